Background: an optimization exercise with open tools, aiming at small area, a short achievable clock period and few clock cycles. Do not read the settings as production practice. At most, simulation tests tie the RTL to the original design; equivalence was not proved. Order is by start time. A run may have started before the one above it ended, and the first run may already hold edits. Some runs may be left out. An edit can pass the tests and still lose a function that they never use. Function not checked in runs 2 to 12, 26, 28, 29, 38 and 39: the RTL went through the layout flow alone. Power and IR drop assume default switching activity.

$ cat design/flow/design.v
module HW2_divider(Clk, Rst, St, Divisor, Dividend, Quotient, Remainder, Overflow, Done );
	input Clk, Rst, St;
	input [15:0] Divisor;
	input [15:0] Dividend;
	output [15:0] Quotient;
	output [15:0] Remainder;
	output  Overflow;
	output reg Done;
	parameter Z = 0;
	reg [15:0] divisor;
	reg [15:0] dividend;
	reg [2:0] State;
	reg [3:0] count;
	reg [16:0] ACC;
	wire B;
	wire [16:0] Sum;
	wire K;
	wire o;
	assign K = (count==15)?1:0;
	assign Sum = ACC+~{1'b0, divisor}+1'b1;
	assign B = Sum[16];
	assign Overflow = (divisor == Z) ? 1'b1 : 1'b0;
	assign Quotient = dividend;
	assign Remainder = ACC[15:0];
	always @(posedge Clk)
	begin
		if (Rst)
			begin
				State<=0;
				Done<=1;
				count<=0;
			end
		else
		case(State)
			0:
				begin
					if(St==1'b1)	
						begin
							dividend<=Dividend;
							divisor<=Divisor;
							ACC<=0;
							State<=1;
							Done<=0;
						end
				end
			1:
				begin
					if(Overflow)
						begin
							State<=0;
							Done<=1;
						end
					else
					begin
						State<=2;
						ACC<={ACC[15:0], dividend[15]};
						dividend<={dividend[14:0], 1'b0};
						count<=count+1;
					end
				end
			2:
				begin
					if(B && ~K)
						begin
							ACC<={ACC[15:0], dividend[15]};
							dividend<={dividend[14:0], 1'b0};
							count<=count+1;
							State<=2;
						end
					else if(~B)
						begin			
							ACC<=Sum;
							dividend[0] = 1'b1;
							State<=2;
						end
					else if(K && B)
						begin
							ACC<={ACC[15:0], dividend[15]};
							dividend<={dividend[14:0], 1'b0};
							count<=count+1;
							State<=3;
						end
				end
			3:
				begin
					if(~B)
						begin			
							ACC<=Sum;
							dividend[0] = 1'b1;
							State<=3;
						end
					else
						begin
							Done<=1;
							State<=0;
						end
				end
		endcase
	end
endmodule
$ cat design/flow/config.mk
export PLATFORM = sky130hd
export DESIGN_NAME = HW2_divider
export DESIGN_NICKNAME = HW2_divider
export VERILOG_FILES = /design/flow/design.v
export SDC_FILE = /design/flow/constraint.sdc
export NUM_CORES = 4
export LEC_CHECK = 0
export CAP_MARGIN = 20
export CORE_MARGIN = 2
export CORE_UTILIZATION = 40
export SLEW_MARGIN = 20
$ cat design/flow/run.sh
#!/bin/bash
# synth_recipe.tcl (not shown) runs the flow's synth.tcl, then flattens the netlist and writes it again
# the make line also repeats each setting of config.mk as NAME=value (left out here)
make -C /OpenROAD-flow-scripts/flow DESIGN_CONFIG=/design/flow/config.mk WORK_HOME=/design/flow/orfs CLKGATE_MAP_FILE= SYNTH_SCRIPT=/design/flow/synth_recipe.tcl finish
$ cat design/flow/constraint.sdc
create_clock -name core_clock -period 6.0 [get_ports {Clk}]
set_input_delay 1.2000 -clock core_clock [delete_from_list [all_inputs] [get_ports {Clk}]]
set_output_delay 1.2000 -clock core_clock [all_outputs]
set_load 0.01 [all_outputs]
==> run notes, run 1 <==
- # clock sinks: 56
- Met1 GRT Util: 25.1%
- Max_cap viols: 0
- I/O Buffers: 68
- Critical Path Fanout Max: 3
- Sw Pwr: 519 uW
- Die Outline Area: 9310 um^2
- Mapped Area: 3420 um^2
- Top FF cell, synth: edfxtp_1
- CP Class: flip-flop to output pin
- WP data required: 4.80 ns
- ANT cells: 0
- Met2 Use GR: 25.7%
- Post-Place Cells: 469
- Synthesized Nets: 376
- CORE AREA: 8260 um^2
- Slowest cell on crit path: clkdlybuf4s50_1
- Static leakage: 0.00161 uW
- Endpoint arrival time on the critical path: 2.21 ns
- Tmin final: 3.41 ns
- Finished Layout Cells: 477
- Gpl congestion: 0.813
- Area of the multi-input gates: 1570 um^2
- Drt pass-1 iters: 4
- Area grow syn2layout: 23.0%
- Library cells used by synthesis: 52
- Unrepaired setup endpoints after global routing: false
- Initial core utilization: 41.5%
- #FFs+latches synth: 56
- Clock root buffer: clkbuf_8
- Worst Setup Start Kind: flip-flop
- Layout cell share with drive strength beyond 1: 10.5%
- Seq. cell area: 1610 um^2
- Max incr delay on CP: 0.54 ns
- Share of the synthesized area in the top cell type: 43.0%
- CTS tree: built
- Seq pwr share: 40.1%
- Most common cell in the synthesized netlist: edfxtp_1
- Slew Limit Fails: 0
- First-pass GRT wire length: 12.3 mm
- Clock transition at path regs: 0.11 ns
- Commonest cells post-synth: edfxtp_1, nor2_1, inv_1
- Fmax: 294 MHz
- Filler cells: 775
- Logic pwr share: 44.1%
- H-tree Lvls: 2
- Total CTS buffers: 5
- HP Class: flip-flop to flip-flop
- Final clock skew: 0.00766 ns
- Cts hold-fix bufs: 0
- DIE WIDTH: 96.5 um
- Status: finished clean
- Net Sw Frac: 36.4%
- Synth Instances: 316
- WL per Instance: 15.8 um
- Synth area leader: edfxtp_1
- Clock Power Share: 15.8%
- Power per cell area: 339 nW/um^2
- Die H: 96.5 um
- Worst-path cell chain: nor4_1, nand4_1, inv_1, clkdlybuf4s50_1
- Gr ovfl total: 0
- Busiest grt layer: met2
- Area contributors post-synth: edfxtp_1, ha_1, mux2_2, dfxtp_1, buf_4
- Drc violations: 0
- Worst-Margin Slew: 0.852 ns
- Number of global-route vias before repair: 2518
- Total GRT Usage: 17.2%
- Final hold violations: 0
- Endpoints failing setup: 0
- Setup TNS: 0 ns
- Internal power: 907 uW
- Cell Rows: 33
- Final wirelength: 7.51 mm
- CP Capture Type: output pin
- Ys async rst share: 0%
- Largest net degree at the start of global routing: 21
- Via count: 2561
- Post-synth EDFFs: 49
- DRT antenna net count: 0
- Total I/O pin count: 69
- Post-DR vias/cell: 5.37
- Max-slew headroom: 43.0%
- CTS max path bufs: 2
- Avg Inst Size Synth: 10.8 um^2
- Final #Nets: 431
- Post-DP HPWL: 5.51 mm
- Met3 usage: 4.50%
- Syn. warnings: 1
- Fin crit share: 56.8%
- Max VDD drop: 141 uV
- Cts repair resizes: 0
- Initial antenna violation count: 0
- DR iter-0 viols: 192
- Seq/Total Area, Yosys: 47.1%
- Clock latency on the worst-skew pair: 0.31 ns
- Design Power: 1430 uW
- # Post-CTS Setup Buffers: 0
[path summary, 6_finish.rpt]
check	slack, ns	end	from	cells past startpoint
max	2.59	Overflow	divisor[13]	4
min	0.55	count[1]	count[1]	2
max reg2reg	2.88	ACC[6]	ACC[0]	10
min reg2reg	0.55	count[1]	count[1]	2
[placed cells by master (no fill, tap or decap), types with 3 or more instances in the layout]
master,netlist,routed
a32oi_1,4,4
nand2_1,14,14
a21o_1,7,7
buf_4,18,3
ha_1,24,24
xnor2_1,10,10
nor2_1,27,27
clkdlybuf4s50_1,0,68
nand3_1,5,5
o211ai_1,3,3
nand2b_1,7,7
a21oi_1,18,18
o21ai_0,13,13
nor3_1,3,3
clkbuf_8,0,5
o21a_1,5,5
edfxtp_1,49,49
nand3b_1,3,3
mux2_2,16,16
nor4_1,4,4
a31oi_1,4,4
inv_1,25,25
a22oi_1,9,9
dfxtp_1,7,7
[stage by stage]
stage | setup slack, ns | area (um^2) | utilization [%] | hold slack [ns]
after floorplan | 1.11 | 3420 | - | 0.488
after global placement | 2.92 | 4110 | 49.8 | 0.510
after detailed placement | 2.90 | 4110 | 49.8 | 0.531
after CTS | 2.58 | 4210 | 51.0 | 0.560
after global routing | 2.51 | 4210 | 51.0 | 0.594
final | 2.59 | 4210 | 51.0 | 0.553
[kinds of logic (layout without fill, tap and decap cells)]
logic type	count (synthesis)	in the layout	share of synthesized area [%]
simple gates	77	77	11.2
flops	56	56	47.1
buf+inv	48	104	7.27
xor+xnor	11	11	2.81
compound gates	81	81	16.4
fa+ha+maj	25	25	9.36
mux	18	18	5.88
[flip-flops by register name (all words and copies together), names as in the netlist]
name,cells
count,4
dividend,16
Done,1
divisor,16
State,2
ACC,17
[power by group through the flow]
stage / Combinational (uW) / Clock [uW] / Sequential (uW)
global route: 699 / 251 / 581
global placement: 626 / 0 / 580
finish: 628 / 225 / 572
CTS: 633 / 234 / 573
detailed placement: 628 / 0 / 581
floorplan: 437 / 0 / 580
[layout make-up]
class / instances / share of cell area [%]
Clock inverter: 3 / 0.624
Clock buffer: 5 / 1.63
Inverter: 25 / 2.23
Multi-Input combinational cell: 212 / 37.4
Sequential cell: 56 / 38.3
Tap cell: 105 / 3.12
Timing Repair Buffer: 71 / 16.7
[per-layer routing]
layer / up-vias / wire length (um)
li1: 1256 / -
met1: 1217 / 3590
met2: 83 / 3310
met3: 5 / 571
met4: 0 / 53
met5: - / 0
[worst max-delay path: cells and delay by family (launching register included)]
family        cells  cell delay (ns)
flops             1             0.42
simple gates      2             0.79
buf+inv           2             0.69
Testbench counts, summed over its fixed seeds: cycles 178,698.
==> run 2, diff against run 1 <==
==> design/flow/design.v (replaced) <==
module HW2_divider(Clk, Rst, St, Divisor, Dividend, Quotient, Remainder, Overflow, Done);
	input Clk, Rst, St;
	input [15:0] Divisor;
	input [15:0] Dividend;
	output [15:0] Quotient;
	output [15:0] Remainder;
	output Overflow;
	output reg Done;
	reg [15:0] R;      
	reg [15:0] D;      
	reg [15:0] Q;      
	reg [3:0] cnt;     
	reg ovf;
	wire z8 = ~|Divisor[15:8];
	wire [15:0] n1 = z8 ? {Divisor[7:0], 8'b0} : Divisor;
	wire z4 = ~|n1[15:12];
	wire [15:0] n2 = z4 ? {n1[11:0], 4'b0} : n1;
	wire z2 = ~|n2[15:14];
	wire [15:0] n3 = z2 ? {n2[13:0], 2'b0} : n2;
	wire z1 = ~n3[15];
	wire [15:0] n4 = z1 ? {n3[14:0], 1'b0} : n3;
	wire [16:0] diff = {1'b0, R} - {1'b0, D};
	wire ge = ~diff[16];
	assign Quotient = Q;
	assign Remainder = R;
	assign Overflow = ovf;
	always @(posedge Clk) begin
		if (Rst) begin
			Done <= 1'b1;
		end else if (Done) begin
			D <= n4;
			cnt <= {z8, z4, z2, z1};
			if (St) begin
				Done <= 1'b0;
				R <= Dividend;
				Q <= 16'd0;
				ovf <= ~|Divisor;
			end
		end else begin
			if (ge) R <= diff[15:0];
			Q <= {Q[14:0], ge};
			D <= {1'b0, D[15:1]};
			cnt <= cnt - 4'd1;
			if (cnt == 4'd0 || ovf) Done <= 1'b1;
		end
	end
endmodule
==> run 2 against run 1 <==
  * Sequential cell count down 2
  * Non-clock buffer count unchanged
  * Hold slack better by 0.011 ns
  * Critical path depth up 3
  * Register-to-register slack about the same
  * Count of clock-buffer cells in the layout increased by 1
  * Clock power is 6% lower
  * Sequential share of layout area decreased by 3.3 points
  * Synthesized area increased by 9.5%
  * Synthesized cell count grew 27%
  * Critical path type is now input port to flip-flop
==> run notes, run 2 <==
- Commonest cells post-synth: edfxtp_1, nor2_1, o21ai_0
- Initial antenna violation count: 0 (unchanged)
- Initial core utilization: 41.0% (-0.48 points)
- Worst reg2reg endpoint: R[2]
- WHS Endpoint: Done
- Post-synth EDFFs: 53 (+8.2%)
- Max Used Layer: met4
- Gr ovfl total: 0 (unchanged)
- Final hold violations: 0 (unchanged)
- Area grow syn2layout: 22.8%
- H-tree Lvls: 2 (unchanged)
- Cell Rows: 35 (+6.1%)
- Most frequent cells in the layout: clkdlybuf4s50_1, edfxtp_1, nor2_1
- Top flop regs: D x16, Q x16, R x16
- I/O Buffers: 68 (unchanged)
- Avg Inst Size Synth: 9.33 um^2 (-14%)
- Top FF cell, synth: edfxtp_1
- Final clock skew: 0.0184 ns (+0.0107 ns)
- Total I/O pin count: 69 (unchanged)
- Finished Layout Cells: 575 (+21%)
- #FFs+latches synth: 54 (-3.6%)
- Critical Path Fanout Max: 21 (+18)
- Die Outline Area: 10200 um^2 (+9.1%)
- FF-to-FF Start: R[0]
- Max-slew headroom: 34.4% (-8.6 points)
- Drt pass-1 iters: 4 (unchanged)
- Hold depth: 2 (unchanged)
- Worst-Margin Slew: 0.984 ns (+0.132 ns)
- Worst Setup Start Kind: input port
- Number of global-route vias before repair: 3031 (+20%)
- Via count: 3143 (+23%)
- Seq/Total Area, Yosys: 43.0% (-4.1 points)
- CTS tree: built
- Met2 wire length: 3.99 mm (+21%)
- Total CTS buffers: 5 (unchanged)
- Tmin final: 4.29 ns (+0.886 ns)
- Final #Nets: 516 (+20%)
- HP Class: flip-flop to flip-flop
- Power per cell area: 221 nW/um^2 (-35%)
- WP data required: 6.15 ns (+1.35 ns)
- Clock latency on the worst-skew pair: 0.31 ns (about the same)
- # Post-CTS Setup Buffers: 0 (unchanged)
- Clock root buffer: clkbuf_8
- Commonest non-fill, non-tap cell in the layout: clkdlybuf4s50_1
- Endpoints failing setup: 0 (unchanged)
- Library cells used by synthesis: 57 (+9.6%)
- Post-DR vias/cell: 5.47 (+1.8%)
- Share of the synthesized area in the top cell type: 42.4% (-0.54 points)
- CP Class: input port to flip-flop
- # clock sinks: 54 (-3.6%)
- Area contributors post-synth: edfxtp_1, ha_1, o21ai_0, a21oi_1, nor2_1
- First-pass GRT wire length: 15.1 mm (+23%)
- Setup TNS: 0 ns (unchanged)
- Max_cap viols: 0 (unchanged)
- DR iter-0 viols: 157 (-18%)
- DRT antenna net count: 0 (unchanged)
- Filler cells: 873 (+13%)
- Layout cell share with drive strength beyond 1: 5.17% (-5.3 points)
- Synth Instances: 402 (+27%)
- Met3 Wirelength: 373 um (-35%)
- DIE WIDTH: 101 um (+4.5%)
- CTS max path bufs: 2 (unchanged)
- Synth area leader: edfxtp_1
- Fin crit share: 71.6% (+15 points)
- WL per Instance: 15.7 um (-0.44%)
- Post-Place Cells: 567 (+21%)
- Clock transition at path regs: 0.10 ns (about the same)
- Endpoint arrival time on the critical path: 4.45 ns (+2.24 ns)
- ANT cells: 0 (unchanged)
- Worst R2R Path Depth: 11 (+1)
- Most common cell in the synthesized netlist: edfxtp_1
- Syn. warnings: 1 (unchanged)
- Slew Limit Fails: 0 (unchanged)
- Design Power: 1020 uW (-29%)
- Final wirelength: 9.02 mm (+20%)
- Drc violations: 0 (unchanged)
- Fmax: 233 MHz (-21%)
- Gpl congestion: 0.828 (+1.9%)
- Cts hold-fix bufs: 0 (unchanged)
- Post-DP HPWL: 6.56 mm (+19%)
- Largest net degree at the start of global routing: 76 (+260%)
- Met1 Wirelength: 4.61 mm (+29%)
- Max VDD drop: 76.5 uV (-46%)
- Status: finished clean
- Cts repair resizes: 0 (unchanged)
- Static leakage: 0.00177 uW (+9.4%)
- Unrepaired setup endpoints after global routing: false
- Ys async rst share: 0% (unchanged)
- Die H: 101 um (+4.5%)
- Reg2reg setup slack: 2.87 ns (about the same)
- Synthesized Nets: 455 (+21%)
- Mapped Area: 3750 um^2 (+9.5%)
- Hold path start: ovf
- Total GRT Usage: 18.4% (+1.3 points)
- CP Capture Type: flip-flop
- CORE AREA: 9150 um^2 (+11%)
==> run 2: cell types whose count changed after synthesis, moves of 14 or more <==
cell	change
nor2_1	+14
a21oi_1	+14
o21ai_0	+20
nor2b_1	+21
buf_4	-16
nand2_1	+18
==> run 2: final cells by class <==
class	instances	area [um^2]	area share (%)
sequential	54	1610	35.0
multi-input combinational	300	1950	42.3
tap	111	139	3.02
inverter	31	116	2.53
clock inverter	2	13.8	0.299
timing repair buffer	71	703	15.3
clock buffer	6	72.6	1.58
==> run 2: kinds of logic after synthesis <==
group / Yosys count / share of synthesized area, %
XOR/XNOR: 10 / 2.34
adder cells (fa/ha/maj): 18 / 6.21
multiplexers: 21 / 5.84
flip-flops: 54 / 43.0
buffers and inverters: 48 / 5.34
AO/OA/AOI/OAI: 114 / 19.5
AND/OR/NAND/NOR: 137 / 17.8
==> run 2: report_power, final <==
group | total [uW] | internal [uW] | leakage, uW | switching (uW)
Sequential | 479 | 459 | 0.000522 | 19.9
Clock | 211 | 83.8 | 0.0000456 | 127
Combinational | 329 | 153 | 0.00120 | 176
Total | 1020 | 696 | 0.00177 | 323
==> run 2: worst max-delay path, cell delays in order <==
cell	delay, ns
clkdlybuf4s50_1	0.49
or4_1	0.74
o21a_1	0.36
a221o_1	0.37
a21oi_2	0.71
mux2_2	0.42
a21oi_1	0.14
==> run 2: worst max path at each step <==
stage               startpoint     to  slack, ns
floorplan                   St   R[0]       2.43
global placement    Divisor[9]  D[13]       1.44
detailed placement  Divisor[9]  D[12]       1.39
CTS                 Divisor[9]  D[12]       1.69
global route        Divisor[9]  D[12]       1.47
finish              Divisor[9]   D[7]       1.71
==> run 2: layer usage <==
| metal | track usage, % | vias to the layer above |
|---|---|---|
| met1 | 28.1 | 1467 |
| met3 | 2.29 | 4 |
| met5 | 0 | - |
| met2 | 28.2 | 77 |
| li1 | - | 1595 |
| met4 | 3.37 | 0 |
==> run 2: stage by stage <==
stage	utilization (%)	worst slack, ns	cell area, um^2	hold WS [ns]
final	50.3	1.71	4610	0.564
after global placement	49.4	1.44	4520	0.531
after global routing	50.3	1.47	4610	0.609
after CTS	50.3	1.69	4610	0.567
after floorplan	-	2.43	3750	0.564
after detailed placement	49.4	1.39	4520	0.539
==> run 3, diff against run 2 <==
--- a/design/flow/config.mk
+++ b/design/flow/config.mk
@@ -6,6 +6,8 @@
 export NUM_CORES = 4
 export LEC_CHECK = 0
+export ABC_CLOCK_PERIOD_IN_PS = 2000
 export CAP_MARGIN = 20
 export CORE_MARGIN = 2
 export CORE_UTILIZATION = 40
+export SETUP_SLACK_MARGIN = 3.8
 export SLEW_MARGIN = 20
==> run 3 against run 2 <==
  * Register-to-register slack improved by 0.50 ns
  * Hold slack gained 0.016 ns
  * Sequential share of layout area down 5.9 points
  * Count of clock-buffer cells in the layout fell by 1
  * Sequential cell count unchanged
  * Via count grew 14%
  * Largest cell class unchanged
==> run notes, run 3 <==
- Gr ovfl total: 0 (unchanged)
- # clock sinks: 54 (unchanged)
- Endpoint arrival time on the critical path: 3.27 ns (-1.18 ns)
- Unrepaired setup endpoints after global routing: true
- H-tree Lvls: 2 (unchanged)
- Post-DP HPWL: 6.49 mm (-1.1%)
- Initial antenna violation count: 0 (unchanged)
- Filler cells: 795 (-8.9%)
- Fin crit share: 53.5% (-18 points)
- Synthesized Nets: 455 (unchanged)
- Max-slew headroom: 59.4% (+25 points)
- Syn. warnings: 1 (unchanged)
- Avg Inst Size Synth: 9.33 um^2 (unchanged)
- Top flop regs: D x16, Q x16, R x16
- Max VDD drop: 116 uV (+51%)
- WL per Instance: 16.7 um (+6.7%)
- Die H: 101 um (unchanged)
- Number of global-route vias before repair: 3452 (+14%)
- DIE WIDTH: 101 um (unchanged)
- Area contributors post-synth: edfxtp_1, ha_1, o21ai_0, a21oi_1, nor2_1
- ANT cells: 0 (unchanged)
- Worst-Margin Slew: 0.610 ns (-0.374 ns)
- Drt pass-1 iters: 4 (unchanged)
- Final #Nets: 588 (+14%)
- Gpl congestion: 0.890 (+7.5%)
- Final wirelength: 10.8 mm (+20%)
- Static leakage: 0.00226 uW (+28%)
- Area grow syn2layout: 48.0%
- Power per cell area: 211 nW/um^2 (-4.5%)
- Main combinational cell family by area after synthesis: compound AO/OA/AOI/OAI gates
- Top FF cell, synth: edfxtp_1
- Total GRT Usage: 21.5% (+3.1 points)
- Initial core utilization: 41.0% (unchanged)
- Most frequent cells in the layout: buf_4, edfxtp_1, nor2_1
- Crit-path most repeated cell: buf_4
- Share of the synthesized area in the top cell type: 42.4% (unchanged)
- Via count: 3573 (+14%)
- Clock transition at path regs: 0.11 ns (about the same)
- First-pass GRT wire length: 17.2 mm (+14%)
- Final Util: 60.6% (+10 points)
- Cell area after layout: 5550 um^2 (+21%)
- Mapped Area: 3750 um^2 (unchanged)
- Slew Limit Fails: 0 (unchanged)
- Cell Rows: 35 (unchanged)
- Fmax: 312 MHz (+34%)
- Slowest cell on crit path: or4_4
- Max_cap viols: 0 (unchanged)
- DR iter-0 viols: 221 (+41%)
- Endpoints failing setup: 0 (unchanged)
- Status: finished clean
- CP Capture Type: flip-flop
- Tmin final: 3.21 ns (-1.09 ns)
- Max incr delay on CP: 0.57 ns (-0.17 ns)
- Synth Area in Compound Gates: 19.5% (unchanged)
- HP Class: flip-flop to flip-flop
- Library cells used by synthesis: 57 (unchanged)
- Seq/Total Area, Yosys: 43.0% (unchanged)
- WP data required: 6.06 ns (-0.09 ns)
- Adder-cell share of the synthesized area: 6.21% (unchanged)
- #FFs+latches synth: 54 (unchanged)
- CTS tree: built
- Worst-path cell chain: buf_8, or4_4, buf_4, o41ai_4, buf_4, o21ba_4, o21ai_1, mux2_4, a21oi_2
- Clock latency on the worst-skew pair: 0.31 ns (about the same)
- Layout cell share with drive strength beyond 1: 34.9% (+30 points)
- Post-DR vias/cell: 5.52 (+1.0%)
- Worst Setup Start Kind: input port
- Clock root buffer: clkbuf_8
- Commonest cells post-synth: edfxtp_1, nor2_1, o21ai_0
- Post-synth EDFFs: 53 (unchanged)
- Final clock skew: 0.00944 ns (-0.00896 ns)
- Total I/O pin count: 69 (unchanged)
- CORE AREA: 9150 um^2 (unchanged)
- Largest net degree at the start of global routing: 59 (-22%)
- Drc violations: 0 (unchanged)
- Setup TNS: 0 ns (unchanged)
- CTS max path bufs: 2 (unchanged)
- Most common cell in the synthesized netlist: edfxtp_1
- Commonest non-fill, non-tap cell in the layout: buf_4
- Synth area leader: edfxtp_1
- Xor and xnor area share after synthesis: 2.34% (unchanged)
- Critical Path Fanout Max: 6 (-71%)
- CP Class: input port to flip-flop
- Ys async rst share: 0% (unchanged)
- Die Outline Area: 10200 um^2 (unchanged)
- Final hold violations: 0 (unchanged)
- DRT antenna net count: 0 (unchanged)
- Simple logic cell fraction of the synthesized area: 17.8% (unchanged)
- Total CTS buffers: 5 (unchanged)
- Synth Instances: 402 (unchanged)
- I/O Buffers: 68 (unchanged)
- Post-DP Area: 4600 um^2 (+1.7%)
- Mux cell area share after synthesis: 5.84% (unchanged)
[run 3: cell counts after synthesis]
No cell type changed its count.
[run 3: layout make-up]
type	instances	area [um^2]	area share [%]
Clock buffer	5	68.8	1.24
Clock inverter	3	28.8	0.518
Inverter	31	123	2.21
Multi-Input combinational cell	303	2390	43.0
Sequential cell	54	1620	29.1
Tap cell	111	139	2.50
Timing Repair Buffer	139	1180	21.3
Timing Repair inverter	1	7.51	0.135
[run 3: cell families after synthesis]
kind of cell	Yosys count
AO/OA/AOI/OAI	114
multiplexers	21
buffers and inverters	48
adder cells (fa/ha/maj)	18
XOR/XNOR	10
AND/OR/NAND/NOR	137
flip-flops	54
[run 3: path summary, 6_finish.rpt]
| kind | to | slack [ns] | startpoint | cells past startpoint |
|---|---|---|---|---|
| setup / recovery | D[12] | 2.79 | Divisor[10] | 9 |
| hold / removal | Q[7] | 0.58 | Q[6] | 1 |
| setup reg to reg | R[2] | 3.37 | D[0] | 11 |
| hold reg to reg | Q[7] | 0.58 | Q[6] | 1 |
[run 3: metrics by stage]
| step | power [uW] | setup slack, ns | cells | hold slack [ns] |
|---|---|---|---|---|
| 6_report | 1170 | 2.79 | 647 | 0.581 |
| 5_1_grt | 1240 | 2.77 | 647 | 0.605 |
| 4_1_cts | 1150 | 2.89 | 634 | 0.586 |
| 3_5_place_dp | 826 | 1.39 | 565 | 0.554 |
| 3_3_place_gp | 821 | 1.44 | 565 | 0.546 |
| 2_1_floorplan | 714 | 2.62 | 402 | 0.562 |
[run 3: per-layer routing]
metal	GRT usage (%)	wire length, um
met4	7.17	307
met5	0	0
met3	2.77	475
met1	29.3	4980
met2	35.4	5060
[run 3: critical path: cells and delay by family]
family | cells | cell delay (ns)
AO/OA/AOI/OAI | 4 | 0.84
multiplexers | 1 | 0.19
AND/OR/NAND/NOR | 1 | 0.57
buffers and inverters | 3 | 0.45
[run 3: report_power, final]
group	internal, uW	total (uW)	switching [uW]
Sequential	459	476	17.3
Combinational	231	471	239
Clock	87.0	226	139
Total	777	1170	395
[run 3: timing repair]
item / in CTS / in global routing
gates cloned: 5 / 1
setup buffers: 56 / 12
hold endpoints to repair: 0 / 0
resized for setup: 195 / 49
endpoints found under the setup margin: 119 / 78
hold buffers: 0 / 0
pin swaps: 32 / 17
==> run 4, diff against run 3 <==
--- a/design/flow/design.v
+++ b/design/flow/design.v
@@ -11,7 +11,8 @@
 	reg [15:0] Q;      
 	reg [3:0] cnt;     
+	reg nrm;           
 	reg ovf;
-	wire z8 = ~|Divisor[15:8];
-	wire [15:0] n1 = z8 ? {Divisor[7:0], 8'b0} : Divisor;
+	wire z8 = ~|D[15:8];
+	wire [15:0] n1 = z8 ? {D[7:0], 8'b0} : D;
 	wire z4 = ~|n1[15:12];
 	wire [15:0] n2 = z4 ? {n1[11:0], 4'b0} : n1;
@@ -28,13 +29,19 @@
 		if (Rst) begin
 			Done <= 1'b1;
+			nrm <= 1'b0;
 		end else if (Done) begin
+			D <= Divisor;
+			if (St) begin
+				Done <= 1'b0;
+				nrm <= 1'b1;
+				R <= Dividend;
+			end
+		end else if (nrm) begin
+			nrm <= 1'b0;
 			D <= n4;
 			cnt <= {z8, z4, z2, z1};
-			if (St) begin
-				Done <= 1'b0;
-				R <= Dividend;
-				Q <= 16'd0;
-				ovf <= ~|Divisor;
-			end
+			Q <= 16'd0;
+			ovf <= ~n4[15];
+			if (~n4[15]) Done <= 1'b1;
 		end else begin
 			if (ge) R <= diff[15:0];
@@ -42,5 +49,5 @@
 			D <= {1'b0, D[15:1]};
 			cnt <= cnt - 4'd1;
-			if (cnt == 4'd0 || ovf) Done <= 1'b1;
+			if (cnt == 4'd0) Done <= 1'b1;
 		end
 	end
--- a/design/flow/config.mk
+++ b/design/flow/config.mk
@@ -10,4 +10,4 @@
 export CORE_MARGIN = 2
 export CORE_UTILIZATION = 40
-export SETUP_SLACK_MARGIN = 3.8
+export SETUP_SLACK_MARGIN = 3.5
 export SLEW_MARGIN = 20
==> run 4 against run 3 <==
  * Still clean
  * Design area rose by 3.8%
  * Via count rose by 4.3%
  * Clock skew barely moved
  * Synthesized area rose by 3.0%
  * Setup slack improved by 0.47 ns
  * Wire length rose by 13%
  * Clock power fell by 4%
  * Synthesized cell count fell by 0.50%
  * Maximum frequency rose by 17%
  * Sequential cell count rose by 1
  * Global-route usage rose by 1.5 points
  * Critical path depth rose by 1
  * Largest cell class unchanged
  * Largest power group is now combinational cells
==> run notes, run 4 <==
- Max-slew headroom: 60.7% (+1.3 points)
- Status: finished clean
- FF-to-FF Start: D[2]
- Setup TNS: 0 ns (unchanged)
- DIE WIDTH: 102 um (+1.4%)
- Post-Place Cells: 582 (+3.0%)
- Library cells used by synthesis: 58 (+1.8%)
- HP Class: flip-flop to flip-flop
- Mapped Area: 3860 um^2 (+3.0%)
- Post-DP HPWL: 7.48 mm (+15%)
- I/O Buffers: 68 (unchanged)
- #FFs+latches synth: 55 (+1.9%)
- Reg2reg setup slack: 3.26 ns (-0.11 ns)
- Clock transition at path regs: 0.11 ns (about the same)
- Slew Limit Fails: 0 (unchanged)
- Initial antenna violation count: 0 (unchanged)
- Top flop regs: D x16, Q x16, R x16
- CP Capture Type: flip-flop
- Fmax: 365 MHz (+17%)
- Critical Path Fanout Max: 8 (+2)
- Buf/Inv on CP: 2 (-1)
- Worst Setup Start Kind: flip-flop
- Power per cell area: 209 nW/um^2 (-1.2%)
- CTS tree: built
- Commonest cells post-synth: edfxtp_1, o21ai_0, nand2_1
- Top FF cell, synth: edfxtp_1
- Most frequent cells in the layout: buf_4, clkdlybuf4s50_1, edfxtp_1
- Worst R2R Path Depth: 10 (-1)
- Worst-path cell chain: inv_2, ha_4, nor2b_2, o31a_1, o211a_1, o41ai_4, nand3b_1, a31oi_4, o22ai_4, clkbuf_16
- Clock root buffer: clkbuf_8
- CTS max path bufs: 2 (unchanged)
- Max VDD drop: 116 uV (+0.24%)
- Die H: 102 um (+1.4%)
- CORE AREA: 9280 um^2 (+1.4%)
- Filler cells: 785 (-1.3%)
- Post-DR vias/cell: 5.54 (+0.40%)
- # clock sinks: 55 (+1.9%)
- Drc violations: 0 (unchanged)
- WL per Instance: 18.2 um (+9.0%)
- Total GRT Usage: 23.1% (+1.5 points)
- Max_cap viols: 0 (unchanged)
- Cell Rows: 35 (unchanged)
- Gpl congestion: 0.889 (about the same)
- DRT antenna net count: 0 (unchanged)
- Final #Nets: 595 (+1.2%)
- Worst-Margin Slew: 0.588 ns (-0.0216 ns)
- Synthesized Nets: 453 (-0.44%)
- Number of global-route vias before repair: 3720 (+7.8%)
- Hold_ws: 0.581 ns (+0.0000430 ns)
- Most common cell in the synthesized netlist: edfxtp_1
- Endpoint arrival time on the critical path: 2.83 ns (-0.44 ns)
- Share of the synthesized area in the top cell type: 41.2% (-1.2 points)
- Setup crit start: D[2]
- ANT cells: 0 (unchanged)
- Cts hold-fix bufs: 0 (unchanged)
- Clock latency on the worst-skew pair: 0.32 ns (about the same)
- Largest net degree at the start of global routing: 39 (-34%)
- CP Class: flip-flop to flip-flop
- CP delay by family, top: compound AO/OA/AOI/OAI gates
- Layout cell share with drive strength beyond 1: 28.5% (-6.3 points)
- Area contributors post-synth: edfxtp_1, ha_1, o21ai_0, mux2i_1, nand2_1
- Slowest cell on crit path: edfxtp_1
- Finished Layout Cells: 672 (+3.9%)
- Total CTS buffers: 5 (unchanged)
- WP data required: 6.09 ns (+0.03 ns)
- Via count: 3726 (+4.3%)
- Commonest non-fill, non-tap cell in the layout: buf_4
- Final wirelength: 12.3 mm (+13%)
- Initial core utilization: 41.6% (+0.63 points)
- Die Outline Area: 10500 um^2 (+2.9%)
- Final Util: 62.1% (+1.4 points)
- Max incr delay on CP: 0.44 ns (-0.13 ns)
- Unrepaired setup endpoints after global routing: true
- Total I/O pin count: 69 (unchanged)
- Post-synth EDFFs: 53 (unchanged)
- DR iter-0 viols: 176 (-20%)
- Tmin final: 2.74 ns (-0.466 ns)
- Area of the multi-input gates: 2370 um^2 (-0.58%)
- Endpoints failing setup: 0 (unchanged)
- H-tree Lvls: 2 (unchanged)
- Seq. cell area: 1640 um^2 (+1.2%)
- Levels on crit path: 10 (+1)
- Gr ovfl total: 0 (unchanged)
- Avg Inst Size Synth: 9.66 um^2 (+3.5%)
- Syn. warnings: 1 (unchanged)
- Seq/Total Area, Yosys: 42.2% (-0.73 points)
- Drt pass-1 iters: 5 (+1)
- Static leakage: 0.00227 uW (+0.81%)
- Final hold violations: 0 (unchanged)
- Ys async rst share: 0% (unchanged)
- Fin crit share: 45.7% (-7.8 points)
- Worst reg2reg endpoint: R[11]
- Synth area leader: edfxtp_1
- First-pass GRT wire length: 18.5 mm (+7.9%)
- Synth Instances: 400 (-0.50%)
- Area grow syn2layout: 49.2%
- CP endpoint: R[11]
- Final clock skew: 0.00936 ns (-0.0000820 ns)
==> run 4: cell types whose count changed after synthesis, moves of 4 or more <==
| cell | delta |
|---|---|
| nor2_1 | -18 |
| nor3_1 | +17 |
| inv_1 | -9 |
| a21oi_1 | -7 |
| clkbuf_1 | +7 |
| o21ai_0 | +7 |
| mux2i_1 | +5 |
| nand2_1 | +5 |
| nor2b_1 | -5 |
| a211oi_1 | -4 |
| a21o_1 | +4 |
| o31ai_1 | -4 |
==> run 4: cell families (layout without fill, tap and decap cells) <==
family          count (synthesis)  count (layout)  synth area share, %
simple gates                  137             137                 19.0
mux                            27              27                 7.64
buf+inv                        40             183                 4.31
flops                          55              55                 42.2
compound gates                112             112                 18.3
fa+ha+maj                      18              18                 6.03
xor+xnor                       11              11                 2.49
==> run 4: what timing repair did <==
item | in CTS | in global routing
endpoints found under the setup margin | 46 | 46
pin swaps | 22 | 28
gates resized for setup | 56 | 32
setup buffers | 59 | 21
gates cloned | 1 | 1
==> run 4: layout make-up <==
cell class              count  area share (%)
clock buffers               6            1.26
inverters                  23            1.56
repair buffers            152            24.5
well taps                 129            2.80
flip-flops and latches     55            28.4
multi-input cells         305            41.2
clock inverters             2           0.282
==> run 4: where the power goes <==
part	internal [uW]	switching, uW
registers	459	21.7
clock network	84.4	134
logic	248	256
total	791	411
==> run 4: per-stage QoR <==
stage	total power, uW	setup slack [ns]	instance area [um^2]
after floorplan	740	3.41	3930
after global placement	848	2.51	4700
after detailed placement	852	2.47	4700
after CTS	1160	3.22	5450
after global routing	1260	3.12	5760
final	1200	3.26	5760
==> run 4: worst min-delay path by stage <==
stage / depth (start not counted) / to / start
2_1_floorplan: 1 / cnt[0] / cnt[0]
3_3_place_gp: 1 / Q[9] / Q[8]
3_5_place_dp: 1 / Q[8] / Q[7]
4_1_cts: 1 / Q[14] / Q[13]
5_1_grt: 1 / Q[10] / Q[9]
6_report: 1 / Q[11] / Q[10]
==> run 4: worst register-to-register path: stages, from the launching register on <==
cell,delay [ns]
edfxtp_1,0.44
inv_2,0.12
ha_4,0.20
nor2b_2,0.15
o31a_1,0.27
o211a_1,0.28
o41ai_4,0.35
nand3b_1,0.18
a31oi_4,0.21
o22ai_4,0.13
clkbuf_16,0.19
==> run 4: metal layers <==
| layer | part of all wire (%) | track usage, % | up-vias |
|---|---|---|---|
| li1 | - | - | 1777 |
| met4 | 2.1 | 7.28 | 0 |
| met1 | 44 | 32.1 | 1785 |
| met3 | 5.9 | 3.69 | 24 |
| met2 | 47 | 37.0 | 140 |
| met5 | 0 | 0 | - |
==> run 5, diff against run 4 <==
--- a/design/flow/config.mk
+++ b/design/flow/config.mk
@@ -6,8 +6,8 @@
 export NUM_CORES = 4
 export LEC_CHECK = 0
-export ABC_CLOCK_PERIOD_IN_PS = 2000
+export ABC_CLOCK_PERIOD_IN_PS = 1500
 export CAP_MARGIN = 20
 export CORE_MARGIN = 2
 export CORE_UTILIZATION = 40
-export SETUP_SLACK_MARGIN = 3.5
+export SETUP_SLACK_MARGIN = 3.9
 export SLEW_MARGIN = 20
==> run 5 against run 4 <==
  * Maximum frequency rose by 2.4%
  * Setup slack improved by 0.063 ns
  * Die area did not move
  * Via count rose by 2.5%
  * Synthesized cell count did not move
  * Clock skew rose by 0.0064 ns
  * Sequential share of layout area fell by 0.45 points
  * Global-route usage rose by 0.16 points
  * Clock power rose by 4%
  * Critical endpoint is now D[7]
  * Count of clock-buffer cells in the layout fell by 1
  * Wire length barely moved
  * Combinational power rose by 4.2%
  * Highest routed layer unchanged
==> run notes, run 5 <==
- Buf/Inv on CP: 1 (-1)
- Final hold violations: 0 (unchanged)
- Via count: 3821 (+2.5%)
- Fin worst setup slack: 3.32 ns (+0.0631 ns)
- Most frequent cells in the layout: buf_4, edfxtp_1, buf_6
- #FFs+latches synth: 55 (unchanged)
- Initial antenna violation count: 0 (unchanged)
- Mapped Area: 3860 um^2 (unchanged)
- Tmin final: 2.68 ns (-0.0631 ns)
- # clock sinks: 55 (unchanged)
- Library cells used by synthesis: 58 (unchanged)
- Max_cap viols: 0 (unchanged)
- Initial core utilization: 41.6% (unchanged)
- Worst Setup Start Kind: flip-flop
- FF-to-FF Start: D[10]
- Total CTS buffers: 5 (unchanged)
- Max-slew headroom: 59.5% (-1.2 points)
- Mux cell area share after synthesis: 7.64% (unchanged)
- Top flop regs: D x16, Q x16, R x16
- Slowest cell on crit path: or4_4
- CP Capture Type: flip-flop
- Die H: 102 um (unchanged)
- Total I/O pin count: 69 (unchanged)
- Worst-Margin Slew: 0.603 ns (+0.0152 ns)
- DR iter-0 viols: 232 (+32%)
- CTS max path bufs: 2 (unchanged)
- DRT antenna net count: 0 (unchanged)
- Static leakage: 0.00235 uW (+3.3%)
- Levels on crit path: 7 (-3)
- Drc violations: 0 (unchanged)
- Total GRT Usage: 23.2% (+0.16 points)
- Reg2reg setup slack: 3.32 ns (+0.06 ns)
- CORE AREA: 9280 um^2 (unchanged)
- Unrepaired setup endpoints after global routing: true
- Die Outline Area: 10500 um^2 (unchanged)
- Cell Rows: 35 (unchanged)
- ANT cells: 0 (unchanged)
- WL per Instance: 17.9 um (-1.9%)
- Commonest non-fill, non-tap cell in the layout: buf_4
- Area contributors post-synth: edfxtp_1, ha_1, o21ai_0, mux2i_1, nand2_1
- Top FF cell, synth: edfxtp_1
- Commonest cells post-synth: edfxtp_1, o21ai_0, nand2_1
- Avg Inst Size Synth: 9.66 um^2 (unchanged)
- Final Util: 63.1% (+1.0 points)
- Clock latency on the worst-skew pair: 0.33 ns (about the same)
- Max VDD drop: 99.7 uV (-14%)
- Final #Nets: 608 (+2.2%)
- CTS tree: built
- Power per cell area: 211 nW/um^2 (+0.92%)
- CP delay by family, top: compound AO/OA/AOI/OAI gates
- Endpoints failing setup: 0 (unchanged)
- Finished Layout Cells: 685 (+1.9%)
- Most common cell in the synthesized netlist: edfxtp_1
- Post-DR vias/cell: 5.58 (+0.60%)
- Worst reg2reg endpoint: D[7]
- Clock root buffer: clkbuf_8
- Fmax: 373 MHz (+2.4%)
- Synth area leader: edfxtp_1
- Area grow syn2layout: 51.6%
- Xor and xnor area share after synthesis: 2.49% (unchanged)
- Hold path start: Q[10]
- Gr ovfl total: 0 (unchanged)
- Synth Instances: 400 (unchanged)
- Largest net degree at the start of global routing: 39 (unchanged)
- Seq/Total Area, Yosys: 42.2% (unchanged)
- Synthesized Nets: 453 (unchanged)
- Slew Limit Fails: 0 (unchanged)
- HP Class: flip-flop to flip-flop
- Layout cell share with drive strength beyond 1: 37.2% (+8.7 points)
- Clock transition at path regs: 0.10 ns (about the same)
- Critical Path Fanout Max: 5 (-3)
- CP endpoint: D[7]
- Number of global-route vias before repair: 3717 (-0.081%)
- Post-Place Cells: 582 (unchanged)
- Setup TNS: 0 ns (unchanged)
- Main combinational cell family by area after synthesis: simple AND/OR/NAND/NOR gates
- Setup crit start: D[10]
- Ys async rst share: 0% (unchanged)
- Cts hold-fix bufs: 0 (unchanged)
- Fin crit share: 44.6% (-1.1 points)
- WP data required: 6.16 ns (+0.07 ns)
- Max incr delay on CP: 0.61 ns (+0.17 ns)
- Worst-path cell chain: or4_4, o31ai_4, buf_4, o21ai_4, a31oi_4, mux4_2, o21ai_1
- Simple logic cell fraction of the synthesized area: 19.0% (unchanged)
- Pre-CTS WS: 2.45 ns (-0.0189 ns)
- Drt pass-1 iters: 7 (+2)
- Syn. warnings: 1 (unchanged)
- Status: finished clean
- Endpoint arrival time on the critical path: 2.84 ns (about the same)
- First-pass GRT wire length: 18.8 mm (+1.3%)
- DIE WIDTH: 102 um (unchanged)
- Post-DP HPWL: 7.45 mm (-0.47%)
- Final wirelength: 12.3 mm (about the same)
- H-tree Lvls: 2 (unchanged)
- Synth Area in Compound Gates: 18.3% (unchanged)
- Gpl congestion: 0.894 (+0.55%)
- Adder-cell share of the synthesized area: 6.03% (unchanged)
- CP Class: flip-flop to flip-flop
- Share of the synthesized area in the top cell type: 41.2% (unchanged)
- I/O Buffers: 68 (unchanged)
- Post-synth EDFFs: 53 (unchanged)
- Final clock skew: 0.0158 ns (+0.00644 ns)
- Worst R2R Path Depth: 7 (-3)
-- run 5: cell counts after synthesis --
Identical to the previous run, type by type.
-- run 5: cell families after synthesis --
logic type / count (synthesis)
muxes: 27
xor gates and xnor gates: 11
DFF: 55
AOI/OAI and AO/OA: 112
and+or+nand+nor: 137
adders and majority gates: 18
buffers and inverters: 40
-- run 5: timing repair --
action | in CTS | in global routing
setup buffers | 76 | 18
pin swaps | 28 | 23
gates cloned | 1 | 0
endpoints found under the hold margin | 0 | 0
endpoints found under the setup margin | 120 | 98
resized for setup | 209 | 41
-- run 5: worst reg2reg max path, cell delays in order, from the launching register on --
cell and delay, ns:
edfxtp_1 0.44, or4_4 0.61, o31ai_4 0.27, buf_4 0.18, o21ai_4 0.06, a31oi_4 0.29, mux4_2 0.55, o21ai_1 0.13
-- run 5: worst min-delay path by stage --
stage / endpoint / slack, ns / cells past startpoint
5_1_grt: Q[12] / 0.60 / 1
6_report: Q[11] / 0.58 / 1
3_3_place_gp: Q[14] / 0.55 / 1
3_5_place_dp: Q[3] / 0.56 / 1
4_1_cts: Q[11] / 0.59 / 1
2_1_floorplan: cnt[0] / 0.57 / 1
-- run 5: area by class of cell --
class                           count  area, um^2
Inverter                           23        95.1
Tap cell                          129         161
Fill cell                         758        3430
Sequential cell                    55        1640
Clock buffer                        5        68.8
Multi-Input combinational cell    305        2450
Timing Repair Buffer              165        1420
Clock inverter                      3        27.5
-- run 5: report_power, final --
part / total, uW / internal, uW / switching [uW] / leakage, uW
Sequential: 481 / 459 / 22.3 / 0.000520
Clock: 226 / 86.2 / 140 / 0.0000463
Combinational: 525 / 260 / 265 / 0.00178
Total: 1230 / 805 / 428 / 0.00235
-- run 5: metal layers --
metal	routed length, um	global-route usage, %
met1	5330	33.0
met2	5850	37.1
met3	873	3.63
met4	201	5.95
met5	0	0
-- run 5: per-stage QoR --
step                instance area (um^2)  total power [uW]  hold WS, ns
floorplan                           3980               746        0.572
global placement                    4750               856        0.545
detailed placement                  4750               858        0.555
CTS                                 5570              1180        0.587
global route                        5860              1300        0.605
finish                              5860              1230        0.578
==> run 6, diff against run 5 <==
==> design/flow/design.v (replaced) <==
module HW2_divider(Clk, Rst, St, Divisor, Dividend, Quotient, Remainder, Overflow, Done);
	input Clk, Rst, St;
	input [15:0] Divisor;
	input [15:0] Dividend;
	output [15:0] Quotient;
	output [15:0] Remainder;
	output Overflow;
	output reg Done;
	reg [15:0] R;      
	reg [15:0] B;      
	reg [15:0] Q;      
	reg [2:0] cnt;     
	reg nrm;           
	reg ovf;
	reg [2:0] e;
	always @(*) begin
		casez (Divisor)
			16'b1???????????????, 16'b01??????????????: e = 3'd0;
			16'b001?????????????, 16'b0001????????????: e = 3'd1;
			16'b00001???????????, 16'b000001??????????: e = 3'd2;
			16'b0000001?????????, 16'b00000001????????: e = 3'd3;
			16'b000000001???????, 16'b0000000001??????: e = 3'd4;
			16'b00000000001?????, 16'b000000000001????: e = 3'd5;
			16'b0000000000001???, 16'b00000000000001??: e = 3'd6;
			default: e = 3'd7;
		endcase
	end
	wire [15:0] n1 = cnt[2] ? {B[7:0], 8'b0} : B;
	wire [15:0] n2 = cnt[1] ? {n1[11:0], 4'b0} : n1;
	wire [15:0] n3 = cnt[0] ? {n2[13:0], 2'b0} : n2;
	wire [17:0] d1 = {2'b0, R} - {2'b0, B};
	wire [17:0] d2 = {2'b0, R} - {1'b0, B, 1'b0};
	wire [18:0] ca = {3'b0, R};
	wire [18:0] cb = ~{3'b0, B};
	wire [18:0] cc = ~{2'b0, B, 1'b0};
	wire [18:0] cs = ca ^ cb ^ cc;
	wire [18:0] cy = {(ca[17:0] & cb[17:0]) | (ca[17:0] & cc[17:0]) | (cb[17:0] & cc[17:0]), 1'b1};
	wire [18:0] d3 = cs + cy + 19'd1;
	wire ge1 = ~d1[17];
	wire ge2 = ~d2[17];
	wire ge3 = ~d3[18];
	assign Quotient = Q;
	assign Remainder = R;
	assign Overflow = ovf;
	always @(posedge Clk) begin
		if (Rst) begin
			Done <= 1'b1;
			nrm <= 1'b0;
		end else if (Done) begin
			B <= Divisor;
			cnt <= e;
			if (St) begin
				Done <= 1'b0;
				nrm <= 1'b1;
				R <= Dividend;
			end
		end else if (nrm) begin
			nrm <= 1'b0;
			B <= n3;
			Q <= 16'd0;
			ovf <= ~|B;
			if (~|B) Done <= 1'b1;
		end else begin
			if (ge3) R <= d3[15:0];
			else if (ge2) R <= d2[15:0];
			else if (ge1) R <= d1[15:0];
			Q <= {Q[13:0], ge2, ge3 | (ge1 & ~ge2)};
			B <= {2'b0, B[15:2]};
			cnt <= cnt - 3'd1;
			if (cnt == 3'd0) Done <= 1'b1;
		end
	end
endmodule
--- a/design/flow/config.mk
+++ b/design/flow/config.mk
@@ -6,8 +6,8 @@
 export NUM_CORES = 4
 export LEC_CHECK = 0
-export ABC_CLOCK_PERIOD_IN_PS = 1500
+export ABC_CLOCK_PERIOD_IN_PS = 2000
 export CAP_MARGIN = 20
 export CORE_MARGIN = 2
 export CORE_UTILIZATION = 40
-export SETUP_SLACK_MARGIN = 3.9
+export SETUP_SLACK_MARGIN = 3.3
 export SLEW_MARGIN = 20
==> run 6 against run 5 <==
  * Design area up 26%
  * First-iteration DRC count up 110%
  * Sequential power up 5.2%
  * Synthesized area up 42%
  * Clock skew down 0.0081 ns
  * Utilization down 7.5 points
  * Die area up 40%
  * Sequential share of layout area down 6.2 points
  * Maximum frequency down 16%
  * Critical endpoint is now R[1]
  * Register-to-register slack worse by 0.51 ns
  * Setup slack worse by 0.51 ns
==> run notes, run 6 <==
- Status: finished clean
- ANT cells: 0 (unchanged)
- Top flop regs: B x16, Q x16, R x16
- Cell Rows: 42 (+20%)
- Share of the synthesized area in the top cell type: 28.5% (-13 points)
- Post-DR vias/cell: 5.82 (+4.4%)
- Reg2reg setup slack: 2.81 ns (-0.51 ns)
- Worst-Margin Slew: 0.785 ns (+0.181 ns)
- Hold_ws: 0.576 ns (-0.00205 ns)
- Most frequent cells in the layout: clkdlybuf4s50_1, edfxtp_1, nand2_1
- First-pass GRT wire length: 26.6 mm (+41%)
- Area grow syn2layout: 34.9%
- Mapped Area: 5470 um^2 (+42%)
- I/O Buffers: 68 (unchanged)
- Fin worst setup slack: 2.81 ns (-0.515 ns)
- Initial core utilization: 41.2% (-0.43 points)
- Top FF cell, synth: edfxtp_1
- Total GRT Usage: 23.1% (-0.10 points)
- Max VDD drop: 132 uV (+32%)
- CP Capture Type: flip-flop
- Initial antenna violation count: 0 (unchanged)
- Ys async rst share: 0% (unchanged)
- Setup TNS: 0 ns (unchanged)
- Commonest non-fill, non-tap cell in the layout: clkdlybuf4s50_1
- Seq. cell area: 1600 um^2 (-2.0%)
- Fmax: 313 MHz (-16%)
- Cts hold-fix bufs: 0 (unchanged)
- Clock transition at path regs: 0.08 ns (-0.02 ns)
- Hold depth: 1 (unchanged)
- Worst Setup Start Kind: flip-flop
- Worst R2R Path Depth: 12 (+5)
- DIE WIDTH: 121 um (+18%)
- Library cells used by synthesis: 73 (+26%)
- Syn. warnings: 1 (unchanged)
- Final #Nets: 814 (+34%)
- Commonest cells post-synth: edfxtp_1, nand2_1, nor2_1
- Post-DP Area: 6380 um^2 (+34%)
- DRT antenna net count: 0 (unchanged)
- Post-Place Cells: 830 (+43%)
- Finished Layout Cells: 889 (+30%)
- Clock latency on the worst-skew pair: 0.31 ns (-0.02 ns)
- WP data required: 6.06 ns (-0.10 ns)
- Power per cell area: 275 nW/um^2 (+30%)
- CORE AREA: 13300 um^2 (+43%)
- Endpoint arrival time on the critical path: 3.25 ns (+0.41 ns)
- #FFs+latches synth: 54 (-1.8%)
- Number of global-route vias before repair: 5115 (+38%)
- DR iter-0 viols: 480 (+110%)
- Final wirelength: 17.2 mm (+40%)
- # clock sinks: 54 (-1.8%)
- Total CTS buffers: 5 (unchanged)
- Max-slew headroom: 47.1% (-12 points)
- H-tree Lvls: 2 (unchanged)
- Layout cell share with drive strength beyond 1: 20.3% (-17 points)
- Clock root buffer: clkbuf_16
- Post-synth EDFFs: 52 (-1.9%)
- WL per Instance: 19.3 um (+8.1%)
- Seq/Total Area, Yosys: 29.3% (-13 points)
- CTS tree: built
- Post-DP HPWL: 12.1 mm (+62%)
- HP Class: flip-flop to flip-flop
- Gr ovfl total: 0 (unchanged)
- Tmin final: 3.19 ns (+0.515 ns)
- Final hold violations: 0 (unchanged)
- Area contributors post-synth: edfxtp_1, ha_1, fa_1, nand2_1, a21oi_1
- Area of the multi-input gates: 4000 um^2 (+63%)
- Slowest cell on crit path: fa_1
- Cell area after layout: 7380 um^2 (+26%)
- Synth Instances: 602 (+51%)
- Synth area leader: edfxtp_1
- Drt pass-1 iters: 5 (-2)
- Via count: 5176 (+35%)
- Max_cap viols: 0 (unchanged)
- Largest net degree at the start of global routing: 34 (-13%)
- Total I/O pin count: 69 (unchanged)
- Static leakage: 0.00295 uW (+26%)
- Gpl congestion: 0.912 (+2.1%)
- Final clock skew: 0.00774 ns (-0.00806 ns)
- Avg Inst Size Synth: 9.09 um^2 (-5.8%)
- Filler cells: 1210 (+60%)
- Endpoints failing setup: 0 (unchanged)
- CTS max path bufs: 2 (unchanged)
- Die Outline Area: 14600 um^2 (+40%)
- CP Class: flip-flop to flip-flop
- Slew Limit Fails: 0 (unchanged)
- Critical Path Fanout Max: 11 (+6)
- Unrepaired setup endpoints after global routing: true
- Fin crit share: 53.2% (+8.6 points)
- Pre-CTS WS: 2.21 ns (-0.236 ns)
- Max incr delay on CP: 0.56 ns (-0.05 ns)
- Drc violations: 0 (unchanged)
- Worst-path cell chain: inv_2, fa_1, ha_1, nor2b_4, o31a_1, o21ai_2, o21a_2, nor3_4, o31ai_4, buf_12, mux2i_1, mux2_2
- Synthesized Nets: 704 (+55%)
- Die H: 121 um (+18%)
[run 6: cell count changes after synthesis, moves of 6 or more]
cell / before / now
o21ai_0: 40 / 34
nand2_1: 37 / 52
nor3_1: 27 / 19
mux2i_1: 19 / 13
a21oi_1: 25 / 38
o211ai_1: 1 / 7
ha_1: 17 / 49
inv_1: 22 / 41
nand2b_1: 3 / 12
fa_1: 1 / 18
nor2_1: 23 / 50
a2bb2oi_1: 0 / 6
xnor2_1: 5 / 20
[run 6: logic make-up (layout without fill, tap and decap cells)]
logic type,Yosys count,in the layout,synth area share [%]
and+or+nand+nor,186,186,16.3
AOI/OAI and AO/OA,183,183,23.4
adders and majority gates,67,67,17.8
buffers and inverters,63,174,4.71
DFF,54,54,29.3
xor gates and xnor gates,28,28,4.48
muxes,21,21,4.02
[run 6: what timing repair did]
item | 4_1_cts | 5_1_grt
setup endpoints to repair | 35 | 35
setup buffers | 34 | 14
pin swaps | 14 | 21
gates resized for setup | 42 | 33
cloned | 2 | 1
[run 6: layout make-up]
cell class              instances  area share [%]
clock buffers                   5            1.69
clock inverters                 3           0.390
inverters                      42            2.24
multi-input cells             485            54.2
flip-flops and latches         54            21.7
well taps                     176            2.98
repair buffers                124            16.8
[run 6: critical path, delay by kind of cell (launching register included)]
family	cells	cell delay (ns)
fa+ha+maj	2	0.79
compound gates	4	0.89
buf+inv	2	0.25
mux	2	0.36
simple gates	2	0.18
flops	1	0.46
[run 6: report_power, final]
part           internal, uW  leakage [uW]  switching [uW]
sequential              459      0.000512            46.9
clock                   160     0.0000759             158
combinational           566       0.00236             638
[run 6: worst paths after layout]
check | startpoint | to
hold reg to reg | Q[6] | Q[8]
setup / recovery | B[1] | R[1]
setup reg to reg | B[1] | R[1]
hold / removal | Q[6] | Q[8]
[run 6: stage by stage]
step / power, uW / utilization, %
after CTS: 1910 / 52.9
after floorplan: 1220 / -
final: 2030 / 55.5
after global routing: 2150 / 55.5
after global placement: 1440 / 48.0
after detailed placement: 1460 / 48.0
[run 6: metal layers]
metal | vias to the layer above | global-route usage (%) | wire length, um
met3 | 19 | 2.58 | 664
met5 | - | 0 | 0
li1 | 2467 | - | -
met4 | 0 | 5.38 | 216
met2 | 161 | 37.4 | 8180
met1 | 2529 | 33.2 | 8130
==> run 7, diff against run 6 <==
--- a/design/flow/design.v
+++ b/design/flow/design.v
@@ -29,15 +29,9 @@
 	wire [15:0] n2 = cnt[1] ? {n1[11:0], 4'b0} : n1;
 	wire [15:0] n3 = cnt[0] ? {n2[13:0], 2'b0} : n2;
-	wire [17:0] d1 = {2'b0, R} - {2'b0, B};
-	wire [17:0] d2 = {2'b0, R} - {1'b0, B, 1'b0};
-	wire [18:0] ca = {3'b0, R};
-	wire [18:0] cb = ~{3'b0, B};
-	wire [18:0] cc = ~{2'b0, B, 1'b0};
-	wire [18:0] cs = ca ^ cb ^ cc;
-	wire [18:0] cy = {(ca[17:0] & cb[17:0]) | (ca[17:0] & cc[17:0]) | (cb[17:0] & cc[17:0]), 1'b1};
-	wire [18:0] d3 = cs + cy + 19'd1;
-	wire ge1 = ~d1[17];
-	wire ge2 = ~d2[17];
-	wire ge3 = ~d3[18];
+	wire [17:0] t2 = {2'b0, R} - {1'b0, B, 1'b0};
+	wire g2 = ~t2[17];
+	wire [15:0] R1 = g2 ? t2[15:0] : R;
+	wire [16:0] t1 = {1'b0, R1} - {1'b0, B};
+	wire g1 = ~t1[16];
 	assign Quotient = Q;
 	assign Remainder = R;
@@ -62,8 +56,6 @@
 			if (~|B) Done <= 1'b1;
 		end else begin
-			if (ge3) R <= d3[15:0];
-			else if (ge2) R <= d2[15:0];
-			else if (ge1) R <= d1[15:0];
-			Q <= {Q[13:0], ge2, ge3 | (ge1 & ~ge2)};
+			R <= g1 ? t1[15:0] : R1;
+			Q <= {Q[13:0], g2, g1};
 			B <= {2'b0, B[15:2]};
 			cnt <= cnt - 3'd1;
--- a/design/flow/config.mk
+++ b/design/flow/config.mk
@@ -6,8 +6,8 @@
 export NUM_CORES = 4
 export LEC_CHECK = 0
-export ABC_CLOCK_PERIOD_IN_PS = 2000
+export ABC_CLOCK_PERIOD_IN_PS = 2500
 export CAP_MARGIN = 20
 export CORE_MARGIN = 2
 export CORE_UTILIZATION = 40
-export SETUP_SLACK_MARGIN = 3.3
+export SETUP_SLACK_MARGIN = 2.6
 export SLEW_MARGIN = 20
==> run 7 against run 6 <==
  * Still clean on timing, DRC and antenna
  * Synthesized area shrank 14%
  * Sequential cell count is the same
  * Sequential share of layout area grew 4.1 points
  * Largest power group unchanged
==> run notes, run 7 <==
- Final wirelength: 13.7 mm (-21%)
- Pre-CTS WS: 0.705 ns (-1.51 ns)
- Post-synth EDFFs: 52 (unchanged)
- Worst-path cell chain: inv_1, ha_1, or3_1, o21ai_2, o211ai_2, a21boi_4, buf_12, buf_6, mux2_4, ha_4, o211a_1, o31ai_4, a31oi_4, a211o_4, o311ai_4, buf_6, o41ai_1, a2111oi_1, a221o_1
- Area grow syn2layout: 32.4%
- Total CTS buffers: 5 (unchanged)
- H-tree Lvls: 2 (unchanged)
- Ys async rst share: 0% (unchanged)
- Setup TNS: 0 ns (unchanged)
- Post-DP Area: 5510 um^2 (-14%)
- Commonest cells post-synth: edfxtp_1, nor2_1, a21oi_1
- Max VDD drop: 137 uV (+3.8%)
- Max incr delay on CP: 0.46 ns (-0.10 ns)
- Synth Instances: 513 (-15%)
- DRT antenna net count: 0 (unchanged)
- Fin crit share: 77.1% (+24 points)
- Layout cell share with drive strength beyond 1: 17.5% (-2.8 points)
- DR iter-0 viols: 261 (-46%)
- ANT cells: 0 (unchanged)
- Fmax: 216 MHz (-31%)
- Initial antenna violation count: 0 (unchanged)
- CTS max path bufs: 2 (unchanged)
- CP Capture Type: flip-flop
- Die Outline Area: 12600 um^2 (-14%)
- CTS tree: built
- Static leakage: 0.00240 uW (-19%)
- I/O Buffers: 68 (unchanged)
- Top flop regs: B x16, Q x16, R x16
- Post-DP HPWL: 9.49 mm (-21%)
- Number of global-route vias before repair: 4051 (-21%)
- Mapped Area: 4680 um^2 (-14%)
- Synth area leader: edfxtp_1
- Worst R2R Path Depth: 19 (+7)
- WL per Instance: 18.2 um (-5.7%)
- #FFs+latches synth: 54 (unchanged)
- Final clock skew: 0.00612 ns (-0.00162 ns)
- Library cells used by synthesis: 68 (-6.8%)
- CP Class: flip-flop to flip-flop
- Endpoint arrival time on the critical path: 4.82 ns (+1.57 ns)
- Unrepaired setup endpoints after global routing: true
- Commonest non-fill, non-tap cell in the layout: clkdlybuf4s50_1
- Drt pass-1 iters: 7 (+2)
- # clock sinks: 54 (unchanged)
- Syn. warnings: 1 (unchanged)
- Slowest cell on crit path: a2111oi_1
- Area contributors post-synth: edfxtp_1, ha_1, a21oi_1, mux2i_1, nor2_1
- Gr ovfl total: 0 (unchanged)
- Slew Limit Fails: 0 (unchanged)
- Clock transition at path regs: 0.08 ns (about the same)
- Die H: 112 um (-7.3%)
- Cell Rows: 39 (-7.1%)
- HP Class: flip-flop to flip-flop
- Largest net degree at the start of global routing: 34 (unchanged)
- DIE WIDTH: 112 um (-7.3%)
- Drc violations: 0 (unchanged)
- Most frequent cells in the layout: clkdlybuf4s50_1, edfxtp_1, nor2_1
- Tmin final: 4.63 ns (+1.43 ns)
- Crit-path most repeated cell: buf_6
- Final #Nets: 675 (-17%)
- Total I/O pin count: 69 (unchanged)
- WP data required: 6.19 ns (+0.13 ns)
- Max_cap viols: 0 (unchanged)
- Cell area after layout: 6200 um^2 (-16%)
- Critical Path Fanout Max: 5 (-6)
- Fin worst setup slack: 1.37 ns (-1.43 ns)
- Max-slew headroom: 54.9% (+7.8 points)
- Avg Inst Size Synth: 9.13 um^2 (+0.37%)
- Worst-Margin Slew: 0.674 ns (-0.111 ns)
- Via count: 4351 (-16%)
- Share of the synthesized area in the top cell type: 33.4% (+4.8 points)
- Filler cells: 1046 (-14%)
- Final hold violations: 0 (unchanged)
- First-pass GRT wire length: 21.2 mm (-20%)
- Clock root buffer: clkbuf_16
- Total GRT Usage: 21.1% (-2.0 points)
- Post-DR vias/cell: 5.81 (-0.23%)
- Most common cell in the synthesized netlist: edfxtp_1
- Endpoints failing setup: 0 (unchanged)
- Hold_ws: 0.574 ns (-0.00155 ns)
- Seq/Total Area, Yosys: 34.2% (+4.9 points)
- CORE AREA: 11400 um^2 (-14%)
- Gpl congestion: 0.915 (+0.29%)
- Power per cell area: 284 nW/um^2 (+3.4%)
- Cts hold-fix bufs: 0 (unchanged)
- Top FF cell, synth: edfxtp_1
- Hold depth: 1 (unchanged)
- Worst Setup Start Kind: flip-flop
- Synthesized Nets: 583 (-17%)
- Initial core utilization: 41.0% (-0.17 points)
- Clock latency on the worst-skew pair: 0.32 ns (about the same)
- Status: finished clean
[run 7: critical path, delay by kind of cell (launching register included)]
kind	cells	cell delay, ns
flops	1	0.39
compound gates	11	2.32
simple gates	1	0.43
buf+inv	4	0.52
mux	1	0.31
fa+ha+maj	2	0.50
[run 7: metrics by stage]
step / std cells / power, uW / util [%]
after floorplan: 513 / 1050 / -
after global placement: 708 / 1230 / 48.3
after detailed placement: 708 / 1240 / 48.3
after CTS: 742 / 1700 / 53.1
after global routing: 749 / 1850 / 54.3
final: 749 / 1760 / 54.3
[run 7: area by class of cell]
type	instances	area, um^2	area share [%]
repair buffers	103	987	15.9
clock buffers	5	125	2.02
inverters	36	135	2.18
clock inverters	3	28.8	0.464
well taps	143	179	2.89
multi-input cells	405	3140	50.7
flip-flops and latches	54	1600	25.8
[run 7: worst paths after layout]
kind | startpoint | to | slack [ns]
hold / removal | Q[9] | Q[11] | 0.57
setup reg to reg | B[6] | R[14] | 1.37
hold reg to reg | Q[9] | Q[11] | 0.57
setup / recovery | B[6] | R[14] | 1.37
[run 7: cells by family (layout without fill, tap and decap cells)]
logic type      after synthesis  after routing  synth area share (%)
compound gates              159            162                  24.1
mux                          31             31                  6.97
xor+xnor                     14             14                  2.62
simple gates                163            163                  17.2
buf+inv                      57            147                  5.18
flops                        54             54                  34.2
fa+ha+maj                    35             35                  9.67
[run 7: what timing repair did]
action | 4_1_cts | 5_1_grt
setup endpoints to repair | 18 | 18
resized for setup | 25 | 23
pin swaps | 16 | 14
setup buffers | 22 | 7
hold endpoints to repair | 0 | 0
gates cloned | 4 | 0
[run 7: where the power goes]
group	switching (uW)	internal (uW)
logic	489	451
clock network	167	160
registers	36.4	457
[run 7: metal layers]
| layer | vias to the layer above | share of wire, % | GRT usage, % | wire [um] |
|---|---|---|---|---|
| met2 | 162 | 47 | 33.1 | 6380 |
| met1 | 2042 | 46 | 29.0 | 6210 |
| met3 | 24 | 5.1 | 3.73 | 694 |
| li1 | 2123 | - | - | - |
| met5 | - | 0 | 0 | 0 |
| met4 | 0 | 2.6 | 8.62 | 361 |
==> run 8, diff against run 7 <==
--- a/design/flow/design.v
+++ b/design/flow/design.v
@@ -11,5 +11,4 @@
 	reg [15:0] Q;      
 	reg [2:0] cnt;     
-	reg nrm;           
 	reg ovf;
 	reg [2:0] e;
@@ -26,12 +25,18 @@
 		endcase
 	end
-	wire [15:0] n1 = cnt[2] ? {B[7:0], 8'b0} : B;
-	wire [15:0] n2 = cnt[1] ? {n1[11:0], 4'b0} : n1;
-	wire [15:0] n3 = cnt[0] ? {n2[13:0], 2'b0} : n2;
-	wire [17:0] t2 = {2'b0, R} - {1'b0, B, 1'b0};
-	wire g2 = ~t2[17];
-	wire [15:0] R1 = g2 ? t2[15:0] : R;
-	wire [16:0] t1 = {1'b0, R1} - {1'b0, B};
-	wire g1 = ~t1[16];
+	wire [15:0] n1 = e[2] ? {Divisor[7:0], 8'b0} : Divisor;
+	wire [15:0] n2 = e[1] ? {n1[11:0], 4'b0} : n1;
+	wire [15:0] n3 = e[0] ? {n2[13:0], 2'b0} : n2;
+	wire [17:0] d1 = {2'b0, R} - {2'b0, B};
+	wire [17:0] d2 = {2'b0, R} - {1'b0, B, 1'b0};
+	wire [18:0] ca = {3'b0, R};
+	wire [18:0] cb = ~{3'b0, B};
+	wire [18:0] cc = ~{2'b0, B, 1'b0};
+	wire [18:0] cs = ca ^ cb ^ cc;
+	wire [18:0] cy = {(ca[17:0] & cb[17:0]) | (ca[17:0] & cc[17:0]) | (cb[17:0] & cc[17:0]), 1'b1};
+	wire [18:0] d3 = cs + cy + 19'd1;
+	wire ge1 = ~d1[17];
+	wire ge2 = ~d2[17];
+	wire ge3 = ~d3[18];
 	assign Quotient = Q;
 	assign Remainder = R;
@@ -40,25 +45,21 @@
 		if (Rst) begin
 			Done <= 1'b1;
-			nrm <= 1'b0;
 		end else if (Done) begin
-			B <= Divisor;
+			B <= n3;
 			cnt <= e;
 			if (St) begin
 				Done <= 1'b0;
-				nrm <= 1'b1;
 				R <= Dividend;
+				Q <= 16'd0;
+				ovf <= ~|Divisor;
 			end
-		end else if (nrm) begin
-			nrm <= 1'b0;
-			B <= n3;
-			Q <= 16'd0;
-			ovf <= ~|B;
-			if (~|B) Done <= 1'b1;
 		end else begin
-			R <= g1 ? t1[15:0] : R1;
-			Q <= {Q[13:0], g2, g1};
+			if (ge3) R <= d3[15:0];
+			else if (ge2) R <= d2[15:0];
+			else if (ge1) R <= d1[15:0];
+			Q <= {Q[13:0], ge2, ge3 | (ge1 & ~ge2)};
 			B <= {2'b0, B[15:2]};
 			cnt <= cnt - 3'd1;
-			if (cnt == 3'd0) Done <= 1'b1;
+			if (cnt == 3'd0 || ovf) Done <= 1'b1;
 		end
 	end
--- a/design/flow/config.mk
+++ b/design/flow/config.mk
@@ -6,8 +6,8 @@
 export NUM_CORES = 4
 export LEC_CHECK = 0
-export ABC_CLOCK_PERIOD_IN_PS = 2500
+export ABC_CLOCK_PERIOD_IN_PS = 2000
 export CAP_MARGIN = 20
 export CORE_MARGIN = 2
 export CORE_UTILIZATION = 40
-export SETUP_SLACK_MARGIN = 2.6
+export SETUP_SLACK_MARGIN = 3.0
 export SLEW_MARGIN = 20
==> run 8 against run 7 <==
  * Utilization is 1.5 points higher
  * Via count is 14% higher
  * Largest power group unchanged
  * Critical path type unchanged
  * Combinational power up about 30%
  * Wire length up 18%
  * Clock power down 1%
==> run notes, run 8 <==
- Area of the multi-input gates: 3850 um^2 (+23%)
- Filler cells: 1172 (+12%)
- Seq. cell area: 1580 um^2 (-1.2%)
- WL per Instance: 18.6 um (+2.2%)
- Worst-Margin Slew: 0.777 ns (+0.103 ns)
- Hold depth: 1 (unchanged)
- Die H: 119 um (+6.1%)
- Worst Setup Start Kind: flip-flop
- Finished Layout Cells: 866 (+16%)
- Number of global-route vias before repair: 4834 (+19%)
- Slowest cell on crit path: edfxtp_1
- Cts hold-fix bufs: 0 (unchanged)
- CP Capture Type: flip-flop
- Total GRT Usage: 22.6% (+1.5 points)
- Post-DP HPWL: 11.4 mm (+20%)
- Drc violations: 0 (unchanged)
- Endpoints failing setup: 0 (unchanged)
- H-tree Lvls: 2 (unchanged)
- Endpoint arrival time on the critical path: 3.55 ns (-1.27 ns)
- Drt pass-1 iters: 5 (-2)
- Max incr delay on CP: 0.49 ns (+0.03 ns)
- Cell area after layout: 7310 um^2 (+18%)
- Ys async rst share: 0% (unchanged)
- Clock root buffer: clkbuf_16
- Final hold violations: 0 (unchanged)
- Fin crit share: 57.0% (-20 points)
- Synth area leader: edfxtp_1
- Post-synth EDFFs: 52 (unchanged)
- Library cells used by synthesis: 73 (+7.4%)
- Via count: 4960 (+14%)
- Final #Nets: 791 (+17%)
- Avg Inst Size Synth: 9.39 um^2 (+2.8%)
- Status: finished clean
- Cell Rows: 42 (+7.7%)
- Initial antenna violation count: 0 (unchanged)
- # clock sinks: 53 (-1.9%)
- HP Class: flip-flop to flip-flop
- Largest net degree at the start of global routing: 71 (+110%)
- Commonest cells post-synth: edfxtp_1, ha_1, a21oi_1
- Total I/O pin count: 69 (unchanged)
- Initial core utilization: 40.5% (-0.55 points)
- Worst-path cell chain: fa_1, ha_1, or3_4, or2_2, o311a_1, a21o_1, o21ai_4, a21bo_4, buf_12, buf_8, nor2_1, o31ai_1
- Post-DR vias/cell: 5.73 (-1.4%)
- DRT antenna net count: 0 (unchanged)
- ANT cells: 0 (unchanged)
- I/O Buffers: 68 (unchanged)
- WHS Endpoint: Q[6]
- First-pass GRT wire length: 25.4 mm (+20%)
- Final wirelength: 16.1 mm (+18%)
- Gr ovfl total: 0 (unchanged)
- Power per cell area: 278 nW/um^2 (-2.2%)
- Top FF cell, synth: edfxtp_1
- CORE AREA: 13100 um^2 (+15%)
- Max VDD drop: 141 uV (+3.0%)
- Worst reg2reg endpoint: R[3]
- Hold_ws: 0.577 ns (+0.00291 ns)
- Fmax: 293 MHz (+35%)
- Unrepaired setup endpoints after global routing: true
- WP data required: 6.14 ns (-0.05 ns)
- Synth Instances: 564 (+9.9%)
- Most frequent cells in the layout: clkdlybuf4s50_1, edfxtp_1, buf_4
- Max_cap viols: 0 (unchanged)
- Static leakage: 0.00293 uW (+22%)
- Layout cell share with drive strength beyond 1: 24.9% (+7.4 points)
- Share of the synthesized area in the top cell type: 29.5% (-3.9 points)
- Hold path start: Q[4]
- Clock latency on the worst-skew pair: 0.31 ns (about the same)
- Post-DP Area: 6220 um^2 (+13%)
- Slew Limit Fails: 0 (unchanged)
- Area grow syn2layout: 38.0%
- DR iter-0 viols: 331 (+27%)
- Top flop regs: B x16, Q x16, R x16
- Mapped Area: 5290 um^2 (+13%)
- Seq/Total Area, Yosys: 29.9% (-4.3 points)
- FF-to-FF Start: R[6]
- Most common cell in the synthesized netlist: edfxtp_1
- Clock transition at path regs: 0.08 ns (about the same)
- CTS max path bufs: 2 (unchanged)
- CTS tree: built
- Syn. warnings: 1 (unchanged)
- Final clock skew: 0.00901 ns (+0.00289 ns)
- CP Class: flip-flop to flip-flop
- Max-slew headroom: 47.9% (-7.1 points)
- #FFs+latches synth: 53 (-1.9%)
- Die Outline Area: 14200 um^2 (+13%)
- Total CTS buffers: 5 (unchanged)
- Commonest non-fill, non-tap cell in the layout: clkdlybuf4s50_1
- Area contributors post-synth: edfxtp_1, ha_1, fa_1, a21oi_1, o21ai_0
- Design Power: 2030 uW (+15%)
- Critical Path Fanout Max: 5 (unchanged)
- Synthesized Nets: 666 (+14%)
- Worst R2R Path Depth: 12 (-7)
- Post-Place Cells: 795 (+12%)
- Setup TNS: 0 ns (unchanged)
- Tmin final: 3.42 ns (-1.21 ns)
- Gpl congestion: 0.874 (-4.5%)
- DIE WIDTH: 119 um (+6.1%)
- Reg2reg setup slack: 2.58 ns (+1.21 ns)
## run 8: report_power, final
group | switching, uW | internal, uW | leakage (uW)
logic | 636 | 589 | 0.00234
registers | 28.9 | 453 | 0.000514
clock network | 162 | 161 | 0.0000763
## run 8: cells by family after synthesis
| kind of cell | share of synthesized area, % |
|---|---|
| simple gates | 14.6 |
| buf+inv | 4.61 |
| mux | 3.17 |
| fa+ha+maj | 18.4 |
| compound gates | 24.7 |
| flops | 29.9 |
| xor+xnor | 4.63 |
## run 8: cell type report
type,instances,area share (%)
inverter,42,2.35
sequential,53,21.7
clock buffer,5,1.71
clock inverter,3,0.394
multi-input combinational,453,52.7
tap,176,3.01
timing repair buffer,134,18.1
## run 8: critical path, delay by kind of cell, from the launching register on
kind            cells  cell delay, ns
flops               1            0.49
compound gates      5            1.06
buf+inv             2            0.25
simple gates        3            0.72
fa+ha+maj           2            0.71
## run 8: worst max-delay path by stage
stage	start	to	slack, ns	cells past startpoint
2_1_floorplan	B[1]	R[11]	2.75	12
3_3_place_gp	Divisor[7]	B[10]	2.00	9
3_5_place_dp	Divisor[7]	B[11]	1.97	9
4_1_cts	B[1]	R[10]	2.66	12
5_1_grt	R[6]	R[3]	2.49	12
6_report	R[6]	R[3]	2.58	12
## run 8: per-layer routing
layer | track usage (%) | vias to the layer above | routed length (um)
li1 | - | 2359 | -
met1 | 31.1 | 2437 | 7160
met2 | 37.6 | 141 | 7840
met3 | 2.92 | 23 | 817
met4 | 5.88 | 0 | 309
met5 | 0 | - | 0
## run 8: metrics by stage
stage	setup WS (ns)	util [%]
6_report	2.58	55.8
5_1_grt	2.49	55.8
4_1_cts	2.66	53.3
3_5_place_dp	1.97	47.5
3_3_place_gp	2.00	47.5
2_1_floorplan	2.75	-
## run 8: what timing repair did
action	4_1_cts	5_1_grt
cloned	1	0
pin swaps	35	25
buffers inserted	45	17
resized for setup	89	40
setup endpoints to repair	66	62
==> run 9, diff against run 8 <==
==> design/flow/flow/run.sh (new file) <==
#!/bin/bash
# The standard layout, with each port buffered by a small buffer instead of
# the delay cell that buffer_ports picks by default.
set -euo pipefail
bash standard.sh "BUFFER_PORTS_ARGS=-buffer_cell sky130_fd_sc_hd__buf_2" finish > standard.log 2>&1
==> design/flow/standard.sh (new file) <==
#!/bin/bash
# synth_recipe.tcl (not shown) runs the flow's synth.tcl, then flattens the netlist and writes it again
# the make line also repeats each setting of config.mk as NAME=value (left out here)
make -C /OpenROAD-flow-scripts/flow DESIGN_CONFIG=/design/flow/config.mk WORK_HOME=/design/flow/orfs CLKGATE_MAP_FILE= SYNTH_SCRIPT=/design/flow/synth_recipe.tcl "${@:-finish}"
removed: design/flow/run.sh
==> run 9 against run 8 <==
  * Maximum frequency up 0.76%
  * Clock power about the same
  * Combinational power down 7%
  * Critical path depth up 1
  * Wire length down 0.36%
  * Clock skew up 0.0022 ns
  * Via count down 0.44%
  * Utilization down 3.9 points
  * Critical path type unchanged
  * Largest cell class unchanged
  * Highest routed layer unchanged
==> run notes, run 9 <==
- Status: finished clean
- Cell Rows: 42 (unchanged)
- Mapped Area: 5290 um^2 (unchanged)
- CP delay by family, top: compound AO/OA/AOI/OAI gates
- Worst R2R Path Depth: 13 (+1)
- Commonest cells post-synth: edfxtp_1, ha_1, a21oi_1
- Xor and xnor area share after synthesis: 4.63% (unchanged)
- Ys async rst share: 0% (unchanged)
- Unrepaired setup endpoints after global routing: true
- Max-slew headroom: 39.4% (-8.5 points)
- Clock latency on the worst-skew pair: 0.32 ns (about the same)
- Post-synth EDFFs: 52 (unchanged)
- Worst reg2reg endpoint: R[11]
- Max incr delay on CP: 0.54 ns (+0.05 ns)
- WP data required: 6.07 ns (-0.07 ns)
- Synth Instances: 564 (unchanged)
- Setup TNS: 0 ns (unchanged)
- Drt pass-1 iters: 5 (unchanged)
- Die Outline Area: 14200 um^2 (unchanged)
- WHS Endpoint: Q[12]
- Slowest cell on crit path: fa_1
- Initial core utilization: 40.5% (unchanged)
- Total GRT Usage: 23.1% (+0.45 points)
- FF-to-FF Start: B[1]
- # clock sinks: 53 (unchanged)
- Total I/O pin count: 69 (unchanged)
- Die H: 119 um (unchanged)
- Worst-Margin Slew: 0.900 ns (+0.123 ns)
- Post-DP HPWL: 11.5 mm (+0.59%)
- Layout cell share with drive strength beyond 1: 30.5% (+5.5 points)
- Worst-path cell chain: buf_6, fa_1, ha_4, buf_12, nor2b_4, o31a_1, o311a_4, a21o_1, o21ai_4, a21bo_4, buf_12, nor3_4, a221o_1
- Largest net degree at the start of global routing: 71 (unchanged)
- Hold path start: Q[10]
- Worst Setup Start Kind: flip-flop
- Gr ovfl total: 0 (unchanged)
- Clock transition at path regs: 0.08 ns (about the same)
- Max_cap viols: 0 (unchanged)
- Top flop regs: B x16, Q x16, R x16
- Crit-path most repeated cell: buf_12
- DIE WIDTH: 119 um (unchanged)
- Max VDD drop: 142 uV (+0.71%)
- Synth Area in Compound Gates: 24.7% (unchanged)
- Slew Limit Fails: 0 (unchanged)
- Endpoints failing setup: 0 (unchanged)
- Fin crit share: 56.5% (-0.43 points)
- Total CTS buffers: 5 (unchanged)
- Most common cell in the synthesized netlist: edfxtp_1
- First-pass GRT wire length: 26.1 mm (+2.8%)
- CORE AREA: 13100 um^2 (unchanged)
- Power per cell area: 287 nW/um^2 (+3.4%)
- Final hold violations: 0 (unchanged)
- Initial antenna violation count: 0 (unchanged)
- Critical Path Fanout Max: 7 (+2)
- Filler cells: 1175 (+0.26%)
- Drc violations: 0 (unchanged)
- Cts hold-fix bufs: 0 (unchanged)
- Library cells used by synthesis: 73 (unchanged)
- ANT cells: 0 (unchanged)
- CTS tree: built
- Number of global-route vias before repair: 4950 (+2.4%)
- Syn. warnings: 1 (unchanged)
- Clock root buffer: clkbuf_16
- Reg2reg setup slack: 2.61 ns (+0.03 ns)
- Setup crit start: B[1]
- Share of the synthesized area in the top cell type: 29.5% (unchanged)
- Mux cell area share after synthesis: 3.17% (unchanged)
- Area contributors post-synth: edfxtp_1, ha_1, fa_1, a21oi_1, o21ai_0
- Most frequent cells in the layout: buf_2, edfxtp_1, ha_1
- HP Class: flip-flop to flip-flop
- Simple logic cell fraction of the synthesized area: 14.6% (unchanged)
- Gpl congestion: 0.873 (-0.13%)
- Synth area leader: edfxtp_1
- Area grow syn2layout: 28.4%
- DRT antenna net count: 0 (unchanged)
- Via count: 4938 (-0.44%)
- #FFs+latches synth: 53 (unchanged)
- Static leakage: 0.00283 uW (-3.4%)
- Design Power: 1950 uW (-3.9%)
- DR iter-0 viols: 402 (+21%)
- Fin worst setup slack: 2.61 ns (+0.0258 ns)
- Synthesized Nets: 666 (unchanged)
- Endpoint arrival time on the critical path: 3.46 ns (-0.09 ns)
- CTS max path bufs: 2 (unchanged)
- H-tree Lvls: 2 (unchanged)
- Final Util: 51.9% (-3.9 points)
- Tmin final: 3.39 ns (-0.0258 ns)
- Buf/Inv on CP: 3 (+1)
- Fmax: 295 MHz (+0.76%)
- Hold depth: 1 (unchanged)
- Pre-CTS WS: 2.10 ns (+0.129 ns)
- Top FF cell, synth: edfxtp_1
- Final #Nets: 777 (-1.8%)
- WL per Instance: 18.9 um (+1.3%)
- Post-DR vias/cell: 5.80 (+1.2%)
- CP Class: flip-flop to flip-flop
- Seq/Total Area, Yosys: 29.9% (unchanged)
- Final clock skew: 0.0112 ns (+0.00224 ns)
- Final wirelength: 16.1 mm (-0.36%)
- Adder-cell share of the synthesized area: 18.4% (unchanged)
- Main combinational cell family by area after synthesis: compound AO/OA/AOI/OAI gates
- CP Capture Type: flip-flop
- Avg Inst Size Synth: 9.39 um^2 (unchanged)
- I/O Buffers: 68 (unchanged)
- Commonest non-fill, non-tap cell in the layout: buf_2
run 9: how the worst max path moves through the flow:
stage | slack, ns | to | depth (start not counted)
finish | 2.61 | R[11] | 13
detailed placement | 2.10 | R[5] | 11
floorplan | 2.75 | R[11] | 12
CTS | 2.64 | R[5] | 11
global placement | 2.20 | R[5] | 11
global route | 2.49 | R[15] | 13
run 9: timing repair:
action                     in CTS  in global routing
pin swaps                      23                 10
setup endpoints to repair      63                 63
buffers inserted               38                  9
gates resized for setup        56                 22
cloned                          2                  0
run 9: cell families after synthesis:
logic type               Yosys count
AO/OA/AOI/OAI                    190
AND/OR/NAND/NOR                  152
adder cells (fa/ha/maj)           67
buffers and inverters             58
flip-flops                        53
XOR/XNOR                          28
multiplexers                      16
run 9: worst register-to-register path, stage by stage, from the launching register on:
cell	delay, ns
edfxtp_1	0.45
buf_6	0.15
fa_1	0.54
ha_4	0.18
buf_12	0.10
nor2b_4	0.03
o31a_1	0.29
o311a_4	0.37
a21o_1	0.19
o21ai_4	0.19
a21bo_4	0.19
buf_12	0.13
nor3_4	0.04
a221o_1	0.28
run 9: per-stage QoR:
stage / hold WS [ns] / cell area (um^2) / std cells
after detailed placement: 0.552 / 5870 / 794
after global routing: 0.582 / 6800 / 852
after global placement: 0.534 / 5870 / 794
after floorplan: 0.549 / 5390 / 564
after CTS: 0.572 / 6610 / 842
final: 0.568 / 6800 / 852
run 9: final cells by class:
type                            count  area [um^2]  area share [%]
Clock buffer                        5          125            1.84
Clock inverter                      3         28.8           0.423
Inverter                           42          166            2.45
Multi-Input combinational cell    453         3760            55.3
Sequential cell                    53         1580            23.3
Tap cell                          176          220            3.24
Timing Repair Buffer              120          911            13.4
run 9: where the power goes:
part           total, uW  internal, uW  switching (uW)  leakage (uW)
registers            482           453            29.6      0.000514
logic               1140           522             622       0.00224
clock network        325           161             164     0.0000763
run 9: metal layers:
| layer | routed length [um] | GRT usage, % | vias up |
|---|---|---|---|
| met5 | 0 | 0 | - |
| met4 | 429 | 7.74 | 0 |
| met3 | 969 | 3.69 | 30 |
| met2 | 7630 | 37.7 | 196 |
| met1 | 7040 | 31.1 | 2382 |
| li1 | - | - | 2330 |
==> run 10, diff against run 9 <==
==> design/flow/run.sh (new file) <==
#!/bin/bash
# synth_recipe.tcl (not shown) runs the flow's synth.tcl, then flattens the netlist and writes it again
# the make line also repeats each setting of config.mk as NAME=value (left out here)
make -C /OpenROAD-flow-scripts/flow DESIGN_CONFIG=/design/flow/config.mk WORK_HOME=/design/flow/orfs CLKGATE_MAP_FILE= SYNTH_SCRIPT=/design/flow/synth_recipe.tcl finish
--- a/design/flow/config.mk
+++ b/design/flow/config.mk
@@ -10,4 +10,4 @@
 export CORE_MARGIN = 2
 export CORE_UTILIZATION = 40
-export SETUP_SLACK_MARGIN = 3.0
+export SETUP_SLACK_MARGIN = 0
 export SLEW_MARGIN = 20
removed: design/flow/flow/run.sh
removed: design/flow/standard.sh
==> run 10 against run 9 <==
  * Still clean
  * Register-to-register slack got worse by 0.56 ns
  * Sequential share of layout area is 1.9 points higher
  * Hold slack got worse by 0.0035 ns
  * Critical path depth decreased by 1
  * Maximum frequency down 14%
  * Wire length is 7.6% lower
  * Synthesized area did not move
  * Via count shrank 7.0%
  * Total power fell by 11%
  * Synthesized cell count unchanged
  * Combinational power shrank 17%
  * Critical endpoint unchanged
  * Largest cell class unchanged
==> run notes, run 10 <==
- Status: finished clean
- Cts hold-fix bufs: 0 (unchanged)
- Via count: 4594 (-7.0%)
- Cell Rows: 42 (unchanged)
- Total CTS buffers: 5 (unchanged)
- Slowest cell on crit path: a21boi_1
- Mapped Area: 5290 um^2 (unchanged)
- WHS Endpoint: Q[11]
- Max_cap viols: 0 (unchanged)
- CTS max path bufs: 2 (unchanged)
- Number of global-route vias before repair: 4479 (-9.5%)
- Filler cells: 1233 (+4.9%)
- Hold depth: 1 (unchanged)
- Fin worst setup slack: 2.05 ns (-0.556 ns)
- Post-Place Cells: 795 (+0.13%)
- Slew Limit Fails: 0 (unchanged)
- Top flop regs: B x16, Q x16, R x16
- Layout cell share with drive strength beyond 1: 5.74% (-25 points)
- Synthesized Nets: 666 (unchanged)
- Hold path start: Q[9]
- Post-DR vias/cell: 5.72 (-1.3%)
- Initial core utilization: 40.5% (unchanged)
- Reg2reg setup slack: 2.05 ns (-0.56 ns)
- Finished Layout Cells: 803 (-5.8%)
- Commonest non-fill, non-tap cell in the layout: clkdlybuf4s50_1
- # Post-CTS Setup Buffers: 0 (-100%)
- Worst R2R Path Depth: 12 (-1)
- Pre-CTS WS: 1.95 ns (-0.152 ns)
- Most frequent cells in the layout: clkdlybuf4s50_1, edfxtp_1, ha_1
- Worst-Margin Slew: 1.00 ns (+0.104 ns)
- Die Outline Area: 14200 um^2 (unchanged)
- Endpoints failing setup: 0 (unchanged)
- Met2 Use GR: 34.0% (-3.7 points)
- Worst Setup Start Kind: flip-flop
- Share of the synthesized area in the top cell type: 29.5% (unchanged)
- Unrepaired setup endpoints after global routing: false
- # clock sinks: 53 (unchanged)
- Max VDD drop: 129 uV (-9.4%)
- I/O Buffers: 68 (unchanged)
- Synth Instances: 564 (unchanged)
- ANT cells: 0 (unchanged)
- Gpl congestion: 0.909 (+4.1%)
- CP Class: flip-flop to flip-flop
- Area grow syn2layout: 18.7%
- Total GRT Usage: 20.9% (-2.2 points)
- Final clock skew: 0.0108 ns (-0.000407 ns)
- Tmin final: 3.95 ns (+0.556 ns)
- #FFs+latches synth: 53 (unchanged)
- Drt pass-1 iters: 6 (+1)
- Initial antenna violation count: 0 (unchanged)
- Clock transition at path regs: 0.07 ns (about the same)
- Clock latency on the worst-skew pair: 0.30 ns (-0.02 ns)
- Endpoint arrival time on the critical path: 3.94 ns (+0.48 ns)
- Post-DP HPWL: 11.8 mm (+2.7%)
- Final #Nets: 728 (-6.3%)
- Top FF cell, synth: edfxtp_1
- Worst-path cell chain: inv_1, fa_1, ha_1, nor2b_1, o31a_1, o311a_1, a21o_1, o21ai_2, a21boi_1, nor2_4, a31oi_1, buf_4
- Static leakage: 0.00248 uW (-12%)
- CTS tree: built
- Setup TNS: 0 ns (unchanged)
- DRT antenna net count: 0 (unchanged)
- FF-to-FF Start: B[1]
- Gr ovfl total: 0 (unchanged)
- Max incr delay on CP: 0.70 ns (+0.16 ns)
- Most common cell in the synthesized netlist: edfxtp_1
- Largest net degree at the start of global routing: 71 (unchanged)
- DR iter-0 viols: 393 (-2.2%)
- Cts repair resizes: 0 (-100%)
- Fin crit share: 65.8% (+9.3 points)
- Final wirelength: 14.8 mm (-7.6%)
- Library cells used by synthesis: 73 (unchanged)
- Busiest grt layer: met2
- Critical Path Fanout Max: 15 (+8)
- Die H: 119 um (unchanged)
- Final hold violations: 0 (unchanged)
- Met3 usage: 2.83% (-0.86 points)
- Avg Inst Size Synth: 9.39 um^2 (unchanged)
- DIE WIDTH: 119 um (unchanged)
- Synth area leader: edfxtp_1
- CORE AREA: 13100 um^2 (unchanged)
- H-tree Lvls: 2 (unchanged)
- Max-slew headroom: 33.1% (-6.3 points)
- Met1 GRT Util: 28.1% (-3.0 points)
- Seq/Total Area, Yosys: 29.9% (unchanged)
- Ys async rst share: 0% (unchanged)
- Fmax: 253 MHz (-14%)
- Drc violations: 0 (unchanged)
- Commonest cells post-synth: edfxtp_1, ha_1, a21oi_1
- First-pass GRT wire length: 23.4 mm (-10%)
- CP Capture Type: flip-flop
- Design Power: 1730 uW (-11%)
- WL per Instance: 18.5 um (-2.0%)
- HP Class: flip-flop to flip-flop
- Post-synth EDFFs: 52 (unchanged)
- Total I/O pin count: 69 (unchanged)
- Area contributors post-synth: edfxtp_1, ha_1, fa_1, a21oi_1, o21ai_0
- Worst reg2reg endpoint: R[11]
- Syn. warnings: 1 (unchanged)
- WP data required: 6.00 ns (-0.07 ns)
- Clock root buffer: clkbuf_16
- Power per cell area: 275 nW/um^2 (-4.1%)
- Hold_ws: 0.565 ns (-0.00345 ns)
run 10: cell counts after synthesis:
No cell type changed its count.
run 10: per-stage QoR:
stage               utilization [%]  instance area, um^2
finish                         48.0                 6280
detailed placement             46.9                 6130
floorplan                         -                 5290
CTS                            48.0                 6280
global placement               46.9                 6130
global route                   48.0                 6280
run 10: cell type report:
cell class | count | area [um^2] | area share [%]
timing repair buffer | 71 | 703 | 11.2
inverter | 42 | 158 | 2.51
tap | 176 | 220 | 3.51
multi-input combinational | 453 | 3470 | 55.2
clock inverter | 3 | 25.0 | 0.398
sequential | 53 | 1580 | 25.2
clock buffer | 5 | 125 | 1.99
run 10: worst max-delay path by stage:
stage	start	end	slack, ns	cells past startpoint
after floorplan	B[1]	R[10]	2.11	11
after global placement	Divisor[4]	B[10]	1.98	9
after detailed placement	Divisor[4]	B[13]	1.95	9
after CTS	B[1]	R[0]	2.05	11
after global routing	B[1]	R[3]	1.86	12
final	B[1]	R[11]	2.05	12
run 10: metal layers:
| metal | wire, um | share of wire [%] | vias to the layer above |
|---|---|---|---|
| li1 | - | - | 2226 |
| met1 | 6830 | 46 | 2216 |
| met2 | 6890 | 46 | 126 |
| met3 | 668 | 4.5 | 26 |
| met4 | 461 | 3.1 | 0 |
| met5 | 0 | 0 | - |
run 10: cell families after synthesis:
family | share of synthesized area, %
compound gates | 24.7
xor+xnor | 4.63
fa+ha+maj | 18.4
buf+inv | 4.61
flops | 29.9
mux | 3.17
simple gates | 14.6
run 10: where the power goes:
part | internal (uW) | total [uW] | switching (uW) | leakage, uW
clock | 158 | 305 | 147 | 0.0000708
sequential | 453 | 483 | 30.1 | 0.000514
combinational | 416 | 942 | 527 | 0.00190
total | 1030 | 1730 | 703 | 0.00248
run 10: worst max-delay path: cells and delay by family, from the launching register on:
kind                       cells  cell delay [ns]
AOI/OAI and AO/OA              6             1.58
adders and majority gates      2             0.84
buffers and inverters          2             0.42
DFF                            1             0.47
and+or+nand+nor                2             0.32
==> run 11, diff against run 10 <==
--- a/design/flow/config.mk
+++ b/design/flow/config.mk
@@ -10,4 +10,4 @@
 export CORE_MARGIN = 2
 export CORE_UTILIZATION = 40
-export SETUP_SLACK_MARGIN = 0
+export SETUP_SLACK_MARGIN = 2
 export SLEW_MARGIN = 20
==> run 11 against run 10 <==
  * Largest cell class unchanged
  * Critical endpoint is now R[5]
  * Synthesized area unchanged
  * Total power is 0.12% higher
  * Global-route usage is the same
  * Clock skew about the same
  * Highest routed layer unchanged
  * Non-clock buffer count stayed put
  * Sequential power about the same
  * Combinational power barely moved
==> run notes, run 11 <==
- Status: finished clean
- Synth Instances: 564 (unchanged)
- Commonest non-fill, non-tap cell in the layout: clkdlybuf4s50_1
- WP data required: 6.04 ns (+0.04 ns)
- Tmin final: 3.81 ns (-0.140 ns)
- Fmax: 263 MHz (+3.7%)
- WHS Endpoint: Q[11]
- Avg Inst Size Synth: 9.39 um^2 (unchanged)
- Max VDD drop: 129 uV (about the same)
- Number of global-route vias before repair: 4479 (unchanged)
- Logic pwr share: 54.5% (about the same)
- FF-to-FF Start: B[1]
- Seq/Total Area, Yosys: 29.9% (unchanged)
- Final clock skew: 0.0104 ns (-0.000417 ns)
- HP Class: flip-flop to flip-flop
- Clock transition at path regs: 0.08 ns (about the same)
- Ys async rst share: 0% (unchanged)
- Max-slew headroom: 31.6% (-1.5 points)
- Commonest cells post-synth: edfxtp_1, ha_1, a21oi_1
- Final hold violations: 0 (unchanged)
- Unrepaired setup endpoints after global routing: true
- CTS max path bufs: 2 (unchanged)
- Worst R2R Path Depth: 11 (-1)
- Internal power: 1030 uW (about the same)
- Worst Setup Start Kind: flip-flop
- Clock root buffer: clkbuf_16
- First-pass GRT wire length: 23.4 mm (unchanged)
- Largest net degree at the start of global routing: 71 (unchanged)
- Top flop regs: B x16, Q x16, R x16
- Post-synth EDFFs: 52 (unchanged)
- Area of the multi-input gates: 3470 um^2 (+0.11%)
- Max_cap viols: 0 (unchanged)
- Slew Limit Fails: 0 (unchanged)
- Final wirelength: 14.9 mm (about the same)
- Reg2reg setup slack: 2.19 ns (+0.14 ns)
- DRT antenna net count: 0 (unchanged)
- Critical Path Fanout Max: 18 (+3)
- Total GRT Usage: 20.9% (unchanged)
- Fin crit share: 63.5% (-2.3 points)
- Top FF cell, synth: edfxtp_1
- Post-DP Area: 6130 um^2 (unchanged)
- DIE WIDTH: 119 um (unchanged)
- Layout cell share with drive strength beyond 1: 5.90% (+0.16 points)
- Initial antenna violation count: 0 (unchanged)
- Seq. cell area: 1580 um^2 (unchanged)
- Power per cell area: 276 nW/um^2 (about the same)
- Most common cell in the synthesized netlist: edfxtp_1
- Post-DP HPWL: 11.8 mm (unchanged)
- Filler cells: 1233 (unchanged)
- Hold_ws: 0.565 ns (-0.000265 ns)
- Hold path start: Q[9]
- CTS tree: built
- Initial core utilization: 40.5% (unchanged)
- Clock Power Share: 17.6% (about the same)
- Share of the synthesized area in the top cell type: 29.5% (unchanged)
- Synth area leader: edfxtp_1
- I/O Buffers: 68 (unchanged)
- Most frequent cells in the layout: clkdlybuf4s50_1, edfxtp_1, ha_1
- Gpl congestion: 0.909 (unchanged)
- Hold depth: 1 (unchanged)
- Seq pwr share: 27.9% (about the same)
- Drt pass-1 iters: 7 (+1)
- WL per Instance: 18.5 um (about the same)
- Cell area after layout: 6290 um^2 (about the same)
- Net Sw Frac: 40.7% (about the same)
- #FFs+latches synth: 53 (unchanged)
- Fin worst setup slack: 2.19 ns (+0.140 ns)
- Area grow syn2layout: 18.7% (about the same)
- Drc violations: 0 (unchanged)
- Cell Rows: 42 (unchanged)
- Die Outline Area: 14200 um^2 (unchanged)
- Endpoints failing setup: 0 (unchanged)
- Synthesized Nets: 666 (unchanged)
- Total I/O pin count: 69 (unchanged)
- Total CTS buffers: 5 (unchanged)
- ANT cells: 0 (unchanged)
- Final #Nets: 728 (unchanged)
- Worst reg2reg endpoint: R[5]
- Clock latency on the worst-skew pair: 0.30 ns (about the same)
- # clock sinks: 53 (unchanged)
- DR iter-0 viols: 393 (unchanged)
- CP Capture Type: flip-flop
- Cts hold-fix bufs: 0 (unchanged)
- H-tree Lvls: 2 (unchanged)
- Library cells used by synthesis: 73 (unchanged)
- Sw Pwr: 705 uW (+0.21%)
- Gr ovfl total: 0 (unchanged)
- Syn. warnings: 1 (unchanged)
- Final Util: 48.0% (about the same)
- Area contributors post-synth: edfxtp_1, ha_1, fa_1, a21oi_1, o21ai_0
- Endpoint arrival time on the critical path: 3.84 ns (-0.10 ns)
- Setup TNS: 0 ns (unchanged)
- Die H: 119 um (unchanged)
- Mapped Area: 5290 um^2 (unchanged)
- Worst-Margin Slew: 1.03 ns (+0.0223 ns)
- Pre-CTS WS: 1.95 ns (unchanged)
- CORE AREA: 13100 um^2 (unchanged)
- Static leakage: 0.00248 uW (about the same)
- CP Class: flip-flop to flip-flop
- Via count: 4600 (+0.13%)
- Post-DR vias/cell: 5.73 (+0.13%)
[run 11: cell types whose count changed in the layout (fill, tap and decap cells not counted)]
cell and change:
a21boi_1 -1, a21boi_2 +1
[run 11: power by group through the flow]
| stage | combinational (uW) | sequential (uW) | clock (uW) |
|---|---|---|---|
| after CTS | 935 | 483 | 310 |
| after global placement | 914 | 491 | 0 |
| after global routing | 1040 | 487 | 321 |
| after floorplan | 681 | 492 | 0 |
| final | 945 | 483 | 305 |
| after detailed placement | 928 | 491 | 0 |
[run 11: metrics by stage]
step | std cells | power, uW
floorplan | 564 | 1170
global placement | 795 | 1410
detailed placement | 795 | 1420
CTS | 803 | 1730
global route | 803 | 1850
finish | 803 | 1730
[run 11: timing repair]
item | 4_1_cts | 5_1_grt
resized for setup | 0 | 1
setup endpoints to repair | 0 | 16
setup buffers | 0 | 0
[run 11: routing by layer]
layer,vias to the layer above,share of wire [%],track usage (%)
met5,-,0,0
met4,0,3.1,8.18
met3,26,4.4,2.83
met2,129,46,34.0
met1,2217,46,28.1
li1,2228,-,-
[run 11: cell families after synthesis]
kind of cell / synth area share, %
AO/OA/AOI/OAI: 24.7
XOR/XNOR: 4.63
adder cells (fa/ha/maj): 18.4
buffers and inverters: 4.61
flip-flops: 29.9
multiplexers: 3.17
AND/OR/NAND/NOR: 14.6
[run 11: cell type report]
class / count / share of cell area [%]
Timing Repair Buffer: 71 / 11.2
Sequential cell: 53 / 25.2
Multi-Input combinational cell: 453 / 55.2
Clock inverter: 3 / 0.398
Clock buffer: 5 / 1.99
Tap cell: 176 / 3.50
Inverter: 42 / 2.51
[run 11: how the worst max path moves through the flow]
stage	start	to	slack, ns	cells past startpoint
after floorplan	B[1]	R[10]	2.11	11
after global placement	Divisor[4]	B[10]	1.98	9
after detailed placement	Divisor[4]	B[13]	1.95	9
after CTS	B[1]	R[0]	2.05	11
after global routing	B[1]	R[15]	1.99	11
final	B[1]	R[5]	2.19	11
[run 11: critical path, cell delays in order, from the launching register on]
cell and delay, ns:
edfxtp_1 0.47, inv_1 0.15, fa_1 0.61, ha_1 0.24, nor2b_1 0.14, o31a_1 0.27, o311a_1 0.37, a21o_1 0.20
o21ai_2 0.17, a21bo_1 0.56, o311a_1 0.30, o31ai_2 0.07
==> run 12, diff against run 11 <==
==> design/flow/flow/run.sh (new file) <==
#!/bin/bash
# The standard layout, with two changes: each port is buffered by a small
# buffer instead of the delay cell that buffer_ports picks by default, and
# synthesis leaves adders to abc instead of mapping them to fa/ha cells.
set -euo pipefail
bash standard.sh "BUFFER_PORTS_ARGS=-buffer_cell sky130_fd_sc_hd__buf_2" "ADDER_MAP_FILE=" finish > standard.log 2>&1
==> design/flow/standard.sh (new file) <==
#!/bin/bash
# synth_recipe.tcl (not shown) runs the flow's synth.tcl, then flattens the netlist and writes it again
# the make line also repeats each setting of config.mk as NAME=value (left out here)
make -C /OpenROAD-flow-scripts/flow DESIGN_CONFIG=/design/flow/config.mk WORK_HOME=/design/flow/orfs CLKGATE_MAP_FILE= SYNTH_SCRIPT=/design/flow/synth_recipe.tcl "${@:-finish}"
--- a/design/flow/config.mk
+++ b/design/flow/config.mk
@@ -10,4 +10,4 @@
 export CORE_MARGIN = 2
 export CORE_UTILIZATION = 40
-export SETUP_SLACK_MARGIN = 2
+export SETUP_SLACK_MARGIN = 3.0
 export SLEW_MARGIN = 20
removed: design/flow/run.sh
==> run 12 against run 11 <==
  * Register-to-register slack improved by 0.40 ns
  * Critical path depth unchanged
  * Still clean
  * Global-route usage increased by 4.3 points
  * Via count increased by 43%
  * Clock skew decreased by 0.0032 ns
  * Utilization increased by 5.5 points
  * Design area increased by 28%
==> run notes, run 12 <==
- Final hold violations: 0 (unchanged)
- Top FF cell, synth: edfxtp_1
- Max VDD drop: 124 uV (-3.5%)
- Clock latency on the worst-skew pair: 0.32 ns (+0.02 ns)
- Max incr delay on CP: 0.46 ns (-0.15 ns)
- Total I/O pin count: 69 (unchanged)
- Power per cell area: 248 nW/um^2 (-10%)
- Critical Path Fanout Max: 8 (-10)
- Post-DP HPWL: 12.7 mm (+7.7%)
- Total CTS buffers: 5 (unchanged)
- Max_cap viols: 0 (unchanged)
- Worst-path cell chain: buf_6, nor2b_4, maj3_2, o21ai_4, a31oi_4, or3_4, nand4_1, a222oi_1, a2111o_1, and3b_2, o31a_4
- CORE AREA: 15000 um^2 (+15%)
- Library cells used by synthesis: 79 (+8.2%)
- Static leakage: 0.00314 uW (+26%)
- Gpl congestion: 0.909 (about the same)
- Drt pass-1 iters: 7 (unchanged)
- DRT antenna net count: 0 (unchanged)
- # clock sinks: 53 (unchanged)
- Largest net degree at the start of global routing: 58 (-18%)
- First-pass GRT wire length: 32.2 mm (+38%)
- Ys async rst share: 0% (unchanged)
- Die Outline Area: 16200 um^2 (+14%)
- Tmin final: 3.41 ns (-0.396 ns)
- Total GRT Usage: 25.1% (+4.3 points)
- Endpoint arrival time on the critical path: 3.46 ns (-0.38 ns)
- Unrepaired setup endpoints after global routing: true
- Met2 Use GR: 40.6% (+6.6 points)
- Clock root buffer: clkbuf_16
- Fmax: 293 MHz (+12%)
- Endpoints failing setup: 0 (unchanged)
- Clock transition at path regs: 0.09 ns (about the same)
- Post-DR vias/cell: 5.93 (+3.5%)
- Slowest cell on crit path: edfxtp_1
- Top flop regs: B x16, Q x16, R x16
- Area of the multi-input gates: 4680 um^2 (+35%)
- Status: finished clean
- H-tree Lvls: 2 (unchanged)
- Setup TNS: 0 ns (unchanged)
- Area grow syn2layout: 32.6%
- I/O Buffers: 68 (unchanged)
- Initial core utilization: 40.3% (-0.12 points)
- Avg Inst Size Synth: 7.73 um^2 (-18%)
- #FFs+latches synth: 53 (unchanged)
- Share of the synthesized area in the top cell type: 25.8% (-3.7 points)
- DIE WIDTH: 127 um (+6.8%)
- Worst-Margin Slew: 0.970 ns (-0.0559 ns)
- Final #Nets: 954 (+31%)
- Gr ovfl total: 0 (unchanged)
- Fin crit share: 56.9% (-6.6 points)
- Final wirelength: 20.8 mm (+40%)
- Synthesized Nets: 819 (+23%)
- Commonest non-fill, non-tap cell in the layout: buf_4
- Cts hold-fix bufs: 0 (unchanged)
- Via count: 6571 (+43%)
- Final clock skew: 0.00720 ns (-0.00321 ns)
- ANT cells: 0 (unchanged)
- CP Class: flip-flop to flip-flop
- DR iter-0 viols: 569 (+45%)
- Filler cells: 1370 (+11%)
- CTS tree: built
- Mapped Area: 6060 um^2 (+15%)
- Final Util: 53.5% (+5.5 points)
- Synth area leader: edfxtp_1
- Most common cell in the synthesized netlist: nand2_1
- Cell Rows: 45 (+7.1%)
- Most frequent cells in the layout: buf_4, nand2_1, buf_2
- CP Capture Type: flip-flop
- Commonest cells post-synth: nand2_1, nor2_1, a21oi_1
- CTS max path bufs: 2 (unchanged)
- WL per Instance: 18.8 um (+1.5%)
- Met3 usage: 4.40% (+1.6 points)
- Post-synth EDFFs: 52 (unchanged)
- Met1 GRT Util: 34.0% (+5.9 points)
- Number of global-route vias before repair: 6116 (+37%)
- Slew Limit Fails: 0 (unchanged)
- WP data required: 6.05 ns (about the same)
- HP Class: flip-flop to flip-flop
- Seq. cell area: 1580 um^2 (unchanged)
- Max-slew headroom: 35.2% (+3.7 points)
- Layout cell share with drive strength beyond 1: 32.8% (+27 points)
- Synth Instances: 784 (+39%)
- Worst Setup Start Kind: flip-flop
- Syn. warnings: 1 (unchanged)
- Initial antenna violation count: 0 (unchanged)
- Drc violations: 0 (unchanged)
- Busiest grt layer: met2
- Area contributors post-synth: edfxtp_1, xnor2_1, nand2_1, a21oi_1, o21ai_0
- Seq/Total Area, Yosys: 26.1% (-3.8 points)
- Die H: 127 um (+6.8%)
-- run 12: changes by cell type in the layout (fill, tap and decap cells not counted), sizes merged, moves of 16 or more --
cell,delta
fa,-18
o21ai,+33
nand2b,+18
nor2,+24
nand2,+58
ha,-49
buf,+180
clkdlybuf4s50,-68
a21oi,+16
xnor2,+26
-- run 12: power breakdown --
group,internal (uW),switching [uW]
sequential,452,40.9
combinational,521,642
clock,162,172
-- run 12: final timing paths --
kind	from	endpoint	slack (ns)	depth (start not counted)
max reg2reg	R[6]	R[1]	2.59	11
max	R[6]	R[1]	2.59	11
min reg2reg	ovf	Done	0.53	2
min	ovf	Done	0.53	2
-- run 12: layout make-up --
class	instances	share of cell area, %
Clock buffer	5	1.56
Clock inverter	3	0.358
Inverter	32	1.57
Multi-Input combinational cell	644	58.3
Sequential cell	53	19.7
Tap cell	188	2.93
Timing Repair Buffer	183	15.7
-- run 12: metrics by stage --
step / instance area (um^2) / hold slack (ns) / instances / power, uW / worst slack, ns
6_report: 8040 / 0.528 / 1108 / 1990 / 2.59
4_1_cts: 7770 / 0.536 / 1092 / 1910 / 2.62
5_1_grt: 8040 / 0.591 / 1108 / 2100 / 2.49
2_1_floorplan: 6140 / 0.552 / 784 / 1170 / 2.78
3_3_place_gp: 6450 / 0.508 / 985 / 1360 / 1.81
3_5_place_dp: 6450 / 0.514 / 985 / 1350 / 1.76
-- run 12: timing repair --
item	CTS	global route
buffers inserted	97	16
resized for setup	80	32
cloned	2	0
pin swaps	24	25
endpoints found under the setup margin	37	39
-- run 12: kinds of logic (layout without fill, tap and decap cells) --
logic type               after synthesis  count (layout)  synth area share [%]
AO/OA/AOI/OAI                        258             260                  28.4
flip-flops                            53              53                  26.1
XOR/XNOR                              68              68                  10.2
adder cells (fa/ha/maj)               10              10                  1.67
multiplexers                          29              29                  5.10
AND/OR/NAND/NOR                      277             277                  22.2
buffers and inverters                 89             223                  6.29
-- run 12: layer usage --
layer | share of wire [%] | vias to the layer above
met3 | 6.5 | 35
met5 | 0 | -
li1 | - | 3144
met4 | 2.4 | 0
met1 | 44 | 3134
met2 | 47 | 258
-- run 12: critical path, delay by kind of cell (launching register included) --
| kind | cells | cell delay [ns] |
|---|---|---|
| flops | 1 | 0.46 |
| simple gates | 4 | 0.97 |
| compound gates | 5 | 1.22 |
| fa+ha+maj | 1 | 0.32 |
| buf+inv | 1 | 0.16 |
==> run 13, diff against run 12 <==
--- a/design/flow/design.v
+++ b/design/flow/design.v
@@ -39,15 +39,26 @@
 	wire ge2 = ~d2[17];
 	wire ge3 = ~d3[18];
+	wire s3 = ge3;
+	wire s2 = ge2 & ~ge3;
+	wire s1 = ge1 & ~ge2;
+	wire s0 = ~ge1;
+	wire [15:0] rn = ({16{s3}} & d3[15:0]) | ({16{s2}} & d2[15:0]) |
+	                 ({16{s1}} & d1[15:0]) | ({16{s0}} & R);
 	assign Quotient = Q;
 	assign Remainder = R;
 	assign Overflow = ovf;
 	always @(posedge Clk) begin
-		if (Rst) begin
+		if (Rst)
 			Done <= 1'b1;
-		end else if (Done) begin
+		else if (Done)
+			Done <= ~St;
+		else if (cnt == 3'd0 || ovf)
+			Done <= 1'b1;
+	end
+	always @(posedge Clk) begin
+		if (Done) begin
 			B <= n3;
 			cnt <= e;
 			if (St) begin
-				Done <= 1'b0;
 				R <= Dividend;
 				Q <= 16'd0;
@@ -55,11 +66,8 @@
 			end
 		end else begin
-			if (ge3) R <= d3[15:0];
-			else if (ge2) R <= d2[15:0];
-			else if (ge1) R <= d1[15:0];
+			R <= rn;
 			Q <= {Q[13:0], ge2, ge3 | (ge1 & ~ge2)};
 			B <= {2'b0, B[15:2]};
 			cnt <= cnt - 3'd1;
-			if (cnt == 3'd0 || ovf) Done <= 1'b1;
 		end
 	end
==> design/flow/flow/run.sh (replaced) <==
#!/bin/bash
# The standard layout, with each port buffered by a small buffer instead of
# the delay cell that buffer_ports picks by default.
set -euo pipefail
bash standard.sh "BUFFER_PORTS_ARGS=-buffer_cell sky130_fd_sc_hd__buf_2" finish > standard.log 2>&1
--- a/design/flow/config.mk
+++ b/design/flow/config.mk
@@ -9,5 +9,5 @@
 export CAP_MARGIN = 20
 export CORE_MARGIN = 2
-export CORE_UTILIZATION = 40
-export SETUP_SLACK_MARGIN = 3.0
+export CORE_UTILIZATION = 60
+export SETUP_SLACK_MARGIN = 3
 export SLEW_MARGIN = 20
==> run 13 against run 12 <==
  * Critical endpoint is now R[15]
  * Largest power group unchanged
  * Synthesized area fell by 17%
  * Setup slack improved by 0.062 ns
  * Sequential cell count did not move
==> run notes, run 13 <==
- Unrepaired setup endpoints after global routing: true
- Die H: 95.8 um (-25%)
- Setup TNS: 0 ns (unchanged)
- Setup crit start: R[1]
- Static leakage: 0.00280 uW (-11%)
- Most common cell in the synthesized netlist: ha_1
- CP Class: flip-flop to flip-flop
- Tmin final: 3.35 ns (-0.0617 ns)
- Initial core utilization: 61.8% (+21 points)
- Via count: 5046 (-23%)
- Slew Limit Fails: 0 (unchanged)
- Avg Inst Size Synth: 8.99 um^2 (+16%)
- Max VDD drop: 329 uV (+170%)
- Initial antenna violation count: 0 (unchanged)
- Final clock skew: 0.0125 ns (+0.00527 ns)
- Gr ovfl total: 0 (unchanged)
- Final hold violations: 0 (unchanged)
- CTS tree: built
- Drt pass-1 iters: 7 (unchanged)
- Post-DP Area: 5560 um^2 (-14%)
- Endpoint arrival time on the critical path: 3.43 ns (-0.03 ns)
- Most frequent cells in the layout: buf_2, ha_1, buf_4
- Final wirelength: 16.0 mm (-23%)
- FF-to-FF Start: R[1]
- Top flop regs: B x16, Q x16, R x16
- Filler cells: 510 (-63%)
- Synth Instances: 562 (-28%)
- #FFs+latches synth: 53 (unchanged)
- Mapped Area: 5050 um^2 (-17%)
- HP Class: flip-flop to flip-flop
- Status: finished clean
- Post-DR vias/cell: 6.48 (+9.2%)
- Cell Rows: 33 (-27%)
- Cell area after layout: 6590 um^2 (-18%)
- Syn. warnings: 1 (unchanged)
- Hold path start: cnt[0]
- Top FF cell, synth: edfxtp_1
- Area grow syn2layout: 30.4%
- CTS max path bufs: 2 (unchanged)
- Drc violations: 0 (unchanged)
- Max_cap viols: 0 (unchanged)
- Post-synth EDFFs: 33 (-37%)
- DRT antenna net count: 0 (unchanged)
- Commonest cells post-synth: ha_1, a21oi_1, nor2_1
- Library cells used by synthesis: 63 (-20%)
- Share of the synthesized area in the top cell type: 19.6% (-6.1 points)
- Post-DP HPWL: 10.3 mm (-19%)
- Ys async rst share: 0% (unchanged)
- CORE AREA: 8180 um^2 (-46%)
- Hold_ws: 0.459 ns (-0.0687 ns)
- DR iter-0 viols: 403 (-29%)
- DIE WIDTH: 95.8 um (-25%)
- Clock root buffer: clkbuf_8
- Largest net degree at the start of global routing: 62 (+6.9%)
- CP Capture Type: flip-flop
- ANT cells: 0 (unchanged)
- Number of global-route vias before repair: 4674 (-24%)
- WL per Instance: 20.5 um (+9.4%)
- Gpl congestion: 0.983 (+8.1%)
- Busiest grt layer: met2
- Clock transition at path regs: 0.11 ns (+0.02 ns)
- Reg2reg setup slack: 2.65 ns (+0.06 ns)
- Critical Path Fanout Max: 2 (-6)
- Endpoints failing setup: 0 (unchanged)
- WP data required: 6.08 ns (+0.03 ns)
- Power per cell area: 395 nW/um^2 (+60%)
- Seq/Total Area, Yosys: 27.5% (+1.4 points)
- Layout cell share with drive strength beyond 1: 32.8% (-0.037 points)
- Met2 Use GR: 56.4% (+16 points)
- Synthesized Nets: 664 (-19%)
- Met3 usage: 4.31% (-0.090 points)
- Die Outline Area: 9170 um^2 (-43%)
- I/O Buffers: 68 (unchanged)
- Total I/O pin count: 69 (unchanged)
- Fin crit share: 55.8% (-1.0 points)
- Fmax: 299 MHz (+1.8%)
- Worst Setup Start Kind: flip-flop
- Max-slew headroom: 28.5% (-6.7 points)
- # clock sinks: 53 (unchanged)
- Met1 GRT Util: 42.4% (+8.4 points)
- Worst-Margin Slew: 1.07 ns (+0.0956 ns)
- Area contributors post-synth: edfxtp_1, ha_1, dfxtp_1, fa_1, a21oi_1
- H-tree Lvls: 2 (unchanged)
- First-pass GRT wire length: 23.3 mm (-27%)
- Commonest non-fill, non-tap cell in the layout: buf_2
- Total CTS buffers: 5 (unchanged)
- Clock latency on the worst-skew pair: 0.33 ns (about the same)
- Total GRT Usage: 33.1% (+8.0 points)
- Final #Nets: 775 (-19%)
- Synth area leader: edfxtp_1
- Cts hold-fix bufs: 0 (unchanged)
[run 13: cell types whose count changed after synthesis, sizes merged, moves of 19 or more]
| cell | previous run | this run |
|---|---|---|
| nand2 | 88 | 34 |
| ha | 0 | 49 |
| o21ai | 69 | 34 |
| nor2 | 66 | 41 |
| xnor2 | 46 | 25 |
| buf | 27 | 8 |
| clkbuf | 30 | 11 |
| dfxtp | 1 | 20 |
| edfxtp | 52 | 33 |
[run 13: cells by family (layout without fill, tap and decap cells)]
| group | after synthesis | count (layout) | share of synthesized area (%) |
|---|---|---|---|
| and+or+nand+nor | 161 | 161 | 16.1 |
| muxes | 13 | 13 | 2.57 |
| buffers and inverters | 50 | 162 | 4.01 |
| AOI/OAI and AO/OA | 183 | 183 | 24.4 |
| DFF | 53 | 53 | 27.5 |
| xor gates and xnor gates | 35 | 35 | 6.07 |
| adders and majority gates | 67 | 67 | 19.3 |
[run 13: what timing repair did]
action / in CTS / in global routing
gates resized for setup: 35 / 60
cloned: 0 / 2
pin swaps: 15 / 32
setup endpoints to repair: 20 / 24
setup buffers: 25 / 24
[run 13: metal layers]
metal  wire [um]  up-vias  part of all wire (%)
li1            -     2307                     -
met1        6270     2425                    39
met2        7770      251                    49
met3        1250       63                   7.8
met4         708        0                   4.4
met5           0        -                     0
[run 13: final cells by class]
type	count	area, um^2	area share, %
multi-input combinational	459	3940	59.7
tap	105	131	1.99
sequential	53	1400	21.2
timing repair buffer	123	870	13.2
inverter	31	121	1.84
clock buffer	5	68.8	1.04
clock inverter	3	65.1	0.988
[run 13: metrics by stage]
step                      power [uW]  utilization, %  std cells  setup WS (ns)
after floorplan                 1510               -        562           2.83
after global placement          1760            68.0        720           2.18
after detailed placement        1800            68.0        720           2.18
after CTS                       2280            74.2        753           2.76
after global routing            2760            80.6        779           2.56
final                           2600            80.6        779           2.65
[run 13: final timing paths]
kind | endpoint | cells after the start
worst max-delay path | R[15] | 13
worst min-delay path | cnt[0] | 1
worst max register to register | R[15] | 13
worst min register to register | cnt[0] | 1
[run 13: power breakdown]
group          switching, uW  leakage, uW  internal [uW]
registers               37.9     0.000506            441
logic                   1000      0.00223            821
clock network            135    0.0000681            166
[run 13: critical path, stage by stage, from the launching register on]
cell	delay, ns
edfxtp_1	0.38
inv_2	0.05
fa_1	0.48
ha_1	0.15
inv_1	0.05
fa_2	0.34
a21o_1	0.22
a2111oi_4	0.40
o31ai_2	0.13
a41oi_2	0.22
mux2i_1	0.31
a21oi_2	0.12
a21oi_1	0.16
a2bb2oi_1	0.09
Testbench counts for the RTL of run 13, summed over its fixed seeds: cycles 47,499.
==> run 14, diff against run 13 <==
==> design/flow/design.v (replaced) <==
module HW2_divider(Clk, Rst, St, Divisor, Dividend, Quotient, Remainder, Overflow, Done);
	input Clk, Rst, St;
	input [15:0] Divisor;
	input [15:0] Dividend;
	output [15:0] Quotient;
	output [15:0] Remainder;
	output Overflow;
	output reg Done;
	reg [15:0] R;      
	reg [15:0] D;      
	reg [15:0] Q;      
	reg [3:0] cnt;     
	reg ovf;
	wire z8 = ~|Divisor[15:8];
	wire [15:0] n1 = z8 ? {Divisor[7:0], 8'b0} : Divisor;
	wire z4 = ~|n1[15:12];
	wire [15:0] n2 = z4 ? {n1[11:0], 4'b0} : n1;
	wire z2 = ~|n2[15:14];
	wire [15:0] n3 = z2 ? {n2[13:0], 2'b0} : n2;
	wire z1 = ~n3[15];
	wire [15:0] n4 = z1 ? {n3[14:0], 1'b0} : n3;
	wire [16:0] diff = {1'b0, R} - {1'b0, D};
	wire ge = ~diff[16];
	assign Quotient = Q;
	assign Remainder = R;
	assign Overflow = ovf;
	always @(posedge Clk) begin
		if (Rst)
			Done <= 1'b1;
		else if (Done)
			Done <= ~St;
		else if (cnt == 4'd0 || ovf)
			Done <= 1'b1;
	end
	always @(posedge Clk) begin
		if (Done) begin
			D <= n4;
			cnt <= {z8, z4, z2, z1};
			if (St) begin
				R <= Dividend;
				Q <= 16'd0;
				ovf <= ~|Divisor;
			end
		end else begin
			if (ge) R <= diff[15:0];
			Q <= {Q[14:0], ge};
			D <= {1'b0, D[15:1]};
			cnt <= cnt - 4'd1;
		end
	end
endmodule
--- a/design/flow/config.mk
+++ b/design/flow/config.mk
@@ -9,5 +9,5 @@
 export CAP_MARGIN = 20
 export CORE_MARGIN = 2
-export CORE_UTILIZATION = 60
-export SETUP_SLACK_MARGIN = 3
+export CORE_UTILIZATION = 40
+export SETUP_SLACK_MARGIN = 3.5
 export SLEW_MARGIN = 20
==> run 14 against run 13 <==
  * First-iteration DRC count shrank 48%
  * Global-route usage fell by 13 points
  * Utilization shrank 23 points
  * Combinational power decreased by 67%
  * Sequential power up 2%
  * Wire length fell by 37%
  * Count of clock-buffer cells in the layout stayed put
  * Largest cell class unchanged
==> run notes, run 14 <==
- Status: finished clean
- WL per Instance: 16.9 um (-18%)
- Met1 GRT Util: 26.2% (-16 points)
- Worst Setup Start Kind: input port
- # clock sinks: 54 (+1.9%)
- Area of the multi-input gates: 2340 um^2 (-41%)
- Library cells used by synthesis: 69 (+9.5%)
- Die Outline Area: 9610 um^2 (+4.8%)
- Max-slew headroom: 49.5% (+21 points)
- Post-DP Area: 3990 um^2 (-28%)
- Final clock skew: 0.00438 ns (-0.00809 ns)
- Initial antenna violation count: 0 (unchanged)
- DR iter-0 viols: 210 (-48%)
- DRT antenna net count: 0 (unchanged)
- Die H: 98.0 um (+2.4%)
- CP Class: input port to flip-flop
- Total I/O pin count: 69 (unchanged)
- HP Class: flip-flop to flip-flop
- Synth Instances: 380 (-32%)
- Design Power: 1320 uW (-49%)
- Most common cell in the synthesized netlist: nand2_1
- Clock root buffer: clkbuf_8
- Filler cells: 758 (+49%)
- Max VDD drop: 130 uV (-61%)
- Worst reg2reg endpoint: R[7]
- Hold_ws: 0.489 ns (+0.0301 ns)
- Mapped Area: 3540 um^2 (-30%)
- Number of global-route vias before repair: 3187 (-32%)
- Initial core utilization: 41.0% (-21 points)
- FF-to-FF Start: R[0]
- Cts hold-fix bufs: 0 (unchanged)
- Drt pass-1 iters: 4 (-3)
- Tmin final: 2.96 ns (-0.388 ns)
- Power per cell area: 267 nW/um^2 (-32%)
- Syn. warnings: 1 (unchanged)
- Area grow syn2layout: 39.5%
- Gr ovfl total: 0 (unchanged)
- WP data required: 6.25 ns (+0.17 ns)
- Hold depth: 2 (+1)
- H-tree Lvls: 2 (unchanged)
- Fmax: 338 MHz (+13%)
- Final #Nets: 536 (-31%)
- Drc violations: 0 (unchanged)
- Clock transition at path regs: 0.11 ns (about the same)
- Max incr delay on CP: 0.58 ns (+0.10 ns)
- First-pass GRT wire length: 15.8 mm (-32%)
- Most frequent cells in the layout: buf_2, edfxtp_1, nand2_1
- Pre-CTS WS: 2.25 ns (+0.0683 ns)
- Top flop regs: D x16, Q x16, R x16
- Total CTS buffers: 5 (unchanged)
- CP Capture Type: flip-flop
- Gpl congestion: 0.951 (-3.2%)
- Seq. cell area: 1420 um^2 (+1.4%)
- Fin crit share: 49.4% (-6.5 points)
- Total GRT Usage: 20.4% (-13 points)
- Layout cell share with drive strength beyond 1: 38.4% (+5.6 points)
- Share of the synthesized area in the top cell type: 28.0% (+8.4 points)
- Commonest non-fill, non-tap cell in the layout: buf_2
- WHS Endpoint: D[10]
- Worst-path cell chain: buf_8, or4_4, o31ai_4, buf_6, buf_12, nor2_4, mux2_4, a211oi_4, nand2_1, o221ai_1
- Fin worst setup slack: 3.04 ns (+0.388 ns)
- Final hold violations: 0 (unchanged)
- Via count: 3377 (-33%)
- Worst-Margin Slew: 0.758 ns (-0.308 ns)
- Seq/Total Area, Yosys: 39.9% (+12 points)
- CTS tree: built
- Buf/Inv on CP: 3 (+1)
- Clock latency on the worst-skew pair: 0.32 ns (about the same)
- Synthesized Nets: 433 (-35%)
- Synth area leader: edfxtp_1
- Post-synth EDFFs: 33 (unchanged)
- Cell Rows: 34 (+3.0%)
- Area contributors post-synth: edfxtp_1, dfxtp_1, ha_1, nand2_1, nor2b_1
- Avg Inst Size Synth: 9.31 um^2 (+3.5%)
- Post-DR vias/cell: 5.70 (-12%)
- Endpoints failing setup: 0 (unchanged)
- Met3 usage: 3.58% (-0.73 points)
- Slowest cell on crit path: or4_4
- Busiest grt layer: met2
- CTS max path bufs: 2 (unchanged)
- Endpoint arrival time on the critical path: 3.21 ns (-0.22 ns)
- Slew Limit Fails: 0 (unchanged)
- Static leakage: 0.00204 uW (-27%)
- Hold path start: D[11]
- Post-DP HPWL: 6.32 mm (-39%)
- Unrepaired setup endpoints after global routing: true
- #FFs+latches synth: 54 (+1.9%)
- Commonest cells post-synth: nand2_1, edfxtp_1, inv_1, nor2_1, o21ai_0
- Setup TNS: 0 ns (unchanged)
- CP delay by family, top: simple AND/OR/NAND/NOR gates
- Largest net degree at the start of global routing: 31 (-50%)
- Reg2reg setup slack: 3.17 ns (+0.52 ns)
- Critical Path Fanout Max: 8 (+6)
- ANT cells: 0 (unchanged)
- Final wirelength: 10.0 mm (-37%)
- DIE WIDTH: 98.0 um (+2.4%)
- CORE AREA: 8640 um^2 (+5.6%)
- Ys async rst share: 0% (unchanged)
- Met2 Use GR: 34.6% (-22 points)
- Worst R2R Path Depth: 12 (-1)
- Max_cap viols: 0 (unchanged)
- Cell area after layout: 4930 um^2 (-25%)
- Top FF cell, synth: edfxtp_1
- I/O Buffers: 68 (unchanged)
run 14: repair_timing:
item                       in CTS  in global routing
setup endpoints to repair      39                 42
gates resized for setup        47                 44
buffers inserted               28                 11
pin swaps                      20                  9
cloned                          4                  0
run 14: metrics by stage:
step | std cells | utilization, %
final | 592 | 57.1
after floorplan | 380 | -
after detailed placement | 541 | 46.2
after CTS | 581 | 53.4
after global placement | 541 | 46.2
after global routing | 592 | 57.1
run 14: worst max-delay path by stage:
stage               cells past startpoint  slack (ns)  endpoint   startpoint
CTS                                     8        3.13      D[9]   Divisor[8]
global route                            9        3.02     D[14]   Divisor[8]
global placement                        8        2.34     D[11]  Divisor[13]
finish                                 10        3.04     D[14]   Divisor[8]
detailed placement                      8        2.25      D[5]  Divisor[13]
floorplan                               8        2.97      D[3]   Divisor[9]
run 14: report_power, final:
group,internal (uW),switching (uW),leakage [uW]
clock,87.8,138,0.0000506
sequential,459,31.4,0.000514
combinational,286,317,0.00147
run 14: cell type report:
cell class	instances	share of cell area, %
clock buffers	5	1.39
clock inverters	3	0.583
inverters	28	2.13
multi-input cells	284	47.5
flip-flops and latches	54	28.7
well taps	108	2.74
repair buffers	110	17.0
run 14: kinds of logic after synthesis:
logic type | synth area share (%)
mux | 2.12
compound gates | 24.8
xor+xnor | 1.49
flops | 39.9
buf+inv | 5.06
fa+ha+maj | 6.58
simple gates | 20.0
run 14: layer usage:
| layer | share of wire (%) | wire [um] | vias up |
|---|---|---|---|
| met2 | 48 | 4830 | 121 |
| met3 | 5.6 | 556 | 17 |
| met4 | 1.9 | 193 | 0 |
| met1 | 44 | 4440 | 1602 |
| li1 | - | - | 1637 |
| met5 | 0 | 0 | - |
run 14: tightest hold or removal path, stage by stage, from the launching register on:
cell	delay (ns)
dfxtp_1	0.35
nand2_1	0.06
o221ai_1	0.06
Testbench counts for the RTL of run 14, summed over its fixed seeds: cycles 83,106.
==> run 15, diff against run 14 <==
--- a/design/flow/config.mk
+++ b/design/flow/config.mk
@@ -10,4 +10,4 @@
 export CORE_MARGIN = 2
 export CORE_UTILIZATION = 40
-export SETUP_SLACK_MARGIN = 3.5
+export SETUP_SLACK_MARGIN = 3.0
 export SLEW_MARGIN = 20
==> run 15 against run 14 <==
  * Total power is 11% lower
  * Critical path depth is 1 lower
  * Highest routed layer unchanged
  * Clock skew is 0.0028 ns higher
  * First-iteration DRC count is 26% lower
==> run notes, run 15 <==
- Static leakage: 0.00181 uW (-11%)
- Ys async rst share: 0% (unchanged)
- Commonest cells post-synth: nand2_1, edfxtp_1, inv_1, nor2_1, o21ai_0
- Max VDD drop: 148 uV (+14%)
- Die Outline Area: 9610 um^2 (unchanged)
- HP Class: flip-flop to flip-flop
- Most common cell in the synthesized netlist: nand2_1
- Area grow syn2layout: 22.7%
- DR iter-0 viols: 156 (-26%)
- Largest net degree at the start of global routing: 97 (+210%)
- #FFs+latches synth: 54 (unchanged)
- CP Capture Type: flip-flop
- Worst Setup Start Kind: input port
- Max-slew headroom: 38.9% (-11 points)
- Total CTS buffers: 5 (unchanged)
- Avg Inst Size Synth: 9.31 um^2 (unchanged)
- Clock latency on the worst-skew pair: 0.31 ns (about the same)
- Initial antenna violation count: 0 (unchanged)
- Synth area leader: edfxtp_1
- Share of the synthesized area in the top cell type: 28.0% (unchanged)
- CP Class: input port to flip-flop
- DRT antenna net count: 0 (unchanged)
- Post-DP Area: 3960 um^2 (-0.63%)
- Library cells used by synthesis: 69 (unchanged)
- Most frequent cells in the layout: buf_2, nand2_1, edfxtp_1
- WL per Instance: 15.6 um (-8.0%)
- Total GRT Usage: 18.1% (-2.3 points)
- Fmax: 338 MHz (+0.13%)
- Post-DP HPWL: 6.12 mm (-3.3%)
- WP data required: 6.23 ns (-0.02 ns)
- # clock sinks: 54 (unchanged)
- I/O Buffers: 68 (unchanged)
- Post-DR vias/cell: 5.54 (-2.8%)
- Gr ovfl total: 0 (unchanged)
- Cell Rows: 34 (unchanged)
- Slew Limit Fails: 0 (unchanged)
- Drc violations: 0 (unchanged)
- Seq/Total Area, Yosys: 39.9% (unchanged)
- Final hold violations: 0 (unchanged)
- Layout cell share with drive strength beyond 1: 28.3% (-10 points)
- Filler cells: 849 (+12%)
- Critical Path Fanout Max: 5 (-3)
- Commonest non-fill, non-tap cell in the layout: buf_2
- ANT cells: 0 (unchanged)
- Post-Place Cells: 542 (+0.18%)
- Via count: 3143 (-6.9%)
- Unrepaired setup endpoints after global routing: true
- Final #Nets: 511 (-4.7%)
- Clock transition at path regs: 0.10 ns (about the same)
- Hold_ws: 0.509 ns (+0.0192 ns)
- Status: finished clean
- Max_cap viols: 0 (unchanged)
- Initial core utilization: 41.0% (unchanged)
- Gpl congestion: 0.898 (-5.6%)
- CTS max path bufs: 2 (unchanged)
- Finished Layout Cells: 567 (-4.2%)
- Top FF cell, synth: edfxtp_1
- Tmin final: 2.96 ns (-0.00394 ns)
- Drt pass-1 iters: 4 (unchanged)
- H-tree Lvls: 2 (unchanged)
- Top flop regs: D x16, Q x16, R x16
- Power per cell area: 271 nW/um^2 (+1.5%)
- Post-synth EDFFs: 33 (unchanged)
- Clock root buffer: clkbuf_8
- Worst-Margin Slew: 0.917 ns (+0.159 ns)
- Setup TNS: 0 ns (unchanged)
- CORE AREA: 8640 um^2 (unchanged)
- Mapped Area: 3540 um^2 (unchanged)
- Number of global-route vias before repair: 2990 (-6.2%)
- First-pass GRT wire length: 14.4 mm (-9.3%)
- DIE WIDTH: 98.0 um (unchanged)
- Die H: 98.0 um (unchanged)
- Endpoints failing setup: 0 (unchanged)
- CTS tree: built
- Total I/O pin count: 69 (unchanged)
- Fin crit share: 49.3% (-0.066 points)
- Endpoint arrival time on the critical path: 3.19 ns (-0.02 ns)
- Final wirelength: 8.82 mm (-12%)
- Syn. warnings: 1 (unchanged)
- Synthesized Nets: 433 (unchanged)
- Area contributors post-synth: edfxtp_1, dfxtp_1, ha_1, nand2_1, nor2b_1
- Synth Instances: 380 (unchanged)
- Final clock skew: 0.00716 ns (+0.00278 ns)
- Cell area after layout: 4340 um^2 (-12%)
## run 15: cell counts after synthesis
No cell type changed its count.
## run 15: worst paths after layout
path,startpoint,end,slack (ns),depth (start not counted)
worst max-delay path,Divisor[8],D[14],3.04,9
worst min-delay path,cnt[0],cnt[0],0.51,1
worst max register to register,R[0],R[1],3.18,11
worst min register to register,cnt[0],cnt[0],0.51,1
## run 15: per-layer routing
layer  up-vias  wire (um)  part of all wire [%]  GRT usage [%]
li1       1583          -                     -              -
met1      1477       4020                    46           23.8
met2        72       4280                    49           31.7
met3        11        384                   4.4           2.86
met4         0        131                   1.5           3.74
met5         -          0                     0              0
## run 15: cell families after synthesis
| logic type | after synthesis | share of synthesized area (%) |
|---|---|---|
| fa+ha+maj | 18 | 6.58 |
| mux | 7 | 2.12 |
| xor+xnor | 6 | 1.49 |
| buf+inv | 44 | 5.06 |
| compound gates | 117 | 24.8 |
| flops | 54 | 39.9 |
| simple gates | 134 | 20.0 |
## run 15: area by class of cell
type	count	area (um^2)	share of cell area, %
Timing Repair Buffer	86	510	11.8
Clock buffer	5	68.8	1.59
Clock inverter	3	28.8	0.663
Multi-Input combinational cell	283	2080	47.9
Sequential cell	54	1410	32.5
Tap cell	108	135	3.11
Inverter	28	105	2.42
## run 15: metrics by stage
stage	total power, uW	worst slack [ns]	util, %
6_report	1180	3.04	50.3
5_1_grt	1270	2.91	50.3
4_1_cts	1170	3.01	48.0
3_5_place_dp	931	2.45	45.9
3_3_place_gp	926	2.48	45.9
2_1_floorplan	809	2.97	-
## run 15: critical path: stages
cell and delay (ns):
buf_8 0.10, or4_4 0.59, o41ai_4 0.38, buf_6 0.17, nor2_4 0.06, mux2_4 0.32, a211oi_4 0.23, nand2_1 0.08
o221ai_1 0.06
## run 15: power by group
part	switching, uW	internal [uW]	total [uW]
sequential	24.6	459	483
combinational	273	199	472
clock	135	87.7	222
## run 15: timing repair
action	in CTS	in global routing
setup buffers	5	11
gates resized for setup	7	22
setup endpoints to repair	32	32
hold buffers	0	0
cloned	0	1
pin swaps	2	14
==> run 16, diff against run 15 <==
==> design/flow/design.v (replaced) <==
module HW2_divider(Clk, Rst, St, Divisor, Dividend, Quotient, Remainder, Overflow, Done);
	input Clk, Rst, St;
	input [15:0] Divisor;
	input [15:0] Dividend;
	output [15:0] Quotient;
	output [15:0] Remainder;
	output Overflow;
	output reg Done;
	reg [15:0] R;      
	reg [15:0] B;      
	reg [15:0] Q;      
	reg [2:0] cnt;     
	reg ovf;
	reg [2:0] e;
	always @(*) begin
		casez (Divisor)
			16'b1???????????????, 16'b01??????????????: e = 3'd0;
			16'b001?????????????, 16'b0001????????????: e = 3'd1;
			16'b00001???????????, 16'b000001??????????: e = 3'd2;
			16'b0000001?????????, 16'b00000001????????: e = 3'd3;
			16'b000000001???????, 16'b0000000001??????: e = 3'd4;
			16'b00000000001?????, 16'b000000000001????: e = 3'd5;
			16'b0000000000001???, 16'b00000000000001??: e = 3'd6;
			default: e = 3'd7;
		endcase
	end
	wire [15:0] n1 = e[2] ? {Divisor[7:0], 8'b0} : Divisor;
	wire [15:0] n2 = e[1] ? {n1[11:0], 4'b0} : n1;
	wire [15:0] n3 = e[0] ? {n2[13:0], 2'b0} : n2;
	wire [17:0] d1 = {2'b0, R} - {2'b0, B};
	wire [17:0] d2 = {2'b0, R} - {1'b0, B, 1'b0};
	wire [18:0] ca = {3'b0, R};
	wire [18:0] cb = ~{3'b0, B};
	wire [18:0] cc = ~{2'b0, B, 1'b0};
	wire [18:0] cs = ca ^ cb ^ cc;
	wire [18:0] cy = {(ca[17:0] & cb[17:0]) | (ca[17:0] & cc[17:0]) | (cb[17:0] & cc[17:0]), 1'b1};
	wire [18:0] d3 = cs + cy + 19'd1;
	wire ge1 = ~d1[17];
	wire ge2 = ~d2[17];
	wire ge3 = ~d3[18];
	wire s3 = ge3;
	wire s2 = ge2 & ~ge3;
	wire s1 = ge1 & ~ge2;
	wire s0 = ~ge1;
	wire [15:0] rn = ({16{s3}} & d3[15:0]) | ({16{s2}} & d2[15:0]) |
	                 ({16{s1}} & d1[15:0]) | ({16{s0}} & R);
	assign Quotient = Q;
	assign Remainder = R;
	assign Overflow = ovf;
	always @(posedge Clk) begin
		if (Rst)
			Done <= 1'b1;
		else if (Done)
			Done <= ~St;
		else if (cnt == 3'd0 || ovf)
			Done <= 1'b1;
	end
	always @(posedge Clk) begin
		if (Done) begin
			B <= n3;
			cnt <= e;
			if (St) begin
				R <= Dividend;
				Q <= 16'd0;
				ovf <= ~|Divisor;
			end
		end else begin
			R <= rn;
			Q <= {Q[13:0], ge2, ge3 | (ge1 & ~ge2)};
			B <= {2'b0, B[15:2]};
			cnt <= cnt - 3'd1;
		end
	end
endmodule
--- a/design/flow/config.mk
+++ b/design/flow/config.mk
@@ -10,4 +10,4 @@
 export CORE_MARGIN = 2
 export CORE_UTILIZATION = 40
-export SETUP_SLACK_MARGIN = 3.0
+export SETUP_SLACK_MARGIN = 2
 export SLEW_MARGIN = 20
==> run 16 against run 15 <==
  * Utilization decreased by 4.4 points
  * Hold slack worse by 0.065 ns
  * Sequential cell count down 1
  * Sequential power about the same
  * Clock power increased by 33%
  * Clock skew is essentially flat
  * First-iteration DRC count rose by 95%
  * Largest power group is now combinational cells
  * Highest routed layer unchanged
==> run notes, run 16 <==
- HP Class: flip-flop to flip-flop
- WL per Instance: 17.7 um (+14%)
- Post-DR vias/cell: 5.69 (+2.6%)
- Filler cells: 1232 (+45%)
- Die Outline Area: 13500 um^2 (+41%)
- Library cells used by synthesis: 63 (-8.7%)
- Finished Layout Cells: 797 (+41%)
- Area of the multi-input gates: 3470 um^2 (+67%)
- Met2 Use GR: 35.2% (+3.6 points)
- Status: finished clean
- Commonest non-fill, non-tap cell in the layout: buf_2
- Top flop regs: B x16, Q x16, R x16
- Worst reg2reg endpoint: R[15]
- Avg Inst Size Synth: 8.99 um^2 (-3.4%)
- H-tree Lvls: 2 (unchanged)
- Final wirelength: 14.1 mm (+60%)
- Layout cell share with drive strength beyond 1: 15.2% (-13 points)
- Fin worst setup slack: 2.15 ns (-0.894 ns)
- Drc violations: 0 (unchanged)
- Number of global-route vias before repair: 4541 (+52%)
- Final #Nets: 726 (+42%)
- Endpoints failing setup: 0 (unchanged)
- Setup TNS: 0 ns (unchanged)
- Max_cap viols: 0 (unchanged)
- Met1 GRT Util: 28.6% (+4.8 points)
- Max-slew headroom: 38.5% (-0.38 points)
- WHS Endpoint: cnt[0]
- First-pass GRT wire length: 22.7 mm (+58%)
- Area grow syn2layout: 13.2%
- Clock transition at path regs: 0.08 ns (-0.02 ns)
- Unrepaired setup endpoints after global routing: true
- Synthesized Nets: 664 (+53%)
- Synth Instances: 562 (+48%)
- Clock root buffer: clkbuf_16
- Slew Limit Fails: 0 (unchanged)
- Gr ovfl total: 0 (unchanged)
- Hold depth: 1 (unchanged)
- Fmax: 260 MHz (-23%)
- Seq. cell area: 1390 um^2 (-1.4%)
- CP Capture Type: flip-flop
- Static leakage: 0.00246 uW (+36%)
- Seq/Total Area, Yosys: 27.5% (-12 points)
- Worst-path cell chain: inv_1, fa_1, ha_1, inv_1, fa_1, a21o_1, a2111oi_2, o31ai_1, a41oi_1, mux2i_1, a21oi_1, a21oi_1, a2bb2oi_1
- Mapped Area: 5050 um^2 (+43%)
- Max incr delay on CP: 0.51 ns (-0.08 ns)
- DIE WIDTH: 116 um (+19%)
- Share of the synthesized area in the top cell type: 19.6% (-8.4 points)
- Total CTS buffers: 5 (unchanged)
- Largest net degree at the start of global routing: 62 (-36%)
- Max VDD drop: 142 uV (-3.8%)
- FF-to-FF Start: R[1]
- CORE AREA: 12500 um^2 (+44%)
- Die H: 116 um (+19%)
- Most common cell in the synthesized netlist: ha_1
- DRT antenna net count: 0 (unchanged)
- # clock sinks: 53 (-1.9%)
- Ys async rst share: 0% (unchanged)
- Total GRT Usage: 21.7% (+3.5 points)
- Post-DP HPWL: 10.8 mm (+77%)
- Post-Place Cells: 789 (+46%)
- Power per cell area: 361 nW/um^2 (+33%)
- Initial core utilization: 40.5% (-0.42 points)
- Pre-CTS WS: 1.99 ns (-0.461 ns)
- Most frequent cells in the layout: buf_2, ha_1, a21oi_1
- #FFs+latches synth: 53 (-1.9%)
- Cell Rows: 41 (+21%)
- Tmin final: 3.85 ns (+0.894 ns)
- CTS max path bufs: 2 (unchanged)
- Clock latency on the worst-skew pair: 0.30 ns (about the same)
- Area contributors post-synth: edfxtp_1, ha_1, dfxtp_1, fa_1, a21oi_1
- Worst Setup Start Kind: flip-flop
- I/O Buffers: 68 (unchanged)
- Slowest cell on crit path: a2111oi_2
- Commonest cells post-synth: ha_1, a21oi_1, nor2_1
- Post-synth EDFFs: 33 (unchanged)
- CP Class: flip-flop to flip-flop
- DR iter-0 viols: 304 (+95%)
- Design Power: 2070 uW (+75%)
- ANT cells: 0 (unchanged)
- Final hold violations: 0 (unchanged)
- Via count: 4533 (+44%)
- Endpoint arrival time on the critical path: 3.90 ns (+0.71 ns)
- Syn. warnings: 1 (unchanged)
- Hold path start: cnt[0]
- Total I/O pin count: 69 (unchanged)
- Critical Path Fanout Max: 6 (+1)
- Reg2reg setup slack: 2.15 ns (-1.03 ns)
- WP data required: 6.05 ns (-0.18 ns)
- Worst-Margin Slew: 0.919 ns (+0.00226 ns)
- Busiest grt layer: met2
- Top FF cell, synth: edfxtp_1
- Final clock skew: 0.00762 ns (+0.000466 ns)
- Drt pass-1 iters: 4 (unchanged)
- Met3 usage: 3.58% (+0.72 points)
- CTS tree: built
- Worst R2R Path Depth: 13 (+2)
- Synth area leader: edfxtp_1
- Initial antenna violation count: 0 (unchanged)
- Hold_ws: 0.443 ns (-0.0653 ns)
- Gpl congestion: 0.956 (+6.5%)
- Fin crit share: 64.2% (+15 points)
[run 16: cell count changes after synthesis, moves of 7 or more]
cell      change
o221ai_1      -9
nor2_1       +13
mux2i_1       +7
a221oi_1      +8
fa_1         +17
xnor2_1      +25
o21ai_1      +15
nor3_1        +8
ha_1         +32
o31ai_1       -8
a21o_1       +19
a21oi_1      +28
[run 16: how the worst max path moves through the flow]
stage,cells past startpoint,end,startpoint
after floorplan,13,R[15],R[1]
after global placement,13,R[15],R[1]
after detailed placement,13,R[15],R[1]
after CTS,13,R[15],R[1]
after global routing,13,R[15],R[1]
final,13,R[15],R[1]
[run 16: per-layer routing]
metal  wire (um)  vias up
met3         806       28
li1            -     2211
met2        6430      144
met5           0        -
met4         395        0
met1        6470     2150
[run 16: where the power goes]
group	total, uW	switching (uW)	leakage (uW)	internal [uW]
clock	295	142	0.0000696	154
sequential	485	43.9	0.000505	441
combinational	1290	741	0.00188	546
total	2070	927	0.00246	1140
[run 16: final cells by class]
cell class                      instances  share of cell area (%)
Tap cell                              172                    3.76
Multi-Input combinational cell        459                    60.6
Clock buffer                            5                    2.19
Timing Repair Buffer                   74                    6.74
Inverter                               31                    2.03
Sequential cell                        53                    24.3
Clock inverter                          3                   0.306
[run 16: repair_timing]
action                                  in CTS  in global routing
hold buffers                                 0                  0
gates resized for setup                      1                  2
endpoints found under the setup margin       1                  4
buffers inserted                             0                  0
[run 16: through the flow]
| step | util [%] | instance area [um^2] |
|---|---|---|
| 3_5_place_dp | 44.7 | 5570 |
| 4_1_cts | 45.8 | 5710 |
| 6_report | 45.9 | 5720 |
| 5_1_grt | 45.9 | 5720 |
| 3_3_place_gp | 44.7 | 5570 |
| 2_1_floorplan | - | 5050 |
[run 16: cells by family (layout without fill, tap and decap cells)]
family | count (synthesis) | count (layout) | synth area share, %
AND/OR/NAND/NOR | 161 | 161 | 16.1
adder cells (fa/ha/maj) | 67 | 67 | 19.3
flip-flops | 53 | 53 | 27.5
buffers and inverters | 50 | 113 | 4.01
multiplexers | 13 | 13 | 2.57
AO/OA/AOI/OAI | 183 | 183 | 24.4
XOR/XNOR | 35 | 35 | 6.07
[run 16: critical path: cells and delay by family, from the launching register on]
family | cells | cell delay, ns
flip-flops | 1 | 0.49
multiplexers | 1 | 0.22
buffers and inverters | 2 | 0.18
AO/OA/AOI/OAI | 7 | 1.62
adder cells (fa/ha/maj) | 3 | 1.08
Testbench counts for the RTL of run 16, summed over its fixed seeds: cycles 47,499.
==> run 17, diff against run 16 <==
==> design/flow/design.v (replaced) <==
module HW2_divider(Clk, Rst, St, Divisor, Dividend, Quotient, Remainder, Overflow, Done);
	input Clk, Rst, St;
	input [15:0] Divisor;
	input [15:0] Dividend;
	output [15:0] Quotient;
	output [15:0] Remainder;
	output Overflow;
	output reg Done;
	reg [15:0] R;      
	reg [15:0] D;      
	reg [15:0] Q;      
	reg [3:0] cnt;     
	reg ovf;
	wire z8 = ~|Divisor[15:8];
	wire [15:0] n1 = z8 ? {Divisor[7:0], 8'b0} : Divisor;
	wire z4 = ~|n1[15:12];
	wire [15:0] n2 = z4 ? {n1[11:0], 4'b0} : n1;
	wire z2 = ~|n2[15:14];
	wire [15:0] n3 = z2 ? {n2[13:0], 2'b0} : n2;
	wire z1 = ~n3[15];
	wire [15:0] n4 = z1 ? {n3[14:0], 1'b0} : n3;
	wire [16:0] diff = {1'b0, R} - {1'b0, D};
	wire ge = ~diff[16];
	assign Quotient = Q;
	assign Remainder = R;
	assign Overflow = ovf;
	always @(posedge Clk) begin
		if (Rst)
			Done <= 1'b1;
		else if (Done)
			Done <= ~St;
		else if (cnt == 4'd0 || ovf)
			Done <= 1'b1;
	end
	always @(posedge Clk) begin
		if (Done) begin
			D <= n4;
			cnt <= {z8, z4, z2, z1};
			if (St) begin
				R <= Dividend;
				Q <= 16'd0;
				ovf <= ~|Divisor;
			end
		end else begin
			if (ge) R <= diff[15:0];
			Q <= {Q[14:0], ge};
			D <= {1'b0, D[15:1]};
			cnt <= cnt - 4'd1;
		end
	end
endmodule
--- a/design/flow/config.mk
+++ b/design/flow/config.mk
@@ -9,5 +9,5 @@
 export CAP_MARGIN = 20
 export CORE_MARGIN = 2
-export CORE_UTILIZATION = 40
-export SETUP_SLACK_MARGIN = 2
+export CORE_UTILIZATION = 55
+export SETUP_SLACK_MARGIN = 3.0
 export SLEW_MARGIN = 20
==> run 17 against run 16 <==
  * Utilization up 25 points
  * Via count down 27%
  * Still clean on timing, DRC and antenna
  * Wire length down 33%
  * Highest routed layer unchanged
  * Cell count down 32%
==> run notes, run 17 <==
- H-tree Lvls: 2 (unchanged)
- CORE AREA: 6280 um^2 (-50%)
- Clock transition at path regs: 0.11 ns (+0.03 ns)
- Library cells used by synthesis: 69 (+9.5%)
- Post-DP Area: 3920 um^2 (-30%)
- Clock root buffer: clkbuf_8
- Drt pass-1 iters: 4 (unchanged)
- Max incr delay on CP: 0.60 ns (+0.09 ns)
- Setup crit start: Divisor[8]
- WP data required: 6.25 ns (+0.20 ns)
- Synth Instances: 380 (-32%)
- Worst Setup Start Kind: input port
- Slowest cell on crit path: or4_4
- Number of global-route vias before repair: 2821 (-38%)
- Static leakage: 0.00187 uW (-24%)
- Largest net degree at the start of global routing: 96 (+55%)
- CP Class: input port to flip-flop
- First-pass GRT wire length: 13.7 mm (-40%)
- Share of the synthesized area in the top cell type: 28.0% (+8.4 points)
- Internal power: 805 uW (-29%)
- Tmin final: 3.03 ns (-0.824 ns)
- Post-DP HPWL: 6.04 mm (-44%)
- Clock latency on the worst-skew pair: 0.32 ns (+0.02 ns)
- Top flop regs: D x16, Q x16, R x16
- Net Sw Frac: 35.8% (-9.1 points)
- # clock sinks: 54 (+1.9%)
- Levels on crit path: 9 (-4)
- Max-slew headroom: 41.1% (+2.6 points)
- Gr ovfl total: 0 (unchanged)
- Met1 GRT Util: 34.0% (+5.4 points)
- ANT cells: 0 (unchanged)
- Commonest cells post-synth: nand2_1, edfxtp_1, inv_1, nor2_1, o21ai_0
- Die Outline Area: 7090 um^2 (-48%)
- Gpl congestion: 0.944 (-1.2%)
- Most frequent cells in the layout: buf_2, nand2_1, edfxtp_1
- Worst reg2reg endpoint: R[1]
- Total CTS buffers: 5 (unchanged)
- CP delay by family, top: simple AND/OR/NAND/NOR gates
- #FFs+latches synth: 54 (+1.9%)
- Cts hold-fix bufs: 0 (unchanged)
- Status: finished clean
- Commonest non-fill, non-tap cell in the layout: buf_2
- WL per Instance: 17.3 um (-2.1%)
- Ys async rst share: 0% (unchanged)
- Area grow syn2layout: 25.0%
- Finished Layout Cells: 545 (-32%)
- Busiest grt layer: met2
- Max_cap viols: 0 (unchanged)
- Worst R2R Path Depth: 11 (-2)
- CP endpoint: D[13]
- Area contributors post-synth: edfxtp_1, dfxtp_1, ha_1, nand2_1, nor2b_1
- Worst-Margin Slew: 0.884 ns (-0.0354 ns)
- Top FF cell, synth: edfxtp_1
- HP Class: flip-flop to flip-flop
- Post-DR vias/cell: 6.09 (+7.0%)
- Syn. warnings: 1 (unchanged)
- Total I/O pin count: 69 (unchanged)
- CTS max path bufs: 2 (unchanged)
- Logic pwr share: 40.7% (-22 points)
- Met3 usage: 3.34% (-0.24 points)
- Endpoints failing setup: 0 (unchanged)
- I/O Buffers: 68 (unchanged)
- Synth area leader: edfxtp_1
- Clock Power Share: 20.7% (+6.4 points)
- Met2 Use GR: 37.5% (+2.3 points)
- Synthesized Nets: 433 (-35%)
- Cell area after layout: 4420 um^2 (-23%)
- DR iter-0 viols: 248 (-18%)
- DRT antenna net count: 0 (unchanged)
- Sw Pwr: 449 uW (-52%)
- Unrepaired setup endpoints after global routing: true
- Mapped Area: 3540 um^2 (-30%)
- Drc violations: 0 (unchanged)
- Post-Place Cells: 510 (-35%)
- Most common cell in the synthesized netlist: nand2_1
- Endpoint arrival time on the critical path: 3.28 ns (-0.62 ns)
- Setup TNS: 0 ns (unchanged)
- Critical Path Fanout Max: 6 (unchanged)
- Worst-path cell chain: buf_8, or4_4, o41ai_4, buf_4, nor2_4, mux2_4, a211oi_4, nor2_2, o22ai_2
- CTS tree: built
- DIE WIDTH: 84.2 um (-28%)
- CP Capture Type: flip-flop
- Initial antenna violation count: 0 (unchanged)
- Initial core utilization: 56.3% (+16 points)
- Final clock skew: 0.00825 ns (+0.000624 ns)
- Final wirelength: 9.44 mm (-33%)
- Final hold violations: 0 (unchanged)
- FF-to-FF Start: R[0]
- Avg Inst Size Synth: 9.31 um^2 (+3.5%)
- Reg2reg setup slack: 3.10 ns (+0.95 ns)
- Final #Nets: 520 (-28%)
- Fin crit share: 50.5% (-14 points)
- Seq pwr share: 38.6% (+15 points)
- Buf/Inv on CP: 2 (unchanged)
- Cell Rows: 29 (-29%)
- Max VDD drop: 188 uV (+32%)
- Die H: 84.2 um (-28%)
- Post-synth EDFFs: 33 (unchanged)
- Slew Limit Fails: 0 (unchanged)
- Total GRT Usage: 23.8% (+2.1 points)
- Via count: 3317 (-27%)
- Power per cell area: 283 nW/um^2 (-22%)
- Seq/Total Area, Yosys: 39.9% (+12 points)
- Fmax: 330 MHz (+27%)
- Layout cell share with drive strength beyond 1: 30.1% (+15 points)
-- run 17: final cells by class --
class                   instances  area (um^2)
clock inverters                 3         47.5
multi-input cells             284         2090
well taps                      77         96.3
repair buffers                 94          598
clock buffers                   5         68.8
flip-flops and latches         54         1410
fillers                       506         1850
inverters                      28          105
-- run 17: worst min-delay path by stage --
stage | depth (start not counted) | endpoint | startpoint
floorplan | 2 | D[10] | D[11]
global placement | 2 | D[10] | D[11]
detailed placement | 1 | cnt[0] | cnt[0]
CTS | 1 | cnt[0] | cnt[0]
global route | 2 | D[7] | D[8]
finish | 1 | cnt[0] | cnt[0]
-- run 17: power groups by stage --
stage	clock network, uW	logic [uW]	registers, uW
final	260	510	484
after global routing	275	563	490
after CTS	259	457	483
after detailed placement	0	438	493
after global placement	0	428	492
after floorplan	0	305	505
-- run 17: cell families after synthesis --
group,after synthesis,synth area share (%)
multiplexers,7,2.12
AND/OR/NAND/NOR,134,20.0
AO/OA/AOI/OAI,117,24.8
adder cells (fa/ha/maj),18,6.58
XOR/XNOR,6,1.49
flip-flops,54,39.9
buffers and inverters,44,5.06
-- run 17: stage by stage --
stage	power (uW)	hold slack [ns]	utilization [%]	setup slack (ns)
detailed placement	930	0.489	62.4	1.98
floorplan	809	0.433	-	2.97
finish	1250	0.508	70.5	2.97
CTS	1200	0.509	66.1	2.96
global route	1330	0.542	70.5	2.89
global placement	920	0.486	62.4	2.04
-- run 17: routing by layer --
metal	vias to the layer above	part of all wire, %
met1	1547	45
li1	1611	-
met2	139	47
met4	0	1.7
met3	20	6.6
met5	-	0
-- run 17: timing repair --
| item | in CTS | in global routing |
|---|---|---|
| cloned | 0 | 3 |
| endpoints found under the setup margin | 34 | 33 |
| hold endpoints to repair | 0 | 0 |
| setup buffers | 7 | 17 |
| resized for setup | 6 | 26 |
| pin swaps | 4 | 17 |
Testbench counts for the RTL of run 17, summed over its fixed seeds: cycles 83,106.
==> run 18, diff against run 17 <==
==> design/flow/design.v (replaced) <==
module HW2_divider(Clk, Rst, St, Divisor, Dividend, Quotient, Remainder, Overflow, Done);
	input Clk, Rst, St;
	input [15:0] Divisor;
	input [15:0] Dividend;
	output [15:0] Quotient;
	output [15:0] Remainder;
	output Overflow;
	output reg Done;
	reg [15:0] R;      
	reg [15:0] B;      
	reg [15:0] Q;      
	reg [2:0] cnt;     
	reg ovf;
	reg [2:0] e;
	always @(*) begin
		casez (Divisor)
			16'b1???????????????, 16'b01??????????????: e = 3'd0;
			16'b001?????????????, 16'b0001????????????: e = 3'd1;
			16'b00001???????????, 16'b000001??????????: e = 3'd2;
			16'b0000001?????????, 16'b00000001????????: e = 3'd3;
			16'b000000001???????, 16'b0000000001??????: e = 3'd4;
			16'b00000000001?????, 16'b000000000001????: e = 3'd5;
			16'b0000000000001???, 16'b00000000000001??: e = 3'd6;
			default: e = 3'd7;
		endcase
	end
	wire [15:0] n1 = e[2] ? {Divisor[7:0], 8'b0} : Divisor;
	wire [15:0] n2 = e[1] ? {n1[11:0], 4'b0} : n1;
	wire [15:0] n3 = e[0] ? {n2[13:0], 2'b0} : n2;
	wire [17:0] d1 = {2'b0, R} - {2'b0, B};
	wire [17:0] d2 = {2'b0, R} - {1'b0, B, 1'b0};
	wire [18:0] ca = {3'b0, R};
	wire [18:0] cb = ~{3'b0, B};
	wire [18:0] cc = ~{2'b0, B, 1'b0};
	wire [18:0] cs = ca ^ cb ^ cc;
	wire [18:0] cy = {(ca[17:0] & cb[17:0]) | (ca[17:0] & cc[17:0]) | (cb[17:0] & cc[17:0]), 1'b1};
	wire [18:0] d3 = cs + cy + 19'd1;
	wire ge1 = ~d1[17];
	wire ge2 = ~d2[17];
	wire ge3 = ~d3[18];
	wire s3 = ge3;
	wire s2 = ge2 & ~ge3;
	wire s1 = ge1 & ~ge2;
	wire s0 = ~ge1;
	wire [15:0] rn = ({16{s3}} & d3[15:0]) | ({16{s2}} & d2[15:0]) |
	                 ({16{s1}} & d1[15:0]) | ({16{s0}} & R);
	assign Quotient = Q;
	assign Remainder = R;
	assign Overflow = ovf;
	always @(posedge Clk) begin
		if (Rst)
			Done <= 1'b1;
		else if (Done)
			Done <= ~St;
		else if (cnt == 3'd0 || ovf)
			Done <= 1'b1;
	end
	always @(posedge Clk) begin
		if (Done) begin
			B <= n3;
			cnt <= e;
			if (St) begin
				R <= Dividend;
				Q <= 16'd0;
				ovf <= ~|Divisor;
			end
		end else begin
			R <= rn;
			Q <= {Q[13:0], ge2, ge3 | (ge1 & ~ge2)};
			B <= {2'b0, B[15:2]};
			cnt <= cnt - 3'd1;
		end
	end
endmodule
==> design/flow/flow/run.sh (replaced) <==
#!/bin/bash
# The standard layout, with each port buffered by a small buffer instead of
# the delay cell that buffer_ports picks by default.
set -euo pipefail
bash standard.sh "BUFFER_PORTS_ARGS=-buffer_cell sky130_fd_sc_hd__buf_1" finish > standard.log 2>&1
--- a/design/flow/config.mk
+++ b/design/flow/config.mk
@@ -9,5 +9,5 @@
 export CAP_MARGIN = 20
 export CORE_MARGIN = 2
-export CORE_UTILIZATION = 55
-export SETUP_SLACK_MARGIN = 3.0
+export CORE_UTILIZATION = 40
+export SETUP_SLACK_MARGIN = 2
 export SLEW_MARGIN = 20
==> run 18 against run 17 <==
  * Largest power group unchanged
  * Count of clock-buffer cells in the layout unchanged
  * Sequential power about the same
  * Still clean
  * Cell count up 46%
==> run notes, run 18 <==
- Initial core utilization: 40.5% (-16 points)
- CTS tree: built
- Top flop regs: B x16, Q x16, R x16
- DRT antenna net count: 0 (unchanged)
- Layout cell share with drive strength beyond 1: 4.49% (-26 points)
- Reg2reg setup slack: 2.26 ns (-0.84 ns)
- Slew Limit Fails: 0 (unchanged)
- Unrepaired setup endpoints after global routing: true
- Filler cells: 1250 (+150%)
- CORE AREA: 12500 um^2 (+99%)
- Max VDD drop: 142 uV (-25%)
- Area grow syn2layout: 11.4%
- Worst R2R Path Depth: 13 (+2)
- Commonest cells post-synth: ha_1, a21oi_1, nor2_1
- Endpoints failing setup: 0 (unchanged)
- Total I/O pin count: 69 (unchanged)
- Clock transition at path regs: 0.07 ns (-0.04 ns)
- Status: finished clean
- Endpoint arrival time on the critical path: 3.79 ns (+0.51 ns)
- # clock sinks: 53 (-1.9%)
- Number of global-route vias before repair: 4582 (+62%)
- Final hold violations: 0 (unchanged)
- Total CTS buffers: 5 (unchanged)
- Hold path start: cnt[0]
- Avg Inst Size Synth: 8.99 um^2 (-3.4%)
- Tmin final: 3.74 ns (+0.714 ns)
- Worst-path cell chain: inv_1, fa_1, ha_1, inv_1, fa_1, a21o_1, a2111oi_2, o31ai_1, a41oi_1, mux2i_1, a21oi_1, a21oi_1, a2bb2oi_1
- FF-to-FF Start: R[1]
- Die H: 116 um (+38%)
- H-tree Lvls: 2 (unchanged)
- Power per cell area: 368 nW/um^2 (+30%)
- Post-DR vias/cell: 5.74 (-5.7%)
- I/O Buffers: 68 (unchanged)
- Synth area leader: edfxtp_1
- Die Outline Area: 13500 um^2 (+91%)
- CP Capture Type: flip-flop
- Clock latency on the worst-skew pair: 0.31 ns (about the same)
- Post-DP HPWL: 10.8 mm (+79%)
- Cts hold-fix bufs: 0 (unchanged)
- WP data required: 6.05 ns (-0.20 ns)
- Max incr delay on CP: 0.50 ns (-0.10 ns)
- CP Class: flip-flop to flip-flop
- Drt pass-1 iters: 5 (+1)
- Initial antenna violation count: 0 (unchanged)
- Ys async rst share: 0% (unchanged)
- #FFs+latches synth: 53 (-1.9%)
- Setup TNS: 0 ns (unchanged)
- DIE WIDTH: 116 um (+38%)
- Clock root buffer: clkbuf_16
- Most common cell in the synthesized netlist: ha_1
- Largest net degree at the start of global routing: 62 (-35%)
- Worst Setup Start Kind: flip-flop
- Most frequent cells in the layout: buf_1, ha_1, a21oi_1
- Seq/Total Area, Yosys: 27.5% (-12 points)
- Gpl congestion: 0.979 (+3.7%)
- Max_cap viols: 0 (unchanged)
- ANT cells: 0 (unchanged)
- Hold depth: 1 (unchanged)
- Cts repair resizes: 0 (-6)
- Top FF cell, synth: edfxtp_1
- Max-slew headroom: 39.9% (-1.2 points)
- Cell Rows: 41 (+41%)
- CTS max path bufs: 2 (unchanged)
- Synth Instances: 562 (+48%)
- Fin crit share: 62.4% (+12 points)
- Gr ovfl total: 0 (unchanged)
- Share of the synthesized area in the top cell type: 19.6% (-8.4 points)
- Via count: 4565 (+38%)
- Total GRT Usage: 21.8% (-2.0 points)
- Post-synth EDFFs: 33 (unchanged)
- Synthesized Nets: 664 (+53%)
- DR iter-0 viols: 299 (+21%)
- First-pass GRT wire length: 22.8 mm (+67%)
- Drc violations: 0 (unchanged)
- Critical Path Fanout Max: 6 (unchanged)
- Library cells used by synthesis: 63 (-8.7%)
- Final clock skew: 0.00772 ns (-0.000522 ns)
- Final wirelength: 14.1 mm (+50%)
- # Post-CTS Setup Buffers: 0 (-7)
- WHS Endpoint: cnt[0]
- Setup crit start: R[1]
- Static leakage: 0.00225 uW (+20%)
- Fmax: 267 MHz (-19%)
- HP Class: flip-flop to flip-flop
- Slowest cell on crit path: edfxtp_1
- Worst-Margin Slew: 0.896 ns (+0.0121 ns)
- Design Power: 2070 uW (+65%)
- Area contributors post-synth: edfxtp_1, ha_1, dfxtp_1, fa_1, a21oi_1
- Syn. warnings: 1 (unchanged)
- Final #Nets: 724 (+39%)
- WL per Instance: 17.8 um (+2.6%)
- Worst reg2reg endpoint: R[15]
- Commonest non-fill, non-tap cell in the layout: buf_1
- Mapped Area: 5050 um^2 (+43%)
run 18: cell families after synthesis:
| kind of cell | after synthesis | share of synthesized area (%) |
|---|---|---|
| simple gates | 161 | 16.1 |
| compound gates | 183 | 24.4 |
| mux | 13 | 2.57 |
| flops | 53 | 27.5 |
| xor+xnor | 35 | 6.07 |
| fa+ha+maj | 67 | 19.3 |
| buf+inv | 50 | 4.01 |
run 18: power breakdown:
part	leakage [uW]	internal [uW]	switching [uW]	total [uW]
clock network	0.0000696	154	145	299
registers	0.000505	441	45.8	487
logic	0.00168	536	748	1280
run 18: layout make-up:
class | instances | area, um^2 | share of cell area (%)
Clock buffer | 5 | 125 | 2.22
Sequential cell | 53 | 1390 | 24.7
Tap cell | 172 | 215 | 3.82
Multi-Input combinational cell | 459 | 3480 | 61.8
Timing Repair Buffer | 72 | 285 | 5.07
Inverter | 31 | 116 | 2.07
Clock inverter | 3 | 17.5 | 0.311
run 18: worst max-delay path: cells and delay by family (launching register included):
family	cells	cell delay [ns]
buffers and inverters	2	0.18
AO/OA/AOI/OAI	7	1.51
flip-flops	1	0.50
adder cells (fa/ha/maj)	3	1.09
multiplexers	1	0.23
run 18: how the worst max path moves through the flow:
stage,end,slack (ns)
2_1_floorplan,R[15],2.51
3_3_place_gp,R[15],2.09
3_5_place_dp,R[15],2.03
4_1_cts,R[15],2.00
5_1_grt,R[15],1.96
6_report,R[15],2.26
run 18: per-layer routing:
metal / vias up / track usage [%] / part of all wire, %
li1: 2210 / - / -
met1: 2183 / 28.1 / 45
met2: 148 / 36.9 / 47
met3: 24 / 4.00 / 5.7
met4: 0 / 7.06 / 2.3
met5: - / 0 / 0
run 18: metrics by stage:
step / worst slack, ns / std cells / instance area [um^2] / hold slack (ns) / util [%]
final: 2.26 / 795 / 5630 / 0.446 / 45.2
after global routing: 1.96 / 795 / 5630 / 0.464 / 45.2
after CTS: 2.00 / 795 / 5610 / 0.445 / 45.0
after detailed placement: 2.03 / 787 / 5470 / 0.434 / 43.9
after global placement: 2.09 / 787 / 5470 / 0.426 / 43.9
after floorplan: 2.51 / 562 / 5050 / 0.411 / -
Testbench counts for the RTL of run 18, summed over its fixed seeds: cycles 47,499.
==> run 19, diff against run 18 <==
==> design/flow/flow/run.sh (replaced) <==
#!/bin/bash
# The standard layout, with each port buffered by a small buffer instead of
# the delay cell that buffer_ports picks by default.
set -euo pipefail
bash standard.sh "BUFFER_PORTS_ARGS=-buffer_cell sky130_fd_sc_hd__buf_2" finish > standard.log 2>&1
--- a/design/flow/config.mk
+++ b/design/flow/config.mk
@@ -6,5 +6,5 @@
 export NUM_CORES = 4
 export LEC_CHECK = 0
-export ABC_CLOCK_PERIOD_IN_PS = 2000
+export ABC_CLOCK_PERIOD_IN_PS = 1500
 export CAP_MARGIN = 20
 export CORE_MARGIN = 2
==> run 19 against run 18 <==
  * Sequential share of layout area decreased by 0.38 points
  * Setup slack got worse by 0.11 ns
  * Combinational power about the same
  * Total power decreased by 0.12%
  * Clock power decreased by 1%
  * Non-clock buffer count increased by 2
  * First-iteration DRC count increased by 1.7%
  * Wire length decreased by 0.18%
  * Largest cell class unchanged
==> run notes, run 19 <==
- Status: finished clean
- ANT cells: 0 (unchanged)
- Initial antenna violation count: 0 (unchanged)
- Slowest cell on crit path: a2111oi_2
- Static leakage: 0.00246 uW (+9.1%)
- Setup crit start: R[1]
- HP Class: flip-flop to flip-flop
- Most common cell in the synthesized netlist: ha_1
- Top FF cell, synth: edfxtp_1
- Gpl congestion: 0.956 (-2.3%)
- Die Outline Area: 13500 um^2 (unchanged)
- Setup TNS: 0 ns (unchanged)
- Avg Inst Size Synth: 8.99 um^2 (unchanged)
- Synth Instances: 562 (unchanged)
- CTS tree: built
- Area contributors post-synth: edfxtp_1, ha_1, dfxtp_1, fa_1, a21oi_1
- Gr ovfl total: 0 (unchanged)
- Post-DR vias/cell: 5.69 (-0.95%)
- Final hold violations: 0 (unchanged)
- Power per cell area: 361 nW/um^2 (-1.7%)
- CP Capture Type: flip-flop
- Post-DP Area: 5570 um^2 (+1.8%)
- #FFs+latches synth: 53 (unchanged)
- Worst-path cell chain: inv_1, fa_1, ha_1, inv_1, fa_1, a21o_1, a2111oi_2, o31ai_1, a41oi_1, mux2i_1, a21oi_1, a21oi_1, a2bb2oi_1
- Number of global-route vias before repair: 4541 (-0.89%)
- Max incr delay on CP: 0.51 ns (about the same)
- Slew Limit Fails: 0 (unchanged)
- Top flop regs: B x16, Q x16, R x16
- Ys async rst share: 0% (unchanged)
- # Post-CTS Setup Buffers: 0 (unchanged)
- Drt pass-1 iters: 4 (-1)
- Total I/O pin count: 69 (unchanged)
- Share of the synthesized area in the top cell type: 19.6% (unchanged)
- Tmin final: 3.85 ns (+0.110 ns)
- Largest net degree at the start of global routing: 62 (unchanged)
- DRT antenna net count: 0 (unchanged)
- Area grow syn2layout: 13.2%
- Commonest cells post-synth: ha_1, a21oi_1, nor2_1
- Final clock skew: 0.00762 ns (-0.000102 ns)
- Drc violations: 0 (unchanged)
- Cell Rows: 41 (unchanged)
- Fmax: 260 MHz (-2.9%)
- Clock latency on the worst-skew pair: 0.30 ns (about the same)
- Final #Nets: 726 (+0.28%)
- I/O Buffers: 68 (unchanged)
- DIE WIDTH: 116 um (unchanged)
- DR iter-0 viols: 304 (+1.7%)
- Endpoint arrival time on the critical path: 3.90 ns (+0.11 ns)
- CP Class: flip-flop to flip-flop
- CORE AREA: 12500 um^2 (unchanged)
- Die H: 116 um (unchanged)
- Worst-Margin Slew: 0.919 ns (+0.0234 ns)
- Post-synth EDFFs: 33 (unchanged)
- Synthesized Nets: 664 (unchanged)
- CTS max path bufs: 2 (unchanged)
- Max-slew headroom: 38.5% (-1.4 points)
- First-pass GRT wire length: 22.7 mm (-0.42%)
- Syn. warnings: 1 (unchanged)
- Endpoints failing setup: 0 (unchanged)
- Synth area leader: edfxtp_1
- Unrepaired setup endpoints after global routing: true
- Initial core utilization: 40.5% (unchanged)
- Final wirelength: 14.1 mm (-0.18%)
- Critical Path Fanout Max: 6 (unchanged)
- Max_cap viols: 0 (unchanged)
- Via count: 4533 (-0.70%)
- Clock root buffer: clkbuf_16
- Mapped Area: 5050 um^2 (unchanged)
- Cell area after layout: 5720 um^2 (+1.6%)
- WP data required: 6.05 ns (about the same)
- Worst Setup Start Kind: flip-flop
- FF-to-FF Start: R[1]
- # clock sinks: 53 (unchanged)
- Max VDD drop: 142 uV (+0.39%)
- Seq/Total Area, Yosys: 27.5% (unchanged)
- Hold path start: cnt[0]
- Total CTS buffers: 5 (unchanged)
- Total GRT Usage: 21.7% (-0.10 points)
- Clock transition at path regs: 0.08 ns (about the same)
- Fin crit share: 64.2% (+1.8 points)
- Post-DP HPWL: 10.8 mm (about the same)
- H-tree Lvls: 2 (unchanged)
- Library cells used by synthesis: 63 (unchanged)
- WL per Instance: 17.7 um (-0.43%)
- Commonest non-fill, non-tap cell in the layout: buf_2
- Layout cell share with drive strength beyond 1: 15.2% (+11 points)
- Most frequent cells in the layout: buf_2, ha_1, a21oi_1
run 19: cell counts after synthesis:
Identical to the previous run, type by type.
run 19: per-stage QoR:
stage | power (uW) | utilization (%) | hold slack [ns] | instances | setup WS, ns
detailed placement | 1750 | 44.7 | 0.433 | 789 | 1.99
global placement | 1730 | 44.7 | 0.424 | 789 | 2.09
global route | 2240 | 45.9 | 0.457 | 797 | 1.85
CTS | 2050 | 45.8 | 0.445 | 797 | 2.07
finish | 2070 | 45.9 | 0.443 | 797 | 2.15
floorplan | 1450 | - | 0.411 | 562 | 2.51
run 19: critical path, delay by kind of cell (launching register included):
family                   cells  cell delay, ns
AO/OA/AOI/OAI                7            1.62
adder cells (fa/ha/maj)      3            1.08
buffers and inverters        2            0.18
flip-flops                   1            0.49
multiplexers                 1            0.22
run 19: final cells by class:
cell class,count,area (um^2)
clock buffer,5,125
sequential,53,1390
multi-input combinational,459,3470
timing repair buffer,74,385
clock inverter,3,17.5
inverter,31,116
fill,1232,6750
tap,172,215
run 19: routing by layer:
metal	global-route usage [%]	vias up	routed length (um)
met5	0	-	0
met4	9.05	0	395
met3	3.58	28	806
met2	35.2	144	6430
met1	28.6	2150	6470
li1	-	2211	-
run 19: logic make-up after synthesis:
family          count (synthesis)  share of synthesized area, %
xor+xnor                       35                          6.07
compound gates                183                          24.4
buf+inv                        50                          4.01
flops                          53                          27.5
simple gates                  161                          16.1
mux                            13                          2.57
fa+ha+maj                      67                          19.3
run 19: repair_timing:
action,4_1_cts,5_1_grt
resized for setup,1,2
hold buffers,0,0
setup endpoints to repair,1,4
run 19: power by group:
part / leakage, uW / switching, uW / internal (uW) / total [uW]
sequential: 0.000505 / 43.9 / 441 / 485
clock: 0.0000696 / 142 / 154 / 295
combinational: 0.00188 / 741 / 546 / 1290
total: 0.00246 / 927 / 1140 / 2070
run 19: worst paths after layout:
kind         slack (ns)  cells past startpoint  endpoint
max                2.15                     13     R[15]
min                0.44                      1    cnt[0]
max reg2reg        2.15                     13     R[15]
min reg2reg        0.44                      1    cnt[0]
==> run 20, diff against run 19 <==
==> design/flow/flow/run.sh (replaced) <==
#!/bin/bash
# The standard layout, with each port buffered by a small buffer instead of
# the delay cell that buffer_ports picks by default.
set -euo pipefail
bash standard.sh "BUFFER_PORTS_ARGS=-buffer_cell sky130_fd_sc_hd__buf_1" finish > standard.log 2>&1
--- a/design/flow/config.mk
+++ b/design/flow/config.mk
@@ -6,8 +6,8 @@
 export NUM_CORES = 4
 export LEC_CHECK = 0
-export ABC_CLOCK_PERIOD_IN_PS = 1500
+export ABC_CLOCK_PERIOD_IN_PS = 2000
 export CAP_MARGIN = 20
 export CORE_MARGIN = 2
 export CORE_UTILIZATION = 40
-export SETUP_SLACK_MARGIN = 2
+export SETUP_SLACK_MARGIN = 2.5
 export SLEW_MARGIN = 20
==> run 20 against run 19 <==
  * Still clean
  * Global-route usage is 0.30 points higher
  * Sequential share of layout area is 0.79 points lower
  * First-iteration DRC count decreased by 14%
  * Synthesized area unchanged
  * Via count rose by 3.4%
  * Combinational power is 14% higher
  * Synthesized cell count unchanged
==> run notes, run 20 <==
- Syn. warnings: 1 (unchanged)
- Number of global-route vias before repair: 4611 (+1.5%)
- Cts hold-fix bufs: 0 (unchanged)
- Most common cell in the synthesized netlist: ha_1
- Library cells used by synthesis: 63 (unchanged)
- Commonest non-fill, non-tap cell in the layout: buf_1
- I/O Buffers: 68 (unchanged)
- Tmin final: 3.45 ns (-0.403 ns)
- Final wirelength: 14.8 mm (+5.3%)
- Clock root buffer: clkbuf_16
- Filler cells: 1216 (-1.3%)
- # clock sinks: 53 (unchanged)
- Max VDD drop: 171 uV (+20%)
- WL per Instance: 18.3 um (+3.4%)
- Drt pass-1 iters: 5 (+1)
- Die H: 116 um (unchanged)
- Worst-Margin Slew: 0.925 ns (+0.00574 ns)
- Layout cell share with drive strength beyond 1: 11.0% (-4.2 points)
- Total I/O pin count: 69 (unchanged)
- Clock latency on the worst-skew pair: 0.31 ns (about the same)
- Mux cell area share after synthesis: 2.57% (unchanged)
- Fin worst setup slack: 2.55 ns (+0.403 ns)
- Hold path start: cnt[0]
- DIE WIDTH: 116 um (unchanged)
- Drc violations: 0 (unchanged)
- Main combinational cell family by area after synthesis: compound AO/OA/AOI/OAI gates
- First-pass GRT wire length: 23.1 mm (+1.5%)
- H-tree Lvls: 2 (unchanged)
- Simple logic cell fraction of the synthesized area: 16.1% (unchanged)
- Seq/Total Area, Yosys: 27.5% (unchanged)
- Commonest cells post-synth: ha_1, a21oi_1, nor2_1
- Via count: 4687 (+3.4%)
- Endpoint arrival time on the critical path: 3.48 ns (-0.42 ns)
- Max-slew headroom: 38.0% (-0.54 points)
- Setup crit start: R[2]
- Most frequent cells in the layout: buf_1, ha_1, a21oi_1
- Largest net degree at the start of global routing: 62 (unchanged)
- CP Class: flip-flop to flip-flop
- Post-synth EDFFs: 33 (unchanged)
- CORE AREA: 12500 um^2 (unchanged)
- Area grow syn2layout: 17.1%
- Unrepaired setup endpoints after global routing: true
- Top flop regs: B x16, Q x16, R x16
- Ys async rst share: 0% (unchanged)
- #FFs+latches synth: 53 (unchanged)
- Share of the synthesized area in the top cell type: 19.6% (unchanged)
- Synthesized Nets: 664 (unchanged)
- Post-DR vias/cell: 5.78 (+1.6%)
- Cell area after layout: 5920 um^2 (+3.4%)
- Avg Inst Size Synth: 8.99 um^2 (unchanged)
- WP data required: 6.03 ns (-0.02 ns)
- Synth Area in Compound Gates: 24.4% (unchanged)
- ANT cells: 0 (unchanged)
- Max_cap viols: 0 (unchanged)
- Xor and xnor area share after synthesis: 6.07% (unchanged)
- Worst Setup Start Kind: flip-flop
- Initial antenna violation count: 0 (unchanged)
- FF-to-FF Start: R[2]
- Hold depth: 1 (unchanged)
- Static leakage: 0.00234 uW (-4.9%)
- Area of the multi-input gates: 3630 um^2 (+4.8%)
- Synth area leader: edfxtp_1
- CTS max path bufs: 2 (unchanged)
- Gpl congestion: 0.979 (+2.4%)
- Critical Path Fanout Max: 10 (+4)
- Die Outline Area: 13500 um^2 (unchanged)
- Status: finished clean
- Top FF cell, synth: edfxtp_1
- Post-DP HPWL: 10.8 mm (about the same)
- Slew Limit Fails: 0 (unchanged)
- Gr ovfl total: 0 (unchanged)
- Pre-CTS WS: 2.03 ns (+0.0366 ns)
- Post-DP Area: 5470 um^2 (-1.8%)
- Endpoints failing setup: 0 (unchanged)
- CP Capture Type: flip-flop
- Power per cell area: 380 nW/um^2 (+5.3%)
- Total GRT Usage: 21.9% (+0.30 points)
- DRT antenna net count: 0 (unchanged)
- Clock transition at path regs: 0.08 ns (about the same)
- Worst R2R Path Depth: 10 (-3)
- Final #Nets: 740 (+1.9%)
- Final clock skew: 0.0103 ns (+0.00271 ns)
- Adder-cell share of the synthesized area: 19.3% (unchanged)
- Hold_ws: 0.446 ns (+0.00236 ns)
- Setup TNS: 0 ns (unchanged)
- CTS tree: built
- DR iter-0 viols: 262 (-14%)
- Fin crit share: 57.5% (-6.7 points)
- Final hold violations: 0 (unchanged)
- Initial core utilization: 40.5% (unchanged)
- Cell Rows: 41 (unchanged)
- Area contributors post-synth: edfxtp_1, ha_1, dfxtp_1, fa_1, a21oi_1
- Fmax: 290 MHz (+12%)
- Synth Instances: 562 (unchanged)
- Mapped Area: 5050 um^2 (unchanged)
- Total CTS buffers: 5 (unchanged)
- HP Class: flip-flop to flip-flop
- Seq. cell area: 1390 um^2 (about the same)
-- run 20: final timing paths --
path / to / slack, ns
min reg2reg: cnt[0] / 0.45
min: cnt[0] / 0.45
max: R[7] / 2.55
max reg2reg: R[7] / 2.55
-- run 20: worst max-delay path, stage by stage, from the launching register on --
cell       delay (ns)
edfxtp_1         0.50
fa_1             0.51
ha_1             0.30
nand2b_1         0.10
a21o_1           0.22
a211o_1          0.36
a21oi_4          0.20
a41o_4           0.35
mux2i_1          0.15
a2111oi_1        0.38
a21oi_1          0.07
-- run 20: cell type report --
class | instances | share of cell area (%)
Multi-Input combinational cell | 459 | 61.4
Inverter | 31 | 1.97
Clock inverter | 3 | 0.296
Tap cell | 172 | 3.64
Sequential cell | 53 | 23.6
Clock buffer | 5 | 2.12
Timing Repair Buffer | 88 | 6.98
-- run 20: cells by family (layout without fill, tap and decap cells) --
group	after synthesis	count (layout)
DFF	53	53
AOI/OAI and AO/OA	183	183
buffers and inverters	50	127
muxes	13	13
xor gates and xnor gates	35	35
adders and majority gates	67	67
and+or+nand+nor	161	161
-- run 20: what timing repair did --
| item | in CTS | in global routing |
|---|---|---|
| endpoints found under the setup margin | 14 | 17 |
| gates resized for setup | 14 | 28 |
| setup buffers | 3 | 13 |
| pin swaps | 0 | 12 |
-- run 20: layer usage --
metal,vias up,track usage [%],part of all wire (%)
met5,-,0,0
met3,28,4.00,6.6
li1,2234,-,-
met4,0,6.98,2.2
met2,176,37.0,48
met1,2249,28.6,43
-- run 20: where the power goes --
part / switching [uW] / internal (uW) / leakage, uW
Combinational: 827 / 642 / 0.00176
Sequential: 41.9 / 441 / 0.000505
Clock: 144 / 154 / 0.0000696
-- run 20: through the flow --
stage | instances | total power (uW) | util (%)
2_1_floorplan | 562 | 1450 | -
3_3_place_gp | 787 | 1720 | 43.9
3_5_place_dp | 787 | 1750 | 43.9
5_1_grt | 811 | 2420 | 47.5
6_report | 811 | 2250 | 47.5
4_1_cts | 798 | 2100 | 45.6
==> run 21, diff against run 20 <==
--- a/design/flow/config.mk
+++ b/design/flow/config.mk
@@ -6,8 +6,9 @@
 export NUM_CORES = 4
 export LEC_CHECK = 0
+export ABC_AREA = 1
 export ABC_CLOCK_PERIOD_IN_PS = 2000
 export CAP_MARGIN = 20
 export CORE_MARGIN = 2
 export CORE_UTILIZATION = 40
-export SETUP_SLACK_MARGIN = 2.5
+export SETUP_SLACK_MARGIN = 2
 export SLEW_MARGIN = 20
==> run 21 against run 20 <==
  * Count of clock-buffer cells in the layout stayed put
  * Total power is 20% higher
  * Critical path depth is 4 higher
  * Design area is 8.5% higher
  * Setup slack better by 0.35 ns
  * Synthesized area is 16% higher
  * Synthesized cell count is 57% higher
  * Combinational power is 26% higher
  * Non-clock buffer count is 18 lower
  * Critical endpoint is now R[9]
==> run notes, run 21 <==
- Reg2reg setup slack: 2.90 ns (+0.35 ns)
- Total GRT Usage: 21.6% (-0.37 points)
- Drc violations: 0 (unchanged)
- Max-slew headroom: 40.9% (+2.9 points)
- Top FF cell, synth: edfxtp_1
- Final clock skew: 0.00979 ns (-0.000534 ns)
- Power per cell area: 419 nW/um^2 (+10%)
- CTS tree: built
- Cts repair resizes: 0 (-14)
- H-tree Lvls: 2 (unchanged)
- Share of the synthesized area in the top cell type: 17.5% (-2.1 points)
- Cell Rows: 44 (+7.3%)
- Total I/O pin count: 69 (unchanged)
- Worst Setup Start Kind: flip-flop
- CORE AREA: 14400 um^2 (+16%)
- Number of global-route vias before repair: 5348 (+16%)
- Setup TNS: 0 ns (unchanged)
- Seq. cell area: 1390 um^2 (-0.18%)
- Area contributors post-synth: nand2_1, edfxtp_1, ha_1, inv_1, nor2_1
- Gr ovfl total: 0 (unchanged)
- Cts hold-fix bufs: 0 (unchanged)
- Total CTS buffers: 5 (unchanged)
- Slew Limit Fails: 0 (unchanged)
- Endpoints failing setup: 0 (unchanged)
- CP Class: flip-flop to flip-flop
- Post-DP Area: 6260 um^2 (+14%)
- Synth area leader: nand2_1
- Gpl congestion: 0.916 (-6.4%)
- HP Class: flip-flop to flip-flop
- Hold_ws: 0.457 ns (+0.0110 ns)
- Synth Instances: 881 (+57%)
- Die H: 125 um (+7.3%)
- DRT antenna net count: 0 (unchanged)
- Library cells used by synthesis: 49 (-22%)
- Fin crit share: 51.6% (-5.9 points)
- Max_cap viols: 0 (unchanged)
- Post-DP HPWL: 13.3 mm (+23%)
- First-pass GRT wire length: 27.0 mm (+17%)
- CTS max path bufs: 2 (unchanged)
- Area grow syn2layout: 9.85%
- Clock transition at path regs: 0.08 ns (about the same)
- Ys async rst share: 0% (unchanged)
- CP Capture Type: flip-flop
- Clock latency on the worst-skew pair: 0.32 ns (about the same)
- ANT cells: 0 (unchanged)
- Unrepaired setup endpoints after global routing: false
- Max VDD drop: 140 uV (-18%)
- Critical Path Fanout Max: 6 (-4)
- Seq/Total Area, Yosys: 23.8% (-3.7 points)
- Initial antenna violation count: 0 (unchanged)
- Drt pass-1 iters: 5 (unchanged)
- Area of the multi-input gates: 3880 um^2 (+6.8%)
- Avg Inst Size Synth: 6.63 um^2 (-26%)
- Status: finished clean
- WL per Instance: 14.8 um (-19%)
- Commonest non-fill, non-tap cell in the layout: nand2_1
- Final #Nets: 1047 (+41%)
- Static leakage: 0.00312 uW (+34%)
- Mapped Area: 5840 um^2 (+16%)
- Syn. warnings: 1 (unchanged)
- Post-synth EDFFs: 33 (unchanged)
- Final hold violations: 0 (unchanged)
- Post-DR vias/cell: 5.01 (-13%)
- #FFs+latches synth: 53 (unchanged)
- Most common cell in the synthesized netlist: nand2_1
- Fmax: 323 MHz (+11%)
- Via count: 5666 (+21%)
- Synthesized Nets: 983 (+48%)
- Layout cell share with drive strength beyond 1: 5.92% (-5.0 points)
- Largest net degree at the start of global routing: 34 (-45%)
- # clock sinks: 53 (unchanged)
- Final wirelength: 16.7 mm (+12%)
- Commonest cells post-synth: nand2_1, inv_1, nor2_1
- Initial core utilization: 40.5% (about the same)
- Filler cells: 1572 (+29%)
- WP data required: 6.08 ns (+0.05 ns)
- Worst-Margin Slew: 0.886 ns (-0.0385 ns)
- DIE WIDTH: 125 um (+7.3%)
- Cell area after layout: 6420 um^2 (+8.5%)
- DR iter-0 viols: 301 (+15%)
- Die Outline Area: 15600 um^2 (+15%)
- Endpoint arrival time on the critical path: 3.18 ns (-0.30 ns)
- Most frequent cells in the layout: nand2_1, inv_1, nor2_1
- I/O Buffers: 68 (unchanged)
- # Post-CTS Setup Buffers: 0 (-3)
- Top flop regs: B x16, Q x16, R x16
- Clock root buffer: clkbuf_16
- Tmin final: 3.10 ns (-0.352 ns)
-- run 21: final timing paths --
kind	from	end	depth (start not counted)
setup reg to reg	R[1]	R[9]	14
hold / removal	cnt[0]	cnt[0]	1
hold reg to reg	cnt[0]	cnt[0]	1
setup / recovery	R[1]	R[9]	14
-- run 21: logic make-up (layout without fill, tap and decap cells) --
family          after synthesis  after routing  synth area share, %
compound gates               91             91                 9.66
fa+ha+maj                    67             67                 16.7
buf+inv                     143            208                 9.74
xor+xnor                     13             13                 1.95
simple gates                514            514                 38.2
flops                        53             53                 23.8
-- run 21: layout make-up --
class	count	share of cell area (%)
Sequential cell	53	21.7
Tap cell	184	3.59
Multi-Input combinational cell	685	60.5
Inverter	130	7.64
Clock inverter	3	0.448
Timing Repair Buffer	70	4.21
Clock buffer	5	1.95
-- run 21: metrics by stage --
stage | setup WS [ns] | total power [uW] | instances | utilization [%]
2_1_floorplan | 3.23 | 1910 | 881 | -
3_3_place_gp | 2.86 | 2340 | 1122 | 43.4
3_5_place_dp | 2.81 | 2360 | 1122 | 43.4
4_1_cts | 2.89 | 2690 | 1130 | 44.5
5_1_grt | 2.68 | 2960 | 1130 | 44.5
6_report | 2.90 | 2690 | 1130 | 44.5
-- run 21: metal layers --
metal | wire length [um] | global-route usage, % | share of wire, %
met3 | 854 | 3.48 | 5.1
met4 | 501 | 7.39 | 3.0
met2 | 7620 | 35.3 | 46
met5 | 0 | 0 | 0
met1 | 7720 | 29.0 | 46
-- run 21: power by group --
| part | leakage [uW] | internal [uW] | switching [uW] |
|---|---|---|---|
| sequential | 0.000506 | 458 | 59.5 |
| clock | 0.0000763 | 161 | 163 |
| combinational | 0.00254 | 637 | 1210 |
-- run 21: worst max-delay path: stages (launching register included) --
cell and delay [ns]:
edfxtp_1 0.47, inv_1 0.10, fa_1 0.49, ha_1 0.21, inv_1 0.13, fa_1 0.45, nand3_1 0.11, nand3_1 0.11
nand3_1 0.09, nand2_1 0.10, or2_2 0.28, nand3_1 0.09, nand3_1 0.07, nor2_1 0.11, nor2_1 0.05
==> run 22, diff against run 21 <==
--- a/design/flow/config.mk
+++ b/design/flow/config.mk
@@ -11,4 +11,4 @@
 export CORE_MARGIN = 2
 export CORE_UTILIZATION = 40
-export SETUP_SLACK_MARGIN = 2
+export SETUP_SLACK_MARGIN = 3.0
 export SLEW_MARGIN = 20
==> run 22 against run 21 <==
  * Maximum frequency rose by 8.3%
  * Total power rose by 4.7%
  * Critical path type unchanged
  * Synthesized cell count did not move
  * Cell count rose by 1.9%
  * Clock power barely moved
  * Sequential share of layout area fell by 0.77 points
==> run notes, run 22 <==
- CTS tree: built
- Post-synth EDFFs: 33 (unchanged)
- Clock transition at path regs: 0.08 ns (about the same)
- Crit-path most repeated cell: nand3_1
- Most common cell in the synthesized netlist: nand2_1
- Worst-path cell chain: inv_1, fa_1, ha_4, inv_2, fa_2, nand3_1, nand3_1, nand3_1, nand2_1, or2_2, nand3_1, nand3_1, nor2_1, nor2_1
- Cell Rows: 44 (unchanged)
- Commonest cells post-synth: nand2_1, inv_1, nor2_1
- Clock root buffer: clkbuf_16
- CTS max path bufs: 2 (unchanged)
- Synthesized Nets: 983 (unchanged)
- First-pass GRT wire length: 27.0 mm (+0.10%)
- Seq/Total Area, Yosys: 23.8% (unchanged)
- Cell area after layout: 6660 um^2 (+3.8%)
- Die Outline Area: 15600 um^2 (unchanged)
- Endpoints failing setup: 0 (unchanged)
- WP data required: 6.08 ns (about the same)
- Post-DP HPWL: 13.3 mm (unchanged)
- Buf/Inv on CP: 2 (unchanged)
- Filler cells: 1560 (-0.76%)
- Area grow syn2layout: 14.0%
- Max incr delay on CP: 0.54 ns (+0.05 ns)
- Initial core utilization: 40.5% (unchanged)
- I/O Buffers: 68 (unchanged)
- Mapped Area: 5840 um^2 (unchanged)
- Most frequent cells in the layout: nand2_1, nor2_1, inv_1
- Syn. warnings: 1 (unchanged)
- Unrepaired setup endpoints after global routing: true
- Endpoint arrival time on the critical path: 2.94 ns (-0.24 ns)
- Final #Nets: 1068 (+2.0%)
- Tmin final: 2.86 ns (-0.238 ns)
- Total I/O pin count: 69 (unchanged)
- Synth area leader: nand2_1
- Initial antenna violation count: 0 (unchanged)
- CP Class: flip-flop to flip-flop
- Clock latency on the worst-skew pair: 0.32 ns (about the same)
- Via count: 5768 (+1.8%)
- Top FF cell, synth: edfxtp_1
- Avg Inst Size Synth: 6.63 um^2 (unchanged)
- Status: finished clean
- Total GRT Usage: 21.6% (about the same)
- Max VDD drop: 149 uV (+6.2%)
- Fin crit share: 47.6% (-4.0 points)
- Drc violations: 0 (unchanged)
- Slew Limit Fails: 0 (unchanged)
- DRT antenna net count: 0 (unchanged)
- Post-DP Area: 6260 um^2 (unchanged)
- # clock sinks: 53 (unchanged)
- Share of the synthesized area in the top cell type: 17.5% (unchanged)
- Max_cap viols: 0 (unchanged)
- Die H: 125 um (unchanged)
- Area contributors post-synth: nand2_1, edfxtp_1, ha_1, inv_1, nor2_1
- Top flop regs: B x16, Q x16, R x16
- Final clock skew: 0.00980 ns (+0.00000231 ns)
- Setup TNS: 0 ns (unchanged)
- Static leakage: 0.00322 uW (+3.2%)
- Synth Instances: 881 (unchanged)
- Library cells used by synthesis: 49 (unchanged)
- Total CTS buffers: 5 (unchanged)
- Final wirelength: 17.0 mm (+1.9%)
- Critical Path Fanout Max: 3 (-3)
- Commonest non-fill, non-tap cell in the layout: nand2_1
- Post-DR vias/cell: 5.01 (about the same)
- Fmax: 350 MHz (+8.3%)
- Number of global-route vias before repair: 5352 (+0.075%)
- Final hold violations: 0 (unchanged)
- Power per cell area: 423 nW/um^2 (+0.89%)
- ANT cells: 0 (unchanged)
- HP Class: flip-flop to flip-flop
- CP Capture Type: flip-flop
- Largest net degree at the start of global routing: 34 (unchanged)
- WL per Instance: 14.8 um (about the same)
- DIE WIDTH: 125 um (unchanged)
- Drt pass-1 iters: 7 (+2)
- CP delay by family, top: adder cells
- H-tree Lvls: 2 (unchanged)
- Worst-Margin Slew: 0.895 ns (+0.00923 ns)
- Max-slew headroom: 40.3% (-0.62 points)
- Ys async rst share: 0% (unchanged)
- Gr ovfl total: 0 (unchanged)
- Gpl congestion: 0.916 (unchanged)
- Layout cell share with drive strength beyond 1: 10.4% (+4.5 points)
- #FFs+latches synth: 53 (unchanged)
- Worst Setup Start Kind: flip-flop
- CORE AREA: 14400 um^2 (unchanged)
- Slowest cell on crit path: fa_1
- DR iter-0 viols: 276 (-8.3%)
-- run 22: cell counts after synthesis --
No cell type changed its count.
-- run 22: stage by stage --
step           cells  util, %  hold slack [ns]  total power [uW]  setup WS [ns]
2_1_floorplan    881        -            0.427              1910           3.23
3_3_place_gp    1122     43.4            0.452              2340           2.86
3_5_place_dp    1122     43.4            0.451              2360           2.81
4_1_cts         1131     44.6            0.464              2690           3.00
5_1_grt         1151     46.2            0.530              3090           2.95
6_report        1151     46.2            0.455              2820           3.14
-- run 22: final timing paths --
kind / to / from / cells after the start / slack (ns)
max: R[9] / R[1] / 14 / 3.14
min: cnt[0] / cnt[0] / 1 / 0.46
max reg2reg: R[9] / R[1] / 14 / 3.14
min reg2reg: cnt[0] / cnt[0] / 1 / 0.46
-- run 22: repair_timing --
item                                    4_1_cts  5_1_grt
resized for setup                             0       28
endpoints found under the setup margin        2       25
buffers inserted                              1       19
hold buffers                                  0        0
pin swaps                                     0        6
gates cloned                                  0        1
-- run 22: logic make-up after synthesis --
logic type | synth area share [%]
and+or+nand+nor | 38.2
buffers and inverters | 9.74
AOI/OAI and AO/OA | 9.66
adders and majority gates | 16.7
DFF | 23.8
xor gates and xnor gates | 1.95
-- run 22: worst reg2reg max path: cells and delay by family (launching register included) --
| family | cells | cell delay, ns |
|---|---|---|
| adders and majority gates | 3 | 1.12 |
| DFF | 1 | 0.36 |
| and+or+nand+nor | 9 | 1.00 |
| buffers and inverters | 2 | 0.14 |
-- run 22: layer usage --
metal | up-vias | track usage [%] | wire length (um)
met5 | - | 0 | 0
met4 | 0 | 7.39 | 571
met3 | 38 | 3.48 | 819
met2 | 159 | 35.4 | 7770
met1 | 2566 | 29.0 | 7850
li1 | 3005 | - | -
-- run 22: final cells by class --
cell class | count | area [um^2] | area share, %
multi-input cells | 686 | 3960 | 59.5
flip-flops and latches | 53 | 1390 | 20.9
clock buffers | 5 | 125 | 1.88
inverters | 130 | 490 | 7.36
well taps | 184 | 230 | 3.46
repair buffers | 90 | 433 | 6.50
clock inverters | 3 | 28.8 | 0.432
-- run 22: where the power goes --
group / internal (uW) / switching, uW
Combinational: 717 / 1270
Clock: 161 / 162
Sequential: 458 / 48.1
Total: 1340 / 1480
==> run 23, diff against run 22 <==
--- a/design/flow/config.mk
+++ b/design/flow/config.mk
@@ -11,4 +11,4 @@
 export CORE_MARGIN = 2
 export CORE_UTILIZATION = 40
-export SETUP_SLACK_MARGIN = 3.0
+export SETUP_SLACK_MARGIN = 2.5
 export SLEW_MARGIN = 20
==> run 23 against run 22 <==
  * Still clean on timing, DRC and antenna
  * Register-to-register slack got worse by 0.24 ns
  * Die area stayed put
  * Clock skew barely moved
  * Wire length fell by 1.9%
  * Hold slack improved by 0.0011 ns
  * Utilization is 1.7 points lower
  * Design area is 3.6% lower
  * Sequential share of layout area rose by 0.77 points
  * Count of clock-buffer cells in the layout unchanged
  * Critical endpoint unchanged
==> run notes, run 23 <==
- Status: finished clean
- Fmax: 323 MHz (-7.7%)
- WL per Instance: 14.8 um (about the same)
- I/O Buffers: 68 (unchanged)
- Worst-path cell chain: inv_1, fa_1, ha_1, inv_1, fa_1, nand3_1, nand3_1, nand3_1, nand2_1, or2_2, nand3_1, nand3_1, nor2_1, nor2_1
- Seq/Total Area, Yosys: 23.8% (unchanged)
- Final hold violations: 0 (unchanged)
- Fin worst setup slack: 2.90 ns (-0.238 ns)
- Cts repair resizes: 0 (unchanged)
- Hold_ws: 0.457 ns (+0.00107 ns)
- Static leakage: 0.00312 uW (-3.1%)
- Max VDD drop: 140 uV (-5.8%)
- DRT antenna net count: 0 (unchanged)
- Synth Instances: 881 (unchanged)
- First-pass GRT wire length: 27.0 mm (about the same)
- Most frequent cells in the layout: nand2_1, inv_1, nor2_1
- Crit-path most repeated cell: nand3_1
- Tmin final: 3.10 ns (+0.238 ns)
- Via count: 5666 (-1.8%)
- CP Class: flip-flop to flip-flop
- Most common cell in the synthesized netlist: nand2_1
- Max incr delay on CP: 0.49 ns (-0.05 ns)
- Worst-Margin Slew: 0.886 ns (-0.00923 ns)
- Drt pass-1 iters: 5 (-2)
- Setup TNS: 0 ns (unchanged)
- Worst R2R Path Depth: 14 (unchanged)
- Final clock skew: 0.00979 ns (-0.00000231 ns)
- Die Outline Area: 15600 um^2 (unchanged)
- Final wirelength: 16.7 mm (-1.9%)
- Clock transition at path regs: 0.08 ns (about the same)
- Share of the synthesized area in the top cell type: 17.5% (unchanged)
- Library cells used by synthesis: 49 (unchanged)
- HP Class: flip-flop to flip-flop
- Fin crit share: 51.6% (+4.0 points)
- # Post-CTS Setup Buffers: 0 (-1)
- Pre-CTS WS: 2.81 ns (unchanged)
- Max-slew headroom: 40.9% (+0.62 points)
- Endpoints failing setup: 0 (unchanged)
- Post-synth EDFFs: 33 (unchanged)
- DIE WIDTH: 125 um (unchanged)
- WP data required: 6.08 ns (about the same)
- Post-DR vias/cell: 5.01 (about the same)
- Buf/Inv on CP: 2 (unchanged)
- #FFs+latches synth: 53 (unchanged)
- CORE AREA: 14400 um^2 (unchanged)
- ANT cells: 0 (unchanged)
- Initial antenna violation count: 0 (unchanged)
- CTS tree: built
- Drc violations: 0 (unchanged)
- Cell Rows: 44 (unchanged)
- Post-Place Cells: 1122 (unchanged)
- Post-DP HPWL: 13.3 mm (unchanged)
- # clock sinks: 53 (unchanged)
- Number of global-route vias before repair: 5348 (-0.075%)
- Unrepaired setup endpoints after global routing: false
- Gpl congestion: 0.916 (unchanged)
- Endpoint arrival time on the critical path: 3.18 ns (+0.24 ns)
- Mapped Area: 5840 um^2 (unchanged)
- Worst reg2reg endpoint: R[9]
- Hold depth: 1 (unchanged)
- Syn. warnings: 1 (unchanged)
- Critical Path Fanout Max: 6 (+3)
- Finished Layout Cells: 1130 (-1.8%)
- Gr ovfl total: 0 (unchanged)
- Power per cell area: 419 nW/um^2 (-0.88%)
- Max_cap viols: 0 (unchanged)
- DR iter-0 viols: 301 (+9.1%)
- Commonest cells post-synth: nand2_1, inv_1, nor2_1
- Avg Inst Size Synth: 6.63 um^2 (unchanged)
- Reg2reg setup slack: 2.90 ns (-0.24 ns)
- FF-to-FF Start: R[1]
- H-tree Lvls: 2 (unchanged)
- Clock latency on the worst-skew pair: 0.32 ns (about the same)
- Worst Setup Start Kind: flip-flop
- Synthesized Nets: 983 (unchanged)
- Area contributors post-synth: nand2_1, edfxtp_1, ha_1, inv_1, nor2_1
- Largest net degree at the start of global routing: 34 (unchanged)
- Area grow syn2layout: 9.85%
- Commonest non-fill, non-tap cell in the layout: nand2_1
- Synth area leader: nand2_1
- Hold path start: cnt[0]
- Ys async rst share: 0% (unchanged)
- Top flop regs: B x16, Q x16, R x16
- Cts hold-fix bufs: 0 (unchanged)
- Slowest cell on crit path: fa_1
- Initial core utilization: 40.5% (unchanged)
- Top FF cell, synth: edfxtp_1
- Die H: 125 um (unchanged)
- WHS Endpoint: cnt[0]
- CP Capture Type: flip-flop
- Total CTS buffers: 5 (unchanged)
- CP delay by family, top: adder cells
- CTS max path bufs: 2 (unchanged)
- Final #Nets: 1047 (-2.0%)
- Total I/O pin count: 69 (unchanged)
- Total GRT Usage: 21.6% (about the same)
- Clock root buffer: clkbuf_16
- Slew Limit Fails: 0 (unchanged)
- Layout cell share with drive strength beyond 1: 5.92% (-4.5 points)
[run 23: changes by cell type in the layout (fill, tap and decap cells not counted), moves of 2 or more]
cell / previous run / this run
buf_4: 21 / 2
nand3_4: 2 / 0
ha_1: 45 / 49
nor2_1: 109 / 111
nor2_2: 2 / 0
ha_4: 2 / 0
ha_2: 2 / 0
inv_1: 107 / 121
inv_2: 22 / 8
[run 23: kinds of logic after synthesis]
logic type,count (synthesis),synth area share (%)
and+or+nand+nor,514,38.2
AOI/OAI and AO/OA,91,9.66
xor gates and xnor gates,13,1.95
DFF,53,23.8
buffers and inverters,143,9.74
adders and majority gates,67,16.7
[run 23: worst max-delay path by stage]
stage | from | to | cells after the start
after floorplan | R[1] | R[9] | 14
after global placement | Divisor[12] | B[6] | 10
after detailed placement | Divisor[12] | B[6] | 10
after CTS | R[1] | R[9] | 14
after global routing | R[1] | R[9] | 14
final | R[1] | R[9] | 14
[run 23: power breakdown]
part	internal [uW]	switching [uW]	leakage [uW]
sequential	458	59.5	0.000506
clock	161	163	0.0000763
combinational	637	1210	0.00254
total	1260	1440	0.00312
[run 23: per-layer routing]
layer | up-vias | GRT usage [%] | part of all wire, %
met3 | 31 | 3.48 | 5.1
met1 | 2536 | 29.0 | 46
met5 | - | 0 | 0
li1 | 2960 | - | -
met4 | 0 | 7.39 | 3.0
met2 | 139 | 35.3 | 46
[run 23: stage by stage]
stage	total power, uW	area, um^2	utilization (%)
global placement	2340	6260	43.4
CTS	2690	6420	44.5
finish	2690	6420	44.5
floorplan	1910	5840	-
global route	2960	6420	44.5
detailed placement	2360	6260	43.4
[run 23: cell type report]
cell class,count,area [um^2]
multi-input combinational,685,3880
tap,184,230
inverter,130,490
sequential,53,1390
timing repair buffer,70,270
clock inverter,3,28.8
clock buffer,5,125
fill,1572,8010
[run 23: worst reg2reg max path: cells and delay by family, from the launching register on]
kind / cells / cell delay [ns]
buf+inv: 2 / 0.23
flops: 1 / 0.47
simple gates: 9 / 1.01
fa+ha+maj: 3 / 1.15
==> run 24, diff against run 23 <==
--- a/design/flow/config.mk
+++ b/design/flow/config.mk
@@ -11,4 +11,4 @@
 export CORE_MARGIN = 2
 export CORE_UTILIZATION = 40
-export SETUP_SLACK_MARGIN = 2.5
+export SETUP_SLACK_MARGIN = 3.4
 export SLEW_MARGIN = 20
==> run 24 against run 23 <==
  * Sequential cell count did not move
  * Clock power rose by 1%
  * Critical path type unchanged
  * Wire length rose by 9.0%
  * Highest routed layer unchanged
  * Critical path depth fell by 1
  * Largest power group unchanged
  * Global-route usage rose by 1.5 points
  * First-iteration DRC count rose by 17%
==> run notes, run 24 <==
- Status: finished clean
- WL per Instance: 15.5 um (+4.9%)
- Worst-path cell chain: fa_1, ha_4, nand2_4, inv_2, a21oi_4, nand3_4, nand2_8, nand2_8, buf_12, nand3_1, nand3_1, nor2_1, nor2_1
- Post-DR vias/cell: 5.13 (+2.4%)
- Total CTS buffers: 5 (unchanged)
- CP Capture Type: flip-flop
- ANT cells: 0 (unchanged)
- Top flop regs: B x16, Q x16, R x16
- Seq/Total Area, Yosys: 23.8% (unchanged)
- Endpoints failing setup: 0 (unchanged)
- CORE AREA: 14400 um^2 (unchanged)
- Fmax: 370 MHz (+14%)
- Worst Setup Start Kind: flip-flop
- DIE WIDTH: 125 um (unchanged)
- Area grow syn2layout: 24.5%
- Unrepaired setup endpoints after global routing: true
- Post-synth EDFFs: 33 (unchanged)
- HP Class: flip-flop to flip-flop
- Ys async rst share: 0% (unchanged)
- I/O Buffers: 68 (unchanged)
- Area contributors post-synth: nand2_1, edfxtp_1, ha_1, inv_1, nor2_1
- Clock transition at path regs: 0.09 ns (about the same)
- Final clock skew: 0.0160 ns (+0.00625 ns)
- Gr ovfl total: 0 (unchanged)
- Setup TNS: 0 ns (unchanged)
- Max_cap viols: 0 (unchanged)
- WP data required: 6.08 ns (about the same)
- Drc violations: 0 (unchanged)
- Top FF cell, synth: edfxtp_1
- Clock root buffer: clkbuf_16
- Gpl congestion: 0.963 (+5.2%)
- Share of the synthesized area in the top cell type: 17.5% (unchanged)
- DRT antenna net count: 0 (unchanged)
- Hold_ws: 0.462 ns (+0.00542 ns)
- Synth area leader: nand2_1
- Most common cell in the synthesized netlist: nand2_1
- CP Class: flip-flop to flip-flop
- Fin crit share: 45.1% (-6.5 points)
- Endpoint arrival time on the critical path: 2.78 ns (-0.40 ns)
- Setup crit start: R[8]
- CTS max path bufs: 2 (unchanged)
- Most frequent cells in the layout: nand2_1, inv_1, nor2_1
- # clock sinks: 53 (unchanged)
- Cell Rows: 44 (unchanged)
- Layout cell share with drive strength beyond 1: 20.0% (+14 points)
- Cell area after layout: 7270 um^2 (+13%)
- Mapped Area: 5840 um^2 (unchanged)
- #FFs+latches synth: 53 (unchanged)
- Initial core utilization: 40.5% (unchanged)
- Clock latency on the worst-skew pair: 0.32 ns (about the same)
- Initial antenna violation count: 0 (unchanged)
- Avg Inst Size Synth: 6.63 um^2 (unchanged)
- DR iter-0 viols: 351 (+17%)
- CTS tree: built
- Power per cell area: 458 nW/um^2 (+9.3%)
- Library cells used by synthesis: 49 (unchanged)
- Commonest non-fill, non-tap cell in the layout: nand2_1
- Post-DP Area: 6270 um^2 (about the same)
- Die Outline Area: 15600 um^2 (unchanged)
- Total I/O pin count: 69 (unchanged)
- First-pass GRT wire length: 28.9 mm (+7.0%)
- FF-to-FF Start: R[8]
- Post-DP HPWL: 13.2 mm (-0.87%)
- Synth Instances: 881 (unchanged)
- Static leakage: 0.00339 uW (+8.7%)
- Worst-Margin Slew: 0.918 ns (+0.0313 ns)
- CP delay by family, top: adder cells
- Final wirelength: 18.2 mm (+9.0%)
- Syn. warnings: 1 (unchanged)
- Design Power: 3330 uW (+24%)
- Final #Nets: 1092 (+4.3%)
- Drt pass-1 iters: 5 (unchanged)
- Die H: 125 um (unchanged)
- Cts hold-fix bufs: 0 (unchanged)
- Commonest cells post-synth: nand2_1, inv_1, nor2_1
- Buf/Inv on CP: 2 (unchanged)
- Slowest cell on crit path: fa_1
- Final hold violations: 0 (unchanged)
- Hold path start: cnt[0]
- Number of global-route vias before repair: 5652 (+5.7%)
- Max incr delay on CP: 0.61 ns (+0.12 ns)
- Filler cells: 1492 (-5.1%)
- Synthesized Nets: 983 (unchanged)
- Max VDD drop: 154 uV (+9.3%)
- Max-slew headroom: 38.8% (-2.1 points)
- Largest net degree at the start of global routing: 38 (+12%)
- Slew Limit Fails: 0 (unchanged)
- Critical Path Fanout Max: 8 (+2)
- Total GRT Usage: 23.1% (+1.5 points)
- Via count: 6031 (+6.4%)
- Tmin final: 2.70 ns (-0.391 ns)
- H-tree Lvls: 2 (unchanged)
run 24: cell counts after synthesis:
No cell type changed its count.
run 24: final timing paths:
check	end	slack, ns	cells past startpoint
hold / removal	cnt[0]	0.46	1
setup / recovery	R[7]	3.30	13
hold reg to reg	cnt[0]	0.46	1
setup reg to reg	R[7]	3.30	13
run 24: area by class of cell:
type	count	area, um^2	area share, %
Clock buffer	5	125	1.72
Clock inverter	3	28.8	0.396
Inverter	130	498	6.85
Multi-Input combinational cell	688	4370	60.1
Sequential cell	53	1400	19.2
Tap cell	184	230	3.16
Timing Repair Buffer	112	626	8.60
run 24: cells by family after synthesis:
group | after synthesis | synth area share, %
adders and majority gates | 67 | 16.7
and+or+nand+nor | 514 | 38.2
DFF | 53 | 23.8
buffers and inverters | 143 | 9.74
AOI/OAI and AO/OA | 91 | 9.66
xor gates and xnor gates | 13 | 1.95
run 24: repair_timing:
| action | CTS | global route |
|---|---|---|
| gates cloned | 2 | 1 |
| buffers inserted | 29 | 13 |
| setup endpoints to repair | 33 | 29 |
| pin swaps | 27 | 41 |
| resized for setup | 68 | 53 |
run 24: where the power goes:
part	total, uW	leakage (uW)	internal (uW)	switching, uW
clock network	328	0.0000763	161	167
logic	2510	0.00281	991	1520
registers	497	0.000507	458	38.7
total	3330	0.00339	1610	1720
run 24: worst reg2reg max path: cells and delay by family (launching register included):
family	cells	cell delay [ns]
adder cells (fa/ha/maj)	2	0.85
AO/OA/AOI/OAI	1	0.16
buffers and inverters	2	0.23
AND/OR/NAND/NOR	8	0.77
flip-flops	1	0.45
run 24: routing by layer:
layer / wire [um] / vias to the layer above / track usage, %
li1: - / 3060 / -
met1: 8280 / 2802 / 31.6
met2: 8680 / 150 / 39.0
met3: 925 / 19 / 2.88
met4: 314 / 0 / 5.10
met5: 0 / - / 0
run 24: metrics by stage:
| stage | std cells | worst slack, ns | util (%) |
|---|---|---|---|
| after floorplan | 881 | 3.31 | - |
| final | 1175 | 3.30 | 50.4 |
| after detailed placement | 1122 | 2.87 | 43.5 |
| after CTS | 1161 | 3.28 | 48.4 |
| after global placement | 1122 | 2.90 | 43.5 |
| after global routing | 1175 | 3.18 | 50.4 |
==> run 25, diff against run 24 <==
==> design/flow/design.v (replaced) <==
module HW2_divider(Clk, Rst, St, Divisor, Dividend, Quotient, Remainder, Overflow, Done);
	input Clk, Rst, St;
	input [15:0] Divisor;
	input [15:0] Dividend;
	output [15:0] Quotient;
	output [15:0] Remainder;
	output Overflow;
	output reg Done;
	reg [15:0] R;      
	reg [15:0] D;      
	reg [15:0] Q;      
	reg [3:0] cnt;     
	reg ovf;
	wire z8 = ~|Divisor[15:8];
	wire [15:0] n1 = z8 ? {Divisor[7:0], 8'b0} : Divisor;
	wire z4 = ~|n1[15:12];
	wire [15:0] n2 = z4 ? {n1[11:0], 4'b0} : n1;
	wire z2 = ~|n2[15:14];
	wire [15:0] n3 = z2 ? {n2[13:0], 2'b0} : n2;
	wire z1 = ~n3[15];
	wire [15:0] n4 = z1 ? {n3[14:0], 1'b0} : n3;
	wire [16:0] diff = {1'b0, R} - {1'b0, D};
	wire ge = ~diff[16];
	assign Quotient = Q;
	assign Remainder = R;
	assign Overflow = ovf;
	always @(posedge Clk) begin
		if (Rst)
			Done <= 1'b1;
		else if (Done)
			Done <= ~St;
		else if (cnt == 4'd0 || ovf)
			Done <= 1'b1;
	end
	always @(posedge Clk) begin
		if (Done) begin
			D <= n4;
			cnt <= {z8, z4, z2, z1};
			if (St) begin
				R <= Dividend;
				Q <= 16'd0;
				ovf <= ~|Divisor;
			end
		end else begin
			if (ge) R <= diff[15:0];
			Q <= {Q[14:0], ge};
			D <= {1'b0, D[15:1]};
			cnt <= cnt - 4'd1;
		end
	end
endmodule
--- a/design/flow/config.mk
+++ b/design/flow/config.mk
@@ -11,4 +11,4 @@
 export CORE_MARGIN = 2
 export CORE_UTILIZATION = 40
-export SETUP_SLACK_MARGIN = 3.4
+export SETUP_SLACK_MARGIN = 3.8
 export SLEW_MARGIN = 20
==> run 25 against run 24 <==
  * Sequential cell count is 1 higher
  * Largest cell class unchanged
  * Critical path type is now input port to flip-flop
  * Hold slack worse by 0.0099 ns
  * Maximum frequency is 9.4% higher
  * Critical path depth stayed put
  * Critical endpoint is now D[0]
==> run notes, run 25 <==
- Initial antenna violation count: 0 (unchanged)
- Top FF cell, synth: edfxtp_1
- Library cells used by synthesis: 35 (-29%)
- Worst R2R Path Depth: 13 (unchanged)
- Total I/O pin count: 69 (unchanged)
- Worst-Margin Slew: 0.404 ns (-0.513 ns)
- Clock transition at path regs: 0.10 ns (about the same)
- Static leakage: 0.00213 uW (-37%)
- Via count: 3278 (-46%)
- Drc violations: 0 (unchanged)
- Final clock skew: 0.0186 ns (+0.00254 ns)
- Max_cap viols: 0 (unchanged)
- Met2 wire length: 4.21 mm (-52%)
- Mapped Area: 3510 um^2 (-40%)
- Design Power: 1190 uW (-64%)
- Finished Layout Cells: 671 (-43%)
- Gr ovfl total: 0 (unchanged)
- Clock latency on the worst-skew pair: 0.32 ns (about the same)
- Final wirelength: 8.63 mm (-53%)
- DRT antenna net count: 0 (unchanged)
- Total GRT Usage: 17.5% (-5.6 points)
- Hold depth: 1 (unchanged)
- CP Capture Type: flip-flop
- Post-DR vias/cell: 4.89 (-4.8%)
- Clock root buffer: clkbuf_8
- #FFs+latches synth: 54 (+1.9%)
- Commonest cells post-synth: nand2_1, inv_1, nor2_1
- Internal power: 743 uW (-54%)
- Fin worst setup slack: 3.53 ns (+0.232 ns)
- ANT cells: 0 (unchanged)
- Synthesized Nets: 526 (-46%)
- CTS max path bufs: 2 (unchanged)
- Layout cell share with drive strength beyond 1: 21.8% (+1.9 points)
- WL per Instance: 12.9 um (-17%)
- CTS tree: built
- Most frequent cells in the layout: nand2_1, inv_1, buf_1
- Worst reg2reg endpoint: R[13]
- Avg Inst Size Synth: 7.42 um^2 (+12%)
- Max incr delay on CP: 0.20 ns (-0.41 ns)
- Seq pwr share: 40.1% (+25 points)
- Cts hold-fix bufs: 0 (unchanged)
- Gpl congestion: 0.898 (-6.8%)
- Cell Rows: 34 (-23%)
- WHS Endpoint: cnt[0]
- Die H: 97.7 um (-22%)
- CP delay by family, top: simple AND/OR/NAND/NOR gates
- Top flop regs: D x16, Q x16, R x16
- Die Outline Area: 9540 um^2 (-39%)
- Share of the synthesized area in the top cell type: 28.2% (+11 points)
- Area grow syn2layout: 30.6%
- Worst-path cell chain: buf_8, nor2_4, nand2_4, nor2_8, inv_6, o21bai_4, nand3_2, nand2_2, nand2_8, a21oi_4, buf_12, nand2_1, o21ai_1
- H-tree Lvls: 2 (unchanged)
- Slowest cell on crit path: nor2_8
- Final #Nets: 615 (-44%)
- Most common cell in the synthesized netlist: nand2_1
- Fin crit share: 41.2% (-3.9 points)
- DR iter-0 viols: 74 (-79%)
- CP Class: input port to flip-flop
- Endpoint arrival time on the critical path: 2.72 ns (-0.06 ns)
- Worst Setup Start Kind: input port
- Area contributors post-synth: edfxtp_1, nand2_1, dfxtp_1, inv_1, ha_1
- Total CTS buffers: 5 (unchanged)
- Status: finished clean
- Net Sw Frac: 37.8% (-14 points)
- Final hold violations: 0 (unchanged)
- FF-to-FF Start: R[0]
- HP Class: flip-flop to flip-flop
- Largest net degree at the start of global routing: 50 (+32%)
- # clock sinks: 54 (+1.9%)
- Clock Power Share: 18.3% (+8.5 points)
- Sw Pwr: 452 uW (-74%)
- Endpoints failing setup: 0 (unchanged)
- Synth Instances: 473 (-46%)
- Pre-CTS WS: 3.02 ns (+0.152 ns)
- Seq/Total Area, Yosys: 40.2% (+16 points)
- Power per cell area: 261 nW/um^2 (-43%)
- Number of global-route vias before repair: 3109 (-45%)
- Syn. warnings: 1 (unchanged)
- Tmin final: 2.47 ns (-0.232 ns)
- Post-Place Cells: 636 (-43%)
- I/O Buffers: 68 (unchanged)
- Hold path start: cnt[0]
- Max-slew headroom: 73.0% (+34 points)
- Met1 Wirelength: 3.93 mm (-53%)
- Setup TNS: 0 ns (unchanged)
- Fmax: 404 MHz (+9.4%)
- Critical Path Fanout Max: 14 (+6)
- Hold_ws: 0.452 ns (-0.00989 ns)
- Ys async rst share: 0% (unchanged)
- Filler cells: 858 (-42%)
- CORE AREA: 8590 um^2 (-40%)
- Max Used Layer: met4
- Post-synth EDFFs: 33 (unchanged)
- Synth area leader: edfxtp_1
- Logic pwr share: 41.6% (-34 points)
- Drt pass-1 iters: 4 (-1)
- Commonest non-fill, non-tap cell in the layout: nand2_1
- Initial core utilization: 40.8% (+0.33 points)
- Slew Limit Fails: 0 (unchanged)
- Max VDD drop: 136 uV (-12%)
- WP data required: 6.24 ns (+0.16 ns)
- Met3 Wirelength: 373 um (-60%)
- Unrepaired setup endpoints after global routing: true
- Reg2reg setup slack: 3.64 ns (+0.34 ns)
- Buf/Inv on CP: 3 (+1)
- First-pass GRT wire length: 14.0 mm (-52%)
- Post-DP HPWL: 6.05 mm (-54%)
- DIE WIDTH: 97.7 um (-22%)
## run 25: routing by layer
| layer | vias up | GRT usage [%] |
|---|---|---|
| li1 | 1707 | - |
| met1 | 1488 | 23.3 |
| met2 | 73 | 30.2 |
| met3 | 10 | 2.73 |
| met4 | 0 | 3.31 |
| met5 | - | 0 |
## run 25: layout make-up
type / count / area, um^2 / share of cell area (%)
inverters: 65 / 262 / 5.71
repair buffers: 95 / 613 / 13.4
clock inverters: 3 / 28.8 / 0.628
flip-flops and latches: 54 / 1420 / 30.9
multi-input cells: 341 / 2060 / 44.9
clock buffers: 5 / 68.8 / 1.50
well taps: 108 / 135 / 2.95
## run 25: how the worst max path moves through the flow
stage / endpoint / depth (start not counted) / from
2_1_floorplan: D[10] / 15 / Divisor[9]
3_3_place_gp: D[0] / 12 / Divisor[11]
3_5_place_dp: D[0] / 12 / Divisor[11]
4_1_cts: Done / 1 / Done
5_1_grt: D[0] / 13 / Divisor[12]
6_report: D[0] / 13 / Divisor[12]
## run 25: worst register-to-register path: stages (launching register included)
cell and delay, ns:
edfxtp_1 0.37, inv_1 0.05, ha_2 0.18, fa_2 0.33, inv_2 0.07, nand3_2 0.06, nand2_2 0.07, inv_2 0.04
o21bai_4 0.23, nand3_4 0.13, nand2_4 0.10, a31oi_4 0.10, o21ai_4 0.18, buf_12 0.16
## run 25: power by group through the flow
stage / Sequential, uW / Clock (uW) / Combinational, uW
4_1_cts: 486 / 226 / 434
5_1_grt: 486 / 242 / 560
3_5_place_dp: 495 / 0 / 401
6_report: 479 / 219 / 497
3_3_place_gp: 494 / 0 / 397
2_1_floorplan: 493 / 0 / 304
## run 25: kinds of logic after synthesis
group | count (synthesis) | synth area share (%)
AOI/OAI and AO/OA | 61 | 10.2
xor gates and xnor gates | 5 | 1.25
adders and majority gates | 18 | 6.63
buffers and inverters | 79 | 9.45
DFF | 54 | 40.2
and+or+nand+nor | 256 | 32.2
## run 25: metrics by stage
| step | instance area (um^2) | util, % |
|---|---|---|
| floorplan | 3630 | - |
| CTS | 4310 | 50.2 |
| detailed placement | 3940 | 45.8 |
| global placement | 3940 | 45.8 |
| finish | 4580 | 53.3 |
| global route | 4580 | 53.3 |
## run 25: what timing repair did
action	CTS	global route
pin swaps	17	10
gates cloned	1	0
buffers inserted	15	11
resized for setup	37	37
endpoints found under the setup margin	39	44
Testbench counts for the RTL of run 25, summed over its fixed seeds: cycles 83,106.
==> run 26, diff against run 25 <==
--- a/design/flow/design.v
+++ b/design/flow/design.v
@@ -12,12 +12,28 @@
 	reg [3:0] cnt;     
 	reg ovf;
-	wire z8 = ~|Divisor[15:8];
-	wire [15:0] n1 = z8 ? {Divisor[7:0], 8'b0} : Divisor;
-	wire z4 = ~|n1[15:12];
-	wire [15:0] n2 = z4 ? {n1[11:0], 4'b0} : n1;
-	wire z2 = ~|n2[15:14];
-	wire [15:0] n3 = z2 ? {n2[13:0], 2'b0} : n2;
-	wire z1 = ~n3[15];
-	wire [15:0] n4 = z1 ? {n3[14:0], 1'b0} : n3;
+	wire [15:0] lead;
+	genvar k;
+	generate
+		for (k = 0; k < 16; k = k + 1) begin : g_lead
+			if (k == 0) begin : g0
+				assign lead[k] = Divisor[15];
+			end else begin : gk
+				assign lead[k] = Divisor[15-k] & ~|Divisor[15:16-k];
+			end
+		end
+	endgenerate
+	reg [15:0] n4;
+	reg [3:0] lz;
+	integer i, j;
+	always @(*) begin
+		n4 = 16'd0;
+		lz = 4'd0;
+		for (i = 0; i < 16; i = i + 1) begin
+			for (j = 0; j < 16; j = j + 1)
+				if (j >= i) n4[j] = n4[j] | (lead[i] & Divisor[j-i]);
+			if (lead[i]) lz = lz | i[3:0];
+		end
+	end
+	wire z8 = lz[3], z4 = lz[2], z2 = lz[1], z1 = lz[0];
 	wire [16:0] diff = {1'b0, R} - {1'b0, D};
 	wire ge = ~diff[16];
--- a/design/flow/config.mk
+++ b/design/flow/config.mk
@@ -11,4 +11,4 @@
 export CORE_MARGIN = 2
 export CORE_UTILIZATION = 40
-export SETUP_SLACK_MARGIN = 3.8
+export SETUP_SLACK_MARGIN = 3.5
 export SLEW_MARGIN = 20
==> run 26 against run 25 <==
  * Combinational power is 13% lower
  * Sequential power is 1% lower
  * Utilization is 7.3 points lower
  * First-iteration DRC count grew to 3.1 times the previous value
  * Sequential cell count stayed put
  * Die area is 17% higher
  * Synthesized cell count is 27% higher
  * Synthesized area is 18% higher
  * Critical path depth is 4 lower
  * Wire length is 35% higher
  * Maximum frequency is 2.8% higher
  * Total power is 7.1% lower
  * Largest power group is now sequential cells
==> run notes, run 26 <==
- Gpl congestion: 0.931 (+3.7%)
- Gr ovfl total: 0 (unchanged)
- FF-to-FF Start: R[0]
- Synthesized Nets: 655 (+25%)
- Largest net degree at the start of global routing: 67 (+34%)
- Die H: 106 um (+8.3%)
- Worst Setup Start Kind: input port
- Top FF cell, synth: edfxtp_1
- Hold path start: D[8]
- Sw Pwr: 429 uW (-5.0%)
- DIE WIDTH: 106 um (+8.3%)
- Reg2reg setup slack: 3.65 ns (about the same)
- Clock transition at path regs: 0.10 ns (about the same)
- Setup TNS: 0 ns (unchanged)
- Initial core utilization: 40.7% (-0.19 points)
- Fmax: 416 MHz (+2.8%)
- Total CTS buffers: 5 (unchanged)
- Max incr delay on CP: 0.24 ns (+0.04 ns)
- First-pass GRT wire length: 18.8 mm (+35%)
- CTS max path bufs: 2 (unchanged)
- Final #Nets: 717 (+17%)
- Post-DR vias/cell: 5.30 (+8.6%)
- Die Outline Area: 11200 um^2 (+17%)
- Post-DP HPWL: 8.58 mm (+42%)
- Total GRT Usage: 20.7% (+3.3 points)
- Post-synth EDFFs: 33 (unchanged)
- Syn. warnings: 1 (unchanged)
- Layout cell share with drive strength beyond 1: 11.3% (-11 points)
- Commonest non-fill, non-tap cell in the layout: nand2_1
- DR iter-0 viols: 226 (+210%)
- Seq/Total Area, Yosys: 34.1% (-6.1 points)
- Synth area leader: edfxtp_1
- Seq pwr share: 42.6% (+2.5 points)
- Final clock skew: 0.00782 ns (-0.0108 ns)
- Most common cell in the synthesized netlist: nand2_1
- Number of global-route vias before repair: 3898 (+25%)
- Status: finished clean
- Clock latency on the worst-skew pair: 0.32 ns (about the same)
- Tmin final: 2.41 ns (-0.0667 ns)
- Endpoint arrival time on the critical path: 2.48 ns (-0.24 ns)
- Total I/O pin count: 69 (unchanged)
- Drc violations: 0 (unchanged)
- CORE AREA: 10200 um^2 (+19%)
- Max VDD drop: 96.7 uV (-29%)
- Design Power: 1110 uW (-7.1%)
- Static leakage: 0.00216 uW (+1.7%)
- Hold depth: 2 (+1)
- Slew Limit Fails: 0 (unchanged)
- Clock root buffer: clkbuf_8
- Commonest cells post-synth: nand2_1, inv_1, nor2_1
- Slowest cell on crit path: nand3_2
- Cell Rows: 37 (+8.8%)
- ANT cells: 0 (unchanged)
- Mapped Area: 4140 um^2 (+18%)
- Net Sw Frac: 38.7% (+0.87 points)
- CP Capture Type: flip-flop
- Endpoints failing setup: 0 (unchanged)
- Worst R2R Path Depth: 14 (+1)
- Avg Inst Size Synth: 6.88 um^2 (-7.3%)
- Setup crit start: Divisor[8]
- WP data required: 6.08 ns (-0.16 ns)
- # clock sinks: 54 (unchanged)
- Initial antenna violation count: 0 (unchanged)
- Filler cells: 1086 (+27%)
- WHS Endpoint: D[7]
- DRT antenna net count: 0 (unchanged)
- I/O Buffers: 68 (unchanged)
- Cts hold-fix bufs: 0 (unchanged)
- Drt pass-1 iters: 4 (unchanged)
- Via count: 4248 (+30%)
- Share of the synthesized area in the top cell type: 23.9% (-4.3 points)
- Ys async rst share: 0% (unchanged)
- HP Class: flip-flop to flip-flop
- CTS tree: built
- Final wirelength: 11.7 mm (+35%)
- Top flop regs: D x16, Q x16, R x16
- Library cells used by synthesis: 42 (+20%)
- H-tree Lvls: 2 (unchanged)
- Worst reg2reg endpoint: R[14]
- Unrepaired setup endpoints after global routing: true
- Power per cell area: 237 nW/um^2 (-9.2%)
- Max-slew headroom: 54.2% (-19 points)
- Internal power: 680 uW (-8.4%)
- Max_cap viols: 0 (unchanged)
- Area contributors post-synth: edfxtp_1, nand2_1, dfxtp_1, inv_1, nor2_1
- CP Class: input port to flip-flop
- Most frequent cells in the layout: nand2_1, inv_1, nor2_1
- Synth Instances: 602 (+27%)
- Logic pwr share: 38.8% (-2.8 points)
- Clock Power Share: 18.7% (+0.4 points)
- Final hold violations: 0 (unchanged)
- Worst-path cell chain: clkbuf_2, inv_1, nand3_2, nor2_2, nand2_1, nor2_2, inv_1, nand4_1, nor3_1
- Area grow syn2layout: 13.2%
- Worst-Margin Slew: 0.686 ns (+0.282 ns)
- Fin crit share: 40.1% (-1.1 points)
- Critical Path Fanout Max: 8 (-6)
- #FFs+latches synth: 54 (unchanged)
- WL per Instance: 14.6 um (+13%)
==> run 26: layer usage <==
metal | routed length, um | part of all wire [%] | vias up | track usage, %
met1 | 5160 | 44 | 1912 | 26.8
li1 | - | - | 2136 | -
met4 | 365 | 3.1 | 0 | 8.83
met5 | 0 | 0 | - | 0
met3 | 719 | 6.2 | 34 | 3.09
met2 | 5420 | 46 | 166 | 34.4
==> run 26: power groups by stage <==
stage / Clock, uW / Combinational, uW / Sequential [uW]
detailed placement: 0 / 407 / 482
floorplan: 0 / 293 / 488
global route: 229 / 489 / 478
CTS: 217 / 413 / 473
finish: 207 / 430 / 473
global placement: 0 / 404 / 480
==> run 26: worst max-delay path by stage <==
stage / end / slack (ns)
final: ovf / 3.59
after CTS: D[13] / 3.47
after global placement: D[13] / 2.65
after detailed placement: D[13] / 2.64
after global routing: R[8] / 3.48
after floorplan: R[0] / 3.52
==> run 26: through the flow <==
stage               instance area (um^2)  hold slack, ns  worst slack [ns]  util, %  std cells
floorplan                           4140           0.426              3.52        -        602
global placement                    4460           0.445              2.65     43.8        784
detailed placement                  4460           0.438              2.64     43.8        784
CTS                                 4580           0.459              3.47     45.0        793
global route                        4690           0.471              3.48     46.0        801
finish                              4690           0.457              3.59     46.0        801
==> run 26: final cells by class <==
class	count	area (um^2)	area share, %
multi-input combinational	435	2330	49.7
sequential	54	1410	30.1
inverter	91	350	7.47
timing repair buffer	76	334	7.13
tap	136	170	3.63
clock buffer	6	72.6	1.55
clock inverter	2	13.8	0.294
timing repair inverter	1	5.00	0.107
==> run 26: logic make-up (layout without fill, tap and decap cells) <==
group                    Yosys count  count (layout)  share of synthesized area, %
buffers and inverters            114             176                          11.0
AO/OA/AOI/OAI                     97              97                          13.4
XOR/XNOR                           4               4                         0.846
AND/OR/NAND/NOR                  315             316                          35.1
flip-flops                        54              54                          34.1
adder cells (fa/ha/maj)           18              18                          5.62
==> run 26: repair_timing <==
item	4_1_cts	5_1_grt
pin swaps	1	2
endpoints found under the setup margin	32	45
resized for setup	11	21
setup buffers	0	7
cloned	1	1
==> run 26: worst max-delay path, delay by kind of cell <==
| family | cells | cell delay, ns |
|---|---|---|
| buf+inv | 3 | 0.42 |
| simple gates | 6 | 0.86 |
==> run 27, diff against run 26 <==
--- a/design/flow/design.v
+++ b/design/flow/design.v
@@ -12,28 +12,12 @@
 	reg [3:0] cnt;     
 	reg ovf;
-	wire [15:0] lead;
-	genvar k;
-	generate
-		for (k = 0; k < 16; k = k + 1) begin : g_lead
-			if (k == 0) begin : g0
-				assign lead[k] = Divisor[15];
-			end else begin : gk
-				assign lead[k] = Divisor[15-k] & ~|Divisor[15:16-k];
-			end
-		end
-	endgenerate
-	reg [15:0] n4;
-	reg [3:0] lz;
-	integer i, j;
-	always @(*) begin
-		n4 = 16'd0;
-		lz = 4'd0;
-		for (i = 0; i < 16; i = i + 1) begin
-			for (j = 0; j < 16; j = j + 1)
-				if (j >= i) n4[j] = n4[j] | (lead[i] & Divisor[j-i]);
-			if (lead[i]) lz = lz | i[3:0];
-		end
-	end
-	wire z8 = lz[3], z4 = lz[2], z2 = lz[1], z1 = lz[0];
+	wire z8 = ~|Divisor[15:8];
+	wire [15:0] n1 = z8 ? {Divisor[7:0], 8'b0} : Divisor;
+	wire z4 = ~|n1[15:12];
+	wire [15:0] n2 = z4 ? {n1[11:0], 4'b0} : n1;
+	wire z2 = ~|n2[15:14];
+	wire [15:0] n3 = z2 ? {n2[13:0], 2'b0} : n2;
+	wire z1 = ~n3[15];
+	wire [15:0] n4 = z1 ? {n3[14:0], 1'b0} : n3;
 	wire [16:0] diff = {1'b0, R} - {1'b0, D};
 	wire ge = ~diff[16];
==> run 27 against run 26 <==
  * Setup slack worse by 0.061 ns
  * Sequential share of layout area up 2.4 points
  * Synthesized area down 15%
  * Combinational power up 3%
  * Via count down 24%
  * Cell count down 17%
  * Synthesized cell count down 21%
  * Maximum frequency down 2.5%
  * Non-clock buffer count up 12
==> run notes, run 27 <==
- Top FF cell, synth: edfxtp_1
- Total CTS buffers: 5 (unchanged)
- Gpl congestion: 0.898 (-3.6%)
- Worst-path cell chain: clkbuf_2, nor2_4, nand2_4, nor2_8, nand2_2, nand2_2, nor2_4, nand3_1, nand2_2, buf_4, buf_4, a21oi_1, nand3_1, nand3_1
- Slowest cell on crit path: nor2_8
- Post-DR vias/cell: 4.85 (-8.5%)
- CTS max path bufs: 2 (unchanged)
- Reg2reg setup slack: 3.59 ns (-0.06 ns)
- DR iter-0 viols: 90 (-60%)
- Mapped Area: 3510 um^2 (-15%)
- #FFs+latches synth: 54 (unchanged)
- Top flop regs: D x16, Q x16, R x16
- Max-slew headroom: 64.5% (+10 points)
- Ys async rst share: 0% (unchanged)
- Final #Nets: 608 (-15%)
- Drt pass-1 iters: 4 (unchanged)
- Endpoint arrival time on the critical path: 2.72 ns (+0.24 ns)
- # clock sinks: 54 (unchanged)
- Via count: 3222 (-24%)
- CORE AREA: 8590 um^2 (-16%)
- Cts hold-fix bufs: 0 (unchanged)
- WHS Endpoint: cnt[0]
- Area grow syn2layout: 23.9%
- Initial antenna violation count: 0 (unchanged)
- Max incr delay on CP: 0.20 ns (-0.04 ns)
- WP data required: 6.25 ns (+0.17 ns)
- Commonest non-fill, non-tap cell in the layout: nand2_1
- Design Power: 1150 uW (+3.7%)
- Final clock skew: 0.0126 ns (+0.00483 ns)
- WL per Instance: 12.5 um (-14%)
- Synth Instances: 473 (-21%)
- Drc violations: 0 (unchanged)
- I/O Buffers: 68 (unchanged)
- Area contributors post-synth: edfxtp_1, nand2_1, dfxtp_1, inv_1, ha_1
- Initial core utilization: 40.8% (+0.19 points)
- FF-to-FF Start: R[0]
- Final hold violations: 0 (unchanged)
- Library cells used by synthesis: 35 (-17%)
- DRT antenna net count: 0 (unchanged)
- Fmax: 405 MHz (-2.5%)
- CP Class: input port to flip-flop
- Fin crit share: 41.1% (+1.0 points)
- Power per cell area: 265 nW/um^2 (+12%)
- Largest net degree at the start of global routing: 50 (-25%)
- Layout cell share with drive strength beyond 1: 16.4% (+5.1 points)
- Max_cap viols: 0 (unchanged)
- Share of the synthesized area in the top cell type: 28.2% (+4.3 points)
- Post-DP Area: 3890 um^2 (-13%)
- Status: finished clean
- Max VDD drop: 112 uV (+16%)
- Slew Limit Fails: 0 (unchanged)
- DIE WIDTH: 97.7 um (-7.6%)
- CTS tree: built
- Cell area after layout: 4350 um^2 (-7.3%)
- Clock latency on the worst-skew pair: 0.31 ns (about the same)
- Gr ovfl total: 0 (unchanged)
- H-tree Lvls: 2 (unchanged)
- First-pass GRT wire length: 13.8 mm (-27%)
- Final wirelength: 8.28 mm (-29%)
- Pre-CTS WS: 3.01 ns (+0.366 ns)
- Commonest cells post-synth: nand2_1, inv_1, nor2_1
- Cell Rows: 34 (-8.1%)
- HP Class: flip-flop to flip-flop
- Post-synth EDFFs: 33 (unchanged)
- Worst R2R Path Depth: 13 (-1)
- Fin worst setup slack: 3.53 ns (-0.0610 ns)
- Worst Setup Start Kind: input port
- Seq/Total Area, Yosys: 40.2% (+6.1 points)
- Total GRT Usage: 17.2% (-3.5 points)
- Static leakage: 0.00205 uW (-5.3%)
- Die Outline Area: 9540 um^2 (-15%)
- Setup TNS: 0 ns (unchanged)
- Post-DP HPWL: 6.04 mm (-30%)
- Hold depth: 1 (-1)
- Critical Path Fanout Max: 8 (unchanged)
- Die H: 97.7 um (-7.6%)
- Clock transition at path regs: 0.11 ns (about the same)
- Endpoints failing setup: 0 (unchanged)
- Tmin final: 2.47 ns (+0.0610 ns)
- Unrepaired setup endpoints after global routing: true
- Syn. warnings: 1 (unchanged)
- Avg Inst Size Synth: 7.42 um^2 (+7.9%)
- Most common cell in the synthesized netlist: nand2_1
- CP Capture Type: flip-flop
- Synthesized Nets: 526 (-20%)
- ANT cells: 0 (unchanged)
- Clock root buffer: clkbuf_8
- Number of global-route vias before repair: 3082 (-21%)
- Worst-Margin Slew: 0.532 ns (-0.154 ns)
- Total I/O pin count: 69 (unchanged)
- Most frequent cells in the layout: nand2_1, buf_1, inv_1
- Synth area leader: edfxtp_1
- Worst reg2reg endpoint: R[12]
- Hold path start: cnt[0]
==> run 27: changes by cell type after synthesis, sizes merged, moves of 10 or more <==
cell   previous run  this run
nand2           141       167
nor2             79        43
a21oi            30        20
o22ai            11         0
o21ai            35        24
nand3            53        35
nand4            19         0
nor3             13         2
inv              89        65
==> run 27: area by class of cell <==
type	count	area, um^2
Clock buffer	5	68.8
Timing Repair Buffer	88	513
Tap cell	108	135
Fill cell	877	4250
Clock inverter	3	28.8
Inverter	65	264
Multi-Input combinational cell	341	1920
Sequential cell	54	1420
==> run 27: worst max-delay path by stage <==
stage | start | to | depth (start not counted)
3_5_place_dp | Divisor[11] | D[0] | 12
2_1_floorplan | Divisor[9] | D[10] | 15
4_1_cts | Divisor[13] | D[5] | 13
6_report | Divisor[10] | D[2] | 14
3_3_place_gp | Divisor[9] | D[0] | 12
5_1_grt | Divisor[12] | D[7] | 15
==> run 27: per-stage QoR <==
step | hold slack, ns | util [%] | instances
2_1_floorplan | 0.409 | - | 473
3_3_place_gp | 0.427 | 45.2 | 636
3_5_place_dp | 0.428 | 45.2 | 636
4_1_cts | 0.441 | 48.1 | 656
5_1_grt | 0.476 | 50.6 | 664
6_report | 0.438 | 50.6 | 664
==> run 27: cells by family (layout without fill, tap and decap cells) <==
| logic type | count (synthesis) | after routing | share of synthesized area, % |
|---|---|---|---|
| adder cells (fa/ha/maj) | 18 | 18 | 6.63 |
| XOR/XNOR | 5 | 5 | 1.25 |
| AO/OA/AOI/OAI | 61 | 61 | 10.2 |
| flip-flops | 54 | 54 | 40.2 |
| buffers and inverters | 79 | 161 | 9.45 |
| AND/OR/NAND/NOR | 256 | 257 | 32.2 |
==> run 27: per-layer routing <==
layer	up-vias	share of wire (%)	global-route usage (%)
li1	1680	-	-
met1	1465	47	22.6
met2	69	48	30.7
met3	8	4.0	2.66
met4	0	0.94	2.56
met5	-	0	0
==> run 27: what timing repair did <==
action	4_1_cts	5_1_grt
pin swaps	6	11
setup buffers	12	6
endpoints found under the setup margin	32	35
gates resized for setup	5	42
cloned	0	2
==> run 27: power by group <==
part | leakage [uW] | switching, uW | internal (uW)
logic | 0.00149 | 263 | 181
clock network | 0.0000502 | 135 | 86.9
registers | 0.000512 | 34.4 | 451
total | 0.00205 | 432 | 719
==> run 27: worst max-delay path, delay by kind of cell <==
family | cells | cell delay, ns
AO/OA/AOI/OAI | 1 | 0.16
buffers and inverters | 3 | 0.38
AND/OR/NAND/NOR | 10 | 0.98
Testbench counts for the RTL of run 27, summed over its fixed seeds: cycles 83,106.
==> run 28, diff against run 27 <==
--- a/design/flow/design.v
+++ b/design/flow/design.v
@@ -10,5 +10,4 @@
 	reg [15:0] D;      
 	reg [15:0] Q;      
-	reg [3:0] cnt;     
 	reg ovf;
 	wire z8 = ~|Divisor[15:8];
@@ -20,4 +19,15 @@
 	wire z1 = ~n3[15];
 	wire [15:0] n4 = z1 ? {n3[14:0], 1'b0} : n3;
+	wire [15:0] lead;
+	genvar k;
+	generate
+		for (k = 0; k < 16; k = k + 1) begin : g_lead
+			if (k == 15) begin : g_top
+				assign lead[k] = Divisor[k];
+			end else begin : g_low
+				assign lead[k] = Divisor[k] & ~|Divisor[15:k+1];
+			end
+		end
+	endgenerate
 	wire [16:0] diff = {1'b0, R} - {1'b0, D};
 	wire ge = ~diff[16];
@@ -30,5 +40,5 @@
 		else if (Done)
 			Done <= ~St;
-		else if (cnt == 4'd0 || ovf)
+		else if (Q[15] || ovf)
 			Done <= 1'b1;
 	end
@@ -36,8 +46,7 @@
 		if (Done) begin
 			D <= n4;
-			cnt <= {z8, z4, z2, z1};
 			if (St) begin
 				R <= Dividend;
-				Q <= 16'd0;
+				Q <= lead;
 				ovf <= ~|Divisor;
 			end
@@ -46,5 +55,4 @@
 			Q <= {Q[14:0], ge};
 			D <= {1'b0, D[15:1]};
-			cnt <= cnt - 4'd1;
 		end
 	end
==> run 28 against run 27 <==
  * Still clean on timing, DRC and antenna
  * Hold slack improved by 0.048 ns
  * Sequential share of layout area decreased by 2.9 points
  * Combinational power increased by 9.5%
==> run notes, run 28 <==
- WL per Instance: 14.3 um (+14%)
- Synthesized Nets: 522 (-0.76%)
- Number of global-route vias before repair: 3265 (+5.9%)
- Mapped Area: 3420 um^2 (-2.6%)
- Status: finished clean
- CTS max path bufs: 2 (unchanged)
- Clock latency on the worst-skew pair: 0.30 ns (about the same)
- DIE WIDTH: 96.4 um (-1.3%)
- Gr ovfl total: 0 (unchanged)
- Worst R2R Path Depth: 10 (-3)
- Largest net degree at the start of global routing: 56 (+12%)
- Hold_ws: 0.486 ns (+0.0480 ns)
- HP Class: flip-flop to flip-flop
- Tmin final: 2.59 ns (+0.123 ns)
- Clock root buffer: clkbuf_8
- Setup TNS: 0 ns (unchanged)
- # clock sinks: 50 (-7.4%)
- Post-Place Cells: 630 (-0.94%)
- Ys async rst share: 0% (unchanged)
- Die Outline Area: 9300 um^2 (-2.5%)
- Total CTS buffers: 5 (unchanged)
- Max-slew headroom: 35.3% (-29 points)
- Final hold violations: 0 (unchanged)
- Total GRT Usage: 20.8% (+3.6 points)
- CTS tree: built
- Final wirelength: 9.47 mm (+14%)
- Synth Instances: 470 (-0.63%)
- Share of the synthesized area in the top cell type: 29.0% (+0.75 points)
- Top FF cell, synth: edfxtp_1
- Fin crit share: 43.2% (+2.1 points)
- Endpoint arrival time on the critical path: 2.83 ns (+0.11 ns)
- Post-synth EDFFs: 33 (unchanged)
- Syn. warnings: 1 (unchanged)
- Max VDD drop: 113 uV (+0.12%)
- Post-DR vias/cell: 5.18 (+6.7%)
- CORE AREA: 8260 um^2 (-3.9%)
- Worst-Margin Slew: 0.970 ns (+0.437 ns)
- Design Power: 1170 uW (+1.6%)
- Cell Rows: 33 (-2.9%)
- Gpl congestion: 0.908 (+1.1%)
- Filler cells: 818 (-6.7%)
- CP Capture Type: flip-flop
- Area contributors post-synth: edfxtp_1, nand2_1, dfxtp_1, ha_1, nand3_1
- Post-DP HPWL: 6.58 mm (+8.9%)
- ANT cells: 0 (unchanged)
- Initial core utilization: 41.4% (+0.55 points)
- Slew Limit Fails: 0 (unchanged)
- Power per cell area: 260 nW/um^2 (-1.6%)
- Initial antenna violation count: 0 (unchanged)
- Endpoints failing setup: 0 (unchanged)
- CP Class: input port to flip-flop
- Cell area after layout: 4490 um^2 (+3.2%)
- First-pass GRT wire length: 15.1 mm (+9.9%)
- WP data required: 6.24 ns (about the same)
- Unrepaired setup endpoints after global routing: true
- Clock transition at path regs: 0.09 ns (-0.02 ns)
- DR iter-0 viols: 200 (+120%)
- Total I/O pin count: 69 (unchanged)
- Most frequent cells in the layout: nand2_1, buf_1, inv_1
- Fmax: 386 MHz (-4.8%)
- Drc violations: 0 (unchanged)
- Layout cell share with drive strength beyond 1: 24.5% (+8.1 points)
- I/O Buffers: 68 (unchanged)
- Area grow syn2layout: 31.3%
- Worst Setup Start Kind: input port
- Finished Layout Cells: 664 (unchanged)
- Max_cap viols: 0 (unchanged)
- Critical Path Fanout Max: 7 (-1)
- Final clock skew: 0.00945 ns (-0.00320 ns)
- Hold depth: 2 (+1)
- Cts hold-fix bufs: 0 (unchanged)
- Commonest non-fill, non-tap cell in the layout: nand2_1
- Most common cell in the synthesized netlist: nand2_1
- Avg Inst Size Synth: 7.27 um^2 (-2.0%)
- Library cells used by synthesis: 38 (+8.6%)
- H-tree Lvls: 2 (unchanged)
- Final #Nets: 610 (+0.33%)
- #FFs+latches synth: 50 (-7.4%)
- DRT antenna net count: 0 (unchanged)
- Via count: 3438 (+6.7%)
- Die H: 96.4 um (-1.3%)
- Commonest cells post-synth: nand2_1, inv_1, nand3_1
- Synth area leader: edfxtp_1
- Post-DP Area: 3770 um^2 (-2.9%)
- Static leakage: 0.00209 uW (+2.2%)
- Top flop regs: D x16, Q x16, R x16
- Seq/Total Area, Yosys: 38.9% (-1.3 points)
- Drt pass-1 iters: 5 (+1)
## run 28: worst max-delay path: stages
cell and delay (ns):
clkbuf_2 0.11, nor2_4 0.14, nand2_4 0.08, nor2_8 0.18, nand2_2 0.09, nand2_2 0.12, nor2_4 0.06, nand3_2 0.09
nand2_4 0.07, buf_6 0.13, nor2_4 0.20, nand2_2 0.08, nand2_2 0.11, nand2_1 0.08, nand3_1 0.08
## run 28: report_power, final
group / switching, uW / internal (uW)
Combinational: 299 / 187
Sequential: 29.8 / 428
Clock: 119 / 106
## run 28: worst paths after layout
path	start	to	slack (ns)
setup / recovery	Divisor[10]	D[8]	3.41
hold / removal	D[10]	D[9]	0.49
setup reg to reg	R[0]	R[2]	3.60
hold reg to reg	D[10]	D[9]	0.49
## run 28: cell type report
class	instances	area, um^2	share of cell area (%)
Clock buffer	7	96.3	2.15
Clock inverter	1	8.76	0.195
Timing Repair Buffer	93	526	11.7
Inverter	52	208	4.63
Multi-Input combinational cell	356	2190	48.7
Sequential cell	50	1330	29.7
Tap cell	105	131	2.93
## run 28: kinds of logic after synthesis
logic type	Yosys count	share of synthesized area, %
simple gates	261	33.0
compound gates	73	13.2
buf+inv	66	7.69
flops	50	38.9
fa+ha+maj	17	6.44
xor+xnor	3	0.769
## run 28: metal layers
| metal | vias to the layer above | share of wire (%) | track usage (%) |
|---|---|---|---|
| li1 | 1729 | - | - |
| met4 | 0 | 2.0 | 6.57 |
| met2 | 89 | 49 | 36.1 |
| met1 | 1606 | 44 | 26.8 |
| met5 | - | 0 | 0 |
| met3 | 14 | 4.3 | 2.72 |
## run 28: timing repair
action                     CTS  global route
buffers inserted            18             5
gates cloned                 3             0
resized for setup           54            63
pin swaps                   27            28
setup endpoints to repair   33            33
## run 28: metrics by stage
step	util, %	worst slack, ns
after CTS	51.2	3.45
final	54.3	3.41
after global routing	54.3	3.31
after floorplan	-	3.40
after global placement	45.7	2.92
after detailed placement	45.7	2.89
==> run 29, diff against run 28 <==
--- a/design/flow/design.v
+++ b/design/flow/design.v
@@ -30,6 +30,10 @@
 		end
 	endgenerate
-	wire [16:0] diff = {1'b0, R} - {1'b0, D};
-	wire ge = ~diff[16];
+	wire [16:0] d1 = {1'b0, R} - {1'b0, D};          
+	wire [16:0] dh = {1'b0, R} - {2'b0, D[15:1]};    
+	wire c1 = ~d1[16];
+	wire c2 = ~dh[16];
+	wire last = Q[15];           
+	wire two = ~c1 & ~last;      
 	assign Quotient = Q;
 	assign Remainder = R;
@@ -40,5 +44,5 @@
 		else if (Done)
 			Done <= ~St;
-		else if (Q[15] || ovf)
+		else if (ovf || (two ? Q[14] : Q[15]))
 			Done <= 1'b1;
 	end
@@ -52,7 +56,15 @@
 			end
 		end else begin
-			if (ge) R <= diff[15:0];
-			Q <= {Q[14:0], ge};
-			D <= {1'b0, D[15:1]};
+			if (c1)
+				R <= d1[15:0];
+			else if (two && c2)
+				R <= dh[15:0];
+			if (two) begin
+				Q <= {Q[13:0], 1'b0, c2};
+				D <= {2'b0, D[15:2]};
+			end else begin
+				Q <= {Q[14:0], c1};
+				D <= {1'b0, D[15:1]};
+			end
 		end
 	end
--- a/design/flow/config.mk
+++ b/design/flow/config.mk
@@ -11,4 +11,4 @@
 export CORE_MARGIN = 2
 export CORE_UTILIZATION = 40
-export SETUP_SLACK_MARGIN = 3.5
+export SETUP_SLACK_MARGIN = 3.3
 export SLEW_MARGIN = 20
==> run 29 against run 28 <==
  * Setup slack worse by 0.12 ns
  * Still clean
  * First-iteration DRC count is 65% higher
  * Critical endpoint is now D[0]
  * Design area is 37% higher
  * Critical path depth stayed put
  * Utilization is 2.7 points lower
  * Combinational power grew to 3.7 times the previous value
  * Total power is 130% higher
  * Clock skew is 0.0040 ns lower
==> run notes, run 29 <==
- Max-slew headroom: 54.1% (+19 points)
- Setup TNS: 0 ns (unchanged)
- HP Class: flip-flop to flip-flop
- Number of global-route vias before repair: 4740 (+45%)
- Tmin final: 2.71 ns (+0.123 ns)
- Final wirelength: 15.4 mm (+62%)
- Clock transition at path regs: 0.07 ns (-0.02 ns)
- Cts repair resizes: 28 (-48%)
- Final hold violations: 0 (unchanged)
- I/O Buffers: 68 (unchanged)
- Total CTS buffers: 5 (unchanged)
- Library cells used by synthesis: 41 (+7.9%)
- Static leakage: 0.00289 uW (+38%)
- Cell area after layout: 6150 um^2 (+37%)
- Gpl congestion: 0.898 (-1.1%)
- Total GRT Usage: 22.8% (+2.0 points)
- Via count: 5191 (+51%)
- Synth area leader: edfxtp_1
- Post-synth EDFFs: 33 (unchanged)
- Final clock skew: 0.00543 ns (-0.00402 ns)
- Syn. warnings: 1 (unchanged)
- Final #Nets: 867 (+42%)
- Area contributors post-synth: edfxtp_1, nand2_1, nand3_1, ha_1, dfxtp_1
- Hold_ws: 0.494 ns (+0.00834 ns)
- Die H: 114 um (+18%)
- Post-DP Area: 5110 um^2 (+36%)
- Top flop regs: D x16, Q x16, R x16
- Seq/Total Area, Yosys: 27.6% (-11 points)
- CORE AREA: 11900 um^2 (+44%)
- CP Class: input port to flip-flop
- Status: finished clean
- Initial antenna violation count: 0 (unchanged)
- Max VDD drop: 159 uV (+41%)
- CTS tree: built
- Ys async rst share: 0% (unchanged)
- Post-DP HPWL: 10.9 mm (+66%)
- Clock latency on the worst-skew pair: 0.29 ns (about the same)
- # Post-CTS Setup Buffers: 22 (+4)
- Fin crit share: 45.2% (+2.0 points)
- Most frequent cells in the layout: nand2_1, inv_1, nand3_1
- Cell Rows: 40 (+21%)
- Top FF cell, synth: edfxtp_1
- Commonest cells post-synth: nand2_1, inv_1, nand3_1
- DR iter-0 viols: 329 (+65%)
- Fmax: 369 MHz (-4.5%)
- Layout cell share with drive strength beyond 1: 19.4% (-5.1 points)
- CP Capture Type: flip-flop
- Gr ovfl total: 0 (unchanged)
- Critical Path Fanout Max: 6 (-1)
- WP data required: 6.18 ns (-0.06 ns)
- Cts hold-fix bufs: 0 (unchanged)
- Initial core utilization: 40.5% (-0.90 points)
- Unrepaired setup endpoints after global routing: true
- Synthesized Nets: 767 (+47%)
- #FFs+latches synth: 50 (unchanged)
- Commonest non-fill, non-tap cell in the layout: nand2_1
- Synth Instances: 699 (+49%)
- DRT antenna net count: 0 (unchanged)
- Most common cell in the synthesized netlist: nand2_1
- Endpoint arrival time on the critical path: 2.89 ns (+0.06 ns)
- Total I/O pin count: 69 (unchanged)
- Share of the synthesized area in the top cell type: 20.5% (-8.4 points)
- Drc violations: 0 (unchanged)
- DIE WIDTH: 114 um (+18%)
- WL per Instance: 16.2 um (+14%)
- Slew Limit Fails: 0 (unchanged)
- Avg Inst Size Synth: 6.90 um^2 (-5.1%)
- Endpoints failing setup: 0 (unchanged)
- First-pass GRT wire length: 23.5 mm (+56%)
- Worst-Margin Slew: 0.688 ns (-0.281 ns)
- ANT cells: 0 (unchanged)
- Area grow syn2layout: 27.4%
- Largest net degree at the start of global routing: 53 (-5.4%)
- Die Outline Area: 13000 um^2 (+39%)
- Drt pass-1 iters: 5 (unchanged)
- Power per cell area: 430 nW/um^2 (+65%)
- H-tree Lvls: 2 (unchanged)
- CTS max path bufs: 2 (unchanged)
- Post-DR vias/cell: 5.48 (+5.9%)
- Max_cap viols: 0 (unchanged)
- Worst Setup Start Kind: input port
- Clock root buffer: clkbuf_16
- # clock sinks: 50 (unchanged)
- Mapped Area: 4820 um^2 (+41%)
[run 29: cell types whose count changed after synthesis, moves of 5 or more]
cell      before  now
nor2_1        26   43
or2_2          7    2
a21oi_1       17   38
o21ai_1        6   13
inv_1         47   82
o21ai_0       21   36
ha_1          16   31
buf_6          0    7
nand2_1      172  183
o211ai_1       0   24
nand3_1       37   81
xor2_1         2   13
a21o_1         4    9
[run 29: metal layers]
layer  part of all wire [%]  GRT usage, %  routed length [um]  vias up
li1                       -             -                   -     2558
met1                     43          30.0                6670     2433
met2                     49          38.9                7480      175
met3                    5.6          2.92                 857       25
met4                    2.3          7.56                 356        0
met5                      0             0                   0        -
[run 29: through the flow]
| stage | power (uW) | util [%] | cells | worst slack (ns) |
|---|---|---|---|---|
| 2_1_floorplan | 1630 | - | 699 | 3.32 |
| 3_3_place_gp | 1940 | 42.9 | 889 | 2.52 |
| 3_5_place_dp | 1960 | 42.9 | 889 | 2.42 |
| 4_1_cts | 2430 | 47.3 | 922 | 3.30 |
| 5_1_grt | 2860 | 51.6 | 947 | 3.19 |
| 6_report | 2640 | 51.6 | 947 | 3.29 |
[run 29: path summary, 6_finish.rpt]
kind                                   from  endpoint  slack (ns)  depth (start not counted)
worst max-delay path            Divisor[15]      D[0]        3.29                         15
worst min-delay path                  D[15]     D[14]        0.49                          2
worst min register to register        D[15]     D[14]        0.49                          2
worst max register to register         R[0]     Q[11]        3.33                         15
[run 29: logic make-up after synthesis]
group	Yosys count	synth area share [%]
xor gates and xnor gates	15	2.72
AOI/OAI and AO/OA	138	17.4
DFF	50	27.6
buffers and inverters	114	10.6
adders and majority gates	33	8.87
and+or+nand+nor	349	32.8
[run 29: final cells by class]
cell class | instances | area, um^2
flip-flops and latches | 50 | 1340
clock inverters | 3 | 16.3
well taps | 147 | 184
clock buffers | 5 | 125
repair buffers | 119 | 812
inverters | 87 | 344
multi-input cells | 536 | 3330
fillers | 1158 | 5770
[run 29: report_power, final]
group          internal [uW]  total [uW]  switching [uW]
Combinational            731        1780            1050
Clock                    153         288             135
Sequential               480         569            88.9
[run 29: critical path: stages]
cell and delay (ns):
buf_6 0.10, nor2_4 0.15, nand2_4 0.08, nor2_4 0.15
buf_6 0.15, nand2_2 0.05, nand2_2 0.09, nor2_4 0.06
nand3_2 0.09, nand2_4 0.09, nor2_4 0.22, clkbuf_16 0.19
nor2_1 0.04, a21oi_1 0.16, a21oi_2 0.04
==> run 30, diff against run 29 <==
==> design/flow/design.v (replaced) <==
module HW2_divider(Clk, Rst, St, Divisor, Dividend, Quotient, Remainder, Overflow, Done);
	input Clk, Rst, St;
	input [15:0] Divisor;
	input [15:0] Dividend;
	output [15:0] Quotient;
	output [15:0] Remainder;
	output Overflow;
	output reg Done;
	reg [15:0] R;      
	reg [15:0] D;      
	reg [15:0] Q;      
	reg [3:0] cnt;     
	reg ovf;
	wire z8 = ~|Divisor[15:8];
	wire [15:0] n1 = z8 ? {Divisor[7:0], 8'b0} : Divisor;
	wire z4 = ~|n1[15:12];
	wire [15:0] n2 = z4 ? {n1[11:0], 4'b0} : n1;
	wire z2 = ~|n2[15:14];
	wire [15:0] n3 = z2 ? {n2[13:0], 2'b0} : n2;
	wire z1 = ~n3[15];
	wire [15:0] n4 = z1 ? {n3[14:0], 1'b0} : n3;
	wire [16:0] diff = {1'b0, R} - {1'b0, D};
	wire ge = ~diff[16];
	assign Quotient = Q;
	assign Remainder = R;
	assign Overflow = ovf;
	always @(posedge Clk) begin
		if (Rst)
			Done <= 1'b1;
		else if (Done)
			Done <= ~St;
		else if (cnt == 4'd0 || ovf)
			Done <= 1'b1;
	end
	always @(posedge Clk) begin
		if (Done) begin
			D <= n4;
			cnt <= {z8, z4, z2, z1};
			if (St) begin
				R <= Dividend;
				Q <= 16'd0;
				ovf <= ~|Divisor;
			end
		end else begin
			if (ge) R <= diff[15:0];
			Q <= {Q[14:0], ge};
			D <= {1'b0, D[15:1]};
			cnt <= cnt - 4'd1;
		end
	end
endmodule
--- a/design/flow/config.mk
+++ b/design/flow/config.mk
@@ -10,5 +10,5 @@
 export CAP_MARGIN = 20
 export CORE_MARGIN = 2
-export CORE_UTILIZATION = 40
-export SETUP_SLACK_MARGIN = 3.3
+export CORE_UTILIZATION = 55
+export SETUP_SLACK_MARGIN = 3.5
 export SLEW_MARGIN = 20
==> run 30 against run 29 <==
  * Still clean
  * Maximum frequency up 8.4%
  * Clock skew is 0.0025 ns higher
  * Sequential share of layout area increased by 10 points
  * First-iteration DRC count down 53%
  * Utilization rose by 18 points
  * Synthesized area decreased by 27%
  * Total power down 56%
  * Design area is 28% lower
  * Critical endpoint is now D[12]
==> run notes, run 30 <==
- Synth area leader: edfxtp_1
- FF-to-FF Start: R[0]
- Most common cell in the synthesized netlist: nand2_1
- CP Class: input port to flip-flop
- ANT cells: 0 (unchanged)
- Logic pwr share: 39.8% (-28 points)
- CP Capture Type: flip-flop
- Worst Setup Start Kind: input port
- Unrepaired setup endpoints after global routing: true
- Net Sw Frac: 38.2% (-10 points)
- Drt pass-1 iters: 4 (-1)
- Final wirelength: 8.36 mm (-46%)
- Fin worst setup slack: 3.50 ns (+0.210 ns)
- Die H: 83.9 um (-26%)
- Total GRT Usage: 22.9% (+0.14 points)
- DRT antenna net count: 0 (unchanged)
- Post-DP Area: 3850 um^2 (-25%)
- Reg2reg setup slack: 3.54 ns (+0.21 ns)
- Post-synth EDFFs: 33 (unchanged)
- Filler cells: 542 (-53%)
- # clock sinks: 54 (+8.0%)
- Ys async rst share: 0% (unchanged)
- Drc violations: 0 (unchanged)
- Initial core utilization: 55.9% (+15 points)
- Total I/O pin count: 69 (unchanged)
- CORE AREA: 6280 um^2 (-47%)
- Gpl congestion: 0.904 (+0.62%)
- Number of global-route vias before repair: 3078 (-35%)
- Cell area after layout: 4400 um^2 (-28%)
- Final clock skew: 0.00797 ns (+0.00254 ns)
- Endpoint arrival time on the critical path: 2.76 ns (-0.13 ns)
- Cell Rows: 29 (-28%)
- Seq/Total Area, Yosys: 40.2% (+13 points)
- Setup TNS: 0 ns (unchanged)
- Post-DP HPWL: 5.93 mm (-46%)
- Synth Instances: 473 (-32%)
- CTS max path bufs: 2 (unchanged)
- WP data required: 6.25 ns (+0.07 ns)
- Hold path start: cnt[0]
- Max-slew headroom: 66.2% (+12 points)
- Post-DR vias/cell: 5.19 (-5.3%)
- Worst R2R Path Depth: 13 (-2)
- First-pass GRT wire length: 13.4 mm (-43%)
- Status: finished clean
- Mapped Area: 3510 um^2 (-27%)
- Clock transition at path regs: 0.10 ns (+0.03 ns)
- WL per Instance: 13.4 um (-18%)
- Worst reg2reg endpoint: R[14]
- Avg Inst Size Synth: 7.42 um^2 (+7.5%)
- Area contributors post-synth: edfxtp_1, nand2_1, dfxtp_1, inv_1, ha_1
- Clock latency on the worst-skew pair: 0.31 ns (+0.02 ns)
- Layout cell share with drive strength beyond 1: 19.9% (+0.48 points)
- Total CTS buffers: 5 (unchanged)
- Hold depth: 1 (-1)
- Most frequent cells in the layout: nand2_1, buf_1, inv_1
- Syn. warnings: 1 (unchanged)
- Internal power: 717 uW (-47%)
- Fmax: 399 MHz (+8.4%)
- WHS Endpoint: cnt[0]
- DIE WIDTH: 83.9 um (-26%)
- Pre-CTS WS: 3.02 ns (+0.595 ns)
- Static leakage: 0.00210 uW (-27%)
- Commonest cells post-synth: nand2_1, inv_1, nor2_1
- Initial antenna violation count: 0 (unchanged)
- Area grow syn2layout: 25.3%
- Commonest non-fill, non-tap cell in the layout: nand2_1
- Sw Pwr: 442 uW (-65%)
- Gr ovfl total: 0 (unchanged)
- Share of the synthesized area in the top cell type: 28.2% (+7.7 points)
- Top flop regs: D x16, Q x16, R x16
- Clock Power Share: 18.5% (+7.6 points)
- #FFs+latches synth: 54 (+8.0%)
- Seq pwr share: 41.8% (+20 points)
- HP Class: flip-flop to flip-flop
- DR iter-0 viols: 154 (-53%)
- Final #Nets: 601 (-31%)
- I/O Buffers: 68 (unchanged)
- Library cells used by synthesis: 35 (-15%)
- Critical Path Fanout Max: 7 (+1)
- Fin crit share: 41.7% (-3.5 points)
- Final hold violations: 0 (unchanged)
- Largest net degree at the start of global routing: 50 (-5.7%)
- Worst-Margin Slew: 0.507 ns (-0.181 ns)
- Max VDD drop: 155 uV (-2.3%)
- Synthesized Nets: 526 (-31%)
- Via count: 3249 (-37%)
- Power per cell area: 264 nW/um^2 (-39%)
- Tmin final: 2.50 ns (-0.210 ns)
- Endpoints failing setup: 0 (unchanged)
- CTS tree: built
- Top FF cell, synth: edfxtp_1
- H-tree Lvls: 2 (unchanged)
- Slew Limit Fails: 0 (unchanged)
- Clock root buffer: clkbuf_8
- Hold_ws: 0.452 ns (-0.0416 ns)
- Max_cap viols: 0 (unchanged)
- Die Outline Area: 7040 um^2 (-46%)
==> run 30: stage by stage <==
step           power, uW  cells  utilization [%]
2_1_floorplan        780    473                -
3_3_place_gp         870    605             61.3
3_5_place_dp         877    605             61.3
4_1_cts             1100    616             63.9
5_1_grt             1240    626             70.0
6_report            1160    626             70.0
==> run 30: what timing repair did <==
item / CTS / global route
pin swaps: 2 / 20
endpoints found under the setup margin: 31 / 35
buffers inserted: 3 / 6
hold buffers: 0 / 0
cloned: 0 / 4
resized for setup: 5 / 76
==> run 30: final cells by class <==
class | instances | area (um^2) | share of cell area, %
clock buffers | 5 | 68.8 | 1.57
flip-flops and latches | 54 | 1420 | 32.2
multi-input cells | 342 | 2080 | 47.4
well taps | 77 | 96.3 | 2.19
inverters | 65 | 256 | 5.83
clock inverters | 3 | 20.0 | 0.455
repair buffers | 80 | 457 | 10.4
==> run 30: kinds of logic (layout without fill, tap and decap cells) <==
kind of cell               after synthesis  in the layout  share of synthesized area, %
xor gates and xnor gates                 5              5                          1.25
and+or+nand+nor                        256            258                          32.2
AOI/OAI and AO/OA                       61             61                          10.2
adders and majority gates               18             18                          6.63
DFF                                     54             54                          40.2
buffers and inverters                   79            153                          9.45
==> run 30: worst max-delay path by stage <==
stage,startpoint,end,slack [ns],cells past startpoint
floorplan,Divisor[9],D[10],3.50,15
global placement,Divisor[9],D[0],3.12,12
detailed placement,Divisor[11],D[0],3.02,12
CTS,Divisor[11],D[0],3.49,13
global route,R[0],R[14],3.39,13
finish,Divisor[15],D[12],3.50,15
==> run 30: worst max-delay path, cell delays in order <==
cell	delay (ns)
buf_6	0.10
nor2_4	0.12
nand2_4	0.09
nor2_8	0.18
nand2_2	0.06
nand2_2	0.09
nor2_4	0.06
nand3_2	0.09
nand2_4	0.08
inv_6	0.09
nand2_8	0.07
a21oi_4	0.20
clkbuf_16	0.21
nand2_1	0.05
nand3_1	0.05
==> run 30: power by group through the flow <==
stage / registers [uW] / clock network (uW) / logic [uW]
detailed placement: 493 / 0 / 384
global route: 491 / 230 / 517
global placement: 492 / 0 / 379
finish: 484 / 214 / 461
CTS: 484 / 216 / 402
floorplan: 493 / 0 / 287
==> run 30: routing by layer <==
layer	GRT usage (%)	wire length (um)	share of wire [%]
met5	0	0	0
met3	3.36	416	5.0
met2	40.0	4260	51
met4	5.87	65	0.78
met1	29.9	3620	43
Testbench counts for the RTL of run 30, summed over its fixed seeds: cycles 83,106.
==> run 31, diff against run 30 <==
--- a/design/flow/config.mk
+++ b/design/flow/config.mk
@@ -10,5 +10,7 @@
 export CAP_MARGIN = 20
 export CORE_MARGIN = 2
-export CORE_UTILIZATION = 55
+export CORE_UTILIZATION = 40
+export CTS_CLUSTER_DIAMETER = 100
+export CTS_CLUSTER_SIZE = 40
 export SETUP_SLACK_MARGIN = 3.5
 export SLEW_MARGIN = 20
==> run 31 against run 30 <==
  * Synthesized area is the same
  * Largest cell class unchanged
  * Sequential power is essentially flat
  * Wire length shrank 0.99%
==> run notes, run 31 <==
- Initial antenna violation count: 0 (unchanged)
- Status: finished clean
- DR iter-0 viols: 90 (-42%)
- Final clock skew: 0.0126 ns (+0.00468 ns)
- Largest net degree at the start of global routing: 50 (unchanged)
- Synthesized Nets: 526 (unchanged)
- Final #Nets: 608 (+1.2%)
- Commonest cells post-synth: nand2_1, inv_1, nor2_1
- Setup TNS: 0 ns (unchanged)
- HP Class: flip-flop to flip-flop
- Cell Rows: 34 (+17%)
- Slew Limit Fails: 0 (unchanged)
- Total GRT Usage: 17.2% (-5.7 points)
- Final hold violations: 0 (unchanged)
- Net Sw Frac: 37.5% (-0.66 points)
- Synth Instances: 473 (unchanged)
- WHS Endpoint: cnt[0]
- Hold_ws: 0.438 ns (-0.0147 ns)
- Fmax: 405 MHz (+1.5%)
- Commonest non-fill, non-tap cell in the layout: nand2_1
- ANT cells: 0 (unchanged)
- WL per Instance: 12.5 um (-6.7%)
- Slowest cell on crit path: nor2_8
- Pre-CTS WS: 3.01 ns (-0.00783 ns)
- Post-DR vias/cell: 4.85 (-6.5%)
- # clock sinks: 54 (unchanged)
- CP Capture Type: flip-flop
- Share of the synthesized area in the top cell type: 28.2% (unchanged)
- Static leakage: 0.00205 uW (-2.6%)
- CORE AREA: 8590 um^2 (+37%)
- Fin crit share: 41.1% (-0.61 points)
- Worst-path cell chain: clkbuf_2, nor2_4, nand2_4, nor2_8, nand2_2, nand2_2, nor2_4, nand3_1, nand2_2, buf_4, buf_4, a21oi_1, nand3_1, nand3_1
- Syn. warnings: 1 (unchanged)
- Die H: 97.7 um (+16%)
- Power per cell area: 265 nW/um^2 (+0.35%)
- Drt pass-1 iters: 4 (unchanged)
- Area contributors post-synth: edfxtp_1, nand2_1, dfxtp_1, inv_1, ha_1
- Endpoint arrival time on the critical path: 2.72 ns (-0.04 ns)
- Drc violations: 0 (unchanged)
- Max-slew headroom: 64.5% (-1.7 points)
- Most common cell in the synthesized netlist: nand2_1
- Max VDD drop: 112 uV (-28%)
- Fin worst setup slack: 3.53 ns (+0.0366 ns)
- Unrepaired setup endpoints after global routing: true
- Met1 GRT Util: 22.6% (-7.3 points)
- Endpoints failing setup: 0 (unchanged)
- Met2 Use GR: 30.7% (-9.3 points)
- CP Class: input port to flip-flop
- Worst R2R Path Depth: 13 (unchanged)
- Design Power: 1150 uW (-0.76%)
- Clock transition at path regs: 0.11 ns (about the same)
- Synth area leader: edfxtp_1
- CTS max path bufs: 2 (unchanged)
- Hold path start: cnt[0]
- Gr ovfl total: 0 (unchanged)
- #FFs+latches synth: 54 (unchanged)
- Seq pwr share: 42.2% (+0.4 points)
- Initial core utilization: 40.8% (-15 points)
- Critical Path Fanout Max: 8 (+1)
- Layout cell share with drive strength beyond 1: 16.4% (-3.5 points)
- Logic pwr share: 38.6% (-1.2 points)
- Die Outline Area: 9540 um^2 (+36%)
- Worst reg2reg endpoint: R[12]
- Post-synth EDFFs: 33 (unchanged)
- Area grow syn2layout: 23.9%
- Hold depth: 1 (unchanged)
- Tmin final: 2.47 ns (-0.0366 ns)
- Final Util: 50.6% (-19 points)
- Post-DP HPWL: 6.04 mm (+2.0%)
- Number of global-route vias before repair: 3082 (+0.13%)
- Mapped Area: 3510 um^2 (unchanged)
- Library cells used by synthesis: 35 (unchanged)
- Internal power: 719 uW (+0.29%)
- Top flop regs: D x16, Q x16, R x16
- Total I/O pin count: 69 (unchanged)
- Top FF cell, synth: edfxtp_1
- Most frequent cells in the layout: nand2_1, buf_1, inv_1
- Clock Power Share: 19.3% (+0.8 points)
- Met3 usage: 2.66% (-0.70 points)
- DIE WIDTH: 97.7 um (+16%)
- Cts hold-fix bufs: 0 (unchanged)
- Max incr delay on CP: 0.20 ns (about the same)
- I/O Buffers: 68 (unchanged)
- Clock latency on the worst-skew pair: 0.31 ns (about the same)
- CTS tree: built
- Via count: 3222 (-0.83%)
- Worst-Margin Slew: 0.532 ns (+0.0250 ns)
- H-tree Lvls: 2 (unchanged)
- Max_cap viols: 0 (unchanged)
- Worst Setup Start Kind: input port
- WP data required: 6.25 ns (about the same)
- Seq/Total Area, Yosys: 40.2% (unchanged)
- First-pass GRT wire length: 13.8 mm (+2.9%)
- Gpl congestion: 0.898 (-0.64%)
- CP delay by family, top: simple AND/OR/NAND/NOR gates
- Clock root buffer: clkbuf_8
- Ys async rst share: 0% (unchanged)
- Final wirelength: 8.28 mm (-0.99%)
- DRT antenna net count: 0 (unchanged)
- Avg Inst Size Synth: 7.42 um^2 (unchanged)
- Busiest grt layer: met2
- Total CTS buffers: 5 (unchanged)
- FF-to-FF Start: R[0]
- Buf/Inv on CP: 3 (unchanged)
- Sw Pwr: 432 uW (-2.5%)
- Reg2reg setup slack: 3.59 ns (+0.05 ns)
==> run 31: logic make-up (layout without fill, tap and decap cells) <==
logic type	count (synthesis)	after routing	synth area share, %
fa+ha+maj	18	18	6.63
simple gates	256	257	32.2
xor+xnor	5	5	1.25
compound gates	61	61	10.2
buf+inv	79	161	9.45
flops	54	54	40.2
==> run 31: per-layer routing <==
metal  routed length [um]  share of wire, %
met5                    0                 0
met4                   78              0.94
met3                  335               4.0
met2                 4000                48
met1                 3860                47
==> run 31: layout make-up <==
type / count / area [um^2]
multi-input combinational: 341 / 1920
clock inverter: 3 / 28.8
timing repair buffer: 88 / 513
tap: 108 / 135
inverter: 65 / 264
sequential: 54 / 1420
fill: 877 / 4250
clock buffer: 5 / 68.8
==> run 31: worst max-delay path by stage <==
stage | slack [ns] | cells after the start | startpoint | end
2_1_floorplan | 3.50 | 15 | Divisor[9] | D[10]
3_3_place_gp | 3.04 | 12 | Divisor[9] | D[0]
3_5_place_dp | 3.01 | 12 | Divisor[11] | D[0]
4_1_cts | 3.50 | 13 | Divisor[13] | D[5]
5_1_grt | 3.43 | 15 | Divisor[12] | D[7]
6_report | 3.53 | 14 | Divisor[10] | D[2]
==> run 31: repair_timing <==
action                     in CTS  in global routing
cloned                          0                  2
setup endpoints to repair      32                 35
pin swaps                       6                 11
buffers inserted               12                  6
gates resized for setup         5                 42
==> run 31: through the flow <==
step | std cells | area [um^2]
floorplan | 473 | 3570
global placement | 636 | 3890
detailed placement | 636 | 3890
finish | 664 | 4350
global route | 664 | 4350
CTS | 656 | 4140
==> run 31: power groups by stage <==
stage / clock network, uW / logic, uW / registers (uW)
6_report: 222 / 444 / 485
5_1_grt: 244 / 502 / 493
4_1_cts: 230 / 413 / 486
3_5_place_dp: 0 / 383 / 495
3_3_place_gp: 0 / 378 / 493
2_1_floorplan: 0 / 287 / 493
==> run 32, diff against run 31 <==
--- a/design/flow/config.mk
+++ b/design/flow/config.mk
@@ -10,7 +10,5 @@
 export CAP_MARGIN = 20
 export CORE_MARGIN = 2
-export CORE_UTILIZATION = 40
-export CTS_CLUSTER_DIAMETER = 100
-export CTS_CLUSTER_SIZE = 40
+export CORE_UTILIZATION = 30
 export SETUP_SLACK_MARGIN = 3.5
 export SLEW_MARGIN = 20
==> run 32 against run 31 <==
  * Critical endpoint is now D[10]
  * First-iteration DRC count up 38%
  * Wire length is 6.5% higher
  * Design area grew 6.8%
  * Die area up 32%
  * Critical path depth down 1
  * Count of clock-buffer cells in the layout stayed put
  * Clock skew is 0.0065 ns lower
  * Combinational power increased by 4%
  * Largest power group unchanged
==> run notes, run 32 <==
- Status: finished clean
- Area grow syn2layout: 32.4%
- Final Util: 40.7% (-9.9 points)
- Most frequent cells in the layout: nand2_1, inv_1, buf_1
- Slew Limit Fails: 0 (unchanged)
- #FFs+latches synth: 54 (unchanged)
- Drc violations: 0 (unchanged)
- Reg2reg setup slack: 3.62 ns (+0.03 ns)
- Total CTS buffers: 5 (unchanged)
- Post-DP Area: 3930 um^2 (+1.1%)
- Final #Nets: 608 (unchanged)
- Fin crit share: 42.9% (+1.7 points)
- ANT cells: 0 (unchanged)
- Number of global-route vias before repair: 3103 (+0.68%)
- Mapped Area: 3510 um^2 (unchanged)
- Syn. warnings: 1 (unchanged)
- Synth area leader: edfxtp_1
- Clock transition at path regs: 0.08 ns (-0.03 ns)
- Final clock skew: 0.00617 ns (-0.00648 ns)
- Library cells used by synthesis: 35 (unchanged)
- Setup TNS: 0 ns (unchanged)
- I/O Buffers: 68 (unchanged)
- Slowest cell on crit path: a21oi_4
- Initial core utilization: 30.7% (-10 points)
- Post-DP HPWL: 6.50 mm (+7.7%)
- Max VDD drop: 151 uV (+34%)
- Gr ovfl total: 0 (unchanged)
- Post-Place Cells: 671 (+5.5%)
- Final hold violations: 0 (unchanged)
- Fmax: 389 MHz (-4.1%)
- Avg Inst Size Synth: 7.42 um^2 (unchanged)
- Clock root buffer: clkbuf_16
- Hold path start: cnt[0]
- Total I/O pin count: 69 (unchanged)
- DR iter-0 viols: 124 (+38%)
- Seq/Total Area, Yosys: 40.2% (unchanged)
- Gpl congestion: 0.854 (-5.0%)
- Synthesized Nets: 526 (unchanged)
- Critical Path Fanout Max: 8 (unchanged)
- Worst-path cell chain: buf_6, nor2_4, nand2_4, nor2_8, buf_6, a21o_1, nand3_2, nand2_4, inv_8, a21oi_4, clkbuf_16, nand2_1, nand3_1
- Hold depth: 1 (unchanged)
- Tmin final: 2.57 ns (+0.105 ns)
- Die H: 112 um (+15%)
- Unrepaired setup endpoints after global routing: true
- Static leakage: 0.00218 uW (+6.6%)
- Pre-CTS WS: 2.98 ns (-0.0254 ns)
- Max_cap viols: 0 (unchanged)
- Worst reg2reg endpoint: R[0]
- Worst R2R Path Depth: 13 (unchanged)
- Seq. cell area: 1420 um^2 (unchanged)
- Initial antenna violation count: 0 (unchanged)
- Post-synth EDFFs: 33 (unchanged)
- WL per Instance: 12.6 um (+1.2%)
- Most common cell in the synthesized netlist: nand2_1
- Worst-Margin Slew: 0.512 ns (-0.0202 ns)
- HP Class: flip-flop to flip-flop
- Die Outline Area: 12600 um^2 (+32%)
- Drt pass-1 iters: 4 (unchanged)
- DIE WIDTH: 112 um (+15%)
- CORE AREA: 11400 um^2 (+33%)
- Max incr delay on CP: 0.22 ns (+0.02 ns)
- # clock sinks: 54 (unchanged)
- Top flop regs: D x16, Q x16, R x16
- Via count: 3219 (-0.093%)
- CTS tree: built
- Total GRT Usage: 13.4% (-3.8 points)
- WP data required: 6.24 ns (about the same)
- CP Class: input port to flip-flop
- Area of the multi-input gates: 2100 um^2 (+9.4%)
- Endpoint arrival time on the critical path: 2.81 ns (+0.09 ns)
- Filler cells: 1180 (+35%)
- Clock latency on the worst-skew pair: 0.29 ns (-0.02 ns)
- Cts hold-fix bufs: 0 (unchanged)
- Worst Setup Start Kind: input port
- Post-DR vias/cell: 4.61 (-5.1%)
- Area contributors post-synth: edfxtp_1, nand2_1, dfxtp_1, inv_1, ha_1
- CTS max path bufs: 2 (unchanged)
- Power per cell area: 268 nW/um^2 (+1.3%)
- Layout cell share with drive strength beyond 1: 22.8% (+6.5 points)
- Final wirelength: 8.82 mm (+6.5%)
- Ys async rst share: 0% (unchanged)
- DRT antenna net count: 0 (unchanged)
- Fin worst setup slack: 3.43 ns (-0.105 ns)
- Top FF cell, synth: edfxtp_1
- Commonest cells post-synth: nand2_1, inv_1, nor2_1
- Cell Rows: 39 (+15%)
- Largest net degree at the start of global routing: 50 (unchanged)
- Finished Layout Cells: 699 (+5.3%)
- First-pass GRT wire length: 14.0 mm (+1.9%)
- Max-slew headroom: 65.8% (+1.3 points)
- CP Capture Type: flip-flop
- FF-to-FF Start: R[0]
- H-tree Lvls: 2 (unchanged)
- Endpoints failing setup: 0 (unchanged)
- Synth Instances: 473 (unchanged)
- Share of the synthesized area in the top cell type: 28.2% (unchanged)
- Cell area after layout: 4650 um^2 (+6.8%)
- WHS Endpoint: cnt[0]
- Commonest non-fill, non-tap cell in the layout: nand2_1
==> run 32: cell counts after synthesis <==
No cell type changed its count.
==> run 32: timing repair <==
item,in CTS,in global routing
gates resized for setup,8,90
pin swaps,4,38
cloned,0,3
endpoints found under the setup margin,34,34
setup buffers,5,12
==> run 32: cells by family (layout without fill, tap and decap cells) <==
kind of cell               Yosys count  in the layout  synth area share (%)
AOI/OAI and AO/OA                   61             61                  10.2
xor gates and xnor gates             5              5                  1.25
DFF                                 54             54                  40.2
buffers and inverters               79            161                  9.45
adders and majority gates           18             18                  6.63
and+or+nand+nor                    256            257                  32.2
==> run 32: worst max-delay path, delay by kind of cell <==
| family | cells | cell delay (ns) |
|---|---|---|
| and+or+nand+nor | 7 | 0.72 |
| buffers and inverters | 4 | 0.50 |
| AOI/OAI and AO/OA | 2 | 0.38 |
==> run 32: layout make-up <==
| cell class | instances | share of cell area (%) |
|---|---|---|
| Clock buffer | 5 | 2.69 |
| Timing Repair Buffer | 88 | 11.5 |
| Inverter | 65 | 5.63 |
| Tap cell | 143 | 3.85 |
| Sequential cell | 54 | 30.5 |
| Multi-Input combinational cell | 341 | 45.3 |
| Clock inverter | 3 | 0.566 |
==> run 32: metrics by stage <==
step           power [uW]  hold slack, ns
2_1_floorplan         780           0.409
3_3_place_gp          873           0.429
3_5_place_dp          879           0.438
4_1_cts              1190           0.445
5_1_grt              1330           0.462
6_report             1250           0.452
==> run 32: where the power goes <==
part / switching, uW / internal, uW / total (uW)
registers: 35.7 / 451 / 487
logic: 276 / 187 / 463
clock network: 138 / 157 / 296
==> run 32: layer usage <==
layer  wire, um  up-vias  global-route usage, %
li1           -     1685                      -
met1       4080     1469                   17.2
met2       4370       59                   23.5
met3        270        6                   1.89
met4         99        0                   4.07
met5          0        -                      0
==> run 32: worst max path at each step <==
stage | slack (ns) | start | end
floorplan | 3.50 | Divisor[9] | D[10]
global placement | 3.04 | Divisor[9] | D[0]
detailed placement | 2.98 | Divisor[9] | D[0]
CTS | 3.48 | Divisor[13] | D[2]
global route | 3.36 | Divisor[11] | D[7]
finish | 3.43 | Divisor[8] | D[10]
==> run 33, diff against run 32 <==
==> design/flow/design.v (replaced) <==
module HW2_divider(Clk, Rst, St, Divisor, Dividend, Quotient, Remainder, Overflow, Done);
	input Clk, Rst, St;
	input [15:0] Divisor;
	input [15:0] Dividend;
	output [15:0] Quotient;
	output [15:0] Remainder;
	output Overflow;
	output reg Done;
	reg [15:0] R;      
	reg [15:0] B;      
	reg [15:0] Q;      
	reg [2:0] cnt;     
	reg ovf;
	reg [2:0] e;
	always @(*) begin
		casez (Divisor)
			16'b1???????????????, 16'b01??????????????: e = 3'd0;
			16'b001?????????????, 16'b0001????????????: e = 3'd1;
			16'b00001???????????, 16'b000001??????????: e = 3'd2;
			16'b0000001?????????, 16'b00000001????????: e = 3'd3;
			16'b000000001???????, 16'b0000000001??????: e = 3'd4;
			16'b00000000001?????, 16'b000000000001????: e = 3'd5;
			16'b0000000000001???, 16'b00000000000001??: e = 3'd6;
			default: e = 3'd7;
		endcase
	end
	wire [15:0] n1 = e[2] ? {Divisor[7:0], 8'b0} : Divisor;
	wire [15:0] n2 = e[1] ? {n1[11:0], 4'b0} : n1;
	wire [15:0] n3 = e[0] ? {n2[13:0], 2'b0} : n2;
	wire [17:0] d1 = {2'b0, R} - {2'b0, B};
	wire [17:0] d2 = {2'b0, R} - {1'b0, B, 1'b0};
	wire [18:0] ca = {3'b0, R};
	wire [18:0] cb = ~{3'b0, B};
	wire [18:0] cc = ~{2'b0, B, 1'b0};
	wire [18:0] cs = ca ^ cb ^ cc;
	wire [18:0] cy = {(ca[17:0] & cb[17:0]) | (ca[17:0] & cc[17:0]) | (cb[17:0] & cc[17:0]), 1'b1};
	wire [18:0] d3 = cs + cy + 19'd1;
	wire ge1 = ~d1[17];
	wire ge2 = ~d2[17];
	wire ge3 = ~d3[18];
	wire s3 = ge3;
	wire s2 = ge2 & ~ge3;
	wire s1 = ge1 & ~ge2;
	wire s0 = ~ge1;
	wire [15:0] rn = ({16{s3}} & d3[15:0]) | ({16{s2}} & d2[15:0]) |
	                 ({16{s1}} & d1[15:0]) | ({16{s0}} & R);
	assign Quotient = Q;
	assign Remainder = R;
	assign Overflow = ovf;
	always @(posedge Clk) begin
		if (Rst)
			Done <= 1'b1;
		else if (Done)
			Done <= ~St;
		else if (cnt == 3'd0 || ovf)
			Done <= 1'b1;
	end
	always @(posedge Clk) begin
		if (Done) begin
			B <= n3;
			cnt <= e;
			if (St) begin
				R <= Dividend;
				Q <= 16'd0;
				ovf <= ~|Divisor;
			end
		end else begin
			R <= rn;
			Q <= {Q[13:0], ge2, ge3 | (ge1 & ~ge2)};
			B <= {2'b0, B[15:2]};
			cnt <= cnt - 3'd1;
		end
	end
endmodule
--- a/design/flow/config.mk
+++ b/design/flow/config.mk
@@ -10,5 +10,5 @@
 export CAP_MARGIN = 20
 export CORE_MARGIN = 2
-export CORE_UTILIZATION = 30
-export SETUP_SLACK_MARGIN = 3.5
+export CORE_UTILIZATION = 45
+export SETUP_SLACK_MARGIN = 3.2
 export SLEW_MARGIN = 20
==> run 33 against run 32 <==
  * Wire length rose by 100%
  * Register-to-register slack got worse by 0.42 ns
  * Count of clock-buffer cells in the layout unchanged
  * Clock skew rose by 0.0079 ns
  * Die area up 11%
  * Design area rose by 52%
  * Hold slack better by 0.014 ns
  * Maximum frequency shrank 8.0%
  * Setup slack got worse by 0.22 ns
  * Non-clock buffer count grew 17
  * Largest power group is now combinational cells
==> run notes, run 33 <==
- Ys async rst share: 0% (unchanged)
- Post-DR vias/cell: 5.14 (+12%)
- Met2 wire length: 8.42 mm (+93%)
- Final hold violations: 0 (unchanged)
- Most common cell in the synthesized netlist: nand2_1
- Clock transition at path regs: 0.09 ns (about the same)
- Post-Place Cells: 1110 (+65%)
- Max VDD drop: 233 uV (+54%)
- Seq/Total Area, Yosys: 23.8% (-16 points)
- H-tree Lvls: 2 (unchanged)
- Commonest cells post-synth: nand2_1, inv_1, nor2_1
- Mapped Area: 5840 um^2 (+66%)
- WL per Instance: 15.5 um (+23%)
- Synth area leader: nand2_1
- Total GRT Usage: 25.6% (+12 points)
- Synthesized Nets: 983 (+87%)
- DIE WIDTH: 118 um (+5.2%)
- DRT antenna net count: 0 (unchanged)
- Layout cell share with drive strength beyond 1: 16.2% (-6.7 points)
- Reg2reg setup slack: 3.20 ns (-0.42 ns)
- Tmin final: 2.80 ns (+0.225 ns)
- Total CTS buffers: 5 (unchanged)
- Status: finished clean
- Top flop regs: B x16, Q x16, R x16
- Number of global-route vias before repair: 5682 (+83%)
- Cell Rows: 41 (+5.1%)
- CTS tree: built
- Endpoints failing setup: 0 (unchanged)
- Hold path start: cnt[0]
- Met3 Wirelength: 858 um (+220%)
- Critical Path Fanout Max: 6 (-2)
- Clock latency on the worst-skew pair: 0.31 ns (+0.02 ns)
- DR iter-0 viols: 476 (+280%)
- I/O Buffers: 68 (unchanged)
- Syn. warnings: 1 (unchanged)
- Top FF cell, synth: edfxtp_1
- WHS Endpoint: cnt[0]
- Drt pass-1 iters: 5 (+1)
- Fmax: 358 MHz (-8.0%)
- Drc violations: 0 (unchanged)
- Die H: 118 um (+5.2%)
- Final clock skew: 0.0141 ns (+0.00792 ns)
- Endpoint arrival time on the critical path: 2.88 ns (+0.07 ns)
- Worst Setup Start Kind: flip-flop
- Post-DP HPWL: 13.3 mm (+100%)
- Final #Nets: 1084 (+78%)
- Final wirelength: 17.9 mm (+100%)
- First-pass GRT wire length: 28.4 mm (+100%)
- CP Class: flip-flop to flip-flop
- # clock sinks: 53 (-1.9%)
- WP data required: 6.08 ns (-0.16 ns)
- Post-synth EDFFs: 33 (unchanged)
- Hold depth: 1 (unchanged)
- Gpl congestion: 0.923 (+8.2%)
- Max-slew headroom: 39.2% (-27 points)
- Max Used Layer: met4
- Area grow syn2layout: 21.2%
- Total I/O pin count: 69 (unchanged)
- Synth Instances: 881 (+86%)
- Library cells used by synthesis: 49 (+40%)
- Initial core utilization: 46.1% (+15 points)
- Die Outline Area: 13900 um^2 (+11%)
- Worst R2R Path Depth: 13 (unchanged)
- Initial antenna violation count: 0 (unchanged)
- Gr ovfl total: 0 (unchanged)
- Slew Limit Fails: 0 (unchanged)
- Avg Inst Size Synth: 6.63 um^2 (-11%)
- Finished Layout Cells: 1155 (+65%)
- CP Capture Type: flip-flop
- Met1 Wirelength: 8.22 mm (+100%)
- HP Class: flip-flop to flip-flop
- Via count: 5932 (+84%)
- ANT cells: 0 (unchanged)
- Power per cell area: 449 nW/um^2 (+68%)
- CTS max path bufs: 2 (unchanged)
- Clock root buffer: clkbuf_16
- Worst reg2reg endpoint: R[6]
- Commonest non-fill, non-tap cell in the layout: nand2_1
- #FFs+latches synth: 53 (-1.9%)
- Unrepaired setup endpoints after global routing: true
- Static leakage: 0.00336 uW (+54%)
- Setup TNS: 0 ns (unchanged)
- Most frequent cells in the layout: nand2_1, nor2_1, inv_1
- Area contributors post-synth: nand2_1, edfxtp_1, ha_1, inv_1, nor2_1
- Worst-Margin Slew: 0.911 ns (+0.399 ns)
- CORE AREA: 12700 um^2 (+11%)
- Share of the synthesized area in the top cell type: 17.5% (-11 points)
- Largest net degree at the start of global routing: 38 (-24%)
- FF-to-FF Start: R[7]
- Fin crit share: 46.6% (+3.7 points)
- Max_cap viols: 0 (unchanged)
[run 33: worst max path at each step]
stage                startpoint     to  slack [ns]  cells after the start
finish                     R[7]   R[6]        3.20                     13
global route               R[1]   R[7]        3.11                     13
CTS                        B[0]   R[9]        3.15                     13
detailed placement  Divisor[12]  B[10]        2.80                     10
global placement    Divisor[12]   B[6]        2.86                     10
floorplan                  R[1]   R[9]        3.23                     14
[run 33: worst max-delay path, cell delays in order (launching register included)]
cell and delay, ns:
edfxtp_1 0.45, fa_2 0.62, ha_4 0.23, nand2_4 0.08, nand2_2 0.05, a21oi_2 0.17, nand3_2 0.16, nand2_4 0.15
nand2_8 0.13, buf_8 0.18, nand3_1 0.08, nand3_1 0.09, nor2_1 0.12, nor2_1 0.04
[run 33: layout make-up]
cell class,count,area [um^2]
fillers,1305,5590
multi-input cells,687,4230
flip-flops and latches,53,1390
repair buffers,105,586
inverters,130,500
well taps,172,215
clock buffers,5,125
clock inverters,3,28.8
[run 33: power breakdown]
part | internal [uW] | switching (uW) | total [uW]
Sequential | 457 | 38.9 | 496
Clock | 161 | 166 | 327
Combinational | 934 | 1420 | 2360
Total | 1550 | 1630 | 3180
[run 33: timing repair]
| item | 4_1_cts | 5_1_grt |
|---|---|---|
| gates cloned | 2 | 1 |
| setup buffers | 25 | 9 |
| resized for setup | 24 | 64 |
| pin swaps | 8 | 36 |
| hold buffers | 0 | 0 |
| hold endpoints to repair | 0 | 0 |
| endpoints found under the setup margin | 24 | 24 |
[run 33: routing by layer]
layer  global-route usage (%)  vias to the layer above
li1                         -                     3045
met1                     34.4                     2720
met2                     43.7                      141
met3                     3.10                       26
met4                     6.48                        0
met5                        0                        -
[run 33: metrics by stage]
stage               setup WS [ns]  util [%]  hold slack, ns  power, uW  area (um^2)
floorplan                    3.23         -           0.427       1910         5840
global placement             2.86      49.3           0.462       2340         6250
detailed placement           2.80      49.3           0.451       2340         6250
CTS                          3.15      52.8           0.472       2840         6690
global route                 3.11      55.9           0.499       3460         7080
finish                       3.20      55.9           0.466       3180         7080
[run 33: cells by family (layout without fill, tap and decap cells)]
kind of cell / Yosys count / after routing / share of synthesized area (%)
and+or+nand+nor: 514 / 516 / 38.2
xor gates and xnor gates: 13 / 13 / 1.95
buffers and inverters: 143 / 243 / 9.74
adders and majority gates: 67 / 67 / 16.7
AOI/OAI and AO/OA: 91 / 91 / 9.66
DFF: 53 / 53 / 23.8
Testbench counts for the RTL of run 33, summed over its fixed seeds: cycles 47,499.
==> run 34, diff against run 33 <==
==> design/flow/design.v (replaced) <==
module HW2_divider(Clk, Rst, St, Divisor, Dividend, Quotient, Remainder, Overflow, Done);
	input Clk, Rst, St;
	input [15:0] Divisor;
	input [15:0] Dividend;
	output [15:0] Quotient;
	output [15:0] Remainder;
	output Overflow;
	output reg Done;
	reg [15:0] R;      
	reg [15:0] D;      
	reg [15:0] Q;      
	reg [3:0] cnt;     
	reg ovf;
	wire z8 = ~|Divisor[15:8];
	wire [15:0] n1 = z8 ? {Divisor[7:0], 8'b0} : Divisor;
	wire z4 = ~|n1[15:12];
	wire [15:0] n2 = z4 ? {n1[11:0], 4'b0} : n1;
	wire z2 = ~|n2[15:14];
	wire [15:0] n3 = z2 ? {n2[13:0], 2'b0} : n2;
	wire z1 = ~n3[15];
	wire [15:0] n4 = z1 ? {n3[14:0], 1'b0} : n3;
	wire [16:0] diff = {1'b0, R} - {1'b0, D};
	wire ge = ~diff[16];
	assign Quotient = Q;
	assign Remainder = R;
	assign Overflow = ovf;
	always @(posedge Clk) begin
		if (Rst)
			Done <= 1'b1;
		else if (Done)
			Done <= ~St;
		else if (cnt == 4'd0 || ovf)
			Done <= 1'b1;
	end
	always @(posedge Clk) begin
		if (Done) begin
			D <= n4;
			cnt <= {z8, z4, z2, z1};
			if (St) begin
				R <= Dividend;
				Q <= 16'd0;
				ovf <= ~|Divisor;
			end
		end else begin
			if (ge) R <= diff[15:0];
			Q <= {Q[14:0], ge};
			D <= {1'b0, D[15:1]};
			cnt <= cnt - 4'd1;
		end
	end
endmodule
--- a/design/flow/config.mk
+++ b/design/flow/config.mk
@@ -10,5 +10,5 @@
 export CAP_MARGIN = 20
 export CORE_MARGIN = 2
-export CORE_UTILIZATION = 45
-export SETUP_SLACK_MARGIN = 3.2
+export CORE_UTILIZATION = 40
+export SETUP_SLACK_MARGIN = 3.1
 export SLEW_MARGIN = 20
==> run 34 against run 33 <==
  * Still clean on timing, DRC and antenna
  * Maximum frequency rose by 5.0%
  * Hold slack got worse by 0.024 ns
  * Critical path depth fell by 12
  * Via count fell by 49%
  * Synthesized area fell by 40%
  * Non-clock buffer count fell by 35
  * Clock skew fell by 0.0072 ns
  * Design area fell by 44%
  * Sequential share of layout area rose by 16 points
  * Total power fell by 66%
  * Global-route usage fell by 9.2 points
  * Largest cell class unchanged
==> run notes, run 34 <==
- Largest net degree at the start of global routing: 50 (+32%)
- Slowest cell on crit path: dfxtp_2
- Drt pass-1 iters: 4 (-1)
- Adder-cell share of the synthesized area: 6.63% (-10 points)
- Buf/Inv on CP: 1 (unchanged)
- Seq. cell area: 1410 um^2 (+1.4%)
- First-pass GRT wire length: 13.2 mm (-54%)
- Endpoints failing setup: 0 (unchanged)
- Endpoint arrival time on the critical path: 1.46 ns (-1.42 ns)
- Die Outline Area: 9540 um^2 (-31%)
- # clock sinks: 54 (+1.9%)
- Xor and xnor area share after synthesis: 1.25% (-0.70 points)
- Area of the multi-input gates: 1780 um^2 (-58%)
- Via count: 3032 (-49%)
- Post-synth EDFFs: 33 (unchanged)
- Area contributors post-synth: edfxtp_1, nand2_1, dfxtp_1, inv_1, ha_1
- DIE WIDTH: 97.7 um (-17%)
- Max incr delay on CP: 0.93 ns (+0.31 ns)
- Met3 usage: 2.88% (-0.22 points)
- Max VDD drop: 132 uV (-43%)
- Final Util: 46.0% (-9.9 points)
- CTS max path bufs: 2 (unchanged)
- Die H: 97.7 um (-17%)
- Gpl congestion: 0.848 (-8.2%)
- Tmin final: 2.66 ns (-0.133 ns)
- Synth Instances: 473 (-46%)
- Post-DP HPWL: 6.00 mm (-55%)
- Worst-Margin Slew: 0.907 ns (-0.00432 ns)
- Mapped Area: 3510 um^2 (-40%)
- CP Capture Type: output pin
- Fmax: 375 MHz (+5.0%)
- Post-DR vias/cell: 4.70 (-8.5%)
- Total CTS buffers: 5 (unchanged)
- Power per cell area: 275 nW/um^2 (-39%)
- I/O Buffers: 68 (unchanged)
- Top FF cell, synth: edfxtp_1
- Final clock skew: 0.00693 ns (-0.00716 ns)
- Clock latency on the worst-skew pair: 0.32 ns (about the same)
- Library cells used by synthesis: 35 (-29%)
- CP Class: flip-flop to output pin
- Top flop regs: D x16, Q x16, R x16
- Cts hold-fix bufs: 0 (unchanged)
- Initial core utilization: 40.8% (-5.3 points)
- CP delay by family, top: flip-flops
- Gr ovfl total: 0 (unchanged)
- Layout cell share with drive strength beyond 1: 8.19% (-8.0 points)
- DRT antenna net count: 0 (unchanged)
- ANT cells: 0 (unchanged)
- Most common cell in the synthesized netlist: nand2_1
- Slew Limit Fails: 0 (unchanged)
- Worst Setup Start Kind: flip-flop
- Commonest cells post-synth: nand2_1, inv_1, nor2_1
- Mux cell area share after synthesis: 0% (unchanged)
- H-tree Lvls: 2 (unchanged)
- Fin worst setup slack: 3.34 ns (+0.133 ns)
- Final wirelength: 7.63 mm (-57%)
- WP data required: 4.80 ns (-1.28 ns)
- Initial antenna violation count: 0 (unchanged)
- Unrepaired setup endpoints after global routing: false
- Simple logic cell fraction of the synthesized area: 32.2% (-6.0 points)
- Main combinational cell family by area after synthesis: simple AND/OR/NAND/NOR gates
- Worst-path cell chain: buf_1
- Total I/O pin count: 69 (unchanged)
- Cell Rows: 34 (-17%)
- Final #Nets: 589 (-46%)
- Ys async rst share: 0% (unchanged)
- Met2 Use GR: 28.9% (-15 points)
- Area grow syn2layout: 12.7%
- HP Class: flip-flop to flip-flop
- Max-slew headroom: 39.5% (+0.29 points)
- WL per Instance: 11.8 um (-24%)
- Critical Path Fanout Max: 49 (+43)
- Static leakage: 0.00186 uW (-44%)
- #FFs+latches synth: 54 (+1.9%)
- Final hold violations: 0 (unchanged)
- Total GRT Usage: 16.5% (-9.2 points)
- Fin crit share: 44.4% (-2.2 points)
- Clock root buffer: clkbuf_8
- Max_cap viols: 0 (unchanged)
- Design Power: 1090 uW (-66%)
- CORE AREA: 8590 um^2 (-32%)
- Commonest non-fill, non-tap cell in the layout: nand2_1
- Met1 GRT Util: 21.5% (-13 points)
- Pre-CTS WS: 2.97 ns (+0.173 ns)
- Filler cells: 902 (-31%)
- Clock transition at path regs: 0.10 ns (about the same)
- Hold_ws: 0.442 ns (-0.0244 ns)
- Number of global-route vias before repair: 2978 (-48%)
- Syn. warnings: 1 (unchanged)
- Busiest grt layer: met2
- CTS tree: built
- Most frequent cells in the layout: nand2_1, buf_1, inv_1
- Setup TNS: 0 ns (unchanged)
- Seq/Total Area, Yosys: 40.2% (+16 points)
- Synthesized Nets: 526 (-46%)
- Synth Area in Compound Gates: 10.2% (+0.57 points)
- Share of the synthesized area in the top cell type: 28.2% (+11 points)
- Avg Inst Size Synth: 7.42 um^2 (+12%)
- DR iter-0 viols: 92 (-81%)
- Synth area leader: edfxtp_1
- Drc violations: 0 (unchanged)
- Status: finished clean
[run 34: final timing paths]
kind / to / start / cells past startpoint / slack (ns)
setup / recovery: Done / Done / 1 / 3.34
hold / removal: cnt[0] / cnt[0] / 1 / 0.44
hold reg to reg: cnt[0] / cnt[0] / 1 / 0.44
setup reg to reg: R[3] / R[0] / 13 / 3.37
[run 34: cell families after synthesis]
kind of cell | after synthesis
flops | 54
simple gates | 256
buf+inv | 79
compound gates | 61
xor+xnor | 5
fa+ha+maj | 18
[run 34: report_power, final]
part / internal (uW) / switching, uW / total [uW]
sequential: 451 / 33.8 / 484
clock: 87.7 / 135 / 222
combinational: 143 / 237 / 380
[run 34: per-layer routing]
layer / part of all wire [%] / vias up
li1: - / 1643
met1: 50 / 1333
met2: 45 / 49
met3: 3.8 / 7
met4: 0.79 / 0
met5: 0 / -
[run 34: layout make-up]
class	instances	share of cell area [%]
multi-input combinational	340	45.0
inverter	65	6.30
clock inverter	3	0.728
timing repair buffer	70	7.15
sequential	54	35.7
clock buffer	5	1.74
tap	108	3.42
[run 34: what timing repair did]
item | 4_1_cts | 5_1_grt
setup buffers | 0 | 1
pin swaps | 0 | 1
endpoints found under the hold margin | 0 | 0
setup endpoints to repair | 16 | 16
gates cloned | 0 | 0
resized for setup | 1 | 0
[run 34: metrics by stage]
| step | area [um^2] | cells |
|---|---|---|
| after floorplan | 3510 | 473 |
| after global placement | 3830 | 636 |
| after detailed placement | 3830 | 636 |
| after CTS | 3940 | 644 |
| after global routing | 3960 | 645 |
| final | 3960 | 645 |
Testbench counts for the RTL of run 34, summed over its fixed seeds: cycles 83,106.
==> run 35, diff against run 34 <==
--- a/design/flow/config.mk
+++ b/design/flow/config.mk
@@ -11,4 +11,4 @@
 export CORE_MARGIN = 2
 export CORE_UTILIZATION = 40
-export SETUP_SLACK_MARGIN = 3.1
+export SETUP_SLACK_MARGIN = 3.2
 export SLEW_MARGIN = 20
==> run 35 against run 34 <==
  * Clock power hardly changed
  * Global-route usage is 0.061 points higher
  * Largest power group unchanged
  * Non-clock buffer count is 1 higher
  * Maximum frequency is 3.2% higher
  * Utilization is 0.31 points higher
  * Synthesized cell count stayed put
  * Largest cell class unchanged
  * Still clean on timing, DRC and antenna
  * Synthesized area stayed put
  * Count of clock-buffer cells in the layout stayed put
  * Die area stayed put
  * Combinational power is 2% higher
  * Wire length is 0.81% higher
==> run notes, run 35 <==
- Die Outline Area: 9540 um^2 (unchanged)
- Post-Place Cells: 636 (unchanged)
- Most common cell in the synthesized netlist: nand2_1
- DR iter-0 viols: 102 (+11%)
- Post-DP HPWL: 6.00 mm (unchanged)
- ANT cells: 0 (unchanged)
- Drt pass-1 iters: 4 (unchanged)
- Total CTS buffers: 5 (unchanged)
- Cell area after layout: 3980 um^2 (+0.66%)
- Power per cell area: 275 nW/um^2 (about the same)
- Critical Path Fanout Max: 16 (-67%)
- Synthesized Nets: 526 (unchanged)
- Final clock skew: 0.00830 ns (+0.00136 ns)
- Clock transition at path regs: 0.11 ns (about the same)
- Final hold violations: 0 (unchanged)
- Final #Nets: 590 (+0.17%)
- Area contributors post-synth: edfxtp_1, nand2_1, dfxtp_1, inv_1, ha_1
- Max incr delay on CP: 0.26 ns (-0.67 ns)
- Gpl congestion: 0.848 (unchanged)
- Avg Inst Size Synth: 7.42 um^2 (unchanged)
- Total I/O pin count: 69 (unchanged)
- Max-slew headroom: 65.7% (+26 points)
- Post-DP Area: 3830 um^2 (unchanged)
- Most frequent cells in the layout: nand2_1, buf_1, inv_1
- Cts hold-fix bufs: 0 (unchanged)
- Tmin final: 2.58 ns (-0.0817 ns)
- Synth Instances: 473 (unchanged)
- Max_cap viols: 0 (unchanged)
- Total GRT Usage: 16.5% (+0.061 points)
- Max VDD drop: 131 uV (-0.56%)
- Ys async rst share: 0% (unchanged)
- FF-to-FF Start: R[0]
- Initial antenna violation count: 0 (unchanged)
- Endpoints failing setup: 0 (unchanged)
- Seq/Total Area, Yosys: 40.2% (unchanged)
- I/O Buffers: 68 (unchanged)
- Static leakage: 0.00188 uW (+0.65%)
- Drc violations: 0 (unchanged)
- Commonest cells post-synth: nand2_1, inv_1, nor2_1
- Mapped Area: 3510 um^2 (unchanged)
- CORE AREA: 8590 um^2 (unchanged)
- Share of the synthesized area in the top cell type: 28.2% (unchanged)
- H-tree Lvls: 2 (unchanged)
- # clock sinks: 54 (unchanged)
- Crit-path most repeated cell: nand2_1
- DRT antenna net count: 0 (unchanged)
- CTS max path bufs: 2 (unchanged)
- CTS tree: built
- Fin crit share: 43.0% (-1.4 points)
- Slowest cell on crit path: o21ai_0
- HP Class: flip-flop to flip-flop
- Library cells used by synthesis: 35 (unchanged)
- Status: finished clean
- Die H: 97.7 um (unchanged)
- Endpoint arrival time on the critical path: 2.84 ns (+1.38 ns)
- DIE WIDTH: 97.7 um (unchanged)
- #FFs+latches synth: 54 (unchanged)
- CP Capture Type: flip-flop
- Worst reg2reg endpoint: R[12]
- CP endpoint: D[11]
- Worst-path cell chain: buf_1, nor2_1, nand2_2, nor2_8, nand2_1, nand2_2, nor2_4, nand2_2, inv_2, o21ai_0, nand2_1, nand2_1, nand2_1, nand3_1
- Top FF cell, synth: edfxtp_1
- First-pass GRT wire length: 13.2 mm (+0.26%)
- Syn. warnings: 1 (unchanged)
- Gr ovfl total: 0 (unchanged)
- Cell Rows: 34 (unchanged)
- Setup crit start: Divisor[13]
- Clock latency on the worst-skew pair: 0.32 ns (about the same)
- Unrepaired setup endpoints after global routing: false
- Hold_ws: 0.441 ns (-0.0000820 ns)
- Fmax: 387 MHz (+3.2%)
- Area grow syn2layout: 13.4%
- Commonest non-fill, non-tap cell in the layout: nand2_1
- WL per Instance: 11.9 um (+0.66%)
- Worst R2R Path Depth: 13 (unchanged)
- Post-DR vias/cell: 4.71 (+0.17%)
- Layout cell share with drive strength beyond 1: 8.55% (+0.36 points)
- Via count: 3042 (+0.33%)
- Initial core utilization: 40.8% (unchanged)
- Clock root buffer: clkbuf_8
- Reg2reg setup slack: 3.45 ns (+0.08 ns)
- Final wirelength: 7.69 mm (+0.81%)
- Largest net degree at the start of global routing: 50 (unchanged)
- CP Class: input port to flip-flop
- Finished Layout Cells: 646 (+0.16%)
- Slew Limit Fails: 0 (unchanged)
- Number of global-route vias before repair: 2979 (+0.034%)
- Post-synth EDFFs: 33 (unchanged)
- Setup TNS: 0 ns (unchanged)
- Top flop regs: D x16, Q x16, R x16
- Worst-Margin Slew: 0.515 ns (-0.392 ns)
- Synth area leader: edfxtp_1
- Design Power: 1090 uW (+0.65%)
- WP data required: 6.26 ns (+1.46 ns)
- Worst Setup Start Kind: input port
==> run 35: cell type report <==
class                      count  area [um^2]
fill                         896         4610
multi-input combinational    340         1780
sequential                    54         1420
timing repair buffer          71          303
inverter                      65          249
tap                          108          135
clock buffer                   5         68.8
clock inverter                 3         28.8
==> run 35: report_power, final <==
group | switching, uW | internal [uW]
Sequential | 33.8 | 451
Clock | 135 | 87.7
Combinational | 239 | 148
==> run 35: worst max-delay path: cells and delay by family <==
family	cells	cell delay, ns
AOI/OAI and AO/OA	1	0.26
and+or+nand+nor	11	1.17
buffers and inverters	2	0.19
==> run 35: logic make-up (layout without fill, tap and decap cells) <==
group,Yosys count,count (layout),synth area share (%)
and+or+nand+nor,256,256,32.2
buffers and inverters,79,144,9.45
AOI/OAI and AO/OA,61,61,10.2
DFF,54,54,40.2
adders and majority gates,18,18,6.63
xor gates and xnor gates,5,5,1.25
==> run 35: how the worst min path moves through the flow <==
stage / end / cells after the start / startpoint / slack, ns
2_1_floorplan: cnt[0] / 1 / cnt[0] / 0.41
3_3_place_gp: cnt[0] / 1 / cnt[0] / 0.43
3_5_place_dp: cnt[0] / 1 / cnt[0] / 0.43
4_1_cts: cnt[0] / 1 / cnt[0] / 0.45
5_1_grt: cnt[0] / 1 / cnt[0] / 0.49
6_report: cnt[0] / 1 / cnt[0] / 0.44
==> run 35: repair_timing <==
action	in CTS	in global routing
setup buffers	2	0
endpoints found under the hold margin	0	0
setup endpoints to repair	16	20
gates resized for setup	1	3
pin swaps	1	0
==> run 35: per-layer routing <==
metal / part of all wire, % / global-route usage [%] / up-vias
met2: 46 / 29.0 / 49
li1: - / - / 1646
met4: 0.78 / 2.88 / 0
met3: 3.4 / 2.88 / 7
met1: 49 / 21.6 / 1340
met5: 0 / 0 / -
==> run 35: metrics by stage <==
step           setup WS, ns  util, %
2_1_floorplan          3.36        -
3_3_place_gp           3.07     44.6
3_5_place_dp           2.97     44.6
4_1_cts                3.28     46.3
5_1_grt                3.20     46.3
6_report               3.42     46.3
==> run 36, diff against run 35 <==
--- a/design/flow/config.mk
+++ b/design/flow/config.mk
@@ -11,4 +11,4 @@
 export CORE_MARGIN = 2
 export CORE_UTILIZATION = 40
-export SETUP_SLACK_MARGIN = 3.2
+export SETUP_SLACK_MARGIN = 3.3
 export SLEW_MARGIN = 20
==> run 36 against run 35 <==
  * Wire length barely moved
  * Count of clock-buffer cells in the layout stayed put
  * Clock power about the same
  * First-iteration DRC count shrank 7.8%
  * Utilization up 0.38 points
  * Sequential share of layout area is 0.29 points lower
  * Critical path depth shrank 1
  * Cell count grew 0.15%
  * Sequential power is essentially flat
  * Critical endpoint is now D[0]
  * Via count increased by 0.33%
  * Die area is the same
==> run notes, run 36 <==
- Filler cells: 897 (+0.11%)
- Gpl congestion: 0.848 (unchanged)
- Clock latency on the worst-skew pair: 0.32 ns (about the same)
- Drt pass-1 iters: 4 (unchanged)
- Seq/Total Area, Yosys: 40.2% (unchanged)
- CP Class: input port to flip-flop
- Post-DR vias/cell: 4.72 (+0.17%)
- Total GRT Usage: 16.5% (unchanged)
- Initial core utilization: 40.8% (unchanged)
- I/O Buffers: 68 (unchanged)
- Status: finished clean
- Total CTS buffers: 5 (unchanged)
- CP Capture Type: flip-flop
- Unrepaired setup endpoints after global routing: false
- Clock Power Share: 20.2% (about the same)
- Via count: 3052 (+0.33%)
- WP data required: 6.25 ns (about the same)
- Final wirelength: 7.70 mm (about the same)
- Endpoint arrival time on the critical path: 2.77 ns (-0.07 ns)
- # clock sinks: 54 (unchanged)
- Share of the synthesized area in the top cell type: 28.2% (unchanged)
- Clock root buffer: clkbuf_8
- Logic pwr share: 35.8% (+0.4 points)
- Top flop regs: D x16, Q x16, R x16
- Drc violations: 0 (unchanged)
- Initial antenna violation count: 0 (unchanged)
- Syn. warnings: 1 (unchanged)
- Final clock skew: 0.00845 ns (+0.000155 ns)
- Hold_ws: 0.438 ns (-0.00303 ns)
- Slew Limit Fails: 0 (unchanged)
- Synthesized Nets: 526 (unchanged)
- Fin crit share: 42.0% (-1.0 points)
- Gr ovfl total: 0 (unchanged)
- HP Class: flip-flop to flip-flop
- Max_cap viols: 0 (unchanged)
- Commonest non-fill, non-tap cell in the layout: nand2_1
- WL per Instance: 11.9 um (-0.12%)
- #FFs+latches synth: 54 (unchanged)
- Number of global-route vias before repair: 2979 (unchanged)
- Layout cell share with drive strength beyond 1: 8.72% (+0.17 points)
- Final #Nets: 591 (+0.17%)
- Endpoints failing setup: 0 (unchanged)
- Cell Rows: 34 (unchanged)
- Total I/O pin count: 69 (unchanged)
- Final hold violations: 0 (unchanged)
- Clock transition at path regs: 0.10 ns (about the same)
- Sw Pwr: 410 uW (+0.51%)
- Max-slew headroom: 65.7% (about the same)
- Post-DP HPWL: 6.00 mm (unchanged)
- Commonest cells post-synth: nand2_1, inv_1, nor2_1
- Synth area leader: edfxtp_1
- Most common cell in the synthesized netlist: nand2_1
- Top FF cell, synth: edfxtp_1
- First-pass GRT wire length: 13.2 mm (unchanged)
- Internal power: 691 uW (+0.71%)
- Worst-Margin Slew: 0.515 ns (+0.000267 ns)
- Tmin final: 2.52 ns (-0.0622 ns)
- Net Sw Frac: 37.2% (-0.046 points)
- Fmax: 397 MHz (+2.5%)
- H-tree Lvls: 2 (unchanged)
- DIE WIDTH: 97.7 um (unchanged)
- CTS max path bufs: 2 (unchanged)
- Area contributors post-synth: edfxtp_1, nand2_1, dfxtp_1, inv_1, ha_1
- ANT cells: 0 (unchanged)
- DRT antenna net count: 0 (unchanged)
- Library cells used by synthesis: 35 (unchanged)
- Seq pwr share: 44.0% (-0.3 points)
- Avg Inst Size Synth: 7.42 um^2 (unchanged)
- Most frequent cells in the layout: nand2_1, buf_1, inv_1
- Setup TNS: 0 ns (unchanged)
- CORE AREA: 8590 um^2 (unchanged)
- Die H: 97.7 um (unchanged)
- Synth Instances: 473 (unchanged)
- Critical Path Fanout Max: 14 (-2)
- DR iter-0 viols: 94 (-7.8%)
- CTS tree: built
- Static leakage: 0.00190 uW (+1.1%)
- Worst Setup Start Kind: input port
- Post-synth EDFFs: 33 (unchanged)
- Max VDD drop: 135 uV (+3.5%)
- Largest net degree at the start of global routing: 50 (unchanged)
- Power per cell area: 274 nW/um^2 (-0.18%)
- Ys async rst share: 0% (unchanged)
- Die Outline Area: 9540 um^2 (unchanged)
- Area grow syn2layout: 14.4%
- Mapped Area: 3510 um^2 (unchanged)
-- run 36: cell counts after synthesis --
No cell type changed its count.
-- run 36: power groups by stage --
stage,clock network [uW],logic (uW),registers (uW)
after CTS,231,387,486
after floorplan,0,281,493
final,222,395,484
after detailed placement,0,375,494
after global routing,245,451,493
after global placement,0,371,493
-- run 36: logic make-up (layout without fill, tap and decap cells) --
logic type                 count (synthesis)  after routing  synth area share [%]
and+or+nand+nor                          256            256                  32.2
DFF                                       54             54                  40.2
xor gates and xnor gates                   5              5                  1.25
adders and majority gates                 18             18                  6.63
buffers and inverters                     79            145                  9.45
AOI/OAI and AO/OA                         61             61                  10.2
-- run 36: stage by stage --
step | utilization [%] | instances | worst slack (ns) | area, um^2 | total power [uW]
after floorplan | - | 473 | 3.36 | 3510 | 774
after global placement | 44.6 | 636 | 3.07 | 3830 | 864
after detailed placement | 44.6 | 636 | 2.97 | 3830 | 869
after CTS | 46.3 | 646 | 3.36 | 3980 | 1100
after global routing | 46.7 | 647 | 3.31 | 4010 | 1190
final | 46.7 | 647 | 3.48 | 4010 | 1100
-- run 36: area by class of cell --
| type | count | area (um^2) | share of cell area (%) |
|---|---|---|---|
| clock buffers | 5 | 68.8 | 1.71 |
| repair buffers | 72 | 323 | 8.04 |
| multi-input cells | 340 | 1790 | 44.7 |
| flip-flops and latches | 54 | 1420 | 35.3 |
| inverters | 65 | 249 | 6.20 |
| well taps | 108 | 135 | 3.37 |
| clock inverters | 3 | 28.8 | 0.717 |
-- run 36: path summary, 6_finish.rpt --
check,to,slack (ns),start,cells after the start
worst max-delay path,D[0],3.48,Divisor[13],13
worst min-delay path,cnt[0],0.44,cnt[0],1
worst max register to register,R[12],3.53,R[0],13
worst min register to register,cnt[0],0.44,cnt[0],1
-- run 36: metal layers --
metal	track usage, %	vias up	wire (um)
li1	-	1643	-
met5	0	-	0
met3	2.88	7	272
met1	21.6	1347	3800
met4	2.88	0	60
met2	29.0	55	3570
-- run 36: timing repair --
item	in CTS	in global routing
setup endpoints to repair	17	30
pin swaps	1	2
buffers inserted	2	1
hold buffers	0	0
hold endpoints to repair	0	0
resized for setup	2	5
-- run 36: critical path, cell delays in order --
cell and delay, ns:
buf_1 0.08, nor2_1 0.13, nand2_2 0.10, nor2_8 0.17
inv_2 0.11, o21bai_1 0.20, nand3_1 0.12, nand2_2 0.13
nand2_4 0.08, a21oi_4 0.17, buf_12 0.15, nand2_1 0.05
o21ai_1 0.07
==> run 37, diff against run 36 <==
--- a/design/flow/config.mk
+++ b/design/flow/config.mk
@@ -11,4 +11,4 @@
 export CORE_MARGIN = 2
 export CORE_UTILIZATION = 40
-export SETUP_SLACK_MARGIN = 3.3
+export SETUP_SLACK_MARGIN = 3.4
 export SLEW_MARGIN = 20
==> run 37 against run 36 <==
  * Still clean
  * Die area is the same
  * First-iteration DRC count grew 29%
  * Sequential share of layout area shrank 1.1 points
  * Count of clock-buffer cells in the layout is the same
  * Sequential cell count is the same
  * Sequential power is essentially flat
  * Cell count grew 1.1%
  * Hold slack gained 0.0064 ns
  * Combinational power grew 4%
  * Synthesized area is the same
  * Utilization grew 1.5 points
==> run notes, run 37 <==
- Hold depth: 1 (unchanged)
- Top flop regs: D x16, Q x16, R x16
- Max_cap viols: 0 (unchanged)
- Syn. warnings: 1 (unchanged)
- Mapped Area: 3510 um^2 (unchanged)
- Met1 Wirelength: 3.75 mm (-1.3%)
- Commonest non-fill, non-tap cell in the layout: nand2_1
- Drc violations: 0 (unchanged)
- Status: finished clean
- Most common cell in the synthesized netlist: nand2_1
- Met2 wire length: 3.80 mm (+6.4%)
- I/O Buffers: 68 (unchanged)
- Worst reg2reg endpoint: R[13]
- Final wirelength: 7.96 mm (+3.4%)
- Reg2reg setup slack: 3.59 ns (+0.06 ns)
- Pre-CTS WS: 3.09 ns (+0.121 ns)
- Post-DP HPWL: 6.09 mm (+1.7%)
- Die H: 97.7 um (unchanged)
- Worst Setup Start Kind: input port
- CORE AREA: 8590 um^2 (unchanged)
- Fmax: 406 MHz (+2.4%)
- Critical Path Fanout Max: 11 (-3)
- Filler cells: 908 (+1.2%)
- Share of the synthesized area in the top cell type: 28.2% (unchanged)
- Clock transition at path regs: 0.10 ns (about the same)
- #FFs+latches synth: 54 (unchanged)
- Cts hold-fix bufs: 0 (unchanged)
- Final Util: 48.2% (+1.5 points)
- # clock sinks: 54 (unchanged)
- Avg Inst Size Synth: 7.42 um^2 (unchanged)
- Seq/Total Area, Yosys: 40.2% (unchanged)
- Setup TNS: 0 ns (unchanged)
- Die Outline Area: 9540 um^2 (unchanged)
- Synth area leader: edfxtp_1
- Power per cell area: 269 nW/um^2 (-1.8%)
- Cell Rows: 34 (unchanged)
- WHS Endpoint: cnt[0]
- DR iter-0 viols: 121 (+29%)
- Endpoint arrival time on the critical path: 2.72 ns (-0.05 ns)
- Slew Limit Fails: 0 (unchanged)
- Post-synth EDFFs: 33 (unchanged)
- Cell area after layout: 4140 um^2 (+3.2%)
- CP Class: input port to flip-flop
- Drt pass-1 iters: 4 (unchanged)
- Area grow syn2layout: 18.0%
- Max Used Layer: met4
- Fin worst setup slack: 3.54 ns (+0.0580 ns)
- Worst-Margin Slew: 0.524 ns (+0.00928 ns)
- Final hold violations: 0 (unchanged)
- HP Class: flip-flop to flip-flop
- H-tree Lvls: 2 (unchanged)
- Post-DP Area: 3840 um^2 (+0.20%)
- Initial core utilization: 40.8% (unchanged)
- Met3 Wirelength: 354 um (+30%)
- WP data required: 6.26 ns (about the same)
- Final #Nets: 598 (+1.2%)
- Tmin final: 2.46 ns (-0.0580 ns)
- Total GRT Usage: 16.8% (+0.31 points)
- Clock root buffer: clkbuf_8
- Number of global-route vias before repair: 2983 (+0.13%)
- CP Capture Type: flip-flop
- Post-DR vias/cell: 4.75 (+0.68%)
- Library cells used by synthesis: 35 (unchanged)
- Max VDD drop: 151 uV (+11%)
- DRT antenna net count: 0 (unchanged)
- DIE WIDTH: 97.7 um (unchanged)
- Via count: 3106 (+1.8%)
- Top FF cell, synth: edfxtp_1
- Worst R2R Path Depth: 13 (unchanged)
- Final clock skew: 0.0156 ns (+0.00710 ns)
- First-pass GRT wire length: 13.4 mm (+1.5%)
- Design Power: 1120 uW (+1.3%)
- Unrepaired setup endpoints after global routing: false
- Synthesized Nets: 526 (unchanged)
- Static leakage: 0.00195 uW (+2.7%)
- Max-slew headroom: 65.0% (-0.62 points)
- Clock latency on the worst-skew pair: 0.32 ns (about the same)
- Synth Instances: 473 (unchanged)
- WL per Instance: 12.2 um (+2.3%)
- Total I/O pin count: 69 (unchanged)
- Gr ovfl total: 0 (unchanged)
- Commonest cells post-synth: nand2_1, inv_1, nor2_1
- Area contributors post-synth: edfxtp_1, nand2_1, dfxtp_1, inv_1, ha_1
- Fin crit share: 41.0% (-0.97 points)
- Total CTS buffers: 5 (unchanged)
- Layout cell share with drive strength beyond 1: 11.4% (+2.6 points)
- Most frequent cells in the layout: nand2_1, buf_1, inv_1
- Endpoints failing setup: 0 (unchanged)
- CTS max path bufs: 2 (unchanged)
- Largest net degree at the start of global routing: 50 (unchanged)
- ANT cells: 0 (unchanged)
- Hold path start: cnt[0]
- Ys async rst share: 0% (unchanged)
- Gpl congestion: 0.869 (+2.6%)
- CTS tree: built
- Initial antenna violation count: 0 (unchanged)
- FF-to-FF Start: R[0]
## run 37: cell counts after synthesis
No cell type changed its count.
## run 37: worst max-delay path by stage
stage	start	to	slack, ns	cells past startpoint
after floorplan	Divisor[13]	D[10]	3.44	15
after global placement	Divisor[13]	D[0]	3.09	12
after detailed placement	Divisor[12]	D[11]	3.09	14
after CTS	Divisor[12]	D[11]	3.43	14
after global routing	Divisor[13]	ovf	3.39	12
final	Divisor[8]	D[14]	3.54	16
## run 37: what timing repair did
action                                 in CTS  in global routing
pin swaps                                   1                  6
resized for setup                           2                 15
setup buffers                               2                  7
setup endpoints to repair                  17                 34
cloned                                      0                  1
endpoints found under the hold margin       0                  0
## run 37: per-layer routing
metal	up-vias	GRT usage, %
met1	1384	22.5
met4	0	4.27
met5	-	0
li1	1654	-
met2	62	28.2
met3	6	3.02
## run 37: kinds of logic (layout without fill, tap and decap cells)
| logic type | after synthesis | after routing | synth area share, % |
|---|---|---|---|
| compound gates | 61 | 61 | 10.2 |
| fa+ha+maj | 18 | 18 | 6.63 |
| buf+inv | 79 | 151 | 9.45 |
| xor+xnor | 5 | 5 | 1.25 |
| simple gates | 256 | 257 | 32.2 |
| flops | 54 | 54 | 40.2 |
## run 37: through the flow
| stage | cells | hold slack, ns |
|---|---|---|
| after floorplan | 473 | 0.409 |
| after global placement | 636 | 0.429 |
| after detailed placement | 636 | 0.439 |
| after CTS | 646 | 0.459 |
| after global routing | 654 | 0.479 |
| final | 654 | 0.445 |
## run 37: worst max-delay path, cell delays in order
cell and delay, ns:
buf_1 0.11, nor2_1 0.06, nand2_2 0.14, nor2_8 0.07
nand2_1 0.07, nand2_2 0.07, nor2_4 0.18, nand3_2 0.12
nand2_4 0.10, inv_4 0.06, nand2_4 0.08, nand2_4 0.07
nor2_4 0.14, buf_12 0.13, nand2_1 0.06, nand3_1 0.06
## run 37: final cells by class
cell class / instances / area [um^2] / area share (%)
clock buffers: 5 / 68.8 / 1.66
well taps: 108 / 135 / 3.26
repair buffers: 78 / 393 / 9.49
inverters: 65 / 251 / 6.07
clock inverters: 3 / 28.8 / 0.695
flip-flops and latches: 54 / 1420 / 34.2
multi-input cells: 341 / 1850 / 44.7
## run 37: report_power, final
| part | leakage, uW | internal, uW | switching [uW] |
|---|---|---|---|
| Clock | 0.0000502 | 86.8 | 132 |
| Sequential | 0.000512 | 451 | 34.7 |
| Combinational | 0.00139 | 161 | 250 |
==> run 38, diff against run 37 <==
--- a/design/flow/design.v
+++ b/design/flow/design.v
@@ -10,5 +10,4 @@
 	reg [15:0] D;      
 	reg [15:0] Q;      
-	reg [3:0] cnt;     
 	reg ovf;
 	wire z8 = ~|Divisor[15:8];
@@ -20,4 +19,15 @@
 	wire z1 = ~n3[15];
 	wire [15:0] n4 = z1 ? {n3[14:0], 1'b0} : n3;
+	wire [15:0] lead;
+	genvar k;
+	generate
+		for (k = 0; k < 16; k = k + 1) begin : g_lead
+			if (k == 15) begin : g_top
+				assign lead[k] = Divisor[k];
+			end else begin : g_low
+				assign lead[k] = Divisor[k] & ~|Divisor[15:k+1];
+			end
+		end
+	endgenerate
 	wire [16:0] diff = {1'b0, R} - {1'b0, D};
 	wire ge = ~diff[16];
@@ -30,5 +40,5 @@
 		else if (Done)
 			Done <= ~St;
-		else if (cnt == 4'd0 || ovf)
+		else if (Q[15] || ovf)
 			Done <= 1'b1;
 	end
@@ -36,8 +46,7 @@
 		if (Done) begin
 			D <= n4;
-			cnt <= {z8, z4, z2, z1};
 			if (St) begin
 				R <= Dividend;
-				Q <= 16'd0;
+				Q <= lead;
 				ovf <= ~|Divisor;
 			end
@@ -46,5 +55,4 @@
 			Q <= {Q[14:0], ge};
 			D <= {1'b0, D[15:1]};
-			cnt <= cnt - 4'd1;
 		end
 	end
--- a/design/flow/config.mk
+++ b/design/flow/config.mk
@@ -11,4 +11,4 @@
 export CORE_MARGIN = 2
 export CORE_UTILIZATION = 40
-export SETUP_SLACK_MARGIN = 3.4
+export SETUP_SLACK_MARGIN = 3.3
 export SLEW_MARGIN = 20
==> run 38 against run 37 <==
  * Combinational power is 5.8% higher
  * Count of clock-buffer cells in the layout unchanged
  * Utilization is 1.6 points higher
  * First-iteration DRC count grew 33%
  * Die area is 2.5% lower
  * Hold slack better by 0.039 ns
  * Clock skew shrank 0.0096 ns
  * Clock power rose by about 10%
  * Via count increased by 4.2%
  * Setup slack lost 0.17 ns
  * Global-route usage up 2.0 points
  * Largest cell class unchanged
  * Highest routed layer unchanged
==> run notes, run 38 <==
- Synth Instances: 470 (-0.63%)
- CP delay by family, top: simple AND/OR/NAND/NOR gates
- Setup TNS: 0 ns (unchanged)
- Logic pwr share: 38.5% (+1.6 points)
- Max VDD drop: 101 uV (-33%)
- Largest net degree at the start of global routing: 57 (+14%)
- Post-DP HPWL: 6.36 mm (+4.4%)
- CP Capture Type: flip-flop
- Post-DP Area: 3750 um^2 (-2.2%)
- Total I/O pin count: 69 (unchanged)
- HP Class: flip-flop to flip-flop
- Sw Pwr: 419 uW (+0.51%)
- Clock latency on the worst-skew pair: 0.30 ns (-0.02 ns)
- Internal power: 713 uW (+2.1%)
- Drt pass-1 iters: 4 (unchanged)
- Gpl congestion: 0.924 (+6.3%)
- Worst-Margin Slew: 0.996 ns (+0.471 ns)
- Fin crit share: 43.8% (+2.8 points)
- Slowest cell on crit path: nor2_8
- Final #Nets: 595 (-0.50%)
- CORE AREA: 8260 um^2 (-3.9%)
- Cell Rows: 33 (-2.9%)
- H-tree Lvls: 2 (unchanged)
- Max incr delay on CP: 0.22 ns (+0.04 ns)
- #FFs+latches synth: 50 (-7.4%)
- Commonest cells post-synth: nand2_1, inv_1, nand3_1
- Crit-path most repeated cell: nand2_4
- I/O Buffers: 68 (unchanged)
- Layout cell share with drive strength beyond 1: 12.5% (+1.1 points)
- Via count: 3235 (+4.2%)
- Final hold violations: 0 (unchanged)
- Drc violations: 0 (unchanged)
- Cts hold-fix bufs: 0 (unchanged)
- DRT antenna net count: 0 (unchanged)
- Seq. cell area: 1330 um^2 (-5.9%)
- Cell area after layout: 4110 um^2 (-0.66%)
- Initial core utilization: 41.4% (+0.55 points)
- Top FF cell, synth: edfxtp_1
- Die Outline Area: 9300 um^2 (-2.5%)
- Status: finished clean
- # clock sinks: 50 (-7.4%)
- WP data required: 6.25 ns (about the same)
- Area of the multi-input gates: 1960 um^2 (+5.8%)
- Total CTS buffers: 5 (unchanged)
- Top flop regs: D x16, Q x16, R x16
- Slew Limit Fails: 0 (unchanged)
- Reg2reg setup slack: 3.52 ns (-0.07 ns)
- Max_cap viols: 0 (unchanged)
- Power per cell area: 275 nW/um^2 (+2.2%)
- Final wirelength: 8.64 mm (+8.6%)
- Buf/Inv on CP: 3 (unchanged)
- Ys async rst share: 0% (unchanged)
- Final clock skew: 0.00591 ns (-0.00965 ns)
- Share of the synthesized area in the top cell type: 29.0% (+0.75 points)
- Most frequent cells in the layout: nand2_1, buf_1, inv_1
- Seq pwr share: 40.3% (-3.2 points)
- Initial antenna violation count: 0 (unchanged)
- Clock root buffer: clkbuf_8
- Endpoints failing setup: 0 (unchanged)
- Clock Power Share: 21.3% (+1.7 points)
- Worst Setup Start Kind: input port
- CTS max path bufs: 2 (unchanged)
- Max-slew headroom: 33.6% (-31 points)
- Fmax: 380 MHz (-6.3%)
- Unrepaired setup endpoints after global routing: false
- Tmin final: 2.63 ns (+0.167 ns)
- Most common cell in the synthesized netlist: nand2_1
- Finished Layout Cells: 649 (-0.76%)
- Synthesized Nets: 522 (-0.76%)
- First-pass GRT wire length: 13.8 mm (+2.6%)
- Area contributors post-synth: edfxtp_1, nand2_1, dfxtp_1, ha_1, nand3_1
- Met2 wire length: 4.08 mm (+7.5%)
- Critical Path Fanout Max: 6 (-5)
- Area grow syn2layout: 20.4%
- Net Sw Frac: 37.0% (-0.36 points)
- Total GRT Usage: 18.9% (+2.0 points)
- Post-Place Cells: 630 (-0.94%)
- Die H: 96.4 um (-1.3%)
- Seq/Total Area, Yosys: 38.9% (-1.3 points)
- Filler cells: 845 (-6.9%)
- Synth area leader: edfxtp_1
- Static leakage: 0.00192 uW (-1.6%)
- Library cells used by synthesis: 38 (+8.6%)
- Max Used Layer: met4
- WL per Instance: 13.3 um (+9.5%)
- Avg Inst Size Synth: 7.27 um^2 (-2.0%)
- Gr ovfl total: 0 (unchanged)
- Endpoint arrival time on the critical path: 2.88 ns (+0.16 ns)
- CP Class: input port to flip-flop
- Worst-path cell chain: clkbuf_2, nor2_4, nand2_4, nor2_8, nand2_2, nand2_2, nor2_4, nand3_2, nand2_4, inv_4, nand2_4, a21oi_4, clkbuf_16, nand2_1, nand3_1
- Syn. warnings: 1 (unchanged)
- DR iter-0 viols: 161 (+33%)
- ANT cells: 0 (unchanged)
- Post-DR vias/cell: 4.98 (+5.0%)
- Mapped Area: 3420 um^2 (-2.6%)
- CTS tree: built
- Commonest non-fill, non-tap cell in the layout: nand2_1
- DIE WIDTH: 96.4 um (-1.3%)
- Clock transition at path regs: 0.10 ns (about the same)
- Met3 Wirelength: 423 um (+19%)
- Met1 Wirelength: 4.04 mm (+7.9%)
- Number of global-route vias before repair: 2958 (-0.84%)
- Post-synth EDFFs: 33 (unchanged)
==> run 38: cells by family (layout without fill, tap and decap cells) <==
family                     count (synthesis)  count (layout)  synth area share (%)
AOI/OAI and AO/OA                         73              73                  13.2
adders and majority gates                 17              17                  6.44
buffers and inverters                     66             139                  7.69
and+or+nand+nor                          261             262                  33.0
xor gates and xnor gates                   3               3                 0.769
DFF                                       50              50                  38.9
==> run 38: cell type report <==
| cell class | instances | area share [%] |
|---|---|---|
| flip-flops and latches | 50 | 32.4 |
| clock buffers | 5 | 1.67 |
| multi-input cells | 355 | 47.6 |
| inverters | 52 | 5.11 |
| well taps | 105 | 3.19 |
| clock inverters | 3 | 0.973 |
| repair buffers | 79 | 9.12 |
==> run 38: worst register-to-register path: cells and delay by family (launching register included) <==
kind | cells | cell delay, ns
compound gates | 3 | 0.63
flops | 1 | 0.36
buf+inv | 1 | 0.05
fa+ha+maj | 2 | 0.61
simple gates | 4 | 0.51
==> run 38: final timing paths <==
path	start	depth (start not counted)	endpoint
setup / recovery	Divisor[14]	15	D[9]
hold / removal	D[15]	2	D[14]
setup reg to reg	R[0]	10	R[2]
hold reg to reg	D[15]	2	D[14]
==> run 38: stage by stage <==
step                utilization, %  total power, uW  setup slack [ns]  hold slack, ns
global route                  49.8             1220              3.27           0.515
finish                        49.8             1130              3.37           0.484
CTS                           47.4             1120              3.28           0.488
detailed placement            45.4              875              2.91           0.463
global placement              45.4              872              2.95           0.461
floorplan                        -              767              3.31           0.442
==> run 38: metal layers <==
layer	GRT usage, %	vias to the layer above
met2	30.6	67
li1	-	1696
met4	4.58	0
met1	26.6	1461
met5	0	-
met3	2.72	11
==> run 38: timing repair <==
action	4_1_cts	5_1_grt
gates cloned	1	1
setup endpoints to repair	31	33
setup buffers	1	8
gates resized for setup	7	35
pin swaps	1	7
==> run 38: power by group through the flow <==
stage          logic, uW  registers (uW)  clock network, uW
2_1_floorplan        295             472                  0
3_3_place_gp         409             463                  0
3_5_place_dp         410             465                  0
4_1_cts              420             457                247
5_1_grt              496             463                265
6_report             435             456                241
==> run 39, diff against run 38 <==
==> design/flow/design.v (replaced) <==
module HW2_divider(Clk, Rst, St, Divisor, Dividend, Quotient, Remainder, Overflow, Done);
	input Clk, Rst, St;
	input [15:0] Divisor;
	input [15:0] Dividend;
	output [15:0] Quotient;
	output [15:0] Remainder;
	output Overflow;
	output reg Done;
	reg [15:0] R;      
	reg [15:0] D;      
	reg [15:0] Q;      
	reg [3:0] cnt;     
	reg ovf;
	wire [15:0] lead;
	genvar k;
	generate
		for (k = 0; k < 16; k = k + 1) begin : g_lead
			if (k == 0) begin : g0
				assign lead[k] = Divisor[15];
			end else begin : gk
				assign lead[k] = Divisor[15-k] & ~|Divisor[15:16-k];
			end
		end
	endgenerate
	reg [15:0] n4;
	reg [3:0] lz;
	integer i, j;
	always @(*) begin
		n4 = 16'd0;
		lz = 4'd0;
		for (i = 0; i < 16; i = i + 1) begin
			for (j = 0; j < 16; j = j + 1)
				if (j >= i) n4[j] = n4[j] | (lead[i] & Divisor[j-i]);
			if (lead[i]) lz = lz | i[3:0];
		end
	end
	wire z8 = lz[3], z4 = lz[2], z2 = lz[1], z1 = lz[0];
	wire [16:0] diff = {1'b0, R} - {1'b0, D};
	wire ge = ~diff[16];
	assign Quotient = Q;
	assign Remainder = R;
	assign Overflow = ovf;
	always @(posedge Clk) begin
		if (Rst)
			Done <= 1'b1;
		else if (Done)
			Done <= ~St;
		else if (cnt == 4'd0 || ovf)
			Done <= 1'b1;
	end
	always @(posedge Clk) begin
		if (Done) begin
			D <= n4;
			cnt <= {z8, z4, z2, z1};
			if (St) begin
				R <= Dividend;
				Q <= 16'd0;
				ovf <= ~|Divisor;
			end
		end else begin
			if (ge) R <= diff[15:0];
			Q <= {Q[14:0], ge};
			D <= {1'b0, D[15:1]};
			cnt <= cnt - 4'd1;
		end
	end
endmodule
==> run 39 against run 38 <==
  * Synthesized area rose by 21%
  * Sequential cell count increased by 4
  * Via count is 29% higher
  * Count of clock-buffer cells in the layout up 1
  * Hold slack got worse by 0.028 ns
  * Critical path type unchanged
  * Largest cell class unchanged
==> run notes, run 39 <==
- Status: finished clean
- Max VDD drop: 97.3 uV (-3.3%)
- Critical Path Fanout Max: 10 (+4)
- CP Capture Type: flip-flop
- Slew Limit Fails: 0 (unchanged)
- Most frequent cells in the layout: nand2_1, inv_1, nor2_1
- Initial core utilization: 40.7% (-0.74 points)
- DRT antenna net count: 0 (unchanged)
- Clock root buffer: clkbuf_8
- Post-DP Area: 4460 um^2 (+19%)
- Total CTS buffers: 5 (unchanged)
- # Post-CTS Setup Buffers: 0 (-1)
- Final hold violations: 0 (unchanged)
- Via count: 4162 (+29%)
- Area contributors post-synth: edfxtp_1, nand2_1, dfxtp_1, inv_1, nor2_1
- Static leakage: 0.00210 uW (+9.7%)
- Tmin final: 2.60 ns (-0.0313 ns)
- Synth Instances: 602 (+28%)
- Clock transition at path regs: 0.10 ns (about the same)
- Drc violations: 0 (unchanged)
- Ys async rst share: 0% (unchanged)
- Die Outline Area: 11200 um^2 (+20%)
- Fin crit share: 43.3% (-0.52 points)
- Synthesized Nets: 655 (+25%)
- Die H: 106 um (+9.6%)
- # clock sinks: 54 (+8.0%)
- Mapped Area: 4140 um^2 (+21%)
- Most common cell in the synthesized netlist: nand2_1
- Synth area leader: edfxtp_1
- HP Class: flip-flop to flip-flop
- Top flop regs: D x16, Q x16, R x16
- Number of global-route vias before repair: 3880 (+31%)
- Commonest cells post-synth: nand2_1, inv_1, nor2_1
- Fmax: 385 MHz (+1.2%)
- Total I/O pin count: 69 (unchanged)
- Final #Nets: 708 (+19%)
- Post-synth EDFFs: 33 (unchanged)
- Commonest non-fill, non-tap cell in the layout: nand2_1
- Gr ovfl total: 0 (unchanged)
- CORE AREA: 10200 um^2 (+23%)
- Worst-Margin Slew: 0.873 ns (-0.123 ns)
- DIE WIDTH: 106 um (+9.6%)
- Final wirelength: 11.4 mm (+31%)
- Hold depth: 2 (unchanged)
- Gpl congestion: 0.931 (+0.80%)
- Worst Setup Start Kind: input port
- Seq/Total Area, Yosys: 34.1% (-4.9 points)
- Library cells used by synthesis: 42 (+11%)
- WL per Instance: 14.3 um (+7.6%)
- Setup TNS: 0 ns (unchanged)
- Initial antenna violation count: 0 (unchanged)
- Post-DR vias/cell: 5.26 (+5.4%)
- Worst R2R Path Depth: 14 (+4)
- Post-Place Cells: 784 (+24%)
- CTS tree: built
- ANT cells: 0 (unchanged)
- Final clock skew: 0.00601 ns (+0.000100 ns)
- Filler cells: 1089 (+29%)
- CP Class: input port to flip-flop
- Layout cell share with drive strength beyond 1: 7.16% (-5.3 points)
- DR iter-0 viols: 274 (+70%)
- Unrepaired setup endpoints after global routing: false
- Power per cell area: 239 nW/um^2 (-13%)
- Avg Inst Size Synth: 6.88 um^2 (-5.4%)
- CTS max path bufs: 2 (unchanged)
- Cell area after layout: 4590 um^2 (+12%)
- Cts hold-fix bufs: 0 (unchanged)
- Drt pass-1 iters: 5 (+1)
- Cell Rows: 37 (+12%)
- Finished Layout Cells: 792 (+22%)
- Design Power: 1100 uW (-3.2%)
- Max_cap viols: 0 (unchanged)
- Area grow syn2layout: 10.8%
- H-tree Lvls: 2 (unchanged)
- #FFs+latches synth: 54 (+8.0%)
- Share of the synthesized area in the top cell type: 23.9% (-5.1 points)
- First-pass GRT wire length: 18.6 mm (+35%)
- Endpoints failing setup: 0 (unchanged)
- WP data required: 6.16 ns (-0.09 ns)
- Total GRT Usage: 20.4% (+1.5 points)
- Endpoint arrival time on the critical path: 2.76 ns (-0.12 ns)
- Top FF cell, synth: edfxtp_1
- Max-slew headroom: 41.8% (+8.2 points)
- Post-DP HPWL: 8.58 mm (+35%)
- Final Util: 45.0% (-4.8 points)
- Clock latency on the worst-skew pair: 0.32 ns (+0.02 ns)
- I/O Buffers: 68 (unchanged)
- Syn. warnings: 1 (unchanged)
- Largest net degree at the start of global routing: 67 (+18%)
run 39: metrics by stage:
step           worst slack (ns)  hold slack, ns
2_1_floorplan              3.52           0.426
3_3_place_gp               2.65           0.445
3_5_place_dp               2.64           0.438
4_1_cts                    3.32           0.459
5_1_grt                    3.30           0.471
6_report                   3.40           0.456
run 39: metal layers:
layer | wire length (um) | global-route usage, % | up-vias
li1 | - | - | 2111
met1 | 5060 | 26.5 | 1866
met2 | 5270 | 33.7 | 157
met3 | 744 | 3.15 | 28
met4 | 281 | 8.55 | 0
met5 | 0 | 0 | -
run 39: cells by family (layout without fill, tap and decap cells):
| kind of cell | Yosys count | after routing | synth area share (%) |
|---|---|---|---|
| flops | 54 | 54 | 34.1 |
| compound gates | 97 | 97 | 13.4 |
| simple gates | 315 | 315 | 35.1 |
| xor+xnor | 4 | 4 | 0.846 |
| buf+inv | 114 | 168 | 11.0 |
| fa+ha+maj | 18 | 18 | 5.62 |
run 39: worst max-delay path: stages:
cell and delay, ns:
buf_1 0.42, clkinvlp_4 0.38, nand2_1 0.17, nor4_1 0.07
o21ai_1 0.22, nand4_1 0.14, nor3_1 0.16
run 39: area by class of cell:
type	instances	area [um^2]	area share, %
clock inverter	2	13.8	0.300
clock buffer	6	72.6	1.58
sequential	54	1410	30.8
tap	136	170	3.71
inverter	91	345	7.53
multi-input combinational	434	2310	50.3
timing repair buffer	69	268	5.84
run 39: repair_timing:
action                     4_1_cts  5_1_grt
gates cloned                     0        0
gates resized for setup          3       10
setup endpoints to repair       20       21
pin swaps                        0        0
run 39: final timing paths:
| kind | startpoint | end | slack (ns) |
|---|---|---|---|
| max reg2reg | R[0] | R[0] | 3.51 |
| max | Divisor[3] | ovf | 3.40 |
| min reg2reg | D[8] | D[7] | 0.46 |
| min | D[8] | D[7] | 0.46 |
run 39: report_power, final:
group | switching [uW] | internal, uW
Clock | 124 | 83.5
Combinational | 275 | 141
Sequential | 24.5 | 448
Total | 423 | 672
==> run 40, diff against run 39 <==
--- a/design/flow/design.v
+++ b/design/flow/design.v
@@ -12,28 +12,12 @@
 	reg [3:0] cnt;     
 	reg ovf;
-	wire [15:0] lead;
-	genvar k;
-	generate
-		for (k = 0; k < 16; k = k + 1) begin : g_lead
-			if (k == 0) begin : g0
-				assign lead[k] = Divisor[15];
-			end else begin : gk
-				assign lead[k] = Divisor[15-k] & ~|Divisor[15:16-k];
-			end
-		end
-	endgenerate
-	reg [15:0] n4;
-	reg [3:0] lz;
-	integer i, j;
-	always @(*) begin
-		n4 = 16'd0;
-		lz = 4'd0;
-		for (i = 0; i < 16; i = i + 1) begin
-			for (j = 0; j < 16; j = j + 1)
-				if (j >= i) n4[j] = n4[j] | (lead[i] & Divisor[j-i]);
-			if (lead[i]) lz = lz | i[3:0];
-		end
-	end
-	wire z8 = lz[3], z4 = lz[2], z2 = lz[1], z1 = lz[0];
+	wire z8 = ~|Divisor[15:8];
+	wire [15:0] n1 = z8 ? {Divisor[7:0], 8'b0} : Divisor;
+	wire z4 = ~|n1[15:12];
+	wire [15:0] n2 = z4 ? {n1[11:0], 4'b0} : n1;
+	wire z2 = ~|n2[15:14];
+	wire [15:0] n3 = z2 ? {n2[13:0], 2'b0} : n2;
+	wire z1 = ~n3[15];
+	wire [15:0] n4 = z1 ? {n3[14:0], 1'b0} : n3;
 	wire [16:0] diff = {1'b0, R} - {1'b0, D};
 	wire ge = ~diff[16];
--- a/design/flow/config.mk
+++ b/design/flow/config.mk
@@ -13,2 +13,3 @@
 export SETUP_SLACK_MARGIN = 3.3
 export SLEW_MARGIN = 20
+export TNS_END_PERCENT = 20
==> run 40 against run 39 <==
  * Total power rose by 0.19%
  * Sequential cell count did not move
  * Still clean
  * Combinational power fell by 6.0%
  * Critical endpoint is now D[11]
  * Largest power group unchanged
==> run notes, run 40 <==
- CP delay by family, top: simple AND/OR/NAND/NOR gates
- Worst-Margin Slew: 0.521 ns (-0.352 ns)
- Fin crit share: 43.2% (-0.13 points)
- Max incr delay on CP: 0.27 ns (-0.15 ns)
- Seq/Total Area, Yosys: 40.2% (+6.1 points)
- Unrepaired setup endpoints after global routing: true
- Setup crit start: Divisor[13]
- Area contributors post-synth: edfxtp_1, nand2_1, dfxtp_1, inv_1, ha_1
- Seq pwr share: 44.1% (+1.0 points)
- Most common cell in the synthesized netlist: nand2_1
- Net Sw Frac: 37.3% (-1.3 points)
- Final wirelength: 7.69 mm (-32%)
- WP data required: 6.26 ns (+0.10 ns)
- Top FF cell, synth: edfxtp_1
- Clock latency on the worst-skew pair: 0.32 ns (about the same)
- Ys async rst share: 0% (unchanged)
- ANT cells: 0 (unchanged)
- Cell Rows: 34 (-8.1%)
- DR iter-0 viols: 97 (-65%)
- Max VDD drop: 132 uV (+36%)
- Endpoint arrival time on the critical path: 2.85 ns (+0.09 ns)
- Static leakage: 0.00188 uW (-11%)
- Top flop regs: D x16, Q x16, R x16
- DRT antenna net count: 0 (unchanged)
- WL per Instance: 11.9 um (-17%)
- Mapped Area: 3510 um^2 (-15%)
- Library cells used by synthesis: 35 (-17%)
- Layout cell share with drive strength beyond 1: 8.55% (+1.4 points)
- Slew Limit Fails: 0 (unchanged)
- Total GRT Usage: 16.5% (-3.9 points)
- Setup TNS: 0 ns (unchanged)
- Initial core utilization: 40.8% (+0.19 points)
- Total CTS buffers: 5 (unchanged)
- Final hold violations: 0 (unchanged)
- Slowest cell on crit path: o21ai_0
- First-pass GRT wire length: 13.2 mm (-29%)
- Clock transition at path regs: 0.11 ns (about the same)
- CTS max path bufs: 2 (unchanged)
- Max_cap viols: 0 (unchanged)
- CTS tree: built
- Fmax: 386 MHz (+0.30%)
- Clock root buffer: clkbuf_8
- Gpl congestion: 0.848 (-9.0%)
- Synthesized Nets: 526 (-20%)
- HP Class: flip-flop to flip-flop
- H-tree Lvls: 2 (unchanged)
- Cts hold-fix bufs: 0 (unchanged)
- Post-Place Cells: 636 (-19%)
- Final Util: 46.4% (+1.4 points)
- Tmin final: 2.59 ns (-0.00774 ns)
- Clock Power Share: 20.3% (+1.3 points)
- Power per cell area: 275 nW/um^2 (+15%)
- Most frequent cells in the layout: nand2_1, buf_1, inv_1
- Post-DR vias/cell: 4.73 (-10%)
- Die Outline Area: 9540 um^2 (-15%)
- Worst-path cell chain: buf_1, nor2_1, nand2_2, nor2_8, nand2_1, nand2_2, nor2_4, nand2_2, inv_2, o21ai_0, nand2_1, nand2_1, nand2_1, nand3_1
- Commonest cells post-synth: nand2_1, inv_1, nor2_1
- Avg Inst Size Synth: 7.42 um^2 (+7.9%)
- Synth Instances: 473 (-21%)
- Buf/Inv on CP: 2 (unchanged)
- Drt pass-1 iters: 4 (-1)
- Sw Pwr: 410 uW (-3.2%)
- Total I/O pin count: 69 (unchanged)
- CORE AREA: 8590 um^2 (-16%)
- Largest net degree at the start of global routing: 50 (-25%)
- I/O Buffers: 68 (unchanged)
- Post-DP HPWL: 6.00 mm (-30%)
- Internal power: 688 uW (+2.3%)
- Fin worst setup slack: 3.41 ns (+0.00774 ns)
- Post-synth EDFFs: 33 (unchanged)
- CP Capture Type: flip-flop
- Worst Setup Start Kind: input port
- Number of global-route vias before repair: 2979 (-23%)
- #FFs+latches synth: 54 (unchanged)
- CP Class: input port to flip-flop
- DIE WIDTH: 97.7 um (-7.6%)
- Crit-path most repeated cell: nand2_1
- Drc violations: 0 (unchanged)
- Initial antenna violation count: 0 (unchanged)
- FF-to-FF Start: R[0]
- Area grow syn2layout: 13.7%
- Status: finished clean
- Finished Layout Cells: 646 (-18%)
- Syn. warnings: 1 (unchanged)
- Endpoints failing setup: 0 (unchanged)
- Logic pwr share: 35.6% (-2.3 points)
- Pre-CTS WS: 2.97 ns (+0.329 ns)
- Max-slew headroom: 65.3% (+24 points)
- Hold path start: cnt[0]
- Via count: 3056 (-27%)
- Final clock skew: 0.00864 ns (+0.00263 ns)
- Critical Path Fanout Max: 16 (+6)
- Die H: 97.7 um (-7.6%)
- Commonest non-fill, non-tap cell in the layout: nand2_1
- Synth area leader: edfxtp_1
- # clock sinks: 54 (unchanged)
- Gr ovfl total: 0 (unchanged)
- Final #Nets: 590 (-17%)
- Share of the synthesized area in the top cell type: 28.2% (+4.3 points)
run 40: layer usage:
| layer | up-vias | GRT usage (%) | routed length [um] |
|---|---|---|---|
| met2 | 61 | 29.0 | 3570 |
| met1 | 1344 | 21.6 | 3780 |
| met5 | - | 0 | 0 |
| met3 | 7 | 2.88 | 285 |
| met4 | 0 | 2.88 | 60 |
| li1 | 1644 | - | - |
run 40: layout make-up:
class | instances | area (um^2)
Clock buffer | 5 | 68.8
Clock inverter | 3 | 28.8
Sequential cell | 54 | 1420
Multi-Input combinational cell | 340 | 1790
Inverter | 65 | 249
Fill cell | 896 | 4600
Tap cell | 108 | 135
Timing Repair Buffer | 71 | 303
run 40: through the flow:
stage | hold slack [ns] | total power (uW) | instance area [um^2]
floorplan | 0.409 | 774 | 3510
global placement | 0.427 | 864 | 3830
detailed placement | 0.428 | 869 | 3830
CTS | 0.445 | 1100 | 3980
global route | 0.485 | 1180 | 3990
finish | 0.441 | 1100 | 3990
run 40: logic make-up after synthesis:
logic type	after synthesis	synth area share (%)
AOI/OAI and AO/OA	61	10.2
xor gates and xnor gates	5	1.25
adders and majority gates	18	6.63
buffers and inverters	79	9.45
DFF	54	40.2
and+or+nand+nor	256	32.2
run 40: path summary, 6_finish.rpt:
kind / endpoint / slack, ns / depth (start not counted)
min reg2reg: cnt[0] / 0.44 / 1
max: D[11] / 3.41 / 14
min: cnt[0] / 0.44 / 1
max reg2reg: R[12] / 3.53 / 13
run 40: what timing repair did:
| action | in CTS | in global routing |
|---|---|---|
| pin swaps | 1 | 1 |
| cloned | 0 | 0 |
| hold endpoints to repair | 0 | 0 |
| setup buffers | 2 | 0 |
| resized for setup | 1 | 4 |
| setup endpoints to repair | 17 | 31 |
run 40: power groups by stage:
stage | sequential [uW] | combinational [uW] | clock, uW
after floorplan | 493 | 281 | 0
after global placement | 493 | 371 | 0
after detailed placement | 494 | 375 | 0
after CTS | 486 | 387 | 231
after global routing | 493 | 447 | 245
final | 484 | 391 | 223
run 40: worst reg2reg max path: cells and delay by family, from the launching register on:
kind / cells / cell delay, ns
adders and majority gates: 2 / 0.55
and+or+nand+nor: 4 / 0.38
DFF: 1 / 0.37
AOI/OAI and AO/OA: 3 / 0.51
buffers and inverters: 4 / 0.38
Testbench counts for the RTL of run 40, summed over its fixed seeds: cycles 83,106.
==> run 41, diff against run 40 <==
--- a/design/flow/config.mk
+++ b/design/flow/config.mk
@@ -11,5 +11,5 @@
 export CORE_MARGIN = 2
 export CORE_UTILIZATION = 40
+export GPL_TIMING_DRIVEN = 0
 export SETUP_SLACK_MARGIN = 3.3
 export SLEW_MARGIN = 20
-export TNS_END_PERCENT = 20
==> run 41 against run 40 <==
  * Sequential power fell by 1%
  * Utilization rose by 1.3 points
  * Sequential cell count did not move
  * First-iteration DRC count rose by 1.0%
  * Via count rose by 4.7%
  * Setup slack got worse by 0.021 ns
  * Combinational power rose by 6.1%
  * Hold slack improved by 0.029 ns
  * Critical path type unchanged
  * Critical endpoint is now ovf
  * Largest power group unchanged
==> run notes, run 41 <==
- Status: finished clean
- Hold_ws: 0.470 ns (+0.0288 ns)
- Commonest non-fill, non-tap cell in the layout: nand2_1
- Pre-CTS WS: 2.80 ns (-0.167 ns)
- Fmax: 383 MHz (-0.81%)
- Seq/Total Area, Yosys: 40.2% (unchanged)
- Via count: 3199 (+4.7%)
- Logic pwr share: 37.2% (+1.6 points)
- DR iter-0 viols: 98 (+1.0%)
- Final #Nets: 606 (+2.7%)
- # clock sinks: 54 (unchanged)
- Final Util: 47.7% (+1.3 points)
- DIE WIDTH: 97.7 um (unchanged)
- WP data required: 6.08 ns (-0.18 ns)
- Initial core utilization: 40.8% (unchanged)
- Power per cell area: 272 nW/um^2 (-1.1%)
- H-tree Lvls: 2 (unchanged)
- Clock transition at path regs: 0.11 ns (about the same)
- Number of global-route vias before repair: 3066 (+2.9%)
- Gr ovfl total: 0 (unchanged)
- Drt pass-1 iters: 5 (+1)
- Synth area leader: edfxtp_1
- Post-DP Area: 3900 um^2 (+1.9%)
- Max-slew headroom: 58.2% (-7.1 points)
- Clock latency on the worst-skew pair: 0.32 ns (about the same)
- Cell area after layout: 4100 um^2 (+2.7%)
- First-pass GRT wire length: 13.8 mm (+4.3%)
- Die H: 97.7 um (unchanged)
- Synthesized Nets: 526 (unchanged)
- I/O Buffers: 68 (unchanged)
- Clock Power Share: 20.0% (-0.3 points)
- Sw Pwr: 421 uW (+2.7%)
- Layout cell share with drive strength beyond 1: 9.93% (+1.4 points)
- Gpl congestion: 0.888 (+4.8%)
- CP delay by family, top: simple AND/OR/NAND/NOR gates
- Slew Limit Fails: 0 (unchanged)
- Fin crit share: 43.5% (+0.35 points)
- Unrepaired setup endpoints after global routing: true
- Total CTS buffers: 5 (unchanged)
- Buf/Inv on CP: 2 (unchanged)
- Mapped Area: 3510 um^2 (unchanged)
- Most common cell in the synthesized netlist: nand2_1
- Top flop regs: D x16, Q x16, R x16
- Tmin final: 2.61 ns (+0.0212 ns)
- Die Outline Area: 9540 um^2 (unchanged)
- Max incr delay on CP: 0.23 ns (-0.04 ns)
- Total I/O pin count: 69 (unchanged)
- Critical Path Fanout Max: 10 (-6)
- Slowest cell on crit path: o21bai_1
- Initial antenna violation count: 0 (unchanged)
- DRT antenna net count: 0 (unchanged)
- Top FF cell, synth: edfxtp_1
- ANT cells: 0 (unchanged)
- Endpoints failing setup: 0 (unchanged)
- Fin worst setup slack: 3.39 ns (-0.0212 ns)
- Most frequent cells in the layout: nand2_1, buf_1, inv_1
- Net Sw Frac: 37.7% (+0.41 points)
- Total GRT Usage: 17.5% (+0.98 points)
- Largest net degree at the start of global routing: 20 (-60%)
- Worst Setup Start Kind: input port
- Setup TNS: 0 ns (unchanged)
- Post-synth EDFFs: 33 (unchanged)
- HP Class: flip-flop to flip-flop
- CP Capture Type: flip-flop
- Max VDD drop: 114 uV (-14%)
- CORE AREA: 8590 um^2 (unchanged)
- Library cells used by synthesis: 35 (unchanged)
- Internal power: 695 uW (+0.94%)
- Avg Inst Size Synth: 7.42 um^2 (unchanged)
- Clock root buffer: clkbuf_8
- Cell Rows: 34 (unchanged)
- Area contributors post-synth: edfxtp_1, nand2_1, dfxtp_1, inv_1, ha_1
- Ys async rst share: 0% (unchanged)
- Final wirelength: 8.30 mm (+7.9%)
- Post-DP HPWL: 6.53 mm (+8.9%)
- Post-DR vias/cell: 4.83 (+2.1%)
- Share of the synthesized area in the top cell type: 28.2% (unchanged)
- Worst-Margin Slew: 0.626 ns (+0.106 ns)
- Seq pwr share: 42.8% (-1.3 points)
- Synth Instances: 473 (unchanged)
- Final clock skew: 0.0163 ns (+0.00764 ns)
- Static leakage: 0.00192 uW (+2.3%)
- Endpoint arrival time on the critical path: 2.69 ns (-0.16 ns)
- Commonest cells post-synth: nand2_1, inv_1, nor2_1
- Max_cap viols: 0 (unchanged)
- #FFs+latches synth: 54 (unchanged)
- Drc violations: 0 (unchanged)
- Final hold violations: 0 (unchanged)
- CP Class: input port to flip-flop
- Worst-path cell chain: buf_1, nor2_2, nand2_2, nor2_8, nand2_1, nand2_2, nor2_4, nand2_2, buf_4, o21bai_1, nand2_1, nand2_1, nor2_2
- Reg2reg setup slack: 3.46 ns (-0.07 ns)
- CTS max path bufs: 2 (unchanged)
- WL per Instance: 12.5 um (+5.3%)
- CTS tree: built
- Area grow syn2layout: 16.8%
- Syn. warnings: 1 (unchanged)
run 41: cell counts after synthesis:
No cell type changed its count.
run 41: final cells by class:
cell class	count	area (um^2)
inverter	65	249
clock inverter	3	28.8
multi-input combinational	341	1810
tap	108	135
sequential	54	1410
clock buffer	5	68.8
fill	924	4500
buffer	14	82.6
timing repair buffer	72	310
run 41: cells by family after synthesis:
logic type / count (synthesis) / synth area share [%]
AND/OR/NAND/NOR: 256 / 32.2
buffers and inverters: 79 / 9.45
AO/OA/AOI/OAI: 61 / 10.2
flip-flops: 54 / 40.2
adder cells (fa/ha/maj): 18 / 6.63
XOR/XNOR: 5 / 1.25
run 41: power by group through the flow:
| stage | logic (uW) | clock network, uW | registers, uW |
|---|---|---|---|
| finish | 415 | 223 | 477 |
| global route | 471 | 247 | 484 |
| CTS | 407 | 228 | 478 |
| detailed placement | 393 | 0 | 487 |
| global placement | 388 | 0 | 485 |
| floorplan | 281 | 0 | 493 |
run 41: per-layer routing:
layer | global-route usage (%) | vias up | part of all wire [%]
met2 | 30.8 | 88 | 47
met1 | 22.5 | 1422 | 47
met5 | 0 | - | 0
met4 | 3.63 | 0 | 0.88
met3 | 3.17 | 9 | 5.3
li1 | - | 1680 | -
run 41: through the flow:
stage | instances | power [uW]
after floorplan | 473 | 774
after global placement | 649 | 872
after detailed placement | 649 | 879
after CTS | 659 | 1110
after global routing | 662 | 1200
final | 662 | 1120
run 41: worst paths after layout:
kind	startpoint	end	cells past startpoint
worst max-delay path	Divisor[10]	ovf	13
worst min-delay path	cnt[0]	cnt[0]	1
worst max register to register	R[0]	R[8]	13
worst min register to register	cnt[0]	cnt[0]	1
run 41: what timing repair did:
item                                    4_1_cts  5_1_grt
resized for setup                             2        4
gates cloned                                  0        1
setup buffers                                 2        2
endpoints found under the setup margin       16       19
pin swaps                                     1        2
hold buffers                                  0        0
==> run 42, diff against run 41 <==
--- a/design/flow/config.mk
+++ b/design/flow/config.mk
@@ -8,8 +8,7 @@
 export ABC_AREA = 1
 export ABC_CLOCK_PERIOD_IN_PS = 2000
-export CAP_MARGIN = 20
+export CAP_MARGIN = 0
 export CORE_MARGIN = 2
 export CORE_UTILIZATION = 40
-export GPL_TIMING_DRIVEN = 0
 export SETUP_SLACK_MARGIN = 3.3
-export SLEW_MARGIN = 20
+export SLEW_MARGIN = 0
==> run 42 against run 41 <==
  * Hold slack lost 0.032 ns
  * Largest cell class unchanged
  * Synthesized area is the same
  * Maximum frequency grew 3.6%
  * Combinational power shrank 4.8%
  * Global-route usage shrank 0.98 points
  * Critical path type unchanged
  * First-iteration DRC count shrank 4.1%
  * Via count shrank 4.6%
==> run notes, run 42 <==
- Status: finished clean
- Cts hold-fix bufs: 0 (unchanged)
- Total CTS buffers: 5 (unchanged)
- Gr ovfl total: 0 (unchanged)
- Synth Area in Compound Gates: 10.2% (unchanged)
- Final #Nets: 591 (-2.5%)
- Power per cell area: 274 nW/um^2 (+0.77%)
- Synthesized Nets: 526 (unchanged)
- Area of the multi-input gates: 1790 um^2 (-0.97%)
- Final wirelength: 7.70 mm (-7.2%)
- Top flop regs: D x16, Q x16, R x16
- Filler cells: 897 (-2.9%)
- Met1 Wirelength: 3.80 mm (-2.4%)
- Drt pass-1 iters: 4 (-1)
- Fmax: 397 MHz (+3.6%)
- Area grow syn2layout: 14.4%
- Static leakage: 0.00190 uW (-1.3%)
- Layout cell share with drive strength beyond 1: 8.72% (-1.2 points)
- Seq. cell area: 1420 um^2 (+0.27%)
- CP Class: input port to flip-flop
- I/O Buffers: 68 (unchanged)
- H-tree Lvls: 2 (unchanged)
- # clock sinks: 54 (unchanged)
- Final hold violations: 0 (unchanged)
- Setup crit start: Divisor[13]
- Fin crit share: 42.0% (-1.5 points)
- Worst Setup Start Kind: input port
- Main combinational cell family by area after synthesis: simple AND/OR/NAND/NOR gates
- Post-synth EDFFs: 33 (unchanged)
- Endpoint arrival time on the critical path: 2.77 ns (+0.08 ns)
- Library cells used by synthesis: 35 (unchanged)
- Number of global-route vias before repair: 2979 (-2.8%)
- Total I/O pin count: 69 (unchanged)
- CTS max path bufs: 2 (unchanged)
- Endpoints failing setup: 0 (unchanged)
- CP endpoint: D[0]
- Max Used Layer: met4
- Initial antenna violation count: 0 (unchanged)
- ANT cells: 0 (unchanged)
- CP Capture Type: flip-flop
- Post-DR vias/cell: 4.72 (-2.4%)
- WP data required: 6.25 ns (+0.17 ns)
- Hold_ws: 0.438 ns (-0.0318 ns)
- CORE AREA: 8590 um^2 (unchanged)
- Syn. warnings: 1 (unchanged)
- Final Util: 46.7% (-0.98 points)
- Final clock skew: 0.00845 ns (-0.00783 ns)
- Total GRT Usage: 16.5% (-0.98 points)
- DIE WIDTH: 97.7 um (unchanged)
- Tmin final: 2.52 ns (-0.0909 ns)
- Avg Inst Size Synth: 7.42 um^2 (unchanged)
- HP Class: flip-flop to flip-flop
- Top FF cell, synth: edfxtp_1
- Synth Instances: 473 (unchanged)
- FF-to-FF Start: R[0]
- Met3 Wirelength: 272 um (-38%)
- Max_cap viols: 0 (unchanged)
- Share of the synthesized area in the top cell type: 28.2% (unchanged)
- Post-DP HPWL: 6.00 mm (-8.2%)
- Clock transition at path regs: 0.10 ns (about the same)
- Critical Path Fanout Max: 14 (+4)
- Max VDD drop: 135 uV (+19%)
- Largest net degree at the start of global routing: 50 (+150%)
- CTS tree: built
- Cell Rows: 34 (unchanged)
- Worst R2R Path Depth: 13 (unchanged)
- Drc violations: 0 (unchanged)
- Most frequent cells in the layout: nand2_1, buf_1, inv_1
- Die H: 97.7 um (unchanged)
- Gpl congestion: 0.848 (-4.6%)
- Commonest non-fill, non-tap cell in the layout: nand2_1
- Die Outline Area: 9540 um^2 (unchanged)
- Unrepaired setup endpoints after global routing: false
- Initial core utilization: 40.8% (unchanged)
- Synth area leader: edfxtp_1
- First-pass GRT wire length: 13.2 mm (-4.1%)
- Simple logic cell fraction of the synthesized area: 32.2% (unchanged)
- Xor and xnor area share after synthesis: 1.25% (unchanged)
- Seq/Total Area, Yosys: 40.2% (unchanged)
- Adder-cell share of the synthesized area: 6.63% (unchanged)
- Worst-Margin Slew: 0.515 ns (-0.111 ns)
- Mapped Area: 3510 um^2 (unchanged)
- Setup TNS: 0 ns (unchanged)
- Clock root buffer: clkbuf_8
- Most common cell in the synthesized netlist: nand2_1
- Mux cell area share after synthesis: 0% (unchanged)
- Met2 wire length: 3.57 mm (-8.4%)
- Design Power: 1100 uW (-1.3%)
- DR iter-0 viols: 94 (-4.1%)
- Area contributors post-synth: edfxtp_1, nand2_1, dfxtp_1, inv_1, ha_1
- Slew Limit Fails: 0 (unchanged)
- Ys async rst share: 0% (unchanged)
- WL per Instance: 11.9 um (-5.1%)
- Reg2reg setup slack: 3.53 ns (+0.07 ns)
- DRT antenna net count: 0 (unchanged)
- #FFs+latches synth: 54 (unchanged)
- Max-slew headroom: 65.7% (+7.4 points)
- Commonest cells post-synth: nand2_1, inv_1, nor2_1
- Worst reg2reg endpoint: R[12]
- Via count: 3052 (-4.6%)
- Clock latency on the worst-skew pair: 0.32 ns (about the same)
run 42: cell counts after synthesis:
No cell type changed its count.
run 42: report_power, final:
part / leakage (uW) / internal, uW / switching (uW) / total [uW]
logic: 0.00133 / 153 / 242 / 395
clock network: 0.0000506 / 87.7 / 134 / 222
registers: 0.000512 / 451 / 33.7 / 484
total: 0.00190 / 691 / 410 / 1100
run 42: worst min path at each step:
stage	from	end	slack (ns)	cells after the start
floorplan	cnt[0]	cnt[0]	0.41	1
global placement	cnt[0]	cnt[0]	0.43	1
detailed placement	cnt[0]	cnt[0]	0.43	1
CTS	cnt[0]	cnt[0]	0.45	1
global route	cnt[0]	cnt[0]	0.48	1
finish	cnt[0]	cnt[0]	0.44	1
run 42: metrics by stage:
stage                     area (um^2)  setup slack, ns  instances
final                            4010             3.48        647
after global placement           3830             3.07        636
after global routing             4010             3.31        647
after floorplan                  3510             3.36        473
after CTS                        3980             3.36        646
after detailed placement         3830             2.97        636
run 42: cells by family (layout without fill, tap and decap cells):
kind of cell | after synthesis | count (layout)
and+or+nand+nor | 256 | 256
AOI/OAI and AO/OA | 61 | 61
DFF | 54 | 54
buffers and inverters | 79 | 145
xor gates and xnor gates | 5 | 5
adders and majority gates | 18 | 18
run 42: cell type report:
class	instances	share of cell area, %
well taps	108	3.37
inverters	65	6.20
flip-flops and latches	54	35.3
multi-input cells	340	44.7
clock inverters	3	0.717
repair buffers	72	8.04
clock buffers	5	1.71
run 42: critical path, cell delays in order:
cell and delay, ns:
buf_1 0.08, nor2_1 0.13, nand2_2 0.10, nor2_8 0.17, inv_2 0.11, o21bai_1 0.20
nand3_1 0.12, nand2_2 0.13, nand2_4 0.08, a21oi_4 0.17, buf_12 0.15, nand2_1 0.05
o21ai_1 0.07
run 42: timing repair:
action / 4_1_cts / 5_1_grt
resized for setup: 2 / 5
pin swaps: 1 / 2
setup buffers: 2 / 1
setup endpoints to repair: 17 / 30
run 42: routing by layer:
layer | up-vias | GRT usage [%]
met1 | 1347 | 21.6
met2 | 55 | 29.0
li1 | 1643 | -
met3 | 7 | 2.88
met5 | - | 0
met4 | 0 | 2.88
==> run 43, diff against run 42 <==
==> design/flow/flow/run.sh (replaced) <==
#!/bin/bash
# The standard layout, with each port buffered by a small buffer instead of
# the delay cell that buffer_ports picks by default, and synthesis leaves
# adders to abc instead of mapping them to fa/ha cells.
set -euo pipefail
bash standard.sh "BUFFER_PORTS_ARGS=-buffer_cell sky130_fd_sc_hd__buf_1" "ADDER_MAP_FILE=" finish > standard.log 2>&1
--- a/design/flow/config.mk
+++ b/design/flow/config.mk
@@ -8,7 +8,7 @@
 export ABC_AREA = 1
 export ABC_CLOCK_PERIOD_IN_PS = 2000
-export CAP_MARGIN = 0
+export CAP_MARGIN = 20
 export CORE_MARGIN = 2
 export CORE_UTILIZATION = 40
 export SETUP_SLACK_MARGIN = 3.3
-export SLEW_MARGIN = 0
+export SLEW_MARGIN = 20
==> run 43 against run 42 <==
  * Still clean
  * Maximum frequency down 0.35%
  * Combinational power down 2%
  * Synthesized area up 1.7%
  * Critical path depth is 11 lower
  * Cell count rose by 10%
  * First-iteration DRC count grew 72%
  * Via count up 11%
  * Design area rose by 1.2%
  * Sequential share of layout area decreased by 0.40 points
  * Register-to-register slack improved by 0.08 ns
  * Count of clock-buffer cells in the layout unchanged
  * Critical path type is now flip-flop to output pin
  * Critical endpoint is now Done
  * Largest power group unchanged
  * Highest routed layer unchanged
==> run notes, run 43 <==
- DIE WIDTH: 98.5 um (+0.80%)
- Finished Layout Cells: 712 (+10%)
- Die H: 98.5 um (+0.80%)
- Cts hold-fix bufs: 0 (unchanged)
- Endpoints failing setup: 0 (unchanged)
- Final Util: 46.8% (+0.076 points)
- DRT antenna net count: 0 (unchanged)
- Net Sw Frac: 38.8% (+1.6 points)
- Synthesized Nets: 569 (+8.2%)
- Area grow syn2layout: 13.8%
- Met2 wire length: 3.97 mm (+11%)
- Met1 Wirelength: 4.06 mm (+7.1%)
- Seq/Total Area, Yosys: 39.6% (-0.66 points)
- Setup TNS: 0 ns (unchanged)
- Post-Place Cells: 699 (+9.9%)
- Post-DP Area: 3890 um^2 (+1.6%)
- Fin worst setup slack: 3.47 ns (-0.00884 ns)
- Final #Nets: 638 (+8.0%)
- Total CTS buffers: 5 (unchanged)
- #FFs+latches synth: 54 (unchanged)
- Cell Rows: 34 (unchanged)
- Share of the synthesized area in the top cell type: 27.8% (-0.47 points)
- Post-DP HPWL: 6.42 mm (+7.1%)
- I/O Buffers: 68 (unchanged)
- CP Class: flip-flop to output pin
- WP data required: 4.80 ns (-1.45 ns)
- Worst-Margin Slew: 0.460 ns (-0.0548 ns)
- First-pass GRT wire length: 13.9 mm (+5.1%)
- CP Capture Type: output pin
- Area contributors post-synth: edfxtp_1, nand2_1, dfxtp_1, inv_1, nor2_1
- Initial antenna violation count: 0 (unchanged)
- Layout cell share with drive strength beyond 1: 7.12% (-1.6 points)
- Commonest cells post-synth: nand2_1, inv_1, nor2_1
- Fin crit share: 42.1% (+0.15 points)
- Status: finished clean
- Post-DR vias/cell: 4.75 (+0.61%)
- Max_cap viols: 0 (unchanged)
- CTS tree: built
- Final clock skew: 0.00954 ns (+0.00108 ns)
- Commonest non-fill, non-tap cell in the layout: nand2_1
- Worst Setup Start Kind: flip-flop
- Critical Path Fanout Max: 23 (+9)
- Static leakage: 0.00196 uW (+3.1%)
- Final hold violations: 0 (unchanged)
- Mapped Area: 3570 um^2 (+1.7%)
- Clock transition at path regs: 0.11 ns (about the same)
- Drt pass-1 iters: 5 (+1)
- Synth area leader: edfxtp_1
- Most frequent cells in the layout: nand2_1, inv_1, nor2_1
- WL per Instance: 11.8 um (-0.81%)
- Fmax: 396 MHz (-0.35%)
- Library cells used by synthesis: 32 (-8.6%)
- Max Used Layer: met4
- Avg Inst Size Synth: 6.68 um^2 (-9.9%)
- Clock Power Share: 20.1% (about the same)
- Clock root buffer: clkbuf_8
- # clock sinks: 54 (unchanged)
- Top FF cell, synth: edfxtp_1
- Tmin final: 2.53 ns (+0.00884 ns)
- Syn. warnings: 1 (unchanged)
- Seq pwr share: 44.6% (+0.6 points)
- Max VDD drop: 141 uV (+4.2%)
- Sw Pwr: 424 uW (+3.5%)
- Die Outline Area: 9690 um^2 (+1.6%)
- DR iter-0 viols: 162 (+72%)
- Most common cell in the synthesized netlist: nand2_1
- Met3 Wirelength: 282 um (+3.7%)
- Unrepaired setup endpoints after global routing: false
- Gr ovfl total: 0 (unchanged)
- Ys async rst share: 0% (unchanged)
- HP Class: flip-flop to flip-flop
- CTS max path bufs: 2 (unchanged)
- Synth Instances: 534 (+13%)
- Drc violations: 0 (unchanged)
- Max-slew headroom: 69.0% (+3.3 points)
- Endpoint arrival time on the critical path: 1.33 ns (-1.44 ns)
- Total I/O pin count: 69 (unchanged)
- Internal power: 668 uW (-3.3%)
- Top flop regs: D x16, Q x16, R x16
- Largest net degree at the start of global routing: 39 (-22%)
- H-tree Lvls: 2 (unchanged)
- Via count: 3379 (+11%)
- Cell area after layout: 4060 um^2 (+1.2%)
- Slew Limit Fails: 0 (unchanged)
- Initial core utilization: 41.1% (+0.28 points)
- CORE AREA: 8680 um^2 (+0.99%)
- Power per cell area: 269 nW/um^2 (-1.9%)
- Gpl congestion: 0.889 (+4.9%)
- Logic pwr share: 35.3% (-0.5 points)
- Final wirelength: 8.40 mm (+9.2%)
- Post-synth EDFFs: 33 (unchanged)
- ANT cells: 0 (unchanged)
- Number of global-route vias before repair: 3181 (+6.8%)
- Total GRT Usage: 17.2% (+0.68 points)
- Pre-CTS WS: 3.07 ns (+0.100 ns)
- Clock latency on the worst-skew pair: 0.31 ns (about the same)
==> run 43: cell count changes after synthesis, moves of 4 or more <==
cell	before	now
nor2_1	38	71
nand2_1	154	183
ha_1	17	0
inv_1	61	78
nand3_1	33	41
nand2_2	11	4
a31oi_1	2	6
o21bai_1	6	2
==> run 43: kinds of logic (layout without fill, tap and decap cells) <==
group / Yosys count / after routing / share of synthesized area, %
compound gates: 57 / 57 / 9.15
buf+inv: 95 / 163 / 11.1
simple gates: 320 / 322 / 38.3
xor+xnor: 8 / 8 / 1.96
flops: 54 / 54 / 39.6
==> run 43: layout make-up <==
class	instances	area, um^2
multi-input cells	387	1780
clock inverters	3	28.8
inverters	82	313
fillers	924	4620
repair buffers	73	318
well taps	108	135
clock buffers	5	68.8
flip-flops and latches	54	1420
==> run 43: worst paths after layout <==
kind                            startpoint     end  slack (ns)  cells after the start
worst min-delay path                cnt[0]  cnt[0]        0.49                      1
worst max-delay path                  Done    Done        3.47                      2
worst min register to register      cnt[0]  cnt[0]        0.49                      1
worst max register to register        R[0]    R[0]        3.61                     13
==> run 43: through the flow <==
| step | hold WS, ns | total power, uW |
|---|---|---|
| final | 0.493 | 1090 |
| after global routing | 0.521 | 1180 |
| after CTS | 0.495 | 1090 |
| after detailed placement | 0.473 | 875 |
| after global placement | 0.467 | 871 |
| after floorplan | 0.431 | 778 |
==> run 43: layer usage <==
metal  global-route usage, %  up-vias
li1                        -     1815
met1                    22.8     1495
met3                    2.55        5
met2                    29.1       64
met4                    5.48        0
met5                       0        -
==> run 43: power by group through the flow <==
stage	clock [uW]	sequential (uW)	combinational, uW
floorplan	0	497	281
global placement	0	494	377
detailed placement	0	496	379
CTS	225	488	381
global route	236	495	447
finish	219	487	386
==> run 43: what timing repair did <==
item / in CTS / in global routing
cloned: 0 / 2
pin swaps: 0 / 4
setup buffers: 0 / 3
setup endpoints to repair: 1 / 31
resized for setup: 1 / 4
==> run 43: worst max-delay path: stages (launching register included) <==
cell and delay [ns]:
dfxtp_4 0.52, buf_4 0.31, buf_1 0.18
==> run 44, diff against run 43 <==
==> design/flow/design.v (replaced) <==
module HW2_divider(Clk, Rst, St, Divisor, Dividend, Quotient, Remainder, Overflow, Done);
	input Clk, Rst, St;
	input [15:0] Divisor;
	input [15:0] Dividend;
	output [15:0] Quotient;
	output [15:0] Remainder;
	output Overflow;
	output reg Done;
	reg [15:0] R;      
	reg [15:0] B;      
	reg [15:0] Q;      
	reg [2:0] cnt;     
	reg ovf;
	reg [2:0] e;
	always @(*) begin
		casez (Divisor)
			16'b1???????????????, 16'b01??????????????: e = 3'd0;
			16'b001?????????????, 16'b0001????????????: e = 3'd1;
			16'b00001???????????, 16'b000001??????????: e = 3'd2;
			16'b0000001?????????, 16'b00000001????????: e = 3'd3;
			16'b000000001???????, 16'b0000000001??????: e = 3'd4;
			16'b00000000001?????, 16'b000000000001????: e = 3'd5;
			16'b0000000000001???, 16'b00000000000001??: e = 3'd6;
			default: e = 3'd7;
		endcase
	end
	wire [15:0] n1 = e[2] ? {Divisor[7:0], 8'b0} : Divisor;
	wire [15:0] n2 = e[1] ? {n1[11:0], 4'b0} : n1;
	wire [15:0] n3 = e[0] ? {n2[13:0], 2'b0} : n2;
	wire [17:0] d1 = {2'b0, R} - {2'b0, B};
	wire [17:0] d2 = {2'b0, R} - {1'b0, B, 1'b0};
	wire [18:0] ca = {3'b0, R};
	wire [18:0] cb = ~{3'b0, B};
	wire [18:0] cc = ~{2'b0, B, 1'b0};
	wire [18:0] cs = ca ^ cb ^ cc;
	wire [18:0] cy = {(ca[17:0] & cb[17:0]) | (ca[17:0] & cc[17:0]) | (cb[17:0] & cc[17:0]), 1'b1};
	wire [18:0] d3 = cs + cy + 19'd1;
	wire ge1 = ~d1[17];
	wire ge2 = ~d2[17];
	wire ge3 = ~d3[18];
	wire s3 = ge3;
	wire s2 = ge2 & ~ge3;
	wire s1 = ge1 & ~ge2;
	wire s0 = ~ge1;
	wire [15:0] rn = ({16{s3}} & d3[15:0]) | ({16{s2}} & d2[15:0]) |
	                 ({16{s1}} & d1[15:0]) | ({16{s0}} & R);
	assign Quotient = Q;
	assign Remainder = R;
	assign Overflow = ovf;
	always @(posedge Clk) begin
		if (Rst)
			Done <= 1'b1;
		else if (Done)
			Done <= ~St;
		else if (cnt == 3'd0 || ovf)
			Done <= 1'b1;
	end
	always @(posedge Clk) begin
		if (Done) begin
			B <= n3;
			cnt <= e;
			if (St) begin
				R <= Dividend;
				Q <= 16'd0;
				ovf <= ~|Divisor;
			end
		end else begin
			R <= rn;
			Q <= {Q[13:0], ge2, ge3 | (ge1 & ~ge2)};
			B <= {2'b0, B[15:2]};
			cnt <= cnt - 3'd1;
		end
	end
endmodule
==> run 44 against run 43 <==
  * Utilization rose by 3.3 points
  * Design area rose by 77%
  * Critical path depth rose by 17
  * Largest cell class unchanged
  * Highest routed layer unchanged
==> run notes, run 44 <==
- Mapped Area: 5830 um^2 (+63%)
- Via count: 6605 (+95%)
- HP Class: flip-flop to flip-flop
- ANT cells: 0 (unchanged)
- Critical Path Fanout Max: 8 (-65%)
- # clock sinks: 53 (-1.9%)
- Total GRT Usage: 23.8% (+6.6 points)
- Drt pass-1 iters: 5 (unchanged)
- Final hold violations: 0 (unchanged)
- Worst Setup Start Kind: flip-flop
- Die H: 125 um (+27%)
- WL per Instance: 14.8 um (+25%)
- I/O Buffers: 68 (unchanged)
- FF-to-FF Start: R[5]
- Ys async rst share: 0% (unchanged)
- Static leakage: 0.00367 uW (+88%)
- Cts hold-fix bufs: 0 (unchanged)
- First-pass GRT wire length: 29.9 mm (+120%)
- Final #Nets: 1147 (+80%)
- Area grow syn2layout: 23.5%
- WHS Endpoint: cnt[0]
- Setup TNS: 0 ns (unchanged)
- Top flop regs: B x16, Q x16, R x16
- CP Class: flip-flop to flip-flop
- Most frequent cells in the layout: nand2_1, inv_1, nor2_1
- Tmin final: 2.59 ns (+0.0631 ns)
- Max incr delay on CP: 0.47 ns (-0.05 ns)
- Final clock skew: 0.00901 ns (-0.000529 ns)
- Largest net degree at the start of global routing: 39 (unchanged)
- Clock transition at path regs: 0.08 ns (-0.03 ns)
- CTS max path bufs: 2 (unchanged)
- Layout cell share with drive strength beyond 1: 21.6% (+14 points)
- Fmax: 386 MHz (-2.4%)
- CP Capture Type: flip-flop
- Cell Rows: 44 (+29%)
- Initial antenna violation count: 0 (unchanged)
- Post-synth EDFFs: 33 (unchanged)
- Seq/Total Area, Yosys: 23.9% (-16 points)
- Worst-path cell chain: buf_4, nand2_4, nand2_4, nand2_2, nand2_2, nand2_4, nand2_4, nor2_4, nand3_2, nand2_4, nand2_2, nand2_4, nand2_8, nand2_8, nor2_4, nand2_1, nand2_1, nor2_2, nor2_1
- Fin crit share: 43.2% (+1.1 points)
- Commonest cells post-synth: nand2_1, inv_1, nor2_1
- DR iter-0 viols: 483 (+200%)
- Total CTS buffers: 5 (unchanged)
- Crit-path most repeated cell: nand2_4
- Number of global-route vias before repair: 5973 (+88%)
- Max-slew headroom: 42.6% (-26 points)
- Clock latency on the worst-skew pair: 0.31 ns (about the same)
- Max Used Layer: met4
- Total I/O pin count: 69 (unchanged)
- CTS tree: built
- Most common cell in the synthesized netlist: nand2_1
- Endpoint arrival time on the critical path: 2.66 ns (+1.33 ns)
- Drc violations: 0 (unchanged)
- Reg2reg setup slack: 3.41 ns (-0.20 ns)
- Endpoints failing setup: 0 (unchanged)
- Power per cell area: 324 nW/um^2 (+20%)
- DIE WIDTH: 125 um (+27%)
- Max VDD drop: 143 uV (+1.5%)
- Synthesized Nets: 1038 (+82%)
- Clock root buffer: clkbuf_16
- Top FF cell, synth: edfxtp_1
- Share of the synthesized area in the top cell type: 20.1% (-7.7 points)
- Met1 Wirelength: 8.62 mm (+110%)
- Slowest cell on crit path: edfxtp_1
- Library cells used by synthesis: 45 (+41%)
- Pre-CTS WS: 2.75 ns (-0.324 ns)
- Synth area leader: nand2_1
- Unrepaired setup endpoints after global routing: true
- Synth Instances: 1003 (+88%)
- Post-DP HPWL: 14.5 mm (+130%)
- Syn. warnings: 1 (unchanged)
- Gr ovfl total: 0 (unchanged)
- Slew Limit Fails: 0 (unchanged)
- Fin worst setup slack: 3.41 ns (-0.0631 ns)
- WP data required: 6.07 ns (+1.27 ns)
- Worst R2R Path Depth: 19 (+6)
- Worst-Margin Slew: 0.860 ns (+0.400 ns)
- Avg Inst Size Synth: 5.81 um^2 (-13%)
- Worst reg2reg endpoint: R[5]
- Met3 Wirelength: 1.24 mm (+340%)
- Final wirelength: 19.1 mm (+130%)
- Met2 wire length: 8.96 mm (+130%)
- H-tree Lvls: 2 (unchanged)
- DRT antenna net count: 0 (unchanged)
- Area contributors post-synth: nand2_1, edfxtp_1, inv_1, nor2_1, nand3_1
- Status: finished clean
- Commonest non-fill, non-tap cell in the layout: nand2_1
- Max_cap viols: 0 (unchanged)
- #FFs+latches synth: 53 (-1.9%)
- CORE AREA: 14400 um^2 (+66%)
- Post-DR vias/cell: 5.09 (+7.3%)
- Initial core utilization: 40.6% (-0.56 points)
- Die Outline Area: 15600 um^2 (+60%)
- Hold path start: cnt[0]
- Hold depth: 1 (unchanged)
- Gpl congestion: 0.944 (+6.2%)
==> run 44: cell count changes in the layout (fill, tap and decap cells not counted), moves of 25 or more <==
cell	change
nand2_2	+49
buf_4	+40
inv_2	+25
nor2_1	+37
nand2_1	+99
nand3_1	+29
inv_1	+63
==> run 44: worst max-delay path by stage <==
| stage | startpoint | endpoint | slack, ns | depth (start not counted) |
|---|---|---|---|---|
| 2_1_floorplan | Divisor[9] | B[8] | 3.32 | 15 |
| 3_3_place_gp | Divisor[14] | B[0] | 2.65 | 12 |
| 3_5_place_dp | Divisor[11] | B[0] | 2.75 | 14 |
| 4_1_cts | R[6] | R[5] | 3.30 | 18 |
| 5_1_grt | Divisor[14] | B[8] | 3.28 | 15 |
| 6_report | R[5] | R[5] | 3.41 | 19 |
==> run 44: per-stage QoR <==
| stage | util (%) | area (um^2) | hold WS, ns | power (uW) | cells |
|---|---|---|---|---|---|
| after floorplan | - | 5840 | 0.435 | 1460 | 1003 |
| after global placement | 43.6 | 6260 | 0.463 | 1750 | 1244 |
| after detailed placement | 43.6 | 6260 | 0.462 | 1750 | 1244 |
| after CTS | 45.5 | 6540 | 0.474 | 2120 | 1261 |
| after global routing | 50.1 | 7200 | 0.516 | 2530 | 1297 |
| final | 50.1 | 7200 | 0.469 | 2330 | 1297 |
==> run 44: routing by layer <==
metal	up-vias	GRT usage (%)
met5	-	0
met2	204	40.0
met4	0	6.08
li1	3400	-
met1	2981	32.8
met3	20	2.06
==> run 44: layout make-up <==
cell class                 count  area, um^2
clock buffer                   5         125
clock inverter                 3        28.8
fill                        1549        7170
inverter                     171         652
multi-input combinational    767        4120
sequential                    53        1400
tap                          184         230
timing repair buffer         114         638
==> run 44: report_power, final <==
part	total [uW]	internal, uW	switching (uW)	leakage (uW)
clock network	315	161	154	0.0000763
logic	1510	523	986	0.00309
registers	504	443	61.1	0.000506
total	2330	1130	1200	0.00367
==> run 44: cell families after synthesis <==
group                    Yosys count  share of synthesized area [%]
XOR/XNOR                          25                           3.76
flip-flops                        53                           23.9
AND/OR/NAND/NOR                  622                           48.2
adder cells (fa/ha/maj)            1                          0.172
AO/OA/AOI/OAI                    118                           11.7
buffers and inverters            184                           12.3
==> run 44: what timing repair did <==
item	4_1_cts	5_1_grt
cloned	0	1
gates resized for setup	15	107
setup buffers	9	35
pin swaps	3	26
setup endpoints to repair	32	33
==> run 44: worst max-delay path, delay by kind of cell, from the launching register on <==
kind,cells,cell delay [ns]
buf+inv,1,0.19
flops,1,0.47
simple gates,18,1.67
Testbench counts for the RTL of run 44, summed over its fixed seeds: cycles 47,499.
==> run 45, diff against run 44 <==
--- a/design/flow/config.mk
+++ b/design/flow/config.mk
@@ -11,4 +11,4 @@
 export CORE_MARGIN = 2
 export CORE_UTILIZATION = 40
-export SETUP_SLACK_MARGIN = 3.3
+export SETUP_SLACK_MARGIN = 3.0
 export SLEW_MARGIN = 20
==> run 45 against run 44 <==
  * Still clean
  * Die area is the same
  * Sequential share of layout area up 2.0 points
  * Clock skew down 0.0017 ns
  * Utilization down 4.9 points
  * Design area decreased by 9.9%
  * Clock power hardly changed
  * Via count down 2.7%
  * Combinational power down 15%
  * Total power fell by 10%
  * Sequential cell count is the same
  * Critical path depth decreased by 4
  * Critical endpoint is now B[11]
==> run notes, run 45 <==
- Unrepaired setup endpoints after global routing: false
- Final #Nets: 1105 (-3.7%)
- Xor and xnor area share after synthesis: 3.76% (unchanged)
- Max_cap viols: 0 (unchanged)
- CTS tree: built
- Worst-Margin Slew: 0.850 ns (-0.0110 ns)
- Synth Instances: 1003 (unchanged)
- # clock sinks: 53 (unchanged)
- Worst R2R Path Depth: 17 (-2)
- HP Class: flip-flop to flip-flop
- Synthesized Nets: 1038 (unchanged)
- Max-slew headroom: 43.4% (+0.73 points)
- Gr ovfl total: 0 (unchanged)
- Die Outline Area: 15600 um^2 (unchanged)
- Fmax: 356 MHz (-7.8%)
- Slew Limit Fails: 0 (unchanged)
- Filler cells: 1597 (+3.1%)
- WP data required: 6.19 ns (+0.12 ns)
- Post-DP HPWL: 14.4 mm (-0.87%)
- Seq. cell area: 1390 um^2 (-0.80%)
- DRT antenna net count: 0 (unchanged)
- Seq/Total Area, Yosys: 23.9% (unchanged)
- Number of global-route vias before repair: 5776 (-3.3%)
- Mapped Area: 5830 um^2 (unchanged)
- Hold depth: 1 (unchanged)
- I/O Buffers: 68 (unchanged)
- Layout cell share with drive strength beyond 1: 11.3% (-10 points)
- Synth area leader: nand2_1
- Drt pass-1 iters: 5 (unchanged)
- Total GRT Usage: 22.7% (-1.0 points)
- Clock latency on the worst-skew pair: 0.31 ns (about the same)
- Final hold violations: 0 (unchanged)
- Status: finished clean
- Syn. warnings: 1 (unchanged)
- Simple logic cell fraction of the synthesized area: 48.2% (unchanged)
- Via count: 6429 (-2.7%)
- CTS max path bufs: 2 (unchanged)
- Post-synth EDFFs: 33 (unchanged)
- Endpoints failing setup: 0 (unchanged)
- Static leakage: 0.00336 uW (-8.3%)
- Ys async rst share: 0% (unchanged)
- Total I/O pin count: 69 (unchanged)
- Commonest cells post-synth: nand2_1, inv_1, nor2_1
- WL per Instance: 14.4 um (-2.7%)
- #FFs+latches synth: 53 (unchanged)
- Total CTS buffers: 5 (unchanged)
- Main combinational cell family by area after synthesis: simple AND/OR/NAND/NOR gates
- Final wirelength: 18.0 mm (-5.8%)
- Adder-cell share of the synthesized area: 0.172% (unchanged)
- Synth Area in Compound Gates: 11.7% (unchanged)
- Final clock skew: 0.00727 ns (-0.00173 ns)
- Drc violations: 0 (unchanged)
- Tmin final: 2.81 ns (+0.220 ns)
- DIE WIDTH: 125 um (unchanged)
- CP Capture Type: flip-flop
- Mux cell area share after synthesis: 0% (unchanged)
- Initial core utilization: 40.6% (unchanged)
- Share of the synthesized area in the top cell type: 20.1% (unchanged)
- Initial antenna violation count: 0 (unchanged)
- DR iter-0 viols: 634 (+31%)
- Critical Path Fanout Max: 12 (+4)
- Post-DR vias/cell: 5.12 (+0.59%)
- Clock transition at path regs: 0.08 ns (about the same)
- Largest net degree at the start of global routing: 38 (-2.6%)
- Clock root buffer: clkbuf_16
- CP Class: input port to flip-flop
- Top flop regs: B x16, Q x16, R x16
- H-tree Lvls: 2 (unchanged)
- Fin crit share: 46.9% (+3.7 points)
- CORE AREA: 14400 um^2 (unchanged)
- Top FF cell, synth: edfxtp_1
- Worst Setup Start Kind: input port
- Die H: 125 um (unchanged)
- Post-Place Cells: 1244 (unchanged)
- Design Power: 2090 uW (-10%)
- Commonest non-fill, non-tap cell in the layout: nand2_1
- Finished Layout Cells: 1255 (-3.2%)
- Area contributors post-synth: nand2_1, edfxtp_1, inv_1, nor2_1, nand3_1
- Power per cell area: 323 nW/um^2 (-0.20%)
- Most common cell in the synthesized netlist: nand2_1
- Max VDD drop: 147 uV (+2.8%)
- Endpoint arrival time on the critical path: 3.00 ns (+0.34 ns)
- Area grow syn2layout: 11.3%
- Setup TNS: 0 ns (unchanged)
- Most frequent cells in the layout: nand2_1, inv_1, nor2_1
- ANT cells: 0 (unchanged)
- Gpl congestion: 0.963 (+2.1%)
- Area of the multi-input gates: 3770 um^2 (-8.6%)
- Library cells used by synthesis: 45 (unchanged)
- First-pass GRT wire length: 28.8 mm (-3.6%)
- Cell Rows: 44 (unchanged)
- Avg Inst Size Synth: 5.81 um^2 (unchanged)
-- run 45: cell count changes in the layout (fill, tap and decap cells not counted), moves of 11 or more --
cell | previous run | this run
nand2_2 | 53 | 36
nand3_1 | 70 | 83
buf_4 | 43 | 5
nor2_1 | 108 | 122
nand2_1 | 281 | 310
nand3_2 | 21 | 10
-- run 45: path summary, 6_finish.rpt --
check	start	endpoint	slack [ns]
setup / recovery	Divisor[11]	B[11]	3.19
hold / removal	cnt[0]	cnt[0]	0.48
setup reg to reg	R[1]	R[7]	3.23
hold reg to reg	cnt[0]	cnt[0]	0.48
-- run 45: stage by stage --
step                      setup WS (ns)  cell area, um^2  hold WS, ns  utilization (%)
after floorplan                    3.23             5830        0.435                -
after global placement             2.59             6260        0.455             43.5
after detailed placement           2.49             6260        0.460             43.5
after CTS                          3.06             6410        0.471             44.6
after global routing               2.97             6490        0.494             45.1
final                              3.19             6490        0.477             45.1
-- run 45: repair_timing --
action,CTS,global route
pin swaps,0,2
endpoints found under the setup margin,15,31
hold buffers,0,0
setup buffers,0,3
gates resized for setup,1,12
-- run 45: layer usage --
layer  up-vias  track usage (%)  share of wire, %
met5         -                0                 0
met1      2866             31.9                47
met4         0             7.60               2.4
met2       221             36.7                45
met3        29             2.02               6.4
li1       3313                -                 -
-- run 45: area by class of cell --
cell class | instances | share of cell area (%)
Clock inverter | 3 | 0.444
Inverter | 171 | 10.0
Tap cell | 184 | 3.55
Sequential cell | 53 | 21.4
Multi-Input combinational cell | 766 | 58.1
Timing Repair Buffer | 73 | 4.51
Clock buffer | 5 | 1.93
-- run 45: worst max-delay path, stage by stage --
cell	delay, ns
buf_1	0.10
inv_1	0.09
nand2_1	0.06
nor2_1	0.17
nand2_2	0.18
nor4_4	0.19
nand2_1	0.09
nand2_1	0.11
nor2_1	0.06
nand3_1	0.09
nand2_1	0.11
nand2_1	0.15
inv_1	0.20
nand2_1	0.12
o211ai_1	0.08
-- run 45: kinds of logic after synthesis --
| group | after synthesis |
|---|---|
| and+or+nand+nor | 622 |
| buffers and inverters | 184 |
| AOI/OAI and AO/OA | 118 |
| DFF | 53 |
| xor gates and xnor gates | 25 |
| adders and majority gates | 1 |
-- run 45: power breakdown --
part	internal (uW)	switching, uW	total, uW
Clock	161	154	315
Combinational	404	875	1280
Sequential	441	60.9	502
Total	1000	1090	2090
==> run 46, diff against run 45 <==
--- a/design/flow/config.mk
+++ b/design/flow/config.mk
@@ -11,4 +11,4 @@
 export CORE_MARGIN = 2
 export CORE_UTILIZATION = 40
-export SETUP_SLACK_MARGIN = 3.0
+export SETUP_SLACK_MARGIN = 2.6
 export SLEW_MARGIN = 20
==> run 46 against run 45 <==
  * Count of clock-buffer cells in the layout is the same
  * Sequential power is essentially flat
  * Sequential cell count stayed put
  * Synthesized area is the same
  * Register-to-register slack worse by 0.13 ns
  * Total power fell by 0.96%
  * Critical path depth is 1 lower
  * Cell count shrank 0.24%
  * Non-clock buffer count decreased by 3
==> run notes, run 46 <==
- Cell Rows: 44 (unchanged)
- Via count: 6462 (+0.51%)
- Area contributors post-synth: nand2_1, edfxtp_1, inv_1, nor2_1, nand3_1
- Die Outline Area: 15600 um^2 (unchanged)
- Total I/O pin count: 69 (unchanged)
- Static leakage: 0.00336 uW (-0.29%)
- Synthesized Nets: 1038 (unchanged)
- Power per cell area: 324 nW/um^2 (+0.20%)
- Commonest non-fill, non-tap cell in the layout: nand2_1
- Library cells used by synthesis: 45 (unchanged)
- Clock Power Share: 15.2% (+0.2 points)
- First-pass GRT wire length: 28.8 mm (unchanged)
- #FFs+latches synth: 53 (unchanged)
- CTS max path bufs: 2 (unchanged)
- Worst-path cell chain: buf_1, inv_1, nand2_1, nor2_1, nand2_1, nor4_1, nand2_1, nand2_1, nor2_1, nand2_1, inv_1, o21ai_0, nand2_1, nand3_1
- CP endpoint: B[12]
- Post-DR vias/cell: 5.16 (+0.75%)
- Avg Inst Size Synth: 5.81 um^2 (unchanged)
- Worst Setup Start Kind: input port
- Synth Instances: 1003 (unchanged)
- Seq pwr share: 24.2% (+0.2 points)
- Final #Nets: 1102 (-0.27%)
- Sw Pwr: 1080 uW (-0.67%)
- Number of global-route vias before repair: 5776 (unchanged)
- DIE WIDTH: 125 um (unchanged)
- Die H: 125 um (unchanged)
- CP Class: input port to flip-flop
- Max_cap viols: 0 (unchanged)
- Share of the synthesized area in the top cell type: 20.1% (unchanged)
- I/O Buffers: 68 (unchanged)
- Clock transition at path regs: 0.07 ns (about the same)
- Max incr delay on CP: 0.49 ns (+0.29 ns)
- Gr ovfl total: 0 (unchanged)
- FF-to-FF Start: R[5]
- Drt pass-1 iters: 6 (+1)
- CORE AREA: 14400 um^2 (unchanged)
- DRT antenna net count: 0 (unchanged)
- HP Class: flip-flop to flip-flop
- Finished Layout Cells: 1252 (-0.24%)
- Post-Place Cells: 1244 (unchanged)
- CTS tree: built
- Largest net degree at the start of global routing: 38 (unchanged)
- Slowest cell on crit path: nor2_1
- Initial core utilization: 40.6% (unchanged)
- CP Capture Type: flip-flop
- Final clock skew: 0.00657 ns (-0.000703 ns)
- Mapped Area: 5830 um^2 (unchanged)
- Status: finished clean
- Total CTS buffers: 5 (unchanged)
- Setup TNS: 0 ns (unchanged)
- Setup crit start: Divisor[11]
- Syn. warnings: 1 (unchanged)
- Post-DP Area: 6260 um^2 (unchanged)
- Critical Path Fanout Max: 12 (unchanged)
- Crit-path most repeated cell: nand2_1
- Total GRT Usage: 22.7% (unchanged)
- Layout cell share with drive strength beyond 1: 10.4% (-0.90 points)
- Clock latency on the worst-skew pair: 0.31 ns (about the same)
- Final hold violations: 0 (unchanged)
- Top FF cell, synth: edfxtp_1
- Worst reg2reg endpoint: R[10]
- Endpoints failing setup: 0 (unchanged)
- Post-synth EDFFs: 33 (unchanged)
- ANT cells: 0 (unchanged)
- Clock root buffer: clkbuf_16
- Logic pwr share: 60.7% (-0.3 points)
- Top flop regs: B x16, Q x16, R x16
- Initial antenna violation count: 0 (unchanged)
- Tmin final: 3.01 ns (+0.201 ns)
- Slew Limit Fails: 0 (unchanged)
- Reg2reg setup slack: 3.10 ns (-0.13 ns)
- Area grow syn2layout: 10.0%
- Post-DP HPWL: 14.4 mm (unchanged)
- Fmax: 332 MHz (-6.7%)
- # clock sinks: 53 (unchanged)
- Gpl congestion: 0.963 (unchanged)
- Worst-Margin Slew: 0.847 ns (-0.00237 ns)
- Hold path start: cnt[0]
- Synth area leader: nand2_1
- Fin crit share: 50.2% (+3.4 points)
- H-tree Lvls: 2 (unchanged)
- Most common cell in the synthesized netlist: nand2_1
- Max-slew headroom: 43.5% (+0.16 points)
- DR iter-0 viols: 570 (-10%)
- Most frequent cells in the layout: nand2_1, inv_1, nor2_1
- Ys async rst share: 0% (unchanged)
- Max VDD drop: 145 uV (-1.2%)
- Cell area after layout: 6410 um^2 (-1.2%)
- Seq/Total Area, Yosys: 23.9% (unchanged)
- WP data required: 6.20 ns (about the same)
- Worst R2R Path Depth: 13 (-4)
- Internal power: 992 uW (-1.3%)
- WL per Instance: 14.4 um (about the same)
- Final wirelength: 18.0 mm (-0.28%)
- Commonest cells post-synth: nand2_1, inv_1, nor2_1
- Net Sw Frac: 52.2% (+0.15 points)
- Endpoint arrival time on the critical path: 3.21 ns (+0.21 ns)
- Unrepaired setup endpoints after global routing: false
- Drc violations: 0 (unchanged)
- Cts hold-fix bufs: 0 (unchanged)
## run 46: cell types whose count changed in the layout (fill, tap and decap cells not counted), moves of 2 or more
cell,before,now
buf_4,5,2
clkinvlp_4,2,0
inv_1,147,149
nand2_1,310,312
## run 46: final cells by class
cell class	count	area, um^2
Inverter	171	644
Fill cell	1604	7960
Tap cell	184	230
Timing Repair Buffer	70	270
Sequential cell	53	1390
Multi-Input combinational cell	766	3720
Clock inverter	3	28.8
Clock buffer	5	125
## run 46: logic make-up after synthesis
family | count (synthesis) | share of synthesized area [%]
AO/OA/AOI/OAI | 118 | 11.7
XOR/XNOR | 25 | 3.76
adder cells (fa/ha/maj) | 1 | 0.172
buffers and inverters | 184 | 12.3
flip-flops | 53 | 23.9
AND/OR/NAND/NOR | 622 | 48.2
## run 46: worst min-delay path by stage
| stage | to | cells after the start |
|---|---|---|
| 6_report | cnt[0] | 1 |
| 5_1_grt | cnt[0] | 1 |
| 4_1_cts | cnt[0] | 1 |
| 3_5_place_dp | cnt[0] | 1 |
| 3_3_place_gp | cnt[0] | 1 |
| 2_1_floorplan | cnt[0] | 1 |
## run 46: critical path: cells and delay by family
kind	cells	cell delay [ns]
AO/OA/AOI/OAI	1	0.15
AND/OR/NAND/NOR	10	1.47
buffers and inverters	3	0.40
## run 46: routing by layer
layer	part of all wire [%]	global-route usage, %	vias to the layer above
met5	0	0	-
met4	2.5	7.60	0
met3	6.0	2.02	35
met2	45	36.7	213
met1	47	31.9	2899
li1	-	-	3315
## run 46: repair_timing
action / 4_1_cts / 5_1_grt
gates resized for setup: 0 / 1
setup endpoints to repair: 0 / 15
buffers inserted: 0 / 0
## run 46: power by group through the flow
stage	Clock (uW)	Combinational (uW)	Sequential [uW]
finish	315	1260	501
CTS	317	1250	501
detailed placement	0	1240	509
global route	334	1420	507
global placement	0	1240	510
floorplan	0	955	502
## run 46: stage by stage
| stage | utilization [%] | total power, uW | setup WS [ns] | hold WS [ns] |
|---|---|---|---|---|
| final | 44.6 | 2070 | 2.99 | 0.477 |
| after CTS | 44.6 | 2070 | 2.80 | 0.471 |
| after global routing | 44.6 | 2260 | 2.67 | 0.494 |
| after floorplan | - | 1460 | 3.23 | 0.435 |
| after detailed placement | 43.5 | 1750 | 2.49 | 0.460 |
| after global placement | 43.5 | 1750 | 2.59 | 0.455 |
==> run 47, diff against run 46 <==
==> design/flow/design.v (replaced) <==
module HW2_divider(Clk, Rst, St, Divisor, Dividend, Quotient, Remainder, Overflow, Done);
	input Clk, Rst, St;
	input [15:0] Divisor;
	input [15:0] Dividend;
	output [15:0] Quotient;
	output [15:0] Remainder;
	output Overflow;
	output reg Done;
	reg [15:0] R;      
	reg [15:0] D;      
	reg [15:0] Q;      
	reg [3:0] cnt;     
	reg ovf;
	wire z8 = ~|Divisor[15:8];
	wire [15:0] n1 = z8 ? {Divisor[7:0], 8'b0} : Divisor;
	wire z4 = ~|n1[15:12];
	wire [15:0] n2 = z4 ? {n1[11:0], 4'b0} : n1;
	wire z2 = ~|n2[15:14];
	wire [15:0] n3 = z2 ? {n2[13:0], 2'b0} : n2;
	wire z1 = ~n3[15];
	wire [15:0] n4 = z1 ? {n3[14:0], 1'b0} : n3;
	wire [16:0] diff = {1'b0, R} - {1'b0, D};
	wire ge = ~diff[16];
	assign Quotient = Q;
	assign Remainder = R;
	assign Overflow = ovf;
	always @(posedge Clk) begin
		if (Rst)
			Done <= 1'b1;
		else if (Done)
			Done <= ~St;
		else if (cnt == 4'd0 || ovf)
			Done <= 1'b1;
	end
	always @(posedge Clk) begin
		if (Done) begin
			D <= n4;
			cnt <= {z8, z4, z2, z1};
			if (St) begin
				R <= Dividend;
				Q <= 16'd0;
				ovf <= ~|Divisor;
			end
		end else begin
			if (ge) R <= diff[15:0];
			Q <= {Q[14:0], ge};
			D <= {1'b0, D[15:1]};
			cnt <= cnt - 4'd1;
		end
	end
endmodule
--- a/design/flow/config.mk
+++ b/design/flow/config.mk
@@ -11,4 +11,4 @@
 export CORE_MARGIN = 2
 export CORE_UTILIZATION = 40
-export SETUP_SLACK_MARGIN = 2.6
+export SETUP_SLACK_MARGIN = 3.0
 export SLEW_MARGIN = 20
==> run 47 against run 46 <==
  * Non-clock buffer count is the same
  * Critical path type is now flip-flop to output pin
  * Synthesized cell count is 47% lower
  * Still clean on timing, DRC and antenna
  * Register-to-register slack better by 0.24 ns
  * Critical path depth down 12
==> run notes, run 47 <==
- Status: finished clean
- Internal power: 664 uW (-33%)
- Initial core utilization: 41.1% (+0.56 points)
- Met2 wire length: 3.84 mm (-52%)
- Syn. warnings: 1 (unchanged)
- Final wirelength: 8.28 mm (-54%)
- Post-DR vias/cell: 4.71 (-8.7%)
- Worst reg2reg endpoint: R[0]
- Max VDD drop: 134 uV (-7.9%)
- Filler cells: 930 (-42%)
- Synth Instances: 534 (-47%)
- Post-DP HPWL: 6.42 mm (-55%)
- CP Class: flip-flop to output pin
- Clock latency on the worst-skew pair: 0.31 ns (about the same)
- Power per cell area: 272 nW/um^2 (-16%)
- Cts repair resizes: 0 (unchanged)
- First-pass GRT wire length: 13.9 mm (-52%)
- Most common cell in the synthesized netlist: nand2_1
- Top flop regs: D x16, Q x16, R x16
- # clock sinks: 54 (+1.9%)
- Synth area leader: edfxtp_1
- HP Class: flip-flop to flip-flop
- Final #Nets: 633 (-43%)
- WP data required: 4.80 ns (-1.40 ns)
- #FFs+latches synth: 54 (+1.9%)
- Setup TNS: 0 ns (unchanged)
- Top FF cell, synth: edfxtp_1
- Cell Rows: 34 (-23%)
- Worst Setup Start Kind: flip-flop
- Via count: 3333 (-48%)
- Logic pwr share: 34.9% (-26 points)
- Largest net degree at the start of global routing: 39 (+2.6%)
- Fmax: 376 MHz (+13%)
- Worst R2R Path Depth: 13 (unchanged)
- Hold path start: cnt[0]
- Die H: 98.5 um (-21%)
- Most frequent cells in the layout: nand2_1, inv_1, nor2_1
- Fin worst setup slack: 3.34 ns (+0.353 ns)
- Post-Place Cells: 699 (-44%)
- Finished Layout Cells: 707 (-44%)
- Post-DP Area: 3890 um^2 (-38%)
- Gr ovfl total: 0 (unchanged)
- Unrepaired setup endpoints after global routing: false
- Avg Inst Size Synth: 6.68 um^2 (+15%)
- Sw Pwr: 421 uW (-61%)
- Hold depth: 1 (unchanged)
- Reg2reg setup slack: 3.34 ns (+0.24 ns)
- Clock transition at path regs: 0.11 ns (+0.04 ns)
- Met3 Wirelength: 313 um (-71%)
- CP Capture Type: output pin
- FF-to-FF Start: R[0]
- Max-slew headroom: 47.2% (+3.7 points)
- Cts hold-fix bufs: 0 (unchanged)
- Library cells used by synthesis: 32 (-29%)
- Total CTS buffers: 5 (unchanged)
- Endpoint arrival time on the critical path: 1.46 ns (-1.75 ns)
- WL per Instance: 11.7 um (-18%)
- Hold_ws: 0.491 ns (+0.0143 ns)
- I/O Buffers: 68 (unchanged)
- Synthesized Nets: 569 (-45%)
- Pre-CTS WS: 3.07 ns (+0.587 ns)
- H-tree Lvls: 2 (unchanged)
- DRT antenna net count: 0 (unchanged)
- Critical Path Fanout Max: 23 (+11)
- Mapped Area: 3570 um^2 (-39%)
- Commonest non-fill, non-tap cell in the layout: nand2_1
- Clock root buffer: clkbuf_8
- CTS max path bufs: 2 (unchanged)
- Share of the synthesized area in the top cell type: 27.8% (+7.7 points)
- Fin crit share: 44.3% (-5.9 points)
- Final clock skew: 0.00886 ns (+0.00229 ns)
- Layout cell share with drive strength beyond 1: 6.18% (-4.2 points)
- Max_cap viols: 0 (unchanged)
- Met1 Wirelength: 4.03 mm (-52%)
- Max Used Layer: met4
- Total GRT Usage: 17.2% (-5.5 points)
- CORE AREA: 8680 um^2 (-40%)
- Static leakage: 0.00192 uW (-43%)
- Area contributors post-synth: edfxtp_1, nand2_1, dfxtp_1, inv_1, nor2_1
- Commonest cells post-synth: nand2_1, inv_1, nor2_1
- Total I/O pin count: 69 (unchanged)
- Gpl congestion: 0.889 (-7.7%)
- Post-synth EDFFs: 33 (unchanged)
- Drt pass-1 iters: 5 (-1)
- ANT cells: 0 (unchanged)
- Cell area after layout: 3990 um^2 (-38%)
- WHS Endpoint: cnt[0]
- Ys async rst share: 0% (unchanged)
- Tmin final: 2.66 ns (-0.353 ns)
- DIE WIDTH: 98.5 um (-21%)
- DR iter-0 viols: 134 (-76%)
- Worst-Margin Slew: 0.790 ns (-0.0570 ns)
- Seq pwr share: 44.9% (+21 points)
- Seq/Total Area, Yosys: 39.6% (+16 points)
- Slew Limit Fails: 0 (unchanged)
- Die Outline Area: 9690 um^2 (-38%)
- # Post-CTS Setup Buffers: 0 (unchanged)
- Clock Power Share: 20.2% (+5.0 points)
- Drc violations: 0 (unchanged)
- Net Sw Frac: 38.8% (-13 points)
- CTS tree: built
- Area grow syn2layout: 11.8%
- Initial antenna violation count: 0 (unchanged)
- Endpoints failing setup: 0 (unchanged)
- Number of global-route vias before repair: 3181 (-45%)
- Final hold violations: 0 (unchanged)
[run 47: critical path, cell delays in order (launching register included)]
cell,delay [ns]
dfxtp_2,0.62
buf_4,0.34
buf_1,0.18
[run 47: worst max path at each step]
stage / start / to / slack [ns] / cells after the start
3_5_place_dp: Divisor[15] / D[11] / 3.07 / 14
3_3_place_gp: Divisor[15] / D[11] / 3.18 / 14
6_report: Done / Done / 3.34 / 2
5_1_grt: R[9] / R[0] / 3.04 / 13
4_1_cts: Done / Done / 3.01 / 2
2_1_floorplan: Divisor[15] / D[9] / 3.44 / 15
[run 47: metal layers]
| layer | up-vias | track usage [%] |
|---|---|---|
| li1 | 1800 | - |
| met1 | 1461 | 22.8 |
| met2 | 65 | 29.1 |
| met3 | 7 | 2.55 |
| met4 | 0 | 5.48 |
| met5 | - | 0 |
[run 47: logic make-up (layout without fill, tap and decap cells)]
logic type	Yosys count	in the layout	synth area share, %
AOI/OAI and AO/OA	57	57	9.15
xor gates and xnor gates	8	8	1.96
buffers and inverters	95	160	11.1
DFF	54	54	39.6
and+or+nand+nor	320	320	38.3
[run 47: per-stage QoR]
stage,util [%],power [uW]
2_1_floorplan,-,778
3_3_place_gp,44.8,871
3_5_place_dp,44.8,875
4_1_cts,46.0,1090
5_1_grt,46.0,1170
6_report,46.0,1080
[run 47: layout make-up]
| type | instances | area (um^2) | share of cell area, % |
|---|---|---|---|
| Sequential cell | 54 | 1410 | 35.4 |
| Inverter | 82 | 313 | 7.84 |
| Clock buffer | 5 | 68.8 | 1.72 |
| Clock inverter | 3 | 28.8 | 0.721 |
| Multi-Input combinational cell | 385 | 1760 | 44.2 |
| Tap cell | 108 | 135 | 3.39 |
| Timing Repair Buffer | 70 | 270 | 6.77 |
[run 47: power by group through the flow]
stage / clock network, uW / registers (uW) / logic, uW
final: 219 / 487 / 379
after global routing: 237 / 495 / 439
after CTS: 225 / 488 / 381
after detailed placement: 0 / 496 / 379
after global placement: 0 / 494 / 377
after floorplan: 0 / 497 / 281
Testbench counts for the RTL of run 47, summed over its fixed seeds: cycles 83,106.
==> run 48, diff against run 47 <==
==> design/flow/design.v (replaced) <==
module HW2_divider(Clk, Rst, St, Divisor, Dividend, Quotient, Remainder, Overflow, Done);
	input Clk, Rst, St;
	input [15:0] Divisor;
	input [15:0] Dividend;
	output [15:0] Quotient;
	output [15:0] Remainder;
	output Overflow;
	output reg Done;
	reg [15:0] R;      
	reg [15:0] Bn;     
	wire [15:0] B = ~Bn;
	reg [15:0] Q;      
	reg [2:0] cnt;     
	reg ovf;
	reg [2:0] e;
	always @(*) begin
		casez (Divisor)
			16'b1???????????????, 16'b01??????????????: e = 3'd0;
			16'b001?????????????, 16'b0001????????????: e = 3'd1;
			16'b00001???????????, 16'b000001??????????: e = 3'd2;
			16'b0000001?????????, 16'b00000001????????: e = 3'd3;
			16'b000000001???????, 16'b0000000001??????: e = 3'd4;
			16'b00000000001?????, 16'b000000000001????: e = 3'd5;
			16'b0000000000001???, 16'b00000000000001??: e = 3'd6;
			default: e = 3'd7;
		endcase
	end
	wire [15:0] n1 = e[2] ? {Divisor[7:0], 8'b0} : Divisor;
	wire [15:0] n2 = e[1] ? {n1[11:0], 4'b0} : n1;
	wire [15:0] n3 = e[0] ? {n2[13:0], 2'b0} : n2;
	wire [17:0] d1 = {2'b0, R} - {2'b0, B};
	wire [17:0] d2 = {2'b0, R} - {1'b0, B, 1'b0};
	wire [18:0] ca = {3'b0, R};
	wire [18:0] cb = ~{3'b0, B};
	wire [18:0] cc = ~{2'b0, B, 1'b0};
	wire [18:0] cs = ca ^ cb ^ cc;
	wire [18:0] cy = {(ca[17:0] & cb[17:0]) | (ca[17:0] & cc[17:0]) | (cb[17:0] & cc[17:0]), 1'b1};
	wire [18:0] d3 = cs + cy + 19'd1;
	wire ge1 = ~d1[17];
	wire ge2 = ~d2[17];
	wire ge3 = ~d3[18];
	wire s3 = ge3;
	wire s2 = ge2 & ~ge3;
	wire s1 = ge1 & ~ge2;
	wire s0 = ~ge1;
	wire [15:0] rn = ({16{s3}} & d3[15:0]) | ({16{s2}} & d2[15:0]) |
	                 ({16{s1}} & d1[15:0]) | ({16{s0}} & R);
	assign Quotient = Q;
	assign Remainder = R;
	assign Overflow = ovf;
	always @(posedge Clk) begin
		if (Rst)
			Done <= 1'b1;
		else if (Done)
			Done <= ~St;
		else if (cnt == 3'd0 || ovf)
			Done <= 1'b1;
	end
	always @(posedge Clk) begin
		if (Done) begin
			Bn <= ~n3;
			cnt <= e;
			if (St) begin
				R <= Dividend;
				Q <= 16'd0;
				ovf <= ~|Divisor;
			end
		end else begin
			R <= rn;
			Q <= {Q[13:0], ge2, ge3 | (ge1 & ~ge2)};
			Bn <= {2'b11, Bn[15:2]};
			cnt <= cnt - 3'd1;
		end
	end
endmodule
==> run 48 against run 47 <==
  * Still clean
  * Setup slack lost 0.12 ns
  * Critical endpoint is now Bn[5]
  * Design area up 60%
  * Synthesized area up 62%
  * Sequential share of layout area shrank 14 points
  * Largest cell class unchanged
  * Clock skew increased by 0.0044 ns
  * Hold slack got worse by 0.010 ns
  * Die area rose by 59%
==> run notes, run 48 <==
- Clock transition at path regs: 0.08 ns (-0.03 ns)
- Worst reg2reg endpoint: R[8]
- Final #Nets: 1075 (+70%)
- # clock sinks: 53 (-1.9%)
- CP Class: input port to flip-flop
- Largest net degree at the start of global routing: 33 (-15%)
- Top FF cell, synth: edfxtp_1
- First-pass GRT wire length: 27.9 mm (+100%)
- Gpl congestion: 0.956 (+7.6%)
- Slew Limit Fails: 0 (unchanged)
- Setup crit start: Divisor[10]
- Library cells used by synthesis: 48 (+50%)
- DIE WIDTH: 124 um (+26%)
- DR iter-0 viols: 385 (+190%)
- WL per Instance: 14.2 um (+22%)
- Most common cell in the synthesized netlist: nand2_1
- CP endpoint: Bn[5]
- Cell Rows: 43 (+26%)
- Endpoint arrival time on the critical path: 3.02 ns (+1.56 ns)
- Seq/Total Area, Yosys: 24.1% (-15 points)
- ANT cells: 0 (unchanged)
- Status: finished clean
- Final wirelength: 17.4 mm (+110%)
- Fin crit share: 46.4% (+2.1 points)
- Fmax: 359 MHz (-4.5%)
- Area grow syn2layout: 11.0%
- Mapped Area: 5770 um^2 (+62%)
- Design Power: 2060 uW (+90%)
- Power per cell area: 322 nW/um^2 (+18%)
- Max VDD drop: 192 uV (+43%)
- Commonest non-fill, non-tap cell in the layout: nand2_1
- Clock latency on the worst-skew pair: 0.31 ns (about the same)
- CORE AREA: 14000 um^2 (+61%)
- Endpoints failing setup: 0 (unchanged)
- Setup TNS: 0 ns (unchanged)
- Layout cell share with drive strength beyond 1: 10.4% (+4.2 points)
- Synth Instances: 979 (+83%)
- Post-DP HPWL: 13.7 mm (+110%)
- Max-slew headroom: 40.6% (-6.6 points)
- Die Outline Area: 15400 um^2 (+59%)
- H-tree Lvls: 2 (unchanged)
- Critical Path Fanout Max: 13 (-43%)
- Total CTS buffers: 5 (unchanged)
- Drt pass-1 iters: 5 (unchanged)
- HP Class: flip-flop to flip-flop
- Avg Inst Size Synth: 5.89 um^2 (-12%)
- Initial core utilization: 41.2% (+0.12 points)
- Final Util: 45.8% (-0.20 points)
- Max_cap viols: 0 (unchanged)
- Share of the synthesized area in the top cell type: 18.3% (-9.4 points)
- WP data required: 6.24 ns (+1.44 ns)
- Worst R2R Path Depth: 17 (+4)
- DRT antenna net count: 0 (unchanged)
- Initial antenna violation count: 0 (unchanged)
- Area contributors post-synth: nand2_1, edfxtp_1, nor2_1, inv_1, nand3_1
- Unrepaired setup endpoints after global routing: true
- Commonest cells post-synth: nand2_1, nor2_1, inv_1
- Worst Setup Start Kind: input port
- Post-DR vias/cell: 5.09 (+7.9%)
- Die H: 124 um (+26%)
- Tmin final: 2.79 ns (+0.125 ns)
- Total I/O pin count: 69 (unchanged)
- Final hold violations: 0 (unchanged)
- Syn. warnings: 1 (unchanged)
- Cts hold-fix bufs: 0 (unchanged)
- Post-synth EDFFs: 33 (unchanged)
- Total GRT Usage: 23.4% (+6.2 points)
- Gr ovfl total: 0 (unchanged)
- Number of global-route vias before repair: 5595 (+76%)
- FF-to-FF Start: R[1]
- Static leakage: 0.00318 uW (+65%)
- Most frequent cells in the layout: nand2_1, nor2_1, inv_1
- Via count: 6212 (+86%)
- CTS max path bufs: 2 (unchanged)
- CP Capture Type: flip-flop
- Worst-Margin Slew: 0.890 ns (+0.100 ns)
- Synthesized Nets: 1014 (+78%)
- Ys async rst share: 0% (unchanged)
- Final clock skew: 0.0132 ns (+0.00436 ns)
- CTS tree: built
- Synth area leader: nand2_1
- Reg2reg setup slack: 3.22 ns (-0.12 ns)
- Clock root buffer: clkbuf_16
- #FFs+latches synth: 53 (-1.9%)
- I/O Buffers: 68 (unchanged)
- Drc violations: 0 (unchanged)
- Top flop regs: Bn x16, Q x16, R x16
## run 48: cell types whose count changed after synthesis, moves of 17 or more
| cell | delta |
|---|---|
| inv_2 | +17 |
| o21ai_0 | +25 |
| nand2_2 | +26 |
| nor2_1 | +79 |
| nand3_1 | +42 |
| a21oi_1 | +20 |
| nand2_1 | +99 |
| inv_1 | +45 |
## run 48: layout make-up
type | instances | area, um^2
clock buffer | 6 | 150
clock inverter | 2 | 20.0
fill | 1528 | 7580
inverter | 142 | 539
multi-input combinational | 767 | 3790
sequential | 53 | 1390
tap | 180 | 225
timing repair buffer | 71 | 290
## run 48: kinds of logic after synthesis
| logic type | share of synthesized area (%) |
|---|---|
| flops | 24.1 |
| buf+inv | 11.1 |
| simple gates | 47.5 |
| xor+xnor | 4.71 |
| mux | 0.174 |
| compound gates | 12.4 |
## run 48: worst min path at each step
stage,startpoint,end,cells after the start
after floorplan,cnt[0],cnt[0],1
after global placement,cnt[2],cnt[2],2
after detailed placement,cnt[0],cnt[0],1
after CTS,cnt[0],cnt[0],1
after global routing,cnt[2],cnt[2],2
final,cnt[0],cnt[0],1
## run 48: power by group
group / switching [uW] / internal [uW]
logic: 828 / 387
registers: 65.4 / 442
clock network: 154 / 184
total: 1050 / 1010
## run 48: per-stage QoR
stage | hold WS (ns) | cell area, um^2 | worst slack [ns] | instances
3_3_place_gp | 0.464 | 6160 | 2.74 | 1212
2_1_floorplan | 0.435 | 5770 | 3.21 | 979
4_1_cts | 0.480 | 6330 | 3.01 | 1220
3_5_place_dp | 0.467 | 6160 | 2.69 | 1212
6_report | 0.481 | 6400 | 3.21 | 1221
5_1_grt | 0.517 | 6400 | 2.98 | 1221
## run 48: what timing repair did
| action | CTS | global route |
|---|---|---|
| resized for setup | 1 | 14 |
| setup endpoints to repair | 2 | 31 |
| pin swaps | 0 | 1 |
| gates cloned | 0 | 0 |
| buffers inserted | 0 | 1 |
## run 48: layer usage
metal	global-route usage [%]	vias to the layer above	wire (um)
met5	0	-	0
met4	4.07	0	162
met3	4.53	14	1070
met2	38.6	163	7910
met1	32.0	2785	8240
li1	-	3250	-
## run 48: critical path, cell delays in order
cell and delay (ns):
buf_1 0.10, nor2_1 0.22, nand4_4 0.22, nor4_2 0.22, nand2_1 0.12, nand2_1 0.08, nor2_1 0.04, nand3b_1 0.16
nand2_1 0.14, nor2_4 0.19, buf_12 0.16, nand2_1 0.05, o211ai_1 0.10
Testbench counts for the RTL of run 48, summed over its fixed seeds: cycles 47,499.
==> run 49, diff against run 48 <==
--- a/design/flow/config.mk
+++ b/design/flow/config.mk
@@ -11,4 +11,4 @@
 export CORE_MARGIN = 2
 export CORE_UTILIZATION = 40
-export SETUP_SLACK_MARGIN = 3.0
+export SETUP_SLACK_MARGIN = 2.9
 export SLEW_MARGIN = 20
==> run 49 against run 48 <==
  * Still clean
  * Global-route usage about the same
  * Clock skew increased by 0.00064 ns
  * Die area is the same
  * Critical endpoint is now R[8]
==> run notes, run 49 <==
- Status: finished clean
- Max_cap viols: 0 (unchanged)
- CP Class: flip-flop to flip-flop
- Max-slew headroom: 41.7% (+1.0 points)
- Design Power: 2050 uW (-0.39%)
- Fmax: 347 MHz (-3.3%)
- Endpoints failing setup: 0 (unchanged)
- Fin crit share: 48.0% (+1.6 points)
- Tmin final: 2.88 ns (+0.0959 ns)
- Syn. warnings: 1 (unchanged)
- #FFs+latches synth: 53 (unchanged)
- Top flop regs: Bn x16, Q x16, R x16
- DRT antenna net count: 0 (unchanged)
- Post-DR vias/cell: 5.06 (-0.61%)
- Total GRT Usage: 23.4% (about the same)
- Power per cell area: 322 nW/um^2 (about the same)
- Final wirelength: 17.4 mm (-0.14%)
- Static leakage: 0.00319 uW (+0.27%)
- Number of global-route vias before repair: 5595 (unchanged)
- Clock latency on the worst-skew pair: 0.32 ns (about the same)
- Synth area leader: nand2_1
- Synth Instances: 979 (unchanged)
- Final clock skew: 0.0139 ns (+0.000637 ns)
- Via count: 6174 (-0.61%)
- HP Class: flip-flop to flip-flop
- Total I/O pin count: 69 (unchanged)
- Commonest cells post-synth: nand2_1, nor2_1, inv_1
- Die H: 124 um (unchanged)
- Ys async rst share: 0% (unchanged)
- Final hold violations: 0 (unchanged)
- Gr ovfl total: 0 (unchanged)
- DIE WIDTH: 124 um (unchanged)
- Clock transition at path regs: 0.08 ns (about the same)
- CP Capture Type: flip-flop
- CTS tree: built
- ANT cells: 0 (unchanged)
- Avg Inst Size Synth: 5.89 um^2 (unchanged)
- CORE AREA: 14000 um^2 (unchanged)
- Area contributors post-synth: nand2_1, edfxtp_1, nor2_1, inv_1, nand3_1
- Library cells used by synthesis: 48 (unchanged)
- Final Util: 45.6% (-0.14 points)
- Seq/Total Area, Yosys: 24.1% (unchanged)
- Post-synth EDFFs: 33 (unchanged)
- Worst-Margin Slew: 0.875 ns (-0.0157 ns)
- Setup TNS: 0 ns (unchanged)
- Largest net degree at the start of global routing: 33 (unchanged)
- Initial antenna violation count: 0 (unchanged)
- WP data required: 6.17 ns (-0.07 ns)
- Cell Rows: 43 (unchanged)
- Commonest non-fill, non-tap cell in the layout: nand2_1
- Max VDD drop: 192 uV (-0.10%)
- Slew Limit Fails: 0 (unchanged)
- Seq. cell area: 1390 um^2 (unchanged)
- Most frequent cells in the layout: nand2_1, nor2_1, inv_1
- H-tree Lvls: 2 (unchanged)
- Area of the multi-input gates: 3770 um^2 (-0.36%)
- Total CTS buffers: 5 (unchanged)
- Drc violations: 0 (unchanged)
- Critical Path Fanout Max: 18 (+5)
- Layout cell share with drive strength beyond 1: 10.1% (-0.29 points)
- CTS max path bufs: 2 (unchanged)
- Die Outline Area: 15400 um^2 (unchanged)
- Initial core utilization: 41.2% (unchanged)
- Final #Nets: 1075 (unchanged)
- Area grow syn2layout: 10.6%
- Cell area after layout: 6380 um^2 (-0.31%)
- Endpoint arrival time on the critical path: 3.05 ns (+0.03 ns)
- WL per Instance: 14.2 um (-0.14%)
- Post-DP HPWL: 13.7 mm (unchanged)
- Top FF cell, synth: edfxtp_1
- Clock root buffer: clkbuf_16
- Gpl congestion: 0.956 (unchanged)
- Drt pass-1 iters: 5 (unchanged)
- First-pass GRT wire length: 27.9 mm (about the same)
- Most common cell in the synthesized netlist: nand2_1
- Post-DP Area: 6160 um^2 (unchanged)
- I/O Buffers: 68 (unchanged)
- Mapped Area: 5770 um^2 (unchanged)
- Unrepaired setup endpoints after global routing: false
- Synthesized Nets: 1014 (unchanged)
- Worst Setup Start Kind: flip-flop
- DR iter-0 viols: 396 (+2.9%)
- Filler cells: 1529 (+0.065%)
- # clock sinks: 53 (unchanged)
- Share of the synthesized area in the top cell type: 18.3% (unchanged)
- Hold_ws: 0.481 ns (+0.000473 ns)
==> run 49: what timing repair did <==
item,4_1_cts,5_1_grt
hold buffers,0,0
buffers inserted,0,1
resized for setup,0,9
setup endpoints to repair,0,29
==> run 49: critical path, cell delays in order (launching register included) <==
cell,delay (ns)
edfxtp_1,0.49
nand2_4,0.14
inv_1,0.05
nor2_2,0.13
nand2_1,0.12
nand2_1,0.15
a21boi_2,0.10
o21ai_2,0.25
nand3_1,0.17
nand2_4,0.28
nand2_4,0.12
inv_2,0.27
nand2_1,0.10
nand2_1,0.09
inv_1,0.04
nand2_1,0.09
nor2_1,0.06
nor2_1,0.07
==> run 49: area by class of cell <==
class | count | area share (%)
clock buffer | 6 | 2.35
timing repair buffer | 71 | 4.55
sequential | 53 | 21.8
tap | 180 | 3.53
clock inverter | 2 | 0.314
inverter | 142 | 8.35
multi-input combinational | 767 | 59.1
==> run 49: kinds of logic (layout without fill, tap and decap cells) <==
family / count (synthesis) / in the layout / share of synthesized area (%)
buffers and inverters: 159 / 221 / 11.1
DFF: 53 / 53 / 24.1
AOI/OAI and AO/OA: 123 / 123 / 12.4
xor gates and xnor gates: 31 / 31 / 4.71
muxes: 1 / 1 / 0.174
and+or+nand+nor: 612 / 612 / 47.5
==> run 49: worst paths after layout <==
check | startpoint | endpoint | slack [ns] | cells after the start
max | R[1] | R[8] | 3.12 | 17
min | cnt[0] | cnt[0] | 0.48 | 1
max reg2reg | R[1] | R[8] | 3.12 | 17
min reg2reg | cnt[0] | cnt[0] | 0.48 | 1
==> run 49: per-stage QoR <==
step,setup slack (ns),std cells
CTS,2.96,1220
detailed placement,2.69,1212
finish,3.12,1221
global placement,2.74,1212
floorplan,3.21,979
global route,2.94,1221
==> run 49: per-layer routing <==
| metal | track usage, % | vias to the layer above | wire, um |
|---|---|---|---|
| met2 | 38.6 | 155 | 7950 |
| met1 | 32.1 | 2754 | 8250 |
| met5 | 0 | - | 0 |
| met4 | 4.07 | 0 | 165 |
| li1 | - | 3249 | - |
| met3 | 4.53 | 16 | 990 |
==> run 49: where the power goes <==
part	leakage (uW)	internal (uW)	total, uW	switching, uW
clock network	0.0000841	184	338	154
registers	0.000505	442	507	65.4
logic	0.00260	384	1210	823
total	0.00319	1010	2050	1040
==> run 50, diff against run 49 <==
--- a/design/flow/config.mk
+++ b/design/flow/config.mk
@@ -11,4 +11,4 @@
 export CORE_MARGIN = 2
 export CORE_UTILIZATION = 40
-export SETUP_SLACK_MARGIN = 2.9
+export SETUP_SLACK_MARGIN = 3.1
 export SLEW_MARGIN = 20
==> run 50 against run 49 <==
  * Synthesized cell count stayed put
  * Clock power hardly changed
  * Global-route usage is 0.11 points higher
  * Non-clock buffer count is 10 higher
  * Clock skew is 0.0013 ns lower
  * First-iteration DRC count is 5.6% higher
  * Design area is 2.0% higher
  * Critical path depth is 5 lower
  * Synthesized area stayed put
  * Sequential share of layout area is 0.42 points lower
  * Wire length is 0.93% higher
  * Critical endpoint is now Bn[1]
  * Largest cell class unchanged
==> run notes, run 50 <==
- Status: finished clean
- Layout cell share with drive strength beyond 1: 11.2% (+1.1 points)
- First-pass GRT wire length: 28.0 mm (+0.40%)
- Slew Limit Fails: 0 (unchanged)
- ANT cells: 0 (unchanged)
- I/O Buffers: 68 (unchanged)
- Seq. cell area: 1390 um^2 (unchanged)
- Setup TNS: 0 ns (unchanged)
- Synthesized Nets: 1014 (unchanged)
- Reg2reg setup slack: 3.33 ns (+0.21 ns)
- Share of the synthesized area in the top cell type: 18.3% (unchanged)
- Top flop regs: Bn x16, Q x16, R x16
- HP Class: flip-flop to flip-flop
- Area contributors post-synth: nand2_1, edfxtp_1, nor2_1, inv_1, nand3_1
- # clock sinks: 53 (unchanged)
- Top FF cell, synth: edfxtp_1
- CTS max path bufs: 2 (unchanged)
- Area grow syn2layout: 12.8%
- Max_cap viols: 0 (unchanged)
- DIE WIDTH: 124 um (unchanged)
- Die H: 124 um (unchanged)
- CP Capture Type: flip-flop
- Fmax: 373 MHz (+7.3%)
- Worst R2R Path Depth: 19 (+2)
- Clock root buffer: clkbuf_16
- Endpoints failing setup: 0 (unchanged)
- Total GRT Usage: 23.5% (+0.11 points)
- Number of global-route vias before repair: 5622 (+0.48%)
- CP endpoint: Bn[1]
- Clock latency on the worst-skew pair: 0.31 ns (about the same)
- Filler cells: 1516 (-0.85%)
- Cell Rows: 43 (unchanged)
- Post-DR vias/cell: 5.07 (+0.30%)
- WL per Instance: 14.2 um (+0.11%)
- Commonest non-fill, non-tap cell in the layout: nand2_1
- Synth Instances: 979 (unchanged)
- Finished Layout Cells: 1231 (+0.82%)
- Via count: 6243 (+1.1%)
- Final wirelength: 17.5 mm (+0.93%)
- FF-to-FF Start: Bn[0]
- Final clock skew: 0.0126 ns (-0.00128 ns)
- Clock transition at path regs: 0.08 ns (about the same)
- Total CTS buffers: 5 (unchanged)
- H-tree Lvls: 2 (unchanged)
- Initial antenna violation count: 0 (unchanged)
- Commonest cells post-synth: nand2_1, nor2_1, inv_1
- Hold depth: 1 (unchanged)
- Worst reg2reg endpoint: R[8]
- #FFs+latches synth: 53 (unchanged)
- Ys async rst share: 0% (unchanged)
- Gr ovfl total: 0 (unchanged)
- Worst Setup Start Kind: input port
- Most common cell in the synthesized netlist: nand2_1
- Final #Nets: 1085 (+0.93%)
- CORE AREA: 14000 um^2 (unchanged)
- Static leakage: 0.00324 uW (+1.8%)
- Most frequent cells in the layout: nand2_1, nor2_1, inv_1
- Max-slew headroom: 40.9% (-0.81 points)
- Power per cell area: 319 nW/um^2 (-0.78%)
- WP data required: 6.18 ns (about the same)
- Final hold violations: 0 (unchanged)
- Initial core utilization: 41.2% (unchanged)
- DR iter-0 viols: 418 (+5.6%)
- Critical Path Fanout Max: 7 (-11)
- Gpl congestion: 0.956 (unchanged)
- Post-DP HPWL: 13.7 mm (unchanged)
- Max VDD drop: 192 uV (about the same)
- Fin crit share: 44.7% (-3.3 points)
- CP Class: input port to flip-flop
- Drc violations: 0 (unchanged)
- Setup crit start: Divisor[8]
- Seq/Total Area, Yosys: 24.1% (unchanged)
- Die Outline Area: 15400 um^2 (unchanged)
- Syn. warnings: 1 (unchanged)
- Tmin final: 2.68 ns (-0.197 ns)
- CTS tree: built
- Mapped Area: 5770 um^2 (unchanged)
- Worst-Margin Slew: 0.887 ns (+0.0122 ns)
- Total I/O pin count: 69 (unchanged)
- Avg Inst Size Synth: 5.89 um^2 (unchanged)
- Area of the multi-input gates: 3820 um^2 (+1.3%)
- DRT antenna net count: 0 (unchanged)
- Post-Place Cells: 1212 (unchanged)
- Synth area leader: nand2_1
- Drt pass-1 iters: 8 (+3)
- Unrepaired setup endpoints after global routing: false
- Largest net degree at the start of global routing: 33 (unchanged)
- Endpoint arrival time on the critical path: 2.86 ns (-0.19 ns)
- Library cells used by synthesis: 48 (unchanged)
- Post-synth EDFFs: 33 (unchanged)
[run 50: routing by layer]
layer / global-route usage, % / routed length [um]
met3: 4.53 / 992
met4: 4.07 / 185
met5: 0 / 0
met2: 38.9 / 7980
met1: 32.1 / 8360
[run 50: cell families after synthesis]
| family | share of synthesized area, % |
|---|---|
| AND/OR/NAND/NOR | 47.5 |
| buffers and inverters | 11.1 |
| AO/OA/AOI/OAI | 12.4 |
| flip-flops | 24.1 |
| XOR/XNOR | 4.71 |
| multiplexers | 0.174 |
[run 50: repair_timing]
action	CTS	global route
hold buffers	0	0
setup buffers	3	8
endpoints found under the setup margin	23	33
pin swaps	1	3
gates resized for setup	5	15
[run 50: worst max-delay path: stages]
cell	delay (ns)
buf_1	0.11
nor2_4	0.18
nand4_4	0.18
nor4_4	0.18
nand2_1	0.14
nand2_1	0.09
nor2_1	0.04
nand3b_1	0.16
nand2_1	0.14
nor2_4	0.19
buf_4	0.17
a22oi_1	0.07
[run 50: cell type report]
type / instances / share of cell area [%]
multi-input combinational: 767 / 58.7
sequential: 53 / 21.4
inverter: 142 / 8.23
timing repair buffer: 81 / 5.61
tap: 180 / 3.46
clock buffer: 6 / 2.31
clock inverter: 2 / 0.308
[run 50: per-stage QoR]
step           total power, uW  worst slack, ns  utilization, %  hold slack (ns)  area (um^2)
2_1_floorplan             1420             3.21               -            0.435         5770
3_3_place_gp              1700             2.74            44.0            0.464         6160
5_1_grt                   2260             3.10            46.5            0.517         6510
6_report                  2080             3.32            46.5            0.481         6510
4_1_cts                   2050             3.08            45.6            0.480         6380
3_5_place_dp              1700             2.69            44.0            0.467         6160
[run 50: report_power, final]
part	leakage (uW)	internal [uW]	switching [uW]	total (uW)
combinational	0.00265	402	830	1230
clock	0.0000841	184	153	337
sequential	0.000505	442	65.8	508
total	0.00324	1030	1050	2080
[run 50: worst min path at each step]
stage                  end    from
finish              cnt[0]  cnt[0]
global route        cnt[2]  cnt[2]
CTS                 cnt[0]  cnt[0]
detailed placement  cnt[0]  cnt[0]
global placement    cnt[2]  cnt[2]
floorplan           cnt[0]  cnt[0]
==> run 51, diff against run 50 <==
--- a/design/flow/config.mk
+++ b/design/flow/config.mk
@@ -11,4 +11,4 @@
 export CORE_MARGIN = 2
 export CORE_UTILIZATION = 40
-export SETUP_SLACK_MARGIN = 3.1
+export SETUP_SLACK_MARGIN = 3.3
 export SLEW_MARGIN = 20
==> run 51 against run 50 <==
  * Sequential cell count is the same
  * Count of clock-buffer cells in the layout shrank 1
  * Synthesized area is the same
  * Wire length grew 3.5%
  * Clock skew shrank 0.0036 ns
  * Setup slack lost 0.16 ns
  * Die area is the same
==> run notes, run 51 <==
- Setup TNS: 0 ns (unchanged)
- DRT antenna net count: 0 (unchanged)
- Static leakage: 0.00339 uW (+4.7%)
- Worst Setup Start Kind: input port
- Clock Power Share: 14.9% (-1.3 points)
- FF-to-FF Start: R[2]
- Max-slew headroom: 42.5% (+1.6 points)
- Final clock skew: 0.00897 ns (-0.00361 ns)
- Max VDD drop: 189 uV (-1.3%)
- Worst-Margin Slew: 0.863 ns (-0.0242 ns)
- Largest net degree at the start of global routing: 33 (unchanged)
- Post-synth EDFFs: 33 (unchanged)
- Total I/O pin count: 69 (unchanged)
- Share of the synthesized area in the top cell type: 18.3% (unchanged)
- Avg Inst Size Synth: 5.89 um^2 (unchanged)
- Worst reg2reg endpoint: R[8]
- WP data required: 6.24 ns (+0.06 ns)
- Net Sw Frac: 50.8% (+0.32 points)
- I/O Buffers: 68 (unchanged)
- Gr ovfl total: 0 (unchanged)
- Cell Rows: 43 (unchanged)
- Power per cell area: 312 nW/um^2 (-2.2%)
- Final Util: 49.0% (+2.5 points)
- Commonest non-fill, non-tap cell in the layout: nand2_1
- Seq pwr share: 23.9% (-0.5 points)
- Post-DP HPWL: 13.9 mm (+1.3%)
- Endpoint arrival time on the critical path: 3.08 ns (+0.22 ns)
- Setup crit start: Divisor[12]
- Initial antenna violation count: 0 (unchanged)
- Synthesized Nets: 1014 (unchanged)
- Total GRT Usage: 24.0% (+0.51 points)
- Seq/Total Area, Yosys: 24.1% (unchanged)
- WL per Instance: 14.4 um (+1.5%)
- ANT cells: 0 (unchanged)
- First-pass GRT wire length: 28.8 mm (+2.7%)
- Via count: 6401 (+2.5%)
- DR iter-0 viols: 454 (+8.6%)
- Synth Instances: 979 (unchanged)
- CP Capture Type: flip-flop
- Drt pass-1 iters: 5 (-3)
- Filler cells: 1558 (+2.8%)
- CORE AREA: 14000 um^2 (unchanged)
- Tmin final: 2.85 ns (+0.161 ns)
- Die H: 124 um (unchanged)
- Worst R2R Path Depth: 20 (+1)
- Final hold violations: 0 (unchanged)
- CTS max path bufs: 2 (unchanged)
- Layout cell share with drive strength beyond 1: 17.1% (+5.9 points)
- Internal power: 1050 uW (+2.4%)
- Die Outline Area: 15400 um^2 (unchanged)
- Clock root buffer: clkbuf_16
- Final #Nets: 1109 (+2.2%)
- Clock transition at path regs: 0.08 ns (about the same)
- Commonest cells post-synth: nand2_1, nor2_1, inv_1
- Slew Limit Fails: 0 (unchanged)
- Design Power: 2140 uW (+3.1%)
- Unrepaired setup endpoints after global routing: true
- Logic pwr share: 61.2% (+1.9 points)
- #FFs+latches synth: 53 (unchanged)
- Max_cap viols: 0 (unchanged)
- Reg2reg setup slack: 3.46 ns (+0.13 ns)
- H-tree Lvls: 2 (unchanged)
- Area grow syn2layout: 18.9%
- CP Class: input port to flip-flop
- CTS tree: built
- # clock sinks: 53 (unchanged)
- Initial core utilization: 41.2% (unchanged)
- Status: finished clean
- Fin crit share: 47.4% (+2.7 points)
- Library cells used by synthesis: 48 (unchanged)
- Most frequent cells in the layout: nand2_1, nor2_1, inv_1
- Synth area leader: nand2_1
- Gpl congestion: 0.876 (-8.4%)
- Post-DR vias/cell: 5.10 (+0.57%)
- DIE WIDTH: 124 um (unchanged)
- HP Class: flip-flop to flip-flop
- Number of global-route vias before repair: 5768 (+2.6%)
- Ys async rst share: 0% (unchanged)
- Syn. warnings: 1 (unchanged)
- Total CTS buffers: 5 (unchanged)
- Sw Pwr: 1090 uW (+3.7%)
- Most common cell in the synthesized netlist: nand2_1
- Top flop regs: Bn x16, Q x16, R x16
- Mapped Area: 5770 um^2 (unchanged)
- Clock latency on the worst-skew pair: 0.32 ns (about the same)
- Fmax: 351 MHz (-5.6%)
- Top FF cell, synth: edfxtp_1
- CP endpoint: Bn[5]
- Cts hold-fix bufs: 0 (unchanged)
- Drc violations: 0 (unchanged)
- Area contributors post-synth: nand2_1, edfxtp_1, nor2_1, inv_1, nand3_1
- Critical Path Fanout Max: 11 (+4)
- Endpoints failing setup: 0 (unchanged)
- Final wirelength: 18.1 mm (+3.5%)
-- run 51: cell types whose count changed in the layout (fill, tap and decap cells not counted), sizes merged --
cell / previous run / this run
buf: 81 / 103
clkinv: 1 / 0
clkinvlp: 0 / 1
dlymetal6s2s: 0 / 1
inv: 143 / 144
-- run 51: worst min-delay path by stage --
stage,slack (ns),startpoint,cells past startpoint,to
after floorplan,0.43,cnt[0],1,cnt[0]
after global placement,0.45,cnt[0],1,cnt[0]
after detailed placement,0.46,cnt[0],1,cnt[0]
after CTS,0.48,cnt[0],1,cnt[0]
after global routing,0.50,cnt[0],1,cnt[0]
final,0.48,cnt[2],2,cnt[2]
-- run 51: per-layer routing --
layer	up-vias	routed length (um)	global-route usage [%]	part of all wire, %
met5	-	0	0	0
met4	0	312	5.90	1.7
met3	26	808	3.71	4.5
met1	2874	8830	32.8	49
li1	3334	-	-	-
met2	167	8180	39.5	45
-- run 51: repair_timing --
| action | CTS | global route |
|---|---|---|
| resized for setup | 10 | 66 |
| endpoints found under the setup margin | 32 | 32 |
| cloned | 0 | 0 |
| buffers inserted | 5 | 29 |
| pin swaps | 4 | 10 |
-- run 51: worst max-delay path: stages --
cell and delay [ns]:
buf_6 0.10, nor2_4 0.16, nand4_4 0.15, nor4_4 0.36, nand2_2 0.12, nand2_1 0.08
nor2_1 0.04, nand3b_1 0.23, nand2_2 0.14, nor2_4 0.19, buf_12 0.15, nand2_1 0.05
o211ai_1 0.10
-- run 51: area by class of cell --
cell class              instances  area [um^2]  share of cell area [%]
multi-input cells             767         3930                    57.2
flip-flops and latches         53         1400                    20.5
repair buffers                105          609                    8.89
inverters                     142          544                    7.94
well taps                     180          225                    3.28
clock buffers                   5          125                    1.82
clock inverters                 3         26.3                   0.383
-- run 51: power groups by stage --
stage	Combinational, uW	Sequential [uW]	Clock, uW
after floorplan	924	502	0
after global placement	1180	519	0
after detailed placement	1190	518	0
after CTS	1220	511	327
after global routing	1470	520	339
final	1310	511	320
-- run 51: stage by stage --
step	cells	area, um^2	worst slack (ns)	hold slack (ns)
after floorplan	979	5810	3.26	0.435
after CTS	1226	6470	3.31	0.475
final	1255	6860	3.16	0.481
after global placement	1213	6210	2.84	0.454
after detailed placement	1213	6210	2.78	0.464
after global routing	1255	6860	3.07	0.498
-- run 51: cell families after synthesis --
family,after synthesis,share of synthesized area (%)
AO/OA/AOI/OAI,123,12.4
XOR/XNOR,31,4.71
buffers and inverters,159,11.1
flip-flops,53,24.1
multiplexers,1,0.174
AND/OR/NAND/NOR,612,47.5
==> run 52, diff against run 51 <==
--- a/design/flow/config.mk
+++ b/design/flow/config.mk
@@ -11,4 +11,4 @@
 export CORE_MARGIN = 2
 export CORE_UTILIZATION = 40
-export SETUP_SLACK_MARGIN = 3.3
+export SETUP_SLACK_MARGIN = 3.2
 export SLEW_MARGIN = 20
==> run 52 against run 51 <==
  * Maximum frequency increased by 7.9%
  * Critical endpoint is now Bn[1]
  * Critical path depth decreased by 1
  * Combinational power decreased by 3%
  * Via count decreased by 2.2%
==> run notes, run 52 <==
- Endpoint arrival time on the critical path: 2.81 ns (-0.27 ns)
- Seq/Total Area, Yosys: 24.1% (unchanged)
- Final wirelength: 17.6 mm (-3.1%)
- Fin crit share: 44.0% (-3.5 points)
- CP delay by family, top: simple AND/OR/NAND/NOR gates
- CP Capture Type: flip-flop
- Slowest cell on crit path: nor2_4
- Die H: 124 um (unchanged)
- Unrepaired setup endpoints after global routing: true
- DIE WIDTH: 124 um (unchanged)
- CORE AREA: 14000 um^2 (unchanged)
- Tmin final: 2.64 ns (-0.207 ns)
- Setup TNS: 0 ns (unchanged)
- # clock sinks: 53 (unchanged)
- Max_cap viols: 0 (unchanged)
- Most frequent cells in the layout: nand2_1, nor2_1, inv_1
- Drc violations: 0 (unchanged)
- Cell Rows: 43 (unchanged)
- Max VDD drop: 192 uV (+1.5%)
- Syn. warnings: 1 (unchanged)
- FF-to-FF Start: R[1]
- Final #Nets: 1094 (-1.4%)
- Layout cell share with drive strength beyond 1: 13.0% (-4.1 points)
- Total GRT Usage: 23.5% (-0.46 points)
- WP data required: 6.18 ns (-0.06 ns)
- Initial core utilization: 41.2% (unchanged)
- #FFs+latches synth: 53 (unchanged)
- Post-DR vias/cell: 5.05 (-0.97%)
- Avg Inst Size Synth: 5.89 um^2 (unchanged)
- Buf/Inv on CP: 2 (unchanged)
- Mapped Area: 5770 um^2 (unchanged)
- Synth area leader: nand2_1
- Area contributors post-synth: nand2_1, edfxtp_1, nor2_1, inv_1, nand3_1
- Pre-CTS WS: 2.69 ns (-0.0867 ns)
- Fin worst setup slack: 3.36 ns (+0.207 ns)
- Clock transition at path regs: 0.08 ns (about the same)
- Top flop regs: Bn x16, Q x16, R x16
- Worst-Margin Slew: 0.881 ns (+0.0181 ns)
- Post-synth EDFFs: 33 (unchanged)
- CTS tree: built
- Synthesized Nets: 1014 (unchanged)
- Met2 wire length: 8.10 mm (-1.0%)
- Area grow syn2layout: 14.9%
- WHS Endpoint: cnt[0]
- Fmax: 379 MHz (+7.9%)
- Top FF cell, synth: edfxtp_1
- Max incr delay on CP: 0.18 ns (-0.18 ns)
- Met3 Wirelength: 938 um (+16%)
- Clock latency on the worst-skew pair: 0.31 ns (about the same)
- Final hold violations: 0 (unchanged)
- Post-Place Cells: 1212 (-0.082%)
- ANT cells: 0 (unchanged)
- Share of the synthesized area in the top cell type: 18.3% (unchanged)
- Hold path start: cnt[0]
- Cts hold-fix bufs: 0 (unchanged)
- Max-slew headroom: 41.3% (-1.2 points)
- Slew Limit Fails: 0 (unchanged)
- Hold depth: 1 (-1)
- Worst R2R Path Depth: 14 (-30%)
- Power per cell area: 319 nW/um^2 (+2.2%)
- Number of global-route vias before repair: 5627 (-2.4%)
- Library cells used by synthesis: 48 (unchanged)
- Via count: 6263 (-2.2%)
- First-pass GRT wire length: 28.0 mm (-2.5%)
- Drt pass-1 iters: 5 (unchanged)
- Ys async rst share: 0% (unchanged)
- Worst reg2reg endpoint: R[7]
- Initial antenna violation count: 0 (unchanged)
- Clock root buffer: clkbuf_16
- Total I/O pin count: 69 (unchanged)
- H-tree Lvls: 2 (unchanged)
- DR iter-0 viols: 417 (-8.1%)
- Finished Layout Cells: 1240 (-1.2%)
- Die Outline Area: 15400 um^2 (unchanged)
- Endpoints failing setup: 0 (unchanged)
- CTS max path bufs: 2 (unchanged)
- CP Class: input port to flip-flop
- HP Class: flip-flop to flip-flop
- Final clock skew: 0.0124 ns (+0.00348 ns)
- Met1 Wirelength: 8.37 mm (-5.2%)
- I/O Buffers: 68 (unchanged)
- Commonest cells post-synth: nand2_1, nor2_1, inv_1
- Most common cell in the synthesized netlist: nand2_1
- Critical Path Fanout Max: 5 (-6)
- Filler cells: 1510 (-3.1%)
- Gr ovfl total: 0 (unchanged)
- Largest net degree at the start of global routing: 33 (unchanged)
- Worst-path cell chain: buf_1, nor2_4, nand4_4, nor4_4, nand2_1, nand2_1, nor2_1, nand3b_1, nand2_2, nor2_4, buf_4, a22oi_1
- DRT antenna net count: 0 (unchanged)
- Synth Instances: 979 (unchanged)
- Worst Setup Start Kind: input port
- Total CTS buffers: 5 (unchanged)
- WL per Instance: 14.2 um (-1.9%)
- Static leakage: 0.00328 uW (-3.3%)
- Post-DP HPWL: 13.7 mm (-1.3%)
- Gpl congestion: 0.956 (+9.2%)
- Commonest non-fill, non-tap cell in the layout: nand2_1
- Status: finished clean
- Reg2reg setup slack: 3.36 ns (-0.10 ns)
- Max Used Layer: met4
## run 52: changes by cell type in the layout (fill, tap and decap cells not counted), moves of 4 or more
cell	change
buf_4	-14
nand2_1	+11
nand2_2	-8
buf_1	+7
buf_6	-6
nor2_1	+6
nor2_2	-5
dfxtp_1	+4
nand3_1	+4
nand3_2	-4
## run 52: stage by stage
| stage | hold slack (ns) | utilization [%] | power (uW) | cell area (um^2) |
|---|---|---|---|---|
| after global placement | 0.464 | 44.0 | 1700 | 6160 |
| final | 0.483 | 47.4 | 2120 | 6630 |
| after global routing | 0.517 | 47.4 | 2300 | 6630 |
| after floorplan | 0.435 | - | 1420 | 5770 |
| after CTS | 0.480 | 45.7 | 2050 | 6400 |
| after detailed placement | 0.467 | 44.0 | 1700 | 6160 |
## run 52: worst max path at each step
stage / from / to / slack (ns) / cells past startpoint
after CTS: R[6] / R[13] / 3.21 / 18
after floorplan: Divisor[12] / Bn[6] / 3.21 / 12
final: Divisor[8] / Bn[1] / 3.36 / 12
after detailed placement: Divisor[12] / Bn[15] / 2.69 / 13
after global routing: Divisor[8] / Bn[14] / 3.18 / 12
after global placement: Divisor[12] / Bn[14] / 2.74 / 13
## run 52: kinds of logic (layout without fill, tap and decap cells)
kind of cell           count (synthesis)  after routing  share of synthesized area, %
AO/OA/AOI/OAI                        123            123                          12.4
AND/OR/NAND/NOR                      612            612                          47.5
buffers and inverters                159            240                          11.1
XOR/XNOR                              31             31                          4.71
flip-flops                            53             53                          24.1
multiplexers                           1              1                         0.174
## run 52: cell type report
cell class / instances / area (um^2) / share of cell area, %
inverter: 142 / 539 / 8.13
clock buffer: 6 / 150 / 2.26
sequential: 53 / 1400 / 21.0
clock inverter: 2 / 20.0 / 0.302
multi-input combinational: 767 / 3860 / 58.2
timing repair buffer: 90 / 445 / 6.72
tap: 180 / 225 / 3.40
## run 52: per-layer routing
layer | GRT usage, % | up-vias
met4 | 4.07 | 0
met3 | 4.35 | 14
met5 | 0 | -
met2 | 39.1 | 130
li1 | - | 3290
met1 | 32.2 | 2829
## run 52: repair_timing
| action | CTS | global route |
|---|---|---|
| gates resized for setup | 10 | 23 |
| pin swaps | 1 | 5 |
| setup buffers | 3 | 17 |
| setup endpoints to repair | 31 | 32 |
## run 52: power by group
group	internal, uW	leakage [uW]	switching, uW	total (uW)
Combinational	428	0.00269	842	1270
Clock	184	0.0000841	153	338
Sequential	442	0.000505	65.1	507

separate check: timing with driven ports:
How much do the figures lean on ideal ports? The routed layouts below were timed once more, with nothing changed but the port constraints.
Step 1 sets driving cells, clkbuf_16 on the clock port and buf_2 on the other inputs (assumed; they add their load-dependent delay and slew).
Step 2 adds t to the input delays and takes it off the output delays; t is the mean of the earliest and latest rising clock arrival at the registers after step 1. Input paths then give back, and output paths get back, about the clock's delay inside the block.
a / b / c = ideal ports / drivers / drivers and shift; a / b = the first two.
run	t, ns	setup slack, ns	hold WS [ns]
run 1	0.344	2.593 / 2.561 / 2.878	0.553 / 0.553 / 0.553
run 2	0.332	1.707 / 1.716 / 1.384	0.564 / 0.564 / 0.564
run 3	0.341	2.792 / 2.782 / 2.442	0.581 / 0.581 / 0.581
run 4	0.347	3.258 / 3.258 / 3.133	0.581 / 0.581 / 0.581
run 5	0.351	3.321 / 3.321 / 3.321	0.578 / 0.578 / 0.578
run 6	0.342	2.807 / 2.807 / 2.573	0.576 / 0.576 / 0.576
run 7	0.352	1.373 / 1.373 / 1.373	0.574 / 0.574 / 0.574
run 8	0.347	2.582 / 2.582 / 2.582	0.577 / 0.577 / 0.577
run 9	0.348	2.608 / 2.608 / 2.571	0.568 / 0.568 / 0.568
run 10	0.337	2.052 / 2.052 / 1.931	0.565 / 0.565 / 0.565
run 11	0.336	2.192 / 2.192 / 1.933	0.565 / 0.565 / 0.565
run 12	0.361	2.588 / 2.588 / 2.588	0.528 / 0.528 / 0.528
run 13	0.351	2.650 / 2.650 / 2.650	0.459 / 0.459 / 0.459
run 14	0.348	3.039 / 3.030 / 2.682	0.489 / 0.489 / 0.489
run 15	0.340	3.043 / 3.031 / 2.692	0.509 / 0.509 / 0.509
run 16	0.342	2.149 / 2.149 / 2.149	0.443 / 0.443 / 0.443
run 17	0.347	2.973 / 2.966 / 2.620	0.508 / 0.508 / 0.508
run 18	0.347	2.259 / 2.259 / 2.259	0.446 / 0.446 / 0.446
run 19	0.342	2.149 / 2.149 / 2.149	0.443 / 0.443 / 0.443
run 20	0.350	2.552 / 2.552 / 2.430	0.446 / 0.446 / 0.446
run 21	0.353	2.905 / 2.905 / 2.791	0.457 / 0.457 / 0.457
run 22	0.353	3.143 / 3.143 / 2.983	0.455 / 0.455 / 0.455
run 23	0.353	2.905 / 2.905 / 2.791	0.457 / 0.457 / 0.457
run 24	0.354	3.296 / 3.296 / 3.272	0.462 / 0.462 / 0.462
run 25	0.337	3.527 / 3.517 / 3.181	0.452 / 0.452 / 0.452
run 26	0.346	3.594 / 3.598 / 3.252	0.457 / 0.457 / 0.457
run 27	0.337	3.533 / 3.526 / 3.190	0.438 / 0.438 / 0.438
run 28	0.331	3.410 / 3.415 / 3.085	0.486 / 0.486 / 0.486
run 29	0.330	3.287 / 3.293 / 2.963	0.494 / 0.494 / 0.494
run 30	0.339	3.496 / 3.498 / 3.159	0.452 / 0.452 / 0.452
run 31	0.337	3.533 / 3.526 / 3.190	0.438 / 0.438 / 0.438
run 32	0.326	3.428 / 3.435 / 3.109	0.452 / 0.452 / 0.452
run 33	0.346	3.204 / 3.204 / 3.084	0.466 / 0.466 / 0.466
run 34	0.341	3.337 / 3.308 / 3.086	0.442 / 0.442 / 0.442
run 35	0.340	3.418 / 3.427 / 3.087	0.441 / 0.441 / 0.441
run 36	0.340	3.481 / 3.489 / 3.149	0.438 / 0.438 / 0.438
run 37	0.340	3.539 / 3.539 / 3.200	0.445 / 0.445 / 0.445
run 38	0.332	3.372 / 3.380 / 3.048	0.484 / 0.484 / 0.484
run 39	0.347	3.403 / 3.408 / 3.061	0.456 / 0.456 / 0.456
run 40	0.340	3.411 / 3.419 / 3.079	0.441 / 0.441 / 0.441
run 41	0.341	3.390 / 3.389 / 3.048	0.470 / 0.470 / 0.470
run 42	0.340	3.481 / 3.489 / 3.149	0.438 / 0.438 / 0.438
run 43	0.339	3.472 / 3.441 / 3.146	0.493 / 0.493 / 0.493
run 44	0.344	3.409 / 3.409 / 3.136	0.469 / 0.469 / 0.469
run 45	0.340	3.188 / 3.199 / 2.860	0.477 / 0.477 / 0.477
run 46	0.339	2.987 / 2.995 / 2.656	0.477 / 0.477 / 0.477
run 47	0.340	3.340 / 3.309 / 3.071	0.491 / 0.491 / 0.491
run 48	0.350	3.215 / 3.224 / 2.886	0.481 / 0.481 / 0.481
run 49	0.351	3.119 / 3.119 / 2.843	0.481 / 0.481 / 0.481
run 50	0.350	3.316 / 3.326 / 2.989	0.481 / 0.481 / 0.481
run 51	0.353	3.155 / 3.163 / 2.809	0.481 / 0.481 / 0.481
run 52	0.350	3.362 / 3.363 / 3.036	0.483 / 0.483 / 0.483
After both steps every run listed still meets setup and hold. For run 14, which loses most, drivers alone change the setup slack by -0.009 ns; drivers and shift together by -0.357 ns.
